Context: an optimization exercise on an open-source flow, tuned for small area, a short achievable clock period and few clock cycles per item. The choices shown serve that exercise and are no tape-out recipe. Where RTL was checked, it was by simulation tests only, not by an equivalence proof against the original. Runs are listed by start time; runs that overlapped did not see each other's results, and the first one shown may already differ from the original design. Not every run is shown, and edits may drop behaviour that the tests do not exercise. Function not checked in runs 1 to 11, 13 to 15, 18 and 20: the RTL went through the layout flow alone. No activity file was given, so power comes from the tool's default toggle rates.

[config.mk]
export PLATFORM = sky130hd
export DESIGN_NAME = mdu_top
export DESIGN_NICKNAME = mdu_top
export VERILOG_FILES = /design/flow/design.v
export SDC_FILE = /design/flow/constraint.sdc
export NUM_CORES = 4
export LEC_CHECK = 0
export CAP_MARGIN = 30
export CORE_MARGIN = 2
export CORE_UTILIZATION = 40
export SLEW_MARGIN = 30
[run.sh]
#!/bin/bash
# synth_recipe.tcl (not shown) runs the flow's synth.tcl, then flattens the netlist and writes it again
# the make line also repeats each setting of config.mk as NAME=value (left out here)
make -C /OpenROAD-flow-scripts/flow DESIGN_CONFIG=/design/flow/config.mk WORK_HOME=/design/flow/orfs CLKGATE_MAP_FILE= SYNTH_SCRIPT=/design/flow/synth_recipe.tcl finish
[constraint.sdc]
create_clock -name core_clock -period 13.0 [get_ports {clk}]
set_input_delay 2.6000 -clock core_clock [delete_from_list [all_inputs] [get_ports {clk}]]
set_output_delay 2.6000 -clock core_clock [all_outputs]
set_load 0.01 [all_outputs]
[design.v]
package rv32i_types;
    typedef enum logic [1:0] {  
        rs1_out  = 2'b00,
        pc_out   = 2'b01,
	    no_out   = 2'b10
    } alu_m1_sel_t;
    typedef enum logic [1:0] {  
        rs2_out  = 2'b00,
        imm_out  = 2'b01,
	    four_out = 2'b10
    } alu_m2_sel_t;
    typedef enum logic [1:0] { 
        empty = 2'b00,
        rob_wait = 2'b01,
        done = 2'b10,
        donex2 = 2'b11
    } status_t;
    typedef enum logic [2:0] {
        alu   = 3'b000,
        mul   = 3'b001,   
        br    = 3'b010,
        mem   = 3'b011,
        none  = 3'b100
    } types_t;
    typedef struct packed {
        logic [31:0] addr;
        logic [31:0] wdata;
        logic [3:0]  wmask;
        logic valid;
    } store_buffer_entry; 
    typedef enum logic [1:0] {
        IDLE = 2'b00,
        BUSY = 2'b01,
        COMPLETE = 2'b10,
        WAIT_STORE = 2'b11
    } status_rs_t;
    typedef enum logic [6:0] {
        op_b_lui       = 7'b0110111,  
        op_b_auipc     = 7'b0010111,  
        op_b_jal       = 7'b1101111,  
        op_b_jalr      = 7'b1100111,  
        op_b_br        = 7'b1100011,  
        op_b_load      = 7'b0000011,  
        op_b_store     = 7'b0100011,  
        op_b_imm       = 7'b0010011,  
        op_b_reg       = 7'b0110011   
    } rv32i_opcode;
    typedef enum logic [2:0] {
        arith_f3_add   = 3'b000,  
        arith_f3_sll   = 3'b001,
        arith_f3_slt   = 3'b010,
        arith_f3_sltu  = 3'b011,
        arith_f3_xor   = 3'b100,
        arith_f3_sr    = 3'b101,  
        arith_f3_or    = 3'b110,
        arith_f3_and   = 3'b111
    } arith_f3_t;
    typedef enum logic [3:0] {
        alu_op_add     = 4'b0000,
        alu_op_sll     = 4'b0001,
        alu_op_sra     = 4'b0010,
        alu_op_sub     = 4'b0011,
        alu_op_xor     = 4'b0100,
        alu_op_srl     = 4'b0101,
        alu_op_or      = 4'b0110,
        alu_op_and     = 4'b0111,
        alu_op_slt     = 4'b1000,
        alu_op_sltu    = 4'b1001,
	    alu_op_none    = 4'b1010
    } alu_ops;
    typedef enum logic [2:0] { 
        mult_op_mul    = 3'b000,
        mult_op_mulh   = 3'b001,
        mult_op_mulhsu = 3'b010,
        mult_op_mulhu  = 3'b011,
        mult_op_div    = 3'b100,
        mult_op_divu   = 3'b101,
        mult_op_rem    = 3'b110,
        mult_op_remu   = 3'b111
    } mult_ops;
    typedef enum logic [2:0] {
        branch_f3_beq  = 3'b000,
        branch_f3_bne  = 3'b001,
        branch_f3_blt  = 3'b100,
        branch_f3_bge  = 3'b101,
        branch_f3_bltu = 3'b110,
        branch_f3_bgeu = 3'b111
    } branch_f3_t;
    typedef enum logic [2:0] {  
        mem_op_none  = 3'b000,
        mem_op_b     = 3'b001,
        mem_op_bu    = 3'b010,
        mem_op_h     = 3'b011,
        mem_op_hu    = 3'b100,
        mem_op_w     = 3'b101
    } mem_ops;
    typedef struct packed {
        logic   [31:0]      inst;
        logic   [31:0]      pc;
        logic   [63:0]      order;
    	logic         	    valid;
        logic prediction;
    } if_id_stage_reg_t;
    typedef enum logic [1:0] {
        q0 = 2'b00, 
        q1 = 2'b01, 
        q2 = 2'b10,
        q_none = 2'b11
    } rv32i_opcode_c;
    typedef struct packed {
        logic   [15:0]      inst;
    	logic         	    valid;
        rv32i_opcode_c      opcode;
        logic   [11:0]      imm;         
        logic   [4:0]       rd_addr;
        logic   [4:0]       rs1_addr;
        logic   [4:0]       rs2_addr;
        logic   [1:0]       funct2;
        logic   [2:0]       funct3;      
        logic   [3:0]       funct4;
        logic   [5:0]       funct6;
        logic   [2:0]       rd_offset;   
        logic   [2:0]       rs1_offset; 
        logic   [2:0]       rs2_offset; 
        logic use_rs1;
        logic use_rs2;   
    } rvc_t;
    typedef struct packed {
        logic   [31:0]      inst;
        logic   [31:0]      pc;
        logic   [63:0]      order;
    	logic         	    valid;
        logic   [6:0]       opcode;
        logic   [2:0]       funct3;
        logic   [6:0]       funct7;
        logic [4:0]         rd_addr;
        logic [4:0]         rd_rob_idx;
        logic [4:0]         rs1_addr;
        logic [4:0]         rs2_addr;
        logic [4:0]         rs1_rob_idx;
        logic [4:0]         rs2_rob_idx;
        logic [31:0]        imm;
	    logic               regf_we;
        alu_m1_sel_t        alu_m1_sel;
        alu_m2_sel_t        alu_m2_sel;
        alu_ops		        aluop;
        mult_ops            multop;
        branch_f3_t         brop;
        mem_ops             memop;  
        logic [31:0] mem_addr;
        logic [3:0]  mem_rmask;
        logic [3:0]  mem_wmask;
        logic [31:0] mem_rdata;
        logic [31:0] mem_wdata;
        types_t             op_type;
        logic use_rs1;
        logic use_rs2;
        logic prediction;
    } id_dis_stage_reg_t;
    typedef struct packed {
        logic           valid;
        logic   [31:0]  pc;
        logic   [63:0]  order;
        logic   [31:0]  inst;
        logic   [6:0]   opcode;
        logic   [4:0]   rd_addr;
        logic   [4:0]   rs1_addr;
        logic   [4:0]   rs2_addr;
        logic   [31:0]  rs1_data;
        logic           rs1_ready;
        logic   [31:0]  rs2_data;
        logic           rs2_ready;
        logic   [31:0]  imm_sext;
        logic           regf_we;
        alu_m1_sel_t    alu_m1_sel;
        alu_m2_sel_t    alu_m2_sel;
        types_t         op_type;
        alu_ops         aluop;
        mult_ops        multop;
        branch_f3_t     brop;
        mem_ops         memop;
        logic [3:0]     mem_rmask;
        logic [3:0]     mem_wmask;
        logic [4:0]     rs1_rob_idx;
        logic [4:0]     rs2_rob_idx;
        logic [4:0]     rd_rob_idx;
        logic [31:0]    pc_new;
        status_rs_t     status;
        logic           prediction;
    } reservation_station_t;
    typedef struct packed {
        logic           valid;
        status_t        status;
        types_t         op_type;
        logic   [4:0]   rd_addr;
        logic   [31:0]  rd_data;
        logic   [4:0]   rd_rob_idx;
        logic           rd_valid;
        logic           regf_we;
        logic [31:0] pc;
        logic [31:0] inst;
        logic [4:0] rs1_addr;
        logic [4:0] rs2_addr;
        logic [31:0] rs1_data;
        logic [31:0] rs2_data;
        logic br_en;
        logic [31:0] pc_new;
        logic [31:0] mem_addr;
        logic [3:0]  mem_rmask;
        logic [3:0]  mem_wmask;
        logic [31:0] mem_rdata;
        logic [31:0] mem_wdata;
        logic prediction;
    } rob_entry_t;
    typedef struct packed {
        logic   [31:0]  data;
        logic           ready;
        logic   [4:0]   rob_idx;
    } rat_arf_entry_t;
    typedef struct packed {
        logic           valid;
        logic   [31:0]  pc;
        logic   [31:0]  inst;
        logic   [4:0]   rd_addr;
        logic   [4:0]   rs1_addr;
        logic   [4:0]   rs2_addr;
        logic           regf_we;
        logic   [4:0]   rd_rob_idx;
        logic   [31:0]  rd_data;    
        logic [31:0]     pc_new;
        logic           br_en;
        logic [31:0] mem_addr;
        logic [3:0]  mem_rmask;
        logic [3:0]  mem_wmask;
        logic [31:0] mem_rdata;
        logic [31:0] mem_wdata;
        logic prediction;
    } to_writeback_t;
    typedef enum logic [2:0] {
        load_f3_lb     = 3'b000,
        load_f3_lh     = 3'b001,
        load_f3_lw     = 3'b010,
        load_f3_lbu    = 3'b100,
        load_f3_lhu    = 3'b101
    } load_f3_t;
    typedef enum logic [2:0] {
        store_f3_sb    = 3'b000,
        store_f3_sh    = 3'b001,
        store_f3_sw    = 3'b010
    } store_f3_t;
    typedef enum logic [6:0] {
        base           = 7'b0000000,
        mult           = 7'b0000001,
        variant        = 7'b0100000
    } funct7_t;
    typedef struct packed {
        logic        alu_valid;  
        logic [31:0] alu_data; 
        logic [4:0]  alu_rob_idx;
        logic [4:0]  alu_rd_addr;  
        logic        mul_valid;  
        logic [31:0] mul_data; 
        logic [4:0]  mul_rob_idx;
        logic [4:0]  mul_rd_addr;  
        logic        br_valid;      
        logic        br_en;   
        logic [31:0] br_data; 
        logic [4:0]  br_rob_idx;
        logic [4:0]  br_rd_addr; 
        logic        mem_valid; 
        logic [31:0] mem_data; 
        logic [4:0]  mem_rob_idx;
        logic [4:0]  mem_rd_addr;  
        logic        regf_we;   
        logic [31:0] commit_data; 
        logic [4:0]  commit_rob_idx;
        logic [4:0]  commit_rd_addr;
        logic [4:0]  rs1_addr;
        logic [4:0]  rs2_addr;
        logic [31:0] rs1_data;
        logic [31:0] rs2_data;
        logic [31:0] inst;
        logic [31:0] pc;
        logic [31:0] pc_new;
        logic        flush;
        logic [31:0] mem_addr;
        logic [3:0]  mem_rmask;
        logic [3:0]  mem_wmask;
        logic [31:0] mem_rdata;
        logic [31:0] mem_wdata;
        logic prediction;
    } cdb;
    typedef union packed {
        logic [31:0] word;
        struct packed {
            logic [11:0] i_imm;
            logic [4:0]  rs1;
            logic [2:0]  funct3;
            logic [4:0]  rd;
            rv32i_opcode opcode;
        } i_type;
        struct packed {
            logic [6:0]  funct7;
            logic [4:0]  rs2;
            logic [4:0]  rs1;
            logic [2:0]  funct3;
            logic [4:0]  rd;
            rv32i_opcode opcode;
        } r_type;
        struct packed {
            logic [11:5] imm_s_top;
            logic [4:0]  rs2;
            logic [4:0]  rs1;
            logic [2:0]  funct3;
            logic [4:0]  imm_s_bot;
            rv32i_opcode opcode;
        } s_type;
        struct packed {
            logic [11:5] imm_b_top;
            logic [4:0]  rs2;
            logic [4:0]  rs1;
            logic [2:0]  funct3;
            logic [4:0]  imm_b_bot;
            rv32i_opcode opcode;
        } b_type;
        struct packed {
            logic [31:12] imm;
            logic [4:0]   rd;
            rv32i_opcode  opcode;
        } j_type;
    } instr_t;
endpackage : rv32i_types
module DW_mult_seq #(
    parameter a_width     = 8,
    parameter b_width     = 8,
    parameter tc_mode     = 0,
    parameter num_cyc     = 3,
    parameter early_start = 0
)(
    input  logic                         clk,
    input  logic                         rst_n,
    input  logic                         hold,
    input  logic                         start,
    input  logic [a_width-1:0]           a,
    input  logic [b_width-1:0]           b,
    output logic                         complete,
    output logic [a_width+b_width-1:0]   product
);
    localparam STEP = (b_width + num_cyc - 1) / num_cyc;
    localparam BW   = STEP * num_cyc;
    localparam CW   = $clog2(num_cyc + 1);
    logic [a_width-1:0]      ma;
    logic [BW-1:0]           mb;
    logic                    neg;
    logic [a_width+BW-1:0]   acc;
    logic [CW-1:0]           cnt;
    logic                    a_neg, b_neg;
    logic [a_width-1:0]      a_mag;
    logic [b_width-1:0]      b_mag;
    logic [a_width+BW-1:0]   acc_neg;
    assign a_neg = (tc_mode != 0) && a[a_width-1];
    assign b_neg = (tc_mode != 0) && b[b_width-1];
    assign a_mag = a_neg ? (~a + 1'b1) : a;
    assign b_mag = b_neg ? (~b + 1'b1) : b;
    always_ff @(posedge clk) begin
        if (!rst_n) begin
            cnt <= CW'(num_cyc);
        end else if (start) begin
            ma  <= a_mag;
            mb  <= BW'(b_mag);
            neg <= a_neg ^ b_neg;
            acc <= '0;
            cnt <= '0;
        end else if (cnt != CW'(num_cyc)) begin
            acc <= (acc << STEP) + (a_width+BW)'(ma * mb[BW-1 -: STEP]);
            mb  <= mb << STEP;
            cnt <= cnt + 1'b1;
        end
    end
    assign acc_neg  = ~acc + 1'b1;
    assign complete = (cnt == CW'(num_cyc));
    assign product  = neg ? acc_neg[a_width+b_width-1:0] : acc[a_width+b_width-1:0];
endmodule
module DW_div_seq #(
    parameter a_width     = 8,
    parameter b_width     = 8,
    parameter tc_mode     = 0,
    parameter num_cyc     = 3,
    parameter early_start = 0
)(
    input  logic                 clk,
    input  logic                 rst_n,
    input  logic                 hold,
    input  logic                 start,
    input  logic [a_width-1:0]   a,
    input  logic [b_width-1:0]   b,
    output logic                 complete,
    output logic                 divide_by_0,
    output logic [a_width-1:0]   quotient,
    output logic [b_width-1:0]   remainder
);
    localparam STEP = (a_width + num_cyc - 1) / num_cyc;
    localparam AW   = STEP * num_cyc;
    localparam CW   = $clog2(num_cyc + 1);
    logic [AW-1:0]        q;
    logic [b_width-1:0]   d;
    logic [b_width-1:0]   r;
    logic                 neg_q, neg_r;
    logic [CW-1:0]        cnt;
    logic                 a_neg, b_neg;
    logic [a_width-1:0]   a_mag;
    logic [b_width-1:0]   b_mag;
    logic [AW-1:0]        q_next;
    logic [b_width-1:0]   r_next;
    logic [b_width:0]     r_shift;
    assign a_neg = (tc_mode != 0) && a[a_width-1];
    assign b_neg = (tc_mode != 0) && b[b_width-1];
    assign a_mag = a_neg ? (~a + 1'b1) : a;
    assign b_mag = b_neg ? (~b + 1'b1) : b;
    always_comb begin
        q_next = q;
        r_next = r;
        for (int i = 0; i < STEP; i++) begin
            r_shift = {r_next, q_next[AW-1]};
            q_next  = q_next << 1;
            if (r_shift >= {1'b0, d}) begin
                r_shift   = r_shift - {1'b0, d};
                q_next[0] = 1'b1;
            end
            r_next = r_shift[b_width-1:0];
        end
    end
    always_ff @(posedge clk) begin
        if (!rst_n) begin
            cnt <= CW'(num_cyc);
        end else if (start) begin
            q           <= AW'(a_mag);
            d           <= b_mag;
            r           <= '0;
            neg_q       <= a_neg ^ b_neg;
            neg_r       <= a_neg;
            divide_by_0 <= (b == '0);
            cnt         <= '0;
        end else if (cnt != CW'(num_cyc)) begin
            q   <= q_next;
            r   <= r_next;
            cnt <= cnt + 1'b1;
        end
    end
    assign complete  = (cnt == CW'(num_cyc));
    assign quotient  = neg_q ? (~q[a_width-1:0] + 1'b1) : q[a_width-1:0];
    assign remainder = neg_r ? (~r + 1'b1) : r;
endmodule
module DW_mult_inst #(
    parameter A_width = 8,
    parameter B_width = 8,
    parameter tc_mode = 1
)( 
    input  logic clk,
    input  logic rst,
    input  logic [A_width-1 : 0] inst_A, 
    input  logic [B_width-1 : 0] inst_B, 
    output logic [A_width+B_width-1 : 0] PRODUCT_inst,
    input  logic start,
    output logic complete
);
    DW_mult_seq #(
        .a_width(A_width), 
        .b_width(B_width),
        .tc_mode(tc_mode),
        .num_cyc(8),
        .early_start(0)
    ) mult_seq_isnt (
        .clk(clk),
        .rst_n(~rst),
        .hold(1'b0),
        .start(start),
        .a(inst_A),
        .b(inst_B),
        .complete(complete),
        .product(PRODUCT_inst)
    );
endmodule
module DW_div_inst #(
    parameter width    = 8,
    parameter tc_mode  = 0
)(
    input  logic clk,
    input  logic rst,
    input  logic [width-1 : 0] inst_A,
    input  logic [width-1 : 0] inst_B,
    output logic [width-1 : 0] quotient,
    output logic [width-1 : 0] remainder,
    output logic divide_by_0,
    input  logic start,
    output logic complete
);
    DW_div_seq #(
        .a_width(width), 
        .b_width(width),
        .tc_mode(tc_mode),
        .num_cyc(8),
        .early_start(0)
    ) div_seq_isnt (
        .clk(clk),
        .rst_n(~rst),
        .hold(1'b0),
        .start(start),
        .a(inst_A),
        .b(inst_B),
        .complete(complete),
        .divide_by_0(divide_by_0),
        .quotient(quotient),
        .remainder(remainder)
    );
endmodule
module mul_unit 
(
    input  logic            clk,
    input  logic            rst,
    input  rv32i_types::reservation_station_t next_execute,
    output rv32i_types::to_writeback_t   execute_output
);
    logic [4:0] start;
    logic [4:0] done;
    logic [31:0] a_mul, b_mul;
    logic [63:0] product_mul_u, product_mul_s;
    logic [65:0] product_mul_su;
    logic [31:0] a_div_u, b_div_u, a_div_s, b_div_s;
    logic [31:0] quotient_u, quotient_s;
    logic [31:0] remainder_u, remainder_s;
    logic        div_by_0_u, div_by_0_s;
    logic div_overflow_s;
    logic new_inst;
    rv32i_types::mult_ops mult_op_running;
    logic [31:0] prev_pc;
    logic [2:0]  module_idx;
    logic [4:0]  prev_rd_rob_idx;
    assign div_overflow_s = (a_div_s == 32'h80000000) && (b_div_s == 32'hFFFFFFFF);
    assign new_inst = next_execute.valid && (prev_pc != next_execute.pc || prev_rd_rob_idx != next_execute.rd_rob_idx);
    DW_mult_inst #(32, 32, 1) multiply_signed (
        .clk(clk), .rst(rst),
        .start(start[0]), .complete(done[0]),
        .inst_A(a_mul), .inst_B(b_mul), 
        .PRODUCT_inst(product_mul_s)
    );
    DW_mult_inst #(32, 32, 0) multiply_unsigned (
        .clk(clk), .rst(rst),
        .start(start[1]), .complete(done[1]),
        .inst_A(a_mul), .inst_B(b_mul), 
        .PRODUCT_inst(product_mul_u)
    );  
    DW_mult_inst #(33, 33, 1) multiply_su ( 
        .clk(clk), .rst(rst), 
        .start(start[2]), .complete(done[2]),
        .inst_A({a_mul[31], a_mul}), .inst_B({1'b0, b_mul}), 
        .PRODUCT_inst(product_mul_su)
    );
    DW_div_inst  #(32, 1) divide_signed (
        .clk(clk), .rst(rst),
        .start(start[3]), .complete(done[3]),
        .inst_A(a_div_s), .inst_B(b_div_s), 
        .quotient(quotient_s), .remainder(remainder_s), 
        .divide_by_0(div_by_0_s)
    );
    DW_div_inst  #(32, 0) divide_unsigned(
        .clk(clk), .rst(rst),
        .start(start[4]), .complete(done[4]),
        .inst_A(a_div_u), .inst_B(b_div_u), 
        .quotient(quotient_u), .remainder(remainder_u), 
        .divide_by_0(div_by_0_u)
    );
    always_comb begin : module_select
        unique case (next_execute.multop)
            rv32i_types::mult_op_mul, rv32i_types::mult_op_mulh: module_idx = 3'd0;
            rv32i_types::mult_op_mulhu: module_idx = 3'd1;
            rv32i_types::mult_op_mulhsu: module_idx = 3'd2;
            rv32i_types::mult_op_div, rv32i_types::mult_op_rem: module_idx = 3'd3;
            rv32i_types::mult_op_divu, rv32i_types::mult_op_remu: module_idx = 3'd4;
        endcase
    end
    always_ff @(posedge clk ) begin
        if (rst) begin
            execute_output <= '0;
            mult_op_running <= rv32i_types::mult_op_mul;
            prev_pc <= 32'd0;
            start <= '0;
        end else begin
            prev_pc <= next_execute.pc;
            prev_rd_rob_idx <= next_execute.rd_rob_idx;
            unique case (next_execute.status)
                rv32i_types::BUSY: begin
                    if (new_inst) begin
                        execute_output.valid <= 1'b0;            
                        execute_output.pc <= next_execute.pc;
                        execute_output.inst <= next_execute.inst;
                        execute_output.rd_addr <= next_execute.rd_addr;
                        execute_output.rs1_addr <= next_execute.rs1_addr;
                        execute_output.rs2_addr <= next_execute.rs2_addr;
                        execute_output.regf_we <= next_execute.regf_we;
                        execute_output.rd_rob_idx <= next_execute.rd_rob_idx;
                        execute_output.rd_data <= '0; 
                        mult_op_running <= next_execute.multop;
                        start[module_idx] <= 1'b1;
                        unique case (next_execute.multop)
                            rv32i_types::mult_op_mul, rv32i_types::mult_op_mulh, rv32i_types::mult_op_mulhsu, rv32i_types::mult_op_mulhu:   begin 
                                a_mul <= next_execute.rs1_data;   
                                b_mul <= next_execute.rs2_data;
                            end
                            rv32i_types::mult_op_div, rv32i_types::mult_op_rem: begin
                                a_div_s <= next_execute.rs1_data;   
                                b_div_s <= next_execute.rs2_data;
                            end
                            rv32i_types::mult_op_divu, rv32i_types::mult_op_remu:  begin
                                a_div_u <= next_execute.rs1_data;   
                                b_div_u <= next_execute.rs2_data;
                            end
                        endcase
                    end
                    else if (start[module_idx] == 1'b1) begin
                        start[module_idx] <= 1'b0;
                    end
                    else if (done[module_idx]) begin
                        unique case (mult_op_running)
                            rv32i_types::mult_op_mul:    execute_output.rd_data <= product_mul_s [31:0]; 
                            rv32i_types::mult_op_mulh:   execute_output.rd_data <= product_mul_s [63:32]; 
                            rv32i_types::mult_op_mulhsu: execute_output.rd_data <= product_mul_su[63:32]; 
                            rv32i_types::mult_op_mulhu:  execute_output.rd_data <= product_mul_u [63:32]; 
                            rv32i_types::mult_op_div: begin
                                if (div_by_0_s)
                                    execute_output.rd_data <= 32'hFFFFFFFF;
                                else if (div_overflow_s)
                                    execute_output.rd_data <= 32'h80000000;
                                else execute_output.rd_data <= quotient_s;
                            end
                            rv32i_types::mult_op_divu: begin 
                                if (div_by_0_u)
                                    execute_output.rd_data <= 32'hFFFFFFFF;
                                else execute_output.rd_data <= quotient_u;
                            end
                            rv32i_types::mult_op_rem: begin 
                                if (div_by_0_s)
                                    execute_output.rd_data <= a_div_s;
                                else if (div_overflow_s)
                                    execute_output.rd_data <= 32'h0;
                                else execute_output.rd_data <= remainder_s; 
                            end
                            rv32i_types::mult_op_remu:  begin 
                                if (div_by_0_u)
                                    execute_output.rd_data <= a_div_u;
                                else execute_output.rd_data <= remainder_u; 
                            end
                        endcase
                        execute_output.valid <= 1'b1; 
                    end
                end 
                rv32i_types::IDLE: begin
                    execute_output.valid <= 1'b0;                  
                end
                rv32i_types::COMPLETE: begin
                    execute_output.valid <= 1'b0;                  
                end
                default: ;
            endcase
        end 
    end
endmodule
module mdu_top
(
    input  logic         clk,
    input  logic         rst,
    input  logic         in_valid,
    input  logic [2:0]   in_op,
    input  logic [31:0]  in_rs1,
    input  logic [31:0]  in_rs2,
    input  logic [31:0]  in_pc,
    input  logic [31:0]  in_inst,
    input  logic [4:0]   in_rd_addr,
    input  logic [4:0]   in_rs1_addr,
    input  logic [4:0]   in_rs2_addr,
    input  logic         in_regf_we,
    input  logic [4:0]   in_rob_idx,
    output logic         out_valid,
    output logic [31:0]  out_rd_data,
    output logic [31:0]  out_pc,
    output logic [31:0]  out_inst,
    output logic [4:0]   out_rd_addr,
    output logic [4:0]   out_rs1_addr,
    output logic [4:0]   out_rs2_addr,
    output logic         out_regf_we,
    output logic [4:0]   out_rob_idx
);
    rv32i_types::reservation_station_t next_execute;
    rv32i_types::to_writeback_t        execute_output;
    always_comb begin
        next_execute            = '0;
        next_execute.valid      = in_valid;
        next_execute.status     = in_valid ? rv32i_types::BUSY : rv32i_types::IDLE;
        next_execute.op_type    = rv32i_types::mul;
        next_execute.multop     = rv32i_types::mult_ops'(in_op);
        next_execute.rs1_data   = in_rs1;
        next_execute.rs2_data   = in_rs2;
        next_execute.rs1_ready  = 1'b1;
        next_execute.rs2_ready  = 1'b1;
        next_execute.pc         = in_pc;
        next_execute.inst       = in_inst;
        next_execute.rd_addr    = in_rd_addr;
        next_execute.rs1_addr   = in_rs1_addr;
        next_execute.rs2_addr   = in_rs2_addr;
        next_execute.regf_we    = in_regf_we;
        next_execute.rd_rob_idx = in_rob_idx;
    end
    mul_unit mul_inst (
        .clk            (clk),
        .rst            (rst),
        .next_execute   (next_execute),
        .execute_output (execute_output)
    );
    assign out_valid    = execute_output.valid;
    assign out_rd_data  = execute_output.rd_data;
    assign out_pc       = execute_output.pc;
    assign out_inst     = execute_output.inst;
    assign out_rd_addr  = execute_output.rd_addr;
    assign out_rs1_addr = execute_output.rs1_addr;
    assign out_rs2_addr = execute_output.rs2_addr;
    assign out_regf_we  = execute_output.regf_we;
    assign out_rob_idx  = execute_output.rd_rob_idx;
endmodule
==> results of run 1 <==
-- metrics by stage --
step	hold WS (ns)	instances	utilization [%]
3_3_place_gp	0.439	10600	44.6
5_1_grt	0.455	10900	46.9
6_report	0.439	10900	46.9
3_5_place_dp	0.437	10600	44.6
4_1_cts	0.451	10900	46.8
2_1_floorplan	0.427	7754	-
-- cells in the mapped netlist (177+ instances only) --
| cell | n | area [sq um] |
|---|---|---|
| edfxtp_1 | 788 | 23700 |
| nand2_1 | 687 | 2580 |
| nor2_1 | 679 | 2550 |
| a21oi_1 | 590 | 2950 |
| ha_1 | 468 | 5860 |
| inv_1 | 423 | 1590 |
| o21ai_0 | 423 | 2120 |
| xnor2_1 | 386 | 3380 |
| xor2_1 | 338 | 2960 |
| clkbuf_1 | 273 | 1020 |
| fa_1 | 255 | 5100 |
| a21o_1 | 225 | 1690 |
| mux2_2 | 180 | 2030 |
| dfxtp_1 | 178 | 3560 |
| and2_1 | 177 | 1110 |
-- worst max-delay path by stage --
stage,end,cells past startpoint
3_3_place_gp,mul_inst.divide_signed.div_seq_isnt.r[25],56
6_report,mul_inst.divide_signed.div_seq_isnt.r[16],55
2_1_floorplan,mul_inst.divide_signed.div_seq_isnt.r[26],52
3_5_place_dp,mul_inst.divide_signed.div_seq_isnt.r[25],56
4_1_cts,mul_inst.divide_signed.div_seq_isnt.r[16],56
5_1_grt,mul_inst.divide_signed.div_seq_isnt.r[29],57
-- sequential cells by signal (all words and copies together), names as in the netlist, 33 cells and up, named ones only --
name and count:
mul_inst.multiply_su.mult_seq_isnt.acc 64, mul_inst.execute_output 118, mul_inst.multiply_su.mult_seq_isnt.mb 40, mul_inst.multiply_signed.mult_seq_isnt.acc 64
mul_inst.multiply_unsigned.mult_seq_isnt.acc 64, mul_inst.multiply_su.mult_seq_isnt.ma 33
-- routing by layer --
layer | GRT usage [%] | vias up
li1 | - | 29000
met1 | 33.4 | 30400
met2 | 43.0 | 2295
met3 | 4.29 | 492
met4 | 13.5 | 0
met5 | 0 | -
-- logic make-up (layout without fill, tap and decap cells) --
family / count (synthesis) / count (layout) / share of synthesized area, %
adders and majority gates: 723 / 723 / 14.8
buffers and inverters: 733 / 1357 / 3.72
and+or+nand+nor: 2389 / 2389 / 15.5
muxes: 342 / 342 / 4.91
DFF: 966 / 966 / 36.6
other: 1 / 10 / 0.00505
AOI/OAI and AO/OA: 1876 / 1876 / 15.9
xor gates and xnor gates: 724 / 724 / 8.54
-- timing repair --
action | in CTS | in global routing
gates resized for setup | 0 | 14
gates cloned | 0 | 0
setup buffers | 4 | 2
endpoints found under the setup margin | 15 | 55
hold buffers | 0 | 0
-- critical path: cells and delay by family (launching register included) --
family,cells,cell delay [ns]
AOI/OAI and AO/OA,28,5.89
DFF,1,0.41
and+or+nand+nor,10,1.94
adders and majority gates,4,1.12
buffers and inverters,10,1.75
muxes,3,0.84
-- final cells by class --
type / count / area (sq um) / share of cell area, %
Timing Repair Buffer: 718 / 6280 / 7.24
Clock inverter: 75 / 891 / 1.03
Inverter: 424 / 1590 / 1.83
Clock buffer: 140 / 3060 / 3.52
Antenna cell: 9 / 22.5 / 0.0260
Sequential cell: 966 / 27200 / 31.4
Tap cell: 2480 / 3100 / 3.58
Multi-Input combinational cell: 6055 / 44500 / 51.4
==> qor.txt, run 1 <==
DRC Markers - 0
Hold Crit Depth - 0
total congestion overflow - 0
GRT Overall Usage - 26.3%
NumNets Final - 9157
Site Rows - 158
Core Footprint - 0.185 sq mm
I/O Pins - 273
ys async rst share - 0%
count of flip-flops with a built-in enable after synthesis - 788
skew final - 0.0518 ns
FF-to-FF End - mul_inst.divide_signed.div_seq_isnt.r[16]
relative slew slack - 27.2%
Filler Cell Count - 17700
Final GP Congestion - 1.01
antenna viol nets, final - 0
DR top layer - met4
dpl ws - 0.105 ns
layout cells sized above 1 - 10.9%
setup tns final - 0 ns
outcome - finished clean
Unique masters post-synth - 89
Reg2Reg Depth - 55
most common cell after layout, fill and taps aside - edfxtp_1
Hold Path Sink - mul_inst.divide_unsigned.div_seq_isnt.d[6]
Routed WL per cell - 23.4 um
Hold Crit Class - flip-flop to flip-flop
design area - 0.0867 sq mm
RSZ-0062 raised after global routing - no
r2r setup slk - 0.71 ns
Iter 0 DRT Violations - 5621
crit-path max cell delay - 0.45 ns
#FFs+latches synth - 966
clock tree buffer depth - 3
first-pass detailed-route iteration total - 6
Placed Area - 0.0826 sq mm
Critical Path AT - 12.80 ns
Die W - 435 um
most used cell, CP - buf_4
maxcap violations - 0
total wire length - 254000 um
synthesis-to-layout area growth - 16.8%
RR Startpoint - mul_inst.divide_signed.div_seq_isnt.d[1]
worst setup path start - mul_inst.divide_signed.div_seq_isnt.d[1]
FMAX - 81.4 MHz
Clock Latency Late Sink - 0.81 ns
Routed met3 length - 17000 um
Mean Syn Cell Area - 9.58 sq um
CTS root buf - clkbuf_16
clock tree from TritonCTS - built
CTS Buf Count - 114
Slowest-stage cell, CP - or4_1
Vias - 62200
Met2 Wirelength - 118000 um
worst path required time - 13.51 ns
port buffer count - 272
worst hold start - mul_inst.b_div_u[6]
Via density - 5.72
setup slack after layout - 0.710 ns
die area - 0.189 sq mm
die height - 435 um
first-pass GRT wire length - 383000 um
HPWL after DPL - 197000 um
commonest cells after routing, fill and taps aside - 788 x edfxtp_1, 685 x nand2_1, 671 x nor2_1
initial antenna violation count - 10
Reg clk slew, reported paths - 0.06 ns
cell area after synthesis - 0.0743 sq mm
Critical Path Fanout Max - 14
Setup-failing EPs final - 0
H-tree Lvls - 3
Final Hold Viols - 0
fin crit share - 94.5%
Final Critical Period - 12.29 ns
Initial Util - 40.1%
largest net degree at the start of global routing - 75
Setup crit end kind - flip-flop
sequential-to-total area share from yosys stat - 36.6%
Main synth FF type - edfxtp_1
Worst Setup Start Kind - flip-flop
clk sinks - 966
critical path type - flip-flop to flip-flop
Metal-1 WL - 104000 um
Slew @ Worst Pin - 1.09 ns
vias in the first global route - 61900
Synth Net Count - 8632
Max Transition Viols Final - 0
Syn. warnings - 7
Gate Count Post-Synth - 7754
Power of run 1 is not shown: default switching activity piles up to over one toggle a cycle in this logic, so the estimate is an artifact.
==> run 2: changes to the inputs <==
==> design.v (replaced) <==
package rv32i_types;
    typedef enum logic [2:0] {
        mult_op_mul    = 3'd0,
        mult_op_mulh   = 3'd1,
        mult_op_mulhsu = 3'd2,
        mult_op_mulhu  = 3'd3,
        mult_op_div    = 3'd4,
        mult_op_divu   = 3'd5,
        mult_op_rem    = 3'd6,
        mult_op_remu   = 3'd7
    } mult_ops;
endpackage
module mdu_bitlen (
    input  logic [31:0] x,
    output logic [5:0]  len
);
    always_comb begin
        len = 6'd0;
        for (int i = 0; i < 32; i++)
            if (x[i]) len = 6'(i + 1);
    end
endmodule
module mul_unit
(
    input  logic         clk,
    input  logic         rst,
    input  logic         in_valid,
    input  logic [2:0]   in_op,
    input  logic [31:0]  in_rs1,
    input  logic [31:0]  in_rs2,
    output logic         out_valid,
    output logic [31:0]  out_data
);
    localparam logic [1:0] S_IDLE  = 2'd0;
    localparam logic [1:0] S_SETUP = 2'd1;
    localparam logic [1:0] S_ITER  = 2'd2;
    localparam logic [1:0] S_OUT   = 2'd3;
    logic [1:0]  state;
    logic [31:0] H, L, M;
    logic [4:0]  k, cnt;
    logic        is_div, minv, neg, sel_h;
    logic        op_div, signed_a, signed_b, sa, sb;
    assign op_div   = in_op[2];
    assign signed_a = (in_op == 3'd0) || (in_op == 3'd1) || (in_op == 3'd2) ||
                      (in_op == 3'd4) || (in_op == 3'd6);
    assign signed_b = (in_op == 3'd0) || (in_op == 3'd1) ||
                      (in_op == 3'd4) || (in_op == 3'd6);
    assign sa = signed_a & in_rs1[31];
    assign sb = signed_b & in_rs2[31];
    logic [5:0]  la, lb;
    logic [5:0]  la_over, lb_over;
    mdu_bitlen len_a (.x(in_rs1 ^ {32{sa}}), .len(la));
    mdu_bitlen len_b (.x(in_rs2 ^ {32{sb}}), .len(lb));
    assign la_over = la + 6'(sa);
    assign lb_over = lb + 6'(sb);
    logic [31:0] abs_a, abs_b;
    assign abs_a = sa ? (~in_rs1 + 32'd1) : in_rs1;
    assign abs_b = sb ? (~in_rs2 + 32'd1) : in_rs2;
    logic        swap;
    logic [5:0]  m_len;
    assign swap  = la_over < lb_over;
    assign m_len = swap ? la_over : lb_over;
    logic signed [7:0] n_div;
    logic [5:0]  n_clamp;
    logic        div_fast;
    assign n_div    = $signed({2'b00, la_over}) - $signed({2'b00, lb}) + 8'sd1;
    assign n_clamp  = (n_div > 8'sd32) ? 6'd32 : n_div[5:0];
    logic        in_dz;
    assign in_dz    = (in_rs2 == 32'd0);
    assign div_fast = in_dz || (n_div <= 8'sd0);
    logic [4:0]  k_new;
    always_comb begin
        if (op_div) k_new = div_fast ? 5'd0 : 5'((n_clamp + 6'd1) >> 1);
        else        k_new = 5'((m_len + 6'd1) >> 1);
    end
    logic [33:0] y_base;
    logic        cin_base;
    assign y_base   = {is_div, is_div, M ^ {32{minv}}};
    assign cin_base = minv;
    function automatic logic [65:0] step(input logic [31:0] h, input logic [31:0] l,
                                         input logic b, input logic [33:0] yb,
                                         input logic cb, input logic dv);
        logic [32:0] x;
        logic [33:0] y, s;
        logic        q;
        logic [31:0] hn, ln;
        x = dv ? {l, b} : {1'b0, l[30:0], 1'b0};
        y = (dv || b) ? yb : 34'd0;
        s = {1'b0, x} + y + 34'(dv ? cb : (b & cb));
        q = ~s[33];
        if (dv) begin
            hn = {h[30:0], q};
            ln = q ? s[31:0] : x[31:0];
        end else begin
            hn = {h[30:0], l[31]} + 32'(s[32]);
            ln = s[31:0];
        end
        step = {2'b00, hn, ln};
    endfunction
    logic [5:0]  p1, p2;
    logic        bit1, bit2;
    assign p1   = {k, 1'b0} - 6'd1;
    assign p2   = {k, 1'b0} - 6'd2;
    assign bit1 = H[p1[4:0]];
    assign bit2 = H[p2[4:0]];
    logic [65:0] st1, st2;
    assign st1 = step(H, L, bit1, y_base, cin_base, is_div);
    assign st2 = step(st1[63:32], st1[31:0], bit2, y_base, cin_base, is_div);
    logic [31:0] shr;
    assign shr = (k == 5'd16) ? 32'd0 : (H >> {k[3:0], 1'b0});
    logic [31:0] mask, v;
    logic        cin_out;
    always_comb begin
        for (int i = 0; i < 32; i++) mask[i] = (i < 32'({k, 1'b0}));
    end
    assign v       = sel_h ? (H & mask) : L;
    assign cin_out = (sel_h && !is_div) ? (L == 32'd0) : 1'b1;
    logic d_zero;
    assign out_data  = (d_zero && sel_h) ? 32'hFFFFFFFF :
                       (neg ? (~v + 32'(cin_out)) : v);
    assign out_valid = (state == S_OUT) && in_valid;
    always_ff @(posedge clk) begin
        if (rst || !in_valid) begin
            state <= S_IDLE;
        end else begin
            unique case (state)
                S_IDLE: begin
                    is_div <= op_div;
                    k      <= k_new;
                    cnt    <= k_new;
                    L      <= (op_div && div_fast) ? abs_a : 32'd0;
                    d_zero <= op_div && in_dz;
                    if (op_div) begin
                        H     <= div_fast ? 32'd0 : abs_a;
                        M     <= in_rs2;
                        minv  <= ~sb;
                        neg   <= (in_op[1] ? sa : (sa ^ sb));
                        sel_h <= ~in_op[1];
                        state <= div_fast ? S_OUT : S_SETUP;
                    end else begin
                        H     <= swap ? abs_a : abs_b;
                        M     <= swap ? in_rs2 : in_rs1;
                        minv  <= swap ? sb : sa;
                        neg   <= sa ^ sb;
                        sel_h <= (in_op != 3'd0);
                        state <= (k_new == 5'd0) ? S_OUT : S_ITER;
                    end
                end
                S_SETUP: begin
                    L     <= shr;
                    state <= S_ITER;
                end
                S_ITER: begin
                    H   <= st2[63:32];
                    L   <= st2[31:0];
                    cnt <= cnt - 5'd1;
                    if (cnt == 5'd1) state <= S_OUT;
                end
                S_OUT: begin
                    state <= S_IDLE;
                end
            endcase
        end
    end
endmodule
module mdu_top
(
    input  logic         clk,
    input  logic         rst,
    input  logic         in_valid,
    input  logic [2:0]   in_op,
    input  logic [31:0]  in_rs1,
    input  logic [31:0]  in_rs2,
    input  logic [31:0]  in_pc,
    input  logic [31:0]  in_inst,
    input  logic [4:0]   in_rd_addr,
    input  logic [4:0]   in_rs1_addr,
    input  logic [4:0]   in_rs2_addr,
    input  logic         in_regf_we,
    input  logic [4:0]   in_rob_idx,
    output logic         out_valid,
    output logic [31:0]  out_rd_data,
    output logic [31:0]  out_pc,
    output logic [31:0]  out_inst,
    output logic [4:0]   out_rd_addr,
    output logic [4:0]   out_rs1_addr,
    output logic [4:0]   out_rs2_addr,
    output logic         out_regf_we,
    output logic [4:0]   out_rob_idx
);
    mul_unit mul_inst (
        .clk      (clk),
        .rst      (rst),
        .in_valid (in_valid),
        .in_op    (in_op),
        .in_rs1   (in_rs1),
        .in_rs2   (in_rs2),
        .out_valid(out_valid),
        .out_data (out_rd_data)
    );
    assign out_pc       = in_pc;
    assign out_inst     = in_inst;
    assign out_rd_addr  = in_rd_addr;
    assign out_rs1_addr = in_rs1_addr;
    assign out_rs2_addr = in_rs2_addr;
    assign out_regf_we  = in_regf_we;
    assign out_rob_idx  = in_rob_idx;
endmodule
==> run 2 against run 1 <==
Area after synthesis decreased by 74%. Maximum frequency increased by 0.87%. First-iteration DRC count decreased by 59%. Via count decreased by 68%. Count of clock-buffer cells in the layout decreased by 123. Register-to-register slack improved by 0.11 ns. Non-clock buffer count decreased by 575. Synthesized cell count decreased by 67%. Sequential share of layout area decreased by 15 points. Cell area decreased by 76%. Routed wire length decreased by 70%.
==> qor.txt, run 2 <==
H-tree Lvls - 4 (+1)
die height - 224 um (-49%)
Hold Crit Class - flip-flop to flip-flop
Main synth FF type - edfxtp_1
Setup-failing EPs final - 0 (unchanged)
clk sinks - 113 (-88%)
Commonest cells post-synth - 247 x nand2_1, 241 x nor2_1, 181 x a21oi_1, 174 x o21ai_0, 159 x xnor2_1
relative slew slack - 31.2% (+4.0 points)
synthesis-to-layout area growth - 6.44%
power per cell area - 158 mW/mm^2
total wire length - 77400 um (-70%)
antenna viol nets, final - 0 (unchanged)
skew final - 0.0109 ns (-0.0408 ns)
Synth Net Count - 2818 (-67%)
port buffer count - 102 (-63%)
CP bufs+invs - 4 (-6)
largest registers - mul_inst.H: 32 flops, mul_inst.L: 32 flops, mul_inst.M: 32 flops
NumNets Final - 2712 (-70%)
sequential-to-total area share from yosys stat - 17.5% (-19 points)
hold_ws - 0.650 ns (+0.211 ns)
critical path type - flip-flop to flip-flop
ant diodes - 0 (-9)
Site Rows - 80 (-49%)
Mean Syn Cell Area - 7.53 sq um (-21%)
design area - 0.0205 sq mm (-76%)
Final GP Congestion - 0.999 (-1.4%)
Unique masters post-synth - 112 (+26%)
I/O Pins - 273 (unchanged)
Clock Power Share - 15.0%
commonest cells after routing, fill and taps aside - 246 x nand2_1, 233 x nor2_1, 180 x a21oi_1
Filler Cell Count - 4883 (-72%)
most used cell, CP - a21oi_1
Slew @ Worst Pin - 1.03 ns (-0.0601 ns)
internal power - 1.64 mW
Clock Latency Late Sink - 0.46 ns (-0.35 ns)
die area - 0.0500 sq mm (-74%)
Placed Area - 0.0200 sq mm (-76%)
Vias - 19800 (-68%)
Setup crit end kind - flip-flop
multiplexer area fraction after synthesis - 6.45% (+1.5 points)
CTS Buf Count - 17 (-85%)
Iter 0 DRT Violations - 2312 (-59%)
Initial Util - 40.5% (+0.35 points)
maxcap violations - 0 (unchanged)
r2r setup slk - 0.82 ns (+0.11 ns)
Routed WL per cell - 25.1 um (+7.4%)
layout cells sized above 1 - 8.75% (-2.1 points)
Final Critical Period - 12.18 ns (-0.106 ns)
setup tns final - 0 ns (unchanged)
Slowest-stage cell, CP - nor2_2
CP top delay family - compound AO/OA/AOI/OAI gates
Syn. warnings - 2 (-5)
Reg clk slew, reported paths - 0.07 ns (about the same)
Via density - 6.41 (+12%)
share of power burned in registers - 17.0%
complex-gate fraction of the synthesized area - 26.1% (+10 points)
largest net degree at the start of global routing - 44 (-41%)
HPWL after DPL - 60800 um (-69%)
Core Footprint - 0.0476 sq mm (-74%)
vias in the first global route - 18500 (-70%)
Max VDD drop - 0.0986 mV
#FFs+latches synth - 113 (-88%)
Post-CTS Hold Fix Bufs - 0 (unchanged)
RSZ-0062 raised after global routing - no
leakage power - 7.67 nW
count of flip-flops with a built-in enable after synthesis - 111 (-86%)
net load switching power - 1.61 mW
initial antenna violation count - 0 (-10)
clock tree from TritonCTS - built
Post-Synth Simple-Gate Area - 23.0% (+7.5 points)
FMAX - 82.1 MHz (+0.87%)
Final Hold Viols - 0 (unchanged)
largest cells by area after synthesis - edfxtp_1 17%, xnor2_1 7.2%, ha_1 6.3%, nand2_1 4.8%, a21oi_1 4.7%
cell area after synthesis - 0.0193 sq mm (-74%)
first-pass detailed-route iteration total - 8 (+2)
first-pass GRT wire length - 115000 um (-70%)
Critical Path Fanout Max - 32 (+18)
most common cell after layout, fill and taps aside - nand2_1
Worst Setup Start Kind - flip-flop
GRT Overall Usage - 30.2% (+3.9 points)
total congestion overflow - 0 (unchanged)
largest family of logic cells by synthesized area - compound AO/OA/AOI/OAI gates
Logic pwr share - 68.1%
XOR/XNOR share of the synthesized area - 10.8% (+2.2 points)
Max Transition Viols Final - 0 (unchanged)
ys async rst share - 0% (unchanged)
count leader, synth - nand2_1
Die W - 224 um (-49%)
CTS root buf - clkbuf_16
Synth top area share - 17.3% (-15 points)
largest area contributor in the netlist - edfxtp_1
Critical Path AT - 12.36 ns (-0.44 ns)
sw frac - 49.5%
worst path required time - 13.18 ns (-0.33 ns)
Synth Area in Adders - 6.81% (-7.9 points)
crit-path max cell delay - 0.78 ns (+0.33 ns)
Gate Count Post-Synth - 2561 (-67%)
fin crit share - 93.7% (-0.82 points)
DRC Markers - 0 (unchanged)
clock tree buffer depth - 2 (-1)
# Post-CTS Setup Buffers - 0 (-4)
outcome - finished clean
CTS resizes - 0 (unchanged)
run 2: worst register-to-register path, delay by kind of cell (launching register included):
family | cells | cell delay (ns)
fa+ha+maj | 5 | 1.91
flops | 1 | 0.75
buf+inv | 4 | 1.06
simple gates | 10 | 2.34
mux | 3 | 1.30
compound gates | 18 | 4.30
xor+xnor | 2 | 0.24
run 2: path summary, 6_finish.rpt:
| check | start | endpoint | cells past startpoint |
|---|---|---|---|
| hold / removal | mul_inst.cnt[0] | mul_inst.cnt[0] | 1 |
| hold reg to reg | mul_inst.cnt[0] | mul_inst.cnt[0] | 1 |
| setup reg to reg | mul_inst.k[1] | mul_inst.H[24] | 42 |
| setup / recovery | mul_inst.k[1] | mul_inst.H[24] | 42 |
run 2: layout make-up:
type / count / area [sq um] / share of cell area [%]
Multi-Input combinational cell: 2088 / 14100 / 68.8
Timing Repair Buffer: 143 / 1330 / 6.47
Clock inverter: 15 / 159 / 0.774
Inverter: 92 / 345 / 1.68
Clock buffer: 17 / 425 / 2.07
Tap cell: 615 / 769 / 3.75
Sequential cell: 113 / 3370 / 16.4
run 2: power groups by stage:
stage | sequential (mW) | clock [mW] | combinational (mW)
detailed placement | 0.554 | 0 | 2.16
global route | 0.553 | 0.501 | 2.40
finish | 0.551 | 0.486 | 2.21
global placement | 0.554 | 0 | 2.14
floorplan | 0.500 | 0 | 1.63
CTS | 0.547 | 0.489 | 2.17
run 2: kinds of logic after synthesis:
kind of cell             Yosys count
XOR/XNOR                         236
multiplexers                     100
flip-flops                       113
buffers and inverters            360
AO/OA/AOI/OAI                    756
AND/OR/NAND/NOR                  894
adder cells (fa/ha/maj)          102
run 2: per-layer routing:
metal  vias up  part of all wire, %  track usage (%)
met1      9428                   41             39.4
met4         0                  6.1             17.2
li1       9102                    -                -
met5         -                    0                0
met3       192                  8.1             4.60
met2      1043                   45             47.4
run 2: through the flow:
| step | setup slack, ns | total power [mW] | cells | utilization, % |
|---|---|---|---|---|
| 5_1_grt | 0.127 | 3.45 | 3083 | 43.1 |
| 6_report | 0.816 | 3.25 | 3083 | 43.1 |
| 3_3_place_gp | 1.52 | 2.70 | 3051 | 41.9 |
| 4_1_cts | 1.15 | 3.21 | 3083 | 43.1 |
| 2_1_floorplan | 3.09 | 2.13 | 2561 | - |
| 3_5_place_dp | 1.21 | 2.71 | 3051 | 41.9 |
==> run 3: changes to the inputs <==
--- a/config.mk
+++ b/config.mk
@@ -5,6 +5,7 @@
 export SDC_FILE = /design/flow/constraint.sdc
 export NUM_CORES = 4
 export LEC_CHECK = 0
+export ABC_AREA = 1
 export CAP_MARGIN = 30
 export CORE_MARGIN = 2
 export CORE_UTILIZATION = 40
==> run 3 against run 2 <==
Still clean. First-iteration DRC count is 6.4% lower. Worst hold slack worse by 0.099 ns. Non-clock buffer count fell by 2. Routed wire length is 3.7% lower. Via count barely moved. Cell area down 2.7%. Largest power group unchanged. Sequential cell count unchanged. Highest routed layer is now met5. Power fell by 12%. Count of clock-buffer cells in the layout is the same.
==> qor.txt, run 3 <==
die height - 219 um (-2.3%)
HPWL after DPL - 60900 um (+0.24%)
Critical Path Fanout Max - 23 (-28%)
placed cells - 3494 (+15%)
Synth Net Count - 3215 (+14%)
die area - 0.0478 sq mm (-4.5%)
Setup-failing EPs final - 0 (unchanged)
first-pass detailed-route iteration total - 6 (-2)
count leader, synth - nand2_1
Unique masters post-synth - 62 (-45%)
Synth Area in Adders - 7.13% (+0.32 points)
complex-gate fraction of the synthesized area - 20.3% (-5.8 points)
largest family of logic cells by synthesized area - simple AND/OR/NAND/NOR gates
Vias - 19800 (+0.086%)
Worst Setup Start Kind - flip-flop
count of flip-flops with a built-in enable after synthesis - 111 (unchanged)
largest area contributor in the netlist - edfxtp_1
vias in the first global route - 18300 (-1.0%)
CTS Buf Count - 17 (unchanged)
DRC Markers - 0 (unchanged)
M3 GR Usage - 4.08% (-0.53 points)
crit-path max cell delay - 0.48 ns (-0.30 ns)
ant diodes - 0 (unchanged)
Iter 0 DRT Violations - 2164 (-6.4%)
Via density - 5.61 (-13%)
Commonest cells post-synth - 578 x nand2_1, 428 x inv_1, 307 x nor2_1, 281 x o21ai_0, 195 x a21oi_1
relative slew slack - 35.0% (+3.8 points)
maxcap violations - 0 (unchanged)
Max Transition Viols Final - 0 (unchanged)
Slowest-stage cell, CP - fa_1
Initial Util - 40.6% (+0.091 points)
Reg clk slew, reported paths - 0.06 ns (about the same)
largest registers - mul_inst.H: 32 flops, mul_inst.L: 32 flops, mul_inst.M: 32 flops
FMAX - 83.7 MHz (+2.0%)
layout cells sized above 1 - 4.44% (-4.3 points)
synthesis-to-layout area growth - 8.48%
clk sinks - 113 (unchanged)
multiplexer area fraction after synthesis - 0.217% (-6.2 points)
Hold Crit Class - flip-flop to flip-flop
ys async rst share - 0% (unchanged)
most common cell after layout, fill and taps aside - nand2_1
Die W - 219 um (-2.3%)
leakage power - 9.13 nW (+19%)
hold_ws - 0.551 ns (-0.0986 ns)
Final GP Congestion - 1.03 (+2.9%)
power per cell area - 143 mW/mm^2 (-9.4%)
cell area after synthesis - 0.0184 sq mm (-4.5%)
Post-CTS Hold Fix Bufs - 0 (unchanged)
Critical Path AT - 12.11 ns (-0.25 ns)
Gate Count Post-Synth - 2958 (+16%)
initial antenna violation count - 2 (+2)
setup tns final - 0 ns (unchanged)
GRT Overall Usage - 30.9% (+0.73 points)
critical path type - flip-flop to flip-flop
GR peak layer - met2
port buffer count - 102 (unchanged)
CTS root buf - clkbuf_16
Slew @ Worst Pin - 0.974 ns (-0.0585 ns)
sequential-to-total area share from yosys stat - 18.3% (+0.83 points)
largest cells by area after synthesis - edfxtp_1 18%, nand2_1 12%, inv_1 8.7%, xor2_1 8.2%, o21ai_0 7.6%
antenna viol nets, final - 0 (unchanged)
NumNets Final - 3172 (+17%)
Final Critical Period - 11.94 ns (-0.239 ns)
CP bufs+invs - 10 (+6)
H-tree Lvls - 4 (unchanged)
first-pass GRT wire length - 111000 um (-3.6%)
met1 Use GR - 41.3% (+1.9 points)
routing usage on met2 - 49.2% (+1.8 points)
Site Rows - 78 (-2.5%)
Core Footprint - 0.0454 sq mm (-4.8%)
Main synth FF type - edfxtp_1
skew final - 0.00766 ns (-0.00329 ns)
Clock Latency Late Sink - 0.45 ns (about the same)
CP top delay family - compound AO/OA/AOI/OAI gates
total congestion overflow - 0 (unchanged)
#FFs+latches synth - 113 (unchanged)
I/O Pins - 273 (unchanged)
Setup crit end kind - flip-flop
largest net degree at the start of global routing - 66 (+50%)
RSZ-0062 raised after global routing - no
fin crit share - 91.9% (-1.8 points)
multi-input logic area - 0.0123 sq mm (-13%)
Mean Syn Cell Area - 6.23 sq um (-17%)
most used cell, CP - nand2_1
total wire length - 74500 um (-3.7%)
worst path required time - 13.17 ns (about the same)
non-filler instance count after layout - 3528 (+14%)
Post-Synth Simple-Gate Area - 26.9% (+3.9 points)
Final Hold Viols - 0 (unchanged)
Routed WL per cell - 21.1 um (-16%)
Filler Cell Count - 4868 (-0.31%)
Synth top area share - 18.1% (+0.82 points)
clock tree from TritonCTS - built
Sequential Area - 0.00337 sq mm (unchanged)
Max VDD drop - 0.0894 mV (-9.3%)
outcome - finished clean
Syn. warnings - 2 (unchanged)
commonest cells after routing, fill and taps aside - 577 x nand2_1, 428 x inv_1, 302 x nor2_1
clock tree buffer depth - 2 (unchanged)
XOR/XNOR share of the synthesized area - 11.9% (+1.2 points)
==> run 3: through the flow <==
| stage | utilization [%] | cell area, sq um | setup slack [ns] | total power [mW] |
|---|---|---|---|---|
| after global routing | 44.0 | 20000 | 0.0120 | 3.09 |
| after floorplan | - | 18400 | 1.56 | 1.86 |
| after detailed placement | 42.7 | 19400 | 0.731 | 2.35 |
| final | 44.0 | 20000 | 1.06 | 2.86 |
| after CTS | 43.9 | 19900 | 0.672 | 2.83 |
| after global placement | 42.7 | 19400 | 0.785 | 2.34 |
==> run 3: worst register-to-register path, delay by kind of cell (launching register included) <==
family | cells | cell delay [ns]
xor gates and xnor gates | 2 | 0.44
AOI/OAI and AO/OA | 31 | 5.11
DFF | 1 | 0.38
adders and majority gates | 5 | 1.41
buffers and inverters | 10 | 1.13
and+or+nand+nor | 25 | 3.21
==> run 3: layout make-up <==
class	count	area share, %
Sequential cell	113	16.9
Tap cell	600	3.76
Inverter	442	8.32
Timing Repair Buffer	141	6.58
Clock inverter	15	0.726
Multi-Input combinational cell	2200	61.6
Clock buffer	17	2.13
==> run 3: cell families after synthesis <==
family,count (synthesis)
DFF,113
and+or+nand+nor,1176
muxes,4
buffers and inverters,645
adders and majority gates,102
xor gates and xnor gates,250
AOI/OAI and AO/OA,668
==> run 3: repair_timing <==
| action | in CTS | in global routing |
|---|---|---|
| buffers inserted | 0 | 2 |
| setup endpoints to repair | 0 | 9 |
| gates resized for setup | 0 | 7 |
==> run 3: routing by layer <==
layer | up-vias | wire length, um
met5 | - | 11
met4 | 2 | 3620
met3 | 145 | 6140
met2 | 937 | 32900
met1 | 9107 | 31800
li1 | 9591 | -
==> run 3: worst paths after layout <==
path	start	to	slack (ns)	cells after the start
worst max-delay path	mul_inst.k[1]	mul_inst.H[26]	1.06	73
worst min-delay path	mul_inst.state[1]	mul_inst.state[1]	0.55	2
worst max register to register	mul_inst.k[1]	mul_inst.H[26]	1.06	73
worst min register to register	mul_inst.state[1]	mul_inst.state[1]	0.55	2
==> run 3: where the power goes <==
group          internal, mW  switching, mW  leakage [nW]  total (mW)
logic                 0.653           1.23          7.79        1.88
registers             0.465         0.0491          1.07       0.514
clock network         0.279          0.191         0.272       0.471
==> run 4: changes to the inputs <==
--- a/design.v
+++ b/design.v
@@ -77,6 +77,14 @@
     logic        cin_base;
     assign y_base   = {is_div, is_div, M ^ {32{minv}}};
     assign cin_base = minv;
+    function automatic logic [31:0] inc32(input logic [31:0] a, input logic c);
+        logic t;
+        t = 1'b1;
+        for (int i = 0; i < 32; i++) begin
+            inc32[i] = a[i] ^ (c & t);
+            t = t & a[i];
+        end
+    endfunction
     function automatic logic [65:0] step(input logic [31:0] h, input logic [31:0] l,
                                          input logic b, input logic [33:0] yb,
                                          input logic cb, input logic dv);
@@ -92,17 +100,16 @@
             hn = {h[30:0], q};
             ln = q ? s[31:0] : x[31:0];
         end else begin
-            hn = {h[30:0], l[31]} + 32'(s[32]);
+            hn = inc32({h[30:0], l[31]}, s[32]);
             ln = s[31:0];
         end
         step = {2'b00, hn, ln};
     endfunction
-    logic [5:0]  p1, p2;
     logic        bit1, bit2;
-    assign p1   = {k, 1'b0} - 6'd1;
-    assign p2   = {k, 1'b0} - 6'd2;
-    assign bit1 = H[p1[4:0]];
-    assign bit2 = H[p2[4:0]];
+    logic [31:0] h_new;
+    logic [4:0]  pn;
+    assign h_new = swap ? abs_a : abs_b;
+    assign pn    = 5'({k, 1'b0} - 6'd3);    
     logic [65:0] st1, st2;
     assign st1 = step(H, L, bit1, y_base, cin_base, is_div);
     assign st2 = step(st1[63:32], st1[31:0], bit2, y_base, cin_base, is_div);
@@ -130,6 +137,8 @@
                     cnt    <= k_new;
                     L      <= (op_div && div_fast) ? abs_a : 32'd0;
                     d_zero <= op_div && in_dz;
+                    bit1 <= h_new[5'({k_new, 1'b0} - 6'd1)];
+                    bit2 <= h_new[5'({k_new, 1'b0} - 6'd2)];
                     if (op_div) begin
                         H     <= div_fast ? 32'd0 : abs_a;
                         M     <= in_rs2;
@@ -148,12 +157,16 @@
                 end
                 S_SETUP: begin
                     L     <= shr;
+                    bit1  <= H[5'(pn + 5'd2)];
+                    bit2  <= H[5'(pn + 5'd1)];
                     state <= S_ITER;
                 end
                 S_ITER: begin
                     H   <= st2[63:32];
                     L   <= st2[31:0];
                     cnt <= cnt - 5'd1;
+                    bit1 <= H[pn];
+                    bit2 <= H[5'(pn - 5'd1)];
                     if (cnt == 5'd1) state <= S_OUT;
                 end
                 S_OUT: begin
==> run 4 against run 3 <==
Sequential power increased by 9.9%. Highest routed layer unchanged. Sequential share of layout area decreased by 0.39 points. Largest power group unchanged. Cell area increased by 4.2%. Via count increased by 6.9%. Critical path type is now input port to flip-flop. Area after synthesis increased by 5.2%. Setup slack improved by 0.47 ns. Power increased by 18%. Register-to-register slack improved by 3.0 ns. Die area increased by 5.1%.
==> qor.txt, run 4 <==
maxcap violations - 0 (unchanged)
largest cells by area after synthesis - edfxtp_1 18%, nand2_1 13%, o21ai_0 8.0%, inv_1 7.3%, xor2_1 7.2%
Syn. warnings - 2 (unchanged)
Clock Latency Late Sink - 0.45 ns (about the same)
Worst Setup Start Kind - input port
largest area contributor in the netlist - edfxtp_1
Max VDD drop - 0.0954 mV (+6.7%)
skew final - 0.0128 ns (+0.00518 ns)
most common cell after layout, fill and taps aside - nand2_1
Slew @ Worst Pin - 0.992 ns (+0.0179 ns)
NumNets Final - 3311 (+4.4%)
ys async rst share - 0% (unchanged)
outcome - finished clean
Post-CTS Hold Fix Bufs - 0 (unchanged)
Iter 0 DRT Violations - 2526 (+17%)
Critical Path AT - 11.68 ns (-0.43 ns)
largest registers - mul_inst.H: 32 flops, mul_inst.L: 32 flops, mul_inst.M: 32 flops
port buffer count - 102 (unchanged)
largest net degree at the start of global routing - 67 (+1.5%)
antenna viol nets, final - 0 (unchanged)
power per cell area - 162 mW/mm^2 (+13%)
H-tree Lvls - 4 (unchanged)
total congestion overflow - 0 (unchanged)
Setup crit end kind - flip-flop
synthesis-to-layout area growth - 7.45%
fin crit share - 88.3% (-3.6 points)
cell area after synthesis - 0.0194 sq mm (+5.2%)
HPWL after DPL - 70300 um (+15%)
# Post-CTS Setup Buffers - 0 (unchanged)
GRT Overall Usage - 33.7% (+2.8 points)
most used cell, CP - nor2_1
count of flip-flops with a built-in enable after synthesis - 113 (+1.8%)
Via density - 5.76 (+2.8%)
I/O Pins - 273 (unchanged)
Main synth FF type - edfxtp_1
relative slew slack - 33.2% (-1.8 points)
crit-path max cell delay - 0.54 ns (+0.06 ns)
clk sinks - 115 (+1.8%)
Mean Syn Cell Area - 6.24 sq um (+0.25%)
first-pass detailed-route iteration total - 6 (unchanged)
CTS Buf Count - 17 (unchanged)
die height - 224 um (+2.5%)
Core Footprint - 0.0477 sq mm (+5.2%)
DRC Markers - 0 (unchanged)
Synth top area share - 17.5% (-0.58 points)
Gate Count Post-Synth - 3104 (+4.9%)
Synth Net Count - 3373 (+4.9%)
Unique masters post-synth - 65 (+4.8%)
Hold Crit Class - flip-flop to flip-flop
Critical Path Fanout Max - 27 (+17%)
RSZ-0062 raised after global routing - no
clock tree from TritonCTS - built
worst path required time - 13.20 ns (+0.03 ns)
count leader, synth - nand2_1
clock tree buffer depth - 2 (unchanged)
Site Rows - 80 (+2.6%)
Setup-failing EPs final - 0 (unchanged)
Max Transition Viols Final - 0 (unchanged)
die area - 0.0502 sq mm (+5.1%)
CTS resizes - 0 (unchanged)
Reg clk slew, reported paths - 0.06 ns (about the same)
Final GP Congestion - 1.01 (-1.2%)
commonest cells after routing, fill and taps aside - 652 x nand2_1, 377 x inv_1, 337 x nor2_1
sequential-to-total area share from yosys stat - 17.7% (-0.59 points)
setup tns final - 0 ns (unchanged)
layout cells sized above 1 - 4.68% (+0.24 points)
initial antenna violation count - 3 (+1)
Die W - 224 um (+2.5%)
Initial Util - 40.6% (about the same)
vias in the first global route - 19700 (+7.3%)
total wire length - 86000 um (+15%)
final core occ - 43.6% (-0.42 points)
leakage power - 9.35 nW (+2.4%)
Final Hold Viols - 0 (unchanged)
first-pass GRT wire length - 125000 um (+13%)
Slowest-stage cell, CP - nand2_2
CTS root buf - clkbuf_16
Vias - 21100 (+6.9%)
Routed WL per cell - 23.4 um (+11%)
Commonest cells post-synth - 653 x nand2_1, 377 x inv_1, 341 x nor2_1, 308 x o21ai_0, 203 x a21oi_1
#FFs+latches synth - 115 (+1.8%)
Final Critical Period - 11.48 ns (-0.466 ns)
Filler Cell Count - 5182 (+6.5%)
FMAX - 87.1 MHz (+4.1%)
critical path type - input port to flip-flop
## run 4: changes by cell type in the layout (fill, tap and decap cells not counted), moves of 10 or more
cell     before  now
xor2_1      171  159
nand2_2       7   17
a32oi_1       1   12
ha_1         96  107
inv_1       428  377
nand3_1     148  132
o22ai_1      17    7
o21ai_1      26   40
nor3_1       51   38
o21ai_0     281  308
nor2_1      302  337
nand2_1     577  652
a21oi_1     191  202
## run 4: cell type report
cell class	count	area [sq um]	share of cell area, %
multi-input cells	2383	13300	64.1
well taps	615	769	3.70
diodes	1	2.50	0.0120
flip-flops and latches	115	3430	16.5
clock inverters	13	95.1	0.457
clock buffers	18	429	2.06
inverters	390	1460	7.03
repair buffers	135	1290	6.19
## run 4: report_power, final
part           total (mW)  switching, mW  internal, mW
Combinational        2.37           1.59         0.785
Sequential          0.565         0.0772         0.488
Clock               0.438          0.182         0.256
## run 4: per-stage QoR
stage | area, sq um | hold WS, ns | setup slack (ns) | std cells | total power [mW]
after global placement | 20300 | 0.521 | 1.34 | 3637 | 2.87
after detailed placement | 20300 | 0.525 | 1.27 | 3638 | 2.88
after floorplan | 19400 | 0.492 | 2.99 | 3104 | 2.20
after CTS | 20800 | 0.533 | 1.70 | 3669 | 3.33
final | 20800 | 0.541 | 1.52 | 3670 | 3.38
after global routing | 20800 | 0.566 | 0.376 | 3670 | 3.64
## run 4: worst paths after layout
path	start	to	slack, ns	cells past startpoint
min reg2reg	mul_inst.state[1]	mul_inst.state[1]	0.54	2
max reg2reg	mul_inst.is_div	mul_inst.H[27]	4.05	48
min	mul_inst.state[1]	mul_inst.state[1]	0.54	2
max	in_op[2]	mul_inst.bit1	1.52	73
## run 4: critical path: cells and delay by family
family / cells / cell delay [ns]
xor+xnor: 3 / 0.62
simple gates: 46 / 4.34
fa+ha+maj: 5 / 1.43
buf+inv: 14 / 2.04
compound gates: 5 / 0.65
## run 4: cells by family after synthesis
| family | synth area share [%] |
|---|---|
| AOI/OAI and AO/OA | 21.0 |
| xor gates and xnor gates | 11.0 |
| adders and majority gates | 7.56 |
| buffers and inverters | 13.7 |
| DFF | 17.7 |
| muxes | 0.730 |
| and+or+nand+nor | 28.3 |
## run 4: per-layer routing
layer	GRT usage, %	part of all wire (%)	routed length [um]	vias to the layer above
li1	-	-	-	10100
met1	44.7	43	36800	9947
met2	53.0	44	38200	952
met3	6.35	8.2	7030	154
met4	15.3	4.7	4000	2
met5	0	0.010	9	-
==> run 5: changes to the inputs <==
==> design.v (replaced) <==
package rv32i_types;
    typedef enum logic [2:0] {
        mult_op_mul    = 3'd0,
        mult_op_mulh   = 3'd1,
        mult_op_mulhsu = 3'd2,
        mult_op_mulhu  = 3'd3,
        mult_op_div    = 3'd4,
        mult_op_divu   = 3'd5,
        mult_op_rem    = 3'd6,
        mult_op_remu   = 3'd7
    } mult_ops;
endpackage
module mdu_thermo (
    input  logic [31:0] x,
    output logic [32:0] t
);
    always_comb begin
        t[32] = 1'b0;
        for (int i = 31; i >= 0; i--) t[i] = t[i+1] | x[i];
    end
endmodule
module mdu_thermo_len #(parameter int W = 33, parameter int LW = 6) (
    input  logic [W-1:0]  t,
    output logic [LW-1:0] len
);
    always_comb begin
        len = '0;
        for (int i = 0; i < W; i++) begin
            if (t[i] && (i == W - 1 || !t[(i == W - 1) ? i : i + 1])) len = len | LW'(i + 1);
        end
    end
endmodule
module mul_unit
(
    input  logic         clk,
    input  logic         rst,
    input  logic         in_valid,
    input  logic [2:0]   in_op,
    input  logic [31:0]  in_rs1,
    input  logic [31:0]  in_rs2,
    output logic         out_valid,
    output logic [31:0]  out_data
);
    localparam logic [1:0] S_IDLE  = 2'd0;
    localparam logic [1:0] S_SETUP = 2'd1;
    localparam logic [1:0] S_ITER  = 2'd2;
    localparam logic [1:0] S_OUT   = 2'd3;
    logic [1:0]  state;
    logic [31:0] H, L, M;
    logic [4:0]  k, cnt;
    logic        is_div, minv, neg, sel_h, d_zero;
    logic        bit1, bit2;
    logic        op_div, signed_a, signed_b, sa, sb;
    assign op_div   = in_op[2];
    assign signed_a = (in_op == 3'd0) || (in_op == 3'd1) || (in_op == 3'd2) ||
                      (in_op == 3'd4) || (in_op == 3'd6);
    assign signed_b = (in_op == 3'd0) || (in_op == 3'd1) ||
                      (in_op == 3'd4) || (in_op == 3'd6);
    assign sa = signed_a & in_rs1[31];
    assign sb = signed_b & in_rs2[31];
    logic [31:0] va, vb;
    assign va = in_rs1 ^ {32{sa}};
    assign vb = in_rs2 ^ {32{sb}};
    logic [32:0] ta, tb, ta_over, tb_over, tm;
    mdu_thermo th_a (.x(va), .t(ta));
    mdu_thermo th_b (.x(vb), .t(tb));
    assign ta_over = sa ? {ta[31:0], 1'b1} : ta;
    assign tb_over = sb ? {tb[31:0], 1'b1} : tb;
    assign tm      = ta_over & tb_over;           
    logic        swap, div_short;
    assign swap      = |(tb_over & ~ta_over);     
    assign div_short = |(tb & ~ta_over);          
    logic [31:0] abs_a, abs_b;
    assign abs_a = va + 32'(sa);
    assign abs_b = vb + 32'(sb);
    logic [16:0] tk;
    logic [4:0]  k_mul;
    always_comb for (int j = 0; j <= 16; j++) tk[j] = tm[2*j];
    mdu_thermo_len #(.W(17), .LW(5)) len_k (.t(tk), .len(k_mul));
    function automatic logic [1:0] top_bits(input logic [31:0] v, input logic [32:0] t,
                                            input logic s);
        logic ones, second, l_odd, m_even;
        logic [31:0] lead;
        for (int i = 0; i < 32; i++) lead[i] = t[i] & ~t[i+1];
        ones   = ~|((v >> 1) & ~v);               
        second = 1'b0;
        l_odd  = 1'b0;
        for (int i = 1; i < 32; i++) second = second | (lead[i] & v[i-1]);
        for (int i = 0; i < 32; i += 2) l_odd = l_odd | lead[i];
        m_even = l_odd ^ ~s;                      
        if (m_even) top_bits = s ? {ones, ~ones} : {1'b1, second};
        else        top_bits = {1'b0, s ? ones : 1'b1};
    endfunction
    logic [1:0]  tb_a, tb_b, tb_new;
    assign tb_a   = top_bits(va, ta, sa);
    assign tb_b   = top_bits(vb, tb, sb);
    assign tb_new = swap ? tb_a : tb_b;
    logic [5:0]  la_over, lb;
    mdu_thermo_len #(.W(33), .LW(6)) len_a (.t(ta_over), .len(la_over));
    mdu_thermo_len #(.W(33), .LW(6)) len_b (.t(tb),      .len(lb));
    logic [6:0]  n_div;
    logic [4:0]  k_div;
    logic        in_dz;
    assign n_div = {1'b0, la_over} - {1'b0, lb} + 7'd1;
    assign k_div = (n_div >= 7'd32) ? 5'd16 : 5'((n_div[5:0] + 6'd1) >> 1);
    assign in_dz = (in_rs2 == 32'd0);
    function automatic logic [32:0] step(input logic [31:0] l, input logic b,
                                         input logic [31:0] mx, input logic mi,
                                         input logic dv);
        logic [33:0] x, y, s;
        logic        g;
        g = dv | b;
        x = {1'b0, dv & l[31], l[30:0], dv & b};
        y = g ? {dv, dv, mx} : 34'd0;
        s = x + y + 34'(g & mi);
        step = {dv ? ~s[33] : s[32], (dv & s[33]) ? x[31:0] : s[31:0]};
    endfunction
    logic [32:0] s1, s2;
    logic        c1, c2;
    logic [31:0] l1, l2;
    assign s1 = step(L,  bit1, M, minv, is_div);
    assign c1 = s1[32];
    assign l1 = s1[31:0];
    assign s2 = step(l1, bit2, M, minv, is_div);
    assign c2 = s2[32];
    assign l2 = s2[31:0];
    logic [2:0]  d;
    logic [29:0] h_inc;
    logic [31:0] h2;
    assign d     = {1'b0, 2'(L[31]) + 2'(c1), 1'b0} + 3'(l1[31]) + 3'(c2);
    assign h_inc = H[29:0] + 30'(d[2]);
    assign h2    = is_div ? {H[29:0], c1, c2} : {h_inc, d[1:0]};
    logic [4:0]  pn;
    assign pn = 5'({k, 1'b0} - 6'd3);             
    logic [31:0] shr;
    assign shr = (k == 5'd16) ? 32'd0 : (H >> {k[3:0], 1'b0});
    logic [31:0] mask, v;
    logic        cin_out;
    always_comb begin
        for (int i = 0; i < 32; i++) mask[i] = (i < 32'({k, 1'b0}));
    end
    assign v         = sel_h ? (H & mask) : L;
    assign cin_out   = (sel_h && !is_div) ? (L == 32'd0) : 1'b1;
    assign out_data  = (d_zero && sel_h) ? 32'hFFFFFFFF :
                       (neg ? (~v + 32'(cin_out)) : v);
    assign out_valid = (state == S_OUT) && in_valid;
    always_ff @(posedge clk) begin
        if (rst || !in_valid) begin
            state <= S_IDLE;
        end else begin
            unique case (state)
                S_IDLE: begin
                    is_div <= op_div;
                    d_zero <= op_div && in_dz;
                    if (op_div) begin
                        k     <= (in_dz || div_short) ? 5'd0 : k_div;
                        cnt   <= k_div;
                        H     <= (in_dz || div_short) ? 32'd0 : abs_a;
                        L     <= abs_a;
                        M     <= in_rs2 ^ {32{~sb}};
                        minv  <= ~sb;
                        neg   <= (in_op[1] ? sa : (sa ^ sb));
                        sel_h <= ~in_op[1];
                        state <= (in_dz || div_short) ? S_OUT : S_SETUP;
                    end else begin
                        k     <= k_mul;
                        cnt   <= k_mul;
                        H     <= swap ? abs_a : abs_b;
                        L     <= 32'd0;
                        M     <= swap ? (in_rs2 ^ {32{sb}}) : (in_rs1 ^ {32{sa}});
                        minv  <= swap ? sb : sa;
                        neg   <= sa ^ sb;
                        sel_h <= (in_op != 3'd0);
                        bit1  <= tb_new[1];
                        bit2  <= tb_new[0];
                        state <= (k_mul == 5'd0) ? S_OUT : S_ITER;
                    end
                end
                S_SETUP: begin
                    L     <= shr;
                    bit1  <= H[5'(pn + 5'd2)];
                    bit2  <= H[5'(pn + 5'd1)];
                    state <= S_ITER;
                end
                S_ITER: begin
                    H     <= h2;
                    L     <= l2;
                    cnt   <= cnt - 5'd1;
                    bit1  <= H[pn];
                    bit2  <= H[5'(pn - 5'd1)];
                    if (cnt == 5'd1) state <= S_OUT;
                end
                S_OUT: begin
                    state <= S_IDLE;
                end
            endcase
        end
    end
endmodule
module mdu_top
(
    input  logic         clk,
    input  logic         rst,
    input  logic         in_valid,
    input  logic [2:0]   in_op,
    input  logic [31:0]  in_rs1,
    input  logic [31:0]  in_rs2,
    input  logic [31:0]  in_pc,
    input  logic [31:0]  in_inst,
    input  logic [4:0]   in_rd_addr,
    input  logic [4:0]   in_rs1_addr,
    input  logic [4:0]   in_rs2_addr,
    input  logic         in_regf_we,
    input  logic [4:0]   in_rob_idx,
    output logic         out_valid,
    output logic [31:0]  out_rd_data,
    output logic [31:0]  out_pc,
    output logic [31:0]  out_inst,
    output logic [4:0]   out_rd_addr,
    output logic [4:0]   out_rs1_addr,
    output logic [4:0]   out_rs2_addr,
    output logic         out_regf_we,
    output logic [4:0]   out_rob_idx
);
    mul_unit mul_inst (
        .clk      (clk),
        .rst      (rst),
        .in_valid (in_valid),
        .in_op    (in_op),
        .in_rs1   (in_rs1),
        .in_rs2   (in_rs2),
        .out_valid(out_valid),
        .out_data (out_rd_data)
    );
    assign out_pc       = in_pc;
    assign out_inst     = in_inst;
    assign out_rd_addr  = in_rd_addr;
    assign out_rs1_addr = in_rs1_addr;
    assign out_rs2_addr = in_rs2_addr;
    assign out_regf_we  = in_regf_we;
    assign out_rob_idx  = in_rob_idx;
endmodule
==> run 5 against run 4 <==
Worst hold slack got worse by 0.025 ns. Critical path depth decreased by 21. Setup slack improved by 0.27 ns. Sequential cell count unchanged. Die area increased by 4.5%. Power decreased by 20%. Synthesized cell count increased by 8.5%. Critical path type is now flip-flop to flip-flop. Global-route usage decreased by 1.6 points. Largest power group unchanged. Area after synthesis increased by 4.5%. Still clean. Largest cell class unchanged. Cell area increased by 4.9%.
==> qor.txt, run 5 <==
outcome - finished clean
Mean Syn Cell Area - 6.01 sq um (-3.7%)
DRC Markers - 0 (unchanged)
vias in the first global route - 20800 (+5.7%)
Commonest cells post-synth - 729 x nand2_1, 457 x inv_1, 406 x nor2_1, 297 x o21ai_0, 228 x a21oi_1
Site Rows - 82 (+2.5%)
CTS root buf - clkbuf_16
Slew @ Worst Pin - 1.01 ns (+0.0227 ns)
layout cells sized above 1 - 4.15% (-0.53 points)
relative slew slack - 31.7% (-1.5 points)
Power, Total - 2.69 mW (-20%)
Synth Net Count - 3633 (+7.7%)
Slowest-stage cell, CP - nor2_2
# Post-CTS Setup Buffers - 0 (unchanged)
first-pass GRT wire length - 128000 um (+2.1%)
design area - 0.0218 sq mm (+4.9%)
port buffer count - 102 (unchanged)
Vias - 22900 (+8.2%)
leakage power - 10.2 nW (+8.9%)
HPWL after DPL - 71000 um (+0.99%)
Routed WL per cell - 21.7 um (-7.4%)
Clock Latency Late Sink - 0.46 ns (about the same)
clock tree buffer depth - 2 (unchanged)
final core occ - 43.6% (about the same)
die height - 229 um (+2.2%)
NumNets Final - 3575 (+8.0%)
Synth top area share - 16.8% (-0.76 points)
Worst Setup Start Kind - flip-flop
Initial Util - 40.5% (-0.13 points)
Setup-failing EPs final - 0 (unchanged)
total congestion overflow - 0 (unchanged)
power per cell area - 123 mW/mm^2 (-24%)
Gate Count Post-Synth - 3368 (+8.5%)
fin crit share - 86.2% (-2.1 points)
placed cells - 3962 (+8.9%)
Final Critical Period - 11.20 ns (-0.274 ns)
setup slack after layout - 1.80 ns (+0.274 ns)
hold_ws - 0.515 ns (-0.0252 ns)
clock tree from TritonCTS - built
clk sinks - 115 (unchanged)
antenna viol nets, final - 0 (unchanged)
multi-input logic area - 0.0140 sq mm (+4.7%)
FMAX - 89.2 MHz (+2.4%)
Core Footprint - 0.0501 sq mm (+4.9%)
largest registers - mul_inst.H: 32 flops, mul_inst.L: 32 flops, mul_inst.M: 32 flops
Critical Path AT - 11.40 ns (-0.28 ns)
Filler Cell Count - 5528 (+6.7%)
Final GP Congestion - 1.08 (+6.0%)
Hold Crit Class - flip-flop to flip-flop
Via density - 5.73 (-0.64%)
Unique masters post-synth - 62 (-4.6%)
Reg clk slew, reported paths - 0.06 ns (about the same)
synthesis-to-layout area growth - 7.80%
Metal-1 WL - 35900 um (-2.2%)
Placed Area - 0.0212 sq mm (+4.5%)
Critical Path Fanout Max - 35 (+30%)
total wire length - 86700 um (+0.76%)
first-pass detailed-route iteration total - 6 (unchanged)
H-tree Lvls - 4 (unchanged)
RSZ-0062 raised after global routing - no
CTS Buf Count - 17 (unchanged)
Syn. warnings - 4 (+2)
most common cell after layout, fill and taps aside - nand2_1
r2r setup slk - 1.80 ns (-2.25 ns)
Setup crit end kind - flip-flop
Met2 Wirelength - 36300 um (-4.9%)
Main synth FF type - edfxtp_1
skew final - 0.0126 ns (-0.000206 ns)
worst path required time - 13.20 ns (about the same)
commonest cells after routing, fill and taps aside - 725 x nand2_1, 456 x inv_1, 401 x nor2_1
GRT Overall Usage - 32.1% (-1.6 points)
Final Hold Viols - 0 (unchanged)
Max Transition Viols Final - 0 (unchanged)
non-filler instance count after layout - 3995 (+8.9%)
largest cells by area after synthesis - edfxtp_1 17%, nand2_1 14%, inv_1 8.5%, nor2_1 7.5%, o21ai_0 7.3%
sequential-to-total area share from yosys stat - 16.9% (-0.77 points)
most used cell, CP - nand2_1
I/O Pins - 273 (unchanged)
count leader, synth - nand2_1
Sequential Area - 0.00343 sq mm (unchanged)
Iter 0 DRT Violations - 2810 (+11%)
count of flip-flops with a built-in enable after synthesis - 113 (unchanged)
#FFs+latches synth - 115 (unchanged)
die area - 0.0525 sq mm (+4.5%)
cell area after synthesis - 0.0203 sq mm (+4.5%)
ys async rst share - 0% (unchanged)
maxcap violations - 0 (unchanged)
crit-path max cell delay - 0.74 ns (+0.20 ns)
critical path type - flip-flop to flip-flop
ant diodes - 0 (-1)
largest net degree at the start of global routing - 68 (+1.5%)
dpl ws - 2.02 ns (+0.755 ns)
Routed met3 length - 8350 um (+19%)
setup tns final - 0 ns (unchanged)
DR top layer - met4
CTS resizes - 0 (unchanged)
Post-CTS Hold Fix Bufs - 0 (unchanged)
largest area contributor in the netlist - edfxtp_1
Max VDD drop - 0.104 mV (+9.3%)
initial antenna violation count - 0 (-3)
Die W - 229 um (+2.2%)
run 5: power breakdown:
group          internal, mW  total, mW  switching [mW]
clock                 0.307      0.514           0.207
combinational         0.543       1.64            1.10
sequential            0.482      0.540          0.0582
run 5: per-layer routing:
layer,global-route usage [%],up-vias
met5,0,-
met4,20.1,0
met3,6.05,183
met2,47.8,1215
met1,42.7,10400
li1,-,11100
run 5: final timing paths:
| path | start | end | cells after the start |
|---|---|---|---|
| setup / recovery | mul_inst.is_div | mul_inst.H[31] | 52 |
| hold reg to reg | mul_inst.state[1] | mul_inst.state[1] | 2 |
| setup reg to reg | mul_inst.is_div | mul_inst.H[31] | 52 |
| hold / removal | mul_inst.state[1] | mul_inst.state[1] | 2 |
run 5: logic make-up after synthesis:
group | share of synthesized area [%]
XOR/XNOR | 6.49
flip-flops | 16.9
buffers and inverters | 14.4
adder cells (fa/ha/maj) | 7.02
multiplexers | 0.692
AO/OA/AOI/OAI | 20.9
AND/OR/NAND/NOR | 33.5
run 5: critical path: cells and delay by family, from the launching register on:
kind / cells / cell delay [ns]
adder cells (fa/ha/maj): 5 / 1.40
buffers and inverters: 2 / 0.46
flip-flops: 1 / 0.66
AND/OR/NAND/NOR: 29 / 5.23
AO/OA/AOI/OAI: 15 / 2.99
XOR/XNOR: 1 / 0.17
run 5: cell type report:
class | count | share of cell area [%]
Sequential cell | 115 | 15.7
Inverter | 466 | 8.02
Timing Repair Buffer | 129 | 5.62
Tap cell | 672 | 3.85
Clock inverter | 15 | 0.900
Multi-Input combinational cell | 2581 | 63.9
Clock buffer | 17 | 1.95
==> run 6: changes to the inputs <==
--- a/config.mk
+++ b/config.mk
@@ -5,7 +5,6 @@
 export SDC_FILE = /design/flow/constraint.sdc
 export NUM_CORES = 4
 export LEC_CHECK = 0
-export ABC_AREA = 1
 export CAP_MARGIN = 30
 export CORE_MARGIN = 2
 export CORE_UTILIZATION = 40
==> run 6 against run 5 <==
Setup slack improved by 0.12 ns. Still clean on timing, DRC and antenna. Power decreased by 5.5%. Cell count decreased by 5.0%. Critical path type unchanged. Sequential power about the same.
==> qor.txt, run 6 <==
outcome - finished clean
vias in the first global route - 23500 (+13%)
Setup-failing EPs final - 0 (unchanged)
crit-path max cell delay - 0.61 ns (-0.13 ns)
Post-CTS Hold Fix Bufs - 0 (unchanged)
largest area contributor in the netlist - edfxtp_1
Max Transition Viols Final - 0 (unchanged)
first-pass detailed-route iteration total - 8 (+2)
Main synth FF type - edfxtp_1
Power, Total - 2.54 mW (-5.5%)
multi-input logic area - 0.0172 sq mm (+23%)
# Post-CTS Setup Buffers - 0 (unchanged)
ys async rst share - 0% (unchanged)
largest net degree at the start of global routing - 71 (+4.4%)
RSZ-0062 raised after global routing - no
I/O Pins - 273 (unchanged)
Sequential Area - 0.00343 sq mm (unchanged)
NumNets Final - 3299 (-7.7%)
first-pass GRT wire length - 156000 um (+22%)
clock tree from TritonCTS - built
relative slew slack - 23.0% (-8.7 points)
Die W - 241 um (+5.3%)
Hold Crit Class - flip-flop to flip-flop
Filler Cell Count - 5773 (+4.4%)
Mean Syn Cell Area - 7.10 sq um (+18%)
Synth top area share - 15.1% (-1.7 points)
Critical Path Fanout Max - 18 (-49%)
worst setup path start - mul_inst.is_div
RR Startpoint - mul_inst.is_div
Routed WL per cell - 28.0 um (+29%)
Worst Setup Start Kind - flip-flop
Reg clk slew, reported paths - 0.06 ns (about the same)
hold_ws - 0.532 ns (+0.0170 ns)
Setup crit end kind - flip-flop
H-tree Lvls - 4 (unchanged)
Clock Latency Late Sink - 0.44 ns (-0.02 ns)
Iter 0 DRT Violations - 3011 (+7.2%)
#FFs+latches synth - 115 (unchanged)
Vias - 24900 (+9.0%)
largest cells by area after synthesis - edfxtp_1 15%, xnor2_1 6.2%, nand2_1 5.9%, o21ai_0 5.9%, ha_1 5.8%
Initial Util - 40.7% (+0.22 points)
Levels on crit path - 41 (-21%)
CTS root buf - clkbuf_16
synthesis-to-layout area growth - 7.16%
layout cells sized above 1 - 6.73% (+2.6 points)
Via density - 6.56 (+15%)
worst path required time - 13.18 ns (-0.02 ns)
Slew @ Worst Pin - 1.15 ns (+0.137 ns)
antenna viol nets, final - 0 (unchanged)
Core Footprint - 0.0553 sq mm (+10%)
DRC Markers - 0 (unchanged)
CTS Buf Count - 17 (unchanged)
die height - 241 um (+5.3%)
cell area after synthesis - 0.0225 sq mm (+11%)
FF-to-FF End - mul_inst.H[26]
CTS resizes - 0 (unchanged)
FMAX - 90.2 MHz (+1.1%)
skew final - 0.0138 ns (+0.00116 ns)
fin crit share - 85.3% (-0.94 points)
maxcap violations - 0 (unchanged)
sequential-to-total area share from yosys stat - 15.3% (-1.7 points)
clk sinks - 115 (unchanged)
Unique masters post-synth - 90 (+45%)
most common cell after layout, fill and taps aside - nand2_1
count leader, synth - nand2_1
Final GP Congestion - 1.05 (-2.9%)
power per cell area - 106 mW/mm^2 (-14%)
initial antenna violation count - 5 (+5)
Max VDD drop - 0.106 mV (+1.4%)
HPWL after DPL - 83500 um (+18%)
Reg2Reg Depth - 41 (-21%)
setup tns final - 0 ns (unchanged)
Slowest-stage cell, CP - nor3_1
Site Rows - 86 (+4.9%)
total wire length - 106000 um (+23%)
Synth Net Count - 3435 (-5.5%)
Gate Count Post-Synth - 3170 (-5.9%)
clock tree buffer depth - 2 (unchanged)
CP top delay family - simple AND/OR/NAND/NOR gates
GRT Overall Usage - 36.1% (+4.0 points)
Syn. warnings - 4 (unchanged)
Final Critical Period - 11.08 ns (-0.122 ns)
leakage power - 8.90 nW (-13%)
total congestion overflow - 0 (unchanged)
count of flip-flops with a built-in enable after synthesis - 113 (unchanged)
port buffer count - 102 (unchanged)
commonest cells after routing, fill and taps aside - 352 x nand2_1, 265 x o21ai_0, 259 x nor2_1
r2r setup slk - 1.92 ns (+0.12 ns)
largest registers - mul_inst.H: 32 flops, mul_inst.L: 32 flops, mul_inst.M: 32 flops
critical path type - flip-flop to flip-flop
Commonest cells post-synth - 354 x nand2_1, 265 x o21ai_0, 263 x nor2_1, 255 x a21oi_1, 187 x clkbuf_1
Final Hold Viols - 0 (unchanged)
die area - 0.0582 sq mm (+11%)
Critical Path AT - 11.26 ns (-0.14 ns)
CP endpoint - mul_inst.H[26]
CP bufs+invs - 3 (+1)
[run 6: through the flow]
step | utilization, % | area [sq um] | setup WS (ns) | std cells
2_1_floorplan | - | 22500 | 3.68 | 3170
3_3_place_gp | 42.3 | 23400 | 2.34 | 3761
3_5_place_dp | 42.4 | 23400 | 2.13 | 3762
4_1_cts | 43.5 | 24100 | 2.08 | 3794
5_1_grt | 43.6 | 24100 | 0.928 | 3795
6_report | 43.6 | 24100 | 1.92 | 3797
[run 6: final cells by class]
class                           instances  share of cell area [%]
Timing Repair Buffer                  169                    6.40
Clock buffer                           20                    1.85
Multi-Input combinational cell       2636                    71.3
Inverter                               95                    1.48
Antenna cell                            2                  0.0208
Tap cell                              748                    3.88
Clock inverter                         12                   0.778
Sequential cell                       115                    14.2
[run 6: worst register-to-register path, delay by kind of cell (launching register included)]
| family | cells | cell delay, ns |
|---|---|---|
| mux | 1 | 0.29 |
| flops | 1 | 0.35 |
| xor+xnor | 2 | 0.20 |
| fa+ha+maj | 6 | 1.44 |
| buf+inv | 3 | 0.69 |
| compound gates | 13 | 3.43 |
| simple gates | 16 | 4.44 |
[run 6: cells by family after synthesis]
logic type / synth area share (%)
compound gates: 30.3
xor+xnor: 8.60
fa+ha+maj: 6.32
buf+inv: 8.71
flops: 15.3
mux: 6.85
simple gates: 24.0
[run 6: how the worst min path moves through the flow]
stage	start	to	depth (start not counted)
after floorplan	mul_inst.state[1]	mul_inst.state[1]	2
after global placement	mul_inst.state[1]	mul_inst.state[1]	2
after detailed placement	mul_inst.state[1]	mul_inst.state[1]	2
after CTS	mul_inst.state[1]	mul_inst.state[1]	2
after global routing	mul_inst.state[1]	mul_inst.state[1]	2
final	mul_inst.state[1]	mul_inst.state[1]	2
[run 6: routing by layer]
layer | up-vias | track usage (%) | wire length, um | part of all wire, %
met5 | - | 0 | 15 | 0.014
met4 | 2 | 25.8 | 8820 | 8.3
met3 | 325 | 4.86 | 8690 | 8.2
met2 | 1463 | 57.3 | 47200 | 44
met1 | 11800 | 45.0 | 41800 | 39
li1 | 11300 | - | - | -
[run 6: power breakdown]
group | switching, mW | internal (mW) | total (mW)
clock | 0.171 | 0.342 | 0.513
sequential | 0.0734 | 0.466 | 0.540
combinational | 0.922 | 0.569 | 1.49
==> run 7: changes to the inputs <==
--- a/config.mk
+++ b/config.mk
@@ -5,7 +5,9 @@
 export SDC_FILE = /design/flow/constraint.sdc
 export NUM_CORES = 4
 export LEC_CHECK = 0
+export ABC_AREA = 1
 export CAP_MARGIN = 30
 export CORE_MARGIN = 2
 export CORE_UTILIZATION = 40
+export SETUP_SLACK_MARGIN = 4
 export SLEW_MARGIN = 30
==> run 7 against run 6 <==
Largest power group unchanged. Cell count rose by 6.8%. Routed wire length fell by 16%. First-iteration DRC count unchanged. Sequential share of layout area grew 0.78 points. Die area is 9.8% lower. Sequential cell count is the same. Combinational power increased by 19%. Clock power hardly changed. Still clean on timing, DRC and antenna. Sequential power about the same. Clock skew down 0.0018 ns. Non-clock buffer count increased by 17. Global-route usage is 3.6 points lower.
==> qor.txt, run 7 <==
first-pass GRT wire length - 129000 um (-17%)
placed cells - 3962 (+5.3%)
first-pass detailed-route iteration total - 6 (-2)
GRT Overall Usage - 32.4% (-3.6 points)
die area - 0.0525 sq mm (-9.8%)
ys async rst share - 0% (unchanged)
Unique masters post-synth - 62 (-31%)
total congestion overflow - 0 (unchanged)
vias in the first global route - 21000 (-11%)
commonest cells after routing, fill and taps aside - 714 x nand2_1, 455 x inv_1, 392 x nor2_1
Vias - 23500 (-5.6%)
Via density - 5.80 (-12%)
Gate Count Post-Synth - 3368 (+6.2%)
sequential-to-total area share from yosys stat - 16.9% (+1.7 points)
crit-path max cell delay - 0.44 ns (-0.17 ns)
Reg clk slew, reported paths - 0.06 ns (about the same)
outcome - finished clean
clock tree from TritonCTS - built
maxcap violations - 0 (unchanged)
NumNets Final - 3636 (+10%)
Placed Area - 0.0212 sq mm (-9.6%)
Post-CTS Hold Fix Bufs - 0 (unchanged)
HPWL after DPL - 71000 um (-15%)
Initial Util - 40.5% (-0.22 points)
H-tree Lvls - 4 (unchanged)
Critical Path AT - 8.84 ns (-2.42 ns)
CTS Buf Count - 17 (unchanged)
clk sinks - 115 (unchanged)
Clock Latency Late Sink - 0.46 ns (+0.02 ns)
largest net degree at the start of global routing - 68 (-4.2%)
most common cell after layout, fill and taps aside - nand2_1
cell area after synthesis - 0.0203 sq mm (-10%)
Main synth FF type - edfxtp_1
Synth Net Count - 3633 (+5.8%)
Setup crit end kind - flip-flop
Die W - 229 um (-5.0%)
largest area contributor in the netlist - edfxtp_1
Mean Syn Cell Area - 6.01 sq um (-15%)
setup tns final - 0 ns (unchanged)
Worst Setup Start Kind - flip-flop
worst path required time - 13.20 ns (+0.02 ns)
DRC Markers - 0 (unchanged)
FMAX - 116 MHz (+28%)
clock tree buffer depth - 2 (unchanged)
I/O Pins - 273 (unchanged)
power per cell area - 124 mW/mm^2 (+17%)
fin crit share - 66.4% (-19 points)
Commonest cells post-synth - 729 x nand2_1, 457 x inv_1, 406 x nor2_1, 297 x o21ai_0, 228 x a21oi_1
port buffer count - 102 (unchanged)
largest cells by area after synthesis - edfxtp_1 17%, nand2_1 14%, inv_1 8.5%, nor2_1 7.5%, o21ai_0 7.3%
Slew @ Worst Pin - 1.37 ns (+0.216 ns)
Synth top area share - 16.8% (+1.7 points)
Core Footprint - 0.0501 sq mm (-9.5%)
setup slack after layout - 4.36 ns (+2.45 ns)
Max VDD drop - 0.107 mV (+1.4%)
CTS root buf - clkbuf_16
relative slew slack - 8.14% (-15 points)
RSZ-0062 raised after global routing - no
Hold Crit Class - flip-flop to flip-flop
Final Hold Viols - 0 (unchanged)
Final Critical Period - 8.64 ns (-2.45 ns)
Max Transition Viols Final - 0 (unchanged)
leakage power - 10.6 nW (+19%)
hold_ws - 0.514 ns (-0.0182 ns)
dpl ws - 2.02 ns (-0.107 ns)
Routed WL per cell - 22.0 um (-22%)
Slowest-stage cell, CP - edfxtp_1
Setup-failing EPs final - 0 (unchanged)
Site Rows - 82 (-4.7%)
Iter 0 DRT Violations - 3011 (unchanged)
count leader, synth - nand2_1
Final GP Congestion - 1.08 (+3.0%)
count of flip-flops with a built-in enable after synthesis - 113 (unchanged)
skew final - 0.0120 ns (-0.00181 ns)
total wire length - 89200 um (-16%)
initial antenna violation count - 0 (-5)
Power, Total - 2.83 mW (+11%)
non-filler instance count after layout - 4056 (+6.8%)
#FFs+latches synth - 115 (unchanged)
final core occ - 45.7% (+2.1 points)
die height - 229 um (-5.0%)
antenna viol nets, final - 0 (unchanged)
synthesis-to-layout area growth - 12.8%
ant diodes - 0 (-2)
Syn. warnings - 4 (unchanged)
design area - 0.0229 sq mm (-5.2%)
Critical Path Fanout Max - 6 (-12)
largest registers - mul_inst.H: 32 flops, mul_inst.L: 32 flops, mul_inst.M: 32 flops
critical path type - flip-flop to flip-flop
layout cells sized above 1 - 8.01% (+1.3 points)
r2r setup slk - 4.36 ns (+2.45 ns)
[run 7: changes by cell type after synthesis, moves of 32 or more]
cell      previous run  this run
a22oi_1             34         1
mux2_2              43         0
nor2_1             263       406
nand2_1            354       729
nand3_1             72       204
and2_1              39         1
mux2i_1             67        14
xor2_1              61       117
clkbuf_1           187        83
inv_1               86       457
xnor2_1            160        33
o21ai_0            265       297
nor2b_1            101         0
and3_1              40         0
[run 7: path summary, 6_finish.rpt]
path / from / to / cells after the start
worst max register to register: mul_inst.bit1 / mul_inst.H[31] / 54
worst min register to register: mul_inst.state[1] / mul_inst.state[1] / 2
worst min-delay path: mul_inst.state[1] / mul_inst.state[1] / 2
worst max-delay path: mul_inst.bit1 / mul_inst.H[31] / 54
[run 7: logic make-up (layout without fill, tap and decap cells)]
group                      count (synthesis)  after routing  synth area share (%)
and+or+nand+nor                         1563           1567                  33.5
muxes                                     14             14                 0.692
DFF                                      115            115                  16.9
buffers and inverters                    672            684                  14.4
xor gates and xnor gates                 150            150                  6.49
adders and majority gates                110            110                  7.02
AOI/OAI and AO/OA                        744            744                  20.9
[run 7: critical path, delay by kind of cell, from the launching register on]
kind	cells	cell delay [ns]
AOI/OAI and AO/OA	18	2.59
xor gates and xnor gates	1	0.16
adders and majority gates	5	1.25
buffers and inverters	4	0.55
DFF	1	0.44
and+or+nand+nor	26	3.37
[run 7: what timing repair did]
item / in CTS / in global routing
setup buffers: 9 / 45
endpoints found under the setup margin: 41 / 42
cloned: 1 / 6
gates resized for setup: 44 / 87
pin swaps: 7 / 38
[run 7: metal layers]
metal	up-vias	routed length (um)	GRT usage [%]
met1	10700	36300	43.1
met5	-	0	0
met4	0	6180	20.6
li1	11200	-	-
met2	1394	37700	48.3
met3	213	8950	5.89
[run 7: where the power goes]
part	switching (mW)	internal (mW)	leakage (nW)
combinational	1.16	0.613	9.23
sequential	0.0583	0.482	1.08
clock	0.210	0.307	0.295
[run 7: final cells by class]
class | instances | area [sq um]
inverters | 466 | 1760
flip-flops and latches | 115 | 3430
clock inverters | 15 | 196
repair buffers | 186 | 1780
multi-input cells | 2585 | 14400
well taps | 672 | 841
fillers | 5445 | 27200
clock buffers | 17 | 425
==> run 8: changes to the inputs <==
--- a/config.mk
+++ b/config.mk
@@ -5,9 +5,8 @@
 export SDC_FILE = /design/flow/constraint.sdc
 export NUM_CORES = 4
 export LEC_CHECK = 0
-export ABC_AREA = 1
+export ABC_CLOCK_PERIOD_IN_PS = 9000
 export CAP_MARGIN = 30
 export CORE_MARGIN = 2
 export CORE_UTILIZATION = 40
-export SETUP_SLACK_MARGIN = 4
 export SLEW_MARGIN = 30
==> run 8 against run 7 <==
Still clean on timing, DRC and antenna. Setup slack worse by 2.4 ns. Critical path depth fell by 13. Clock power about the same. Die area is 11% higher. Sequential share of layout area shrank 0.78 points. Non-clock buffer count fell by 17. Cell count down 6.4%. Register-to-register slack got worse by 2.4 ns. Worst hold slack improved by 0.018 ns.
==> qor.txt, run 8 <==
first-pass GRT wire length - 156000 um (+21%)
GRT Overall Usage - 36.1% (+3.6 points)
placed cells - 3762 (-5.0%)
layout cells sized above 1 - 6.73% (-1.3 points)
Setup-failing EPs final - 0 (unchanged)
CTS root buf - clkbuf_16
CTS resizes - 0 (-100%)
Logic pwr share - 58.6% (-4.0 points)
Gate Count Post-Synth - 3170 (-5.9%)
count leader, synth - nand2_1
Clock Power Share - 20.2% (+1.9 points)
Post-CTS Hold Fix Bufs - 0 (unchanged)
cell area after synthesis - 0.0225 sq mm (+11%)
net load switching power - 1.17 mW (-18%)
hold_ws - 0.532 ns (+0.0182 ns)
Unique masters post-synth - 90 (+45%)
largest net degree at the start of global routing - 71 (+4.4%)
critical path type - flip-flop to flip-flop
Vias - 24900 (+5.9%)
skew final - 0.0138 ns (+0.00181 ns)
antenna viol nets, final - 0 (unchanged)
Setup crit end kind - flip-flop
FMAX - 90.2 MHz (-22%)
outcome - finished clean
Die W - 241 um (+5.3%)
Clock Latency Late Sink - 0.44 ns (-0.02 ns)
most common cell after layout, fill and taps aside - nand2_1
relative slew slack - 23.0% (+15 points)
internal power - 1.38 mW (-1.8%)
Critical Path Fanout Max - 18 (+12)
Critical Path AT - 11.26 ns (+2.42 ns)
NumNets Final - 3299 (-9.3%)
CTS Buf Count - 17 (unchanged)
I/O Pins - 273 (unchanged)
Site Rows - 86 (+4.9%)
Slowest-stage cell, CP - nor3_1
Max Transition Viols Final - 0 (unchanged)
HPWL after DPL - 83500 um (+18%)
leakage power - 8.90 nW (-16%)
largest cells by area after synthesis - edfxtp_1 15%, xnor2_1 6.2%, nand2_1 5.9%, o21ai_0 5.9%, ha_1 5.8%
Hold Crit Class - flip-flop to flip-flop
maxcap violations - 0 (unchanged)
Final GP Congestion - 1.05 (-2.9%)
multi-input logic area - 0.0172 sq mm (+19%)
clk sinks - 115 (unchanged)
Synth top area share - 15.1% (-1.7 points)
sw frac - 45.8% (-4.6 points)
sequential-to-total area share from yosys stat - 15.3% (-1.7 points)
share of power burned in registers - 21.2% (+2.1 points)
Sequential Area - 0.00343 sq mm (unchanged)
H-tree Lvls - 4 (unchanged)
fin crit share - 85.3% (+19 points)
vias in the first global route - 23500 (+12%)
Iter 0 DRT Violations - 3011 (unchanged)
DRC Markers - 0 (unchanged)
Synth Net Count - 3435 (-5.5%)
first-pass detailed-route iteration total - 8 (+2)
power per cell area - 106 mW/mm^2 (-15%)
Main synth FF type - edfxtp_1
Worst Setup Start Kind - flip-flop
Mean Syn Cell Area - 7.10 sq um (+18%)
synthesis-to-layout area growth - 7.16%
# Post-CTS Setup Buffers - 0 (-9)
Final Critical Period - 11.08 ns (+2.45 ns)
Syn. warnings - 4 (unchanged)
commonest cells after routing, fill and taps aside - 352 x nand2_1, 265 x o21ai_0, 259 x nor2_1
non-filler instance count after layout - 3797 (-6.4%)
Power, Total - 2.54 mW (-10%)
Commonest cells post-synth - 354 x nand2_1, 265 x o21ai_0, 263 x nor2_1, 255 x a21oi_1, 187 x clkbuf_1
Core Footprint - 0.0553 sq mm (+10%)
Slew @ Worst Pin - 1.15 ns (-0.216 ns)
ys async rst share - 0% (unchanged)
clock tree from TritonCTS - built
setup tns final - 0 ns (unchanged)
#FFs+latches synth - 115 (unchanged)
Reg clk slew, reported paths - 0.06 ns (about the same)
port buffer count - 102 (unchanged)
crit-path max cell delay - 0.61 ns (+0.17 ns)
largest registers - mul_inst.H: 32 flops, mul_inst.L: 32 flops, mul_inst.M: 32 flops
Via density - 6.56 (+13%)
largest area contributor in the netlist - edfxtp_1
Final Hold Viols - 0 (unchanged)
Routed WL per cell - 28.0 um (+28%)
total wire length - 106000 um (+19%)
total congestion overflow - 0 (unchanged)
Filler Cell Count - 5773 (+6.0%)
RSZ-0062 raised after global routing - no
worst path required time - 13.18 ns (-0.02 ns)
die area - 0.0582 sq mm (+11%)
final core occ - 43.6% (-2.1 points)
count of flip-flops with a built-in enable after synthesis - 113 (unchanged)
initial antenna violation count - 5 (+5)
Max VDD drop - 0.106 mV (-1.3%)
die height - 241 um (+5.3%)
Initial Util - 40.7% (+0.22 points)
clock tree buffer depth - 2 (unchanged)
==> run 8: cell count changes in the layout (fill, tap and decap cells not counted), moves of 101 or more <==
| cell | change |
|---|---|
| inv_1 | -370 |
| nor2_1 | -133 |
| nand3_1 | -130 |
| nand2_1 | -362 |
| xnor2_1 | +125 |
| nor2b_1 | +101 |
==> run 8: worst max-delay path: cells and delay by family (launching register included) <==
family / cells / cell delay, ns
AND/OR/NAND/NOR: 16 / 4.43
XOR/XNOR: 2 / 0.20
adder cells (fa/ha/maj): 6 / 1.44
AO/OA/AOI/OAI: 13 / 3.43
flip-flops: 1 / 0.35
buffers and inverters: 3 / 0.69
multiplexers: 1 / 0.28
==> run 8: worst paths after layout <==
path / start / end / slack (ns) / cells after the start
max: mul_inst.is_div / mul_inst.H[26] / 1.92 / 41
min: mul_inst.state[1] / mul_inst.state[1] / 0.53 / 2
max reg2reg: mul_inst.is_div / mul_inst.H[26] / 1.92 / 41
min reg2reg: mul_inst.state[1] / mul_inst.state[1] / 0.53 / 2
==> run 8: logic make-up (layout without fill, tap and decap cells) <==
kind of cell | after synthesis | after routing | share of synthesized area (%)
xor+xnor | 221 | 221 | 8.60
mux | 133 | 133 | 6.85
simple gates | 1124 | 1124 | 24.0
compound gates | 1048 | 1048 | 30.3
fa+ha+maj | 110 | 110 | 6.32
buf+inv | 419 | 296 | 8.71
other cells | 0 | 2 | 0
flops | 115 | 115 | 15.3
==> run 8: layout make-up <==
type / instances / share of cell area (%)
Antenna cell: 2 / 0.0208
Timing Repair Buffer: 169 / 6.40
Sequential cell: 115 / 14.2
Inverter: 95 / 1.48
Clock buffer: 20 / 1.85
Multi-Input combinational cell: 2636 / 71.3
Tap cell: 748 / 3.88
Clock inverter: 12 / 0.778
==> run 8: power by group through the flow <==
| stage | Combinational, mW | Sequential (mW) | Clock [mW] |
|---|---|---|---|
| 5_1_grt | 1.61 | 0.539 | 0.529 |
| 3_3_place_gp | 1.44 | 0.545 | 0 |
| 6_report | 1.49 | 0.540 | 0.513 |
| 2_1_floorplan | 1.04 | 0.494 | 0 |
| 3_5_place_dp | 1.45 | 0.544 | 0 |
| 4_1_cts | 1.46 | 0.537 | 0.512 |
==> run 8: per-layer routing <==
layer | vias up | GRT usage, % | wire, um | share of wire [%]
met1 | 11800 | 45.0 | 41800 | 39
met2 | 1463 | 57.3 | 47200 | 44
met5 | - | 0 | 15 | 0.014
met3 | 325 | 4.86 | 8690 | 8.2
li1 | 11300 | - | - | -
met4 | 2 | 25.8 | 8820 | 8.3
==> run 8: per-stage QoR <==
stage          cell area (sq um)  setup WS [ns]
6_report                   24100           1.92
5_1_grt                    24100          0.928
4_1_cts                    24100           2.08
3_5_place_dp               23400           2.13
3_3_place_gp               23400           2.34
2_1_floorplan              22500           3.68
==> run 9: changes to the inputs <==
--- a/design.v
+++ b/design.v
@@ -48,8 +48,8 @@
     logic [1:0]  state;
     logic [31:0] H, L, M;
     logic [4:0]  k, cnt;
-    logic        is_div, minv, neg, sel_h, d_zero;
-    logic        bit1, bit2;
+    logic        is_div, minv, neg, sel_h;
+    logic        bit1, bit2, g1, g2;    
     logic        op_div, signed_a, signed_b, sa, sb;
     assign op_div   = in_op[2];
     assign signed_a = (in_op == 3'd0) || (in_op == 3'd1) || (in_op == 3'd2) ||
@@ -105,11 +105,10 @@
     assign k_div = (n_div >= 7'd32) ? 5'd16 : 5'((n_div[5:0] + 6'd1) >> 1);
     assign in_dz = (in_rs2 == 32'd0);
     function automatic logic [32:0] step(input logic [31:0] l, input logic b,
+                                         input logic g,
                                          input logic [31:0] mx, input logic mi,
                                          input logic dv);
         logic [33:0] x, y, s;
-        logic        g;
-        g = dv | b;
         x = {1'b0, dv & l[31], l[30:0], dv & b};
         y = g ? {dv, dv, mx} : 34'd0;
         s = x + y + 34'(g & mi);
@@ -118,18 +117,25 @@
     logic [32:0] s1, s2;
     logic        c1, c2;
     logic [31:0] l1, l2;
-    assign s1 = step(L,  bit1, M, minv, is_div);
+    assign s1 = step(L,  bit1, g1, M, minv, is_div);
     assign c1 = s1[32];
     assign l1 = s1[31:0];
-    assign s2 = step(l1, bit2, M, minv, is_div);
+    assign s2 = step(l1, bit2, g2, M, minv, is_div);
     assign c2 = s2[32];
     assign l2 = s2[31:0];
+    logic [31:0] used, hc;
+    always_comb for (int i = 0; i < 32; i++) used[i] = (5'(i >> 1) == 5'(k - 5'd1));
+    assign hc = H & ~used;
     logic [2:0]  d;
-    logic [29:0] h_inc;
+    logic [29:0] ones, h_inc;
     logic [31:0] h2;
-    assign d     = {1'b0, 2'(L[31]) + 2'(c1), 1'b0} + 3'(l1[31]) + 3'(c2);
-    assign h_inc = H[29:0] + 30'(d[2]);
-    assign h2    = is_div ? {H[29:0], c1, c2} : {h_inc, d[1:0]};
+    assign d = {1'b0, 2'(L[31]) + 2'(c1), 1'b0} + 3'(l1[31]) + 3'(c2);
+    always_comb begin
+        ones[0] = 1'b1;
+        for (int i = 1; i < 30; i++) ones[i] = ones[i-1] & hc[i-1];
+    end
+    assign h_inc = hc[29:0] ^ (ones & {30{d[2]}});
+    assign h2    = is_div ? {hc[29:0], c1, c2} : {h_inc, d[1:0]};
     logic [4:0]  pn;
     assign pn = 5'({k, 1'b0} - 6'd3);             
     logic [31:0] shr;
@@ -139,10 +145,9 @@
     always_comb begin
         for (int i = 0; i < 32; i++) mask[i] = (i < 32'({k, 1'b0}));
     end
-    assign v         = sel_h ? (H & mask) : L;
+    assign v         = sel_h ? H : L;
     assign cin_out   = (sel_h && !is_div) ? (L == 32'd0) : 1'b1;
-    assign out_data  = (d_zero && sel_h) ? 32'hFFFFFFFF :
-                       (neg ? (~v + 32'(cin_out)) : v);
+    assign out_data  = neg ? (~v + 32'(cin_out)) : v;
     assign out_valid = (state == S_OUT) && in_valid;
     always_ff @(posedge clk) begin
         if (rst || !in_valid) begin
@@ -151,15 +156,14 @@
             unique case (state)
                 S_IDLE: begin
                     is_div <= op_div;
-                    d_zero <= op_div && in_dz;
                     if (op_div) begin
                         k     <= (in_dz || div_short) ? 5'd0 : k_div;
                         cnt   <= k_div;
-                        H     <= (in_dz || div_short) ? 32'd0 : abs_a;
+                        H     <= in_dz ? 32'hFFFFFFFF : (div_short ? 32'd0 : abs_a);
                         L     <= abs_a;
                         M     <= in_rs2 ^ {32{~sb}};
                         minv  <= ~sb;
-                        neg   <= (in_op[1] ? sa : (sa ^ sb));
+                        neg   <= in_op[1] ? sa : (sa ^ sb) & ~in_dz;
                         sel_h <= ~in_op[1];
                         state <= (in_dz || div_short) ? S_OUT : S_SETUP;
                     end else begin
@@ -173,13 +177,18 @@
                         sel_h <= (in_op != 3'd0);
                         bit1  <= tb_new[1];
                         bit2  <= tb_new[0];
+                        g1    <= tb_new[1];
+                        g2    <= tb_new[0];
                         state <= (k_mul == 5'd0) ? S_OUT : S_ITER;
                     end
                 end
                 S_SETUP: begin
                     L     <= shr;
+                    H     <= H & mask;
                     bit1  <= H[5'(pn + 5'd2)];
                     bit2  <= H[5'(pn + 5'd1)];
+                    g1    <= 1'b1;
+                    g2    <= 1'b1;
                     state <= S_ITER;
                 end
                 S_ITER: begin
@@ -188,6 +197,8 @@
                     cnt   <= cnt - 5'd1;
                     bit1  <= H[pn];
                     bit2  <= H[5'(pn - 5'd1)];
+                    g1    <= is_div | H[pn];
+                    g2    <= is_div | H[5'(pn - 5'd1)];
                     if (cnt == 5'd1) state <= S_OUT;
                 end
                 S_OUT: begin
--- a/config.mk
+++ b/config.mk
@@ -5,8 +5,9 @@
 export SDC_FILE = /design/flow/constraint.sdc
 export NUM_CORES = 4
 export LEC_CHECK = 0
-export ABC_CLOCK_PERIOD_IN_PS = 9000
+export ABC_AREA = 1
 export CAP_MARGIN = 30
 export CORE_MARGIN = 2
 export CORE_UTILIZATION = 40
+export SETUP_SLACK_MARGIN = 5
 export SLEW_MARGIN = 30
==> run 9 against run 8 <==
Worst hold slack got worse by 0.0033 ns. Power rose by 4.0%. Core utilization rose by 2.5 points. Sequential share of layout area fell by 0.29 points. Highest routed layer is now met4. Via count rose by 1.0%. Sequential cell count rose by 1. Clock skew rose by 0.0096 ns. Register-to-register slack improved by 3.4 ns. First-iteration DRC count rose by 13%. Synthesized cell count rose by 15%.
==> qor.txt, run 9 <==
leakage power - 11.5 nW (+29%)
critical path type - flip-flop to output pin
most common cell after layout, fill and taps aside - nand2_1
Via density - 5.75 (-12%)
die area - 0.0563 sq mm (-3.2%)
Critical Path AT - 5.09 ns (-6.17 ns)
Max Transition Viols Final - 0 (unchanged)
clk sinks - 116 (+0.87%)
Mean Syn Cell Area - 5.95 sq um (-16%)
Site Rows - 85 (-1.2%)
worst path required time - 10.40 ns (-2.78 ns)
CTS Buf Count - 17 (unchanged)
largest cells by area after synthesis - nand2_1 16%, edfxtp_1 16%, inv_1 7.7%, nor2_1 6.9%, o21ai_0 6.8%
CTS root buf - clkbuf_16
commonest cells after routing, fill and taps aside - 911 x nand2_1, 439 x inv_1, 369 x nor2_1
count leader, synth - nand2_1
Syn. warnings - 4 (unchanged)
power per cell area - 107 mW/mm^2 (+1.0%)
Hold Crit Class - flip-flop to flip-flop
ys async rst share - 0% (unchanged)
largest area contributor in the netlist - nand2_1
Core Footprint - 0.0538 sq mm (-2.7%)
routing usage on met2 - 49.3% (-7.9 points)
clock tree buffer depth - 2 (unchanged)
port buffer count - 102 (unchanged)
die height - 237 um (-1.6%)
largest registers - mul_inst.H: 32 flops, mul_inst.L: 32 flops, mul_inst.M: 32 flops
total wire length - 95500 um (-10%)
total congestion overflow - 0 (unchanged)
vias in the first global route - 22600 (-3.9%)
HPWL after DPL - 74500 um (-11%)
FMAX - 130 MHz (+44%)
clock tree from TritonCTS - built
Initial Util - 40.5% (-0.21 points)
ant diodes - 0 (-2)
M3 GR Usage - 4.95% (+0.086 points)
Synth top area share - 16.0% (+0.93 points)
initial antenna violation count - 1 (-4)
layout cells sized above 1 - 11.6% (+4.9 points)
Worst Setup Start Kind - flip-flop
synthesis-to-layout area growth - 14.0%
fin crit share - 59.2% (-26 points)
Routed WL per cell - 21.8 um (-22%)
maxcap violations - 0 (unchanged)
Filler Cell Count - 5811 (+0.66%)
DRC Markers - 0 (unchanged)
largest net degree at the start of global routing - 100 (+41%)
met1 Use GR - 45.0% (about the same)
Synth Net Count - 3924 (+14%)
first-pass GRT wire length - 138000 um (-11%)
Final Hold Viols - 0 (unchanged)
Setup-failing EPs final - 0 (unchanged)
Unique masters post-synth - 77 (-14%)
first-pass detailed-route iteration total - 6 (-2)
relative slew slack - 34.7% (+12 points)
skew final - 0.0234 ns (+0.00964 ns)
cell area after synthesis - 0.0218 sq mm (-3.2%)
I/O Pins - 273 (unchanged)
setup tns final - 0 ns (unchanged)
Critical Path Fanout Max - 4 (-14)
Final GP Congestion - 1.03 (-1.2%)
Gate Count Post-Synth - 3660 (+15%)
Iter 0 DRT Violations - 3404 (+13%)
RSZ-0062 raised after global routing - yes
Final Critical Period - 7.69 ns (-3.39 ns)
H-tree Lvls - 4 (unchanged)
sequential-to-total area share from yosys stat - 15.9% (+0.64 points)
GRT Overall Usage - 32.4% (-3.7 points)
Max VDD drop - 0.107 mV (+1.5%)
#FFs+latches synth - 116 (+0.87%)
antenna viol nets, final - 0 (unchanged)
outcome - finished clean
Post-CTS Hold Fix Bufs - 0 (unchanged)
Setup crit end kind - output pin
Main synth FF type - edfxtp_1
Commonest cells post-synth - 929 x nand2_1, 446 x inv_1, 401 x nor2_1, 298 x o21ai_0, 279 x nand3_1
Die W - 237 um (-1.6%)
Clock Latency Late Sink - 0.45 ns (about the same)
NumNets Final - 3937 (+19%)
count of flip-flops with a built-in enable after synthesis - 114 (+0.88%)
Slew @ Worst Pin - 0.955 ns (-0.196 ns)
Vias - 25200 (+1.0%)
design area - 0.0248 sq mm (+3.0%)
GR peak layer - met2
Placed Area - 0.0226 sq mm (-3.7%)
Reg clk slew, reported paths - 0.07 ns (about the same)
-- run 9: changes by cell type after synthesis, moves of 37 or more --
cell,delta
mux2i_1,-63
and2_1,-37
xnor2_1,-111
a21oi_1,-43
nand3_1,+207
mux2_2,-43
inv_1,+360
clkbuf_1,-105
xor2_1,+49
and3_1,-38
nand2_1,+575
nor2b_1,-101
nor2_1,+138
-- run 9: logic make-up (layout without fill, tap and decap cells) --
kind of cell             after synthesis  after routing  share of synthesized area [%]
XOR/XNOR                             168            168                           7.12
AO/OA/AOI/OAI                        702            702                           18.1
adder cells (fa/ha/maj)              109            109                           6.47
flip-flops                           116            116                           15.9
buffers and inverters                696            717                           14.3
multiplexers                           4              4                          0.184
AND/OR/NAND/NOR                     1865           1870                           37.9
-- run 9: cell type report --
type                       instances  area (sq um)  area share [%]
clock inverter                    15           150           0.605
inverter                         475          1790            7.23
clock buffer                      17           425            1.71
tap                              696           871            3.51
timing repair buffer             210          2000            8.04
sequential                       116          3460            13.9
multi-input combinational       2853         16100            65.0
-- run 9: path summary, 6_finish.rpt --
| kind | to | from | cells past startpoint | slack [ns] |
|---|---|---|---|---|
| worst max-delay path | out_rd_data[31] | mul_inst.L[27] | 16 | 5.31 |
| worst max register to register | mul_inst.H[25] | mul_inst.g1 | 51 | 5.31 |
| worst min register to register | mul_inst.state[1] | mul_inst.state[1] | 2 | 0.53 |
| worst min-delay path | mul_inst.state[1] | mul_inst.state[1] | 2 | 0.53 |
-- run 9: layer usage --
layer | part of all wire, % | up-vias
met5 | 0 | -
met4 | 5.2 | 0
met3 | 9.5 | 187
met2 | 43 | 1369
met1 | 42 | 11600
li1 | - | 12000
-- run 9: report_power, final --
part           switching, mW  internal (mW)
registers             0.0626          0.477
clock network          0.199          0.268
logic                   1.08          0.557
-- run 9: what timing repair did --
action / 4_1_cts / 5_1_grt
resized for setup: 83 / 157
endpoints found under the setup margin: 79 / 35
gates cloned: 6 / 5
buffers inserted: 23 / 52
pin swaps: 20 / 70
-- run 9: metrics by stage --
stage               utilization [%]  std cells  hold WS [ns]  total power [mW]  worst slack, ns
floorplan                         -       3660         0.477              1.55             5.05
global placement               42.0       4264         0.510              2.00             3.15
detailed placement             42.0       4264         0.512              1.99             3.26
CTS                            44.1       4325         0.524              2.51             5.00
global route                   46.1       4382         0.537              2.80             4.81
finish                         46.1       4382         0.529              2.65             5.31
-- run 9: worst max-delay path: stages (launching register included) --
cell and delay (ns):
edfxtp_1 0.58, nor4_1 0.59, nand4_1 0.27, o211ai_1 0.35
ha_1 0.27, nand3_1 0.11, nor3_1 0.23, nand2_1 0.10
nor3_1 0.21, nand3_1 0.14, nor4_1 0.43, nand3_1 0.14
nand2_1 0.13, o21ai_0 0.17, nor2_1 0.17, xor2_1 0.19
clkdlybuf4s50_1 0.57
==> run 10: changes to the inputs <==
==> design.v (replaced) <==
package rv32i_types;
    typedef enum logic [2:0] {
        mult_op_mul    = 3'd0,
        mult_op_mulh   = 3'd1,
        mult_op_mulhsu = 3'd2,
        mult_op_mulhu  = 3'd3,
        mult_op_div    = 3'd4,
        mult_op_divu   = 3'd5,
        mult_op_rem    = 3'd6,
        mult_op_remu   = 3'd7
    } mult_ops;
endpackage
module mdu_thermo (
    input  logic [31:0] x,
    output logic [32:0] t
);
    always_comb begin
        t[32] = 1'b0;
        for (int i = 31; i >= 0; i--) t[i] = t[i+1] | x[i];
    end
endmodule
module mdu_thermo_len #(parameter int W = 33, parameter int LW = 6) (
    input  logic [W-1:0]  t,
    output logic [LW-1:0] len
);
    always_comb begin
        len = '0;
        for (int i = 0; i < W; i++) begin
            if (t[i] && (i == W - 1 || !t[(i == W - 1) ? i : i + 1])) len = len | LW'(i + 1);
        end
    end
endmodule
module mul_unit
(
    input  logic         clk,
    input  logic         rst,
    input  logic         in_valid,
    input  logic [2:0]   in_op,
    input  logic [31:0]  in_rs1,
    input  logic [31:0]  in_rs2,
    output logic         out_valid,
    output logic [31:0]  out_data
);
    localparam logic [1:0] S_IDLE  = 2'd0;
    localparam logic [1:0] S_SETUP = 2'd1;
    localparam logic [1:0] S_ITER  = 2'd2;
    localparam logic [1:0] S_OUT   = 2'd3;
    logic [1:0]  state;
    logic [31:0] H, L, M;
    logic [5:0]  kq;            
    logic [4:0]  cnt;           
    logic [3:0]  nib;           
    logic        is_div, minv, neg, sel_h;
    logic        op_div, signed_a, signed_b, sa, sb;
    assign op_div   = in_op[2];
    assign signed_a = (in_op == 3'd0) || (in_op == 3'd1) || (in_op == 3'd2) ||
                      (in_op == 3'd4) || (in_op == 3'd6);
    assign signed_b = (in_op == 3'd0) || (in_op == 3'd1) ||
                      (in_op == 3'd4) || (in_op == 3'd6);
    assign sa = signed_a & in_rs1[31];
    assign sb = signed_b & in_rs2[31];
    logic [31:0] va, vb;
    assign va = in_rs1 ^ {32{sa}};
    assign vb = in_rs2 ^ {32{sb}};
    logic [32:0] ta, tb, ta_over, tb_over, tm;
    mdu_thermo th_a (.x(va), .t(ta));
    mdu_thermo th_b (.x(vb), .t(tb));
    assign ta_over = sa ? {ta[31:0], 1'b1} : ta;
    assign tb_over = sb ? {tb[31:0], 1'b1} : tb;
    assign tm      = ta_over & tb_over;           
    logic        swap, div_short;
    assign swap      = |(tb_over & ~ta_over);     
    assign div_short = |(tb & ~ta_over);          
    logic [31:0] abs_a, abs_b;
    assign abs_a = va + 32'(sa);
    assign abs_b = vb + 32'(sb);
    logic [8:0]  tk4;
    logic [3:0]  k_mul;
    always_comb for (int j = 0; j <= 8; j++) tk4[j] = tm[4*j];
    mdu_thermo_len #(.W(9), .LW(4)) len_k (.t(tk4), .len(k_mul));
    logic [31:0] h_mul;
    logic [3:0]  nib_mul;
    assign h_mul   = swap ? abs_a : abs_b;
    assign nib_mul = 4'(h_mul >> {k_mul - 4'd1, 2'b00});
    logic [5:0]  la_over, lb;
    mdu_thermo_len #(.W(33), .LW(6)) len_a (.t(ta_over), .len(la_over));
    mdu_thermo_len #(.W(33), .LW(6)) len_b (.t(tb),      .len(lb));
    logic [6:0]  n_div;
    logic [4:0]  k_div;
    logic        in_dz;
    assign n_div = {1'b0, la_over} - {1'b0, lb} + 7'd1;
    assign k_div = (n_div >= 7'd32) ? 5'd16 : 5'((n_div[5:0] + 6'd1) >> 1);
    assign in_dz = (in_rs2 == 32'd0);
    function automatic logic [73:0] csa(input logic [36:0] a, input logic [36:0] b,
                                        input logic [36:0] c);
        csa = {(a & b | a & c | b & c) << 1, a ^ b ^ c};
    endfunction
    logic [36:0] pp0, pp1, pp2, pp3, ol;
    logic [73:0] cs1, cs2, cs3;
    assign ol  = {1'b0, L, 4'b0000};
    assign pp3 = nib[3] ? {2'b00, M, 3'b000} : 37'd0;
    assign pp2 = nib[2] ? {3'b000, M, 2'b00} : 37'd0;
    assign pp1 = nib[1] ? {4'b0000, M, 1'b0} : 37'd0;
    assign pp0 = nib[0] ? {5'b00000, M}      : 37'd0;
    assign cs1 = csa(ol, pp3, pp2);
    assign cs2 = csa(cs1[36:0], cs1[73:37], pp1);
    assign cs3 = csa(cs2[36:0], cs2[73:37], pp0);
    logic [33:0] x1, x2, y, s2;
    logic [36:0] sa1, sb1, s1;
    assign x1  = {1'b0, L, nib[3]};
    assign y   = {2'b11, M};
    assign sa1 = is_div ? {3'b000, x1}    : cs3[36:0];
    assign sb1 = is_div ? {3'b111, y}     : cs3[73:37];
    assign s1  = sa1 + sb1 + 37'(is_div & minv);
    logic        q1, q2;
    logic [31:0] l1, l2;
    assign q1 = ~s1[36];
    assign l1 = q1 ? s1[31:0] : x1[31:0];
    assign x2 = {1'b0, l1, nib[2]};
    assign s2 = x2 + y + 34'(minv);
    assign q2 = ~s2[33];
    assign l2 = q2 ? s2[31:0] : x2[31:0];
    logic [31:0] below, below_next, used, hc;
    always_comb begin
        for (int i = 0; i < 32; i++) begin
            below[i]      = (i < 32'(kq));
            below_next[i] = (i < 32'(kq)) && (i + (is_div ? 2 : 4) < 32'(kq));
        end
    end
    assign used = below & ~below_next;
    assign hc   = H & ~used;
    logic [27:0] ones, h_inc;
    always_comb begin
        ones[0] = 1'b1;
        for (int i = 1; i < 28; i++) ones[i] = ones[i-1] & hc[i-1];
    end
    assign h_inc = hc[27:0] ^ (ones & {28{s1[36]}});
    logic [31:0] h_next, l_next;
    assign h_next = is_div ? {hc[29:0], q1, q2} : {h_inc, s1[35:32]};
    assign l_next = is_div ? l2 : s1[31:0];
    logic [5:0]  pn;
    logic [3:0]  nib_next;
    assign pn       = kq - (is_div ? 6'd2 : 6'd4);    
    assign nib_next = 4'({H, 4'b0000} >> pn);         
    logic [31:0] shr;
    assign shr = (kq == 6'd32) ? 32'd0 : (H >> kq[4:0]);
    logic [31:0] v;
    logic        cin_out;
    assign v         = sel_h ? H : L;
    assign cin_out   = (sel_h && !is_div) ? (L == 32'd0) : 1'b1;
    assign out_data  = neg ? (~v + 32'(cin_out)) : v;
    assign out_valid = (state == S_OUT) && in_valid;
    always_ff @(posedge clk) begin
        if (rst || !in_valid) begin
            state <= S_IDLE;
        end else begin
            unique case (state)
                S_IDLE: begin
                    is_div <= op_div;
                    if (op_div) begin
                        kq    <= (in_dz || div_short) ? 6'd0 : {k_div, 1'b0};
                        cnt   <= k_div;
                        H     <= in_dz ? 32'hFFFFFFFF : (div_short ? 32'd0 : abs_a);
                        L     <= abs_a;
                        M     <= in_rs2 ^ {32{~sb}};
                        minv  <= ~sb;
                        neg   <= in_op[1] ? sa : (sa ^ sb) & ~in_dz;
                        sel_h <= ~in_op[1];
                        state <= (in_dz || div_short) ? S_OUT : S_SETUP;
                    end else begin
                        kq    <= {k_mul, 2'b00};
                        cnt   <= 5'(k_mul);
                        H     <= h_mul;
                        L     <= 32'd0;
                        M     <= swap ? abs_b : abs_a;
                        minv  <= 1'b0;
                        neg   <= sa ^ sb;
                        sel_h <= (in_op != 3'd0);
                        nib   <= nib_mul;
                        state <= (k_mul == 4'd0) ? S_OUT : S_ITER;
                    end
                end
                S_SETUP: begin
                    L     <= shr;
                    H     <= H & below;
                    nib   <= 4'({H, 4'b0000} >> kq);
                    state <= S_ITER;
                end
                S_ITER: begin
                    H     <= h_next;
                    L     <= l_next;
                    cnt   <= cnt - 5'd1;
                    nib   <= nib_next;
                    if (cnt == 5'd1) state <= S_OUT;
                end
                S_OUT: begin
                    state <= S_IDLE;
                end
            endcase
        end
    end
endmodule
module mdu_top
(
    input  logic         clk,
    input  logic         rst,
    input  logic         in_valid,
    input  logic [2:0]   in_op,
    input  logic [31:0]  in_rs1,
    input  logic [31:0]  in_rs2,
    input  logic [31:0]  in_pc,
    input  logic [31:0]  in_inst,
    input  logic [4:0]   in_rd_addr,
    input  logic [4:0]   in_rs1_addr,
    input  logic [4:0]   in_rs2_addr,
    input  logic         in_regf_we,
    input  logic [4:0]   in_rob_idx,
    output logic         out_valid,
    output logic [31:0]  out_rd_data,
    output logic [31:0]  out_pc,
    output logic [31:0]  out_inst,
    output logic [4:0]   out_rd_addr,
    output logic [4:0]   out_rs1_addr,
    output logic [4:0]   out_rs2_addr,
    output logic         out_regf_we,
    output logic [4:0]   out_rob_idx
);
    mul_unit mul_inst (
        .clk      (clk),
        .rst      (rst),
        .in_valid (in_valid),
        .in_op    (in_op),
        .in_rs1   (in_rs1),
        .in_rs2   (in_rs2),
        .out_valid(out_valid),
        .out_data (out_rd_data)
    );
    assign out_pc       = in_pc;
    assign out_inst     = in_inst;
    assign out_rd_addr  = in_rd_addr;
    assign out_rs1_addr = in_rs1_addr;
    assign out_rs2_addr = in_rs2_addr;
    assign out_regf_we  = in_regf_we;
    assign out_rob_idx  = in_rob_idx;
endmodule
==> run 10 against run 9 <==
Still clean. Via count is 12% higher. Cell count grew 12%. Area after synthesis increased by 13%. Sequential share of layout area fell by 1.9 points. Worst hold slack gained 0.0036 ns. Core utilization up 1.3 points. Count of clock-buffer cells in the layout stayed put. Maximum frequency is 9.0% lower. Routed wire length is 11% higher.
==> qor.txt, run 10 <==
RSZ-0062 raised after global routing - yes
Max VDD drop - 0.0990 mV (-7.7%)
antenna viol nets, final - 0 (unchanged)
Worst Setup Start Kind - flip-flop
worst hold start - mul_inst.state[1]
Die W - 252 um (+6.2%)
Power, Total - 3.83 mW (+45%)
largest cells by area after synthesis - nand2_1 16%, edfxtp_1 14%, inv_1 8.4%, o21ai_0 7.7%, fa_1 7.7%
first-pass GRT wire length - 157000 um (+14%)
Hold Path Sink - mul_inst.state[1]
routing usage on met2 - 51.8% (+2.5 points)
sequential-to-total area share from yosys stat - 14.1% (-1.8 points)
Hold Crit Class - flip-flop to flip-flop
Main synth FF type - edfxtp_1
H-tree Lvls - 4 (unchanged)
HPWL after DPL - 80300 um (+7.7%)
initial antenna violation count - 0 (-1)
Hold Crit Depth - 2 (unchanged)
Filler Cell Count - 6392 (+10%)
final core occ - 47.5% (+1.3 points)
most common cell after layout, fill and taps aside - nand2_1
ys async rst share - 0% (unchanged)
non-filler instance count after layout - 4898 (+12%)
setup tns final - 0 ns (unchanged)
ant diodes - 0 (unchanged)
critical path type - flip-flop to flip-flop
commonest cells after routing, fill and taps aside - 1007 x nand2_1, 537 x inv_1, 333 x o21ai_0
Post-CTS Hold Fix Bufs - 0 (unchanged)
FMAX - 118 MHz (-9.0%)
Initial Util - 40.6% (+0.13 points)
Clock Latency Late Sink - 0.45 ns (about the same)
Mean Syn Cell Area - 6.12 sq um (+2.9%)
GR peak layer - met2
Site Rows - 90 (+5.9%)
Routed WL per cell - 21.7 um (-0.59%)
Final GP Congestion - 0.996 (-3.4%)
clock tree buffer depth - 2 (unchanged)
crit-path max cell delay - 0.56 ns (-0.03 ns)
M3 GR Usage - 5.32% (+0.38 points)
count of flip-flops with a built-in enable after synthesis - 114 (unchanged)
clock tree from TritonCTS - built
NumNets Final - 4471 (+14%)
RR Startpoint - mul_inst.nib[3]
Critical Path Fanout Max - 10 (+6)
port buffer count - 102 (unchanged)
Vias - 28100 (+12%)
FF-to-FF End - mul_inst.L[25]
first-pass detailed-route iteration total - 17 (+11)
vias in the first global route - 26000 (+15%)
Synth Net Count - 4385 (+12%)
Final Critical Period - 8.46 ns (+0.761 ns)
Max Transition Viols Final - 0 (unchanged)
die height - 252 um (+6.2%)
largest registers - mul_inst.H: 32 flops, mul_inst.L: 32 flops, mul_inst.M: 32 flops
layout cells sized above 1 - 12.7% (+1.0 points)
Core Footprint - 0.0606 sq mm (+13%)
Setup crit end kind - flip-flop
Sequential Area - 0.00346 sq mm (unchanged)
multi-input logic area - 0.0185 sq mm (+15%)
largest net degree at the start of global routing - 86 (-14%)
total congestion overflow - 0 (unchanged)
#FFs+latches synth - 116 (unchanged)
synthesis-to-layout area growth - 16.9%
Slew @ Worst Pin - 0.954 ns (-0.00132 ns)
CTS root buf - clkbuf_16
Iter 0 DRT Violations - 3409 (+0.15%)
Final Hold Viols - 0 (unchanged)
r2r setup slk - 4.54 ns (-0.76 ns)
placed cells - 4675 (+9.6%)
Slowest-stage cell, CP - fa_1
leakage power - 13.6 nW (+19%)
power per cell area - 133 mW/mm^2 (+25%)
Gate Count Post-Synth - 4017 (+9.8%)
Syn. warnings - 4 (unchanged)
cell area after synthesis - 0.0246 sq mm (+13%)
Reg2Reg Depth - 49 (-3.9%)
outcome - finished clean
fin crit share - 65.0% (+5.9 points)
total wire length - 106000 um (+11%)
worst path required time - 13.20 ns (+2.80 ns)
Unique masters post-synth - 63 (-18%)
CTS Buf Count - 17 (unchanged)
Critical Path AT - 8.66 ns (+3.57 ns)
met1 Use GR - 42.1% (-2.9 points)
count leader, synth - nand2_1
Synth top area share - 16.0% (about the same)
Commonest cells post-synth - 1050 x nand2_1, 551 x inv_1, 378 x o21ai_0, 311 x nor2_1, 289 x nand3_1
maxcap violations - 0 (unchanged)
skew final - 0.0111 ns (-0.0124 ns)
die area - 0.0635 sq mm (+13%)
I/O Pins - 273 (unchanged)
GRT Overall Usage - 32.4% (+0.046 points)
clk sinks - 116 (unchanged)
Setup-failing EPs final - 0 (unchanged)
Via density - 5.74 (-0.11%)
largest area contributor in the netlist - nand2_1
DRC Markers - 0 (unchanged)
Reg clk slew, reported paths - 0.06 ns (about the same)
relative slew slack - 35.8% (+1.1 points)
[run 10: cell types whose count changed in the layout (fill, tap and decap cells not counted), moves of 32 or more]
cell / delta
inv_1: +98
o21ai_0: +63
nand2_1: +96
nor2_1: -76
fa_1: +86
buf_4: +96
nand4_1: +74
a21oi_1: -32
ha_1: +37
[run 10: kinds of logic (layout without fill, tap and decap cells)]
| family | count (synthesis) | in the layout | share of synthesized area (%) |
|---|---|---|---|
| muxes | 11 | 11 | 0.448 |
| buffers and inverters | 826 | 920 | 14.4 |
| DFF | 116 | 116 | 14.1 |
| adders and majority gates | 213 | 213 | 13.7 |
| AOI/OAI and AO/OA | 741 | 741 | 16.7 |
| and+or+nand+nor | 1950 | 1955 | 35.0 |
| xor gates and xnor gates | 160 | 160 | 5.70 |
[run 10: cell type report]
cell class / instances / share of cell area, %
Clock inverter: 15 / 0.661
Inverter: 562 / 7.38
Sequential cell: 116 / 12.0
Clock buffer: 17 / 1.48
Multi-Input combinational cell: 3080 / 64.2
Timing Repair inverter: 1 / 0.0174
Tap cell: 782 / 3.40
Timing Repair Buffer: 325 / 10.8
[run 10: timing repair]
action,CTS,global route
resized for setup,155,141
buffers inserted,113,62
cloned,14,2
endpoints found under the setup margin,111,116
pin swaps,49,126
[run 10: per-stage QoR]
step	hold WS, ns	cell area, sq um	setup slack [ns]
2_1_floorplan	0.492	24700	4.99
3_3_place_gp	0.524	25500	2.64
3_5_place_dp	0.528	25500	2.33
4_1_cts	0.539	27800	4.64
5_1_grt	0.565	28800	4.17
6_report	0.533	28800	4.54
[run 10: worst max-delay path by stage]
stage,start,end,cells past startpoint
finish,mul_inst.nib[3],mul_inst.L[25],49
global route,mul_inst.nib[3],mul_inst.L[30],49
CTS,mul_inst.nib[3],mul_inst.L[25],53
detailed placement,mul_inst.nib[3],mul_inst.L[25],51
global placement,mul_inst.nib[2],mul_inst.L[18],51
floorplan,mul_inst.nib[2],mul_inst.L[7],52
[run 10: power breakdown]
group / internal, mW / switching [mW]
clock network: 0.307 / 0.209
logic: 1.12 / 1.66
registers: 0.464 / 0.0653
[run 10: worst max-delay path, delay by kind of cell, from the launching register on]
family	cells	cell delay, ns
buf+inv	11	1.34
flops	1	0.50
simple gates	12	1.02
compound gates	21	3.18
fa+ha+maj	5	2.16
[run 10: routing by layer]
layer	vias up	share of wire, %
met2	1517	45
met1	12900	40
li1	13300	-
met3	311	9.0
met4	0	6.2
met5	-	0
==> run 11: changes to the inputs <==
--- a/design.v
+++ b/design.v
@@ -49,7 +49,7 @@
     logic [31:0] H, L, M;
     logic [5:0]  kq;            
     logic [4:0]  cnt;           
-    logic [3:0]  nib;           
+    logic [4:0]  nb;            
     logic        is_div, minv, neg, sel_h;
     logic        op_div, signed_a, signed_b, sa, sb;
     assign op_div   = in_op[2];
@@ -78,10 +78,11 @@
     logic [3:0]  k_mul;
     always_comb for (int j = 0; j <= 8; j++) tk4[j] = tm[4*j];
     mdu_thermo_len #(.W(9), .LW(4)) len_k (.t(tk4), .len(k_mul));
-    logic [31:0] h_mul;
-    logic [3:0]  nib_mul;
-    assign h_mul   = swap ? abs_a : abs_b;
-    assign nib_mul = 4'(h_mul >> {k_mul - 4'd1, 2'b00});
+    logic [31:0] h_mul, m_mul;
+    logic [4:0]  nb_mul;
+    assign h_mul  = swap ? abs_a : abs_b;
+    assign m_mul  = swap ? abs_b : abs_a;
+    assign nb_mul = 5'({h_mul, 1'b0} >> {k_mul - 4'd1, 2'b00});
     logic [5:0]  la_over, lb;
     mdu_thermo_len #(.W(33), .LW(6)) len_a (.t(ta_over), .len(la_over));
     mdu_thermo_len #(.W(33), .LW(6)) len_b (.t(tb),      .len(lb));
@@ -91,35 +92,41 @@
     assign n_div = {1'b0, la_over} - {1'b0, lb} + 7'd1;
     assign k_div = (n_div >= 7'd32) ? 5'd16 : 5'((n_div[5:0] + 6'd1) >> 1);
     assign in_dz = (in_rs2 == 32'd0);
-    function automatic logic [73:0] csa(input logic [36:0] a, input logic [36:0] b,
-                                        input logic [36:0] c);
+    function automatic logic [37:0] booth_pp(input logic [2:0] t, input logic [31:0] m);
+        logic        one, two, ng;
+        logic [35:0] mag;
+        one = t[1] ^ t[0];
+        two = t[2] ? (~t[1] & ~t[0]) : (t[1] & t[0]);
+        ng  = t[2];
+        mag = one ? {4'b0000, m} : (two ? {3'b000, m, 1'b0} : 36'd0);
+        booth_pp = {{2{ng}}, mag ^ {36{ng}}};
+    endfunction
+    function automatic logic [75:0] csa(input logic [37:0] a, input logic [37:0] b,
+                                        input logic [37:0] c);
         csa = {(a & b | a & c | b & c) << 1, a ^ b ^ c};
     endfunction
-    logic [36:0] pp0, pp1, pp2, pp3, ol;
-    logic [73:0] cs1, cs2, cs3;
-    assign ol  = {1'b0, L, 4'b0000};
-    assign pp3 = nib[3] ? {2'b00, M, 3'b000} : 37'd0;
-    assign pp2 = nib[2] ? {3'b000, M, 2'b00} : 37'd0;
-    assign pp1 = nib[1] ? {4'b0000, M, 1'b0} : 37'd0;
-    assign pp0 = nib[0] ? {5'b00000, M}      : 37'd0;
-    assign cs1 = csa(ol, pp3, pp2);
-    assign cs2 = csa(cs1[36:0], cs1[73:37], pp1);
-    assign cs3 = csa(cs2[36:0], cs2[73:37], pp0);
-    logic [33:0] x1, x2, y, s2;
-    logic [36:0] sa1, sb1, s1;
-    assign x1  = {1'b0, L, nib[3]};
-    assign y   = {2'b11, M};
-    assign sa1 = is_div ? {3'b000, x1}    : cs3[36:0];
-    assign sb1 = is_div ? {3'b111, y}     : cs3[73:37];
-    assign s1  = sa1 + sb1 + 37'(is_div & minv);
+    logic [37:0] ph_raw, ph, pl, ol;
+    logic [75:0] cs;
+    assign ph_raw = booth_pp(nb[4:2], M);
+    assign ph = {ph_raw[35:0], 2'b00};
+    assign pl = booth_pp(nb[2:0], M);
+    assign ol = {2'b00, L, 1'b0, nb[4], 1'b0, nb[2]};    
+    assign cs = csa(ol, ph, pl);
+    logic [33:0] x1, x2, y, s1;
     logic        q1, q2;
     logic [31:0] l1, l2;
-    assign q1 = ~s1[36];
+    assign x1 = {1'b0, L, nb[4]};
+    assign y  = {2'b11, M};
+    assign s1 = x1 + y + 34'(minv);
+    assign q1 = ~s1[33];
     assign l1 = q1 ? s1[31:0] : x1[31:0];
-    assign x2 = {1'b0, l1, nib[2]};
-    assign s2 = x2 + y + 34'(minv);
-    assign q2 = ~s2[33];
-    assign l2 = q2 ? s2[31:0] : x2[31:0];
+    logic [37:0] sa2, sb2, s2;
+    assign x2  = {1'b0, l1, nb[3]};
+    assign sa2 = is_div ? {4'b0000, x2} : cs[37:0];
+    assign sb2 = is_div ? {4'b1111, y}  : cs[75:38];
+    assign s2  = sa2 + sb2 + 38'(is_div & minv);
+    assign q2  = ~s2[37];
+    assign l2  = q2 ? s2[31:0] : x2[31:0];
     logic [31:0] below, below_next, used, hc;
     always_comb begin
         for (int i = 0; i < 32; i++) begin
@@ -129,19 +136,25 @@
     end
     assign used = below & ~below_next;
     assign hc   = H & ~used;
-    logic [27:0] ones, h_inc;
-    always_comb begin
-        ones[0] = 1'b1;
-        for (int i = 1; i < 28; i++) ones[i] = ones[i-1] & hc[i-1];
-    end
-    assign h_inc = hc[27:0] ^ (ones & {28{s1[36]}});
+    logic [27:0] ones, zeros, h_pm;
+    always_comb begin
+        ones[0]  = 1'b1;
+        zeros[0] = 1'b1;
+        for (int i = 1; i < 28; i++) begin
+            ones[i]  = ones[i-1] & hc[i-1];
+            zeros[i] = zeros[i-1] & ~hc[i-1];
+        end
+    end
+    assign h_pm = hc[27:0] ^ (s2[37] ? zeros : (s2[36] ? ones : 28'd0));
     logic [31:0] h_next, l_next;
-    assign h_next = is_div ? {hc[29:0], q1, q2} : {h_inc, s1[35:32]};
-    assign l_next = is_div ? l2 : s1[31:0];
+    assign h_next = is_div ? {hc[29:0], q1, q2} : {h_pm, s2[35:32]};
+    assign l_next = is_div ? l2 : s2[31:0];
     logic [5:0]  pn;
-    logic [3:0]  nib_next;
-    assign pn       = kq - (is_div ? 6'd2 : 6'd4);    
-    assign nib_next = 4'({H, 4'b0000} >> pn);         
+    logic [4:0]  nb_next;
+    assign pn      = kq - (is_div ? 6'd2 : 6'd4);     
+    logic [4:0]  nb_sel;
+    assign nb_sel  = 5'({H, 5'b00000} >> pn);         
+    assign nb_next = {nb_sel[4:1], nb_sel[0] & (cnt != 5'd2)};
     logic [31:0] shr;
     assign shr = (kq == 6'd32) ? 32'd0 : (H >> kq[4:0]);
     logic [31:0] v;
@@ -171,26 +184,26 @@
                         kq    <= {k_mul, 2'b00};
                         cnt   <= 5'(k_mul);
                         H     <= h_mul;
-                        L     <= 32'd0;
-                        M     <= swap ? abs_b : abs_a;
+                        L     <= nb_mul[4] ? m_mul : 32'd0;
+                        M     <= m_mul;
                         minv  <= 1'b0;
                         neg   <= sa ^ sb;
                         sel_h <= (in_op != 3'd0);
-                        nib   <= nib_mul;
+                        nb    <= nb_mul;
                         state <= (k_mul == 4'd0) ? S_OUT : S_ITER;
                     end
                 end
                 S_SETUP: begin
                     L     <= shr;
                     H     <= H & below;
-                    nib   <= 4'({H, 4'b0000} >> kq);
+                    nb    <= 5'({H, 5'b00000} >> kq);
                     state <= S_ITER;
                 end
                 S_ITER: begin
                     H     <= h_next;
                     L     <= l_next;
                     cnt   <= cnt - 5'd1;
-                    nib   <= nib_next;
+                    nb    <= nb_next;
                     if (cnt == 5'd1) state <= S_OUT;
                 end
                 S_OUT: begin
==> run 11 against run 10 <==
Count of clock-buffer cells in the layout increased by 1. Combinational power is 16% lower. Synthesized cell count is 2.2% lower. Via count up 1.0%. Critical path depth fell by 11. Setup slack gained 0.67 ns. Critical path type is now input port to flip-flop. Critical endpoint is now mul_inst.L[10].
==> qor.txt, run 11 <==
outcome - finished clean
Unique masters post-synth - 72 (+14%)
net load switching power - 1.82 mW (-6.1%)
Clock Power Share - 15.7% (+2.2 points)
DRC Markers - 0 (unchanged)
first-pass GRT wire length - 168000 um (+7.0%)
placed cells - 4589 (-1.8%)
critical path type - input port to flip-flop
most used cell, CP - nor2_4
clk sinks - 117 (+0.86%)
FF-to-FF End - mul_inst.H[30]
Synth top area share - 14.3% (-1.7 points)
total congestion overflow - 0 (unchanged)
vias in the first global route - 25800 (-0.65%)
Routed WL per cell - 24.8 um (+14%)
Critical Path Fanout Max - 13 (+3)
layout cells sized above 1 - 10.8% (-1.9 points)
Final Critical Period - 7.79 ns (-0.670 ns)
largest area contributor in the netlist - edfxtp_1
Main synth FF type - edfxtp_1
largest registers - mul_inst.H: 32 flops, mul_inst.L: 32 flops, mul_inst.M: 32 flops
Slowest-stage cell, CP - nor3_4
internal power - 1.62 mW (-14%)
GRT Overall Usage - 35.9% (+3.5 points)
count leader, synth - nand2_1
Clock Latency Late Sink - 0.44 ns (about the same)
count of flip-flops with a built-in enable after synthesis - 115 (+0.88%)
crit-path max cell delay - 0.23 ns (-0.33 ns)
sequential-to-total area share from yosys stat - 14.5% (+0.43 points)
setup slack after layout - 5.21 ns (+0.670 ns)
Post-CTS Hold Fix Bufs - 0 (unchanged)
NumNets Final - 4236 (-5.3%)
port buffer count - 102 (unchanged)
die height - 249 um (-1.1%)
Site Rows - 89 (-1.1%)
Vias - 28400 (+1.0%)
FMAX - 128 MHz (+8.6%)
clock tree from TritonCTS - built
CTS Buf Count - 17 (unchanged)
RR Startpoint - mul_inst.L[20]
relative slew slack - 32.6% (-3.1 points)
ant diodes - 0 (unchanged)
largest net degree at the start of global routing - 90 (+4.7%)
worst hold start - mul_inst.state[0]
#FFs+latches synth - 117 (+0.86%)
leakage power - 12.2 nW (-10%)
Hold Crit Class - flip-flop to flip-flop
largest cells by area after synthesis - edfxtp_1 14%, nand2_1 14%, o21ai_0 8.6%, inv_1 7.5%, xor2_1 6.5%
H-tree Lvls - 4 (unchanged)
fin crit share - 59.9% (-5.2 points)
Initial Util - 40.6% (about the same)
r2r setup slk - 5.24 ns (+0.70 ns)
ys async rst share - 0% (unchanged)
Final GP Congestion - 1.06 (+6.9%)
final core occ - 46.3% (-1.1 points)
Reg2Reg Depth - 35 (-29%)
Mean Syn Cell Area - 6.13 sq um (about the same)
CTS root buf - clkbuf_16
Syn. warnings - 4 (unchanged)
Hold Crit Depth - 2 (unchanged)
most common cell after layout, fill and taps aside - nand2_1
skew final - 0.0130 ns (+0.00192 ns)
sw frac - 52.8% (+2.2 points)
clock tree buffer depth - 2 (unchanged)
Max VDD drop - 0.0961 mV (-2.9%)
Synth Net Count - 4235 (-3.4%)
Via density - 6.02 (+4.9%)
first-pass detailed-route iteration total - 6 (-11)
Power, Total - 3.44 mW (-10%)
maxcap violations - 0 (unchanged)
Setup crit end kind - flip-flop
worst path required time - 13.29 ns (+0.09 ns)
commonest cells after routing, fill and taps aside - 844 x nand2_1, 463 x inv_1, 399 x o21ai_0
Commonest cells post-synth - 882 x nand2_1, 480 x inv_1, 416 x o21ai_0, 326 x nor2_1, 273 x a21oi_1
Iter 0 DRT Violations - 3574 (+4.8%)
Critical Path AT - 8.07 ns (-0.59 ns)
non-filler instance count after layout - 4716 (-3.7%)
Die W - 249 um (-1.1%)
share of power burned in registers - 16.0% (+2.2 points)
Filler Cell Count - 6349 (-0.67%)
Max Transition Viols Final - 0 (unchanged)
Reg clk slew, reported paths - 0.06 ns (about the same)
setup tns final - 0 ns (unchanged)
Setup-failing EPs final - 0 (unchanged)
synthesis-to-layout area growth - 14.0%
power per cell area - 126 mW/mm^2 (-5.8%)
RSZ-0062 raised after global routing - yes
initial antenna violation count - 2 (+2)
Core Footprint - 0.0592 sq mm (-2.2%)
cell area after synthesis - 0.0241 sq mm (-2.1%)
Hold Path Sink - mul_inst.state[0]
die area - 0.0622 sq mm (-2.1%)
I/O Pins - 273 (unchanged)
Final Hold Viols - 0 (unchanged)
total wire length - 117000 um (+10%)
Worst Setup Start Kind - input port
dpl ws - 2.43 ns (+0.0917 ns)
Gate Count Post-Synth - 3929 (-2.2%)
Logic pwr share - 68.3% (-4.4 points)
HPWL after DPL - 90500 um (+13%)
antenna viol nets, final - 0 (unchanged)
Slew @ Worst Pin - 0.998 ns (+0.0446 ns)
## run 11: how the worst max path moves through the flow
| stage | start | end | depth (start not counted) |
|---|---|---|---|
| floorplan | mul_inst.nb[4] | mul_inst.H[30] | 58 |
| CTS | mul_inst.nb[4] | mul_inst.H[30] | 63 |
| global placement | in_op[1] | mul_inst.L[10] | 34 |
| global route | mul_inst.L[20] | mul_inst.H[30] | 37 |
| finish | in_op[2] | mul_inst.L[10] | 38 |
| detailed placement | in_op[1] | mul_inst.L[1] | 35 |
## run 11: cell families (layout without fill, tap and decap cells)
family | count (synthesis) | count (layout) | synth area share [%]
AOI/OAI and AO/OA | 985 | 985 | 23.5
xor gates and xnor gates | 222 | 222 | 8.11
adders and majority gates | 151 | 151 | 9.03
buffers and inverters | 754 | 761 | 13.4
DFF | 117 | 117 | 14.5
muxes | 14 | 14 | 0.582
and+or+nand+nor | 1686 | 1693 | 30.8
## run 11: area by class of cell
class / count / area [sq um] / area share (%)
clock buffers: 18 / 429 / 1.56
clock inverters: 14 / 233 / 0.848
inverters: 491 / 1900 / 6.93
multi-input cells: 3065 / 18200 / 66.4
flip-flops and latches: 117 / 3490 / 12.7
well taps: 773 / 967 / 3.52
repair buffers: 237 / 2190 / 7.96
repair inverters: 1 / 5.00 / 0.0182
## run 11: power by group through the flow
stage / combinational [mW] / sequential [mW] / clock, mW
finish: 2.35 / 0.552 / 0.540
global route: 2.57 / 0.550 / 0.558
detailed placement: 2.11 / 0.551 / 0
floorplan: 1.49 / 0.515 / 0
CTS: 2.23 / 0.544 / 0.544
global placement: 2.12 / 0.552 / 0
## run 11: routing by layer
metal / part of all wire (%) / up-vias / GRT usage [%]
met5: 0.0094 / - / 0
met3: 9.6 / 259 / 6.35
li1: - / 13200 / -
met2: 43 / 1609 / 55.0
met4: 6.0 / 2 / 19.2
met1: 41 / 13300 / 47.9
## run 11: what timing repair did
| item | in CTS | in global routing |
|---|---|---|
| setup endpoints to repair | 112 | 90 |
| pin swaps | 50 | 74 |
| cloned | 9 | 1 |
| gates resized for setup | 141 | 119 |
| buffers inserted | 35 | 50 |
## run 11: per-stage QoR
| stage | hold WS [ns] | instance area (sq um) |
|---|---|---|
| 6_report | 0.538 | 27400 |
| 5_1_grt | 0.558 | 27400 |
| 4_1_cts | 0.534 | 26600 |
| 3_5_place_dp | 0.523 | 25100 |
| 3_3_place_gp | 0.524 | 25100 |
| 2_1_floorplan | 0.494 | 24100 |
## run 11: worst max-delay path, delay by kind of cell
family                   cells  cell delay, ns
AO/OA/AOI/OAI                3            0.53
buffers and inverters        6            0.71
adder cells (fa/ha/maj)      1            0.19
AND/OR/NAND/NOR             28            4.02
==> run 12: changes to the inputs <==
--- a/design.v
+++ b/design.v
@@ -49,7 +49,7 @@
     logic [31:0] H, L, M;
     logic [5:0]  kq;            
     logic [4:0]  cnt;           
-    logic [4:0]  nb;            
+    logic [3:0]  nib;           
     logic        is_div, minv, neg, sel_h;
     logic        op_div, signed_a, signed_b, sa, sb;
     assign op_div   = in_op[2];
@@ -78,11 +78,10 @@
     logic [3:0]  k_mul;
     always_comb for (int j = 0; j <= 8; j++) tk4[j] = tm[4*j];
     mdu_thermo_len #(.W(9), .LW(4)) len_k (.t(tk4), .len(k_mul));
-    logic [31:0] h_mul, m_mul;
-    logic [4:0]  nb_mul;
-    assign h_mul  = swap ? abs_a : abs_b;
-    assign m_mul  = swap ? abs_b : abs_a;
-    assign nb_mul = 5'({h_mul, 1'b0} >> {k_mul - 4'd1, 2'b00});
+    logic [31:0] h_mul;
+    logic [3:0]  nib_mul;
+    assign h_mul   = swap ? abs_a : abs_b;
+    assign nib_mul = 4'(h_mul >> {k_mul - 4'd1, 2'b00});
     logic [5:0]  la_over, lb;
     mdu_thermo_len #(.W(33), .LW(6)) len_a (.t(ta_over), .len(la_over));
     mdu_thermo_len #(.W(33), .LW(6)) len_b (.t(tb),      .len(lb));
@@ -92,40 +91,34 @@
     assign n_div = {1'b0, la_over} - {1'b0, lb} + 7'd1;
     assign k_div = (n_div >= 7'd32) ? 5'd16 : 5'((n_div[5:0] + 6'd1) >> 1);
     assign in_dz = (in_rs2 == 32'd0);
-    function automatic logic [37:0] booth_pp(input logic [2:0] t, input logic [31:0] m);
-        logic        one, two, ng;
-        logic [35:0] mag;
-        one = t[1] ^ t[0];
-        two = t[2] ? (~t[1] & ~t[0]) : (t[1] & t[0]);
-        ng  = t[2];
-        mag = one ? {4'b0000, m} : (two ? {3'b000, m, 1'b0} : 36'd0);
-        booth_pp = {{2{ng}}, mag ^ {36{ng}}};
-    endfunction
-    function automatic logic [75:0] csa(input logic [37:0] a, input logic [37:0] b,
-                                        input logic [37:0] c);
+    function automatic logic [73:0] csa(input logic [36:0] a, input logic [36:0] b,
+                                        input logic [36:0] c);
         csa = {(a & b | a & c | b & c) << 1, a ^ b ^ c};
     endfunction
-    logic [37:0] ph_raw, ph, pl, ol;
-    logic [75:0] cs;
-    assign ph_raw = booth_pp(nb[4:2], M);
-    assign ph = {ph_raw[35:0], 2'b00};
-    assign pl = booth_pp(nb[2:0], M);
-    assign ol = {2'b00, L, 1'b0, nb[4], 1'b0, nb[2]};    
-    assign cs = csa(ol, ph, pl);
+    logic [36:0] pp0, pp1, pp2, pp3, ol;
+    logic [73:0] cs1, cs2, cs3;
+    assign ol  = {1'b0, L, 4'b0000};
+    assign pp3 = nib[3] ? {2'b00, M, 3'b000} : 37'd0;
+    assign pp2 = nib[2] ? {3'b000, M, 2'b00} : 37'd0;
+    assign pp1 = nib[1] ? {4'b0000, M, 1'b0} : 37'd0;
+    assign pp0 = nib[0] ? {5'b00000, M}      : 37'd0;
+    assign cs1 = csa(ol, pp3, pp2);
+    assign cs2 = csa(cs1[36:0], cs1[73:37], pp1);
+    assign cs3 = csa(cs2[36:0], cs2[73:37], pp0);
     logic [33:0] x1, x2, y, s1;
     logic        q1, q2;
     logic [31:0] l1, l2;
-    assign x1 = {1'b0, L, nb[4]};
+    assign x1 = {1'b0, L, nib[3]};
     assign y  = {2'b11, M};
     assign s1 = x1 + y + 34'(minv);
     assign q1 = ~s1[33];
     assign l1 = q1 ? s1[31:0] : x1[31:0];
-    logic [37:0] sa2, sb2, s2;
-    assign x2  = {1'b0, l1, nb[3]};
-    assign sa2 = is_div ? {4'b0000, x2} : cs[37:0];
-    assign sb2 = is_div ? {4'b1111, y}  : cs[75:38];
-    assign s2  = sa2 + sb2 + 38'(is_div & minv);
-    assign q2  = ~s2[37];
+    logic [36:0] sa2, sb2, s2;
+    assign x2  = {1'b0, l1, nib[2]};
+    assign sa2 = is_div ? {3'b000, x2} : cs3[36:0];
+    assign sb2 = is_div ? {3'b111, y}  : cs3[73:37];
+    assign s2  = sa2 + sb2 + 37'(is_div & minv);
+    assign q2  = ~s2[36];
     assign l2  = q2 ? s2[31:0] : x2[31:0];
     logic [31:0] below, below_next, used, hc;
     always_comb begin
@@ -136,25 +129,19 @@
     end
     assign used = below & ~below_next;
     assign hc   = H & ~used;
-    logic [27:0] ones, zeros, h_pm;
-    always_comb begin
-        ones[0]  = 1'b1;
-        zeros[0] = 1'b1;
-        for (int i = 1; i < 28; i++) begin
-            ones[i]  = ones[i-1] & hc[i-1];
-            zeros[i] = zeros[i-1] & ~hc[i-1];
-        end
-    end
-    assign h_pm = hc[27:0] ^ (s2[37] ? zeros : (s2[36] ? ones : 28'd0));
+    logic [27:0] ones, h_inc;
+    always_comb begin
+        ones[0] = 1'b1;
+        for (int i = 1; i < 28; i++) ones[i] = ones[i-1] & hc[i-1];
+    end
+    assign h_inc = hc[27:0] ^ (ones & {28{s2[36]}});
     logic [31:0] h_next, l_next;
-    assign h_next = is_div ? {hc[29:0], q1, q2} : {h_pm, s2[35:32]};
+    assign h_next = is_div ? {hc[29:0], q1, q2} : {h_inc, s2[35:32]};
     assign l_next = is_div ? l2 : s2[31:0];
     logic [5:0]  pn;
-    logic [4:0]  nb_next;
-    assign pn      = kq - (is_div ? 6'd2 : 6'd4);     
-    logic [4:0]  nb_sel;
-    assign nb_sel  = 5'({H, 5'b00000} >> pn);         
-    assign nb_next = {nb_sel[4:1], nb_sel[0] & (cnt != 5'd2)};
+    logic [3:0]  nib_next;
+    assign pn       = kq - (is_div ? 6'd2 : 6'd4);    
+    assign nib_next = 4'({H, 4'b0000} >> pn);         
     logic [31:0] shr;
     assign shr = (kq == 6'd32) ? 32'd0 : (H >> kq[4:0]);
     logic [31:0] v;
@@ -184,26 +171,26 @@
                         kq    <= {k_mul, 2'b00};
                         cnt   <= 5'(k_mul);
                         H     <= h_mul;
-                        L     <= nb_mul[4] ? m_mul : 32'd0;
-                        M     <= m_mul;
+                        L     <= 32'd0;
+                        M     <= swap ? abs_b : abs_a;
                         minv  <= 1'b0;
                         neg   <= sa ^ sb;
                         sel_h <= (in_op != 3'd0);
-                        nb    <= nb_mul;
+                        nib   <= nib_mul;
                         state <= (k_mul == 4'd0) ? S_OUT : S_ITER;
                     end
                 end
                 S_SETUP: begin
                     L     <= shr;
                     H     <= H & below;
-                    nb    <= 5'({H, 5'b00000} >> kq);
+                    nib   <= 4'({H, 4'b0000} >> kq);
                     state <= S_ITER;
                 end
                 S_ITER: begin
                     H     <= h_next;
                     L     <= l_next;
                     cnt   <= cnt - 5'd1;
-                    nb    <= nb_next;
+                    nib   <= nib_next;
                     if (cnt == 5'd1) state <= S_OUT;
                 end
                 S_OUT: begin
==> run 12 against run 11 <==
Largest cell class unchanged. Worst hold slack better by 0.084 ns. Count of clock-buffer cells in the layout down 1. Sequential cell count down 1.
==> qor.txt, run 12 <==
most common cell after layout, fill and taps aside - nand2_1
Worst Setup Start Kind - input port
#FFs+latches synth - 116 (-0.85%)
Max Transition Viols Final - 0 (unchanged)
Critical Path Fanout Max - 14 (+1)
Critical Path AT - 8.05 ns (-0.02 ns)
first-pass detailed-route iteration total - 6 (unchanged)
HPWL after DPL - 83800 um (-7.4%)
Final Critical Period - 7.84 ns (+0.0525 ns)
worst path required time - 13.21 ns (-0.08 ns)
die height - 252 um (+1.2%)
Placed Area - 0.0255 sq mm (+1.7%)
Site Rows - 90 (+1.1%)
crit-path max cell delay - 0.36 ns (+0.13 ns)
total congestion overflow - 0 (unchanged)
ys async rst share - 0% (unchanged)
initial antenna violation count - 3 (+1)
total wire length - 108000 um (-7.2%)
setup tns final - 0 ns (unchanged)
leakage power - 13.3 nW (+8.5%)
Main synth FF type - edfxtp_1
maxcap violations - 0 (unchanged)
clk sinks - 116 (-0.85%)
I/O Pins - 273 (unchanged)
count of flip-flops with a built-in enable after synthesis - 114 (-0.87%)
GRT Overall Usage - 33.5% (-2.4 points)
antenna viol nets, final - 0 (unchanged)
FMAX - 128 MHz (-0.67%)
Slew @ Worst Pin - 1.03 ns (+0.0334 ns)
Setup-failing EPs final - 0 (unchanged)
Max VDD drop - 0.0993 mV (+3.3%)
Die W - 252 um (+1.2%)
outcome - finished clean
largest registers - mul_inst.H: 32 flops, mul_inst.L: 32 flops, mul_inst.M: 32 flops
CTS root buf - clkbuf_16
Gate Count Post-Synth - 4015 (+2.2%)
NumNets Final - 4420 (+4.3%)
RR Startpoint - mul_inst.L[1]
Syn. warnings - 4 (unchanged)
Commonest cells post-synth - 998 x nand2_1, 571 x inv_1, 411 x o21ai_0, 320 x nand3_1, 312 x nor2_1
count leader, synth - nand2_1
design area - 0.0279 sq mm (+1.7%)
cell area after synthesis - 0.0246 sq mm (+2.4%)
Power, Total - 3.05 mW (-11%)
sequential-to-total area share from yosys stat - 14.1% (-0.46 points)
Iter 0 DRT Violations - 3191 (-11%)
relative slew slack - 31.2% (-1.4 points)
Final Hold Viols - 0 (unchanged)
skew final - 0.0126 ns (-0.000374 ns)
largest net degree at the start of global routing - 74 (-18%)
die area - 0.0636 sq mm (+2.4%)
Setup crit end kind - flip-flop
worst hold start - mul_inst.state[1]
hold_ws - 0.623 ns (+0.0841 ns)
Reg clk slew, reported paths - 0.07 ns (about the same)
ant diodes - 0 (unchanged)
commonest cells after routing, fill and taps aside - 982 x nand2_1, 557 x inv_1, 384 x o21ai_0
Vias - 28100 (-0.94%)
power per cell area - 109 mW/mm^2 (-13%)
Clock Latency Late Sink - 0.47 ns (+0.03 ns)
H-tree Lvls - 4 (unchanged)
fin crit share - 60.3% (+0.40 points)
Unique masters post-synth - 71 (-1.4%)
synthesis-to-layout area growth - 13.3%
layout cells sized above 1 - 10.8% (-0.028 points)
RSZ-0062 raised after global routing - yes
Initial Util - 40.7% (+0.052 points)
Mean Syn Cell Area - 6.14 sq um (+0.20%)
largest area contributor in the netlist - nand2_1
DRC Markers - 0 (unchanged)
largest cells by area after synthesis - nand2_1 15%, edfxtp_1 14%, inv_1 8.7%, o21ai_0 8.3%, fa_1 7.6%
Slowest-stage cell, CP - xor2_2
first-pass GRT wire length - 161000 um (-4.3%)
Synth Net Count - 4383 (+3.5%)
port buffer count - 102 (unchanged)
CTS Buf Count - 17 (unchanged)
clock tree buffer depth - 2 (unchanged)
Synth top area share - 15.2% (+0.85 points)
most used cell, CP - nand3_1
clock tree from TritonCTS - built
worst setup path start - in_op[2]
vias in the first global route - 26200 (+1.5%)
Via density - 5.80 (-3.6%)
Hold Crit Class - flip-flop to flip-flop
Core Footprint - 0.0606 sq mm (+2.3%)
Routed WL per cell - 22.4 um (-9.7%)
Final GP Congestion - 1.03 (-3.3%)
critical path type - input port to flip-flop
==> run 12: cell count changes after synthesis, sizes merged, moves of 23 or more <==
cell,before,now
a21oi,273,207
or2,64,41
o22ai,83,20
xor2,181,114
a32oi,50,2
nand3,251,326
nand2,892,1018
clkbuf,140,116
inv,485,581
fa,38,94
==> run 12: routing by layer <==
| metal | up-vias | part of all wire (%) | GRT usage (%) |
|---|---|---|---|
| li1 | 13200 | - | - |
| met1 | 13200 | 39 | 42.0 |
| met2 | 1510 | 46 | 55.9 |
| met3 | 285 | 9.0 | 5.58 |
| met4 | 4 | 5.4 | 15.9 |
| met5 | - | 0.022 | 0 |
==> run 12: critical path: cells and delay by family <==
kind                      cells  cell delay, ns
buffers and inverters         6            0.80
AOI/OAI and AO/OA             1            0.28
and+or+nand+nor              22            3.99
xor gates and xnor gates      1            0.36
==> run 12: timing repair <==
action | 4_1_cts | 5_1_grt
gates resized for setup | 133 | 112
setup endpoints to repair | 125 | 91
gates cloned | 8 | 2
buffers inserted | 52 | 64
hold buffers | 0 | 0
pin swaps | 43 | 85
==> run 12: area by class of cell <==
cell class	count	area (sq um)
Clock inverter	15	168
Multi-Input combinational cell	3072	18300
Clock buffer	17	425
Fill cell	6596	32700
Inverter	587	2230
Timing Repair Buffer	258	2330
Sequential cell	116	3460
Tap cell	782	978
==> run 12: cell families after synthesis <==
group | count (synthesis) | synth area share [%]
multiplexers | 15 | 0.609
AND/OR/NAND/NOR | 1900 | 34.0
adder cells (fa/ha/maj) | 213 | 13.7
XOR/XNOR | 155 | 5.51
flip-flops | 116 | 14.1
AO/OA/AOI/OAI | 782 | 17.3
buffers and inverters | 834 | 14.9
==> run 12: stage by stage <==
| step | std cells | worst slack [ns] | utilization [%] |
|---|---|---|---|
| finish | 4847 | 5.16 | 46.1 |
| global route | 4847 | 4.80 | 46.1 |
| CTS | 4781 | 4.98 | 44.6 |
| detailed placement | 4689 | 2.22 | 42.1 |
| global placement | 4689 | 2.38 | 42.1 |
| floorplan | 4015 | 5.06 | - |
==> run 12: power by group <==
group	total (mW)	internal, mW	switching (mW)	leakage (nW)
Clock	0.508	0.287	0.221	0.292
Combinational	2.03	0.725	1.31	11.9
Sequential	0.508	0.464	0.0445	1.10
==> run 12: final timing paths <==
kind                            end  slack [ns]  cells past startpoint
setup / recovery    mul_inst.nib[3]        5.16                     30
hold / removal    mul_inst.state[1]        0.62                      2
setup reg to reg     mul_inst.H[31]        5.24                     49
hold reg to reg   mul_inst.state[1]        0.62                      2
Testbench counts for the RTL of run 12, summed over its fixed seeds: cycles 142,920, ops 24,000.
==> run 13: changes to the inputs <==
--- a/design.v
+++ b/design.v
@@ -49,7 +49,7 @@
     logic [31:0] H, L, M;
     logic [5:0]  kq;            
     logic [4:0]  cnt;           
-    logic [3:0]  nib;           
+    logic [8:0]  nb;            
     logic        is_div, minv, neg, sel_h;
     logic        op_div, signed_a, signed_b, sa, sb;
     assign op_div   = in_op[2];
@@ -74,14 +74,15 @@
     logic [31:0] abs_a, abs_b;
     assign abs_a = va + 32'(sa);
     assign abs_b = vb + 32'(sb);
-    logic [8:0]  tk4;
-    logic [3:0]  k_mul;
-    always_comb for (int j = 0; j <= 8; j++) tk4[j] = tm[4*j];
-    mdu_thermo_len #(.W(9), .LW(4)) len_k (.t(tk4), .len(k_mul));
-    logic [31:0] h_mul;
-    logic [3:0]  nib_mul;
-    assign h_mul   = swap ? abs_a : abs_b;
-    assign nib_mul = 4'(h_mul >> {k_mul - 4'd1, 2'b00});
+    logic [4:0]  tk8;
+    logic [2:0]  k_mul;
+    always_comb for (int j = 0; j <= 4; j++) tk8[j] = tm[8*j];
+    mdu_thermo_len #(.W(5), .LW(3)) len_k (.t(tk8), .len(k_mul));
+    logic [31:0] h_mul, m_mul;
+    logic [8:0]  nb_mul;
+    assign h_mul  = swap ? abs_a : abs_b;
+    assign m_mul  = swap ? abs_b : abs_a;
+    assign nb_mul = 9'({h_mul, 1'b0} >> {k_mul - 3'd1, 3'b000});
     logic [5:0]  la_over, lb;
     mdu_thermo_len #(.W(33), .LW(6)) len_a (.t(ta_over), .len(la_over));
     mdu_thermo_len #(.W(33), .LW(6)) len_b (.t(tb),      .len(lb));
@@ -91,57 +92,72 @@
     assign n_div = {1'b0, la_over} - {1'b0, lb} + 7'd1;
     assign k_div = (n_div >= 7'd32) ? 5'd16 : 5'((n_div[5:0] + 6'd1) >> 1);
     assign in_dz = (in_rs2 == 32'd0);
-    function automatic logic [73:0] csa(input logic [36:0] a, input logic [36:0] b,
-                                        input logic [36:0] c);
+    localparam int W = 42;
+    function automatic logic [W-1:0] booth_pp(input logic [2:0] t, input logic [31:0] m);
+        logic        one, two, ng;
+        logic [W-1:0] mag;
+        one = t[1] ^ t[0];
+        two = t[2] ? (~t[1] & ~t[0]) : (t[1] & t[0]);
+        ng  = t[2];
+        mag = one ? W'(m) : (two ? W'({m, 1'b0}) : '0);
+        booth_pp = mag ^ {W{ng}};
+    endfunction
+    function automatic logic [2*W-1:0] csa(input logic [W-1:0] a, input logic [W-1:0] b,
+                                          input logic [W-1:0] c);
         csa = {(a & b | a & c | b & c) << 1, a ^ b ^ c};
     endfunction
-    logic [36:0] pp0, pp1, pp2, pp3, ol;
-    logic [73:0] cs1, cs2, cs3;
-    assign ol  = {1'b0, L, 4'b0000};
-    assign pp3 = nib[3] ? {2'b00, M, 3'b000} : 37'd0;
-    assign pp2 = nib[2] ? {3'b000, M, 2'b00} : 37'd0;
-    assign pp1 = nib[1] ? {4'b0000, M, 1'b0} : 37'd0;
-    assign pp0 = nib[0] ? {5'b00000, M}      : 37'd0;
-    assign cs1 = csa(ol, pp3, pp2);
-    assign cs2 = csa(cs1[36:0], cs1[73:37], pp1);
-    assign cs3 = csa(cs2[36:0], cs2[73:37], pp0);
+    logic [W-1:0]   p0, p1, p2, p3, ol;
+    logic [2*W-1:0] ca, cb, cs;
+    assign p3 = booth_pp(nb[8:6], M) << 6;
+    assign p2 = booth_pp(nb[6:4], M) << 4;
+    assign p1 = booth_pp(nb[4:2], M) << 2;
+    assign p0 = booth_pp(nb[2:0], M);
+    assign ol = {2'b00, L, 1'b0, nb[8], 1'b0, nb[6], 1'b0, nb[4], 1'b0, nb[2]};
+    assign ca = csa(ol, p3, p2);
+    assign cb = csa(ca[W-1:0], ca[2*W-1:W], p1);
+    assign cs = csa(cb[W-1:0], cb[2*W-1:W], p0);
     logic [33:0] x1, x2, y, s1;
     logic        q1, q2;
     logic [31:0] l1, l2;
-    assign x1 = {1'b0, L, nib[3]};
+    assign x1 = {1'b0, L, nb[8]};
     assign y  = {2'b11, M};
     assign s1 = x1 + y + 34'(minv);
     assign q1 = ~s1[33];
     assign l1 = q1 ? s1[31:0] : x1[31:0];
-    logic [36:0] sa2, sb2, s2;
-    assign x2  = {1'b0, l1, nib[2]};
-    assign sa2 = is_div ? {3'b000, x2} : cs3[36:0];
-    assign sb2 = is_div ? {3'b111, y}  : cs3[73:37];
-    assign s2  = sa2 + sb2 + 37'(is_div & minv);
-    assign q2  = ~s2[36];
+    logic [W-1:0] sa2, sb2, s2;
+    assign x2  = {1'b0, l1, nb[7]};
+    assign sa2 = is_div ? W'(x2)                 : cs[W-1:0];
+    assign sb2 = is_div ? {{(W-34){1'b1}}, y}    : cs[2*W-1:W];
+    assign s2  = sa2 + sb2 + W'(is_div & minv);
+    assign q2  = ~s2[W-1];
     assign l2  = q2 ? s2[31:0] : x2[31:0];
     logic [31:0] below, below_next, used, hc;
     always_comb begin
         for (int i = 0; i < 32; i++) begin
             below[i]      = (i < 32'(kq));
-            below_next[i] = (i < 32'(kq)) && (i + (is_div ? 2 : 4) < 32'(kq));
+            below_next[i] = (i < 32'(kq)) && (i + (is_div ? 2 : 8) < 32'(kq));
         end
     end
     assign used = below & ~below_next;
     assign hc   = H & ~used;
-    logic [27:0] ones, h_inc;
-    always_comb begin
-        ones[0] = 1'b1;
-        for (int i = 1; i < 28; i++) ones[i] = ones[i-1] & hc[i-1];
-    end
-    assign h_inc = hc[27:0] ^ (ones & {28{s2[36]}});
+    logic [23:0] ones, zeros, h_pm;
+    always_comb begin
+        ones[0]  = 1'b1;
+        zeros[0] = 1'b1;
+        for (int i = 1; i < 24; i++) begin
+            ones[i]  = ones[i-1] & hc[i-1];
+            zeros[i] = zeros[i-1] & ~hc[i-1];
+        end
+    end
+    assign h_pm = hc[23:0] ^ (s2[41] ? zeros : (s2[40] ? ones : 24'd0));
     logic [31:0] h_next, l_next;
-    assign h_next = is_div ? {hc[29:0], q1, q2} : {h_inc, s2[35:32]};
+    assign h_next = is_div ? {hc[29:0], q1, q2} : {h_pm, s2[39:32]};
     assign l_next = is_div ? l2 : s2[31:0];
     logic [5:0]  pn;
-    logic [3:0]  nib_next;
-    assign pn       = kq - (is_div ? 6'd2 : 6'd4);    
-    assign nib_next = 4'({H, 4'b0000} >> pn);         
+    logic [8:0]  nb_next, nb_sel;
+    assign pn      = kq - (is_div ? 6'd2 : 6'd8);     
+    assign nb_sel  = 9'({H, 9'b0} >> pn);             
+    assign nb_next = {nb_sel[8:1], nb_sel[0] & (cnt != 5'd2)};
     logic [31:0] shr;
     assign shr = (kq == 6'd32) ? 32'd0 : (H >> kq[4:0]);
     logic [31:0] v;
@@ -168,29 +184,29 @@
                         sel_h <= ~in_op[1];
                         state <= (in_dz || div_short) ? S_OUT : S_SETUP;
                     end else begin
-                        kq    <= {k_mul, 2'b00};
+                        kq    <= {k_mul, 3'b000};
                         cnt   <= 5'(k_mul);
                         H     <= h_mul;
-                        L     <= 32'd0;
-                        M     <= swap ? abs_b : abs_a;
+                        L     <= nb_mul[8] ? m_mul : 32'd0;
+                        M     <= m_mul;
                         minv  <= 1'b0;
                         neg   <= sa ^ sb;
                         sel_h <= (in_op != 3'd0);
-                        nib   <= nib_mul;
+                        nb    <= nb_mul;
                         state <= (k_mul == 4'd0) ? S_OUT : S_ITER;
                     end
                 end
                 S_SETUP: begin
                     L     <= shr;
                     H     <= H & below;
-                    nib   <= 4'({H, 4'b0000} >> kq);
+                    nb    <= 9'({H, 9'b0} >> kq);
                     state <= S_ITER;
                 end
                 S_ITER: begin
                     H     <= h_next;
                     L     <= l_next;
                     cnt   <= cnt - 5'd1;
-                    nib   <= nib_next;
+                    nb    <= nb_next;
                     if (cnt == 5'd1) state <= S_OUT;
                 end
                 S_OUT: begin
==> run 13 against run 12 <==
Sequential cell count is 5 higher. Sequential power is 17% higher. Area after synthesis is 14% higher. Power is 92% higher. Largest cell class unchanged. Largest power group unchanged. Highest routed layer is now met4.
==> qor.txt, run 13 <==
outcome - finished clean
Setup-failing EPs final - 0 (unchanged)
critical path type - flip-flop to flip-flop
largest net degree at the start of global routing - 76 (+2.7%)
Max Transition Viols Final - 0 (unchanged)
cell area after synthesis - 0.0282 sq mm (+14%)
Clock Power Share - 9.4% (-7.2 points)
Site Rows - 97 (+7.8%)
r2r setup slk - 4.96 ns (-0.28 ns)
maxcap violations - 0 (unchanged)
Final Critical Period - 8.04 ns (+0.198 ns)
share of power burned in registers - 10.1% (-6.6 points)
Mean Syn Cell Area - 6.34 sq um (+3.2%)
Critical Path AT - 8.32 ns (+0.27 ns)
CP top delay family - buffers and inverters
Reg2Reg Depth - 59 (+20%)
Gate Count Post-Synth - 4449 (+11%)
vias in the first global route - 30400 (+16%)
Worst Setup Start Kind - flip-flop
RR Startpoint - mul_inst.nb[8]
Initial Util - 40.3% (-0.35 points)
CP bufs+invs - 36 (+30)
Synth Net Count - 4842 (+10%)
count leader, synth - nand2_1
ys async rst share - 0% (unchanged)
worst hold start - mul_inst.state[1]
GRT Overall Usage - 35.8% (+2.3 points)
first-pass detailed-route iteration total - 7 (+1)
clock tree buffer depth - 2 (unchanged)
Main synth FF type - edfxtp_1
skew final - 0.0121 ns (-0.000536 ns)
Logic pwr share - 80.4% (+14 points)
final core occ - 47.5% (+1.4 points)
Placed Area - 0.0292 sq mm (+14%)
leakage power - 14.9 nW (+12%)
die area - 0.0726 sq mm (+14%)
largest cells by area after synthesis - nand2_1 13%, edfxtp_1 13%, xor2_1 7.9%, fa_1 7.7%, inv_1 7.2%
synthesis-to-layout area growth - 17.8%
crit-path max cell delay - 0.41 ns (+0.05 ns)
Vias - 33200 (+18%)
Max VDD drop - 0.107 mV (+7.6%)
dpl ws - 2.56 ns (+0.346 ns)
port buffer count - 102 (unchanged)
most common cell after layout, fill and taps aside - nand2_1
Final GP Congestion - 1.07 (+4.2%)
sequential-to-total area share from yosys stat - 12.8% (-1.2 points)
Hold Path Sink - mul_inst.state[1]
clk sinks - 121 (+4.3%)
relative slew slack - 35.8% (+4.5 points)
H-tree Lvls - 4 (unchanged)
largest registers - mul_inst.H: 32 flops, mul_inst.L: 32 flops, mul_inst.M: 32 flops
Sequential Area - 0.00361 sq mm (+4.3%)
Syn. warnings - 4 (unchanged)
Unique masters post-synth - 73 (+2.8%)
multi-input logic area - 0.0220 sq mm (+20%)
FF-to-FF End - mul_inst.L[29]
most used cell, CP - buf_4
FMAX - 124 MHz (-2.5%)
first-pass GRT wire length - 197000 um (+23%)
Routed WL per cell - 24.8 um (+11%)
RSZ-0062 raised after global routing - yes
Synth top area share - 12.7% (-2.5 points)
Slew @ Worst Pin - 0.954 ns (-0.0779 ns)
Power, Total - 5.85 mW (+92%)
initial antenna violation count - 1 (-2)
Hold Crit Class - flip-flop to flip-flop
Iter 0 DRT Violations - 4943 (+55%)
internal power - 2.62 mW (+78%)
Via density - 6.00 (+3.3%)
Clock Latency Late Sink - 0.43 ns (-0.04 ns)
#FFs+latches synth - 121 (+4.3%)
fin crit share - 61.8% (+1.5 points)
worst path required time - 13.28 ns (+0.07 ns)
total congestion overflow - 0 (unchanged)
commonest cells after routing, fill and taps aside - 934 x nand2_1, 519 x inv_1, 385 x nor2_1
sw frac - 55.2% (+3.6 points)
I/O Pins - 273 (unchanged)
Final Hold Viols - 0 (unchanged)
net load switching power - 3.23 mW (+110%)
power per cell area - 176 mW/mm^2 (+61%)
Slowest-stage cell, CP - edfxtp_1
Setup crit end kind - flip-flop
Die W - 270 um (+6.9%)
layout cells sized above 1 - 14.4% (+3.6 points)
CTS Buf Count - 17 (unchanged)
Reg clk slew, reported paths - 0.07 ns (about the same)
DRC Markers - 0 (unchanged)
design area - 0.0332 sq mm (+19%)
Hold Crit Depth - 2 (unchanged)
count of flip-flops with a built-in enable after synthesis - 119 (+4.4%)
Commonest cells post-synth - 955 x nand2_1, 540 x inv_1, 414 x nor2_1, 399 x o21ai_0, 292 x a21oi_1
setup slack after layout - 4.96 ns (-0.198 ns)
total wire length - 137000 um (+27%)
Critical Path Fanout Max - 3 (-11)
HPWL after DPL - 103000 um (+23%)
die height - 270 um (+6.9%)
antenna viol nets, final - 0 (unchanged)
setup tns final - 0 ns (unchanged)
CTS root buf - clkbuf_16
largest area contributor in the netlist - nand2_1
Filler Cell Count - 7367 (+12%)
NumNets Final - 4971 (+12%)
clock tree from TritonCTS - built
Core Footprint - 0.0699 sq mm (+15%)
-- run 13: changes by cell type after synthesis, sizes merged, moves of 55 or more --
| cell | change |
|---|---|
| nand2 | -55 |
| nand3 | -84 |
| a21oi | +90 |
| xor2 | +143 |
| o22ai | +97 |
| nor2 | +91 |
-- run 13: stage by stage --
step,hold slack [ns],std cells
floorplan,0.494,4449
global placement,0.521,5248
CTS,0.538,5454
detailed placement,0.527,5249
global route,0.586,5531
finish,0.530,5532
-- run 13: final cells by class --
type,count,area share [%]
Multi-Input combinational cell,3480,66.2
Sequential cell,121,10.9
Timing Repair Buffer,395,10.6
Inverter,558,6.55
Tap cell,940,3.54
Clock buffer,18,1.32
Clock inverter,14,0.731
Timing Repair inverter,5,0.109
Antenna cell,1,0.00753
-- run 13: worst max-delay path by stage --
| stage | start | end | slack [ns] | cells after the start |
|---|---|---|---|---|
| floorplan | mul_inst.nb[4] | mul_inst.H[18] | 5.02 | 39 |
| global placement | in_op[1] | mul_inst.L[24] | 2.58 | 33 |
| detailed placement | mul_inst.nb[6] | mul_inst.H[31] | 2.56 | 39 |
| CTS | mul_inst.nb[8] | mul_inst.H[31] | 4.98 | 55 |
| global route | mul_inst.nb[8] | mul_inst.H[31] | 4.80 | 56 |
| finish | mul_inst.nb[8] | mul_inst.L[29] | 4.96 | 59 |
-- run 13: what timing repair did --
action,CTS,global route
buffers inserted,163,72
endpoints found under the setup margin,119,91
pin swaps,62,113
gates resized for setup,182,207
hold buffers,0,0
cloned,10,5
-- run 13: cell families after synthesis --
kind of cell               after synthesis  synth area share, %
and+or+nand+nor                       1863                 28.7
buffers and inverters                  852                 13.2
muxes                                   21                0.750
AOI/OAI and AO/OA                     1047                 21.3
adders and majority gates              238                 13.5
xor gates and xnor gates               307                 9.72
DFF                                    121                 12.8
-- run 13: layer usage --
| metal | wire length [um] | vias to the layer above | track usage (%) |
|---|---|---|---|
| met2 | 56800 | 2182 | 53.0 |
| li1 | - | 15000 | - |
| met3 | 14900 | 479 | 7.09 |
| met5 | 0 | - | 0.197 |
| met1 | 54800 | 15500 | 47.7 |
| met4 | 10900 | 0 | 22.5 |
-- run 13: power by group through the flow --
stage               Sequential (mW)  Clock (mW)  Combinational [mW]
finish                        0.593       0.553                4.71
detailed placement            0.592           0                3.74
global placement              0.593           0                3.74
CTS                           0.583       0.554                4.19
global route                  0.589       0.572                5.07
floorplan                     0.536           0                2.65
-- run 13: worst register-to-register path, delay by kind of cell, from the launching register on --
kind	cells	cell delay [ns]
buffers and inverters	36	4.35
AO/OA/AOI/OAI	14	1.95
AND/OR/NAND/NOR	7	0.60
adder cells (fa/ha/maj)	2	0.59
flip-flops	1	0.41
==> run 14: changes to the inputs <==
--- a/design.v
+++ b/design.v
@@ -30,6 +30,58 @@
         end
     end
 endmodule
+module mdu_bk_add #(parameter int W = 32) (
+    input  logic [W-1:0] a,
+    input  logic [W-1:0] b,
+    input  logic         cin,
+    output logic [W-1:0] sum,
+    output logic         cout
+);
+    logic [W-1:0] p, g, gg, pp;
+    always_comb begin
+        p  = a ^ b;
+        g  = a & b;
+        gg = g;
+        pp = p;
+        gg[0] = g[0] | (p[0] & cin);
+        for (int d = 1; d < W; d = d * 2) begin
+            for (int i = 2 * d - 1; i < W; i = i + 2 * d) begin
+                gg[i] = gg[i] | (pp[i] & gg[i - d]);
+                pp[i] = pp[i] & pp[i - d];
+            end
+        end
+        for (int d = 1 << ($clog2(W) - 1); d >= 1; d = d / 2) begin
+            for (int i = 3 * d - 1; i < W; i = i + 2 * d) begin
+                gg[i] = gg[i] | (pp[i] & gg[i - d]);
+                pp[i] = pp[i] & pp[i - d];
+            end
+        end
+        sum[0] = p[0] ^ cin;
+        for (int i = 1; i < W; i++) sum[i] = p[i] ^ gg[i-1];
+        cout = gg[W-1];
+    end
+endmodule
+module mdu_bk_inc #(parameter int W = 32) (
+    input  logic [W-1:0] a,
+    input  logic         cin,
+    output logic [W-1:0] sum
+);
+    logic [W-1:0] pp;
+    always_comb begin
+        pp = a;
+        pp[0] = a[0] & cin;
+        for (int d = 1; d < W; d = d * 2) begin
+            for (int i = 2 * d - 1; i < W; i = i + 2 * d)
+                pp[i] = pp[i] & pp[i - d];
+        end
+        for (int d = 1 << ($clog2(W) - 1); d >= 1; d = d / 2) begin
+            for (int i = 3 * d - 1; i < W; i = i + 2 * d)
+                pp[i] = pp[i] & pp[i - d];
+        end
+        sum[0] = a[0] ^ cin;
+        for (int i = 1; i < W; i++) sum[i] = a[i] ^ pp[i-1];
+    end
+endmodule
 module mul_unit
 (
     input  logic         clk,
@@ -49,7 +101,7 @@
     logic [31:0] H, L, M;
     logic [5:0]  kq;            
     logic [4:0]  cnt;           
-    logic [8:0]  nb;            
+    logic [4:0]  nb;            
     logic        is_div, minv, neg, sel_h;
     logic        op_div, signed_a, signed_b, sa, sb;
     assign op_div   = in_op[2];
@@ -72,17 +124,17 @@
     assign swap      = |(tb_over & ~ta_over);     
     assign div_short = |(tb & ~ta_over);          
     logic [31:0] abs_a, abs_b;
-    assign abs_a = va + 32'(sa);
-    assign abs_b = vb + 32'(sb);
-    logic [4:0]  tk8;
-    logic [2:0]  k_mul;
-    always_comb for (int j = 0; j <= 4; j++) tk8[j] = tm[8*j];
-    mdu_thermo_len #(.W(5), .LW(3)) len_k (.t(tk8), .len(k_mul));
+    mdu_bk_inc #(.W(32)) inc_a (.a(va), .cin(sa), .sum(abs_a));
+    mdu_bk_inc #(.W(32)) inc_b (.a(vb), .cin(sb), .sum(abs_b));
+    logic [8:0]  tk4;
+    logic [3:0]  k_mul;
+    always_comb for (int j = 0; j <= 8; j++) tk4[j] = tm[4*j];
+    mdu_thermo_len #(.W(9), .LW(4)) len_k (.t(tk4), .len(k_mul));
     logic [31:0] h_mul, m_mul;
-    logic [8:0]  nb_mul;
+    logic [4:0]  nb_mul;
     assign h_mul  = swap ? abs_a : abs_b;
     assign m_mul  = swap ? abs_b : abs_a;
-    assign nb_mul = 9'({h_mul, 1'b0} >> {k_mul - 3'd1, 3'b000});
+    assign nb_mul = 5'({h_mul, 1'b0} >> {k_mul - 4'd1, 2'b00});
     logic [5:0]  la_over, lb;
     mdu_thermo_len #(.W(33), .LW(6)) len_a (.t(ta_over), .len(la_over));
     mdu_thermo_len #(.W(33), .LW(6)) len_b (.t(tb),      .len(lb));
@@ -92,106 +144,108 @@
     assign n_div = {1'b0, la_over} - {1'b0, lb} + 7'd1;
     assign k_div = (n_div >= 7'd32) ? 5'd16 : 5'((n_div[5:0] + 6'd1) >> 1);
     assign in_dz = (in_rs2 == 32'd0);
-    localparam int W = 42;
-    function automatic logic [W-1:0] booth_pp(input logic [2:0] t, input logic [31:0] m);
+    function automatic logic [37:0] booth_pp(input logic [2:0] t, input logic [31:0] m);
         logic        one, two, ng;
-        logic [W-1:0] mag;
+        logic [35:0] mag;
         one = t[1] ^ t[0];
         two = t[2] ? (~t[1] & ~t[0]) : (t[1] & t[0]);
         ng  = t[2];
-        mag = one ? W'(m) : (two ? W'({m, 1'b0}) : '0);
-        booth_pp = mag ^ {W{ng}};
+        mag = one ? {4'b0000, m} : (two ? {3'b000, m, 1'b0} : 36'd0);
+        booth_pp = {{2{ng}}, mag ^ {36{ng}}};
     endfunction
-    function automatic logic [2*W-1:0] csa(input logic [W-1:0] a, input logic [W-1:0] b,
-                                          input logic [W-1:0] c);
+    function automatic logic [75:0] csa(input logic [37:0] a, input logic [37:0] b,
+                                        input logic [37:0] c);
         csa = {(a & b | a & c | b & c) << 1, a ^ b ^ c};
     endfunction
-    logic [W-1:0]   p0, p1, p2, p3, ol;
-    logic [2*W-1:0] ca, cb, cs;
-    assign p3 = booth_pp(nb[8:6], M) << 6;
-    assign p2 = booth_pp(nb[6:4], M) << 4;
-    assign p1 = booth_pp(nb[4:2], M) << 2;
-    assign p0 = booth_pp(nb[2:0], M);
-    assign ol = {2'b00, L, 1'b0, nb[8], 1'b0, nb[6], 1'b0, nb[4], 1'b0, nb[2]};
-    assign ca = csa(ol, p3, p2);
-    assign cb = csa(ca[W-1:0], ca[2*W-1:W], p1);
-    assign cs = csa(cb[W-1:0], cb[2*W-1:W], p0);
+    logic [37:0] ph_raw, ph, pl, ol;
+    logic [75:0] cs;
+    assign ph_raw = booth_pp(nb[4:2], M);
+    assign ph = {ph_raw[35:0], 2'b00};
+    assign pl = booth_pp(nb[2:0], M);
+    assign ol = {2'b00, L, 1'b0, nb[4], 1'b0, nb[2]};    
+    assign cs = csa(ol, ph, pl);
     logic [33:0] x1, x2, y, s1;
     logic        q1, q2;
     logic [31:0] l1, l2;
-    assign x1 = {1'b0, L, nb[8]};
+    assign x1 = {1'b0, L, nb[4]};
     assign y  = {2'b11, M};
-    assign s1 = x1 + y + 34'(minv);
+    mdu_bk_add #(.W(34)) add1 (.a(x1), .b(y), .cin(minv), .sum(s1), .cout());
     assign q1 = ~s1[33];
     assign l1 = q1 ? s1[31:0] : x1[31:0];
-    logic [W-1:0] sa2, sb2, s2;
-    assign x2  = {1'b0, l1, nb[7]};
-    assign sa2 = is_div ? W'(x2)                 : cs[W-1:0];
-    assign sb2 = is_div ? {{(W-34){1'b1}}, y}    : cs[2*W-1:W];
-    assign s2  = sa2 + sb2 + W'(is_div & minv);
-    assign q2  = ~s2[W-1];
+    logic [37:0] sa2, sb2, s2;
+    assign x2  = {1'b0, l1, nb[3]};
+    assign sa2 = is_div ? {4'b0000, x2} : cs[37:0];
+    assign sb2 = is_div ? {4'b1111, y}  : cs[75:38];
+    mdu_bk_add #(.W(38)) add2 (.a(sa2), .b(sb2), .cin(is_div & minv), .sum(s2), .cout());
+    assign q2  = ~s2[37];
     assign l2  = q2 ? s2[31:0] : x2[31:0];
     logic [31:0] below, below_next, used, hc;
     always_comb begin
         for (int i = 0; i < 32; i++) begin
             below[i]      = (i < 32'(kq));
-            below_next[i] = (i < 32'(kq)) && (i + (is_div ? 2 : 8) < 32'(kq));
+            below_next[i] = (i < 32'(kq)) && (i + (is_div ? 2 : 4) < 32'(kq));
         end
     end
     assign used = below & ~below_next;
     assign hc   = H & ~used;
-    logic [23:0] ones, zeros, h_pm;
+    logic [27:0] ones, zeros, h_pm;
     always_comb begin
         ones[0]  = 1'b1;
         zeros[0] = 1'b1;
-        for (int i = 1; i < 24; i++) begin
+        for (int i = 1; i < 28; i++) begin
             ones[i]  = ones[i-1] & hc[i-1];
             zeros[i] = zeros[i-1] & ~hc[i-1];
         end
     end
-    assign h_pm = hc[23:0] ^ (s2[41] ? zeros : (s2[40] ? ones : 24'd0));
+    assign h_pm = hc[27:0] ^ (s2[37] ? zeros : (s2[36] ? ones : 28'd0));
     logic [31:0] h_next, l_next;
-    assign h_next = is_div ? {hc[29:0], q1, q2} : {h_pm, s2[39:32]};
+    assign h_next = is_div ? {hc[29:0], q1, q2} : {h_pm, s2[35:32]};
     assign l_next = is_div ? l2 : s2[31:0];
     logic [5:0]  pn;
-    logic [8:0]  nb_next, nb_sel;
-    assign pn      = kq - (is_div ? 6'd2 : 6'd8);     
-    assign nb_sel  = 9'({H, 9'b0} >> pn);             
-    assign nb_next = {nb_sel[8:1], nb_sel[0] & (cnt != 5'd2)};
+    logic [4:0]  nb_next;
+    assign pn      = kq - (is_div ? 6'd2 : 6'd4);     
+    logic [4:0]  nb_sel;
+    assign nb_sel  = 5'({H, 5'b00000} >> pn);         
+    assign nb_next = {nb_sel[4:1], nb_sel[0] & (cnt != 5'd2)};
     logic [31:0] shr;
     assign shr = (kq == 6'd32) ? 32'd0 : (H >> kq[4:0]);
     logic [31:0] v;
     logic        cin_out;
     assign v         = sel_h ? H : L;
     assign cin_out   = (sel_h && !is_div) ? (L == 32'd0) : 1'b1;
-    assign out_data  = neg ? (~v + 32'(cin_out)) : v;
+    mdu_bk_inc #(.W(32)) inc_o (.a(v ^ {32{neg}}), .cin(neg & cin_out), .sum(out_data));
     assign out_valid = (state == S_OUT) && in_valid;
+    always_ff @(posedge clk) begin
+        is_div <= op_div;
+        if (op_div) begin
+            kq    <= (in_dz || div_short) ? 6'd0 : {k_div, 1'b0};
+            M     <= in_rs2 ^ {32{~sb}};
+            minv  <= ~sb;
+            neg   <= in_op[1] ? sa : (sa ^ sb) & ~in_dz;
+            sel_h <= ~in_op[1];
+        end else begin
+            kq    <= {k_mul, 2'b00};
+            M     <= m_mul;
+            minv  <= 1'b0;
+            neg   <= sa ^ sb;
+            sel_h <= (in_op != 3'd0);
+        end
+    end
     always_ff @(posedge clk) begin
         if (rst || !in_valid) begin
             state <= S_IDLE;
         end else begin
             unique case (state)
                 S_IDLE: begin
-                    is_div <= op_div;
                     if (op_div) begin
-                        kq    <= (in_dz || div_short) ? 6'd0 : {k_div, 1'b0};
                         cnt   <= k_div;
                         H     <= in_dz ? 32'hFFFFFFFF : (div_short ? 32'd0 : abs_a);
                         L     <= abs_a;
-                        M     <= in_rs2 ^ {32{~sb}};
-                        minv  <= ~sb;
-                        neg   <= in_op[1] ? sa : (sa ^ sb) & ~in_dz;
-                        sel_h <= ~in_op[1];
                         state <= (in_dz || div_short) ? S_OUT : S_SETUP;
                     end else begin
-                        kq    <= {k_mul, 3'b000};
                         cnt   <= 5'(k_mul);
                         H     <= h_mul;
-                        L     <= nb_mul[8] ? m_mul : 32'd0;
-                        M     <= m_mul;
-                        minv  <= 1'b0;
-                        neg   <= sa ^ sb;
-                        sel_h <= (in_op != 3'd0);
+                        L     <= nb_mul[4] ? m_mul : 32'd0;
                         nb    <= nb_mul;
                         state <= (k_mul == 4'd0) ? S_OUT : S_ITER;
                     end
@@ -199,7 +253,7 @@
                 S_SETUP: begin
                     L     <= shr;
                     H     <= H & below;
-                    nb    <= 9'({H, 9'b0} >> kq);
+                    nb    <= 5'({H, 5'b00000} >> kq);
                     state <= S_ITER;
                 end
                 S_ITER: begin
==> run 14 against run 13 <==
Worst hold slack worse by 0.022 ns. Count of clock-buffer cells in the layout up 1. Sequential power up 2%. Global-route usage down 2.8 points. Non-clock buffer count down 118. Clock skew about the same. Power down 27%. Sequential cell count down 4. Core utilization up 0.094 points. First-iteration DRC count down 31%. Clock power down 11%. Area after synthesis down 16%.
==> qor.txt, run 14 <==
setup tns final - 0 ns (unchanged)
Slew @ Worst Pin - 1.11 ns (+0.161 ns)
Setup-failing EPs final - 0 (unchanged)
FF-to-FF End - mul_inst.H[21]
Synth top area share - 11.2% (-1.5 points)
vias in the first global route - 24300 (-20%)
sequential-to-total area share from yosys stat - 13.1% (+0.27 points)
Setup crit end kind - flip-flop
most common cell after layout, fill and taps aside - nand2_1
DRC Markers - 0 (unchanged)
largest net degree at the start of global routing - 74 (-2.6%)
critical path type - flip-flop to flip-flop
cell area after synthesis - 0.0236 sq mm (-16%)
RR Startpoint - mul_inst.nb[4]
Max Transition Viols Final - 0 (unchanged)
CP endpoint - mul_inst.H[21]
Post-CTS Hold Fix Bufs - 0 (unchanged)
port buffer count - 102 (unchanged)
largest cells by area after synthesis - nand2_1 11%, edfxtp_1 9.4%, inv_1 8.5%, ha_1 8.2%, o21ai_0 7.5%
antenna viol nets, final - 0 (unchanged)
net load switching power - 2.33 mW (-28%)
Slowest-stage cell, CP - edfxtp_1
#FFs+latches synth - 117 (-3.3%)
Hold Crit Depth - 2 (unchanged)
leakage power - 12.9 nW (-14%)
Gate Count Post-Synth - 3657 (-18%)
Power, Total - 4.29 mW (-27%)
Critical Path AT - 9.60 ns (+1.28 ns)
most used cell, CP - buf_6
Mean Syn Cell Area - 6.44 sq um (+1.6%)
CTS Buf Count - 17 (unchanged)
share of power burned in registers - 14.1% (+4.0 points)
first-pass detailed-route iteration total - 9 (+2)
commonest cells after routing, fill and taps aside - 681 x nand2_1, 497 x inv_1, 299 x o21ai_0
internal power - 1.97 mW (-25%)
Commonest cells post-synth - 704 x nand2_1, 531 x inv_1, 355 x o21ai_0, 246 x nor2_1, 199 x nand3_1
Syn. warnings - 7 (+3)
clock tree from TritonCTS - built
die area - 0.0609 sq mm (-16%)
Hold Crit Class - flip-flop to flip-flop
Reg clk slew, reported paths - 0.06 ns (about the same)
die height - 247 um (-8.5%)
total congestion overflow - 0 (unchanged)
ant diodes - 0 (-1)
Final Hold Viols - 0 (unchanged)
FMAX - 106 MHz (-15%)
Critical Path Fanout Max - 7 (+4)
NumNets Final - 4073 (-18%)
largest registers - mul_inst.H: 32 flops, mul_inst.L: 32 flops, mul_inst.M: 32 flops
Clock Latency Late Sink - 0.46 ns (+0.03 ns)
CTS root buf - clkbuf_16
GRT Overall Usage - 33.0% (-2.8 points)
synthesis-to-layout area growth - 17.0%
Die W - 247 um (-8.5%)
worst path required time - 13.18 ns (-0.10 ns)
count leader, synth - nand2_1
crit-path max cell delay - 0.42 ns (about the same)
clock tree buffer depth - 2 (unchanged)
power per cell area - 156 mW/mm^2 (-12%)
Logic pwr share - 74.4% (-6.0 points)
layout cells sized above 1 - 15.0% (+0.63 points)
H-tree Lvls - 4 (unchanged)
Filler Cell Count - 6047 (-18%)
Core Footprint - 0.0579 sq mm (-17%)
Routed WL per cell - 23.3 um (-6.2%)
worst setup path start - mul_inst.nb[4]
r2r setup slk - 3.58 ns (-1.38 ns)
HPWL after DPL - 78600 um (-24%)
total wire length - 104000 um (-24%)
placed cells - 4296 (-18%)
count of flip-flops with a built-in enable after synthesis - 74 (-38%)
Reg2Reg Depth - 62 (+5.1%)
Max VDD drop - 0.122 mV (+14%)
Final Critical Period - 9.42 ns (+1.38 ns)
clk sinks - 117 (-3.3%)
outcome - finished clean
ys async rst share - 0% (unchanged)
Synth Net Count - 4037 (-17%)
relative slew slack - 24.9% (-11 points)
first-pass GRT wire length - 150000 um (-24%)
sw frac - 54.2% (-1.0 points)
largest area contributor in the netlist - nand2_1
Worst Setup Start Kind - flip-flop
I/O Pins - 273 (unchanged)
Vias - 26800 (-19%)
initial antenna violation count - 3 (+2)
Final GP Congestion - 1.06 (-1.3%)
RSZ-0062 raised after global routing - yes
Clock Power Share - 11.5% (+2.1 points)
Iter 0 DRT Violations - 3413 (-31%)
Site Rows - 88 (-9.3%)
non-filler instance count after layout - 4471 (-19%)
Unique masters post-synth - 72 (-1.4%)
Main synth FF type - edfxtp_1
maxcap violations - 0 (unchanged)
fin crit share - 72.4% (+11 points)
skew final - 0.0123 ns (+0.000210 ns)
Via density - 6.00 (about the same)
Initial Util - 40.7% (+0.34 points)
==> run 14: kinds of logic after synthesis <==
| kind of cell | synth area share (%) |
|---|---|
| buffers and inverters | 15.2 |
| flip-flops | 13.1 |
| XOR/XNOR | 7.36 |
| AND/OR/NAND/NOR | 27.0 |
| adder cells (fa/ha/maj) | 14.2 |
| multiplexers | 0.552 |
| AO/OA/AOI/OAI | 22.5 |
==> run 14: repair_timing <==
action,4_1_cts,5_1_grt
pin swaps,108,123
buffers inserted,70,61
cloned,8,4
endpoints found under the setup margin,125,95
gates resized for setup,223,190
==> run 14: worst min-delay path by stage <==
stage                      startpoint                 to  slack, ns
finish              mul_inst.state[1]  mul_inst.state[1]       0.51
global route        mul_inst.state[1]  mul_inst.state[1]       0.56
CTS                 mul_inst.state[1]  mul_inst.state[1]       0.51
detailed placement  mul_inst.state[1]  mul_inst.state[1]       0.50
global placement    mul_inst.state[1]  mul_inst.state[1]       0.50
floorplan           mul_inst.state[1]  mul_inst.state[1]       0.48
==> run 14: critical path, delay by kind of cell (launching register included) <==
kind	cells	cell delay, ns
DFF	1	0.42
adders and majority gates	4	1.28
xor gates and xnor gates	1	0.15
and+or+nand+nor	22	2.48
AOI/OAI and AO/OA	21	3.48
buffers and inverters	14	1.31
==> run 14: layout make-up <==
type	instances	area, sq um	share of cell area (%)
clock buffer	19	433	1.57
timing repair buffer	277	2570	9.31
timing repair inverter	1	7.51	0.0272
inverter	549	2190	7.93
sequential	117	3090	11.2
tap	765	957	3.47
multi-input combinational	2730	18200	65.9
clock inverter	13	158	0.572
==> run 14: power groups by stage <==
| stage | logic [mW] | registers, mW | clock network, mW |
|---|---|---|---|
| after detailed placement | 2.61 | 0.601 | 0 |
| final | 3.19 | 0.605 | 0.494 |
| after floorplan | 1.87 | 0.537 | 0 |
| after global placement | 2.62 | 0.601 | 0 |
| after global routing | 3.43 | 0.606 | 0.507 |
| after CTS | 2.90 | 0.595 | 0.491 |
==> run 14: layer usage <==
layer  GRT usage (%)  vias up  routed length, um
li1                -    12300                  -
met1            43.8    12500              42000
met2            49.5     1656              44200
met3            6.85      318              11400
met4            18.4        0               6500
met5               0        -                  0
==> run 14: through the flow <==
| stage | worst slack, ns | utilization [%] | instance area (sq um) | hold WS, ns |
|---|---|---|---|---|
| after floorplan | 4.28 | - | 23700 | 0.477 |
| after global placement | 2.28 | 42.2 | 24400 | 0.501 |
| after detailed placement | 2.16 | 42.2 | 24400 | 0.503 |
| after CTS | 3.63 | 45.5 | 26400 | 0.511 |
| after global routing | 3.21 | 47.6 | 27600 | 0.557 |
| final | 3.58 | 47.6 | 27600 | 0.509 |
==> run 15: changes to the inputs <==
--- a/design.v
+++ b/design.v
@@ -14,9 +14,15 @@
     input  logic [31:0] x,
     output logic [32:0] t
 );
+    logic [31:0] r;
     always_comb begin
+        for (int i = 0; i < 32; i++) r[i] = x[31 - i];
+        for (int d = 1; d < 32; d = d * 2)
+            for (int i = 2 * d - 1; i < 32; i = i + 2 * d) r[i] = r[i] | r[i - d];
+        for (int d = 16; d >= 1; d = d / 2)
+            for (int i = 3 * d - 1; i < 32; i = i + 2 * d) r[i] = r[i] | r[i - d];
         t[32] = 1'b0;
-        for (int i = 31; i >= 0; i--) t[i] = t[i+1] | x[i];
+        for (int i = 0; i < 32; i++) t[i] = r[31 - i];
     end
 endmodule
 module mdu_thermo_len #(parameter int W = 33, parameter int LW = 6) (
==> run 15 against run 14 <==
Still clean on timing, DRC and antenna. Cell area shrank 4.5%. Cell count grew 0.34%. Routed wire length is essentially flat. Non-clock buffer count shrank 72. Global-route usage grew 0.21 points. Combinational power shrank 6.3%. Register-to-register slack gained 1.7 ns. Largest power group unchanged. Highest routed layer unchanged.
==> qor.txt, run 15 <==
ys async rst share - 0% (unchanged)
total congestion overflow - 0 (unchanged)
final core occ - 44.7% (-2.9 points)
setup slack after layout - 5.24 ns (+1.66 ns)
Setup crit end kind - flip-flop
Placed Area - 0.0247 sq mm (+1.0%)
dpl ws - 2.90 ns (+0.736 ns)
CTS Buf Count - 17 (unchanged)
Final Critical Period - 7.76 ns (-1.66 ns)
Worst Setup Start Kind - input port
largest area contributor in the netlist - nand2_1
GRT Overall Usage - 33.2% (+0.21 points)
RSZ-0062 raised after global routing - yes
outcome - finished clean
Hold Crit Class - flip-flop to flip-flop
vias in the first global route - 24300 (+0.087%)
relative slew slack - 31.3% (+6.3 points)
clock tree from TritonCTS - built
CTS root buf - clkbuf_16
Slew @ Worst Pin - 1.02 ns (-0.0961 ns)
Critical Path AT - 8.05 ns (-1.55 ns)
count leader, synth - nand2_1
design area - 0.0263 sq mm (-4.5%)
largest net degree at the start of global routing - 84 (+14%)
fin crit share - 59.7% (-13 points)
largest cells by area after synthesis - nand2_1 13%, edfxtp_1 9.3%, ha_1 8.1%, o21ai_0 7.7%, inv_1 7.6%
ant diodes - 0 (unchanged)
Die W - 248 um (+0.48%)
Syn. warnings - 7 (unchanged)
r2r setup slk - 5.28 ns (+1.70 ns)
die height - 248 um (+0.48%)
Vias - 26700 (-0.35%)
synthesis-to-layout area growth - 10.7%
worst path required time - 13.29 ns (+0.11 ns)
Core Footprint - 0.0589 sq mm (+1.7%)
Iter 0 DRT Violations - 3877 (+14%)
DRC Markers - 0 (unchanged)
FMAX - 129 MHz (+21%)
first-pass GRT wire length - 153000 um (+1.8%)
leakage power - 12.3 nW (-4.0%)
commonest cells after routing, fill and taps aside - 808 x nand2_1, 459 x inv_1, 337 x o21ai_0
clk sinks - 117 (unchanged)
Mean Syn Cell Area - 6.36 sq um (-1.3%)
clock tree buffer depth - 2 (unchanged)
I/O Pins - 273 (unchanged)
critical path type - input port to flip-flop
Via density - 5.96 (-0.68%)
sequential-to-total area share from yosys stat - 13.0% (-0.13 points)
Clock Latency Late Sink - 0.45 ns (about the same)
#FFs+latches synth - 117 (unchanged)
largest registers - mul_inst.H: 32 flops, mul_inst.L: 32 flops, mul_inst.M: 32 flops
Site Rows - 89 (+1.1%)
Reg2Reg Depth - 48 (-23%)
Reg clk slew, reported paths - 0.06 ns (about the same)
total wire length - 104000 um (about the same)
count of flip-flops with a built-in enable after synthesis - 74 (unchanged)
Gate Count Post-Synth - 3741 (+2.3%)
port buffer count - 102 (unchanged)
Setup-failing EPs final - 0 (unchanged)
Max VDD drop - 0.0933 mV (-24%)
skew final - 0.0158 ns (+0.00348 ns)
antenna viol nets, final - 0 (unchanged)
layout cells sized above 1 - 9.80% (-5.2 points)
power per cell area - 155 mW/mm^2 (-0.72%)
most common cell after layout, fill and taps aside - nand2_1
Final GP Congestion - 1.08 (+1.7%)
first-pass detailed-route iteration total - 7 (-2)
Synth top area share - 12.9% (+1.7 points)
die area - 0.0614 sq mm (+0.97%)
Hold Crit Depth - 2 (unchanged)
maxcap violations - 0 (unchanged)
Main synth FF type - edfxtp_1
Commonest cells post-synth - 816 x nand2_1, 483 x inv_1, 367 x o21ai_0, 255 x nor2_1, 180 x nand3_1
Unique masters post-synth - 74 (+2.8%)
NumNets Final - 4080 (+0.17%)
Critical Path Fanout Max - 32 (+25)
Initial Util - 40.4% (-0.29 points)
Routed WL per cell - 23.2 um (-0.32%)
cell area after synthesis - 0.0238 sq mm (+0.98%)
Synth Net Count - 4121 (+2.1%)
Final Hold Viols - 0 (unchanged)
setup tns final - 0 ns (unchanged)
HPWL after DPL - 80500 um (+2.4%)
initial antenna violation count - 1 (-2)
Max Transition Viols Final - 0 (unchanged)
hold_ws - 0.522 ns (+0.0137 ns)
H-tree Lvls - 4 (unchanged)
run 15: cell count changes in the layout (fill, tap and decap cells not counted), moves of 15 or more:
cell	previous run	this run
buf_4	151	91
inv_1	497	459
o21ai_2	24	6
nor2_1	224	249
a31oi_1	20	35
nand2_1	681	808
o21ai_0	299	337
run 15: what timing repair did:
| item | 4_1_cts | 5_1_grt |
|---|---|---|
| hold buffers | 0 | 0 |
| endpoints found under the setup margin | 86 | 72 |
| resized for setup | 76 | 96 |
| buffers inserted | 24 | 31 |
| pin swaps | 20 | 33 |
| cloned | 6 | 2 |
run 15: report_power, final:
group	total, mW	internal [mW]	switching, mW
clock	0.486	0.276	0.209
sequential	0.593	0.489	0.104
combinational	2.99	1.06	1.93
run 15: kinds of logic (layout without fill, tap and decap cells):
kind of cell    Yosys count  in the layout  share of synthesized area (%)
compound gates          885            885                           22.4
xor+xnor                196            196                           7.25
fa+ha+maj               225            225                           14.1
buf+inv                 785            754                           14.4
flops                   117            117                           13.0
mux                      10             10                          0.421
simple gates           1523           1526                           28.5
run 15: cell type report:
type                    count  area (sq um)
fillers                  6216         32600
repair buffers            205          1940
well taps                 773           967
multi-input cells        2842         17800
repair inverters            1          7.51
clock buffers              19           454
clock inverters            13           120
flip-flops and latches    117          3090
inverters                 516          1970
run 15: per-stage QoR:
step           power (mW)  cells
3_5_place_dp         3.23   4391
3_3_place_gp         3.23   4389
4_1_cts              3.84   4453
2_1_floorplan        2.38   3741
6_report             4.07   4486
5_1_grt              4.34   4486
run 15: final timing paths:
kind	from	end
min reg2reg	mul_inst.state[1]	mul_inst.state[1]
min	mul_inst.state[1]	mul_inst.state[1]
max	in_op[2]	mul_inst.cnt[1]
max reg2reg	mul_inst.nb[4]	mul_inst.H[19]
run 15: critical path, cell delays in order:
cell and delay (ns):
clkbuf_4 0.23, inv_6 0.30, nand2_1 0.12, a21oi_2 0.13
buf_4 0.29, nor2_1 0.12, nor2_1 0.14, nand2_1 0.13
nor2_4 0.22, buf_4 0.15, nand3b_1 0.06, nor2_1 0.28
inv_1 0.15, a211oi_1 0.70, o2111ai_1 0.28, ha_1 0.38
fa_1 0.47, a21oi_1 0.16, o21ai_0 0.11, xnor2_1 0.15
nand2_1 0.06, nor2_1 0.11, inv_1 0.05, nor2_1 0.21
nand3_1 0.16, nand2_1 0.11, nand2_1 0.05, o21ai_0 0.09
run 15: layer usage:
metal,up-vias,track usage [%],wire (um)
li1,12400,-,-
met1,12200,45.1,42500
met2,1730,49.0,43300
met3,313,6.13,11600
met4,0,18.7,6790
met5,-,0,0
==> run 16: changes to the inputs <==
--- a/design.v
+++ b/design.v
@@ -175,14 +175,14 @@
     logic [31:0] l1, l2;
     assign x1 = {1'b0, L, nb[4]};
     assign y  = {2'b11, M};
-    mdu_bk_add #(.W(34)) add1 (.a(x1), .b(y), .cin(minv), .sum(s1), .cout());
+    assign s1 = x1 + y + 34'(minv);
     assign q1 = ~s1[33];
     assign l1 = q1 ? s1[31:0] : x1[31:0];
     logic [37:0] sa2, sb2, s2;
     assign x2  = {1'b0, l1, nb[3]};
     assign sa2 = is_div ? {4'b0000, x2} : cs[37:0];
     assign sb2 = is_div ? {4'b1111, y}  : cs[75:38];
-    mdu_bk_add #(.W(38)) add2 (.a(sa2), .b(sb2), .cin(is_div & minv), .sum(s2), .cout());
+    assign s2  = sa2 + sb2 + 38'(is_div & minv);
     assign q2  = ~s2[37];
     assign l2  = q2 ? s2[31:0] : x2[31:0];
     logic [31:0] below, below_next, used, hc;
@@ -208,18 +208,16 @@
     assign h_next = is_div ? {hc[29:0], q1, q2} : {h_pm, s2[35:32]};
     assign l_next = is_div ? l2 : s2[31:0];
     logic [5:0]  pn;
-    logic [4:0]  nb_next;
-    assign pn      = kq - (is_div ? 6'd2 : 6'd4);     
     logic [4:0]  nb_sel;
-    assign nb_sel  = 5'({H, 5'b00000} >> pn);         
-    assign nb_next = {nb_sel[4:1], nb_sel[0] & (cnt != 5'd2)};
+    assign pn     = (state == S_SETUP) ? kq : kq - (is_div ? 6'd2 : 6'd4);
+    assign nb_sel = 5'({H, 5'b00000} >> pn);          
     logic [31:0] shr;
     assign shr = (kq == 6'd32) ? 32'd0 : (H >> kq[4:0]);
     logic [31:0] v;
     logic        cin_out;
     assign v         = sel_h ? H : L;
     assign cin_out   = (sel_h && !is_div) ? (L == 32'd0) : 1'b1;
-    mdu_bk_inc #(.W(32)) inc_o (.a(v ^ {32{neg}}), .cin(neg & cin_out), .sum(out_data));
+    assign out_data  = neg ? (~v + 32'(cin_out)) : v;
     assign out_valid = (state == S_OUT) && in_valid;
     always_ff @(posedge clk) begin
         is_div <= op_div;
@@ -238,40 +236,40 @@
         end
     end
     always_ff @(posedge clk) begin
+        unique case (state)
+            S_SETUP: begin
+                L <= shr;
+                H <= H & below;
+            end
+            S_ITER: begin
+                H <= h_next;
+                L <= l_next;
+            end
+            default: begin
+                if (op_div) begin
+                    H <= in_dz ? 32'hFFFFFFFF : (div_short ? 32'd0 : abs_a);
+                    L <= abs_a;
+                end else begin
+                    H <= h_mul;
+                    L <= nb_mul[4] ? m_mul : 32'd0;
+                end
+            end
+        endcase
+        nb  <= (state == S_IDLE) ? nb_mul : {nb_sel[4:1], nb_sel[0] & (cnt != 5'd2)};
+        cnt <= (state == S_ITER) ? cnt - 5'd1 : (op_div ? k_div : 5'(k_mul));
+    end
+    always_ff @(posedge clk) begin
         if (rst || !in_valid) begin
             state <= S_IDLE;
         end else begin
             unique case (state)
                 S_IDLE: begin
-                    if (op_div) begin
-                        cnt   <= k_div;
-                        H     <= in_dz ? 32'hFFFFFFFF : (div_short ? 32'd0 : abs_a);
-                        L     <= abs_a;
-                        state <= (in_dz || div_short) ? S_OUT : S_SETUP;
-                    end else begin
-                        cnt   <= 5'(k_mul);
-                        H     <= h_mul;
-                        L     <= nb_mul[4] ? m_mul : 32'd0;
-                        nb    <= nb_mul;
-                        state <= (k_mul == 4'd0) ? S_OUT : S_ITER;
-                    end
-                end
-                S_SETUP: begin
-                    L     <= shr;
-                    H     <= H & below;
-                    nb    <= 5'({H, 5'b00000} >> kq);
-                    state <= S_ITER;
-                end
-                S_ITER: begin
-                    H     <= h_next;
-                    L     <= l_next;
-                    cnt   <= cnt - 5'd1;
-                    nb    <= nb_next;
-                    if (cnt == 5'd1) state <= S_OUT;
-                end
-                S_OUT: begin
-                    state <= S_IDLE;
+                    if (op_div) state <= (in_dz || div_short) ? S_OUT : S_SETUP;
+                    else        state <= (k_mul == 4'd0) ? S_OUT : S_ITER;
                 end
+                S_SETUP: state <= S_ITER;
+                S_ITER:  if (cnt == 5'd1) state <= S_OUT;
+                S_OUT:   state <= S_IDLE;
             endcase
         end
     end
--- a/config.mk
+++ b/config.mk
@@ -6,6 +6,7 @@
 export NUM_CORES = 4
 export LEC_CHECK = 0
 export ABC_AREA = 1
+export ABC_CLOCK_PERIOD_IN_PS = 7000
 export CAP_MARGIN = 30
 export CORE_MARGIN = 2
 export CORE_UTILIZATION = 40
==> run 16 against run 15 <==
Still clean. Worst hold slack worse by 0.054 ns. Area after synthesis down 2.8%. Sequential share of layout area down 2.4 points. Maximum frequency up 0.53%.
==> qor.txt, run 16 <==
synthesis-to-layout area growth - 8.40%
Max Transition Viols Final - 0 (unchanged)
total wire length - 113000 um (+8.4%)
total congestion overflow - 0 (unchanged)
Setup crit end kind - flip-flop
largest cells by area after synthesis - nand2_1 13%, dfxtp_1 10%, o21ai_0 9.1%, ha_1 7.7%, inv_1 6.6%
Syn. warnings - 5 (-2)
ant diodes - 0 (unchanged)
XOR/XNOR share of the synthesized area - 7.83% (+0.58 points)
Initial Util - 40.2% (-0.15 points)
commonest cells after routing, fill and taps aside - 804 x nand2_1, 416 x o21ai_0, 402 x inv_1
Slowest-stage cell, CP - dlygate4sd2_1
first-pass GRT wire length - 164000 um (+7.2%)
cell area after synthesis - 0.0231 sq mm (-2.8%)
first-pass detailed-route iteration total - 8 (+1)
largest family of logic cells by synthesized area - simple AND/OR/NAND/NOR gates
count of flip-flops with a built-in enable after synthesis - 0 (-100%)
Sequential Area - 0.00235 sq mm (-24%)
Unique masters post-synth - 73 (-1.4%)
clock tree buffer depth - 2 (unchanged)
most common cell after layout, fill and taps aside - nand2_1
count leader, synth - nand2_1
Final Hold Viols - 0 (unchanged)
maxcap violations - 0 (unchanged)
FMAX - 130 MHz (+0.53%)
clock tree from TritonCTS - built
Filler Cell Count - 6440 (+3.6%)
Worst Setup Start Kind - input port
Synth Net Count - 4222 (+2.5%)
Commonest cells post-synth - 807 x nand2_1, 422 x o21ai_0, 406 x inv_1, 332 x nor2_1, 261 x a21oi_1
Slew @ Worst Pin - 1.05 ns (+0.0277 ns)
HPWL after DPL - 89900 um (+12%)
CTS Buf Count - 17 (unchanged)
H-tree Lvls - 4 (unchanged)
worst setup path start - in_rs2[31]
final core occ - 43.6% (-1.1 points)
Mean Syn Cell Area - 5.95 sq um (-6.4%)
sequential-to-total area share from yosys stat - 10.1% (-2.8 points)
Via density - 6.10 (+2.3%)
NumNets Final - 4131 (+1.3%)
Main synth FF type - dfxtp_1
Critical Path Fanout Max - 16 (-50%)
CP bufs+invs - 9 (+3)
CTS root buf - clkbuf_16
setup tns final - 0 ns (unchanged)
crit-path max cell delay - 0.57 ns (-0.13 ns)
Setup-failing EPs final - 0 (unchanged)
fin crit share - 59.4% (-0.31 points)
multiplexer area fraction after synthesis - 0.606% (+0.19 points)
Site Rows - 88 (-1.1%)
Critical Path AT - 8.01 ns (-0.04 ns)
Synth top area share - 13.1% (+0.22 points)
worst path required time - 13.29 ns (about the same)
multi-input logic area - 0.0180 sq mm (+1.2%)
layout cells sized above 1 - 6.98% (-2.8 points)
Levels on crit path - 28 (unchanged)
die height - 244 um (-1.4%)
most used cell, CP - nor2_1
I/O Pins - 273 (unchanged)
RR Startpoint - mul_inst.nb[4]
CP top delay family - simple AND/OR/NAND/NOR gates
Clock Latency Late Sink - 0.44 ns (about the same)
relative slew slack - 29.5% (-1.7 points)
DRC Markers - 0 (unchanged)
Post-CTS Hold Fix Bufs - 0 (unchanged)
critical path type - input port to flip-flop
port buffer count - 102 (unchanged)
Die W - 244 um (-1.4%)
Final GP Congestion - 1.06 (-1.5%)
largest net degree at the start of global routing - 103 (+23%)
Hold Crit Class - flip-flop to flip-flop
skew final - 0.0134 ns (-0.00237 ns)
Synth Area in Adders - 11.0% (-3.1 points)
Reg clk slew, reported paths - 0.06 ns (about the same)
outcome - finished clean
Final Critical Period - 7.72 ns (-0.0406 ns)
#FFs+latches synth - 117 (unchanged)
die area - 0.0598 sq mm (-2.8%)
worst hold start - mul_inst.cnt[3]
largest registers - mul_inst.H: 32 flops, mul_inst.L: 32 flops, mul_inst.M: 32 flops
Vias - 27900 (+4.3%)
ys async rst share - 0% (unchanged)
clk sinks - 117 (unchanged)
Core Footprint - 0.0575 sq mm (-2.4%)
RSZ-0062 raised after global routing - yes
Hold Crit Depth - 2 (unchanged)
largest area contributor in the netlist - nand2_1
Routed WL per cell - 24.7 um (+6.3%)
Reg2Reg Depth - 36 (-25%)
antenna viol nets, final - 0 (unchanged)
complex-gate fraction of the synthesized area - 25.4% (+3.0 points)
initial antenna violation count - 1 (unchanged)
vias in the first global route - 25300 (+4.1%)
Post-Synth Simple-Gate Area - 31.6% (+3.1 points)
GRT Overall Usage - 36.3% (+3.1 points)
Iter 0 DRT Violations - 3399 (-12%)
Gate Count Post-Synth - 3887 (+3.9%)
run 16: cell types whose count changed in the layout (fill, tap and decap cells not counted), sizes merged, moves of 48 or more:
cell,previous run,this run
inv,507,432
o21ai,392,440
nand3,189,257
o22ai,76,21
dfxtp,43,117
nor2,289,351
a21oi,153,262
edfxtp,74,0
run 16: cell families after synthesis:
logic type               Yosys count
multiplexers                      14
adder cells (fa/ha/maj)          180
AND/OR/NAND/NOR                 1660
XOR/XNOR                         205
flip-flops                       117
buffers and inverters            714
AO/OA/AOI/OAI                    997
run 16: cell type report:
type,instances,area share (%)
clock buffer,19,1.81
clock inverter,13,0.589
inverter,443,6.74
multi-input combinational,3063,71.8
sequential,117,9.37
tap,765,3.82
timing repair buffer,154,5.87
run 16: per-stage QoR:
step           area [sq um]  worst slack (ns)  hold slack [ns]  std cells
2_1_floorplan         23100              6.19            0.438       3887
3_3_place_gp          24000              2.94            0.466       4522
3_5_place_dp          24000              3.39            0.460       4522
4_1_cts               24700              4.97            0.469       4561
5_1_grt               25100              4.93            0.497       4574
6_report              25100              5.28            0.468       4574
run 16: worst paths after layout:
kind                                        end  slack (ns)
worst max-delay path              mul_inst.L[6]        5.28
worst min-delay path            mul_inst.cnt[3]        0.47
worst max register to register   mul_inst.H[28]        5.55
worst min register to register  mul_inst.cnt[3]        0.47
run 16: per-layer routing:
layer	up-vias	GRT usage (%)	wire length, um
met4	0	21.0	7770
met2	1766	55.3	47600
li1	12900	-	-
met3	303	5.07	11400
met5	-	0	0
met1	12900	48.8	46200
run 16: worst register-to-register path, delay by kind of cell, from the launching register on:
family	cells	cell delay [ns]
flops	1	0.33
mux	1	0.19
simple gates	14	2.18
compound gates	11	2.11
fa+ha+maj	3	1.10
buf+inv	6	1.28
xor+xnor	1	0.10
run 16: repair_timing:
| action | 4_1_cts | 5_1_grt |
|---|---|---|
| gates cloned | 3 | 5 |
| gates resized for setup | 26 | 51 |
| pin swaps | 3 | 8 |
| setup buffers | 4 | 8 |
| setup endpoints to repair | 98 | 77 |
Testbench counts for the RTL of run 16, summed over its fixed seeds: cycles 142,920, ops 24,000.
Power of run 16 is not shown: the default activity estimate is doubtful for this run.
==> run 17: changes to the inputs <==
--- a/config.mk
+++ b/config.mk
@@ -6,7 +6,6 @@
 export NUM_CORES = 4
 export LEC_CHECK = 0
 export ABC_AREA = 1
-export ABC_CLOCK_PERIOD_IN_PS = 7000
 export CAP_MARGIN = 30
 export CORE_MARGIN = 2
 export CORE_UTILIZATION = 40
==> run 17 against run 16 <==
Die area unchanged. Register-to-register slack barely moved. Critical path depth is the same. Clock skew did not move. Sequential cell count unchanged. Sequential share of layout area stayed put. Core utilization is the same. Count of clock-buffer cells in the layout stayed put. Highest routed layer unchanged.
==> qor.txt, run 17 <==
clock tree buffer depth - 2 (unchanged)
cell area after synthesis - 0.0231 sq mm (unchanged)
H-tree Lvls - 4 (unchanged)
sequential-to-total area share from yosys stat - 10.1% (unchanged)
Slew @ Worst Pin - 1.05 ns (unchanged)
r2r setup slk - 5.55 ns (about the same)
Reg clk slew, reported paths - 0.06 ns (about the same)
largest registers - mul_inst.H: 32 flops, mul_inst.L: 32 flops, mul_inst.M: 32 flops
Main synth FF type - dfxtp_1
count leader, synth - nand2_1
most common cell after layout, fill and taps aside - nand2_1
total congestion overflow - 0 (unchanged)
largest cells by area after synthesis - nand2_1 13%, dfxtp_1 10%, o21ai_0 9.1%, ha_1 7.7%, inv_1 6.6%
Hold Path Sink - mul_inst.cnt[3]
Final GP Congestion - 1.06 (unchanged)
outcome - finished clean
I/O Pins - 273 (unchanged)
GRT Overall Usage - 36.3% (unchanged)
Worst Setup Start Kind - input port
Routed WL per cell - 24.7 um (unchanged)
antenna viol nets, final - 0 (unchanged)
layout cells sized above 1 - 6.98% (unchanged)
synthesis-to-layout area growth - 8.40% (unchanged)
initial antenna violation count - 1 (unchanged)
Initial Util - 40.2% (unchanged)
worst path required time - 13.29 ns (about the same)
worst setup path start - in_rs2[31]
count of flip-flops with a built-in enable after synthesis - 0 (unchanged)
Final Hold Viols - 0 (unchanged)
Mean Syn Cell Area - 5.95 sq um (unchanged)
CTS root buf - clkbuf_16
Clock Latency Late Sink - 0.44 ns (about the same)
Synth top area share - 13.1% (unchanged)
Commonest cells post-synth - 807 x nand2_1, 422 x o21ai_0, 406 x inv_1, 332 x nor2_1, 261 x a21oi_1
maxcap violations - 0 (unchanged)
Reg2Reg Depth - 36 (unchanged)
Critical Path Fanout Max - 16 (unchanged)
first-pass GRT wire length - 164000 um (unchanged)
FMAX - 130 MHz (unchanged)
Core Footprint - 0.0575 sq mm (unchanged)
Hold Crit Depth - 2 (unchanged)
ant diodes - 0 (unchanged)
die area - 0.0598 sq mm (unchanged)
relative slew slack - 29.5% (unchanged)
Syn. warnings - 5 (unchanged)
commonest cells after routing, fill and taps aside - 804 x nand2_1, 416 x o21ai_0, 402 x inv_1
clk sinks - 117 (unchanged)
worst hold start - mul_inst.cnt[3]
#FFs+latches synth - 117 (unchanged)
port buffer count - 102 (unchanged)
Die W - 244 um (unchanged)
Setup-failing EPs final - 0 (unchanged)
Synth Net Count - 4222 (unchanged)
Unique masters post-synth - 73 (unchanged)
Max Transition Viols Final - 0 (unchanged)
Via density - 6.10 (unchanged)
Gate Count Post-Synth - 3887 (unchanged)
fin crit share - 59.4% (unchanged)
total wire length - 113000 um (unchanged)
Site Rows - 88 (unchanged)
die height - 244 um (unchanged)
Post-CTS Hold Fix Bufs - 0 (unchanged)
clock tree from TritonCTS - built
Vias - 27900 (unchanged)
skew final - 0.0134 ns (unchanged)
RR Startpoint - mul_inst.nb[4]
Hold Crit Class - flip-flop to flip-flop
Setup crit end kind - flip-flop
HPWL after DPL - 89900 um (unchanged)
setup tns final - 0 ns (unchanged)
DRC Markers - 0 (unchanged)
RSZ-0062 raised after global routing - yes
CTS Buf Count - 17 (unchanged)
largest net degree at the start of global routing - 103 (unchanged)
Critical Path AT - 8.01 ns (about the same)
FF-to-FF End - mul_inst.H[28]
Final Critical Period - 7.72 ns (unchanged)
first-pass detailed-route iteration total - 8 (unchanged)
ys async rst share - 0% (unchanged)
NumNets Final - 4131 (unchanged)
critical path type - input port to flip-flop
largest area contributor in the netlist - nand2_1
vias in the first global route - 25300 (unchanged)
Iter 0 DRT Violations - 3399 (unchanged)
-- run 17: layout make-up --
| class | count | area, sq um |
|---|---|---|
| fillers | 6440 | 32400 |
| multi-input cells | 3063 | 18000 |
| flip-flops and latches | 117 | 2350 |
| inverters | 443 | 1690 |
| repair buffers | 154 | 1470 |
| well taps | 765 | 957 |
| clock buffers | 19 | 453 |
| clock inverters | 13 | 148 |
-- run 17: cell families (layout without fill, tap and decap cells) --
kind of cell,Yosys count,after routing,share of synthesized area (%)
compound gates,997,997,25.4
xor+xnor,205,205,7.83
fa+ha+maj,180,180,11.0
buf+inv,714,629,13.4
flops,117,117,10.1
mux,14,14,0.606
simple gates,1660,1667,31.6
-- run 17: worst max-delay path by stage --
stage          depth (start not counted)         endpoint
2_1_floorplan                         27  mul_inst.cnt[4]
3_3_place_gp                          31  mul_inst.cnt[4]
3_5_place_dp                          33  mul_inst.cnt[4]
4_1_cts                               36   mul_inst.H[28]
5_1_grt                               38   mul_inst.H[28]
6_report                              28    mul_inst.L[6]
-- run 17: critical path, cell delays in order --
cell and delay [ns]:
dlygate4sd2_1 0.57, nand3_4 0.26, buf_4 0.26, or2_2 0.30
nand2_1 0.22, nor3_2 0.10, nand2_2 0.14, inv_2 0.08
nand2_2 0.17, clkinv_4 0.12, nand2_4 0.13, inv_2 0.08
nand2_1 0.09, nor2_1 0.07, nor2_1 0.12, clkinv_1 0.11
nand2_1 0.09, nand3_2 0.40, inv_4 0.34, ha_1 0.29
clkinvlp_4 0.26, nor2_1 0.13, inv_2 0.15, nor2_1 0.07
nor2_2 0.36, nand2_4 0.23, nand4_1 0.14, a21oi_1 0.07
-- run 17: layer usage --
| metal | global-route usage, % | vias to the layer above | wire length [um] | share of wire, % |
|---|---|---|---|---|
| met5 | 0 | - | 0 | 0 |
| met1 | 48.8 | 12900 | 46200 | 41 |
| met3 | 5.07 | 303 | 11400 | 10 |
| met2 | 55.3 | 1766 | 47600 | 42 |
| li1 | - | 12900 | - | - |
| met4 | 21.0 | 0 | 7770 | 6.9 |
-- run 17: repair_timing --
item / 4_1_cts / 5_1_grt
gates resized for setup: 26 / 51
buffers inserted: 4 / 8
setup endpoints to repair: 98 / 77
pin swaps: 3 / 8
cloned: 3 / 5
-- run 17: metrics by stage --
stage	cells	hold WS (ns)	utilization, %	worst slack, ns	instance area, sq um
5_1_grt	4574	0.497	43.6	4.93	25100
3_3_place_gp	4522	0.466	41.7	2.94	24000
6_report	4574	0.468	43.6	5.28	25100
3_5_place_dp	4522	0.460	41.7	3.39	24000
4_1_cts	4561	0.469	43.0	4.97	24700
2_1_floorplan	3887	0.438	-	6.19	23100
Power of run 17 is not shown: the default activity estimate is doubtful for this run.
==> run 18: changes to the inputs <==
--- a/design.v
+++ b/design.v
@@ -107,7 +107,7 @@
     logic [31:0] H, L, M;
     logic [5:0]  kq;            
     logic [4:0]  cnt;           
-    logic [4:0]  nb;            
+    logic [6:0]  nb;            
     logic        is_div, minv, neg, sel_h;
     logic        op_div, signed_a, signed_b, sa, sb;
     assign op_div   = in_op[2];
@@ -132,15 +132,17 @@
     logic [31:0] abs_a, abs_b;
     mdu_bk_inc #(.W(32)) inc_a (.a(va), .cin(sa), .sum(abs_a));
     mdu_bk_inc #(.W(32)) inc_b (.a(vb), .cin(sb), .sum(abs_b));
-    logic [8:0]  tk4;
-    logic [3:0]  k_mul;
-    always_comb for (int j = 0; j <= 8; j++) tk4[j] = tm[4*j];
-    mdu_thermo_len #(.W(9), .LW(4)) len_k (.t(tk4), .len(k_mul));
+    logic [5:0]  tk6;
+    logic [2:0]  k_mul;
+    logic [5:0]  kq_mul;
+    always_comb for (int j = 0; j <= 5; j++) tk6[j] = tm[6*j];
+    mdu_thermo_len #(.W(6), .LW(3)) len_k (.t(tk6), .len(k_mul));
+    assign kq_mul = {1'b0, k_mul, 2'b00} + {2'b00, k_mul, 1'b0};
     logic [31:0] h_mul, m_mul;
-    logic [4:0]  nb_mul;
+    logic [6:0]  nb_mul;
     assign h_mul  = swap ? abs_a : abs_b;
     assign m_mul  = swap ? abs_b : abs_a;
-    assign nb_mul = 5'({h_mul, 1'b0} >> {k_mul - 4'd1, 2'b00});
+    assign nb_mul = 7'({6'b0, h_mul, 1'b0} >> (kq_mul - 6'd6));
     logic [5:0]  la_over, lb;
     mdu_thermo_len #(.W(33), .LW(6)) len_a (.t(ta_over), .len(la_over));
     mdu_thermo_len #(.W(33), .LW(6)) len_b (.t(tb),      .len(lb));
@@ -150,67 +152,69 @@
     assign n_div = {1'b0, la_over} - {1'b0, lb} + 7'd1;
     assign k_div = (n_div >= 7'd32) ? 5'd16 : 5'((n_div[5:0] + 6'd1) >> 1);
     assign in_dz = (in_rs2 == 32'd0);
-    function automatic logic [37:0] booth_pp(input logic [2:0] t, input logic [31:0] m);
+    localparam int W = 40;
+    function automatic logic [W-1:0] booth_pp(input logic [2:0] t, input logic [31:0] m);
         logic        one, two, ng;
-        logic [35:0] mag;
+        logic [W-1:0] mag;
         one = t[1] ^ t[0];
         two = t[2] ? (~t[1] & ~t[0]) : (t[1] & t[0]);
         ng  = t[2];
-        mag = one ? {4'b0000, m} : (two ? {3'b000, m, 1'b0} : 36'd0);
-        booth_pp = {{2{ng}}, mag ^ {36{ng}}};
+        mag = one ? W'(m) : (two ? W'({m, 1'b0}) : '0);
+        booth_pp = mag ^ {W{ng}};
     endfunction
-    function automatic logic [75:0] csa(input logic [37:0] a, input logic [37:0] b,
-                                        input logic [37:0] c);
+    function automatic logic [2*W-1:0] csa(input logic [W-1:0] a, input logic [W-1:0] b,
+                                          input logic [W-1:0] c);
         csa = {(a & b | a & c | b & c) << 1, a ^ b ^ c};
     endfunction
-    logic [37:0] ph_raw, ph, pl, ol;
-    logic [75:0] cs;
-    assign ph_raw = booth_pp(nb[4:2], M);
-    assign ph = {ph_raw[35:0], 2'b00};
-    assign pl = booth_pp(nb[2:0], M);
-    assign ol = {2'b00, L, 1'b0, nb[4], 1'b0, nb[2]};    
-    assign cs = csa(ol, ph, pl);
+    logic [W-1:0]   p0, p1, p2, ol;
+    logic [2*W-1:0] ca, cs;
+    assign p2 = booth_pp(nb[6:4], M) << 4;
+    assign p1 = booth_pp(nb[4:2], M) << 2;
+    assign p0 = booth_pp(nb[2:0], M);
+    assign ol = {2'b00, L, 1'b0, nb[6], 1'b0, nb[4], 1'b0, nb[2]};
+    assign ca = csa(ol, p2, p1);
+    assign cs = csa(ca[W-1:0], ca[2*W-1:W], p0);
     logic [33:0] x1, x2, y, s1;
     logic        q1, q2;
     logic [31:0] l1, l2;
-    assign x1 = {1'b0, L, nb[4]};
+    assign x1 = {1'b0, L, nb[6]};
     assign y  = {2'b11, M};
     assign s1 = x1 + y + 34'(minv);
     assign q1 = ~s1[33];
     assign l1 = q1 ? s1[31:0] : x1[31:0];
-    logic [37:0] sa2, sb2, s2;
-    assign x2  = {1'b0, l1, nb[3]};
-    assign sa2 = is_div ? {4'b0000, x2} : cs[37:0];
-    assign sb2 = is_div ? {4'b1111, y}  : cs[75:38];
-    assign s2  = sa2 + sb2 + 38'(is_div & minv);
-    assign q2  = ~s2[37];
+    logic [W-1:0] sa2, sb2, s2;
+    assign x2  = {1'b0, l1, nb[5]};
+    assign sa2 = is_div ? W'(x2)              : cs[W-1:0];
+    assign sb2 = is_div ? {{(W-34){1'b1}}, y} : cs[2*W-1:W];
+    assign s2  = sa2 + sb2 + W'(is_div & minv);
+    assign q2  = ~s2[W-1];
     assign l2  = q2 ? s2[31:0] : x2[31:0];
     logic [31:0] below, below_next, used, hc;
     always_comb begin
         for (int i = 0; i < 32; i++) begin
             below[i]      = (i < 32'(kq));
-            below_next[i] = (i < 32'(kq)) && (i + (is_div ? 2 : 4) < 32'(kq));
+            below_next[i] = (i < 32'(kq)) && (i + (is_div ? 2 : 6) < 32'(kq));
         end
     end
     assign used = below & ~below_next;
     assign hc   = H & ~used;
-    logic [27:0] ones, zeros, h_pm;
+    logic [25:0] ones, zeros, h_pm;
     always_comb begin
         ones[0]  = 1'b1;
         zeros[0] = 1'b1;
-        for (int i = 1; i < 28; i++) begin
+        for (int i = 1; i < 26; i++) begin
             ones[i]  = ones[i-1] & hc[i-1];
             zeros[i] = zeros[i-1] & ~hc[i-1];
         end
     end
-    assign h_pm = hc[27:0] ^ (s2[37] ? zeros : (s2[36] ? ones : 28'd0));
+    assign h_pm = hc[25:0] ^ (s2[39] ? zeros : (s2[38] ? ones : 26'd0));
     logic [31:0] h_next, l_next;
-    assign h_next = is_div ? {hc[29:0], q1, q2} : {h_pm, s2[35:32]};
+    assign h_next = is_div ? {hc[29:0], q1, q2} : {h_pm, s2[37:32]};
     assign l_next = is_div ? l2 : s2[31:0];
     logic [5:0]  pn;
-    logic [4:0]  nb_sel;
-    assign pn     = (state == S_SETUP) ? kq : kq - (is_div ? 6'd2 : 6'd4);
-    assign nb_sel = 5'({H, 5'b00000} >> pn);          
+    logic [6:0]  nb_sel;
+    assign pn     = (state == S_SETUP) ? kq : kq - (is_div ? 6'd2 : 6'd6);
+    assign nb_sel = 7'({H, 7'b0} >> pn);              
     logic [31:0] shr;
     assign shr = (kq == 6'd32) ? 32'd0 : (H >> kq[4:0]);
     logic [31:0] v;
@@ -228,7 +232,7 @@
             neg   <= in_op[1] ? sa : (sa ^ sb) & ~in_dz;
             sel_h <= ~in_op[1];
         end else begin
-            kq    <= {k_mul, 2'b00};
+            kq    <= kq_mul;
             M     <= m_mul;
             minv  <= 1'b0;
             neg   <= sa ^ sb;
@@ -251,11 +255,11 @@
                     L <= abs_a;
                 end else begin
                     H <= h_mul;
-                    L <= nb_mul[4] ? m_mul : 32'd0;
+                    L <= nb_mul[6] ? m_mul : 32'd0;
                 end
             end
         endcase
-        nb  <= (state == S_IDLE) ? nb_mul : {nb_sel[4:1], nb_sel[0] & (cnt != 5'd2)};
+        nb  <= (state == S_IDLE) ? nb_mul : {nb_sel[6:1], nb_sel[0] & (cnt != 5'd2)};
         cnt <= (state == S_ITER) ? cnt - 5'd1 : (op_div ? k_div : 5'(k_mul));
     end
     always_ff @(posedge clk) begin
@@ -265,7 +269,7 @@
             unique case (state)
                 S_IDLE: begin
                     if (op_div) state <= (in_dz || div_short) ? S_OUT : S_SETUP;
-                    else        state <= (k_mul == 4'd0) ? S_OUT : S_ITER;
+                    else        state <= (k_mul == 3'd0) ? S_OUT : S_ITER;
                 end
                 S_SETUP: state <= S_ITER;
                 S_ITER:  if (cnt == 5'd1) state <= S_OUT;
==> run 18 against run 17 <==
Critical path depth grew 7. Still clean on timing, DRC and antenna. Synthesized cell count grew 15%. Largest cell class unchanged. Sequential cell count grew 2.
==> qor.txt, run 18 <==
Slew @ Worst Pin - 1.05 ns (+0.00729 ns)
port buffer count - 102 (unchanged)
die height - 260 um (+6.4%)
Via density - 6.01 (-1.4%)
maxcap violations - 0 (unchanged)
Final Hold Viols - 0 (unchanged)
Iter 0 DRT Violations - 4526 (+33%)
vias in the first global route - 28900 (+14%)
largest registers - mul_inst.H: 32 flops, mul_inst.L: 32 flops, mul_inst.M: 32 flops
Reg2Reg Depth - 38 (+5.6%)
clock tree buffer depth - 2 (unchanged)
RR Startpoint - mul_inst.nb[6]
NumNets Final - 4721 (+14%)
Sequential Area - 0.00239 sq mm (+1.8%)
Vias - 31300 (+12%)
skew final - 0.0138 ns (+0.000448 ns)
die area - 0.0677 sq mm (+13%)
Final GP Congestion - 1.10 (+3.2%)
clk sinks - 119 (+1.7%)
Die W - 260 um (+6.4%)
Unique masters post-synth - 69 (-5.5%)
antenna viol nets, final - 0 (unchanged)
GRT Overall Usage - 36.3% (about the same)
CTS Buf Count - 17 (unchanged)
Site Rows - 93 (+5.7%)
sequential-to-total area share from yosys stat - 9.08% (-1.1 points)
outcome - finished clean
Max Transition Viols Final - 0 (unchanged)
Critical Path AT - 8.13 ns (+0.12 ns)
CTS root buf - clkbuf_16
CP top delay family - simple AND/OR/NAND/NOR gates
setup tns final - 0 ns (unchanged)
DRC Markers - 0 (unchanged)
Critical Path Fanout Max - 34 (+18)
Mean Syn Cell Area - 5.88 sq um (-1.2%)
commonest cells after routing, fill and taps aside - 969 x nand2_1, 546 x inv_1, 478 x o21ai_0
first-pass detailed-route iteration total - 9 (+1)
most common cell after layout, fill and taps aside - nand2_1
layout cells sized above 1 - 5.54% (-1.4 points)
r2r setup slk - 5.47 ns (-0.08 ns)
Routed WL per cell - 24.2 um (-1.9%)
total wire length - 126000 um (+12%)
relative slew slack - 29.6% (about the same)
most used cell, CP - nand2_1
Synth Net Count - 4845 (+15%)
final core occ - 43.5% (-0.13 points)
count of flip-flops with a built-in enable after synthesis - 0 (unchanged)
H-tree Lvls - 4 (unchanged)
Core Footprint - 0.0647 sq mm (+13%)
worst path required time - 13.38 ns (+0.09 ns)
Setup crit end kind - flip-flop
ys async rst share - 0% (unchanged)
Synth top area share - 13.9% (+0.82 points)
ant diodes - 0 (unchanged)
Clock Latency Late Sink - 0.46 ns (+0.02 ns)
Reg clk slew, reported paths - 0.06 ns (about the same)
FF-to-FF End - mul_inst.H[24]
critical path type - input port to flip-flop
Hold Crit Depth - 2 (unchanged)
Slowest-stage cell, CP - fa_1
clock tree from TritonCTS - built
HPWL after DPL - 101000 um (+12%)
Hold Crit Class - flip-flop to flip-flop
cell area after synthesis - 0.0262 sq mm (+13%)
Initial Util - 40.6% (+0.33 points)
RSZ-0062 raised after global routing - yes
largest net degree at the start of global routing - 98 (-4.9%)
FMAX - 129 MHz (-0.38%)
Final Critical Period - 7.75 ns (+0.0293 ns)
fin crit share - 59.6% (+0.23 points)
Hold Path Sink - mul_inst.state[1]
largest cells by area after synthesis - nand2_1 14%, o21ai_0 9.1%, dfxtp_1 9.1%, inv_1 8.0%, nand3_1 7.9%
largest area contributor in the netlist - nand2_1
worst hold start - mul_inst.state[1]
Commonest cells post-synth - 973 x nand2_1, 558 x inv_1, 479 x o21ai_0, 415 x nand3_1, 319 x nor2_1
Syn. warnings - 5 (unchanged)
Setup-failing EPs final - 0 (unchanged)
total congestion overflow - 0 (unchanged)
count leader, synth - nand2_1
initial antenna violation count - 2 (+1)
first-pass GRT wire length - 185000 um (+13%)
Filler Cell Count - 7194 (+12%)
synthesis-to-layout area growth - 7.19%
#FFs+latches synth - 119 (+1.7%)
multi-input logic area - 0.0202 sq mm (+12%)
crit-path max cell delay - 0.39 ns (-0.18 ns)
Worst Setup Start Kind - input port
CP bufs+invs - 8 (-1)
I/O Pins - 273 (unchanged)
Gate Count Post-Synth - 4464 (+15%)
Main synth FF type - dfxtp_1
run 18: stage by stage:
stage	instances	setup WS, ns	cell area, sq um	hold WS [ns]
finish	5208	5.25	28100	0.513
global route	5208	4.99	28100	0.543
CTS	5201	5.01	27900	0.518
detailed placement	5158	3.00	27000	0.509
global placement	5157	3.10	27000	0.500
floorplan	4464	6.22	26200	0.471
run 18: worst max path at each step:
stage,from,cells after the start,to
final,in_op[2],35,mul_inst.cnt[1]
after global routing,mul_inst.nb[2],32,mul_inst.H[24]
after CTS,in_op[0],26,mul_inst.cnt[1]
after detailed placement,in_rs2[31],24,mul_inst.L[11]
after global placement,in_rs2[31],24,mul_inst.L[22]
after floorplan,in_op[2],33,mul_inst.L[16]
run 18: layer usage:
layer	track usage [%]	vias to the layer above	share of wire (%)
li1	-	14500	-
met1	48.7	14400	41
met2	54.0	2011	42
met3	6.81	352	11
met4	21.5	2	6.8
met5	0	-	0.0079
run 18: worst reg2reg max path, delay by kind of cell (launching register included):
kind	cells	cell delay [ns]
xor+xnor	1	0.17
simple gates	22	3.27
fa+ha+maj	3	1.05
compound gates	5	1.47
buf+inv	6	0.86
mux	1	0.14
flops	1	0.45
run 18: cell families (layout without fill, tap and decap cells):
group                    after synthesis  count (layout)  synth area share, %
AND/OR/NAND/NOR                     1954            1958                 32.6
AO/OA/AOI/OAI                       1011            1011                 21.9
buffers and inverters                896             781                 14.7
XOR/XNOR                             240             240                 8.12
adder cells (fa/ha/maj)              226             226                 12.9
flip-flops                           119             119                 9.08
multiplexers                          18              18                0.691
run 18: what timing repair did:
action / 4_1_cts / 5_1_grt
hold buffers: 0 / 0
pin swaps: 5 / 3
gates cloned: 5 / 3
endpoints found under the setup margin: 94 / 73
gates resized for setup: 36 / 36
buffers inserted: 6 / 4
run 18: final cells by class:
cell class | count | share of cell area, %
repair inverters | 1 | 0.0178
inverters | 590 | 7.98
well taps | 855 | 3.80
clock inverters | 15 | 0.685
multi-input cells | 3453 | 72.0
repair buffers | 158 | 5.54
flip-flops and latches | 119 | 8.50
clock buffers | 17 | 1.51
Power of run 18 is not shown: the default activity estimate is doubtful for this run.
==> run 19: changes to the inputs <==
==> design.v: back to that of run 16 <==
--- a/config.mk
+++ b/config.mk
@@ -8,6 +8,6 @@
 export ABC_AREA = 1
 export CAP_MARGIN = 30
 export CORE_MARGIN = 2
-export CORE_UTILIZATION = 40
+export CORE_UTILIZATION = 55
 export SETUP_SLACK_MARGIN = 5
 export SLEW_MARGIN = 30
==> run 19 against run 18 <==
Highest routed layer unchanged. Via count fell by 6.9%. Routed wire length fell by 12%. Non-clock buffer count rose by 8. Core utilization rose by 16 points. Sequential cell count fell by 2. Area after synthesis fell by 12%. Critical path depth fell by 6. Count of clock-buffer cells in the layout rose by 3. Still clean on timing, DRC and antenna. Die area fell by 35%. Sequential share of layout area rose by 0.91 points.
==> qor.txt, run 19 <==
outcome - finished clean
RR Startpoint - mul_inst.nb[2]
DRC Markers - 0 (unchanged)
total congestion overflow - 0 (unchanged)
largest cells by area after synthesis - nand2_1 13%, dfxtp_1 10%, o21ai_0 9.1%, ha_1 7.7%, inv_1 6.6%
antenna viol nets, final - 0 (unchanged)
Slowest-stage cell, CP - dlygate4sd2_1
most used cell, CP - nand2_1
GRT Overall Usage - 47.9% (+12 points)
Final GP Congestion - 1.17 (+6.4%)
relative slew slack - 25.2% (-4.4 points)
Final Hold Viols - 0 (unchanged)
skew final - 0.0112 ns (-0.00268 ns)
Placed Area - 0.0237 sq mm (-12%)
worst hold start - mul_inst.cnt[3]
first-pass GRT wire length - 160000 um (-14%)
RSZ-0062 raised after global routing - yes
clock tree from TritonCTS - built
Gate Count Post-Synth - 3887 (-13%)
worst setup path start - in_rs2[31]
setup tns final - 0 ns (unchanged)
Synth Net Count - 4222 (-13%)
Unique masters post-synth - 73 (+5.8%)
largest registers - mul_inst.H: 32 flops, mul_inst.L: 32 flops, mul_inst.M: 32 flops
cell area after synthesis - 0.0231 sq mm (-12%)
Routed WL per cell - 25.3 um (+4.5%)
NumNets Final - 4145 (-12%)
count of flip-flops with a built-in enable after synthesis - 0 (unchanged)
commonest cells after routing, fill and taps aside - 804 x nand2_1, 416 x o21ai_0, 400 x inv_1
most common cell after layout, fill and taps aside - nand2_1
clk sinks - 117 (-1.7%)
I/O Pins - 273 (unchanged)
layout cells sized above 1 - 7.06% (+1.5 points)
synthesis-to-layout area growth - 7.88%
Initial Util - 55.4% (+15 points)
Reg2Reg Depth - 31 (-18%)
Main synth FF type - dfxtp_1
CTS Buf Count - 17 (unchanged)
largest area contributor in the netlist - nand2_1
Reg clk slew, reported paths - 0.06 ns (about the same)
die area - 0.0437 sq mm (-35%)
initial antenna violation count - 4 (+2)
Final Critical Period - 7.86 ns (+0.113 ns)
Vias - 29200 (-6.9%)
first-pass detailed-route iteration total - 9 (unchanged)
Site Rows - 75 (-19%)
H-tree Lvls - 4 (unchanged)
Setup-failing EPs final - 0 (unchanged)
crit-path max cell delay - 0.62 ns (+0.23 ns)
ys async rst share - 0% (unchanged)
Critical Path AT - 8.16 ns (+0.03 ns)
critical path type - input port to flip-flop
Slew @ Worst Pin - 1.11 ns (+0.0573 ns)
Syn. warnings - 5 (unchanged)
count leader, synth - nand2_1
CTS root buf - clkbuf_16
Critical Path Fanout Max - 8 (-76%)
Clock Latency Late Sink - 0.44 ns (-0.02 ns)
Mean Syn Cell Area - 5.95 sq um (+1.2%)
Post-CTS Hold Fix Bufs - 0 (unchanged)
sequential-to-total area share from yosys stat - 10.1% (+1.1 points)
Max Transition Viols Final - 0 (unchanged)
total wire length - 111000 um (-12%)
fin crit share - 60.5% (+0.87 points)
largest net degree at the start of global routing - 93 (-5.1%)
FMAX - 127 MHz (-1.4%)
Commonest cells post-synth - 807 x nand2_1, 422 x o21ai_0, 406 x inv_1, 332 x nor2_1, 261 x a21oi_1
maxcap violations - 0 (unchanged)
HPWL after DPL - 86000 um (-15%)
Worst Setup Start Kind - input port
Setup crit end kind - flip-flop
worst path required time - 13.30 ns (-0.08 ns)
Hold Crit Depth - 2 (unchanged)
Die W - 209 um (-20%)
Via density - 6.68 (+11%)
port buffer count - 102 (unchanged)
design area - 0.0249 sq mm (-11%)
#FFs+latches synth - 117 (-1.7%)
vias in the first global route - 26200 (-9.3%)
Core Footprint - 0.0418 sq mm (-35%)
Iter 0 DRT Violations - 5244 (+16%)
Filler Cell Count - 4097 (-43%)
Hold Crit Class - flip-flop to flip-flop
clock tree buffer depth - 2 (unchanged)
Hold Path Sink - mul_inst.cnt[3]
FF-to-FF End - mul_inst.L[9]
die height - 209 um (-20%)
r2r setup slk - 5.42 ns (-0.05 ns)
Synth top area share - 13.1% (-0.82 points)
-- run 19: cell count changes in the layout (fill, tap and decap cells not counted), sizes merged, moves of 13 or more --
cell | before | now
nand4 | 76 | 89
o21ai | 502 | 440
xnor2 | 62 | 49
xor2 | 178 | 156
nor2 | 338 | 351
clkinv | 26 | 13
a31oi | 57 | 43
fa | 75 | 38
o21bai | 12 | 36
nand3 | 421 | 257
inv | 572 | 429
nand2 | 991 | 822
-- run 19: logic make-up after synthesis --
logic type,count (synthesis),share of synthesized area (%)
and+or+nand+nor,1660,31.6
muxes,14,0.606
AOI/OAI and AO/OA,997,25.4
xor gates and xnor gates,205,7.83
buffers and inverters,714,13.4
adders and majority gates,180,11.0
DFF,117,10.1
-- run 19: per-layer routing --
layer	vias to the layer above	wire length [um]	GRT usage [%]
met2	2311	45600	71.5
li1	13000	-	-
met1	13300	39900	59.8
met3	556	15500	13.1
met4	6	9460	33.0
met5	-	97	0
-- run 19: stage by stage --
step / hold WS (ns) / cells / util (%) / setup WS (ns)
detailed placement: 0.467 / 4298 / 56.8 / 3.68
global placement: 0.449 / 4298 / 56.8 / 3.86
global route: 0.498 / 4362 / 59.7 / 4.96
finish: 0.473 / 4365 / 59.7 / 5.14
CTS: 0.475 / 4333 / 58.6 / 5.00
floorplan: 0.438 / 3887 / - / 6.19
-- run 19: cell type report --
cell class / instances / area [sq um] / area share (%)
Sequential cell: 117 / 2350 / 9.41
Tap cell: 539 / 674 / 2.70
Clock buffer: 20 / 457 / 1.83
Inverter: 443 / 1700 / 6.80
Clock inverter: 12 / 201 / 0.807
Timing Repair inverter: 1 / 7.51 / 0.0301
Antenna cell: 3 / 7.51 / 0.0301
Timing Repair Buffer: 166 / 1560 / 6.24
Multi-Input combinational cell: 3064 / 18000 / 72.1
-- run 19: critical path: cells and delay by family --
family | cells | cell delay (ns)
xor gates and xnor gates | 1 | 0.24
and+or+nand+nor | 17 | 2.79
buffers and inverters | 6 | 1.19
AOI/OAI and AO/OA | 2 | 0.31
adders and majority gates | 3 | 0.98
-- run 19: how the worst max path moves through the flow --
stage / endpoint / slack [ns] / cells past startpoint
floorplan: mul_inst.cnt[4] / 6.19 / 27
global placement: mul_inst.cnt[4] / 3.86 / 33
detailed placement: mul_inst.cnt[4] / 3.68 / 31
finish: mul_inst.cnt[3] / 5.14 / 29
CTS: mul_inst.cnt[3] / 5.00 / 26
global route: mul_inst.L[25] / 4.96 / 40
-- run 19: what timing repair did --
| action | 4_1_cts | 5_1_grt |
|---|---|---|
| gates cloned | 3 | 7 |
| gates resized for setup | 22 | 54 |
| buffers inserted | 0 | 20 |
| pin swaps | 1 | 8 |
| setup endpoints to repair | 87 | 91 |
Testbench counts for the RTL of run 19, summed over its fixed seeds: cycles 142,920, ops 24,000.
Power of run 19 is not shown: the default activity estimate is doubtful for this run.
==> run 20: changes to the inputs <==
--- a/design.v
+++ b/design.v
@@ -88,6 +88,43 @@
         for (int i = 1; i < W; i++) sum[i] = a[i] ^ pp[i-1];
     end
 endmodule
+module mdu_hc_add #(parameter int W = 32) (
+    input  logic [W-1:0] a,
+    input  logic [W-1:0] b,
+    input  logic         cin,
+    output logic [W-1:0] sum
+);
+    logic [W-1:0] p, g, gg, pp, gn, pn;
+    always_comb begin
+        p  = a ^ b;
+        g  = a & b;
+        gg = g;
+        pp = p;
+        gg[0] = g[0] | (p[0] & cin);
+        pp[0] = 1'b0;
+        for (int i = 1; i < W; i = i + 2) begin
+            gg[i] = gg[i] | (pp[i] & gg[i-1]);
+            pp[i] = pp[i] & pp[i-1];
+        end
+        for (int d = 2; d < W; d = d * 2) begin
+            gn = gg;
+            pn = pp;
+            for (int i = 1; i < W; i = i + 2) begin
+                if (i - d >= 0) begin
+                    gn[i] = gg[i] | (pp[i] & gg[i-d]);
+                    pn[i] = pp[i] & pp[i-d];
+                end
+            end
+            gg = gn;
+            pp = pn;
+        end
+        for (int i = 2; i < W; i = i + 2) begin
+            gg[i] = gg[i] | (pp[i] & gg[i-1]);
+        end
+        sum[0] = p[0] ^ cin;
+        for (int i = 1; i < W; i++) sum[i] = p[i] ^ gg[i-1];
+    end
+endmodule
 module mul_unit
 (
     input  logic         clk,
@@ -175,14 +212,14 @@
     logic [31:0] l1, l2;
     assign x1 = {1'b0, L, nb[4]};
     assign y  = {2'b11, M};
-    assign s1 = x1 + y + 34'(minv);
+    mdu_hc_add #(.W(34)) add1 (.a(x1), .b(y), .cin(minv), .sum(s1));
     assign q1 = ~s1[33];
     assign l1 = q1 ? s1[31:0] : x1[31:0];
     logic [37:0] sa2, sb2, s2;
     assign x2  = {1'b0, l1, nb[3]};
     assign sa2 = is_div ? {4'b0000, x2} : cs[37:0];
     assign sb2 = is_div ? {4'b1111, y}  : cs[75:38];
-    assign s2  = sa2 + sb2 + 38'(is_div & minv);
+    mdu_hc_add #(.W(38)) add2 (.a(sa2), .b(sb2), .cin(is_div & minv), .sum(s2));
     assign q2  = ~s2[37];
     assign l2  = q2 ? s2[31:0] : x2[31:0];
     logic [31:0] below, below_next, used, hc;
--- a/config.mk
+++ b/config.mk
@@ -8,6 +8,6 @@
 export ABC_AREA = 1
 export CAP_MARGIN = 30
 export CORE_MARGIN = 2
-export CORE_UTILIZATION = 55
+export CORE_UTILIZATION = 40
 export SETUP_SLACK_MARGIN = 5
 export SLEW_MARGIN = 30
==> run 20 against run 19 <==
Core utilization fell by 14 points. Register-to-register slack got worse by 0.72 ns. Non-clock buffer count rose by 54. Cell area rose by 1.2%. Cell count rose by 0.89%. Critical path type is now flip-flop to flip-flop. Critical endpoint is now mul_inst.H[28]. Largest cell class unchanged. Highest routed layer unchanged.
==> qor.txt, run 20 <==
first-pass GRT wire length - 154000 um (-3.2%)
layout cells sized above 1 - 10.1% (+3.0 points)
Reg2Reg Depth - 51 (+65%)
cell area after synthesis - 0.0224 sq mm (-3.2%)
RSZ-0062 raised after global routing - yes
ant diodes - 0 (-3)
Final Hold Viols - 0 (unchanged)
Slowest-stage cell, CP - fa_2
Unique masters post-synth - 74 (+1.4%)
Core Footprint - 0.0552 sq mm (+32%)
sequential-to-total area share from yosys stat - 10.5% (+0.34 points)
largest area contributor in the netlist - nand2_1
most used cell, CP - nand2_2
worst path required time - 13.38 ns (+0.08 ns)
Synth Net Count - 4036 (-4.4%)
Gate Count Post-Synth - 3671 (-5.6%)
outcome - finished clean
Clock Latency Late Sink - 0.45 ns (about the same)
Setup-failing EPs final - 0 (unchanged)
die area - 0.0579 sq mm (+32%)
commonest cells after routing, fill and taps aside - 756 x nand2_1, 389 x inv_1, 378 x o21ai_0
Reg clk slew, reported paths - 0.07 ns (about the same)
Die W - 241 um (+15%)
vias in the first global route - 24100 (-8.2%)
largest registers - mul_inst.H: 32 flops, mul_inst.L: 32 flops, mul_inst.M: 32 flops
#FFs+latches synth - 117 (unchanged)
HPWL after DPL - 82800 um (-3.8%)
Site Rows - 86 (+15%)
Final GP Congestion - 1.06 (-8.9%)
clock tree buffer depth - 2 (unchanged)
count leader, synth - nand2_1
first-pass detailed-route iteration total - 8 (-1)
Final Critical Period - 8.30 ns (+0.436 ns)
Routed WL per cell - 24.2 um (-4.6%)
antenna viol nets, final - 0 (unchanged)
dpl ws - 2.89 ns (-0.789 ns)
XOR/XNOR share of the synthesized area - 7.61% (-0.21 points)
ys async rst share - 0% (unchanged)
Commonest cells post-synth - 770 x nand2_1, 401 x o21ai_0, 399 x inv_1, 316 x nor2_1, 222 x nand3_1
Hold Crit Depth - 2 (unchanged)
largest family of logic cells by synthesized area - simple AND/OR/NAND/NOR gates
Critical Path AT - 8.68 ns (+0.52 ns)
Mean Syn Cell Area - 6.10 sq um (+2.5%)
largest net degree at the start of global routing - 73 (-22%)
critical path type - flip-flop to flip-flop
maxcap violations - 0 (unchanged)
H-tree Lvls - 4 (unchanged)
Max Transition Viols Final - 0 (unchanged)
setup slack after layout - 4.70 ns (-0.436 ns)
initial antenna violation count - 3 (-1)
most common cell after layout, fill and taps aside - nand2_1
Slew @ Worst Pin - 0.908 ns (-0.203 ns)
total wire length - 106000 um (-3.7%)
multiplexer area fraction after synthesis - 0.632% (+0.026 points)
Post-CTS Hold Fix Bufs - 0 (unchanged)
Worst Setup Start Kind - flip-flop
Main synth FF type - dfxtp_1
CTS root buf - clkbuf_16
DRC Markers - 0 (unchanged)
Filler Cell Count - 5971 (+46%)
I/O Pins - 273 (unchanged)
count of flip-flops with a built-in enable after synthesis - 0 (unchanged)
largest cells by area after synthesis - nand2_1 13%, dfxtp_1 10%, o21ai_0 9.0%, ha_1 7.8%, inv_1 6.7%
Iter 0 DRT Violations - 3101 (-41%)
CTS Buf Count - 17 (unchanged)
skew final - 0.0120 ns (+0.000883 ns)
Hold Crit Class - flip-flop to flip-flop
FMAX - 121 MHz (-5.3%)
relative slew slack - 38.9% (+14 points)
clk sinks - 117 (unchanged)
Setup crit end kind - flip-flop
clock tree from TritonCTS - built
Via density - 5.95 (-11%)
die height - 241 um (+15%)
fin crit share - 63.8% (+3.4 points)
setup tns final - 0 ns (unchanged)
Vias - 26200 (-10%)
NumNets Final - 4008 (-3.3%)
synthesis-to-layout area growth - 12.9%
Post-Synth Simple-Gate Area - 29.6% (-2.0 points)
Synth top area share - 12.9% (-0.18 points)
GRT Overall Usage - 35.8% (-12 points)
port buffer count - 102 (unchanged)
Critical Path Fanout Max - 4 (-4)
complex-gate fraction of the synthesized area - 23.8% (-1.7 points)
crit-path max cell delay - 0.47 ns (-0.15 ns)
Synth Area in Adders - 14.1% (+3.2 points)
Initial Util - 40.5% (-15 points)
total congestion overflow - 0 (unchanged)
Syn. warnings - 7 (+2)
[run 20: changes by cell type after synthesis, moves of 21 or more]
cell / change
fa_1: +33
nand4_1: -24
nand2_1: -37
o21ai_0: -21
nand3_1: -26
a21oi_1: -43
[run 20: layout make-up]
cell class / count / area, sq um / share of cell area (%)
inverters: 432 / 1650 / 6.51
repair buffers: 220 / 2150 / 8.51
clock inverters: 14 / 189 / 0.748
repair inverters: 3 / 20.0 / 0.0793
multi-input cells: 2852 / 17500 / 69.4
flip-flops and latches: 117 / 2350 / 9.31
clock buffers: 18 / 439 / 1.74
well taps: 748 / 936 / 3.71
[run 20: metrics by stage]
step / cells / cell area (sq um) / hold WS, ns / utilization (%)
finish: 4404 / 25300 / 0.492 / 45.8
global route: 4404 / 25300 / 0.510 / 45.8
CTS: 4380 / 24700 / 0.483 / 44.8
detailed placement: 4294 / 23200 / 0.473 / 42.1
global placement: 4294 / 23200 / 0.461 / 42.1
floorplan: 3671 / 22400 / 0.438 / -
[run 20: what timing repair did]
| action | CTS | global route |
|---|---|---|
| setup buffers | 48 | 21 |
| pin swaps | 44 | 59 |
| setup endpoints to repair | 76 | 73 |
| resized for setup | 117 | 89 |
| cloned | 6 | 3 |
[run 20: worst paths after layout]
path | from | end | slack (ns)
worst max register to register | mul_inst.nb[4] | mul_inst.H[28] | 4.70
worst max-delay path | mul_inst.nb[4] | mul_inst.H[28] | 4.70
worst min register to register | mul_inst.cnt[3] | mul_inst.cnt[3] | 0.49
worst min-delay path | mul_inst.cnt[3] | mul_inst.cnt[3] | 0.49
[run 20: kinds of logic (layout without fill, tap and decap cells)]
group / after synthesis / after routing
adders and majority gates: 210 / 210
AOI/OAI and AO/OA: 908 / 908
DFF: 117 / 117
muxes: 14 / 14
xor gates and xnor gates: 192 / 192
buffers and inverters: 705 / 687
and+or+nand+nor: 1525 / 1528
[run 20: worst max-delay path: cells and delay by family (launching register included)]
| family | cells | cell delay (ns) |
|---|---|---|
| simple gates | 26 | 3.28 |
| flops | 1 | 0.35 |
| buf+inv | 6 | 0.65 |
| fa+ha+maj | 5 | 1.87 |
| compound gates | 13 | 1.83 |
| mux | 1 | 0.22 |
[run 20: routing by layer]
| layer | up-vias | wire length (um) | share of wire [%] | track usage, % |
|---|---|---|---|---|
| met5 | - | 39 | 0.037 | 0 |
| met4 | 6 | 6950 | 6.5 | 20.7 |
| met3 | 320 | 10700 | 10 | 6.46 |
| met2 | 1574 | 46400 | 44 | 55.8 |
| met1 | 12100 | 42200 | 40 | 46.5 |
| li1 | 12200 | - | - | - |
Power of run 20 is not shown: the default activity estimate is doubtful for this run.
==> run 21: changes to the inputs <==
--- a/design.v
+++ b/design.v
@@ -88,43 +88,6 @@
         for (int i = 1; i < W; i++) sum[i] = a[i] ^ pp[i-1];
     end
 endmodule
-module mdu_hc_add #(parameter int W = 32) (
-    input  logic [W-1:0] a,
-    input  logic [W-1:0] b,
-    input  logic         cin,
-    output logic [W-1:0] sum
-);
-    logic [W-1:0] p, g, gg, pp, gn, pn;
-    always_comb begin
-        p  = a ^ b;
-        g  = a & b;
-        gg = g;
-        pp = p;
-        gg[0] = g[0] | (p[0] & cin);
-        pp[0] = 1'b0;
-        for (int i = 1; i < W; i = i + 2) begin
-            gg[i] = gg[i] | (pp[i] & gg[i-1]);
-            pp[i] = pp[i] & pp[i-1];
-        end
-        for (int d = 2; d < W; d = d * 2) begin
-            gn = gg;
-            pn = pp;
-            for (int i = 1; i < W; i = i + 2) begin
-                if (i - d >= 0) begin
-                    gn[i] = gg[i] | (pp[i] & gg[i-d]);
-                    pn[i] = pp[i] & pp[i-d];
-                end
-            end
-            gg = gn;
-            pp = pn;
-        end
-        for (int i = 2; i < W; i = i + 2) begin
-            gg[i] = gg[i] | (pp[i] & gg[i-1]);
-        end
-        sum[0] = p[0] ^ cin;
-        for (int i = 1; i < W; i++) sum[i] = p[i] ^ gg[i-1];
-    end
-endmodule
 module mul_unit
 (
     input  logic         clk,
@@ -212,14 +175,14 @@
     logic [31:0] l1, l2;
     assign x1 = {1'b0, L, nb[4]};
     assign y  = {2'b11, M};
-    mdu_hc_add #(.W(34)) add1 (.a(x1), .b(y), .cin(minv), .sum(s1));
+    assign s1 = x1 + y + 34'(minv);
     assign q1 = ~s1[33];
     assign l1 = q1 ? s1[31:0] : x1[31:0];
     logic [37:0] sa2, sb2, s2;
     assign x2  = {1'b0, l1, nb[3]};
     assign sa2 = is_div ? {4'b0000, x2} : cs[37:0];
     assign sb2 = is_div ? {4'b1111, y}  : cs[75:38];
-    mdu_hc_add #(.W(38)) add2 (.a(sa2), .b(sb2), .cin(is_div & minv), .sum(s2));
+    assign s2  = sa2 + sb2 + 38'(is_div & minv);
     assign q2  = ~s2[37];
     assign l2  = q2 ? s2[31:0] : x2[31:0];
     logic [31:0] below, below_next, used, hc;
--- a/config.mk
+++ b/config.mk
@@ -9,5 +9,7 @@
 export CAP_MARGIN = 30
 export CORE_MARGIN = 2
 export CORE_UTILIZATION = 40
+export CTS_BUF_LIST = sky130_fd_sc_hd__clkbuf_4 sky130_fd_sc_hd__clkbuf_8
+export CTS_CLUSTER_SIZE = 30
 export SETUP_SLACK_MARGIN = 5
 export SLEW_MARGIN = 30
==> run 21 against run 20 <==
Still clean on timing, DRC and antenna. Area after synthesis grew 3.3%. Via count grew 6.4%. Die area grew 3.3%. Critical path type is now input port to flip-flop. Critical endpoint is now mul_inst.cnt[4]. Highest routed layer is now met4.
==> qor.txt, run 21 <==
Filler Cell Count - 6474 (+8.4%)
Iter 0 DRT Violations - 3456 (+11%)
Worst Setup Start Kind - input port
antenna viol nets, final - 0 (unchanged)
Unique masters post-synth - 73 (-1.4%)
outcome - finished clean
port buffer count - 102 (unchanged)
I/O Pins - 273 (unchanged)
die area - 0.0598 sq mm (+3.3%)
Final Critical Period - 7.67 ns (-0.630 ns)
ys async rst share - 0% (unchanged)
largest area contributor in the netlist - nand2_1
Mean Syn Cell Area - 5.95 sq um (-2.4%)
RSZ-0062 raised after global routing - yes
layout cells sized above 1 - 6.99% (-3.1 points)
HPWL after DPL - 89900 um (+8.6%)
clk sinks - 117 (unchanged)
Setup-failing EPs final - 0 (unchanged)
Synth top area share - 13.1% (+0.18 points)
clock tree buffer depth - 2 (unchanged)
skew final - 0.0210 ns (+0.00892 ns)
#FFs+latches synth - 117 (unchanged)
worst path required time - 13.35 ns (-0.03 ns)
synthesis-to-layout area growth - 7.49%
Commonest cells post-synth - 807 x nand2_1, 422 x o21ai_0, 406 x inv_1, 332 x nor2_1, 261 x a21oi_1
vias in the first global route - 25300 (+5.1%)
H-tree Lvls - 4 (unchanged)
Core Footprint - 0.0575 sq mm (+4.1%)
count of flip-flops with a built-in enable after synthesis - 0 (unchanged)
commonest cells after routing, fill and taps aside - 804 x nand2_1, 416 x o21ai_0, 402 x inv_1
largest net degree at the start of global routing - 103 (+41%)
largest registers - mul_inst.H: 32 flops, mul_inst.L: 32 flops, mul_inst.M: 32 flops
GRT Overall Usage - 36.2% (+0.32 points)
Critical Path Fanout Max - 13 (+9)
Syn. warnings - 5 (-2)
critical path type - input port to flip-flop
Via density - 6.09 (+2.4%)
Site Rows - 88 (+2.3%)
relative slew slack - 34.2% (-4.7 points)
DRC Markers - 0 (unchanged)
fin crit share - 59.0% (-4.8 points)
Routed WL per cell - 24.5 um (+1.6%)
Critical Path AT - 8.02 ns (-0.66 ns)
Die W - 244 um (+1.6%)
Vias - 27900 (+6.4%)
Final GP Congestion - 1.06 (about the same)
Hold Crit Class - flip-flop to flip-flop
FMAX - 130 MHz (+8.2%)
sequential-to-total area share from yosys stat - 10.1% (-0.34 points)
Initial Util - 40.2% (-0.30 points)
total congestion overflow - 0 (unchanged)
total wire length - 112000 um (+5.5%)
NumNets Final - 4130 (+3.0%)
clock tree from TritonCTS - built
Reg clk slew, reported paths - 0.08 ns (about the same)
Clock Latency Late Sink - 0.48 ns (+0.03 ns)
cell area after synthesis - 0.0231 sq mm (+3.3%)
Max Transition Viols Final - 0 (unchanged)
Slew @ Worst Pin - 0.977 ns (+0.0691 ns)
maxcap violations - 0 (unchanged)
CTS root buf - clkbuf_8
CTS Buf Count - 17 (unchanged)
setup tns final - 0 ns (unchanged)
most common cell after layout, fill and taps aside - nand2_1
Main synth FF type - dfxtp_1
die height - 244 um (+1.6%)
Setup crit end kind - flip-flop
initial antenna violation count - 2 (-1)
first-pass GRT wire length - 163000 um (+5.6%)
Synth Net Count - 4222 (+4.6%)
Final Hold Viols - 0 (unchanged)
first-pass detailed-route iteration total - 6 (-2)
count leader, synth - nand2_1
Gate Count Post-Synth - 3887 (+5.9%)
largest cells by area after synthesis - nand2_1 13%, dfxtp_1 10%, o21ai_0 9.1%, ha_1 7.7%, inv_1 6.6%
[run 21: critical path, cell delays in order]
cell and delay (ns):
clkdlybuf4s50_1 0.75, nand2_4 0.23, nand2_1 0.22, nand2_1 0.13, nor2_1 0.17, nand3_1 0.21
nor2_4 0.24, nand2_1 0.14, a21oi_4 0.26, nor2_1 0.12, nor4_1 0.27, nand3_1 0.18
nor3_2 0.28, nand2_1 0.07, a2111o_1 0.33, ha_1 0.20, ha_1 0.21, fa_1 0.40
a21oi_1 0.15, o21ai_0 0.11, xnor2_1 0.16, a21boi_4 0.24, o21ai_0 0.15, nand3_1 0.09
o21ai_0 0.09
[run 21: what timing repair did]
action	CTS	global route
setup buffers	4	8
hold buffers	0	0
pin swaps	2	9
endpoints found under the setup margin	98	82
resized for setup	25	50
gates cloned	2	5
[run 21: cell type report]
cell class	count	area (sq um)	area share, %
multi-input combinational	3063	18000	72.5
sequential	117	2350	9.45
inverter	443	1690	6.78
timing repair buffer	153	1440	5.79
tap	765	957	3.85
clock buffer	19	262	1.05
clock inverter	13	148	0.594
antenna	2	5.00	0.0201
[run 21: kinds of logic (layout without fill, tap and decap cells)]
family	Yosys count	after routing	share of synthesized area [%]
flip-flops	117	117	10.1
adder cells (fa/ha/maj)	180	180	11.0
AND/OR/NAND/NOR	1660	1667	31.6
XOR/XNOR	205	205	7.83
other	0	2	0
buffers and inverters	714	628	13.4
AO/OA/AOI/OAI	997	997	25.4
multiplexers	14	14	0.606
[run 21: path summary, 6_finish.rpt]
path | slack (ns) | end | startpoint | cells after the start
hold / removal | 0.47 | mul_inst.cnt[3] | mul_inst.cnt[3] | 2
setup reg to reg | 5.49 | mul_inst.H[28] | mul_inst.nb[4] | 36
setup / recovery | 5.33 | mul_inst.cnt[4] | in_rs1[31] | 25
hold reg to reg | 0.47 | mul_inst.cnt[3] | mul_inst.cnt[3] | 2
[run 21: routing by layer]
layer,wire [um],up-vias,GRT usage (%)
li1,-,12900,-
met1,45700,12900,48.4
met2,47300,1726,55.0
met3,11400,326,5.08
met4,7920,0,21.7
met5,0,-,0
[run 21: per-stage QoR]
stage          std cells  utilization [%]  setup WS [ns]  instance area [sq um]  hold WS, ns
2_1_floorplan       3887                -           6.19                  23100        0.438
3_3_place_gp        4522             41.7           2.94                  24000        0.466
3_5_place_dp        4522             41.7           3.39                  24000        0.460
4_1_cts             4560             42.7           4.97                  24500        0.472
5_1_grt             4574             43.2           4.93                  24900        0.501
6_report            4575             43.2           5.33                  24900        0.471
Testbench counts for the RTL of run 21, summed over its fixed seeds: cycles 142,920, ops 24,000.
Power of run 21 is not shown: the default activity estimate is doubtful for this run.
==> run 22: changes to the inputs <==
--- a/config.mk
+++ b/config.mk
@@ -8,7 +8,7 @@
 export ABC_AREA = 1
 export CAP_MARGIN = 30
 export CORE_MARGIN = 2
-export CORE_UTILIZATION = 40
+export CORE_UTILIZATION = 45
 export CTS_BUF_LIST = sky130_fd_sc_hd__clkbuf_4 sky130_fd_sc_hd__clkbuf_8
 export CTS_CLUSTER_SIZE = 30
 export SETUP_SLACK_MARGIN = 5
==> run 22 against run 21 <==
Highest routed layer is now met5. Maximum frequency decreased by 0.49%. Critical endpoint unchanged. Count of clock-buffer cells in the layout shrank 1. Core utilization rose by 5.4 points. Area after synthesis stayed put. Critical path type unchanged. Synthesized cell count stayed put.
==> qor.txt, run 22 <==
initial antenna violation count - 2 (unchanged)
ys async rst share - 0% (unchanged)
Worst Setup Start Kind - input port
sequential-to-total area share from yosys stat - 10.1% (unchanged)
CTS root buf - clkbuf_8
Main synth FF type - dfxtp_1
r2r setup slk - 5.42 ns (-0.07 ns)
multi-input logic area - 0.0180 sq mm (-0.20%)
RSZ-0062 raised after global routing - no
Initial Util - 45.3% (+5.0 points)
Met2 Wirelength - 48300 um (+2.1%)
largest area contributor in the netlist - nand2_1
clk sinks - 117 (unchanged)
Critical Path AT - 8.07 ns (+0.05 ns)
Sequential Area - 0.00235 sq mm (about the same)
largest net degree at the start of global routing - 85 (-17%)
total congestion overflow - 0 (unchanged)
worst setup path start - in_op[0]
Hold Crit Depth - 2 (unchanged)
#FFs+latches synth - 117 (unchanged)
Unique masters post-synth - 73 (unchanged)
Via density - 6.25 (+2.7%)
relative slew slack - 37.3% (+3.1 points)
Gate Count Post-Synth - 3887 (unchanged)
clock tree buffer depth - 2 (unchanged)
Reg2Reg Depth - 29 (-19%)
Setup crit end kind - flip-flop
Die W - 231 um (-5.6%)
Mean Syn Cell Area - 5.95 sq um (unchanged)
cell area after synthesis - 0.0231 sq mm (unchanged)
Reg clk slew, reported paths - 0.09 ns (about the same)
first-pass detailed-route iteration total - 6 (unchanged)
Final Critical Period - 7.71 ns (+0.0380 ns)
Critical Path Fanout Max - 8 (-5)
commonest cells after routing, fill and taps aside - 803 x nand2_1, 418 x o21ai_0, 399 x inv_1
FMAX - 130 MHz (-0.49%)
count of flip-flops with a built-in enable after synthesis - 0 (unchanged)
port buffer count - 102 (unchanged)
Synth top area share - 13.1% (unchanged)
DR top layer - met5
RR Startpoint - mul_inst.nb[2]
Iter 0 DRT Violations - 3840 (+11%)
setup tns final - 0 ns (unchanged)
worst path required time - 13.37 ns (+0.02 ns)
Metal-1 WL - 46900 um (+2.7%)
critical path type - input port to flip-flop
Core Footprint - 0.0511 sq mm (-11%)
clock tree from TritonCTS - built
Max Transition Viols Final - 0 (unchanged)
Vias - 28100 (+0.89%)
Placed Area - 0.0239 sq mm (-0.27%)
count leader, synth - nand2_1
Clock Latency Late Sink - 0.50 ns (+0.02 ns)
die area - 0.0532 sq mm (-11%)
DRC Markers - 0 (unchanged)
fin crit share - 59.3% (+0.29 points)
I/O Pins - 273 (unchanged)
Final Hold Viols - 0 (unchanged)
H-tree Lvls - 4 (unchanged)
design area - 0.0248 sq mm (-0.11%)
Routed met3 length - 11900 um (+4.2%)
first-pass GRT wire length - 166000 um (+2.0%)
Syn. warnings - 5 (unchanged)
maxcap violations - 0 (unchanged)
FF-to-FF End - mul_inst.H[19]
largest cells by area after synthesis - nand2_1 13%, dfxtp_1 10%, o21ai_0 9.1%, ha_1 7.7%, inv_1 6.6%
most common cell after layout, fill and taps aside - nand2_1
Setup-failing EPs final - 0 (unchanged)
synthesis-to-layout area growth - 7.37%
Site Rows - 83 (-5.7%)
outcome - finished clean
antenna viol nets, final - 0 (unchanged)
Hold Path Sink - mul_inst.cnt[3]
Filler Cell Count - 5744 (-11%)
Routed WL per cell - 25.6 um (+4.3%)
layout cells sized above 1 - 6.97% (-0.011 points)
largest registers - mul_inst.H: 32 flops, mul_inst.L: 32 flops, mul_inst.M: 32 flops
CTS Buf Count - 17 (unchanged)
Synth Net Count - 4222 (unchanged)
total wire length - 115000 um (+2.4%)
Slew @ Worst Pin - 0.930 ns (-0.0462 ns)
GRT Overall Usage - 41.7% (+5.5 points)
NumNets Final - 4136 (+0.15%)
HPWL after DPL - 91700 um (+2.0%)
Commonest cells post-synth - 807 x nand2_1, 422 x o21ai_0, 406 x inv_1, 332 x nor2_1, 261 x a21oi_1
hold_ws - 0.474 ns (+0.00316 ns)
worst hold start - mul_inst.cnt[3]
vias in the first global route - 25600 (+1.3%)
Post-CTS Hold Fix Bufs - 0 (unchanged)
skew final - 0.0224 ns (+0.00145 ns)
Hold Crit Class - flip-flop to flip-flop
Final GP Congestion - 1.04 (-2.5%)
die height - 231 um (-5.6%)
-- run 22: cell counts after synthesis --
No cell type changed its count.
-- run 22: per-stage QoR --
stage	worst slack (ns)	utilization [%]	std cells
2_1_floorplan	6.19	-	3887
3_3_place_gp	3.36	46.8	4443
3_5_place_dp	3.38	46.8	4443
4_1_cts	5.04	47.9	4478
5_1_grt	5.01	48.6	4494
6_report	5.29	48.6	4495
-- run 22: area by class of cell --
type,instances,share of cell area [%]
Sequential cell,117,9.46
Inverter,443,6.84
Timing Repair Buffer,156,6.05
Clock inverter,14,0.801
Timing Repair inverter,1,0.0202
Antenna cell,1,0.0101
Tap cell,680,3.43
Clock buffer,18,0.998
Multi-Input combinational cell,3065,72.4
-- run 22: repair_timing --
action                     4_1_cts  5_1_grt
resized for setup               29       48
setup endpoints to repair       89       75
cloned                           3        8
pin swaps                        1        8
setup buffers                    0        8
-- run 22: worst max-delay path, cell delays in order --
cell and delay (ns):
clkdlybuf4s50_1 0.60, nand2_4 0.17, nand3_4 0.23, buf_4 0.21
xor2_1 0.49, nor2_1 0.18, nand2_1 0.11, nor3_2 0.05
nand2_2 0.16, nor2_1 0.11, inv_1 0.14, nor2_1 0.07
nor3_1 0.26, nand4_1 0.15, nor4_1 0.68, ha_1 0.39
ha_1 0.29, nand3_1 0.09, nand2_1 0.08, nand2_1 0.08
nand2_1 0.07, a21oi_1 0.07, or2_2 0.30, a21boi_4 0.18
o21ai_0 0.14, nand3_1 0.08, o21ai_0 0.08
-- run 22: worst max path at each step --
stage               depth (start not counted)               to
floorplan                                  27  mul_inst.cnt[4]
global placement                           36   mul_inst.L[24]
detailed placement                         36   mul_inst.L[24]
CTS                                        38   mul_inst.L[24]
global route                               36   mul_inst.H[19]
finish                                     27  mul_inst.cnt[4]
-- run 22: layer usage --
layer,vias to the layer above,track usage [%]
li1,12900,-
met2,1721,62.4
met5,-,0
met4,4,24.1
met1,13100,55.3
met3,345,8.56
-- run 22: logic make-up (layout without fill, tap and decap cells) --
group	Yosys count	count (layout)	share of synthesized area [%]
compound gates	997	997	25.4
simple gates	1660	1669	31.6
fa+ha+maj	180	180	11.0
xor+xnor	205	205	7.83
buf+inv	714	632	13.4
other cells	0	1	0
flops	117	117	10.1
mux	14	14	0.606
Power of run 22 is not shown: the default activity estimate is doubtful for this run.
==> run 23: changes to the inputs <==
--- a/config.mk
+++ b/config.mk
@@ -8,8 +8,9 @@
 export ABC_AREA = 1
 export CAP_MARGIN = 30
 export CORE_MARGIN = 2
-export CORE_UTILIZATION = 45
+export CORE_UTILIZATION = 40
 export CTS_BUF_LIST = sky130_fd_sc_hd__clkbuf_4 sky130_fd_sc_hd__clkbuf_8
 export CTS_CLUSTER_SIZE = 30
+export GPL_ROUTABILITY_DRIVEN = 0
 export SETUP_SLACK_MARGIN = 5
 export SLEW_MARGIN = 30
==> run 23 against run 22 <==
Clock skew is 0.0011 ns higher. Count of clock-buffer cells in the layout up 4. Via count decreased by 1.1%. Die area up 12%. Register-to-register slack better by 0.12 ns. Synthesized cell count stayed put. Global-route usage shrank 7.8 points. Routed wire length down 8.2%. First-iteration DRC count rose by 15%. Setup slack lost 0.0021 ns. Core utilization is 5.4 points lower. Maximum frequency hardly changed. Highest routed layer unchanged.
==> qor.txt, run 23 <==
outcome - finished clean
Clock Latency Late Sink - 0.48 ns (-0.02 ns)
largest registers - mul_inst.H: 32 flops, mul_inst.L: 32 flops, mul_inst.M: 32 flops
Initial Util - 40.2% (-5.0 points)
RSZ-0062 raised after global routing - no
Critical Path AT - 8.04 ns (-0.03 ns)
die height - 244 um (+6.0%)
first-pass detailed-route iteration total - 7 (+1)
Via density - 6.09 (-2.7%)
HPWL after DPL - 83500 um (-9.0%)
CTS Buf Count - 17 (unchanged)
clock tree from TritonCTS - built
initial antenna violation count - 3 (+1)
relative slew slack - 36.4% (-0.94 points)
Max Transition Viols Final - 0 (unchanged)
Die W - 244 um (+6.0%)
Reg2Reg Depth - 38 (+31%)
FMAX - 130 MHz (about the same)
Slowest-stage cell, CP - fa_1
cell area after synthesis - 0.0231 sq mm (unchanged)
largest cells by area after synthesis - nand2_1 13%, dfxtp_1 10%, o21ai_0 9.1%, ha_1 7.7%, inv_1 6.6%
CTS root buf - clkbuf_8
worst path required time - 13.33 ns (-0.04 ns)
Final Critical Period - 7.71 ns (+0.00205 ns)
Hold Crit Class - flip-flop to flip-flop
Commonest cells post-synth - 807 x nand2_1, 422 x o21ai_0, 406 x inv_1, 332 x nor2_1, 261 x a21oi_1
Hold Crit Depth - 2 (unchanged)
Post-CTS Hold Fix Bufs - 0 (unchanged)
H-tree Lvls - 4 (unchanged)
layout cells sized above 1 - 6.76% (-0.22 points)
Critical Path Fanout Max - 40 (+32)
Setup crit end kind - flip-flop
Routed WL per cell - 23.1 um (-9.7%)
Setup-failing EPs final - 0 (unchanged)
critical path type - input port to flip-flop
clock tree buffer depth - 2 (unchanged)
Worst Setup Start Kind - input port
Iter 0 DRT Violations - 4432 (+15%)
clk sinks - 117 (unchanged)
DRC Markers - 0 (unchanged)
Unique masters post-synth - 73 (unchanged)
Filler Cell Count - 6319 (+10%)
Core Footprint - 0.0575 sq mm (+12%)
synthesis-to-layout area growth - 7.31% (about the same)
Final Hold Viols - 0 (unchanged)
#FFs+latches synth - 117 (unchanged)
vias in the first global route - 24800 (-3.3%)
Vias - 27800 (-1.1%)
Synth top area share - 13.1% (unchanged)
ys async rst share - 0% (unchanged)
Site Rows - 88 (+6.0%)
maxcap violations - 0 (unchanged)
count leader, synth - nand2_1
NumNets Final - 4127 (-0.22%)
I/O Pins - 273 (unchanged)
Synth Net Count - 4222 (unchanged)
Main synth FF type - dfxtp_1
skew final - 0.0235 ns (+0.00113 ns)
antenna viol nets, final - 0 (unchanged)
die area - 0.0598 sq mm (+12%)
total congestion overflow - 0 (unchanged)
GRT Overall Usage - 33.9% (-7.8 points)
port buffer count - 102 (unchanged)
first-pass GRT wire length - 154000 um (-7.2%)
crit-path max cell delay - 0.41 ns (-0.27 ns)
Gate Count Post-Synth - 3887 (unchanged)
fin crit share - 59.3% (about the same)
Mean Syn Cell Area - 5.95 sq um (unchanged)
count of flip-flops with a built-in enable after synthesis - 0 (unchanged)
sequential-to-total area share from yosys stat - 10.1% (unchanged)
setup tns final - 0 ns (unchanged)
total wire length - 106000 um (-8.2%)
commonest cells after routing, fill and taps aside - 803 x nand2_1, 418 x o21ai_0, 400 x inv_1
Reg clk slew, reported paths - 0.08 ns (about the same)
Slew @ Worst Pin - 0.952 ns (+0.0216 ns)
largest net degree at the start of global routing - 67 (-21%)
Syn. warnings - 5 (unchanged)
most common cell after layout, fill and taps aside - nand2_1
largest area contributor in the netlist - nand2_1
==> run 23: cell counts after synthesis <==
No cell type changed its count.
==> run 23: final cells by class <==
class / count / area (sq um) / area share (%)
Multi-Input combinational cell: 3061 / 18000 / 72.4
Sequential cell: 117 / 2350 / 9.48
Inverter: 443 / 1690 / 6.81
Timing Repair Buffer: 151 / 1470 / 5.93
Tap cell: 765 / 957 / 3.86
Clock buffer: 22 / 284 / 1.14
Clock inverter: 9 / 80.1 / 0.323
Timing Repair inverter: 1 / 5.00 / 0.0202
Antenna cell: 1 / 2.50 / 0.0101
==> run 23: cells by family (layout without fill, tap and decap cells) <==
kind of cell,count (synthesis),count (layout),share of synthesized area (%)
AOI/OAI and AO/OA,997,997,25.4
xor gates and xnor gates,205,205,7.83
adders and majority gates,180,180,11.0
other,0,1,0
DFF,117,117,10.1
buffers and inverters,714,626,13.4
and+or+nand+nor,1660,1665,31.6
muxes,14,14,0.606
==> run 23: per-layer routing <==
metal / GRT usage (%) / vias up / share of wire, %
met1: 45.9 / 12500 / 40
met2: 49.9 / 1941 / 41
met5: 0 / - / 0.010
li1: - / 12900 / -
met4: 20.4 / 2 / 7.2
met3: 5.94 / 403 / 12
==> run 23: critical path: cells and delay by family <==
family	cells	cell delay, ns
simple gates	16	2.43
buf+inv	6	0.86
fa+ha+maj	3	0.99
compound gates	6	1.00
xor+xnor	1	0.12
==> run 23: repair_timing <==
action	in CTS	in global routing
setup endpoints to repair	77	74
endpoints found under the hold margin	0	0
pin swaps	2	6
cloned	4	3
resized for setup	29	46
buffers inserted	0	15
==> run 23: worst paths after layout <==
| check | from | endpoint | slack, ns |
|---|---|---|---|
| hold reg to reg | mul_inst.cnt[3] | mul_inst.cnt[3] | 0.47 |
| setup / recovery | in_op[2] | mul_inst.cnt[4] | 5.29 |
| setup reg to reg | mul_inst.nb[4] | mul_inst.L[25] | 5.54 |
| hold / removal | mul_inst.cnt[3] | mul_inst.cnt[3] | 0.47 |
==> run 23: stage by stage <==
stage	hold WS (ns)	instances	setup slack, ns	utilization, %	cell area (sq um)
floorplan	0.438	3887	6.19	-	23100
global placement	0.452	4514	3.52	41.6	23900
detailed placement	0.462	4515	3.62	41.7	23900
CTS	0.473	4550	5.09	42.5	24500
global route	0.497	4570	5.00	43.2	24800
finish	0.467	4570	5.29	43.2	24800
Power of run 23 is not shown: the default activity estimate is doubtful for this run.
==> run 24: changes to the inputs <==
--- a/config.mk
+++ b/config.mk
@@ -10,7 +10,6 @@
 export CORE_MARGIN = 2
 export CORE_UTILIZATION = 40
 export CTS_BUF_LIST = sky130_fd_sc_hd__clkbuf_4 sky130_fd_sc_hd__clkbuf_8
-export CTS_CLUSTER_SIZE = 30
-export GPL_ROUTABILITY_DRIVEN = 0
+export CTS_CLUSTER_SIZE = 50
 export SETUP_SLACK_MARGIN = 5
 export SLEW_MARGIN = 30
==> run 24 against run 23 <==
Highest routed layer is now met4. Maximum frequency up 0.52%. Critical path type unchanged. Core utilization is 0.072 points higher. Cell area up 0.17%. Sequential share of layout area hardly changed. Count of clock-buffer cells in the layout down 3. Sequential cell count did not move. Global-route usage rose by 2.3 points.
==> qor.txt, run 24 <==
outcome - finished clean
CTS Buf Count - 17 (unchanged)
worst setup path start - in_rs1[31]
sequential-to-total area share from yosys stat - 10.1% (unchanged)
layout cells sized above 1 - 6.99% (+0.23 points)
Synth top area share - 13.1% (unchanged)
FMAX - 130 MHz (+0.52%)
count of flip-flops with a built-in enable after synthesis - 0 (unchanged)
clock tree from TritonCTS - built
most common cell after layout, fill and taps aside - nand2_1
die area - 0.0598 sq mm (unchanged)
ys async rst share - 0% (unchanged)
vias in the first global route - 25300 (+2.0%)
NumNets Final - 4130 (+0.073%)
HPWL after DPL - 89900 um (+7.7%)
largest family of logic cells by synthesized area - simple AND/OR/NAND/NOR gates
CP endpoint - mul_inst.cnt[4]
Max Transition Viols Final - 0 (unchanged)
worst path required time - 13.35 ns (+0.02 ns)
clk sinks - 117 (unchanged)
setup tns final - 0 ns (unchanged)
Unique masters post-synth - 73 (unchanged)
Commonest cells post-synth - 807 x nand2_1, 422 x o21ai_0, 406 x inv_1, 332 x nor2_1, 261 x a21oi_1
Clock Latency Late Sink - 0.48 ns (about the same)
Syn. warnings - 5 (unchanged)
cell area after synthesis - 0.0231 sq mm (unchanged)
count leader, synth - nand2_1
initial antenna violation count - 2 (-1)
critical path type - input port to flip-flop
RR Startpoint - mul_inst.nb[4]
Slew @ Worst Pin - 0.977 ns (+0.0245 ns)
fin crit share - 59.0% (-0.31 points)
first-pass detailed-route iteration total - 6 (-1)
die height - 244 um (unchanged)
Routed WL per cell - 24.5 um (+6.3%)
multiplexer area fraction after synthesis - 0.606% (unchanged)
antenna viol nets, final - 0 (unchanged)
total congestion overflow - 0 (unchanged)
Hold Crit Depth - 2 (unchanged)
H-tree Lvls - 4 (unchanged)
Iter 0 DRT Violations - 3456 (-22%)
Setup-failing EPs final - 0 (unchanged)
DRC Markers - 0 (unchanged)
Vias - 27900 (+0.18%)
Gate Count Post-Synth - 3887 (unchanged)
Final Critical Period - 7.67 ns (-0.0400 ns)
relative slew slack - 34.2% (-2.2 points)
Worst Setup Start Kind - input port
Post-Synth Simple-Gate Area - 31.6% (unchanged)
port buffer count - 102 (unchanged)
Initial Util - 40.2% (unchanged)
total wire length - 112000 um (+6.4%)
Core Footprint - 0.0575 sq mm (unchanged)
largest area contributor in the netlist - nand2_1
largest net degree at the start of global routing - 103 (+54%)
Mean Syn Cell Area - 5.95 sq um (unchanged)
Synth Area in Adders - 11.0% (unchanged)
largest cells by area after synthesis - nand2_1 13%, dfxtp_1 10%, o21ai_0 9.1%, ha_1 7.7%, inv_1 6.6%
CTS root buf - clkbuf_8
I/O Pins - 273 (unchanged)
Final GP Congestion - 1.06
Die W - 244 um (unchanged)
Filler Cell Count - 6474 (+2.5%)
Reg clk slew, reported paths - 0.08 ns (about the same)
#FFs+latches synth - 117 (unchanged)
Hold Crit Class - flip-flop to flip-flop
largest registers - mul_inst.H: 32 flops, mul_inst.L: 32 flops, mul_inst.M: 32 flops
r2r setup slk - 5.49 ns (-0.05 ns)
commonest cells after routing, fill and taps aside - 804 x nand2_1, 416 x o21ai_0, 402 x inv_1
FF-to-FF End - mul_inst.H[28]
clock tree buffer depth - 2 (unchanged)
Setup crit end kind - flip-flop
synthesis-to-layout area growth - 7.49%
Main synth FF type - dfxtp_1
Final Hold Viols - 0 (unchanged)
RSZ-0062 raised after global routing - yes
Critical Path Fanout Max - 13 (-68%)
maxcap violations - 0 (unchanged)
XOR/XNOR share of the synthesized area - 7.83% (unchanged)
Post-CTS Hold Fix Bufs - 0 (unchanged)
first-pass GRT wire length - 163000 um (+5.7%)
Site Rows - 88 (unchanged)
Reg2Reg Depth - 36 (-5.3%)
Synth Net Count - 4222 (unchanged)
GRT Overall Usage - 36.2% (+2.3 points)
Via density - 6.09 (about the same)
complex-gate fraction of the synthesized area - 25.4% (unchanged)
Critical Path AT - 8.02 ns (-0.02 ns)
skew final - 0.0210 ns (-0.00258 ns)
[run 24: how the worst min path moves through the flow]
stage,start,end,slack [ns]
2_1_floorplan,mul_inst.cnt[3],mul_inst.cnt[3],0.44
3_3_place_gp,mul_inst.cnt[3],mul_inst.cnt[3],0.47
3_5_place_dp,mul_inst.cnt[3],mul_inst.cnt[3],0.46
4_1_cts,mul_inst.cnt[3],mul_inst.cnt[3],0.47
5_1_grt,mul_inst.cnt[3],mul_inst.cnt[3],0.50
6_report,mul_inst.cnt[3],mul_inst.cnt[3],0.47
[run 24: kinds of logic (layout without fill, tap and decap cells)]
kind of cell,count (synthesis),after routing
other cells,0,2
simple gates,1660,1667
fa+ha+maj,180,180
flops,117,117
mux,14,14
buf+inv,714,628
compound gates,997,997
xor+xnor,205,205
[run 24: layout make-up]
type / instances / area (sq um) / area share [%]
flip-flops and latches: 117 / 2350 / 9.45
multi-input cells: 3063 / 18000 / 72.5
diodes: 2 / 5.00 / 0.0201
inverters: 443 / 1690 / 6.78
well taps: 765 / 957 / 3.85
clock buffers: 19 / 262 / 1.05
clock inverters: 13 / 148 / 0.594
repair buffers: 153 / 1440 / 5.79
[run 24: routing by layer]
layer / GRT usage [%] / up-vias / share of wire (%)
met5: 0 / - / 0
met2: 55.0 / 1726 / 42
met4: 21.7 / 0 / 7.1
met3: 5.08 / 326 / 10
li1: - / 12900 / -
met1: 48.4 / 12900 / 41
[run 24: repair_timing]
action / 4_1_cts / 5_1_grt
resized for setup: 25 / 50
setup buffers: 4 / 8
pin swaps: 2 / 9
endpoints found under the setup margin: 98 / 82
gates cloned: 2 / 5
[run 24: critical path: stages]
cell and delay, ns:
clkdlybuf4s50_1 0.75, nand2_4 0.23, nand2_1 0.22, nand2_1 0.13, nor2_1 0.17, nand3_1 0.21
nor2_4 0.24, nand2_1 0.14, a21oi_4 0.26, nor2_1 0.12, nor4_1 0.27, nand3_1 0.18
nor3_2 0.28, nand2_1 0.07, a2111o_1 0.33, ha_1 0.20, ha_1 0.21, fa_1 0.40
a21oi_1 0.15, o21ai_0 0.11, xnor2_1 0.16, a21boi_4 0.24, o21ai_0 0.15, nand3_1 0.09
o21ai_0 0.09
[run 24: per-stage QoR]
stage | std cells | util [%] | setup slack (ns) | hold WS (ns) | instance area [sq um]
after floorplan | 3887 | - | 6.19 | 0.438 | 23100
after global routing | 4574 | 43.2 | 4.93 | 0.501 | 24900
after detailed placement | 4522 | 41.7 | 3.39 | 0.460 | 24000
after CTS | 4560 | 42.7 | 4.97 | 0.472 | 24500
final | 4575 | 43.2 | 5.33 | 0.471 | 24900
after global placement | 4522 | 41.7 | 2.94 | 0.466 | 24000
Power of run 24 is not shown: the default activity estimate is doubtful for this run.
==> run 25: changes to the inputs <==
--- a/config.mk
+++ b/config.mk
@@ -10,6 +10,7 @@
 export CORE_MARGIN = 2
 export CORE_UTILIZATION = 40
 export CTS_BUF_LIST = sky130_fd_sc_hd__clkbuf_4 sky130_fd_sc_hd__clkbuf_8
-export CTS_CLUSTER_SIZE = 50
+export CTS_CLUSTER_SIZE = 30
+export PLACE_DENSITY = 0.7
 export SETUP_SLACK_MARGIN = 5
 export SLEW_MARGIN = 30
==> run 25 against run 24 <==
Largest cell class unchanged. Highest routed layer is now met5. Die area did not move. Still clean. Global-route usage fell by 0.051 points. Core utilization fell by 0.063 points.
==> qor.txt, run 25 <==
Max Transition Viols Final - 0 (unchanged)
Slowest-stage cell, CP - nor3_1
Setup crit end kind - flip-flop
Hold Crit Depth - 2 (unchanged)
Via density - 6.15 (+1.1%)
count leader, synth - nand2_1
Unique masters post-synth - 73 (unchanged)
Initial Util - 40.2% (unchanged)
CP bufs+invs - 5 (+4)
Iter 0 DRT Violations - 3509 (+1.5%)
relative slew slack - 30.5% (-3.7 points)
layout cells sized above 1 - 6.66% (-0.33 points)
CTS Buf Count - 17 (unchanged)
cell area after synthesis - 0.0231 sq mm (unchanged)
Synth top area share - 13.1% (unchanged)
RR Startpoint - mul_inst.nb[2]
Reg clk slew, reported paths - 0.08 ns (about the same)
Critical Path AT - 8.15 ns (+0.13 ns)
Routed WL per cell - 24.5 um (-0.22%)
Site Rows - 88 (unchanged)
sequential-to-total area share from yosys stat - 10.1% (unchanged)
die area - 0.0598 sq mm (unchanged)
I/O Pins - 273 (unchanged)
Worst Setup Start Kind - input port
Die W - 244 um (unchanged)
worst hold start - mul_inst.cnt[3]
CTS root buf - clkbuf_8
DRC Markers - 0 (unchanged)
Commonest cells post-synth - 807 x nand2_1, 422 x o21ai_0, 406 x inv_1, 332 x nor2_1, 261 x a21oi_1
antenna viol nets, final - 0 (unchanged)
largest net degree at the start of global routing - 71 (-31%)
dpl ws - 3.33 ns (-0.0614 ns)
skew final - 0.0193 ns (-0.00165 ns)
first-pass detailed-route iteration total - 7 (+1)
CP top delay family - compound AO/OA/AOI/OAI gates
NumNets Final - 4123 (-0.17%)
GRT Overall Usage - 36.1% (-0.051 points)
worst path required time - 13.35 ns (about the same)
fin crit share - 60.0% (+1.0 points)
Final Hold Viols - 0 (unchanged)
HPWL after DPL - 89500 um (-0.47%)
RSZ-0062 raised after global routing - no
setup tns final - 0 ns (unchanged)
crit-path max cell delay - 0.62 ns (-0.13 ns)
Core Footprint - 0.0575 sq mm (unchanged)
commonest cells after routing, fill and taps aside - 803 x nand2_1, 417 x o21ai_0, 402 x inv_1
Reg2Reg Depth - 28 (-22%)
Critical Path Fanout Max - 41 (+28)
clk sinks - 117 (unchanged)
maxcap violations - 0 (unchanged)
Hold Crit Class - flip-flop to flip-flop
Clock Latency Late Sink - 0.49 ns (about the same)
clock tree from TritonCTS - built
Vias - 28100 (+0.95%)
setup slack after layout - 5.20 ns (-0.132 ns)
Main synth FF type - dfxtp_1
clock tree buffer depth - 2 (unchanged)
die height - 244 um (unchanged)
most common cell after layout, fill and taps aside - nand2_1
largest cells by area after synthesis - nand2_1 13%, dfxtp_1 10%, o21ai_0 9.1%, ha_1 7.7%, inv_1 6.6%
initial antenna violation count - 5 (+3)
critical path type - input port to flip-flop
Synth Net Count - 4222 (unchanged)
non-filler instance count after layout - 4570 (-0.11%)
placed cells - 4516 (-0.13%)
largest registers - mul_inst.H: 32 flops, mul_inst.L: 32 flops, mul_inst.M: 32 flops
port buffer count - 102 (unchanged)
largest area contributor in the netlist - nand2_1
Mean Syn Cell Area - 5.95 sq um (unchanged)
Setup-failing EPs final - 0 (unchanged)
Final Critical Period - 7.80 ns (+0.132 ns)
FMAX - 128 MHz (-1.7%)
ys async rst share - 0% (unchanged)
synthesis-to-layout area growth - 7.33%
Slew @ Worst Pin - 1.03 ns (+0.0554 ns)
total congestion overflow - 0 (unchanged)
Syn. warnings - 5 (unchanged)
#FFs+latches synth - 117 (unchanged)
Hold Path Sink - mul_inst.cnt[3]
total wire length - 112000 um (-0.33%)
Filler Cell Count - 6328 (-2.3%)
H-tree Lvls - 4 (unchanged)
first-pass GRT wire length - 163000 um (-0.33%)
Gate Count Post-Synth - 3887 (unchanged)
r2r setup slk - 5.47 ns (-0.02 ns)
Final GP Congestion - 1.11 (+4.7%)
count of flip-flops with a built-in enable after synthesis - 0 (unchanged)
FF-to-FF End - mul_inst.H[18]
vias in the first global route - 25500 (+0.88%)
outcome - finished clean
## run 25: kinds of logic (layout without fill, tap and decap cells)
| kind of cell | Yosys count | in the layout | share of synthesized area, % |
|---|---|---|---|
| fa+ha+maj | 180 | 180 | 11.0 |
| other cells | 0 | 4 | 0 |
| xor+xnor | 205 | 205 | 7.83 |
| buf+inv | 714 | 620 | 13.4 |
| compound gates | 997 | 997 | 25.4 |
| simple gates | 1660 | 1668 | 31.6 |
| mux | 14 | 14 | 0.606 |
| flops | 117 | 117 | 10.1 |
## run 25: stage by stage
step / util [%] / cell area (sq um) / hold slack, ns
floorplan: - / 23100 / 0.438
global placement: 41.6 / 23900 / 0.458
detailed placement: 41.6 / 23900 / 0.459
CTS: 42.7 / 24600 / 0.471
global route: 43.2 / 24800 / 0.510
finish: 43.2 / 24800 / 0.468
## run 25: repair_timing
action / in CTS / in global routing
gates resized for setup: 36 / 38
setup endpoints to repair: 102 / 84
cloned: 4 / 5
buffers inserted: 4 / 5
pin swaps: 2 / 8
hold buffers: 0 / 0
## run 25: routing by layer
metal	GRT usage (%)	share of wire, %	wire, um	vias to the layer above
met3	6.35	10	11700	417
met4	25.1	8.1	9110	2
li1	-	-	-	12900
met2	54.7	42	47000	1831
met1	46.5	39	44200	13000
met5	0	0.012	13	-
## run 25: worst max path at each step
stage / from / endpoint / slack [ns] / cells past startpoint
4_1_cts: in_op[2] / mul_inst.cnt[4] / 5.05 / 33
3_3_place_gp: in_op[2] / mul_inst.cnt[4] / 3.46 / 32
5_1_grt: mul_inst.nb[2] / mul_inst.H[28] / 5.00 / 28
2_1_floorplan: in_op[2] / mul_inst.cnt[4] / 6.19 / 27
3_5_place_dp: in_op[2] / mul_inst.cnt[4] / 3.33 / 32
6_report: in_op[2] / mul_inst.cnt[4] / 5.20 / 25
## run 25: layout make-up
type	count	area, sq um	share of cell area (%)
repair buffers	144	1380	5.55
inverters	443	1700	6.85
repair inverters	1	5.00	0.0202
flip-flops and latches	117	2350	9.46
clock inverters	14	176	0.711
well taps	765	957	3.86
clock buffers	18	248	0.998
diodes	4	10.0	0.0403
multi-input cells	3064	18000	72.5
## run 25: worst min-delay path: cells and delay by family, from the launching register on
kind               cells  cell delay, ns
DFF                    1            0.32
AOI/OAI and AO/OA      2            0.11
Power of run 25 is not shown: the default activity estimate is doubtful for this run.
==> run 26: changes to the inputs <==
--- a/config.mk
+++ b/config.mk
@@ -11,6 +11,6 @@
 export CORE_UTILIZATION = 40
 export CTS_BUF_LIST = sky130_fd_sc_hd__clkbuf_4 sky130_fd_sc_hd__clkbuf_8
 export CTS_CLUSTER_SIZE = 30
-export PLACE_DENSITY = 0.7
 export SETUP_SLACK_MARGIN = 5
 export SLEW_MARGIN = 30
+export TNS_END_PERCENT = 20
==> run 26 against run 25 <==
Core utilization hardly changed. Cell count is 0.11% higher. Clock skew is 0.0013 ns lower. Critical path depth is 4 higher. Register-to-register slack hardly changed. Highest routed layer is now met4. Routed wire length is 0.16% higher. Synthesized cell count stayed put.
==> qor.txt, run 26 <==
Filler Cell Count - 6474 (+2.3%)
synthesis-to-layout area growth - 7.35% (about the same)
I/O Pins - 273 (unchanged)
worst hold start - mul_inst.cnt[3]
maxcap violations - 0 (unchanged)
layout cells sized above 1 - 6.93% (+0.28 points)
Site Rows - 88 (unchanged)
Core Footprint - 0.0575 sq mm (unchanged)
Setup crit end kind - flip-flop
Mean Syn Cell Area - 5.95 sq um (unchanged)
Slew @ Worst Pin - 1.02 ns (-0.0152 ns)
CTS Buf Count - 17 (unchanged)
sequential-to-total area share from yosys stat - 10.1% (unchanged)
clk sinks - 117 (unchanged)
commonest cells after routing, fill and taps aside - 805 x nand2_1, 416 x o21ai_0, 402 x inv_1
Syn. warnings - 5 (unchanged)
CP top delay family - simple AND/OR/NAND/NOR gates
first-pass GRT wire length - 163000 um (+0.34%)
most common cell after layout, fill and taps aside - nand2_1
Critical Path AT - 8.32 ns (+0.17 ns)
Final Hold Viols - 0 (unchanged)
Reg clk slew, reported paths - 0.08 ns (about the same)
worst setup path start - in_op[1]
DRC Markers - 0 (unchanged)
count of flip-flops with a built-in enable after synthesis - 0 (unchanged)
GRT Overall Usage - 36.2% (+0.051 points)
first-pass detailed-route iteration total - 6 (-1)
largest area contributor in the netlist - nand2_1
Final Critical Period - 7.97 ns (+0.174 ns)
Gate Count Post-Synth - 3887 (unchanged)
multi-input logic area - 0.0180 sq mm (about the same)
worst path required time - 13.35 ns (about the same)
Post-CTS Hold Fix Bufs - 0 (unchanged)
Routed WL per cell - 24.5 um (about the same)
crit-path max cell delay - 0.80 ns (+0.18 ns)
antenna viol nets, final - 0 (unchanged)
total wire length - 112000 um (+0.16%)
#FFs+latches synth - 117 (unchanged)
Clock Latency Late Sink - 0.47 ns (-0.02 ns)
largest registers - mul_inst.H: 32 flops, mul_inst.L: 32 flops, mul_inst.M: 32 flops
largest cells by area after synthesis - nand2_1 13%, dfxtp_1 10%, o21ai_0 9.1%, ha_1 7.7%, inv_1 6.6%
relative slew slack - 31.6% (+1.1 points)
Hold Crit Class - flip-flop to flip-flop
Iter 0 DRT Violations - 3525 (+0.46%)
Setup-failing EPs final - 0 (unchanged)
clock tree from TritonCTS - built
outcome - finished clean
Critical Path Fanout Max - 12 (-71%)
setup tns final - 0 ns (unchanged)
port buffer count - 102 (unchanged)
Vias - 27900 (-0.81%)
Via density - 6.10 (-0.92%)
FMAX - 125 MHz (-2.2%)
largest net degree at the start of global routing - 103 (+45%)
critical path type - input port to flip-flop
skew final - 0.0180 ns (-0.00128 ns)
Initial Util - 40.2% (unchanged)
Worst Setup Start Kind - input port
CP bufs+invs - 4 (-1)
Unique masters post-synth - 73 (unchanged)
total congestion overflow - 0 (unchanged)
count leader, synth - nand2_1
cell area after synthesis - 0.0231 sq mm (unchanged)
Synth Net Count - 4222 (unchanged)
Synth top area share - 13.1% (unchanged)
ys async rst share - 0% (unchanged)
Die W - 244 um (unchanged)
H-tree Lvls - 4 (unchanged)
die area - 0.0598 sq mm (unchanged)
CTS root buf - clkbuf_8
RSZ-0062 raised after global routing - yes
RR Startpoint - mul_inst.nb[4]
Main synth FF type - dfxtp_1
Sequential Area - 0.00235 sq mm (about the same)
initial antenna violation count - 2 (-3)
vias in the first global route - 25300 (-0.87%)
clock tree buffer depth - 2 (unchanged)
HPWL after DPL - 89900 um (+0.48%)
fin crit share - 61.3% (+1.3 points)
die height - 244 um (unchanged)
NumNets Final - 4130 (+0.17%)
Max Transition Viols Final - 0 (unchanged)
Slowest-stage cell, CP - nor4_1
Final GP Congestion - 1.06 (-4.4%)
Commonest cells post-synth - 807 x nand2_1, 422 x o21ai_0, 406 x inv_1, 332 x nor2_1, 261 x a21oi_1
## run 26: cell counts after synthesis
Identical to the previous run, type by type.
## run 26: logic make-up after synthesis
| group | Yosys count | synth area share (%) |
|---|---|---|
| xor gates and xnor gates | 205 | 7.83 |
| buffers and inverters | 714 | 13.4 |
| DFF | 117 | 10.1 |
| AOI/OAI and AO/OA | 997 | 25.4 |
| adders and majority gates | 180 | 11.0 |
| muxes | 14 | 0.606 |
| and+or+nand+nor | 1660 | 31.6 |
## run 26: worst paths after layout
path / endpoint / slack [ns] / cells past startpoint
hold / removal: mul_inst.cnt[3] / 0.47 / 2
setup / recovery: mul_inst.cnt[4] / 5.03 / 29
setup reg to reg: mul_inst.H[28] / 5.48 / 36
hold reg to reg: mul_inst.cnt[3] / 0.47 / 2
## run 26: cell type report
class	instances	share of cell area (%)
antenna	2	0.0202
sequential	117	9.46
inverter	443	6.79
clock inverter	13	0.595
tap	765	3.86
timing repair buffer	153	5.79
clock buffer	19	1.05
multi-input combinational	3063	72.4
## run 26: metrics by stage
stage / setup WS [ns] / cells / utilization [%] / instance area [sq um] / hold slack (ns)
after global placement: 2.94 / 4522 / 41.7 / 24000 / 0.466
final: 5.03 / 4575 / 43.2 / 24800 / 0.471
after CTS: 4.97 / 4560 / 42.7 / 24500 / 0.472
after global routing: 4.82 / 4574 / 43.2 / 24800 / 0.501
after floorplan: 6.19 / 3887 / - / 23100 / 0.438
after detailed placement: 3.39 / 4522 / 41.7 / 24000 / 0.460
## run 26: routing by layer
layer	up-vias	routed length (um)	track usage, %
li1	12900	-	-
met1	12900	46000	48.4
met2	1711	47400	55.0
met3	310	10800	5.08
met4	0	7840	21.7
met5	-	0	0
## run 26: timing repair
action | 4_1_cts | 5_1_grt
buffers inserted | 4 | 8
resized for setup | 25 | 44
pin swaps | 2 | 7
gates cloned | 2 | 5
endpoints found under the setup margin | 98 | 82
## run 26: worst reg2reg max path, delay by kind of cell, from the launching register on
family	cells	cell delay [ns]
AO/OA/AOI/OAI	11	2.14
buffers and inverters	6	1.29
AND/OR/NAND/NOR	14	2.20
adder cells (fa/ha/maj)	3	1.10
multiplexers	1	0.20
XOR/XNOR	1	0.10
flip-flops	1	0.34
Power of run 26 is not shown: the default activity estimate is doubtful for this run.
==> run 27: changes to the inputs <==
--- a/config.mk
+++ b/config.mk
@@ -5,7 +5,6 @@
 export SDC_FILE = /design/flow/constraint.sdc
 export NUM_CORES = 4
 export LEC_CHECK = 0
-export ABC_AREA = 1
 export CAP_MARGIN = 30
 export CORE_MARGIN = 2
 export CORE_UTILIZATION = 40
@@ -13,4 +12,3 @@
 export CTS_CLUSTER_SIZE = 30
 export SETUP_SLACK_MARGIN = 5
 export SLEW_MARGIN = 30
-export TNS_END_PERCENT = 20
==> run 27 against run 26 <==
Sequential cell count is the same. Die area up 2.1%. Synthesized cell count is 14% lower. Routed wire length is essentially flat. Setup slack improved by 0.21 ns. Cell area rose by 4.2%. Sequential share of layout area shrank 0.36 points. Critical endpoint is now mul_inst.nb[1].
==> qor.txt, run 27 <==
Core Footprint - 0.0587 sq mm (+2.1%)
Clock Latency Late Sink - 0.49 ns (+0.02 ns)
clk sinks - 117 (unchanged)
Commonest cells post-synth - 321 x nor2_1, 320 x nand2_1, 238 x a21oi_1, 211 x xnor2_1, 200 x o21ai_0
total wire length - 112000 um (about the same)
Post-CTS Hold Fix Bufs - 0 (unchanged)
non-filler instance count after layout - 4015 (-12%)
Reg2Reg Depth - 29 (-19%)
placed cells - 3956 (-13%)
Max VDD drop - 0.170 mV
first-pass GRT wire length - 163000 um (-0.28%)
Worst Setup Start Kind - input port
Critical Path Fanout Max - 39 (+27)
first-pass detailed-route iteration total - 9 (+3)
Final Critical Period - 7.77 ns (-0.208 ns)
GRT Overall Usage - 35.7% (-0.48 points)
largest net degree at the start of global routing - 68 (-34%)
count of flip-flops with a built-in enable after synthesis - 0 (unchanged)
die area - 0.0610 sq mm (+2.1%)
worst hold start - mul_inst.cnt[0]
relative slew slack - 30.2% (-1.4 points)
HPWL after DPL - 87100 um (-3.2%)
largest registers - mul_inst.H: 32 flops, mul_inst.L: 32 flops, mul_inst.M: 32 flops
worst path required time - 13.39 ns (+0.04 ns)
setup tns final - 0 ns (unchanged)
die height - 247 um (+1.0%)
Site Rows - 89 (+1.1%)
Main synth FF type - dfxtp_1
CTS Buf Count - 17 (unchanged)
clock tree from TritonCTS - built
cell area after synthesis - 0.0236 sq mm (+2.1%)
Setup crit end kind - flip-flop
Unique masters post-synth - 95 (+30%)
Hold Crit Class - flip-flop to flip-flop
Hold Crit Depth - 1 (-1)
clock tree buffer depth - 2 (unchanged)
Die W - 247 um (+1.0%)
Via density - 6.63 (+8.7%)
worst setup path start - in_rs2[13]
#FFs+latches synth - 117 (unchanged)
count leader, synth - nor2_1
DRC Markers - 0 (unchanged)
Synth top area share - 9.92% (-3.2 points)
skew final - 0.0144 ns (-0.00363 ns)
power per cell area - 286 mW/mm^2
Critical Path AT - 8.16 ns (-0.16 ns)
layout cells sized above 1 - 10.6% (+3.7 points)
Synth Net Count - 3674 (-13%)
RR Startpoint - mul_inst.nb[4]
Power, Total - 7.39 mW
H-tree Lvls - 4 (unchanged)
Final GP Congestion - 1.06 (-0.49%)
synthesis-to-layout area growth - 9.49%
r2r setup slk - 5.35 ns (-0.13 ns)
fin crit share - 59.7% (-1.6 points)
total congestion overflow - 0 (unchanged)
Max Transition Viols Final - 0 (unchanged)
largest area contributor in the netlist - dfxtp_1
outcome - finished clean
Routed WL per cell - 27.9 um (+14%)
Hold Path Sink - mul_inst.cnt[0]
most common cell after layout, fill and taps aside - nand2_1
antenna viol nets, final - 0 (unchanged)
Initial Util - 40.3% (about the same)
commonest cells after routing, fill and taps aside - 317 x nand2_1, 312 x nor2_1, 235 x a21oi_1
critical path type - input port to flip-flop
setup slack after layout - 5.23 ns (+0.208 ns)
Setup-failing EPs final - 0 (unchanged)
ys async rst share - 0% (unchanged)
design area - 0.0259 sq mm (+4.2%)
Gate Count Post-Synth - 3339 (-14%)
maxcap violations - 0 (unchanged)
RSZ-0062 raised after global routing - no
largest cells by area after synthesis - dfxtp_1 9.9%, xnor2_1 7.8%, ha_1 7.5%, mux2i_1 6.1%, nor2_1 5.1%
Final Hold Viols - 0 (unchanged)
FF-to-FF End - mul_inst.H[23]
FMAX - 129 MHz (+2.7%)
CTS root buf - clkbuf_8
initial antenna violation count - 1 (-1)
vias in the first global route - 24300 (-3.8%)
Placed Area - 0.0247 sq mm (+2.8%)
leakage power - 10.1 nW
port buffer count - 102 (unchanged)
NumNets Final - 3563 (-14%)
Iter 0 DRT Violations - 3553 (+0.79%)
Vias - 26600 (-4.6%)
Mean Syn Cell Area - 7.07 sq um (+19%)
dpl ws - 3.14 ns (-0.257 ns)
Slew @ Worst Pin - 1.04 ns (+0.0229 ns)
I/O Pins - 273 (unchanged)
Syn. warnings - 5 (unchanged)
Reg clk slew, reported paths - 0.08 ns (about the same)
sequential-to-total area share from yosys stat - 9.92% (-0.21 points)
[run 27: cell count changes after synthesis, moves of 100 or more]
cell | previous run | this run
inv_1 | 406 | 104
mux2i_1 | 14 | 144
nand2_1 | 807 | 320
nand3_1 | 248 | 94
o21ai_0 | 422 | 200
xnor2_1 | 49 | 211
xor2_1 | 154 | 54
[run 27: cell families after synthesis]
family,Yosys count,synth area share [%]
simple gates,1114,22.2
compound gates,989,27.6
buf+inv,439,8.50
xor+xnor,265,9.83
mux,235,11.2
fa+ha+maj,180,10.7
flops,117,9.92
[run 27: cell type report]
type	instances	area, sq um
clock buffers	20	269
fillers	6088	32800
multi-input cells	2783	19800
well taps	773	967
inverters	109	423
diodes	1	2.50
repair buffers	200	1890
flip-flops and latches	117	2350
clock inverters	12	199
[run 27: repair_timing]
item	4_1_cts	5_1_grt
hold endpoints to repair	0	0
gates cloned	0	3
endpoints found under the setup margin	80	73
buffers inserted	8	15
pin swaps	4	8
gates resized for setup	56	53
[run 27: critical path, stage by stage]
cell             delay [ns]
clkdlybuf4s50_1        0.68
or4_1                  0.69
a211oi_1               0.41
o22ai_1                0.28
nor3_1                 0.44
nor2_1                 0.09
nor4_1                 0.54
nand3_2                0.34
nor2_4                 0.37
buf_4                  0.49
mux2i_1                0.38
mux2i_1                0.13
mux4_1                 0.53
a22o_1                 0.19
[run 27: power by group]
part	leakage [nW]	internal [mW]	total, mW	switching, mW
Sequential	0.984	0.477	0.756	0.279
Combinational	8.85	2.50	6.22	3.72
Clock	0.237	0.241	0.414	0.174
Total	10.1	3.22	7.39	4.17
[run 27: routing by layer]
| metal | GRT usage (%) | wire length, um |
|---|---|---|
| met2 | 53.8 | 47500 |
| met3 | 5.81 | 10800 |
| met1 | 46.9 | 45300 |
| met5 | 0 | 12 |
| met4 | 23.3 | 8520 |
[run 27: worst max-delay path by stage]
stage                                 end  slack [ns]
after floorplan            mul_inst.L[29]        5.06
after global placement     mul_inst.H[15]        3.28
after detailed placement   mul_inst.H[15]        3.14
after CTS                 mul_inst.cnt[1]        5.01
after global routing      mul_inst.cnt[1]        4.98
final                      mul_inst.nb[1]        5.23
[run 27: through the flow]
step | hold WS (ns) | utilization, %
floorplan | 0.471 | -
detailed placement | 0.520 | 42.0
finish | 0.523 | 44.1
global route | 0.551 | 44.1
global placement | 0.501 | 42.0
CTS | 0.529 | 43.3

==> what the ideal ports hide <==
The flow's constraints put no driver on any port. The routed layouts listed below were extracted and timed again, unchanged, in two steps.
Step 1 sets driving cells, clkbuf_16 on the clock port and buf_2 on the other inputs (assumed; they add their load-dependent delay and slew).
Step 2 adds t to the input delays and takes it off the output delays; t is the mean of the earliest and latest rising clock arrival at the registers after step 1. Input paths then give back, and output paths get back, about the clock's delay inside the block.
Three values: ideal ports, drivers, drivers and shift; two values: the first two.
| run | t, ns | slack for setup (ns) | worst setup path after step 2 | clock arrival spread, ns |
|---|---|---|---|---|
| run 1 | 0.872 | 0.710 / 0.710 / 0.710 | register to register | 0.055 / 0.054 |
| run 2 | 0.508 | 0.816 / 0.816 / 0.816 | register to register | 0.011 / 0.011 |
| run 3 | 0.496 | 1.055 / 1.055 / 1.055 | register to register | 0.007 / 0.008 |
| run 4 | 0.498 | 1.521 / 1.559 / 1.060 | input to register | 0.013 / 0.013 |
| run 5 | 0.506 | 1.795 / 1.795 / 1.795 | register to register | 0.013 / 0.012 |
| run 6 | 0.481 | 1.917 / 1.917 / 1.917 | register to register | 0.013 / 0.014 |
| run 7 | 0.514 | 4.364 / 4.364 / 4.035 | input to register | 0.012 / 0.012 |
| run 8 | 0.481 | 1.917 / 1.917 / 1.917 | register to register | 0.013 / 0.014 |
| run 9 | 0.490 | 5.305 / 5.248 / 4.997 | input to register | 0.024 / 0.023 |
| run 10 | 0.508 | 4.544 / 4.544 / 4.544 | register to register | 0.012 / 0.011 |
| run 11 | 0.491 | 5.213 / 5.180 / 4.689 | input to register | 0.014 / 0.013 |
| run 12 | 0.526 | 5.161 / 5.177 / 4.650 | input to register | 0.013 / 0.013 |
| run 13 | 0.478 | 4.963 / 4.963 / 4.658 | input to register | 0.013 / 0.013 |
| run 14 | 0.515 | 3.582 / 3.582 / 3.582 | register to register | 0.013 / 0.012 |
| run 15 | 0.500 | 5.240 / 5.275 / 4.774 | input to register | 0.016 / 0.015 |
| run 16 | 0.492 | 5.280 / 5.322 / 4.830 | input to register | 0.013 / 0.014 |
| run 17 | 0.492 | 5.280 / 5.322 / 4.830 | input to register | 0.013 / 0.014 |
| run 18 | 0.504 | 5.251 / 5.279 / 4.775 | input to register | 0.014 / 0.014 |
| run 19 | 0.494 | 5.138 / 5.171 / 4.676 | input to register | 0.011 / 0.011 |
| run 20 | 0.503 | 4.702 / 4.702 / 4.702 | register to register | 0.012 / 0.012 |
| run 21 | 0.524 | 5.332 / 5.352 / 4.841 | input to register | 0.021 / 0.021 |
| run 22 | 0.538 | 5.294 / 5.275 / 4.737 | input to register | 0.023 / 0.023 |
| run 23 | 0.518 | 5.292 / 5.255 / 4.737 | input to register | 0.024 / 0.024 |
| run 24 | 0.524 | 5.332 / 5.352 / 4.841 | input to register | 0.021 / 0.021 |
| run 25 | 0.542 | 5.200 / 5.207 / 4.665 | input to register | 0.019 / 0.019 |
| run 26 | 0.520 | 5.026 / 5.055 / 4.535 | input to register | 0.018 / 0.018 |
| run 27 | 0.549 | 5.234 / 5.270 / 4.721 | input to register | 0.015 / 0.014 |
After both steps every run listed still meets setup and hold. For run 22, which loses most, drivers alone change the setup slack by -0.019 ns; drivers and shift together by -0.557 ns.
